Source: an optimization exercise on an open RTL-to-GDS flow (aim: small area). Production flows keep margins and buffers that such runs may drop. Where RTL was checked, it was by simulation tests only, not by an equivalence proof against the original. The runs stand in the order in which they began. Some may have run side by side, so a run need not build on the results above it, and the first need not be the original design. Not every run is shown, and edits may drop behaviour that the tests do not exercise. Function not checked in run 11: the RTL went through the layout flow alone. The clock port is modelled as an ideal driver; clocking choices that lean on that would not hold on a real chip. Power and IR drop assume default switching activity.

==> run.sh <==
#!/bin/bash
# synth_recipe.tcl (not shown) runs the flow's synth.tcl, then flattens the netlist and writes it again
# the make line also repeats each setting of config.mk as NAME=value (left out here)
make -C /OpenROAD-flow-scripts/flow DESIGN_CONFIG=/design/flow/config.mk WORK_HOME=/design/flow/orfs CLKGATE_MAP_FILE= SYNTH_SCRIPT=/design/flow/synth_recipe.tcl finish
==> config.mk <==
export PLATFORM = sky130hd
export DESIGN_NAME = color_find
export DESIGN_NICKNAME = color_find
export VERILOG_FILES = /design/flow/design.v
export SDC_FILE = /design/flow/constraint.sdc
export NUM_CORES = 4
export LEC_CHECK = 0
export CAP_MARGIN = 20
export CORE_MARGIN = 2
export CORE_UTILIZATION = 40
export SLEW_MARGIN = 20
==> constraint.sdc <==
create_clock -name core_clock -period 160.0 [get_ports {clk}]
set_input_delay 32.0000 -clock core_clock [delete_from_list [all_inputs] [get_ports {clk}]]
set_output_delay 32.0000 -clock core_clock [all_outputs]
set_load 0.01 [all_outputs]
==> design.v <==
`timescale 1ns / 1ps
module color_find #(
    DISPLAY_W = 640,
    DISPLAY_H = 480
) (
    input clk,
    input reset,
    input [9:0] x_pixel,
    input [9:0] y_pixel,
    input [3:0] R,
    input [3:0] G,
    input [3:0] B,
    output logic [1:0] USER
);
    reg [31:0] blue_flag_U_count;
    reg [31:0] blue_flag_D_count;
    reg [31:0] red_flag_U_count;
    reg [31:0] red_flag_D_count;
    reg blue_flag, red_flag;
    rgb4_to_color_detect u_rgb_to_color_detect (
        .R      (R),
        .G      (G),
        .B      (B),
        .is_red (red_flag),
        .is_blue(blue_flag)
    );
    always_ff @(posedge clk, posedge reset) begin : COLOR_FIND
        if (reset) begin
            blue_flag_U_count <= 0;
            blue_flag_D_count <= 0;
            red_flag_U_count  <= 0;
            red_flag_D_count  <= 0;
        end else begin
            if (x_pixel == DISPLAY_W && y_pixel == DISPLAY_H) begin
                USER[1] <= (red_flag_D_count < red_flag_U_count);
                USER[0] <= (blue_flag_D_count < blue_flag_U_count);
            end else if (x_pixel == 0 && y_pixel == 0) begin
                blue_flag_U_count <= 0;
                blue_flag_D_count <= 0;
                red_flag_U_count  <= 0;
                red_flag_D_count  <= 0;
            end else begin
                if (blue_flag) begin   
                    if (y_pixel < DISPLAY_H >> 1)   
                        blue_flag_U_count <= blue_flag_U_count + 1;
                    else blue_flag_D_count <= blue_flag_D_count + 1;
                end else if (red_flag) begin   
                    if (y_pixel < DISPLAY_H >> 1)   
                        red_flag_U_count <= red_flag_U_count + 1;
                    else red_flag_D_count <= red_flag_D_count + 1;
                end
            end
        end
    end
endmodule
module rgb4_to_color_detect (
    input  [3:0] R,
    input  [3:0] G,
    input  [3:0] B,
    output       is_red,
    output       is_blue
);
    wire [7:0] R8 = (R * 255) / 15;
    wire [7:0] G8 = (G * 255) / 15;
    wire [7:0] B8 = (B * 255) / 15;
    wire [7:0] Cmax = (R8 > G8) ? ((R8 > B8) ? R8 : B8) : ((G8 > B8) ? G8 : B8);
    wire [7:0] Cmin = (R8 < G8) ? ((R8 < B8) ? R8 : B8) : ((G8 < B8) ? G8 : B8);
    wire [7:0] delta = Cmax - Cmin;
    wire [7:0] V = Cmax;
    wire [15:0] S = (Cmax == 0) ? 0 : (delta * 255) / Cmax;
    reg [15:0] H_raw;
    always @(*) begin
        if (delta == 0) begin
            H_raw = 0;
        end else if (Cmax == R8) begin
            H_raw = (60 * (G8 - B8)) / delta;
            if (H_raw < 0) H_raw = H_raw + 360;
        end else if (Cmax == G8) begin
            H_raw = (60 * (B8 - R8)) / delta + 120;
        end else begin
            H_raw = (60 * (R8 - G8)) / delta + 240;
        end
    end
    wire [8:0] H = H_raw % 360;
    assign is_red  = (S > 50 && V > 50) && (H <= 15 || H >= 345);
    assign is_blue = (S > 50 && V > 50) && (H >= 210 && H <= 270);
endmodule
==> results of run 1 <==
==> kinds of logic (layout without fill, tap and decap cells) <==
kind of cell,Yosys count,count (layout),synth area share [%]
compound gates,4505,4505,32.48
xor+xnor,837,837,7.543
fa+ha+maj,1269,1269,16.84
buf+inv,1006,840,4.357
flops,130,130,3.320
mux,419,419,4.592
other cells,1,16,0.003816
simple gates,5950,5950,30.86
==> worst paths after layout <==
check                                startpoint               endpoint  slack, ps
setup / recovery                           R[1]    red_flag_D_count[0]      10350
hold / removal             red_flag_U_count[24]   red_flag_U_count[24]        550
setup reg to reg            red_flag_U_count[1]                USER[1]     155350
hold reg to reg            red_flag_U_count[24]   red_flag_U_count[24]        550
max in group asynchronous                 reset  blue_flag_U_count[10]     126500
min in group asynchronous                 reset    red_flag_U_count[3]      32180
==> cells in the mapped netlist, types with 183 or more instances <==
| cell | count |
|---|---|
| nor2_1 | 1514 |
| nand2_1 | 1166 |
| ha_1 | 1155 |
| nor3_1 | 889 |
| a21oi_1 | 874 |
| o21a_1 | 677 |
| o21ai_0 | 630 |
| inv_1 | 622 |
| xnor2_1 | 596 |
| nand3_1 | 441 |
| o31ai_1 | 290 |
| nand4_1 | 256 |
| a21o_1 | 249 |
| xor2_1 | 231 |
| mux2_2 | 213 |
| clkbuf_1 | 205 |
| a211oi_1 | 197 |
| and2_1 | 187 |
| mux2i_1 | 183 |
==> final cells by class <==
class                   instances  area [um^2]
multi-input cells           12996        91020
clock inverters                 9        80.08
fillers                     25732       141000
repair buffers                172         1376
clock buffers                  23        488.0
inverters                     636         2427
flip-flops and latches        130         3263
well taps                    3202         4006
==> critical path: cells and delay by family <==
| kind | cells | cell delay (ps) |
|---|---|---|
| xor gates and xnor gates | 5 | 1710 |
| AOI/OAI and AO/OA | 258 | 56200 |
| muxes | 14 | 4260 |
| adders and majority gates | 41 | 12900 |
| and+or+nand+nor | 155 | 36240 |
| buffers and inverters | 38 | 6290 |
==> sequential cells by signal (all words and copies together), names as in the netlist <==
signal,flops
USER,2
blue_flag_D_count,32
blue_flag_U_count,32
red_flag_D_count,32
red_flag_U_count,32
==> routing by layer <==
layer  GRT usage, %  wire [um]  up-vias
met4          5.365       7388        0
met2          38.42     134800     2402
li1               -          -    53289
met1          33.87     153600    48853
met5              0          0        -
met3          1.195      11980      327
==> per-stage QoR <==
stage	setup slack, ps	TNS (ps)
after detailed placement	8748	0
after global routing	-12.86	-20.08
final	10350	0
after CTS	8760	0
after floorplan	23520	0
after global placement	9563	0
==> timing repair <==
action / 4_1_cts / 5_1_grt
gates resized for setup: 0 / 26
endpoints found under the setup margin: 0 / 128
hold endpoints to repair: 0 / 0
buffers inserted: 0 / 7
==> placed cells by master, fill, tap and decap left out, drive strengths merged, types with 180 or more instances in the layout <==
cell type | netlist | routed
a21o | 251 | 251
a21oi | 889 | 889
nand4 | 266 | 266
ha | 1155 | 1155
nor2 | 1526 | 1526
mux2i | 191 | 191
nand2b | 180 | 180
and3 | 184 | 184
nor2b | 183 | 183
o21ai | 734 | 734
nand2 | 1174 | 1174
o31ai | 302 | 302
and2 | 193 | 193
or2 | 205 | 205
inv | 634 | 633
xor2 | 234 | 234
o21a | 679 | 679
a211oi | 218 | 218
xnor2 | 602 | 602
mux2 | 228 | 228
nor3 | 912 | 912
nand3 | 449 | 449
==> flow_metrics.env, run 1 <==
export IMPL_status="finished clean"
export IMPL_hpwl_um=249100
export IMPL_syn_avg_cell_area_um2=6.962
export IMPL_async_flop_share_pct=98.46
export IMPL_whs_path_depth=2
export IMPL_synth_seq_cells=130
export IMPL_yosysSeqAreaShare_pct=3.320
export IMPL_rows=181
export IMPL_worstPathRequired_ps=160300
export IMPL_nets=15238
export IMPL_critPathKind="input pin to flop"
export IMPL_clk_pin_slew_ps=60
export IMPL_grt_pass1_wl_um=506200
export IMPL_drc=0
export IMPL_synth_edf_count=2
export IMPL_fmax_mhz=6.682
export IMPL_cpMostUsedCell="o21a_1"
export IMPL_num_io_pins=36
export IMPL_stdcell_area_um2=102700
export IMPL_worst_pin_slew_ps=1197
export IMPL_cts_hold_buffers=0
export IMPL_synth_flop_cell="dfrtp_1"
export IMPL_ys_types=187
export IMPL_detail_route_wl_per_cell_um=17.93
export IMPL_ant_nets=0
export IMPL_cts_tree="yes"
export IMPL_hold_viol=0
export IMPL_n_antenna_cell=0
export IMPL_rr_worst_depth=32
export IMPL_placedCellCount=17128
export IMPL_coreArea_um2=243700
export IMPL_clock_sinks=130
export IMPL_io_buffers=35
export IMPL_synth_area_leader_cell="ha_1"
export IMPL_layout_cells_non_filler=17168
export IMPL_start_kind="input pin"
export IMPL_synth_top_cell_area_share_pct=14.70
export IMPL_insertion_delay_ps=420
export IMPL_drt_iter0_markers=7972
export IMPL_crit_fanout=53
export IMPL_slew_headroom_pct=19.49
export IMPL_period_minus_slack_ps=149650
export IMPL_syn_to_final_growth_pct=4.458
export IMPL_drt_wl_total_um=307800
export IMPL_gp_congestion=0.9437
export IMPL_chipHeight_um=499.7
export IMPL_dr_total_vias=104871
export IMPL_vias_per_cell=6.109
export IMPL_cts_htree_levels=4
export IMPL_report_final_slew_viol_count=0
export IMPL_fp_dieArea_um2=249700
export IMPL_grt_max_degree=96
export IMPL_first_global_vias=96231
export IMPL_setup_violations=0
export IMPL_dpl_cell_area_um2=101900
export IMPL_ys_warn_count=2
export IMPL_timing_final_crit_share_pct=93.53
export IMPL_detail_route_first_pass_iterations=6
export IMPL_die_x_um=499.7
export IMPL_clockBufferDepth=2
export IMPL_netlist_area_um2=98280
export IMPL_grt_remaining_overflow=0
export IMPL_cts_root_buffer="clkbuf_16"
export IMPL_synthCells=14117
export IMPL_ys_top_cells_by_area="ha_1 (15%), nor2_1 (5.8%), xnor2_1 (5.3%)"
export IMPL_cp_slowest_cell="fa_1"
export IMPL_skew_ps=10.01
export IMPL_antenna_found_initial=1
export IMPL_hold_path_class="flop to flop"
export IMPL_max_cap_violations=0
export IMPL_track_usage_pct=23.55
export IMPL_cts_made_buffers=17
export IMPL_worst_hold_slack_ps=546.4
export IMPL_cpPeakStageDelay_ps=710
export IMPL_start_util_pct=40.33
export IMPL_worst_ep_arrival_time_ps=149950
export IMPL_final_core_util_pct=42.13
export IMPL_drive_gt1_share_pct=7.096
export IMPL_cp_end_kind="flop"
Power of run 1 is not shown: default switching activity piles up to over one toggle a cycle in this logic, so the estimate is an artifact.
==> run 2, diff against run 1 <==
==> design.v (replaced) <==
`timescale 1ns / 1ps
module color_find #(
    parameter DISPLAY_W = 640,
    parameter DISPLAY_H = 480
) (
    input clk,
    input reset,
    input [9:0] x_pixel,
    input [9:0] y_pixel,
    input [3:0] R,
    input [3:0] G,
    input [3:0] B,
    output logic [1:0] USER
);
    localparam N = 22;   
    wire is_red, is_blue;
    color_cls u_cls (
        .r3(R[3]), .r2(R[2]), .r1(R[1]), .r0(R[0]),
        .g3(G[3]), .g2(G[2]), .g1(G[1]), .g0(G[0]),
        .b3(B[3]), .b2(B[2]), .b1(B[1]), .b0(B[0]),
        .red(is_red), .blue(is_blue)
    );
    wire latch_pt = (x_pixel == DISPLAY_W) && (y_pixel == DISPLAY_H);
    wire clear_pt = (x_pixel == 0) && (y_pixel == 0);
    wire upper    = (y_pixel < (DISPLAY_H >> 1));
    wire en_b = is_blue & ~latch_pt;
    wire en_r = is_red & ~latch_pt;
    reg [N-1:0] cnt_b, cnt_r;   
    function automatic [N-1:0] step(input [N-1:0] c, input en, input dn);
        reg t;
        integer i;
        begin
            t = en;
            for (i = 0; i < N; i = i + 1) begin
                step[i] = c[i] ^ t;
                t = t & (c[i] ^ dn);
            end
        end
    endfunction
    always_ff @(posedge clk, posedge reset) begin
        if (reset) begin
            cnt_b <= 0;
            cnt_r <= 0;
        end else if (clear_pt & ~latch_pt) begin
            cnt_b <= 0;
            cnt_r <= 0;
        end else begin
            cnt_b <= step(cnt_b, en_b, upper);
            cnt_r <= step(cnt_r, en_r, upper);
        end
    end
    always_ff @(posedge clk) begin
        if (latch_pt & ~reset) USER <= {cnt_r[N-1], cnt_b[N-1]};
    end
endmodule
module color_cls (input r3, r2, r1, r0, g3, g2, g1, g0, b3, b2, b1, b0, output red, blue);
  wire new_n15, new_n16, new_n17, new_n18, new_n19, new_n20, new_n21,     new_n22, new_n23, new_n24, new_n25, new_n26, new_n27, new_n28, new_n29,     new_n30, new_n31, new_n32, new_n33, new_n34, new_n35, new_n36, new_n37,     new_n38, new_n39, new_n40, new_n41, new_n42, new_n43, new_n44, new_n45,     new_n46, new_n47, new_n48, new_n49, new_n50, new_n51, new_n52, new_n53,     new_n54, new_n55, new_n56, new_n57, new_n58, new_n59, new_n60, new_n61,     new_n62, new_n63, new_n64, new_n65, new_n66, new_n67, new_n68, new_n69,     new_n70, new_n71, new_n72, new_n73, new_n74, new_n75, new_n76, new_n77,     new_n78, new_n79, new_n80, new_n81, new_n82, new_n83, new_n84, new_n85,     new_n86, new_n87, new_n88, new_n89, new_n90, new_n91, new_n92, new_n93,     new_n94, new_n95, new_n96, new_n97, new_n98, new_n99, new_n100,     new_n101, new_n102, new_n103, new_n104, new_n105, new_n106, new_n107,     new_n108, new_n109, new_n110, new_n111, new_n112, new_n113, new_n114,     new_n115, new_n116, new_n117, new_n118, new_n119, new_n120, new_n121,     new_n122, new_n123, new_n124, new_n125, new_n126, new_n127, new_n128,     new_n129, new_n130, new_n131, new_n132, new_n133, new_n134, new_n135,     new_n136, new_n137, new_n138, new_n139, new_n140, new_n141, new_n142,     new_n143, new_n144, new_n145, new_n146, new_n147, new_n148, new_n149,     new_n150, new_n151, new_n152, new_n153, new_n154, new_n155, new_n156,     new_n157, new_n158, new_n159, new_n160, new_n161, new_n162, new_n163,     new_n164, new_n165, new_n166, new_n167, new_n168, new_n169, new_n170,     new_n171, new_n172, new_n173, new_n174, new_n175, new_n176, new_n177,     new_n178, new_n179, new_n180, new_n181, new_n182, new_n183, new_n184,     new_n185, new_n186, new_n187, new_n188, new_n189, new_n190, new_n191,     new_n192, new_n193, new_n194, new_n195, new_n196, new_n197, new_n198,     new_n199, new_n200, new_n201, new_n202, new_n203, new_n204, new_n205,     new_n206, new_n207, new_n208, new_n209, new_n210, new_n211, new_n212,     new_n213, new_n214, new_n215, new_n216, new_n217, new_n218, new_n219,     new_n220, new_n221, new_n222, new_n223, new_n224, new_n225, new_n226,     new_n227, new_n228, new_n229, new_n230, new_n231, new_n232, new_n233,     new_n234, new_n235, new_n237, new_n238, new_n239, new_n240, new_n241,     new_n242, new_n243, new_n244, new_n245, new_n246, new_n247, new_n248,     new_n249, new_n250, new_n251, new_n252, new_n253, new_n254, new_n255,     new_n256, new_n257, new_n258, new_n259, new_n260, new_n261, new_n262,     new_n263, new_n264, new_n265, new_n266, new_n267, new_n268, new_n269,     new_n270, new_n271, new_n272, new_n273, new_n274, new_n275, new_n276,     new_n277, new_n278, new_n279, new_n280, new_n281, new_n282, new_n283,     new_n284, new_n285, new_n286, new_n287, new_n288, new_n289, new_n290,     new_n291, new_n292, new_n293, new_n294, new_n295, new_n296, new_n297,     new_n298, new_n299, new_n300, new_n301, new_n302, new_n303, new_n304,     new_n305, new_n306, new_n307, new_n308, new_n309, new_n310, new_n311,     new_n312, new_n313, new_n314, new_n315, new_n316, new_n317, new_n318,     new_n319, new_n320, new_n321, new_n322, new_n323, new_n324, new_n325,     new_n326, new_n327, new_n328, new_n329, new_n330, new_n331, new_n332,     new_n333, new_n334, new_n335, new_n336, new_n337, new_n338, new_n339,     new_n340, new_n341, new_n342, new_n343, new_n344, new_n345, new_n346,     new_n347, new_n348, new_n349;
  assign new_n15 = (~(g3));
  assign new_n16 = (~(b0));
  assign new_n17 = (~(r0)&~(new_n16));
  assign new_n18 = (~(new_n17));
  assign new_n19 = (~(g0)&~(new_n18));
  assign new_n20 = (~(b1));
  assign new_n21 = (~(g0)&~(new_n16));
  assign new_n22 = (~(g0));
  assign new_n23 = (~(b0)&~(new_n22));
  assign new_n24 = (~(new_n21)&~(new_n23));
  assign new_n25 = (~(new_n24));
  assign new_n26 = (~(new_n20)&~(new_n25));
  assign new_n27 = (~(new_n26)) | (~(new_n18));
  assign new_n28 = (~(new_n22)&~(g1)) | (~(b1)&~(g1));
  assign new_n29 = (~(new_n27)) | (~(new_n28));
  assign new_n30 = (~(new_n19)&~(new_n29));
  assign new_n31 = (~(r0)&~(new_n22));
  assign new_n32 = (~(g1)&~(new_n31));
  assign new_n33 = (~(g1));
  assign new_n34 = (~(r0));
  assign new_n35 = (~(g0)&~(new_n34));
  assign new_n36 = (~(new_n33)&~(new_n35));
  assign new_n37 = (~(new_n32)&~(new_n36));
  assign new_n38 = (~(new_n37));
  assign new_n39 = (~(r1));
  assign new_n40 = (~(new_n38)) | (~(new_n39));
  assign new_n41 = (~(new_n23)&~(new_n40));
  assign new_n42 = (~(new_n31));
  assign new_n43 = (~(new_n33)&~(new_n42));
  assign new_n44 = (~(new_n39)&~(new_n43));
  assign new_n45 = (~(new_n44));
  assign new_n46 = (~(new_n32)&~(new_n45));
  assign new_n47 = (~(new_n46));
  assign new_n48 = (~(new_n31)) | (~(b1)) | (~(b0));
  assign new_n49 = (~(new_n48)) | (~(new_n33));
  assign new_n50 = (~(new_n42)&~(new_n49));
  assign new_n51 = (~(new_n50));
  assign new_n52 = (~(new_n35));
  assign new_n53 = (~(b1)&~(new_n52));
  assign new_n54 = (~(new_n53));
  assign new_n55 = (~(new_n33)&~(new_n31));
  assign new_n56 = (~(b1)&~(new_n21));
  assign new_n57 = (~(new_n23));
  assign new_n58 = (~(new_n55)) | (~(new_n56)) | (~(new_n57));
  assign new_n59 = (~(new_n36));
  assign new_n60 = (~(new_n58)&~(new_n39)) | (~(new_n59)&~(new_n39));
  assign new_n61 = (~(new_n51)&~(new_n60)) | (~(new_n33)&~(new_n60)) | (~(new_n54)&~(new_n60));
  assign new_n62 = (~(new_n18)&~(new_n61)) | (~(new_n26)&~(new_n61));
  assign new_n63 = (~(new_n47)&~(new_n62));
  assign new_n64 = (~(new_n30)&~(new_n63)) | (~(new_n41)&~(new_n63));
  assign new_n65 = (~(g2));
  assign new_n66 = (~(new_n15)&~(new_n64)) | (~(new_n65));
  assign new_n67 = (~(new_n56));
  assign new_n68 = (~(g1)&~(new_n35));
  assign new_n69 = (~(new_n68)&~(new_n39)) | (~(new_n42)&~(new_n39));
  assign new_n70 = (~(b1)&~(new_n57));
  assign new_n71 = (~(new_n70));
  assign new_n72 = (~(new_n33)&~(new_n71));
  assign new_n73 = (~(new_n72));
  assign new_n74 = (~(r0)&~(new_n73));
  assign new_n75 = (~(r1)&~(new_n74));
  assign new_n76 = (~(new_n67)&~(new_n69)&~(new_n75)) | (~(new_n15));
  assign new_n77 = (~(g1)&~(g0)&~(new_n67));
  assign new_n78 = (~(new_n77)) | (~(new_n69));
  assign new_n79 = (~(new_n15)&~(new_n65));
  assign new_n80 = (~(r3));
  assign new_n81 = (~(new_n78)&~(new_n80)) | (~(new_n79)&~(new_n80));
  assign new_n82 = (~(r1)&~(g3));
  assign new_n83 = (~(new_n82));
  assign new_n84 = (~(b0)&~(new_n34));
  assign new_n85 = (~(b1)&~(new_n17)&~(new_n84));
  assign new_n86 = (~(new_n85));
  assign new_n87 = (~(new_n83)&~(new_n59)&~(new_n86));
  assign new_n88 = (~(new_n20)&~(new_n84));
  assign new_n89 = (~(new_n88));
  assign new_n90 = (~(new_n17)&~(new_n89));
  assign new_n91 = (~(new_n21)) | (~(b1));
  assign new_n92 = (~(g1)&~(new_n91));
  assign new_n93 = (~(new_n90));
  assign new_n94 = (~(new_n92)&~(new_n93));
  assign new_n95 = (~(new_n32)&~(new_n94));
  assign new_n96 = (~(r1)&~(new_n95));
  assign new_n97 = (~(new_n44)&~(new_n96)) | (~(new_n44)&~(new_n85)) | (~(new_n90)&~(new_n96)) | (~(new_n90)&~(new_n85));
  assign new_n98 = (~(new_n15)&~(new_n97));
  assign new_n99 = (~(new_n87)&~(new_n98)) | (~(new_n65));
  assign new_n100 = (~(g3)&~(new_n65));
  assign new_n101 = (~(new_n100));
  assign new_n102 = (~(new_n86)&~(new_n101)) | (~(new_n39)&~(new_n101));
  assign new_n103 = (~(new_n39)&~(new_n94)) | (~(new_n102));
  assign new_n104 = (~(new_n99)) | (~(new_n103));
  assign new_n105 = (~(r2));
  assign new_n106 = ((new_n66)&(new_n76)&(new_n81)) | ((new_n104)&(new_n105));
  assign new_n107 = (~(r2)&~(new_n80));
  assign new_n108 = (~(new_n107));
  assign new_n109 = (~(new_n106)) | (~(b2)) | (~(new_n108));
  assign new_n110 = (~(g3)&~(new_n64));
  assign new_n111 = (~(new_n110)) | (~(g2));
  assign new_n112 = (~(new_n21)&~(g1)) | (~(new_n20)&~(g1));
  assign new_n113 = (~(new_n112));
  assign new_n114 = (~(b1)&~(new_n113)) | (~(new_n23)&~(new_n113));
  assign new_n115 = (~(new_n32)&~(new_n114));
  assign new_n116 = (~(new_n115)) | (~(new_n39)) | (~(new_n33)) | (~(new_n67));
  assign new_n117 = (~(new_n77)&~(new_n15)) | (~(r1)&~(new_n15));
  assign new_n118 = (~(new_n116)) | (~(new_n117));
  assign new_n119 = (~(new_n76)) | (~(new_n65)) | (~(new_n118));
  assign new_n120 = (~(new_n111)&~(new_n108)) | (~(new_n119)&~(new_n108));
  assign new_n121 = (~(new_n56)&~(new_n33)) | (~(new_n57)&~(new_n33));
  assign new_n122 = (~(new_n91));
  assign new_n123 = (~(new_n122)&~(g1)) | (~(r0)&~(g1));
  assign new_n124 = (~(new_n55)&~(new_n121)&~(new_n123)) | (~(r1));
  assign new_n125 = (~(new_n58)) | (~(new_n39));
  assign new_n126 = (~(new_n31)&~(r1)) | (~(g1)&~(r1)) | (~(b1)&~(r1));
  assign new_n127 = (~(g3)&~(new_n126)&~(new_n69));
  assign new_n128 = (~(new_n124)&~(new_n127)) | (~(g3)&~(new_n127)) | (~(new_n125)&~(new_n127));
  assign new_n129 = (~(new_n89)) | (~(new_n39));
  assign new_n130 = (~(new_n16)&~(new_n52));
  assign new_n131 = (~(new_n129)) | (~(g3)) | (~(new_n28)) | (~(new_n130));
  assign new_n132 = (~(g2)&~(new_n131)) | (~(new_n80));
  assign new_n133 = (~(new_n74));
  assign new_n134 = (~(new_n39)&~(new_n101)&~(new_n133));
  assign new_n135 = (~(new_n132)&~(new_n134)) | (~(r2));
  assign new_n136 = (~(new_n20)&~(new_n26)) | (~(new_n130)&~(new_n26));
  assign new_n137 = (~(new_n136));
  assign new_n138 = (~(new_n123)) | (~(new_n67));
  assign new_n139 = (~(new_n33)&~(new_n137)) | (~(new_n39)) | (~(new_n138));
  assign new_n140 = (~(new_n33)&~(new_n122));
  assign new_n141 = (~(new_n140));
  assign new_n142 = (~(new_n56)&~(new_n141));
  assign new_n143 = (~(new_n33)&~(new_n142)) | (~(new_n56)&~(new_n142));
  assign new_n144 = ((new_n39)) | ((new_n143));
  assign new_n145 = (~(new_n36)&~(new_n139)) | (~(new_n144));
  assign new_n146 = (~(g2)&~(new_n80));
  assign new_n147 = (~(new_n146));
  assign new_n148 = (~(new_n31)&~(new_n35));
  assign new_n149 = (~(new_n148));
  assign new_n150 = (~(new_n83)&~(new_n149)&~(new_n141));
  assign new_n151 = (~(new_n145)&~(new_n147)&~(new_n150)) | (~(g3)&~(new_n147)&~(new_n150));
  assign new_n152 = (~(r3)&~(new_n135)&~(new_n151)) | (~(new_n128)&~(new_n135)&~(new_n151)) | (~(g2)&~(new_n135)&~(new_n151));
  assign new_n153 = (~(b2));
  assign new_n154 = (~(new_n120)&~(new_n152)) | (~(new_n153));
  assign new_n155 = (~(new_n143)) | (~(new_n39)) | (~(new_n58));
  assign new_n156 = (~(new_n20)&~(new_n19));
  assign new_n157 = (~(new_n113)&~(new_n156));
  assign new_n158 = (~(new_n140)&~(new_n157)) | (~(new_n71)&~(new_n157));
  assign new_n159 = (~(new_n158)) | (~(r1));
  assign new_n160 = (~(r1)&~(new_n36));
  assign new_n161 = (~(new_n160));
  assign new_n162 = (~(new_n48)&~(new_n161));
  assign new_n163 = (~(new_n162)) | (~(g3));
  assign new_n164 = (~(new_n163));
  assign new_n165 = (~(new_n155)&~(new_n164)) | (~(new_n159)&~(new_n164)) | (~(new_n15)&~(new_n164));
  assign new_n166 = (~(r1)&~(new_n92));
  assign new_n167 = (~(new_n29)) | (~(new_n33));
  assign new_n168 = (~(new_n166)&~(new_n167));
  assign new_n169 = (~(new_n67)) | (~(new_n55));
  assign new_n170 = (~(g3)&~(new_n147));
  assign new_n171 = (~(new_n169)&~(new_n40)) | (~(new_n170));
  assign new_n172 = (~(new_n15)&~(new_n147)&~(new_n168)) | (~(new_n171));
  assign new_n173 = (~(new_n161)&~(new_n93));
  assign new_n174 = (~(new_n173));
  assign new_n175 = (~(r1)&~(new_n53));
  assign new_n176 = (~(new_n25)&~(new_n143));
  assign new_n177 = (~(new_n176)) | (~(new_n59));
  assign new_n178 = (~(new_n175)&~(new_n177)) | (~(new_n114)&~(new_n174));
  assign new_n179 = (~(new_n101)&~(new_n46));
  assign new_n180 = (~(new_n79));
  assign new_n181 = (~(new_n34)&~(new_n71));
  assign new_n182 = (~(new_n181)&~(r1)) | (~(g1)&~(r1));
  assign new_n183 = ((new_n73)) | ((new_n182));
  assign new_n184 = (~(new_n180)&~(new_n183)) | (~(new_n80));
  assign new_n185 = (~(new_n178)&~(new_n110)&~(new_n184)) | (~(new_n178)&~(new_n65)&~(new_n184)) | (~(new_n179)&~(new_n110)&~(new_n184)) | (~(new_n179)&~(new_n65)&~(new_n184));
  assign new_n186 = (~(r3)&~(new_n172)&~(new_n185)) | (~(g2)&~(new_n172)&~(new_n185)) | (~(new_n165)&~(new_n172)&~(new_n185));
  assign new_n187 = (~(g2)&~(new_n74));
  assign new_n188 = (~(new_n130)&~(new_n65)) | (~(new_n28)&~(new_n65));
  assign new_n189 = (~(r3)&~(g3));
  assign new_n190 = (~(new_n189)) | (~(r1));
  assign new_n191 = (~(new_n43));
  assign new_n192 = (~(new_n144)) | (~(new_n15));
  assign new_n193 = (~(new_n192));
  assign new_n194 = (~(new_n39)&~(new_n34));
  assign new_n195 = (~(new_n194));
  assign new_n196 = (~(new_n72)&~(new_n168)&~(new_n15)) | (~(new_n72)&~(new_n24)&~(new_n15)) | (~(new_n195)&~(new_n168)&~(new_n15)) | (~(new_n195)&~(new_n24)&~(new_n15));
  assign new_n197 = (~(new_n193)&~(new_n196)) | (~(new_n139)&~(new_n196));
  assign new_n198 = (~(new_n191)&~(new_n83)) | (~(g2)) | (~(new_n197));
  assign new_n199 = (~(g2)&~(new_n128)) | (~(new_n198));
  assign new_n200 = (~(new_n199)) | (~(r3));
  assign new_n201 = (~(new_n187)&~(new_n188)&~(new_n190)) | (~(new_n105)) | (~(new_n200));
  assign new_n202 = (~(new_n105)&~(new_n186)) | (~(b2)) | (~(new_n201));
  assign new_n203 = (~(new_n191)&~(new_n70)&~(new_n137));
  assign new_n204 = (~(new_n142)&~(new_n203)) | (~(r1));
  assign new_n205 = (~(new_n33)&~(new_n70));
  assign new_n206 = (~(new_n205)&~(new_n15)&~(new_n114)) | (~(new_n39)&~(new_n15)&~(new_n114)) | (~(new_n91)&~(new_n15)&~(new_n114));
  assign new_n207 = (~(new_n124)) | (~(new_n125));
  assign new_n208 = (~(g3)&~(new_n207)) | (~(new_n80));
  assign new_n209 = (~(new_n204)&~(new_n208)) | (~(new_n206)&~(new_n208));
  assign new_n210 = (~(new_n95)) | (~(new_n39));
  assign new_n211 = (~(new_n203)) | (~(r1));
  assign new_n212 = (~(new_n158)&~(new_n210)&~(new_n176)) | (~(new_n211));
  assign new_n213 = (~(new_n137)&~(r1)&~(new_n92)) | (~(new_n33)&~(r1)&~(new_n92));
  assign new_n214 = (~(new_n60)&~(new_n213)&~(new_n192)) | (~(r3));
  assign new_n215 = (~(new_n212)&~(new_n214)) | (~(g3)&~(new_n214));
  assign new_n216 = (~(new_n141)) | (~(new_n67));
  assign new_n217 = (~(r3)&~(g2));
  assign new_n218 = (~(new_n170)&~(new_n197)&~(new_n105)) | (~(new_n170)&~(new_n217)&~(new_n105)) | (~(new_n216)&~(new_n197)&~(new_n105)) | (~(new_n216)&~(new_n217)&~(new_n105));
  assign new_n219 = (~(new_n65)&~(new_n209)&~(new_n215)) | (~(new_n218));
  assign new_n220 = (~(new_n195)&~(new_n177)) | (~(new_n33)&~(new_n174)) | (~(new_n15));
  assign new_n221 = (~(new_n183)&~(g2)) | (~(g3)&~(g2));
  assign new_n222 = (~(new_n114));
  assign new_n223 = (~(new_n222)) | (~(new_n51));
  assign new_n224 = (~(new_n180)&~(new_n205)&~(new_n223)&~(new_n182));
  assign new_n225 = (~(new_n220)&~(new_n224)) | (~(new_n221)&~(new_n224));
  assign new_n226 = (~(new_n182)) | (~(new_n115));
  assign new_n227 = (~(g1)&~(new_n181));
  assign new_n228 = (~(new_n39)&~(new_n227));
  assign new_n229 = (~(new_n121));
  assign new_n230 = (~(new_n228)&~(new_n15)) | (~(new_n229)&~(new_n15));
  assign new_n231 = (~(new_n142)&~(new_n226)) | (~(new_n230));
  assign new_n232 = (~(new_n165)&~(new_n80)) | (~(new_n65)&~(new_n80));
  assign new_n233 = (~(new_n101)&~(new_n168)) | (~(new_n65)&~(new_n231)) | (~(new_n232));
  assign new_n234 = (~(r3)&~(new_n225)) | (~(new_n105)) | (~(new_n233));
  assign new_n235 = (~(new_n219)&~(b3)) | (~(new_n153)&~(b3)) | (~(new_n234)&~(b3));
  assign red = (~(new_n109)&~(new_n202)) | (~(new_n109)&~(new_n235)) | (~(b3)&~(new_n202)) | (~(new_n154)&~(new_n202)) | (~(b3)&~(new_n235)) | (~(new_n154)&~(new_n235));
  assign new_n237 = (~(new_n168)) | (~(new_n84));
  assign new_n238 = (~(new_n189)) | (~(g2));
  assign new_n239 = (~(new_n36)&~(new_n175)) | (~(new_n80));
  assign new_n240 = (~(new_n176)) | (~(new_n79)) | (~(new_n239));
  assign new_n241 = (~(new_n141)) | (~(new_n67)) | (~(new_n38)) | (~(new_n69));
  assign new_n242 = (~(new_n122)&~(new_n149));
  assign new_n243 = (~(new_n242)) | (~(new_n39)) | (~(new_n33)) | (~(new_n67));
  assign new_n244 = (~(new_n173)&~(new_n15)) | (~(new_n222)&~(new_n15));
  assign new_n245 = (~(new_n241)&~(new_n244)) | (~(new_n15)&~(new_n244)) | (~(new_n243)&~(new_n244));
  assign new_n246 = (~(new_n245)) | (~(new_n146));
  assign new_n247 = (~(new_n55)&~(new_n121));
  assign new_n248 = (~(new_n247)) | (~(new_n49));
  assign new_n249 = (~(new_n59)&~(new_n89)) | (~(new_n248));
  assign new_n250 = (~(new_n249)) | (~(r1));
  assign new_n251 = (~(r1)&~(new_n16)&~(new_n167)) | (~(new_n250));
  assign new_n252 = (~(new_n193)) | (~(new_n217)) | (~(new_n251));
  assign new_n253 = (~(new_n237)&~(new_n238)) | (~(new_n240)) | (~(new_n246)) | (~(new_n252));
  assign new_n254 = (~(new_n39)&~(new_n89));
  assign new_n255 = (~(new_n254)) | (~(new_n33)) | (~(new_n148));
  assign new_n256 = (~(g3)&~(new_n255)) | (~(new_n131));
  assign new_n257 = (~(new_n39)&~(new_n133));
  assign new_n258 = (~(new_n162)&~(new_n257)) | (~(new_n189));
  assign new_n259 = (~(new_n32)&~(new_n44));
  assign new_n260 = (~(new_n80)&~(new_n259)) | (~(g3)) | (~(new_n176));
  assign new_n261 = (~(new_n258)) | (~(new_n260));
  assign new_n262 = (~(new_n217)&~(new_n261)) | (~(new_n217)&~(g2)) | (~(new_n256)&~(new_n261)) | (~(new_n256)&~(g2));
  assign new_n263 = (~(g1)&~(new_n242));
  assign new_n264 = (~(new_n263)) | (~(new_n51));
  assign new_n265 = (~(new_n37)&~(new_n216)&~(new_n264));
  assign new_n266 = (~(new_n39)&~(new_n265)) | (~(new_n40)) | (~(new_n170)) | (~(new_n129));
  assign new_n267 = (~(new_n262)&~(new_n105)) | (~(new_n266)&~(new_n105));
  assign new_n268 = (~(new_n105)&~(b3)&~(new_n267)) | (~(new_n253)&~(b3)&~(new_n267));
  assign new_n269 = (~(r1)&~(new_n249));
  assign new_n270 = (~(new_n92)&~(new_n69)&~(new_n269));
  assign new_n271 = (~(new_n67)&~(new_n149));
  assign new_n272 = (~(new_n271));
  assign new_n273 = (~(new_n272)&~(new_n68)) | (~(g1)&~(new_n68));
  assign new_n274 = (~(r1)&~(new_n273)) | (~(new_n61));
  assign new_n275 = (~(new_n274)&~(g2)) | (~(new_n15)&~(g2));
  assign new_n276 = (~(new_n229)) | (~(new_n160));
  assign new_n277 = (~(new_n28)&~(new_n276)) | (~(g3));
  assign new_n278 = ((new_n275)&(new_n277)) | ((new_n100)&(new_n270)) | ((new_n80));
  assign new_n279 = (~(new_n228)&~(new_n39)) | (~(new_n228)&~(new_n90)) | (~(new_n20)&~(new_n39)) | (~(new_n84)&~(new_n39)) | (~(new_n20)&~(new_n90)) | (~(new_n84)&~(new_n90));
  assign new_n280 = (~(new_n45)) | (~(new_n15));
  assign new_n281 = (~(new_n280)&~(new_n96)) | (~(new_n15)&~(new_n173));
  assign new_n282 = (~(g2)&~(new_n281)) | (~(new_n101)&~(new_n279)) | (~(new_n80));
  assign new_n283 = (~(b3));
  assign new_n284 = (~(new_n227)) | (~(new_n54));
  assign new_n285 = (~(new_n272)) | (~(new_n36)) | (~(new_n89));
  assign new_n286 = (~(r1)&~(new_n32));
  assign new_n287 = (~(new_n284)&~(new_n285)) | (~(new_n284)&~(new_n286)) | (~(r1)&~(new_n285)) | (~(new_n169)&~(new_n285)) | (~(r1)&~(new_n286)) | (~(new_n169)&~(new_n286));
  assign new_n288 = (~(new_n39)&~(new_n58)) | ((new_n287));
  assign new_n289 = (~(new_n284)) | (~(new_n33));
  assign new_n290 = (~(new_n289)&~(g3)) | (~(new_n39)&~(g3));
  assign new_n291 = (~(new_n223)) | (~(new_n52)) | (~(new_n126));
  assign new_n292 = (~(new_n19)&~(new_n37)) | (~(new_n254));
  assign new_n293 = (~(r1)&~(new_n138)) | (~(new_n292));
  assign new_n294 = (~(new_n291)&~(new_n15)) | (~(new_n293)&~(new_n15));
  assign new_n295 = (~(new_n250)&~(new_n294)) | (~(new_n290)&~(new_n294));
  assign new_n296 = (~(new_n288)&~(new_n295)&~(r3)) | (~(new_n288)&~(new_n65)&~(r3)) | (~(new_n100)&~(new_n295)&~(r3)) | (~(new_n100)&~(new_n65)&~(r3));
  assign new_n297 = (~(new_n126)) | (~(new_n52));
  assign new_n298 = (~(new_n297)&~(new_n50));
  assign new_n299 = (~(new_n85)) | (~(r1));
  assign new_n300 = (~(new_n299)&~(new_n47)) | (~(new_n59)&~(new_n47)) | (~(new_n58)&~(new_n47));
  assign new_n301 = (~(new_n298)&~(new_n300)) | (~(new_n15));
  assign new_n302 = (~(new_n255)&~(g2)) | (~(g3)&~(g2));
  assign new_n303 = (~(new_n33)&~(new_n70)&~(new_n149));
  assign new_n304 = (~(new_n93)&~(new_n166)) | (~(new_n39)&~(new_n166));
  assign new_n305 = (~(new_n39)&~(new_n273)) | (~(new_n303)&~(new_n304));
  assign new_n306 = (~(new_n257)) | (~(g3));
  assign new_n307 = (~(g3)&~(new_n305)) | (~(new_n306));
  assign new_n308 = (~(new_n301)&~(new_n307)&~(new_n80)) | (~(new_n301)&~(g2)&~(new_n80)) | (~(new_n302)&~(new_n307)&~(new_n80)) | (~(new_n302)&~(g2)&~(new_n80));
  assign new_n309 = (~(new_n105)&~(new_n296)&~(new_n308));
  assign new_n310 = (~(new_n105)&~(new_n283)&~(new_n309)) | (~(new_n278)&~(new_n283)&~(new_n309)) | (~(new_n282)&~(new_n283)&~(new_n309));
  assign new_n311 = (~(new_n237)&~(g2)) | (~(g3)&~(g2));
  assign new_n312 = (~(g3)&~(new_n270)) | (~(new_n311));
  assign new_n313 = (~(new_n276)&~(new_n30)) | (~(new_n39)&~(new_n248));
  assign new_n314 = (~(new_n313)) | (~(new_n100));
  assign new_n315 = (~(new_n312)&~(new_n105)) | (~(new_n314)&~(new_n105));
  assign new_n316 = (~(new_n291)&~(new_n65)) | (~(new_n293)&~(new_n65));
  assign new_n317 = (~(g2)&~(new_n46)&~(new_n287));
  assign new_n318 = (~(r2)&~(g3)&~(new_n316)&~(new_n317)) | (~(new_n283));
  assign new_n319 = (~(g3)&~(new_n259)) | (~(new_n65)) | (~(new_n299));
  assign new_n320 = (~(g3)&~(new_n299)) | (~(g2)) | (~(new_n131));
  assign new_n321 = (~(new_n319)) | (~(new_n105)) | (~(new_n320));
  assign new_n322 = (~(new_n321)) | (~(b3));
  assign new_n323 = (~(new_n15)&~(new_n279));
  assign new_n324 = (~(new_n15)&~(g2)&~(new_n82)&~(new_n323)) | (~(new_n289)&~(g2)&~(new_n82)&~(new_n323));
  assign new_n325 = (~(g2)&~(new_n105)&~(new_n324)) | (~(new_n281)&~(new_n105)&~(new_n324));
  assign new_n326 = (~(new_n322)&~(new_n325)) | (~(new_n315)&~(new_n318));
  assign new_n327 = (~(new_n326)) | (~(new_n80));
  assign new_n328 = (~(g1)&~(new_n54)) | (~(new_n75));
  assign new_n329 = (~(new_n328)) | (~(new_n15));
  assign new_n330 = (~(new_n133)) | (~(new_n36));
  assign new_n331 = (~(new_n330)&~(new_n39)) | (~(new_n264)&~(new_n39));
  assign new_n332 = (~(new_n270)) | (~(g3)) | (~(new_n129));
  assign new_n333 = (~(new_n329)&~(new_n331)) | (~(new_n65)) | (~(new_n332));
  assign new_n334 = (~(new_n92)&~(new_n180)) | (~(new_n39)&~(new_n180));
  assign new_n335 = (~(new_n274)&~(new_n105)&~(new_n334)) | (~(new_n100)&~(new_n105)&~(new_n334));
  assign new_n336 = (~(new_n65)&~(new_n295));
  assign new_n337 = (~(r2)&~(new_n336));
  assign new_n338 = (~(new_n82)&~(new_n287)) | (~(new_n82)&~(g3)) | (~(new_n249)&~(new_n287)) | (~(new_n249)&~(g3));
  assign new_n339 = (~(new_n338)) | (~(new_n65));
  assign new_n340 = (~(new_n333)&~(new_n337)) | (~(new_n333)&~(new_n339)) | (~(new_n335)&~(new_n337)) | (~(new_n335)&~(new_n339));
  assign new_n341 = (~(new_n164)&~(new_n307)) | (~(new_n65));
  assign new_n342 = (~(new_n256)&~(r2)) | (~(g2)&~(r2));
  assign new_n343 = (~(new_n341)) | (~(new_n342));
  assign new_n344 = (~(new_n245)) | (~(g2));
  assign new_n345 = (~(new_n47)) | (~(new_n15)) | (~(new_n65)) | (~(new_n40));
  assign new_n346 = (~(new_n344)&~(b3)) | (~(r2)&~(b3)) | (~(new_n345)&~(b3));
  assign new_n347 = (~(new_n343)&~(new_n80)) | (~(new_n346)&~(new_n80));
  assign new_n348 = (~(new_n283)&~(new_n340)) | (~(new_n347));
  assign new_n349 = (~(new_n327)) | (~(b2)) | (~(new_n348));
  assign blue = (~(b2)&~(new_n268)&~(new_n310)) | (~(new_n349));
endmodule
--- a/config.mk
+++ b/config.mk
@@ -5,6 +5,7 @@
 export SDC_FILE = /design/flow/constraint.sdc
 export NUM_CORES = 4
 export LEC_CHECK = 0
+export ABC_AREA = 1
 export CAP_MARGIN = 20
 export CORE_MARGIN = 2
 export CORE_UTILIZATION = 40
==> run 2 against run 1 <==
  * Still clean
  * Area after synthesis shrank 95%
  * Synthesized cell count shrank 94%
  * Clock-buffer cell count shrank 18
  * Design area shrank 95%
  * First-iteration DRC count shrank 93%
  * Worst hold slack lost 91 ps
  * Non-clock buffer count shrank 133
  * Global-route usage grew 1.6 points
==> flow_metrics.env, run 2 <==
export IMPL_min_from="cnt_b[21]"
export IMPL_detail_route_wl_per_cell_um=16.32
export IMPL_path_cells="clkdlybuf4s50_1 > inv_2 > a21oi_1 > inv_1 > nor2_1 > nor2_1 > nand2_1 > nand3_1 > nand2_1 > a21oi_1 > a21oi_1 > nand2_1 > nand2_1 > nand4_2 > nor3_2 > nand4_1 > nor2_2 > nand4_1 > nand2_1 > nand2_1 > nor2_1"
export IMPL_clk_pin_slew_ps=60
export IMPL_worst_pin_slew_ps=951.8
export IMPL_status="finished clean"
export IMPL_detail_route_first_pass_iterations=5
export IMPL_reg_top3="cnt_b x22, cnt_r x22, USER x2"
export IMPL_cts_root_buffer="clkbuf_16"
export IMPL_hold_path_endpoint="USER[0]"
export IMPL_cp_slowest_cell="clkdlybuf4s50_1"
export IMPL_cpPeakStageDelay_ps=1060
export IMPL_worstPathRequired_ps=160210
export IMPL_io_buffers=35
export IMPL_max_cap_violations=0
export IMPL_start_util_pct=40.61
export IMPL_fp_dieArea_um2=12990
export IMPL_cpMostUsedCell="nand2_1"
export IMPL_num_io_pins=36
export IMPL_rr_worst_depth=12
export IMPL_grt_pass1_wl_um=25940
export IMPL_rsz0062_at_grt="false"
export IMPL_n_antenna_cell=0
export IMPL_comb_power_share_pct=36.5
export IMPL_hpwl_um=12310
export IMPL_netlist_area_um2=4837
export IMPL_setup_violations=0
export IMPL_coreArea_um2=11910
export IMPL_ys_warn_count=1
export IMPL_drc=0
export IMPL_ys_types=47
export IMPL_internal_power_mw=0.02418
export IMPL_leakagePower_nw=2.723
export IMPL_first_global_vias=5093
export IMPL_die_x_um=114.0
export IMPL_clock_sinks=46
export IMPL_crit_fanout=31
export IMPL_skew_ps=7.944
export IMPL_slew_headroom_pct=36.35
export IMPL_grt_max_degree=45
export IMPL_report_final_slew_viol_count=0
export IMPL_hold_viol=0
export IMPL_cts_made_buffers=5
export IMPL_r2r_start="cnt_r[0]"
export IMPL_synth_most_common_cell="nand2_1"
export IMPL_hold_path_class="flop to flop"
export IMPL_synth_top_cell_area_share_pct=22.76
export IMPL_rows=40
export IMPL_antenna_found_initial=0
export IMPL_power_frac_clock_pct=24.9
export IMPL_p_switching_mw=0.01518
export IMPL_worst_hold_slack_ps=455.5
export IMPL_vias_per_cell=5.567
export IMPL_yosysSeqAreaShare_pct=24.00
export IMPL_start_kind="input pin"
export IMPL_cts_hold_buffers=0
export IMPL_synth_flop_cell="dfrtp_1"
export IMPL_nets=882
export IMPL_ir_worst_vdd_v=0.000005520
export IMPL_synth_area_leader_cell="dfrtp_1"
export IMPL_postCtsResizedCells=0
export IMPL_track_usage_pct=25.18
export IMPL_fmax_mhz=27.65
export IMPL_cts_setup_buffers=0
export IMPL_insertion_delay_ps=290
export IMPL_synth_top_cells_by_count="nand2_1 (241), nor2_1 (97), nand3_1 (89)"
export IMPL_pwr_share_seq_pct=38.7
export IMPL_critPathKind="input pin to flop"
export IMPL_drive_gt1_share_pct=7.236
export IMPL_synth_edf_count=2
export IMPL_synthCells=825
export IMPL_chipHeight_um=114.0
export IMPL_setup_slack_ps=123830
export IMPL_worst_path_buf_inv=3
export IMPL_grt_remaining_overflow=0
export IMPL_async_flop_share_pct=95.65
export IMPL_clockBufferDepth=2
export IMPL_dp_slack_ps=123610
export IMPL_timing_final_crit_share_pct=22.61
export IMPL_cts_htree_levels=2
export IMPL_syn_avg_cell_area_um2=5.863
export IMPL_ys_top_cells_by_area="dfrtp_1 (23%), nand2_1 (19%), nand3_1 (9.2%)"
export IMPL_dr_total_vias=5511
export IMPL_gp_congestion=1.024
export IMPL_period_minus_slack_ps=36170
export IMPL_synth_seq_cells=46
export IMPL_drt_iter0_markers=575
export IMPL_syn_to_final_growth_pct=11.82
export IMPL_cts_tree="yes"
export IMPL_final_cell_mix="nand2_1 (241), nor2_1 (97), nand3_1 (89), inv_1 (82), o21ai_0 (58)"
export IMPL_crit_family="simple AND/OR/NAND/NOR gates"
export IMPL_ant_nets=0
export IMPL_drt_wl_total_um=16160
export IMPL_final_common_cell="nand2_1"
export IMPL_r2r_slack_ps=157750
export IMPL_worst_ep_arrival_time_ps=36380
export IMPL_tns_ps=0
export IMPL_p_per_area_nw_per_um2=7.279
export IMPL_whs_path_depth=0
export IMPL_cp_end_kind="flop"
export IMPL_r2r_end="cnt_r[20]"
export IMPL_swShare_pct=38.57
[run 2: cell count changes after synthesis, moves of 226 or more]
cell / before / now
nand3_1: 441 / 89
a21o_1: 249 / 2
o21ai_0: 630 / 58
nor2_1: 1514 / 97
ha_1: 1155 / 5
inv_1: 622 / 83
o21a_1: 677 / 5
nand4_1: 256 / 15
xnor2_1: 596 / 2
a21oi_1: 874 / 56
nand2_1: 1166 / 241
nor3_1: 889 / 9
xor2_1: 231 / 5
o31ai_1: 290 / 2
[run 2: final cells by class]
class	instances	area [um^2]
timing repair buffer	39	380.4
clock inverter	2	10.01
tap	147	183.9
sequential	46	1161
fill	1293	6502
multi-input combinational	658	3192
clock buffer	5	125.1
inverter	93	356.6
[run 2: power groups by stage]
| stage | logic (mW) | registers, mW | clock network, mW |
|---|---|---|---|
| 5_1_grt | 0.0162 | 0.0155 | 0.0106 |
| 3_3_place_gp | 0.0141 | 0.0153 | 0 |
| 2_1_floorplan | 0.0105 | 0.0151 | 0 |
| 4_1_cts | 0.0142 | 0.0152 | 0.0102 |
| 3_5_place_dp | 0.0142 | 0.0154 | 0 |
| 6_report | 0.0144 | 0.0152 | 0.00979 |
[run 2: per-layer routing]
layer  routed length [um]  global-route usage (%)
met2                 6745                   37.10
met3                 1259                   5.313
met1                 7792                   37.21
met4                  359                   6.667
met5                    0                       0
[run 2: worst max-delay path by stage]
stage | from | end | slack, ps | cells past startpoint
6_report | R[1] | cnt_b[21] | 123830 | 21
4_1_cts | R[1] | cnt_b[21] | 123910 | 21
3_3_place_gp | R[1] | cnt_b[21] | 123540 | 21
3_5_place_dp | R[1] | cnt_b[21] | 123610 | 21
5_1_grt | R[1] | cnt_b[21] | 123390 | 21
2_1_floorplan | G[0] | cnt_r[20] | 125460 | 26
[run 2: worst reg2reg max path: stages, from the launching register on]
cell and delay, ps:
dfrtp_1 400, nor2_1 130, inv_1 50, o21ai_0 410, nand4_4 230, nor2_8 210, nand4_4 130, nor2_4 200
nand2_2 90, nor2_2 120, nand2_1 60, nand2_1 50, nor2_1 50
[run 2: cell families after synthesis]
| family | Yosys count | share of synthesized area [%] |
|---|---|---|
| buffers and inverters | 121 | 10.14 |
| AOI/OAI and AO/OA | 150 | 16.84 |
| DFF | 46 | 24.00 |
| and+or+nand+nor | 496 | 46.46 |
| adders and majority gates | 5 | 1.293 |
| xor gates and xnor gates | 7 | 1.267 |
[run 2: through the flow]
step                cells  power [mW]  area (um^2)  util (%)
floorplan             825     0.02561         4837         -
global placement      983     0.02943         5274     44.28
detailed placement    983     0.02956         5274     44.28
CTS                   990     0.03959         5409     45.41
global route          990     0.04233         5409     45.41
finish                990     0.03937         5409     45.41
==> run 3, diff against run 2 <==
==> design.v (replaced) <==
`timescale 1ns / 1ps
module color_find #(
    parameter DISPLAY_W = 640,
    parameter DISPLAY_H = 480
) (
    input clk,
    input reset,
    input [9:0] x_pixel,
    input [9:0] y_pixel,
    input [3:0] R,
    input [3:0] G,
    input [3:0] B,
    output logic [1:0] USER
);
    localparam N = 22;
    wire is_red, is_blue;
    color_cls u_cls (
        .r3(R[3]), .r2(R[2]), .r1(R[1]), .r0(R[0]),
        .g3(G[3]), .g2(G[2]), .g1(G[1]), .g0(G[0]),
        .b3(B[3]), .b2(B[2]), .b1(B[1]), .b0(B[0]),
        .red(is_red), .blue(is_blue)
    );
    wire latch_pt = (x_pixel == DISPLAY_W) && (y_pixel == DISPLAY_H);
    wire clear_pt = (x_pixel == 0) && (y_pixel == 0);
    wire upper    = (y_pixel < (DISPLAY_H >> 1));
    wire en_b = is_blue & ~latch_pt;
    wire en_r = is_red & ~latch_pt;
    reg [N-1:0] cnt_b, cnt_r;
    wire [N:0] tb, tr;
    assign tb[0] = en_b;
    assign tr[0] = en_r;
    genvar i;
    generate
        for (i = 0; i < N; i = i + 1) begin : g_cnt
            assign tb[i+1] = tb[i] & (cnt_b[i] ^ upper);
            assign tr[i+1] = tr[i] & (cnt_r[i] ^ upper);
            always_ff @(posedge clk, posedge reset) begin
                if (reset) begin
                    cnt_b[i] <= 1'b0;
                    cnt_r[i] <= 1'b0;
                end else begin
                    cnt_b[i] <= ~clear_pt & (cnt_b[i] ^ tb[i]);
                    cnt_r[i] <= ~clear_pt & (cnt_r[i] ^ tr[i]);
                end
            end
        end
    endgenerate
    always_ff @(posedge clk) begin
        if (latch_pt & ~reset) USER <= {cnt_r[N-1], cnt_b[N-1]};
    end
endmodule
module color_cls ( 
    r3, r2, r1, r0, g3, g2, g1, g0, b3, b2, b1, b0,
    red, blue  );
  input  r3, r2, r1, r0, g3, g2, g1, g0, b3, b2, b1, b0;
  output red, blue;
  wire new_n15, new_n16, new_n17, new_n18, new_n19, new_n20, new_n21,
    new_n22, new_n23, new_n24, new_n25, new_n26, new_n27, new_n28, new_n29,
    new_n30, new_n31, new_n32, new_n33, new_n34, new_n35, new_n36, new_n37,
    new_n38, new_n39, new_n40, new_n41, new_n42, new_n43, new_n44, new_n45,
    new_n46, new_n47, new_n48, new_n49, new_n50, new_n51, new_n52, new_n53,
    new_n54, new_n55, new_n56, new_n57, new_n58, new_n59, new_n60, new_n61,
    new_n62, new_n63, new_n64, new_n65, new_n66, new_n67, new_n68, new_n69,
    new_n70, new_n71, new_n72, new_n73, new_n74, new_n75, new_n76, new_n77,
    new_n78, new_n79, new_n80, new_n81, new_n82, new_n83, new_n84, new_n85,
    new_n86, new_n87, new_n88, new_n89, new_n90, new_n91, new_n92, new_n93,
    new_n94, new_n95, new_n96, new_n97, new_n98, new_n99, new_n100,
    new_n101, new_n102, new_n103, new_n104, new_n105, new_n106, new_n107,
    new_n108, new_n109, new_n110, new_n111, new_n112, new_n113, new_n114,
    new_n115, new_n116, new_n117, new_n118, new_n119, new_n120, new_n121,
    new_n122, new_n123, new_n124, new_n125, new_n126, new_n127, new_n128,
    new_n129, new_n130, new_n131, new_n132, new_n133, new_n134, new_n135,
    new_n136, new_n137, new_n138, new_n139, new_n140, new_n141, new_n142,
    new_n143, new_n144, new_n145, new_n146, new_n147, new_n148, new_n149,
    new_n150, new_n151, new_n152, new_n153, new_n154, new_n155, new_n156,
    new_n157, new_n158, new_n159, new_n160, new_n161, new_n162, new_n163,
    new_n164, new_n165, new_n166, new_n167, new_n168, new_n169, new_n170,
    new_n171, new_n172, new_n173, new_n174, new_n175, new_n176, new_n177,
    new_n178, new_n179, new_n180, new_n181, new_n182, new_n183, new_n184,
    new_n185, new_n186, new_n187, new_n188, new_n189, new_n190, new_n191,
    new_n192, new_n193, new_n194, new_n195, new_n196, new_n197, new_n198,
    new_n199, new_n201, new_n202, new_n203, new_n204, new_n205, new_n206,
    new_n207, new_n208, new_n209, new_n210, new_n211, new_n212, new_n213,
    new_n214, new_n215, new_n216, new_n217, new_n218, new_n219, new_n220,
    new_n221;
  assign new_n15 = g2 & ~b2;
  assign new_n16 = ~g2 & b2;
  assign new_n17 = ~new_n15 & ~new_n16;
  assign new_n18 = ~g1 & b1;
  assign new_n19 = g1 & ~b1;
  assign new_n20 = ~new_n18 & ~new_n19;
  assign new_n21 = ~g0 & b0;
  assign new_n22 = new_n20 & new_n21;
  assign new_n23 = ~new_n18 & ~new_n22;
  assign new_n24 = new_n17 & ~new_n23;
  assign new_n25 = ~new_n17 & new_n23;
  assign new_n26 = ~new_n24 & ~new_n25;
  assign new_n27 = ~r2 & b2;
  assign new_n28 = r2 & ~b2;
  assign new_n29 = ~new_n27 & ~new_n28;
  assign new_n30 = r1 & ~b1;
  assign new_n31 = ~r1 & b1;
  assign new_n32 = ~r0 & b0;
  assign new_n33 = ~new_n31 & ~new_n32;
  assign new_n34 = ~new_n30 & ~new_n33;
  assign new_n35 = new_n29 & new_n34;
  assign new_n36 = ~new_n29 & ~new_n34;
  assign new_n37 = ~new_n35 & ~new_n36;
  assign new_n38 = g0 & ~b0;
  assign new_n39 = ~new_n21 & ~new_n38;
  assign new_n40 = new_n20 & new_n39;
  assign new_n41 = new_n17 & new_n40;
  assign new_n42 = ~g3 & b3;
  assign new_n43 = g3 & ~b3;
  assign new_n44 = ~new_n42 & ~new_n43;
  assign new_n45 = ~new_n16 & ~new_n24;
  assign new_n46 = new_n44 & ~new_n45;
  assign new_n47 = ~new_n44 & new_n45;
  assign new_n48 = ~new_n46 & ~new_n47;
  assign new_n49 = ~new_n41 & ~new_n48;
  assign new_n50 = new_n37 & new_n49;
  assign new_n51 = ~r0 & g0;
  assign new_n52 = ~r1 & g1;
  assign new_n53 = r1 & ~g1;
  assign new_n54 = ~new_n52 & ~new_n53;
  assign new_n55 = new_n51 & new_n54;
  assign new_n56 = ~new_n51 & ~new_n54;
  assign new_n57 = ~new_n55 & ~new_n56;
  assign new_n58 = r0 & ~g0;
  assign new_n59 = ~new_n51 & ~new_n58;
  assign new_n60 = ~new_n39 & ~new_n59;
  assign new_n61 = new_n57 & ~new_n60;
  assign new_n62 = ~new_n30 & ~new_n31;
  assign new_n63 = r0 & ~b0;
  assign new_n64 = ~new_n32 & ~new_n63;
  assign new_n65 = ~new_n62 & new_n64;
  assign new_n66 = ~new_n61 & ~new_n65;
  assign new_n67 = ~new_n37 & ~new_n49;
  assign new_n68 = ~new_n66 & ~new_n67;
  assign new_n69 = ~new_n50 & new_n68;
  assign new_n70 = new_n26 & ~new_n69;
  assign new_n71 = ~new_n52 & ~new_n55;
  assign new_n72 = ~r2 & ~g2;
  assign new_n73 = r2 & g2;
  assign new_n74 = ~new_n72 & ~new_n73;
  assign new_n75 = ~new_n71 & ~new_n74;
  assign new_n76 = new_n71 & new_n74;
  assign new_n77 = ~new_n75 & ~new_n76;
  assign new_n78 = ~new_n49 & new_n77;
  assign new_n79 = ~new_n26 & new_n69;
  assign new_n80 = ~new_n78 & ~new_n79;
  assign new_n81 = ~new_n70 & new_n80;
  assign new_n82 = r3 & ~g3;
  assign new_n83 = ~r3 & g3;
  assign new_n84 = ~new_n82 & ~new_n83;
  assign new_n85 = new_n44 & new_n84;
  assign new_n86 = ~new_n81 & new_n85;
  assign new_n87 = ~r2 & g2;
  assign new_n88 = ~new_n75 & ~new_n87;
  assign new_n89 = new_n84 & ~new_n88;
  assign new_n90 = ~new_n84 & new_n88;
  assign new_n91 = ~new_n89 & ~new_n90;
  assign new_n92 = ~new_n29 & new_n77;
  assign new_n93 = new_n91 & new_n92;
  assign new_n94 = ~new_n86 & ~new_n93;
  assign new_n95 = ~new_n20 & ~new_n21;
  assign new_n96 = ~new_n22 & ~new_n95;
  assign new_n97 = ~new_n26 & ~new_n96;
  assign new_n98 = ~new_n37 & new_n97;
  assign new_n99 = ~new_n29 & ~new_n31;
  assign new_n100 = ~new_n35 & ~new_n63;
  assign new_n101 = ~new_n62 & ~new_n100;
  assign new_n102 = ~new_n99 & ~new_n101;
  assign new_n103 = ~new_n42 & ~new_n46;
  assign new_n104 = new_n102 & new_n103;
  assign new_n105 = ~new_n98 & ~new_n104;
  assign new_n106 = r2 & ~r1;
  assign new_n107 = ~r2 & r1;
  assign new_n108 = ~new_n106 & ~new_n107;
  assign new_n109 = b2 & b1;
  assign new_n110 = ~b2 & ~b1;
  assign new_n111 = ~r3 & ~new_n110;
  assign new_n112 = ~new_n109 & new_n111;
  assign new_n113 = ~new_n108 & new_n112;
  assign new_n114 = ~new_n105 & ~new_n113;
  assign new_n115 = new_n26 & new_n103;
  assign new_n116 = new_n39 & ~new_n115;
  assign new_n117 = new_n26 & ~new_n39;
  assign new_n118 = ~new_n116 & ~new_n117;
  assign new_n119 = new_n57 & new_n118;
  assign new_n120 = ~b2 & ~b0;
  assign new_n121 = new_n72 & new_n120;
  assign new_n122 = g3 & ~new_n121;
  assign new_n123 = ~g3 & new_n121;
  assign new_n124 = ~new_n122 & ~new_n123;
  assign new_n125 = ~new_n119 & new_n124;
  assign new_n126 = new_n114 & ~new_n125;
  assign new_n127 = ~new_n94 & new_n126;
  assign new_n128 = ~r3 & b3;
  assign new_n129 = r3 & ~b3;
  assign new_n130 = ~new_n128 & ~new_n129;
  assign new_n131 = ~new_n27 & ~new_n35;
  assign new_n132 = new_n130 & ~new_n131;
  assign new_n133 = ~new_n128 & ~new_n132;
  assign new_n134 = ~new_n39 & ~new_n96;
  assign new_n135 = new_n26 & new_n77;
  assign new_n136 = ~new_n26 & ~new_n77;
  assign new_n137 = new_n57 & ~new_n136;
  assign new_n138 = new_n91 & ~new_n137;
  assign new_n139 = ~new_n135 & ~new_n138;
  assign new_n140 = new_n134 & ~new_n139;
  assign new_n141 = ~new_n130 & new_n131;
  assign new_n142 = ~new_n132 & ~new_n141;
  assign new_n143 = new_n114 & new_n142;
  assign new_n144 = ~new_n140 & new_n143;
  assign new_n145 = ~new_n57 & ~new_n77;
  assign new_n146 = ~new_n114 & new_n145;
  assign new_n147 = new_n59 & ~new_n146;
  assign new_n148 = ~new_n144 & new_n147;
  assign new_n149 = ~new_n57 & new_n148;
  assign new_n150 = ~new_n39 & new_n148;
  assign new_n151 = new_n57 & new_n91;
  assign new_n152 = ~new_n150 & new_n151;
  assign new_n153 = ~new_n149 & ~new_n152;
  assign new_n154 = ~new_n97 & ~new_n103;
  assign new_n155 = ~new_n153 & new_n154;
  assign new_n156 = ~new_n83 & ~new_n89;
  assign new_n157 = new_n57 & new_n77;
  assign new_n158 = ~new_n39 & new_n145;
  assign new_n159 = ~new_n95 & ~new_n158;
  assign new_n160 = ~new_n134 & ~new_n159;
  assign new_n161 = ~new_n157 & ~new_n160;
  assign new_n162 = ~new_n26 & ~new_n142;
  assign new_n163 = ~new_n98 & ~new_n162;
  assign new_n164 = ~new_n91 & ~new_n163;
  assign new_n165 = ~new_n161 & new_n164;
  assign new_n166 = ~new_n140 & ~new_n165;
  assign new_n167 = ~new_n156 & ~new_n166;
  assign new_n168 = new_n54 & new_n59;
  assign new_n169 = new_n39 & ~new_n168;
  assign new_n170 = new_n37 & ~new_n169;
  assign new_n171 = new_n96 & ~new_n170;
  assign new_n172 = new_n142 & ~new_n171;
  assign new_n173 = new_n37 & new_n134;
  assign new_n174 = new_n26 & ~new_n173;
  assign new_n175 = new_n48 & new_n174;
  assign new_n176 = ~new_n172 & new_n175;
  assign new_n177 = ~new_n167 & ~new_n176;
  assign new_n178 = ~new_n155 & new_n177;
  assign new_n179 = new_n133 & ~new_n178;
  assign new_n180 = ~new_n59 & new_n145;
  assign new_n181 = ~new_n91 & new_n180;
  assign new_n182 = ~new_n37 & ~new_n57;
  assign new_n183 = ~new_n142 & ~new_n182;
  assign new_n184 = ~new_n65 & ~new_n183;
  assign new_n185 = ~new_n102 & ~new_n156;
  assign new_n186 = ~new_n184 & new_n185;
  assign new_n187 = ~new_n181 & new_n186;
  assign new_n188 = ~new_n77 & ~new_n168;
  assign new_n189 = ~new_n48 & new_n188;
  assign new_n190 = new_n91 & ~new_n189;
  assign new_n191 = ~new_n81 & new_n190;
  assign new_n192 = ~new_n187 & ~new_n191;
  assign new_n193 = new_n48 & ~new_n181;
  assign new_n194 = new_n81 & ~new_n193;
  assign new_n195 = new_n64 & ~new_n103;
  assign new_n196 = new_n185 & new_n195;
  assign new_n197 = ~new_n194 & new_n196;
  assign new_n198 = new_n192 & new_n197;
  assign new_n199 = ~new_n179 & ~new_n198;
  assign red = ~new_n127 & ~new_n199;
  assign new_n201 = new_n40 & new_n133;
  assign new_n202 = ~new_n172 & new_n201;
  assign new_n203 = new_n49 & new_n202;
  assign new_n204 = new_n172 & new_n181;
  assign new_n205 = new_n118 & new_n204;
  assign new_n206 = ~new_n203 & ~new_n205;
  assign new_n207 = ~new_n156 & ~new_n206;
  assign new_n208 = ~new_n48 & ~new_n57;
  assign new_n209 = new_n37 & new_n65;
  assign new_n210 = new_n77 & new_n209;
  assign new_n211 = ~new_n182 & ~new_n210;
  assign new_n212 = ~new_n208 & new_n211;
  assign new_n213 = ~new_n91 & ~new_n212;
  assign new_n214 = ~new_n49 & new_n57;
  assign new_n215 = ~new_n59 & ~new_n214;
  assign new_n216 = ~new_n213 & new_n215;
  assign new_n217 = new_n133 & ~new_n216;
  assign new_n218 = ~new_n148 & new_n217;
  assign new_n219 = new_n192 & ~new_n218;
  assign new_n220 = ~new_n103 & ~new_n219;
  assign new_n221 = ~new_n207 & ~new_n220;
  assign blue = ~new_n127 & ~new_n221;
endmodule
==> run 3 against run 2 <==
  * Still clean on timing, DRC and antenna
  * Sequential cell count did not move
  * Cell count fell by 34%
  * Combinational power fell by 12%
  * Synthesized cell count fell by 38%
  * Area after synthesis fell by 24%
  * Routed wire length fell by 48%
  * Clock skew barely moved
  * Clock power fell by 9.8%
  * Critical path type unchanged
  * Critical endpoint unchanged
==> flow_metrics.env, run 3 <==
export IMPL_status="finished clean"
export IMPL_yosysSeqAreaShare_pct=31.62
export IMPL_stdcell_area_um2=4260
export IMPL_dp_slack_ps=123720
export IMPL_cts_tree="yes"
export IMPL_ys_warn_count=1
export IMPL_start_util_pct=41.70
export IMPL_clk_pin_slew_ps=100
export IMPL_fin_total_pwr_mw=0.03662
export IMPL_cp_slowest_cell="clkdlybuf4s50_1"
export IMPL_period_minus_slack_ps=35970
export IMPL_r2r_end="cnt_b[21]"
export IMPL_synth_top_cells_by_count="nand2_1 (105), inv_1 (83), nor2_1 (54)"
export IMPL_antenna_found_initial=0
export IMPL_crit_path_start="G[0]"
export IMPL_reg_top3="cnt_b x22, cnt_r x22, USER x2"
export IMPL_fp_dieArea_um2=9963
export IMPL_syn_to_final_growth_pct=16.01
export IMPL_hold_path_class="flop to flop"
export IMPL_postCtsResizedCells=0
export IMPL_worst_pin_slew_ps=910.5
export IMPL_first_global_vias=3292
export IMPL_rsz0062_at_grt="false"
export IMPL_slew_headroom_pct=39.23
export IMPL_n_antenna_cell=0
export IMPL_cts_hold_buffers=0
export IMPL_hpwl_um=6103
export IMPL_cts_setup_buffers=0
export IMPL_ant_nets=0
export IMPL_clock_sinks=46
export IMPL_report_final_slew_viol_count=0
export IMPL_worst_ep_arrival_time_ps=36220
export IMPL_skew_ps=8.412
export IMPL_dr_total_vias=3339
export IMPL_synth_edf_count=2
export IMPL_grt_max_degree=38
export IMPL_setup_violations=0
export IMPL_rr_worst_depth=12
export IMPL_ys_top_cells_by_area="dfrtp_1 (30%), nand2_1 (11%), inv_1 (8.5%)"
export IMPL_leakagePower_nw=2.149
export IMPL_chipHeight_um=99.82
export IMPL_r2r_start="cnt_b[0]"
export IMPL_cpMostUsedCell="nand2_1"
export IMPL_gp_congestion=0.9400
export IMPL_grt_pass1_wl_um=14660
export IMPL_p_per_area_nw_per_um2=8.595
export IMPL_final_cell_mix="nand2_1 (105), inv_1 (82), nor2_1 (53), o21ai_0 (49), dfrtp_1 (44)"
export IMPL_cpPeakStageDelay_ps=480
export IMPL_grt_remaining_overflow=0
export IMPL_synthCells=513
export IMPL_detail_route_first_pass_iterations=5
export IMPL_drt_wl_total_um=8348
export IMPL_track_usage_pct=17.78
export IMPL_worstPathRequired_ps=160240
export IMPL_setup_slack_ps=124030
export IMPL_synth_area_leader_cell="dfrtp_1"
export IMPL_r2r_slack_ps=157970
export IMPL_endpoint="cnt_b[21]"
export IMPL_die_x_um=99.82
export IMPL_synth_flop_cell="dfrtp_1"
export IMPL_drc=0
export IMPL_tns_ps=0
export IMPL_hold_viol=0
export IMPL_cts_root_buffer="clkbuf_8"
export IMPL_timing_final_crit_share_pct=22.48
export IMPL_dpl_cell_area_um2=4148
export IMPL_netlist_area_um2=3672
export IMPL_coreArea_um2=8806
export IMPL_critPathKind="input pin to flop"
export IMPL_drt_iter0_markers=158
export IMPL_crit_fanout=6
export IMPL_cts_made_buffers=5
export IMPL_max_cap_violations=0
export IMPL_cts_htree_levels=2
export IMPL_detail_route_wl_per_cell_um=12.69
export IMPL_nets=606
export IMPL_ir_worst_vdd_v=0.000005994
export IMPL_rows=34
export IMPL_start_kind="input pin"
export IMPL_synth_top_cell_area_share_pct=29.98
export IMPL_cp_end_kind="flop"
export IMPL_drive_gt1_share_pct=7.091
export IMPL_syn_avg_cell_area_um2=7.158
export IMPL_vias_per_cell=5.074
export IMPL_fmax_mhz=27.80
export IMPL_ys_types=46
export IMPL_async_flop_share_pct=95.65
export IMPL_clockBufferDepth=2
export IMPL_synth_most_common_cell="nand2_1"
export IMPL_final_common_cell="nand2_1"
export IMPL_io_buffers=35
export IMPL_insertion_delay_ps=300
export IMPL_num_io_pins=36
export IMPL_synth_seq_cells=46
[run 3: critical path: cells and delay by family]
kind                     cells  cell delay, ps
adder cells (fa/ha/maj)      4            1440
AO/OA/AOI/OAI                4             530
buffers and inverters        4             810
AND/OR/NAND/NOR             13            1450
[run 3: kinds of logic (layout without fill, tap and decap cells)]
group / after synthesis / count (layout) / share of synthesized area, %
multiplexers: 5 / 5 / 1.533
flip-flops: 46 / 46 / 31.62
AND/OR/NAND/NOR: 228 / 228 / 28.86
buffers and inverters: 94 / 131 / 9.676
AO/OA/AOI/OAI: 106 / 106 / 16.22
XOR/XNOR: 11 / 11 / 2.623
adder cells (fa/ha/maj): 23 / 23 / 9.472
[run 3: per-stage QoR]
stage	cells	hold slack, ps	utilization, %
floorplan	513	424.9	-
CTS	658	462.2	48.38
finish	658	458.1	48.38
global placement	650	431.1	47.10
detailed placement	650	438.5	47.10
global route	658	485.6	48.38
[run 3: final cells by class]
type / count / area (um^2)
Clock buffer: 5 / 68.82
Clock inverter: 3 / 43.79
Fill cell: 837 / 4546
Inverter: 85 / 320.3
Multi-Input combinational cell: 373 / 2158
Sequential cell: 46 / 1161
Tap cell: 108 / 135.1
Timing Repair Buffer: 38 / 372.9
[run 3: power by group]
group	internal (mW)	switching (mW)	leakage [nW]
logic	0.00522	0.00748	1.60
registers	0.0135	0.00155	0.492
clock network	0.00469	0.00415	0.0585
[run 3: how the worst min path moves through the flow]
stage / slack, ps / depth (start not counted) / start / end
floorplan: 420 / 0 / cnt_b[21] / USER[0]
global placement: 430 / 0 / cnt_b[21] / USER[0]
detailed placement: 440 / 0 / cnt_b[21] / USER[0]
CTS: 460 / 0 / cnt_b[21] / USER[0]
global route: 490 / 0 / cnt_b[21] / USER[0]
finish: 460 / 0 / cnt_b[21] / USER[0]
[run 3: layer usage]
metal,vias to the layer above,GRT usage [%],share of wire (%)
met1,1520,24.12,49
li1,1728,-,-
met4,0,2.950,0.49
met5,-,0,0
met2,87,30.77,46
met3,4,2.646,5.1
==> run 4, diff against run 3 <==
==> flow/run.sh (new file) <==
#!/bin/bash
# Standard ORFS layout with two changes:
#  - synthesis maps with flow/abc_area.script (area-oriented ABC mapping, no
#    ABC buffering/upsizing); everything else in synthesis is the standard flow's own
#    standard synthesis (synth_recipe.tcl), so registers are unchanged;
#  - port buffers are buf_1 cells (flow/extra.mk).
set -euo pipefail
rm -rf scripts_mod
cp -r "$FLOW_HOME/scripts" scripts_mod
cp flow/abc_area.script scripts_mod/abc_area.script
cat flow/extra.mk >> config.mk
export SCRIPTS_DIR="$PWD/scripts_mod"
bash standard.sh > standard.log 2>&1
==> flow/abc_area.script (new file) <==
strash
dch
amap
topo
==> flow/extra.mk (new file) <==
# small buffers on the ports (the standard flow picks clkdlybuf4s50_1)
export BUFFER_PORTS_ARGS = -buffer_cell sky130_fd_sc_hd__buf_1
==> standard.sh (new file) <==
#!/bin/bash
# synth_recipe.tcl (not shown) runs the flow's synth.tcl, then flattens the netlist and writes it again
# the make line also repeats each setting of config.mk as NAME=value (left out here)
make -C /OpenROAD-flow-scripts/flow DESIGN_CONFIG=/design/flow/config.mk WORK_HOME=/design/flow/orfs CLKGATE_MAP_FILE= SYNTH_SCRIPT=/design/flow/synth_recipe.tcl "${@:-finish}"
--- a/config.mk
+++ b/config.mk
@@ -10,3 +10,5 @@
 export CORE_MARGIN = 2
 export CORE_UTILIZATION = 40
 export SLEW_MARGIN = 20
+# small buffers on the ports (the standard flow picks clkdlybuf4s50_1)
+export BUFFER_PORTS_ARGS = -buffer_cell sky130_fd_sc_hd__buf_1
removed: run.sh
==> run 4 against run 3 <==
  * Still clean
  * Clock-buffer cell count grew 3
  * Sequential cell count stayed put
  * Clock skew about the same
  * Worst hold slack improved by 20 ps
  * Total power down 5.7%
  * Worst setup slack got worse by 5600 ps
  * Utilization decreased by 2.3 points
  * Cell count decreased by 22%
  * Critical path depth rose by 18
  * Critical path type unchanged
  * Critical endpoint unchanged
  * Largest cell class unchanged
  * Largest power group unchanged
==> flow_metrics.env, run 4 <==
export IMPL_status="finished clean"
export IMPL_worst_ep_arrival_time_ps=41760
export IMPL_nets=464
export IMPL_fmax_mhz=24.07
export IMPL_synth_fa_ha_area_share_pct=11.02
export IMPL_synth_most_common_cell="clkinv_1"
export IMPL_worst_pin_slew_ps=924.7
export IMPL_p_switching_mw=0.01239
export IMPL_grt_remaining_overflow=0
export IMPL_skew_ps=8.375
export IMPL_final_common_cell="clkinv_1"
export IMPL_cts_made_buffers=5
export IMPL_synth_top_cells_by_count="clkinv_1 (85), nor2_1 (57), dfrtp_1 (44)"
export IMPL_cts_setup_buffers=0
export IMPL_drt_wl_total_um=6654
export IMPL_ant_nets=0
export IMPL_synth_top_family_by_area="compound AO/OA/AOI/OAI gates"
export IMPL_drc=0
export IMPL_start_util_pct=41.05
export IMPL_clock_sinks=46
export IMPL_final_cell_mix="clkinv_1 (84), nor2_1 (57), dfrtp_1 (44), buf_1 (35), a211oi_1 (32)"
export IMPL_ys_types=30
export IMPL_grt_max_degree=46
export IMPL_num_io_pins=36
export IMPL_clockBufferDepth=2
export IMPL_hpwl_um=4731
export IMPL_synth_edf_count=2
export IMPL_period_minus_slack_ps=41550
export IMPL_async_flop_share_pct=95.65
export IMPL_timing_final_crit_share_pct=25.97
export IMPL_netlist_area_um2=3156
export IMPL_reg_top3="cnt_b x22, cnt_r x22, USER x2"
export IMPL_crit_fanout=4
export IMPL_rows=32
export IMPL_synth_flop_cell="dfrtp_1"
export IMPL_grt_pass1_wl_um=11710
export IMPL_synth_area_leader_cell="dfrtp_1"
export IMPL_chipHeight_um=92.82
export IMPL_cpPeakStageDelay_ps=500
export IMPL_clk_pin_slew_ps=80
export IMPL_muxShareOfSynthArea_pct=0
export IMPL_syn_avg_cell_area_um2=8.717
export IMPL_cts_htree_levels=2
export IMPL_slew_headroom_pct=38.26
export IMPL_first_global_vias=2612
export IMPL_synth_top_cell_area_share_pct=34.89
export IMPL_synth_simple_gate_area_share_pct=12.77
export IMPL_swShare_pct=35.89
export IMPL_coreArea_um2=7687
export IMPL_r2r_slack_ps=153170
export IMPL_die_x_um=92.82
export IMPL_track_usage_pct=16.25
export IMPL_detail_route_first_pass_iterations=4
export IMPL_cts_root_buffer="clkbuf_8"
export IMPL_gp_congestion=0.9382
export IMPL_synth_xor_area_share_pct=0
export IMPL_dr_total_vias=2870
export IMPL_cts_hold_buffers=0
export IMPL_postCtsResizedCells=0
export IMPL_cp_end_kind="flop"
export IMPL_rsz0062_at_grt="false"
export IMPL_internal_power_mw=0.02214
export IMPL_io_buffers=35
export IMPL_p_per_area_nw_per_um2=9.749
export IMPL_synthCells=362
export IMPL_antenna_found_initial=0
export IMPL_ys_top_cells_by_area="dfrtp_1 (35%), clkinv_1 (10%), a221oi_1 (8.3%)"
export IMPL_setup_slack_ps=118450
export IMPL_insertion_delay_ps=290
export IMPL_nFillCells=757
export IMPL_report_final_slew_viol_count=0
export IMPL_drt_iter0_markers=207
export IMPL_comb_power_share_pct=32.1
export IMPL_ir_worst_vdd_v=0.000005497
export IMPL_fp_dieArea_um2=8616
export IMPL_yosysSeqAreaShare_pct=36.80
export IMPL_hold_viol=0
export IMPL_dp_slack_ps=118130
export IMPL_ys_warn_count=1
export IMPL_cpMostUsedCell="o221ai_1"
export IMPL_synth_compound_area_share_pct=29.30
export IMPL_drive_gt1_share_pct=2.696
export IMPL_power_frac_clock_pct=19.7
export IMPL_start_kind="input pin"
export IMPL_worstPathRequired_ps=160210
export IMPL_n_antenna_cell=0
export IMPL_pwr_share_seq_pct=48.2
export IMPL_synth_seq_cells=46
export IMPL_leakagePower_nw=1.251
export IMPL_vias_per_cell=5.627
export IMPL_detail_route_wl_per_cell_um=13.05
export IMPL_final_core_util_pct=46.08
export IMPL_syn_to_final_growth_pct=12.25
export IMPL_critPathKind="input pin to flop"
export IMPL_hold_path_class="flop to flop"
export IMPL_setup_violations=0
export IMPL_max_cap_violations=0
export IMPL_tns_ps=0
export IMPL_cts_tree="yes"
export IMPL_cp_slowest_cell="fa_1"
-- run 4: cell types whose count changed in the layout (fill, tap and decap cells not counted), sizes merged, moves of 25 or more --
cell,change
clkdlybuf4s50,-35
o21ai,-50
o221ai,+25
inv,-83
buf,+35
a211oi,+31
a21oi,-33
nand3,-30
clkinv,+81
a221oi,+30
nand2,-97
-- run 4: path summary, 6_finish.rpt --
path                       startpoint   endpoint  cells past startpoint
max                              G[0]  cnt_b[21]                     43
min                         cnt_r[21]  cnt_r[21]                      1
max reg2reg                  cnt_b[0]  cnt_b[21]                     29
min reg2reg                 cnt_r[21]  cnt_r[21]                      1
max in group asynchronous       reset  cnt_b[10]                      2
min in group asynchronous       reset  cnt_r[21]                      2
-- run 4: critical path: cells and delay by family --
| kind | cells | cell delay [ps] |
|---|---|---|
| AO/OA/AOI/OAI | 27 | 7000 |
| adder cells (fa/ha/maj) | 4 | 1480 |
| buffers and inverters | 9 | 940 |
| AND/OR/NAND/NOR | 3 | 320 |
-- run 4: stage by stage --
step	power (mW)	instances	area, um^2	hold WS (ps)
floorplan	0.02517	362	3156	443.0
global placement	0.02764	502	3462	463.5
detailed placement	0.02789	502	3462	470.8
CTS	0.03481	510	3542	483.2
global route	0.03720	510	3542	498.8
finish	0.03453	510	3542	478.2
-- run 4: area by class of cell --
class                      count  area [um^2]  share of cell area [%]
tap                          102        127.6                   3.603
inverter                      85        319.1                   9.007
multi-input combinational    231         1700                   48.00
clock buffer                   8        80.08                   2.261
sequential                    46         1161                   32.78
timing repair buffer          38        153.9                   4.345
-- run 4: per-layer routing --
layer  part of all wire (%)  up-vias  GRT usage, %
met5                      0        -             0
met4                   0.90        0         3.554
met3                    6.2       10         2.685
met2                     43       95         24.82
met1                     50     1323         24.21
li1                       -     1442             -
-- run 4: kinds of logic (layout without fill, tap and decap cells) --
| kind of cell | Yosys count | count (layout) |
|---|---|---|
| compound gates | 117 | 117 |
| buf+inv | 85 | 131 |
| simple gates | 91 | 91 |
| fa+ha+maj | 23 | 23 |
| flops | 46 | 46 |
-- run 4: power groups by stage --
stage	combinational, mW	sequential, mW	clock [mW]
CTS	0.0111	0.0166	0.00709
global placement	0.0109	0.0167	0
detailed placement	0.0110	0.0169	0
global route	0.0126	0.0171	0.00756
finish	0.0111	0.0166	0.00680
floorplan	0.00864	0.0165	0
==> run 5, diff against run 4 <==
==> design.v (replaced) <==
`timescale 1ns / 1ps
module color_find #(
    parameter DISPLAY_W = 640,
    parameter DISPLAY_H = 480
) (
    input clk,
    input reset,
    input [9:0] x_pixel,
    input [9:0] y_pixel,
    input [3:0] R,
    input [3:0] G,
    input [3:0] B,
    output logic [1:0] USER
);
    localparam N = 22;
    wire is_red, is_blue;
    color_cls u_cls (
        .r3(R[3]), .r2(R[2]), .r1(R[1]), .r0(R[0]),
        .g3(G[3]), .g2(G[2]), .g1(G[1]), .g0(G[0]),
        .b3(B[3]), .b2(B[2]), .b1(B[1]), .b0(B[0]),
        .red(is_red), .blue(is_blue)
    );
    wire latch_pt = (x_pixel == DISPLAY_W) && (y_pixel == DISPLAY_H);
    wire clear_pt = (x_pixel == 0) && (y_pixel == 0);
    wire upper    = (y_pixel < (DISPLAY_H >> 1));
    reg zero;
    always_ff @(posedge clk, posedge reset) begin
        if (reset) zero <= 1'b1;
        else zero <= clear_pt | (zero & latch_pt);
    end
    wire en_b = is_blue & ~latch_pt;
    wire en_r = is_red & ~latch_pt;
    wire n_s0_b = ~(zero & en_b);
    wire n_s1_b = ~(zero & en_b & upper);
    wire n_s0_r = ~(zero & en_r);
    wire n_s1_r = ~(zero & en_r & upper);
    reg  [N-1:0] cnt_b, cnt_r;
    wire [N-1:0] nx_b, nx_r;
    cnt_next u_nb (.c(cnt_b), .en(en_b), .dn(upper), .n_keep(zero),
                   .n_s0(n_s0_b), .n_s1(n_s1_b), .d(nx_b));
    cnt_next u_nr (.c(cnt_r), .en(en_r), .dn(upper), .n_keep(zero),
                   .n_s0(n_s0_r), .n_s1(n_s1_r), .d(nx_r));
    always_ff @(posedge clk) begin
        cnt_b <= nx_b;
        cnt_r <= nx_r;
    end
    always_ff @(posedge clk) begin
        if (latch_pt & ~reset) USER <= {cnt_r[N-1] & ~zero, cnt_b[N-1] & ~zero};
    end
endmodule
module cnt_next (
    input  [21:0] c,
    input         en,
    input         dn,
    input         n_keep,
    input         n_s0,
    input         n_s1,
    output [21:0] d
);
    wire [21:0] t;   
    wire [21:0] nx;  
    assign t[0] = en;
    genvar i;
    generate
        for (i = 0; i < 22; i = i + 1) begin : g_bit
            if (i % 2 == 0) begin : g_even
                g_xnor2 u_x (.A(c[i]), .B(t[i]), .Y(nx[i]));
                if (i < 21) begin : g_ch
                    wire p;
                    g_xor2  u_p (.A(c[i]), .B(dn), .X(p));
                    g_nand2 u_t (.A(t[i]), .B(p), .Y(t[i+1]));
                end
            end else begin : g_odd
                g_xor2 u_x (.A(c[i]), .B(t[i]), .X(nx[i]));
                if (i < 21) begin : g_ch
                    wire np;
                    g_xnor2 u_p (.A(c[i]), .B(dn), .Y(np));
                    g_nor2  u_t (.A(t[i]), .B(np), .Y(t[i+1]));
                end
            end
            g_o21ai u_d (.A1(nx[i]), .A2(n_keep), .B1(i == 0 ? n_s0 : n_s1), .Y(d[i]));
        end
    endgenerate
endmodule
module color_cls (input r3, r2, r1, r0, g3, g2, g1, g0, b3, b2, b1, b0, output red, blue);
  wire new_n15, new_n16, new_n17, new_n18, new_n19, new_n20, new_n21, new_n22, new_n23, new_n24, new_n25, new_n26, new_n27, new_n28, new_n29, new_n30, new_n31, new_n32, new_n33, new_n34, new_n35, new_n36, new_n37, new_n38, new_n39, new_n40, new_n41, new_n42, new_n43, new_n44, new_n45, new_n46, new_n47, new_n48, new_n49, new_n50, new_n51, new_n52, new_n53, new_n54, new_n55, new_n56, new_n57, new_n58, new_n59, new_n60, new_n61, new_n62, new_n63, new_n64, new_n65, new_n66, new_n67, new_n68, new_n69, new_n70, new_n71, new_n72, new_n73, new_n74, new_n75, new_n76, new_n77, new_n78, new_n79, new_n80, new_n81, new_n82, new_n83, new_n84, new_n85, new_n86, new_n87, new_n88, new_n89, new_n90, new_n91, new_n92, new_n93, new_n94, new_n95, new_n96, new_n97, new_n98, new_n99, new_n100, new_n101, new_n102, new_n103, new_n104, new_n105, new_n106, new_n107, new_n108, new_n109, new_n110, new_n111, new_n112, new_n113, new_n114, new_n115, new_n116, new_n117, new_n118, new_n119, new_n120, new_n121, new_n122, new_n123, new_n124, new_n125, new_n126, new_n127, new_n128, new_n129, new_n130, new_n131, new_n132, new_n133, new_n134, new_n135, new_n136, new_n137, new_n138, new_n139, new_n140, new_n141, new_n143, new_n144, new_n145, new_n146, new_n147, new_n148, new_n149, new_n150;
  g_clkinv u_0 (.A(r2), .Y(new_n15));
  g_nor2 u_1 (.A(new_n15), .B(b2), .Y(new_n16));
  g_a21oi u_2 (.A1(new_n15), .A2(b2), .B1(new_n16), .Y(new_n17));
  g_clkinv u_3 (.A(g1), .Y(new_n18));
  g_clkinv u_4 (.A(g0), .Y(new_n19));
  g_nor2 u_5 (.A(r0), .B(new_n19), .Y(new_n20));
  g_clkinv u_6 (.A(r1), .Y(new_n21));
  g_a22oi u_7 (.A1(new_n21), .A2(g1), .B1(r1), .B2(new_n18), .Y(new_n22));
  g_nand2 u_8 (.A(new_n20), .B(new_n22), .Y(new_n23));
  g_o21ai u_9 (.A1(r1), .A2(new_n18), .B1(new_n23), .Y(new_n24));
  g_clkinv u_10 (.A(g2), .Y(new_n25));
  g_a22oi u_11 (.A1(new_n15), .A2(g2), .B1(r2), .B2(new_n25), .Y(new_n26));
  g_nand2 u_12 (.A(new_n24), .B(new_n26), .Y(new_n27));
  g_o21ai u_13 (.A1(new_n24), .A2(new_n26), .B1(new_n27), .Y(new_n28));
  g_o21ai u_14 (.A1(r2), .A2(new_n25), .B1(new_n27), .Y(new_n29));
  g_clkinv u_15 (.A(g3), .Y(new_n30));
  g_clkinv u_16 (.A(r3), .Y(new_n31));
  g_a22oi u_17 (.A1(r3), .A2(new_n30), .B1(new_n31), .B2(g3), .Y(new_n32));
  g_nand2 u_18 (.A(new_n29), .B(new_n32), .Y(new_n33));
  g_o21ai u_19 (.A1(new_n29), .A2(new_n32), .B1(new_n33), .Y(new_n34));
  g_clkinv u_20 (.A(b2), .Y(new_n35));
  g_o22ai u_21 (.A1(g2), .A2(new_n35), .B1(new_n25), .B2(b2), .Y(new_n36));
  g_clkinv u_22 (.A(new_n36), .Y(new_n37));
  g_clkinv u_23 (.A(b1), .Y(new_n38));
  g_clkinv u_24 (.A(b0), .Y(new_n39));
  g_nor2 u_25 (.A(g0), .B(new_n39), .Y(new_n40));
  g_a22oi u_26 (.A1(new_n18), .A2(b1), .B1(g1), .B2(new_n38), .Y(new_n41));
  g_nand2 u_27 (.A(new_n40), .B(new_n41), .Y(new_n42));
  g_o21ai u_28 (.A1(g1), .A2(new_n38), .B1(new_n42), .Y(new_n43));
  g_nand2 u_29 (.A(new_n37), .B(new_n43), .Y(new_n44));
  g_o21ai u_30 (.A1(new_n37), .A2(new_n43), .B1(new_n44), .Y(new_n45));
  g_a21oi u_31 (.A1(g0), .A2(new_n39), .B1(new_n40), .Y(new_n46));
  g_nand2 u_32 (.A(new_n41), .B(new_n46), .Y(new_n47));
  g_clkinv u_33 (.A(b3), .Y(new_n48));
  g_a22oi u_34 (.A1(new_n30), .A2(b3), .B1(g3), .B2(new_n48), .Y(new_n49));
  g_o21ai u_35 (.A1(g2), .A2(new_n35), .B1(new_n44), .Y(new_n50));
  g_nand2 u_36 (.A(new_n49), .B(new_n50), .Y(new_n51));
  g_o21ai u_37 (.A1(new_n49), .A2(new_n50), .B1(new_n51), .Y(new_n52));
  g_o21ai u_38 (.A1(new_n36), .A2(new_n47), .B1(new_n52), .Y(new_n53));
  g_clkinv u_39 (.A(new_n53), .Y(new_n54));
  g_nor2 u_40 (.A(new_n21), .B(b1), .Y(new_n55));
  g_clkinv u_41 (.A(r0), .Y(new_n56));
  g_nand2 u_42 (.A(new_n56), .B(b0), .Y(new_n57));
  g_nor2 u_43 (.A(r1), .B(new_n38), .Y(new_n58));
  g_clkinv u_44 (.A(new_n58), .Y(new_n59));
  g_o21ai u_45 (.A1(new_n55), .A2(new_n57), .B1(new_n59), .Y(new_n60));
  g_nand2 u_46 (.A(new_n17), .B(new_n60), .Y(new_n61));
  g_o21ai u_47 (.A1(new_n17), .A2(new_n60), .B1(new_n61), .Y(new_n62));
  g_clkinv u_48 (.A(new_n62), .Y(new_n63));
  g_nor2 u_49 (.A(new_n55), .B(new_n58), .Y(new_n64));
  g_o21ai u_50 (.A1(new_n56), .A2(b0), .B1(new_n57), .Y(new_n65));
  g_nor2 u_51 (.A(new_n64), .B(new_n65), .Y(new_n66));
  g_clkinv u_52 (.A(new_n46), .Y(new_n67));
  g_a21oi u_53 (.A1(r0), .A2(new_n19), .B1(new_n20), .Y(new_n68));
  g_clkinv u_54 (.A(new_n68), .Y(new_n69));
  g_o21ai u_55 (.A1(new_n20), .A2(new_n22), .B1(new_n23), .Y(new_n70));
  g_a21oi u_56 (.A1(new_n67), .A2(new_n69), .B1(new_n70), .Y(new_n71));
  g_nor2 u_57 (.A(new_n66), .B(new_n71), .Y(new_n72));
  g_a221oi u_58 (.A1(new_n54), .A2(new_n63), .B1(new_n53), .B2(new_n62), .C1(new_n72), .Y(new_n73));
  g_clkinv u_59 (.A(new_n28), .Y(new_n74));
  g_nor2 u_60 (.A(new_n45), .B(new_n73), .Y(new_n75));
  g_a221oi u_61 (.A1(new_n45), .A2(new_n73), .B1(new_n53), .B2(new_n74), .C1(new_n75), .Y(new_n76));
  g_a22oi u_62 (.A1(new_n31), .A2(b3), .B1(r3), .B2(new_n48), .Y(new_n77));
  g_nand2 u_63 (.A(new_n49), .B(new_n77), .Y(new_n78));
  g_o32a u_64 (.A1(new_n17), .A2(new_n28), .A3(new_n34), .B1(new_n76), .B2(new_n78), .X(new_n79));
  g_o21ai u_65 (.A1(new_n40), .A2(new_n41), .B1(new_n42), .Y(new_n80));
  g_a22oi u_66 (.A1(r0), .A2(new_n39), .B1(new_n17), .B2(new_n60), .Y(new_n81));
  g_o22a u_67 (.A1(new_n58), .A2(new_n17), .B1(new_n64), .B2(new_n81), .X(new_n82));
  g_o21ai u_68 (.A1(g3), .A2(new_n48), .B1(new_n51), .Y(new_n83));
  g_clkinv u_69 (.A(new_n83), .Y(new_n84));
  g_clkinv u_70 (.A(new_n45), .Y(new_n85));
  g_clkinv u_71 (.A(new_n80), .Y(new_n86));
  g_nor2 u_72 (.A(new_n85), .B(new_n86), .Y(new_n87));
  g_nand2 u_73 (.A(r2), .B(r1), .Y(new_n88));
  g_nand2 u_74 (.A(new_n35), .B(new_n38), .Y(new_n89));
  g_o2111ai u_75 (.A1(new_n59), .A2(new_n16), .B1(new_n31), .C1(new_n88), .D1(new_n89), .Y(new_n90));
  g_o221ai u_76 (.A1(new_n80), .A2(new_n82), .B1(new_n84), .B2(new_n87), .C1(new_n90), .Y(new_n91));
  g_nor4 u_77 (.A(g2), .B(b2), .C(r2), .D(b0), .Y(new_n92));
  g_o22ai u_78 (.A1(new_n45), .A2(new_n46), .B1(new_n85), .B2(new_n67), .Y(new_n93));
  g_nand2 u_79 (.A(new_n30), .B(new_n92), .Y(new_n94));
  g_o221a u_80 (.A1(new_n30), .A2(new_n92), .B1(new_n70), .B2(new_n93), .C1(new_n94), .X(new_n95));
  g_nor3 u_81 (.A(new_n79), .B(new_n91), .C(new_n95), .Y(new_n96));
  g_clkinv u_82 (.A(new_n65), .Y(new_n97));
  g_o21ai u_83 (.A1(r3), .A2(new_n30), .B1(new_n33), .Y(new_n98));
  g_nor2b u_84 (.A(new_n82), .B_N(new_n98), .Y(new_n99));
  g_clkinv u_85 (.A(new_n52), .Y(new_n100));
  g_nand4 u_86 (.A(new_n70), .B(new_n28), .C(new_n34), .D(new_n69), .Y(new_n101));
  g_nand2 u_87 (.A(new_n100), .B(new_n101), .Y(new_n102));
  g_nand3 u_88 (.A(new_n70), .B(new_n28), .C(new_n91), .Y(new_n103));
  g_nand2 u_89 (.A(new_n68), .B(new_n103), .Y(new_n104));
  g_nand2 u_90 (.A(new_n67), .B(new_n80), .Y(new_n105));
  g_a21oi u_91 (.A1(new_n45), .A2(new_n28), .B1(new_n70), .Y(new_n106));
  g_nor2 u_92 (.A(new_n34), .B(new_n106), .Y(new_n107));
  g_a21oi u_93 (.A1(new_n85), .A2(new_n74), .B1(new_n107), .Y(new_n108));
  g_nor2 u_94 (.A(new_n105), .B(new_n108), .Y(new_n109));
  g_o21ai u_95 (.A1(r2), .A2(new_n35), .B1(new_n61), .Y(new_n110));
  g_nand2 u_96 (.A(new_n77), .B(new_n110), .Y(new_n111));
  g_o21ai u_97 (.A1(new_n77), .A2(new_n110), .B1(new_n111), .Y(new_n112));
  g_clkinv u_98 (.A(new_n112), .Y(new_n113));
  g_clkinv u_99 (.A(new_n87), .Y(new_n114));
  g_o22ai u_100 (.A1(new_n85), .A2(new_n113), .B1(new_n63), .B2(new_n114), .Y(new_n115));
  g_o21ai u_101 (.A1(new_n84), .A2(new_n115), .B1(new_n113), .Y(new_n116));
  g_nor2 u_102 (.A(new_n109), .B(new_n116), .Y(new_n117));
  g_nor2 u_103 (.A(new_n104), .B(new_n117), .Y(new_n118));
  g_nor3 u_104 (.A(new_n100), .B(new_n74), .C(new_n118), .Y(new_n119));
  g_nor2b u_105 (.A(new_n63), .B_N(new_n70), .Y(new_n120));
  g_clkinv u_106 (.A(new_n66), .Y(new_n121));
  g_o21ai u_107 (.A1(new_n113), .A2(new_n120), .B1(new_n121), .Y(new_n122));
  g_nand3 u_108 (.A(new_n122), .B(new_n99), .C(new_n101), .Y(new_n123));
  g_o31ai u_109 (.A1(new_n34), .A2(new_n119), .A3(new_n76), .B1(new_n123), .Y(new_n124));
  g_a21oi u_110 (.A1(new_n76), .A2(new_n102), .B1(new_n124), .Y(new_n125));
  g_nor2 u_111 (.A(new_n62), .B(new_n105), .Y(new_n126));
  g_a21oi u_112 (.A1(new_n64), .A2(new_n97), .B1(new_n47), .Y(new_n127));
  g_a211oi u_113 (.A1(new_n62), .A2(new_n86), .B1(new_n112), .C1(new_n127), .Y(new_n128));
  g_or4 u_114 (.A(new_n45), .B(new_n126), .C(new_n128), .D(new_n52), .X(new_n129));
  g_clkinv u_115 (.A(new_n34), .Y(new_n130));
  g_a31oi u_116 (.A1(new_n70), .A2(new_n28), .A3(new_n67), .B1(new_n80), .Y(new_n131));
  g_o21ai u_117 (.A1(new_n105), .A2(new_n106), .B1(new_n115), .Y(new_n132));
  g_nor3 u_118 (.A(new_n130), .B(new_n131), .C(new_n132), .Y(new_n133));
  g_o21ai u_119 (.A1(new_n109), .A2(new_n133), .B1(new_n98), .Y(new_n134));
  g_nor2 u_120 (.A(new_n22), .B(new_n104), .Y(new_n135));
  g_nor2 u_121 (.A(new_n46), .B(new_n104), .Y(new_n136));
  g_nor3 u_122 (.A(new_n70), .B(new_n34), .C(new_n136), .Y(new_n137));
  g_o211ai u_123 (.A1(new_n135), .A2(new_n137), .B1(new_n83), .C1(new_n114), .Y(new_n138));
  g_o21ai u_124 (.A1(r3), .A2(new_n48), .B1(new_n111), .Y(new_n139));
  g_a31oi u_125 (.A1(new_n129), .A2(new_n134), .A3(new_n138), .B1(new_n139), .Y(new_n140));
  g_a41oi u_126 (.A1(new_n97), .A2(new_n83), .A3(new_n99), .A4(new_n125), .B1(new_n140), .Y(new_n141));
  g_nor2 u_127 (.A(new_n96), .B(new_n141), .Y(red));
  g_or4 u_128 (.A(new_n93), .B(new_n86), .C(new_n101), .D(new_n116), .X(new_n143));
  g_nor4 u_129 (.A(new_n47), .B(new_n139), .C(new_n53), .D(new_n128), .Y(new_n144));
  g_nand2 u_130 (.A(new_n98), .B(new_n144), .Y(new_n145));
  g_nor2 u_131 (.A(new_n121), .B(new_n62), .Y(new_n146));
  g_a221oi u_132 (.A1(new_n70), .A2(new_n52), .B1(new_n74), .B2(new_n146), .C1(new_n120), .Y(new_n147));
  g_o221a u_133 (.A1(new_n70), .A2(new_n54), .B1(new_n130), .B2(new_n147), .C1(new_n69), .X(new_n148));
  g_nor3 u_134 (.A(new_n139), .B(new_n148), .C(new_n118), .Y(new_n149));
  g_o21ai u_135 (.A1(new_n124), .A2(new_n149), .B1(new_n83), .Y(new_n150));
  g_a31oi u_136 (.A1(new_n143), .A2(new_n145), .A3(new_n150), .B1(new_n96), .Y(blue));
endmodule
module g_a211oi (input A1, input A2, input B1, input C1, output Y);
  assign Y = (~A1&~B1&~C1) | (~A2&~B1&~C1);
endmodule
module g_a21oi (input A1, input A2, input B1, output Y);
  assign Y = (~A1&~B1) | (~A2&~B1);
endmodule
module g_a221oi (input A1, input A2, input B1, input B2, input C1, output Y);
  assign Y = (~A1&~B1&~C1) | (~A1&~B2&~C1) | (~A2&~B1&~C1) | (~A2&~B2&~C1);
endmodule
module g_a22oi (input A1, input A2, input B1, input B2, output Y);
  assign Y = (~A1&~B1) | (~A1&~B2) | (~A2&~B1) | (~A2&~B2);
endmodule
module g_a31oi (input A1, input A2, input A3, input B1, output Y);
  assign Y = (~A1&~B1) | (~A2&~B1) | (~A3&~B1);
endmodule
module g_a41oi (input A1, input A2, input A3, input A4, input B1, output Y);
  assign Y = (~A1&~B1) | (~A2&~B1) | (~A3&~B1) | (~A4&~B1);
endmodule
module g_clkinv (input A, output Y);
  assign Y = (~A);
endmodule
module g_nand2 (input A, input B, output Y);
  assign Y = (~A) | (~B);
endmodule
module g_nand3 (input A, input B, input C, output Y);
  assign Y = (~A) | (~B) | (~C);
endmodule
module g_nand4 (input A, input B, input C, input D, output Y);
  assign Y = (~A) | (~B) | (~C) | (~D);
endmodule
module g_nor2 (input A, input B, output Y);
  assign Y = (~A&~B);
endmodule
module g_nor2b (input A, input B_N, output Y);
  assign Y = (~A&B_N);
endmodule
module g_nor3 (input A, input B, input C, output Y);
  assign Y = (~A&~B&~C);
endmodule
module g_nor4 (input A, input B, input C, input D, output Y);
  assign Y = (~A&~B&~C&~D);
endmodule
module g_o2111ai (input A1, input A2, input B1, input C1, input D1, output Y);
  assign Y = (~A1&~A2) | (~B1) | (~C1) | (~D1);
endmodule
module g_o211ai (input A1, input A2, input B1, input C1, output Y);
  assign Y = (~A1&~A2) | (~B1) | (~C1);
endmodule
module g_o21ai (input A1, input A2, input B1, output Y);
  assign Y = (~A1&~A2) | (~B1);
endmodule
module g_o221a (input A1, input A2, input B1, input B2, input C1, output X);
  assign X = (A1&B1&C1) | (A2&B1&C1) | (A1&B2&C1) | (A2&B2&C1);
endmodule
module g_o221ai (input A1, input A2, input B1, input B2, input C1, output Y);
  assign Y = (~B1&~B2) | (~A1&~A2) | (~C1);
endmodule
module g_o22a (input A1, input A2, input B1, input B2, output X);
  assign X = (A1&B1) | (A2&B1) | (A1&B2) | (A2&B2);
endmodule
module g_o22ai (input A1, input A2, input B1, input B2, output Y);
  assign Y = (~B1&~B2) | (~A1&~A2);
endmodule
module g_o31ai (input A1, input A2, input A3, input B1, output Y);
  assign Y = (~A1&~A2&~A3) | (~B1);
endmodule
module g_o32a (input A1, input A2, input A3, input B1, input B2, output X);
  assign X = (A1&B1) | (A1&B2) | (A2&B1) | (A3&B1) | (A2&B2) | (A3&B2);
endmodule
module g_or4 (input A, input B, input C, input D, output X);
  assign X = (A) | (B) | (C) | (D);
endmodule
module g_xnor2 (input A, input B, output Y);
  assign Y = (~A&~B) | (A&B);
endmodule
module g_xor2 (input A, input B, output X);
  assign X = (A&~B) | (~A&B);
endmodule
--- a/flow/run.sh
+++ b/flow/run.sh
@@ -3,7 +3,8 @@
 #  - synthesis maps with flow/abc_area.script (area-oriented ABC mapping, no
 #    ABC buffering/upsizing); everything else in synthesis is the standard flow's own
 #    standard synthesis (synth_recipe.tcl), so registers are unchanged;
-#  - port buffers are buf_1 cells (flow/extra.mk).
+#  - no full-adder extraction, buf_1 port buffers and a smaller clock
+#    tree (flow/extra.mk).
 set -euo pipefail
 rm -rf scripts_mod
 cp -r "$FLOW_HOME/scripts" scripts_mod
==> flow/extra.mk (replaced) <==
# no full-adder extraction: ABC maps all logic
export ADDER_MAP_FILE =
# small buffers on the ports (the standard flow picks clkdlybuf4s50_1)
export BUFFER_PORTS_ARGS = -buffer_cell sky130_fd_sc_hd__buf_1
# smaller clock tree, no dummy loads
export CTS_ARGS = -sink_clustering_enable -repair_clock_nets -dont_use_dummy_load -buf_list sky130_fd_sc_hd__clkbuf_16 -root_buf sky130_fd_sc_hd__clkbuf_16 -sink_clustering_size 50 -sink_clustering_max_diameter 500
--- a/config.mk
+++ b/config.mk
@@ -10,5 +10,11 @@
 export CORE_MARGIN = 2
 export CORE_UTILIZATION = 40
 export SLEW_MARGIN = 20
+export SYNTH_HIERARCHICAL = 1
+export SYNTH_MINIMUM_KEEP_SIZE = 0
+# no full-adder extraction: ABC maps all logic
+export ADDER_MAP_FILE =
 # small buffers on the ports (the standard flow picks clkdlybuf4s50_1)
 export BUFFER_PORTS_ARGS = -buffer_cell sky130_fd_sc_hd__buf_1
+# smaller clock tree, no dummy loads
+export CTS_ARGS = -sink_clustering_enable -repair_clock_nets -dont_use_dummy_load -buf_list sky130_fd_sc_hd__clkbuf_16 -root_buf sky130_fd_sc_hd__clkbuf_16 -sink_clustering_size 50 -sink_clustering_max_diameter 500
==> run 5 against run 4 <==
  * Still clean
  * Total power fell by 6.7%
  * Via count rose by 8.8%
  * Design area fell by 5.5%
  * Sequential power fell by 9%
  * Sequential cell count rose by 1
  * Sequential share of layout area fell by 3.9 points
  * Synthesized cell count rose by 30%
  * Cell count rose by 20%
  * Routed wire length rose by 0.29%
  * Non-clock buffer count fell by 1
  * Fmax rose by 8.0%
  * Critical path type unchanged
==> flow_metrics.env, run 5 <==
export IMPL_rsz0062_at_grt="false"
export IMPL_crit_fanout=5
export IMPL_clock_sinks=47
export IMPL_synth_area_leader_cell="dfxtp_1"
export IMPL_report_final_slew_viol_count=0
export IMPL_drt_wl_total_um=6673
export IMPL_grt_pass1_wl_um=10830
export IMPL_cts_tree="yes"
export IMPL_ant_nets=0
export IMPL_syn_avg_cell_area_um2=6.261
export IMPL_num_io_pins=36
export IMPL_detail_route_wl_per_cell_um=10.94
export IMPL_p_per_area_nw_per_um2=9.622
export IMPL_vias_per_cell=5.120
export IMPL_drt_iter0_markers=174
export IMPL_worst_hold_slack_ps=563.2
export IMPL_antenna_found_initial=0
export IMPL_syn_to_final_growth_pct=13.98
export IMPL_fmax_mhz=25.99
export IMPL_stdcell_area_um2=3347
export IMPL_worst_pin_slew_ps=818.1
export IMPL_ir_worst_vdd_v=0.000003887
export IMPL_synth_flop_cell="dfxtp_1"
export IMPL_worstPathRequired_ps=160200
export IMPL_synth_most_common_cell="o21ai_0"
export IMPL_cts_hold_buffers=0
export IMPL_ys_types=30
export IMPL_yosysSeqAreaShare_pct=32.94
export IMPL_start_util_pct=40.92
export IMPL_insertion_delay_ps=280
export IMPL_cts_setup_buffers=0
export IMPL_reg_top3="cnt_b x22, cnt_r x22, USER x2"
export IMPL_fp_dieArea_um2=8043
export IMPL_hold_path_class="flop to flop"
export IMPL_fin_total_pwr_mw=0.03221
export IMPL_ys_top_cells_by_area="dfxtp_1 (30%), o21ai_0 (19%), nor2_1 (11%)"
export IMPL_hold_viol=0
export IMPL_drc=0
export IMPL_skew_ps=19.84
export IMPL_ys_warn_count=7
export IMPL_tns_ps=0
export IMPL_leakagePower_nw=1.092
export IMPL_synth_top_cell_area_share_pct=30.00
export IMPL_cts_htree_levels=2
export IMPL_synth_top_cells_by_count="o21ai_0 (110), nor2_1 (89), nand2_1 (84)"
export IMPL_timing_final_crit_share_pct=24.05
export IMPL_cts_root_buffer="clkbuf_16"
export IMPL_clockBufferDepth=2
export IMPL_placedCellCount=605
export IMPL_max_cap_violations=0
export IMPL_grt_remaining_overflow=0
export IMPL_drive_gt1_share_pct=1.761
export IMPL_rr_worst_depth=26
export IMPL_start_kind="input pin"
export IMPL_slew_headroom_pct=44.88
export IMPL_hpwl_um=4840
export IMPL_final_common_cell="o21ai_0"
export IMPL_rows=31
export IMPL_grt_max_degree=87
export IMPL_first_global_vias=2491
export IMPL_setup_violations=0
export IMPL_status="finished clean"
export IMPL_detail_route_first_pass_iterations=4
export IMPL_whs_path_depth=2
export IMPL_track_usage_pct=16.74
export IMPL_async_flop_share_pct=2.128
export IMPL_cpPeakStageDelay_ps=450
export IMPL_io_buffers=35
export IMPL_nFillCells=763
export IMPL_synth_edf_count=2
export IMPL_period_minus_slack_ps=38470
export IMPL_netlist_area_um2=2937
export IMPL_nets=547
export IMPL_chipHeight_um=89.68
export IMPL_dr_total_vias=3123
export IMPL_cp_slowest_cell="a221oi_1"
export IMPL_clk_pin_slew_ps=70
export IMPL_synth_seq_cells=47
export IMPL_cp_end_kind="flop"
export IMPL_synthCells=469
export IMPL_die_x_um=89.68
export IMPL_gp_congestion=0.9634
export IMPL_worst_ep_arrival_time_ps=38670
export IMPL_n_antenna_cell=0
export IMPL_postCtsResizedCells=0
export IMPL_critPathKind="input pin to flop"
export IMPL_layout_cells_non_filler=610
export IMPL_final_cell_mix="o21ai_0 (110), nor2_1 (89), nand2_1 (84), a21oi_1 (52), dfxtp_1 (44)"
export IMPL_coreArea_um2=7176
export IMPL_cts_made_buffers=5
export IMPL_dpl_cell_area_um2=3222
-- run 5: through the flow --
| step | setup slack [ps] | utilization [%] |
|---|---|---|
| after detailed placement | 121320 | 44.90 |
| after global routing | 120470 | 46.64 |
| after CTS | 121570 | 46.64 |
| after global placement | 121330 | 44.90 |
| after floorplan | 121470 | - |
| final | 121530 | 46.64 |
-- run 5: worst paths after layout --
| kind | start | to | slack (ps) |
|---|---|---|---|
| setup reg to reg | cnt_r[0] | cnt_r[21] | 156130 |
| hold reg to reg | cnt_b[21] | cnt_b[21] | 560 |
| setup / recovery | B[1] | cnt_r[21] | 121530 |
| max in group asynchronous | reset | zero | 128290 |
| hold / removal | cnt_b[21] | cnt_b[21] | 560 |
| min in group asynchronous | reset | zero | 31690 |
-- run 5: critical path: cells and delay by family --
kind / cells / cell delay, ps
compound gates: 12 / 2480
simple gates: 27 / 3740
buf+inv: 3 / 430
-- run 5: logic make-up after synthesis --
| group | count (synthesis) | share of synthesized area, % |
|---|---|---|
| AND/OR/NAND/NOR | 202 | 28.08 |
| AO/OA/AOI/OAI | 190 | 35.15 |
| flip-flops | 47 | 32.94 |
| buffers and inverters | 30 | 3.835 |
-- run 5: final cells by class --
type	instances	area [um^2]	share of cell area (%)
Multi-Input combinational cell	392	1872	55.93
Sequential cell	47	967.2	28.90
Timing Repair Buffer	37	146.4	4.374
Clock buffer	5	125.1	3.738
Tap cell	99	123.9	3.701
Inverter	30	112.6	3.364
-- run 5: Yosys stat by module, one instance, submodules excluded, a selection --
| module | copies in the design | cells | flops+latches | cell area, um^2 |
|---|---|---|---|---|
| g_nand4 | 1 | 1 | 0 | 6.256 |
| g_a21oi | 8 | 1 | 0 | 5.005 |
| g_o211ai | 1 | 1 | 0 | 7.507 |
| g_o22ai | 3 | 1 | 0 | 6.256 |
| g_nor2b | 2 | 1 | 0 | 6.256 |
| g_o221a | 2 | 1 | 0 | 11.26 |
| g_o221ai | 1 | 1 | 0 | 8.758 |
| g_or4 | 2 | 1 | 0 | 7.507 |
| g_o31ai | 1 | 1 | 0 | 7.507 |
-- run 5: layer usage --
metal	GRT usage, %	wire [um]
met1	21.80	3323
met2	27.87	2950
met3	2.742	249
met4	6.106	150
met5	0	0
-- run 5: power breakdown --
part	switching (mW)	internal (mW)
registers	0.00149	0.0136
logic	0.00460	0.00306
clock network	0.00391	0.00552
total	0.0100	0.0222
==> run 6, diff against run 5 <==
==> flow/extra.mk (replaced) <==
# no full-adder extraction: ABC maps all logic
export ADDER_MAP_FILE =
# small buffers on the ports (the standard flow picks clkdlybuf4s50_1)
export BUFFER_PORTS_ARGS = -buffer_cell sky130_fd_sc_hd__buf_1
# smaller clock tree, no dummy loads
export CTS_ARGS = -sink_clustering_enable -repair_clock_nets -dont_use_dummy_load -buf_list sky130_fd_sc_hd__clkbuf_8 -root_buf sky130_fd_sc_hd__clkbuf_8
--- a/config.mk
+++ b/config.mk
@@ -17,4 +17,4 @@
 # small buffers on the ports (the standard flow picks clkdlybuf4s50_1)
 export BUFFER_PORTS_ARGS = -buffer_cell sky130_fd_sc_hd__buf_1
 # smaller clock tree, no dummy loads
-export CTS_ARGS = -sink_clustering_enable -repair_clock_nets -dont_use_dummy_load -buf_list sky130_fd_sc_hd__clkbuf_16 -root_buf sky130_fd_sc_hd__clkbuf_16 -sink_clustering_size 50 -sink_clustering_max_diameter 500
+export CTS_ARGS = -sink_clustering_enable -repair_clock_nets -dont_use_dummy_load -buf_list sky130_fd_sc_hd__clkbuf_8 -root_buf sky130_fd_sc_hd__clkbuf_8
==> run 6 against run 5 <==
  * Still clean on timing, DRC and antenna
  * Via count rose by 0.70%
  * First-iteration DRC count rose by 4.6%
  * Area after synthesis did not move
  * Utilization fell by 0.78 points
  * Largest cell class unchanged
==> flow_metrics.env, run 6 <==
export IMPL_status="finished clean"
export IMPL_grt_remaining_overflow=0
export IMPL_fmax_mhz=26.02
export IMPL_cts_root_buffer="clkbuf_8"
export IMPL_dr_total_vias=3145
export IMPL_crit_family="simple AND/OR/NAND/NOR gates"
export IMPL_report_final_slew_viol_count=0
export IMPL_worst_ep_arrival_time_ps=38640
export IMPL_worst_path_buf_inv=3
export IMPL_final_core_util_pct=45.86
export IMPL_cp_slowest_cell="a221oi_1"
export IMPL_first_global_vias=2496
export IMPL_die_x_um=89.68
export IMPL_worstPathRequired_ps=160210
export IMPL_vias_per_cell=5.156
export IMPL_drt_wl_total_um=6671
export IMPL_detail_route_wl_per_cell_um=10.94
export IMPL_cts_tree="yes"
export IMPL_dpl_cell_area_um2=3222
export IMPL_timing_final_crit_share_pct=24.02
export IMPL_postCtsResizedCells=0
export IMPL_io_buffers=35
export IMPL_chipHeight_um=89.68
export IMPL_cp_end_kind="flop"
export IMPL_synth_edf_count=2
export IMPL_ys_top_cells_by_area="dfxtp_1 (30%), o21ai_0 (19%), nor2_1 (11%)"
export IMPL_nets=547
export IMPL_p_switching_mw=0.009674
export IMPL_cts_made_buffers=5
export IMPL_antenna_found_initial=0
export IMPL_swShare_pct=33.17
export IMPL_insertion_delay_ps=290
export IMPL_rsz0062_at_grt="false"
export IMPL_synth_most_common_cell="o21ai_0"
export IMPL_track_usage_pct=16.57
export IMPL_worst_hold_slack_ps=566.8
export IMPL_nFillCells=768
export IMPL_crit_fanout=5
export IMPL_slew_headroom_pct=46.26
export IMPL_synth_area_leader_cell="dfxtp_1"
export IMPL_synth_flop_cell="dfxtp_1"
export IMPL_worst_pin_slew_ps=797.7
export IMPL_drc=0
export IMPL_cpPeakStageDelay_ps=440
export IMPL_setup_violations=0
export IMPL_hold_viol=0
export IMPL_synth_top_cell_area_share_pct=30.00
export IMPL_drive_gt1_share_pct=1.761
export IMPL_clock_sinks=47
export IMPL_reg_top3="cnt_b x22, cnt_r x22, USER x2"
export IMPL_critPathKind="input pin to flop"
export IMPL_syn_to_final_growth_pct=12.06
export IMPL_internal_power_mw=0.01949
export IMPL_coreArea_um2=7176
export IMPL_skew_ps=25.14
export IMPL_synth_seq_cells=47
export IMPL_cts_setup_buffers=0
export IMPL_final_common_cell="o21ai_0"
export IMPL_tns_ps=0
export IMPL_ir_worst_vdd_v=0.000003871
export IMPL_ys_warn_count=7
export IMPL_hold_path_class="flop to flop"
export IMPL_comb_power_share_pct=26.3
export IMPL_period_minus_slack_ps=38430
export IMPL_setup_slack_ps=121570
export IMPL_hpwl_um=4840
export IMPL_drt_iter0_markers=182
export IMPL_rows=31
export IMPL_power_frac_clock_pct=21.9
export IMPL_ant_nets=0
export IMPL_clk_pin_slew_ps=90
export IMPL_dp_slack_ps=121320
export IMPL_synthCells=469
export IMPL_pwr_share_seq_pct=51.8
export IMPL_async_flop_share_pct=2.128
export IMPL_cts_htree_levels=2
export IMPL_fp_dieArea_um2=8043
export IMPL_syn_avg_cell_area_um2=6.261
export IMPL_cts_hold_buffers=0
export IMPL_num_io_pins=36
export IMPL_max_cap_violations=0
export IMPL_start_util_pct=40.92
export IMPL_stdcell_area_um2=3291
export IMPL_ys_types=30
export IMPL_leakagePower_nw=1.066
export IMPL_start_kind="input pin"
export IMPL_netlist_area_um2=2937
export IMPL_gp_congestion=0.9634
export IMPL_detail_route_first_pass_iterations=4
export IMPL_final_cell_mix="o21ai_0 (110), nor2_1 (89), nand2_1 (84), a21oi_1 (52), dfxtp_1 (44)"
export IMPL_n_antenna_cell=0
export IMPL_clockBufferDepth=2
export IMPL_grt_pass1_wl_um=10810
export IMPL_p_per_area_nw_per_um2=8.863
export IMPL_grt_max_degree=87
export IMPL_synth_top_cells_by_count="o21ai_0 (110), nor2_1 (89), nand2_1 (84)"
export IMPL_yosysSeqAreaShare_pct=32.94
## run 6: cell types whose count changed in the layout (fill, tap and decap cells not counted)
cell       previous run  this run
clkbuf_8              0         5
clkbuf_16             5         0
## run 6: Yosys stat by module, one instance, submodules excluded, a selection
| module | cells | flops+latches | cell area, um^2 | copies in the design |
|---|---|---|---|---|
| g_nand3 | 1 | 0 | 5.005 | 2 |
| g_nor2b | 1 | 0 | 6.256 | 2 |
| g_o221ai | 1 | 0 | 8.758 | 1 |
| g_or4 | 1 | 0 | 7.507 | 2 |
| color_find | 74 | 47 | 1114 | 1 |
| g_nor2 | 1 | 0 | 3.754 | 39 |
| g_a31oi | 1 | 0 | 6.256 | 3 |
| g_a211oi | 1 | 0 | 7.507 | 1 |
| g_a221oi | 1 | 0 | 8.758 | 3 |
## run 6: cell families after synthesis
| kind of cell | count (synthesis) | share of synthesized area (%) |
|---|---|---|
| AND/OR/NAND/NOR | 202 | 28.08 |
| AO/OA/AOI/OAI | 190 | 35.15 |
| flip-flops | 47 | 32.94 |
| buffers and inverters | 30 | 3.835 |
## run 6: path summary, 6_finish.rpt
check | startpoint | endpoint | slack [ps] | cells after the start
max | B[1] | cnt_r[21] | 121570 | 42
min | cnt_b[21] | cnt_b[21] | 570 | 2
max reg2reg | cnt_r[0] | cnt_r[21] | 156150 | 26
min reg2reg | cnt_b[21] | cnt_b[21] | 570 | 2
max in group asynchronous | reset | zero | 128310 | 2
min in group asynchronous | reset | zero | 31670 | 2
## run 6: layer usage
metal | track usage [%] | share of wire (%) | routed length, um | up-vias
li1 | - | - | - | 1750
met1 | 21.52 | 49 | 3300 | 1309
met2 | 28.21 | 45 | 2978 | 75
met3 | 2.468 | 3.9 | 257 | 11
met4 | 5.292 | 2.0 | 134 | 0
met5 | 0 | 0 | 0 | -
## run 6: cell type report
cell class	count	area [um^2]	area share (%)
Clock buffer	5	68.82	2.091
Inverter	30	112.6	3.422
Sequential cell	47	967.2	29.39
Tap cell	99	123.9	3.764
Timing Repair Buffer	37	146.4	4.449
Multi-Input combinational cell	392	1872	56.88
## run 6: tightest hold or removal path: stages (launching register included)
cell and delay, ps:
dfxtp_1 330, a21oi_1 130, o21ai_0 70
## run 6: power groups by stage
stage	Clock [mW]	Combinational (mW)	Sequential, mW
CTS	0.00673	0.00761	0.0151
detailed placement	0	0.00760	0.0154
global route	0.00704	0.00889	0.0155
finish	0.00639	0.00767	0.0151
global placement	0	0.00765	0.0153
floorplan	0	0.00596	0.0151
## run 6: stage by stage
| stage | power (mW) | cells |
|---|---|---|
| after global routing | 0.03141 | 610 |
| final | 0.02917 | 610 |
| after floorplan | 0.02106 | 469 |
| after CTS | 0.02944 | 610 |
| after global placement | 0.02295 | 605 |
| after detailed placement | 0.02295 | 605 |
==> run 7, diff against run 6 <==
==> flow/extra.mk (replaced) <==
# no full-adder extraction: ABC maps all logic
export ADDER_MAP_FILE =
# small buffers on the ports (the standard flow picks clkdlybuf4s50_1)
export BUFFER_PORTS_ARGS = -buffer_cell sky130_fd_sc_hd__buf_1
# smaller clock tree, no dummy loads
export CTS_ARGS = -repair_clock_nets -dont_use_dummy_load -buf_list sky130_fd_sc_hd__clkbuf_8 -root_buf sky130_fd_sc_hd__clkbuf_8
--- a/config.mk
+++ b/config.mk
@@ -17,4 +17,4 @@
 # small buffers on the ports (the standard flow picks clkdlybuf4s50_1)
 export BUFFER_PORTS_ARGS = -buffer_cell sky130_fd_sc_hd__buf_1
 # smaller clock tree, no dummy loads
-export CTS_ARGS = -sink_clustering_enable -repair_clock_nets -dont_use_dummy_load -buf_list sky130_fd_sc_hd__clkbuf_8 -root_buf sky130_fd_sc_hd__clkbuf_8
+export CTS_ARGS = -repair_clock_nets -dont_use_dummy_load -buf_list sky130_fd_sc_hd__clkbuf_8 -root_buf sky130_fd_sc_hd__clkbuf_8
==> run 7 against run 6 <==
  * Fmax is the same
  * Worst hold slack unchanged
  * Register-to-register slack about the same
  * Sequential power about the same
  * Sequential share of layout area did not move
  * Synthesized cell count unchanged
  * Clock power hardly changed
  * Critical path depth stayed put
  * Combinational power about the same
  * Total power unchanged
  * Critical endpoint unchanged
  * Largest cell class unchanged
  * Largest power group unchanged
==> flow_metrics.env, run 7 <==
export IMPL_status="finished clean"
export IMPL_internal_power_mw=0.01949
export IMPL_drt_iter0_markers=182
export IMPL_chipHeight_um=89.68
export IMPL_crit_fanout=5
export IMPL_clock_sinks=47
export IMPL_num_io_pins=36
export IMPL_worst_pin_slew_ps=797.7
export IMPL_synth_flop_cell="dfxtp_1"
export IMPL_vias_per_cell=5.156
export IMPL_postCtsResizedCells=0
export IMPL_insertion_delay_ps=290
export IMPL_syn_avg_cell_area_um2=6.261
export IMPL_leakagePower_nw=1.066
export IMPL_start_util_pct=40.92
export IMPL_yosysSeqAreaShare_pct=32.94
export IMPL_coreArea_um2=7176
export IMPL_rows=31
export IMPL_nets=547
export IMPL_start_kind="input pin"
export IMPL_comb_power_share_pct=26.3
export IMPL_nFillCells=768
export IMPL_drive_gt1_share_pct=1.761
export IMPL_cp_slowest_cell="a221oi_1"
export IMPL_netlist_area_um2=2937
export IMPL_n_antenna_cell=0
export IMPL_ir_worst_vdd_v=0.000003871
export IMPL_ys_top_cells_by_area="dfxtp_1 (30%), o21ai_0 (19%), nor2_1 (11%)"
export IMPL_cpPeakStageDelay_ps=440
export IMPL_cts_htree_levels=2
export IMPL_period_minus_slack_ps=38430
export IMPL_power_frac_clock_pct=21.9
export IMPL_skew_ps=25.14
export IMPL_synth_most_common_cell="o21ai_0"
export IMPL_setup_violations=0
export IMPL_syn_to_final_growth_pct=12.06
export IMPL_final_core_util_pct=45.86
export IMPL_worst_ep_arrival_time_ps=38640
export IMPL_cts_hold_buffers=0
export IMPL_timing_final_crit_share_pct=24.02
export IMPL_critPathKind="input pin to flop"
export IMPL_io_buffers=35
export IMPL_cts_setup_buffers=0
export IMPL_clk_pin_slew_ps=90
export IMPL_synth_edf_count=2
export IMPL_multi_input_area_um2=1872
export IMPL_max_cap_violations=0
export IMPL_synth_area_leader_cell="dfxtp_1"
export IMPL_p_per_area_nw_per_um2=8.863
export IMPL_synth_top_cell_area_share_pct=30.00
export IMPL_cts_tree="yes"
export IMPL_final_common_cell="o21ai_0"
export IMPL_gp_congestion=0.9634
export IMPL_first_global_vias=2496
export IMPL_crit_family="simple AND/OR/NAND/NOR gates"
export IMPL_hold_path_class="flop to flop"
export IMPL_synthCells=469
export IMPL_die_x_um=89.68
export IMPL_drc=0
export IMPL_fin_total_pwr_mw=0.02917
export IMPL_drt_wl_total_um=6671
export IMPL_detail_route_first_pass_iterations=4
export IMPL_slew_headroom_pct=46.26
export IMPL_grt_remaining_overflow=0
export IMPL_cp_end_kind="flop"
export IMPL_pwr_share_seq_pct=51.8
export IMPL_antenna_found_initial=0
export IMPL_synth_seq_cells=47
export IMPL_reg_top3="cnt_b x22, cnt_r x22, USER x2"
export IMPL_fmax_mhz=26.02
export IMPL_detail_route_wl_per_cell_um=10.94
export IMPL_track_usage_pct=16.57
export IMPL_synth_top_cells_by_count="o21ai_0 (110), nor2_1 (89), nand2_1 (84)"
export IMPL_seqCellArea_um2=967.2
export IMPL_dr_total_vias=3145
export IMPL_hpwl_um=4840
export IMPL_async_flop_share_pct=2.128
export IMPL_ys_types=30
export IMPL_rsz0062_at_grt="false"
export IMPL_final_cell_mix="o21ai_0 (110), nor2_1 (89), nand2_1 (84), a21oi_1 (52), dfxtp_1 (44)"
export IMPL_cts_root_buffer="clkbuf_8"
export IMPL_tns_ps=0
export IMPL_swShare_pct=33.17
export IMPL_grt_pass1_wl_um=10810
export IMPL_report_final_slew_viol_count=0
export IMPL_grt_max_degree=87
export IMPL_worst_path_buf_inv=3
export IMPL_worstPathRequired_ps=160210
export IMPL_p_switching_mw=0.009674
export IMPL_ys_warn_count=7
export IMPL_ant_nets=0
export IMPL_cts_made_buffers=5
export IMPL_fp_dieArea_um2=8043
export IMPL_hold_viol=0
export IMPL_clockBufferDepth=2
[run 7: worst register-to-register path, delay by kind of cell, from the launching register on]
kind	cells	cell delay, ps
and+or+nand+nor	23	3100
DFF	1	370
AOI/OAI and AO/OA	3	310
[run 7: layout make-up]
type                    instances  area share, %
multi-input cells             392          56.88
repair buffers                 37          4.449
clock buffers                   5          2.091
inverters                      30          3.422
well taps                      99          3.764
flip-flops and latches         47          29.39
[run 7: cell families after synthesis]
kind of cell	Yosys count	synth area share, %
compound gates	190	35.15
buf+inv	30	3.835
flops	47	32.94
simple gates	202	28.08
[run 7: final timing paths]
| kind | startpoint | end | slack [ps] | cells after the start |
|---|---|---|---|---|
| max in group asynchronous | reset | zero | 128310 | 2 |
| worst min register to register | cnt_b[21] | cnt_b[21] | 570 | 2 |
| worst max register to register | cnt_r[0] | cnt_r[21] | 156150 | 26 |
| worst max-delay path | B[1] | cnt_r[21] | 121570 | 42 |
| worst min-delay path | cnt_b[21] | cnt_b[21] | 570 | 2 |
| min in group asynchronous | reset | zero | 31670 | 2 |
[run 7: through the flow]
stage,setup slack [ps],std cells,area [um^2],hold WS [ps]
detailed placement,121320,605,3222,557.4
global route,120480,610,3291,602.3
global placement,121330,605,3222,544.4
CTS,121590,610,3291,570.1
floorplan,121470,469,2937,526.5
finish,121570,610,3291,566.8
[run 7: metal layers]
layer	wire length [um]	share of wire, %	track usage (%)	vias to the layer above
met4	134	2.0	5.292	0
met1	3300	49	21.52	1309
met3	257	3.9	2.468	11
li1	-	-	-	1750
met5	0	0	0	-
met2	2978	45	28.21	75
[run 7: power by group through the flow]
stage,registers (mW),clock network [mW],logic (mW)
floorplan,0.0151,0,0.00596
global placement,0.0153,0,0.00765
detailed placement,0.0154,0,0.00760
CTS,0.0151,0.00673,0.00761
global route,0.0155,0.00704,0.00889
finish,0.0151,0.00639,0.00767
[run 7: per-module statistics from Yosys (local to each module, per instance), a selection]
module    cells inside  copies in the design  flops+latches  cell area [um^2]
g_a211oi             1                     1              0             7.507
g_o22ai              1                     3              0             6.256
g_a41oi              1                     1              0             8.758
g_nor4               1                     2              0             6.256
g_clkinv             1                    28              0             3.754
g_o221a              1                     2              0             11.26
g_o221ai             1                     1              0             8.758
g_xnor2              2                    42              0             8.758
g_a22oi              1                     7              0             7.507
==> run 8, diff against run 7 <==
==> flow/extra.mk (replaced) <==
# no full-adder extraction: ABC maps all logic
export ADDER_MAP_FILE =
# small buffers on the ports (the standard flow picks clkdlybuf4s50_1)
export BUFFER_PORTS_ARGS = -buffer_cell sky130_fd_sc_hd__buf_1
# smaller clock tree, no dummy loads
export CTS_ARGS = -sink_clustering_enable -repair_clock_nets -dont_use_dummy_load -buf_list sky130_fd_sc_hd__clkbuf_8 -root_buf sky130_fd_sc_hd__clkbuf_8
==> config.mk (replaced) <==
export PLATFORM = sky130hd
export DESIGN_NAME = color_find
export DESIGN_NICKNAME = color_find
export VERILOG_FILES = /design/flow/design.v
export SDC_FILE = /design/flow/constraint.sdc
export NUM_CORES = 4
export LEC_CHECK = 0
export ABC_AREA = 1
export CAP_MARGIN = 0
export CORE_MARGIN = 2
export CORE_UTILIZATION = 40
export SLEW_MARGIN = 0
export SYNTH_HIERARCHICAL = 1
export SYNTH_MINIMUM_KEEP_SIZE = 0
# no full-adder extraction: ABC maps all logic
export ADDER_MAP_FILE =
# small buffers on the ports (the standard flow picks clkdlybuf4s50_1)
export BUFFER_PORTS_ARGS = -buffer_cell sky130_fd_sc_hd__buf_1
# smaller clock tree, no dummy loads
export CTS_ARGS = -sink_clustering_enable -repair_clock_nets -dont_use_dummy_load -buf_list sky130_fd_sc_hd__clkbuf_8 -root_buf sky130_fd_sc_hd__clkbuf_8
==> run 8 against run 7 <==
  * Sequential power about the same
  * Area after synthesis unchanged
  * Global-route usage unchanged
  * Via count unchanged
  * Synthesized cell count unchanged
  * Sequential share of layout area unchanged
  * First-iteration DRC count unchanged
  * Still clean on timing, DRC and antenna
  * Sequential cell count unchanged
  * Utilization unchanged
  * Fmax unchanged
  * Largest cell class unchanged
==> flow_metrics.env, run 8 <==
export IMPL_die_x_um=89.68
export IMPL_fmax_mhz=26.02
export IMPL_num_io_pins=36
export IMPL_drt_wl_total_um=6671
export IMPL_grt_max_degree=87
export IMPL_syn_avg_cell_area_um2=6.261
export IMPL_max_cap_violations=0
export IMPL_ys_types=30
export IMPL_track_usage_pct=16.57
export IMPL_drt_iter0_markers=182
export IMPL_synth_edf_count=2
export IMPL_report_final_slew_viol_count=0
export IMPL_worst_ep_arrival_time_ps=38640
export IMPL_fin_total_pwr_mw=0.02917
export IMPL_detail_route_wl_per_cell_um=10.94
export IMPL_synth_top_cells_by_count="o21ai_0 (110), nor2_1 (89), nand2_1 (84)"
export IMPL_detail_route_first_pass_iterations=4
export IMPL_rr_worst_depth=26
export IMPL_endpoint="cnt_r[21]"
export IMPL_hold_viol=0
export IMPL_ant_nets=0
export IMPL_io_buffers=35
export IMPL_coreArea_um2=7176
export IMPL_final_core_util_pct=45.86
export IMPL_fp_dieArea_um2=8043
export IMPL_synth_fa_ha_area_share_pct=0
export IMPL_insertion_delay_ps=290
export IMPL_synth_xor_area_share_pct=0
export IMPL_synth_compound_area_share_pct=35.15
export IMPL_synth_top_family_by_area="compound AO/OA/AOI/OAI gates"
export IMPL_crit_fanout=5
export IMPL_rsz0062_at_grt="false"
export IMPL_vias_per_cell=5.156
export IMPL_antenna_found_initial=0
export IMPL_timing_final_crit_share_pct=24.02
export IMPL_cpPeakStageDelay_ps=440
export IMPL_gp_congestion=0.9634
export IMPL_placedCellCount=605
export IMPL_skew_ps=25.14
export IMPL_cp_end_kind="flop"
export IMPL_cts_root_buffer="clkbuf_8"
export IMPL_drc=0
export IMPL_final_cell_mix="o21ai_0 (110), nor2_1 (89), nand2_1 (84), a21oi_1 (52), dfxtp_1 (44)"
export IMPL_period_minus_slack_ps=38430
export IMPL_drive_gt1_share_pct=1.761
export IMPL_tns_ps=0
export IMPL_n_antenna_cell=0
export IMPL_clock_sinks=47
export IMPL_nets=547
export IMPL_syn_to_final_growth_pct=12.06
export IMPL_netlist_area_um2=2937
export IMPL_critPathKind="input pin to flop"
export IMPL_worst_hold_slack_ps=566.8
export IMPL_dpl_cell_area_um2=3222
export IMPL_synth_flop_cell="dfxtp_1"
export IMPL_async_flop_share_pct=2.128
export IMPL_cts_htree_levels=2
export IMPL_r2r_end="cnt_r[21]"
export IMPL_postCtsResizedCells=0
export IMPL_r2r_start="cnt_r[0]"
export IMPL_setup_slack_ps=121570
export IMPL_dp_slack_ps=121320
export IMPL_status="finished clean"
export IMPL_worst_pin_slew_ps=797.7
export IMPL_synthCells=469
export IMPL_first_global_vias=2496
export IMPL_cp_slowest_cell="a221oi_1"
export IMPL_slew_headroom_pct=46.26
export IMPL_cts_made_buffers=5
export IMPL_synth_top_cell_area_share_pct=30.00
export IMPL_synth_area_leader_cell="dfxtp_1"
export IMPL_synth_seq_cells=47
export IMPL_synth_simple_gate_area_share_pct=28.08
export IMPL_synth_most_common_cell="o21ai_0"
export IMPL_nFillCells=768
export IMPL_stdcell_area_um2=3291
export IMPL_worstPathRequired_ps=160210
export IMPL_start_util_pct=40.92
export IMPL_final_common_cell="o21ai_0"
export IMPL_layout_cells_non_filler=610
export IMPL_chipHeight_um=89.68
export IMPL_clockBufferDepth=2
export IMPL_cts_setup_buffers=0
export IMPL_ys_warn_count=7
export IMPL_rows=31
export IMPL_ys_top_cells_by_area="dfxtp_1 (30%), o21ai_0 (19%), nor2_1 (11%)"
export IMPL_grt_pass1_wl_um=10810
export IMPL_reg_top3="cnt_b x22, cnt_r x22, USER x2"
export IMPL_muxShareOfSynthArea_pct=0
export IMPL_hpwl_um=4840
export IMPL_cts_hold_buffers=0
export IMPL_crit_path_start="B[1]"
export IMPL_ir_worst_vdd_v=0.000003871
export IMPL_grt_remaining_overflow=0
export IMPL_leakagePower_nw=1.066
export IMPL_start_kind="input pin"
export IMPL_r2r_slack_ps=156150
export IMPL_dr_total_vias=3145
export IMPL_hold_path_class="flop to flop"
export IMPL_p_per_area_nw_per_um2=8.863
export IMPL_yosysSeqAreaShare_pct=32.94
export IMPL_cts_tree="yes"
export IMPL_clk_pin_slew_ps=90
export IMPL_setup_violations=0
-- run 8: worst min-delay path by stage --
stage	startpoint	endpoint	slack, ps	cells past startpoint
after floorplan	cnt_b[21]	cnt_b[21]	530	2
after global placement	cnt_r[21]	cnt_r[21]	540	2
after detailed placement	cnt_b[21]	cnt_b[21]	560	2
after CTS	cnt_b[21]	cnt_b[21]	570	2
after global routing	cnt_r[2]	cnt_r[2]	600	2
final	cnt_b[21]	cnt_b[21]	570	2
-- run 8: Yosys stat by module, one instance, submodules excluded, a selection --
| module | cells | cell area (um^2) | copies in the design | flops+latches |
|---|---|---|---|---|
| g_o2111ai | 1 | 8.758 | 1 | 0 |
| g_o22a | 1 | 8.758 | 1 | 0 |
| g_nor2b | 1 | 6.256 | 2 | 0 |
| g_a21oi | 1 | 5.005 | 8 | 0 |
| g_xnor2 | 2 | 8.758 | 42 | 0 |
| g_nor3 | 1 | 5.005 | 5 | 0 |
-- run 8: worst max-delay path, delay by kind of cell --
kind	cells	cell delay (ps)
AND/OR/NAND/NOR	27	3730
buffers and inverters	3	430
AO/OA/AOI/OAI	12	2470
-- run 8: logic make-up (layout without fill, tap and decap cells) --
kind of cell,after synthesis,in the layout
AND/OR/NAND/NOR,202,202
AO/OA/AOI/OAI,190,190
flip-flops,47,47
buffers and inverters,30,72
-- run 8: per-layer routing --
| metal | vias to the layer above | track usage (%) | share of wire (%) |
|---|---|---|---|
| met1 | 1309 | 21.52 | 49 |
| met5 | - | 0 | 0 |
| met2 | 75 | 28.21 | 45 |
| li1 | 1750 | - | - |
| met4 | 0 | 5.292 | 2.0 |
| met3 | 11 | 2.468 | 3.9 |
-- run 8: report_power, final --
part | leakage, nW | internal [mW] | switching, mW
registers | 0.392 | 0.0136 | 0.00149
clock network | 0.0359 | 0.00283 | 0.00357
logic | 0.638 | 0.00306 | 0.00461
total | 1.07 | 0.0195 | 0.00967
-- run 8: layout make-up --
type	instances	area [um^2]	area share, %
inverter	30	112.6	3.422
sequential	47	967.2	29.39
tap	99	123.9	3.764
clock buffer	5	68.82	2.091
multi-input combinational	392	1872	56.88
timing repair buffer	37	146.4	4.449
==> run 9, diff against run 8 <==
==> design.v (replaced) <==
`timescale 1ns / 1ps
module color_find #(
    parameter DISPLAY_W = 640,
    parameter DISPLAY_H = 480
) (
    input clk,
    input reset,
    input [9:0] x_pixel,
    input [9:0] y_pixel,
    input [3:0] R,
    input [3:0] G,
    input [3:0] B,
    output logic [1:0] USER
);
    localparam N = 22;
    wire is_red, is_blue;
    color_cls u_cls (
        .r3(R[3]), .r2(R[2]), .r1(R[1]), .r0(R[0]),
        .g3(G[3]), .g2(G[2]), .g1(G[1]), .g0(G[0]),
        .b3(B[3]), .b2(B[2]), .b1(B[1]), .b0(B[0]),
        .red(is_red), .blue(is_blue)
    );
    wire latch_pt = (x_pixel == DISPLAY_W) && (y_pixel == DISPLAY_H);
    wire clear_pt = (x_pixel == 0) && (y_pixel == 0);
    wire upper    = (y_pixel < (DISPLAY_H >> 1));
    reg zero;
    always_ff @(posedge clk, posedge reset) begin
        if (reset) zero <= 1'b1;
        else zero <= clear_pt | (zero & latch_pt);
    end
    wire en_b = is_blue & ~latch_pt;
    wire en_r = is_red & ~latch_pt;
    reg  [N-1:0] cnt_b, cnt_r;   
    reg          par_b, par_r;   
    wire [N-1:0] nx_b, nx_r;
    wire         npar_b, npar_r;
    gcnt_next u_nb (.c(cnt_b), .par(par_b), .en(en_b), .dn(upper), .zero(zero),
                    .d(nx_b), .npar(npar_b));
    gcnt_next u_nr (.c(cnt_r), .par(par_r), .en(en_r), .dn(upper), .zero(zero),
                    .d(nx_r), .npar(npar_r));
    always_ff @(posedge clk) begin
        cnt_b <= nx_b;
        cnt_r <= nx_r;
        par_b <= npar_b;
        par_r <= npar_r;
    end
    always_ff @(posedge clk) begin
        if (latch_pt & ~reset) USER <= {cnt_r[N-1] & ~zero, cnt_b[N-1] & ~zero};
    end
endmodule
module gcnt_next (
    input  [21:0] c,
    input         par,
    input         en,
    input         dn,
    input         zero,
    output [21:0] d,
    output        npar
);
    wire m = par ^ dn;
    wire [20:0] w;
    wire [20:1] fl;
    assign w[0] = en & m;
    genvar i;
    generate
        for (i = 1; i <= 20; i = i + 1) begin : g_bit
            wire nx;   
            if (i % 2 == 1) begin : g_odd
                g_nand2 u_f (.A(w[i-1]), .B(c[i-1]), .Y(fl[i]));
                g_nand2 u_w (.A(w[i-1]), .B(fl[i]), .Y(w[i]));
                g_xor2  u_x (.A(c[i]), .B(fl[i]), .X(nx));
            end else begin : g_even
                g_nor2  u_w (.A(w[i-1]), .B(c[i-1]), .Y(w[i]));
                g_nor2  u_f (.A(w[i-1]), .B(w[i]), .Y(fl[i]));
                g_xnor2 u_x (.A(c[i]), .B(fl[i]), .Y(nx));
            end
            g_nor2 u_d (.A(zero), .B(nx), .Y(d[i]));
        end
    endgenerate
    assign d[0]  = zero ? (en & ~dn) : (c[0] ^ (en & ~m));
    assign d[21] = zero ? (en & dn) : (c[21] ^ w[20]);
    assign npar  = zero ? en : (par ^ en);
endmodule
module color_cls (input r3, r2, r1, r0, g3, g2, g1, g0, b3, b2, b1, b0, output red, blue);
  wire new_n15, new_n16, new_n17, new_n18, new_n19, new_n20, new_n21, new_n22, new_n23, new_n24, new_n25, new_n26, new_n27, new_n28, new_n29, new_n30, new_n31, new_n32, new_n33, new_n34, new_n35, new_n36, new_n37, new_n38, new_n39, new_n40, new_n41, new_n42, new_n43, new_n44, new_n45, new_n46, new_n47, new_n48, new_n49, new_n50, new_n51, new_n52, new_n53, new_n54, new_n55, new_n56, new_n57, new_n58, new_n59, new_n60, new_n61, new_n62, new_n63, new_n64, new_n65, new_n66, new_n67, new_n68, new_n69, new_n70, new_n71, new_n72, new_n73, new_n74, new_n75, new_n76, new_n77, new_n78, new_n79, new_n80, new_n81, new_n82, new_n83, new_n84, new_n85, new_n86, new_n87, new_n88, new_n89, new_n90, new_n91, new_n92, new_n93, new_n94, new_n95, new_n96, new_n97, new_n98, new_n99, new_n100, new_n101, new_n102, new_n103, new_n104, new_n105, new_n106, new_n107, new_n108, new_n109, new_n110, new_n111, new_n112, new_n113, new_n114, new_n115, new_n116, new_n117, new_n118, new_n119, new_n120, new_n121, new_n122, new_n123, new_n124, new_n125, new_n126, new_n127, new_n128, new_n129, new_n130, new_n131, new_n132, new_n133, new_n134, new_n136, new_n137, new_n138, new_n139, new_n140, new_n141, new_n142, new_n143, new_n144, new_n145;
  g_clkinv u_0 (.A(r3), .Y(new_n15));
  g_clkinv u_1 (.A(r2), .Y(new_n16));
  g_clkinv u_2 (.A(r1), .Y(new_n17));
  g_nand2 u_3 (.A(new_n16), .B(new_n17), .Y(new_n18));
  g_clkinv u_4 (.A(b2), .Y(new_n19));
  g_clkinv u_5 (.A(b1), .Y(new_n20));
  g_a222oi u_6 (.A1(r2), .A2(r1), .B1(b2), .B2(b1), .C1(new_n19), .C2(new_n20), .Y(new_n21));
  g_clkinv u_7 (.A(g0), .Y(new_n22));
  g_nand2 u_8 (.A(new_n22), .B(b0), .Y(new_n23));
  g_nand2 u_9 (.A(g1), .B(new_n20), .Y(new_n24));
  g_o21ai u_10 (.A1(g1), .A2(new_n20), .B1(new_n24), .Y(new_n25));
  g_o22ai u_11 (.A1(g1), .A2(new_n20), .B1(new_n23), .B2(new_n25), .Y(new_n26));
  g_clkinv u_12 (.A(g2), .Y(new_n27));
  g_a22oi u_13 (.A1(new_n27), .A2(b2), .B1(g2), .B2(new_n19), .Y(new_n28));
  g_nand2 u_14 (.A(new_n26), .B(new_n28), .Y(new_n29));
  g_o21ai u_15 (.A1(new_n26), .A2(new_n28), .B1(new_n29), .Y(new_n30));
  g_nand2 u_16 (.A(new_n23), .B(new_n25), .Y(new_n31));
  g_o21ai u_17 (.A1(new_n23), .A2(new_n25), .B1(new_n31), .Y(new_n32));
  g_clkinv u_18 (.A(b3), .Y(new_n33));
  g_o21ai u_19 (.A1(g2), .A2(new_n19), .B1(new_n29), .Y(new_n34));
  g_clkinv u_20 (.A(g3), .Y(new_n35));
  g_a22oi u_21 (.A1(new_n35), .A2(b3), .B1(g3), .B2(new_n33), .Y(new_n36));
  g_nand2 u_22 (.A(new_n34), .B(new_n36), .Y(new_n37));
  g_o21a u_23 (.A1(g3), .A2(new_n33), .B1(new_n37), .X(new_n38));
  g_a21oi u_24 (.A1(new_n30), .A2(new_n32), .B1(new_n38), .Y(new_n39));
  g_a31o u_25 (.A1(new_n15), .A2(new_n18), .A3(new_n21), .B1(new_n39), .X(new_n40));
  g_nor4 u_26 (.A(g2), .B(b2), .C(r2), .D(b0), .Y(new_n41));
  g_o21ai u_27 (.A1(new_n22), .A2(b0), .B1(new_n23), .Y(new_n42));
  g_o22ai u_28 (.A1(r3), .A2(new_n35), .B1(new_n15), .B2(g3), .Y(new_n43));
  g_clkinv u_29 (.A(new_n43), .Y(new_n44));
  g_nor2 u_30 (.A(r0), .B(new_n22), .Y(new_n45));
  g_clkinv u_31 (.A(new_n45), .Y(new_n46));
  g_nand2 u_32 (.A(new_n17), .B(g1), .Y(new_n47));
  g_o21ai u_33 (.A1(new_n17), .A2(g1), .B1(new_n47), .Y(new_n48));
  g_o21ai u_34 (.A1(new_n46), .A2(new_n48), .B1(new_n47), .Y(new_n49));
  g_a22oi u_35 (.A1(new_n16), .A2(g2), .B1(r2), .B2(new_n27), .Y(new_n50));
  g_nand2 u_36 (.A(new_n49), .B(new_n50), .Y(new_n51));
  g_o21ai u_37 (.A1(r2), .A2(new_n27), .B1(new_n51), .Y(new_n52));
  g_nand2 u_38 (.A(new_n44), .B(new_n52), .Y(new_n53));
  g_o21ai u_39 (.A1(new_n44), .A2(new_n52), .B1(new_n53), .Y(new_n54));
  g_nor2 u_40 (.A(new_n42), .B(new_n54), .Y(new_n55));
  g_o21ai u_41 (.A1(new_n34), .A2(new_n36), .B1(new_n37), .Y(new_n56));
  g_clkinv u_42 (.A(new_n56), .Y(new_n57));
  g_nor3 u_43 (.A(new_n55), .B(new_n57), .C(new_n40), .Y(new_n58));
  g_clkinv u_44 (.A(new_n48), .Y(new_n59));
  g_clkinv u_45 (.A(r0), .Y(new_n60));
  g_o21ai u_46 (.A1(new_n60), .A2(g0), .B1(new_n46), .Y(new_n61));
  g_nor2 u_47 (.A(new_n59), .B(new_n61), .Y(new_n62));
  g_clkinv u_48 (.A(new_n32), .Y(new_n63));
  g_o22ai u_49 (.A1(new_n46), .A2(new_n48), .B1(new_n45), .B2(new_n59), .Y(new_n64));
  g_clkinv u_50 (.A(new_n64), .Y(new_n65));
  g_o22ai u_51 (.A1(new_n32), .A2(new_n62), .B1(new_n63), .B2(new_n65), .Y(new_n66));
  g_clkinv u_52 (.A(new_n66), .Y(new_n67));
  g_nor2 u_53 (.A(new_n35), .B(new_n41), .Y(new_n68));
  g_a221oi u_54 (.A1(new_n35), .A2(new_n41), .B1(new_n58), .B2(new_n67), .C1(new_n68), .Y(new_n69));
  g_clkinv u_55 (.A(new_n54), .Y(new_n70));
  g_o22ai u_56 (.A1(new_n70), .A2(new_n66), .B1(new_n54), .B2(new_n67), .Y(new_n71));
  g_o21ai u_57 (.A1(new_n49), .A2(new_n50), .B1(new_n51), .Y(new_n72));
  g_a21oi u_58 (.A1(new_n48), .A2(new_n72), .B1(new_n58), .Y(new_n73));
  g_o21a u_59 (.A1(new_n48), .A2(new_n72), .B1(new_n58), .X(new_n74));
  g_nor3 u_60 (.A(new_n73), .B(new_n61), .C(new_n74), .Y(new_n75));
  g_a22oi u_61 (.A1(new_n16), .A2(b2), .B1(r2), .B2(new_n19), .Y(new_n76));
  g_nor2 u_62 (.A(new_n17), .B(b1), .Y(new_n77));
  g_nand2 u_63 (.A(new_n60), .B(b0), .Y(new_n78));
  g_o22ai u_64 (.A1(r1), .A2(new_n20), .B1(new_n77), .B2(new_n78), .Y(new_n79));
  g_nand2 u_65 (.A(new_n76), .B(new_n79), .Y(new_n80));
  g_o21ai u_66 (.A1(new_n76), .A2(new_n79), .B1(new_n80), .Y(new_n81));
  g_clkinv u_67 (.A(new_n30), .Y(new_n82));
  g_nor2 u_68 (.A(r1), .B(new_n20), .Y(new_n83));
  g_o21ai u_69 (.A1(new_n60), .A2(b0), .B1(new_n78), .Y(new_n84));
  g_clkinv u_70 (.A(new_n84), .Y(new_n85));
  g_o21ai u_71 (.A1(new_n83), .A2(new_n77), .B1(new_n85), .Y(new_n86));
  g_o21ai u_72 (.A1(new_n82), .A2(new_n86), .B1(new_n64), .Y(new_n87));
  g_nor2 u_73 (.A(new_n30), .B(new_n32), .Y(new_n88));
  g_o21ai u_74 (.A1(r2), .A2(new_n19), .B1(new_n80), .Y(new_n89));
  g_nor2 u_75 (.A(new_n15), .B(b3), .Y(new_n90));
  g_a21oi u_76 (.A1(new_n15), .A2(b3), .B1(new_n90), .Y(new_n91));
  g_nand2 u_77 (.A(new_n89), .B(new_n91), .Y(new_n92));
  g_o21ai u_78 (.A1(new_n89), .A2(new_n91), .B1(new_n92), .Y(new_n93));
  g_clkinv u_79 (.A(new_n93), .Y(new_n94));
  g_nand2 u_80 (.A(new_n94), .B(new_n86), .Y(new_n95));
  g_o21ai u_81 (.A1(new_n84), .A2(new_n81), .B1(new_n95), .Y(new_n96));
  g_a21oi u_82 (.A1(new_n88), .A2(new_n96), .B1(new_n64), .Y(new_n97));
  g_o21ai u_83 (.A1(new_n70), .A2(new_n97), .B1(new_n56), .Y(new_n98));
  g_o311a u_84 (.A1(new_n81), .A2(new_n87), .A3(new_n56), .B1(new_n61), .C1(new_n98), .X(new_n99));
  g_o21ai u_85 (.A1(r3), .A2(new_n33), .B1(new_n92), .Y(new_n100));
  g_o21bai u_86 (.A1(new_n75), .A2(new_n99), .B1_N(new_n100), .Y(new_n101));
  g_o21a u_87 (.A1(new_n69), .A2(new_n71), .B1(new_n101), .X(new_n102));
  g_clkinv u_88 (.A(new_n81), .Y(new_n103));
  g_o32ai u_89 (.A1(r2), .A2(new_n47), .A3(new_n46), .B1(new_n90), .B2(new_n43), .Y(new_n104));
  g_o21ai u_90 (.A1(new_n93), .A2(new_n103), .B1(new_n104), .Y(new_n105));
  g_nor3 u_91 (.A(new_n40), .B(new_n102), .C(new_n105), .Y(new_n106));
  g_o21a u_92 (.A1(new_n70), .A2(new_n62), .B1(new_n39), .X(new_n107));
  g_clkinv u_93 (.A(new_n42), .Y(new_n108));
  g_o21ai u_94 (.A1(new_n108), .A2(new_n85), .B1(new_n65), .Y(new_n109));
  g_o21ai u_95 (.A1(new_n70), .A2(new_n72), .B1(new_n109), .Y(new_n110));
  g_o21a u_96 (.A1(new_n100), .A2(new_n107), .B1(new_n110), .X(new_n111));
  g_a21oi u_97 (.A1(new_n72), .A2(new_n65), .B1(new_n108), .Y(new_n112));
  g_nor2 u_98 (.A(new_n30), .B(new_n112), .Y(new_n113));
  g_o21a u_99 (.A1(r3), .A2(new_n35), .B1(new_n53), .X(new_n114));
  g_a21oi u_100 (.A1(new_n108), .A2(new_n81), .B1(new_n56), .Y(new_n115));
  g_nand2 u_101 (.A(new_n103), .B(new_n66), .Y(new_n116));
  g_nor2 u_102 (.A(new_n108), .B(new_n94), .Y(new_n117));
  g_o21ai u_103 (.A1(new_n63), .A2(new_n117), .B1(new_n105), .Y(new_n118));
  g_a31oi u_104 (.A1(new_n31), .A2(new_n116), .A3(new_n117), .B1(new_n118), .Y(new_n119));
  g_or3 u_105 (.A(new_n114), .B(new_n115), .C(new_n119), .X(new_n120));
  g_nor3 u_106 (.A(new_n113), .B(new_n120), .C(new_n55), .Y(new_n121));
  g_nor2 u_107 (.A(new_n84), .B(new_n95), .Y(new_n122));
  g_o21ai u_108 (.A1(new_n42), .A2(new_n122), .B1(new_n103), .Y(new_n123));
  g_o21a u_109 (.A1(new_n82), .A2(new_n56), .B1(new_n123), .X(new_n124));
  g_nor2 u_110 (.A(new_n88), .B(new_n124), .Y(new_n125));
  g_a21oi u_111 (.A1(new_n63), .A2(new_n123), .B1(new_n93), .Y(new_n126));
  g_nor3 u_112 (.A(new_n56), .B(new_n125), .C(new_n126), .Y(new_n127));
  g_clkinv u_113 (.A(new_n72), .Y(new_n128));
  g_o21ai u_114 (.A1(new_n128), .A2(new_n103), .B1(new_n87), .Y(new_n129));
  g_o211ai u_115 (.A1(new_n72), .A2(new_n81), .B1(new_n129), .C1(new_n93), .Y(new_n130));
  g_nor3 u_116 (.A(new_n82), .B(new_n86), .C(new_n130), .Y(new_n131));
  g_nor2 u_117 (.A(new_n122), .B(new_n131), .Y(new_n132));
  g_o21ai u_118 (.A1(new_n70), .A2(new_n132), .B1(new_n100), .Y(new_n133));
  g_o31ai u_119 (.A1(new_n111), .A2(new_n121), .A3(new_n127), .B1(new_n133), .Y(new_n134));
  g_nor2 u_120 (.A(new_n106), .B(new_n134), .Y(red));
  g_nor2 u_121 (.A(new_n94), .B(new_n67), .Y(new_n136));
  g_nor2 u_122 (.A(new_n25), .B(new_n28), .Y(new_n137));
  g_a21oi u_123 (.A1(new_n108), .A2(new_n137), .B1(new_n57), .Y(new_n138));
  g_o32a u_124 (.A1(new_n38), .A2(new_n136), .A3(new_n96), .B1(new_n100), .B2(new_n138), .X(new_n139));
  g_nor2b u_125 (.A(new_n124), .B_N(new_n96), .Y(new_n140));
  g_a21oi u_126 (.A1(new_n72), .A2(new_n84), .B1(new_n94), .Y(new_n141));
  g_nor2 u_127 (.A(new_n57), .B(new_n141), .Y(new_n142));
  g_a21oi u_128 (.A1(new_n82), .A2(new_n86), .B1(new_n130), .Y(new_n143));
  g_o31a u_129 (.A1(new_n54), .A2(new_n142), .A3(new_n143), .B1(new_n101), .X(new_n144));
  g_o32a u_130 (.A1(new_n114), .A2(new_n139), .A3(new_n140), .B1(new_n38), .B2(new_n144), .X(new_n145));
  g_nor2 u_131 (.A(new_n106), .B(new_n145), .Y(blue));
endmodule
module g_a21oi (input A1, input A2, input B1, output Y);
  assign Y = (~A1&~B1) | (~A2&~B1);
endmodule
module g_a221oi (input A1, input A2, input B1, input B2, input C1, output Y);
  assign Y = (~A1&~B1&~C1) | (~A1&~B2&~C1) | (~A2&~B1&~C1) | (~A2&~B2&~C1);
endmodule
module g_a222oi (input A1, input A2, input B1, input B2, input C1, input C2, output Y);
  assign Y = (~A1&~B1&~C1) | (~A1&~B1&~C2) | (~A1&~B2&~C1) | (~A2&~B1&~C1) | (~A1&~B2&~C2) | (~A2&~B1&~C2) | (~A2&~B2&~C1) | (~A2&~B2&~C2);
endmodule
module g_a22oi (input A1, input A2, input B1, input B2, output Y);
  assign Y = (~A1&~B1) | (~A1&~B2) | (~A2&~B1) | (~A2&~B2);
endmodule
module g_a31o (input A1, input A2, input A3, input B1, output X);
  assign X = (A1&A2&A3) | (B1);
endmodule
module g_a31oi (input A1, input A2, input A3, input B1, output Y);
  assign Y = (~A1&~B1) | (~A2&~B1) | (~A3&~B1);
endmodule
module g_clkinv (input A, output Y);
  assign Y = (~A);
endmodule
module g_nand2 (input A, input B, output Y);
  assign Y = (~A) | (~B);
endmodule
module g_nor2 (input A, input B, output Y);
  assign Y = (~A&~B);
endmodule
module g_nor2b (input A, input B_N, output Y);
  assign Y = (~A&B_N);
endmodule
module g_nor3 (input A, input B, input C, output Y);
  assign Y = (~A&~B&~C);
endmodule
module g_nor4 (input A, input B, input C, input D, output Y);
  assign Y = (~A&~B&~C&~D);
endmodule
module g_o211ai (input A1, input A2, input B1, input C1, output Y);
  assign Y = (~A1&~A2) | (~B1) | (~C1);
endmodule
module g_o21a (input A1, input A2, input B1, output X);
  assign X = (A1&B1) | (A2&B1);
endmodule
module g_o21ai (input A1, input A2, input B1, output Y);
  assign Y = (~A1&~A2) | (~B1);
endmodule
module g_o21bai (input A1, input A2, input B1_N, output Y);
  assign Y = (~A1&~A2) | (B1_N);
endmodule
module g_o22ai (input A1, input A2, input B1, input B2, output Y);
  assign Y = (~B1&~B2) | (~A1&~A2);
endmodule
module g_o311a (input A1, input A2, input A3, input B1, input C1, output X);
  assign X = (A1&B1&C1) | (A2&B1&C1) | (A3&B1&C1);
endmodule
module g_o31a (input A1, input A2, input A3, input B1, output X);
  assign X = (A1&B1) | (A2&B1) | (A3&B1);
endmodule
module g_o31ai (input A1, input A2, input A3, input B1, output Y);
  assign Y = (~A1&~A2&~A3) | (~B1);
endmodule
module g_o32a (input A1, input A2, input A3, input B1, input B2, output X);
  assign X = (A1&B1) | (A1&B2) | (A2&B1) | (A3&B1) | (A2&B2) | (A3&B2);
endmodule
module g_o32ai (input A1, input A2, input A3, input B1, input B2, output Y);
  assign Y = (~A1&~A2&~A3) | (~B1&~B2);
endmodule
module g_or3 (input A, input B, input C, output X);
  assign X = (A) | (B) | (C);
endmodule
module g_xnor2 (input A, input B, output Y);
  assign Y = (~A&~B) | (A&B);
endmodule
module g_xor2 (input A, input B, output X);
  assign X = (A&~B) | (~A&B);
endmodule
--- a/config.mk
+++ b/config.mk
@@ -6,10 +6,10 @@
 export NUM_CORES = 4
 export LEC_CHECK = 0
 export ABC_AREA = 1
-export CAP_MARGIN = 0
+export CAP_MARGIN = 20
 export CORE_MARGIN = 2
-export CORE_UTILIZATION = 40
-export SLEW_MARGIN = 0
+export CORE_UTILIZATION = 70
+export SLEW_MARGIN = 20
 export SYNTH_HIERARCHICAL = 1
 export SYNTH_MINIMUM_KEEP_SIZE = 0
 # no full-adder extraction: ABC maps all logic
==> run 9 against run 8 <==
  * Design area decreased by 11%
  * Register-to-register slack got worse by 350 ps
  * Critical path type unchanged
  * Sequential share of layout area increased by 3.5 points
  * Non-clock buffer count decreased by 2
  * Worst setup slack got worse by 470 ps
  * Synthesized cell count decreased by 10%
  * Routed wire length decreased by 14%
  * Clock-buffer cell count unchanged
  * Fmax decreased by 1.2%
  * First-iteration DRC count increased by 21%
  * Highest routed layer unchanged
  * Still clean
==> flow_metrics.env, run 9 <==
export IMPL_highest_layer="met4"
export IMPL_route_met2_wl_um=2667
export IMPL_ys_warn_count=7
export IMPL_drt_iter0_markers=220
export IMPL_grt_pass1_wl_um=9563
export IMPL_crit_fanout=6
export IMPL_synthCells=420
export IMPL_rows=22
export IMPL_grt_remaining_overflow=0
export IMPL_slew_headroom_pct=43.53
export IMPL_tns_ps=0
export IMPL_met3_length_um=378
export IMPL_antenna_found_initial=0
export IMPL_crit_family="simple AND/OR/NAND/NOR gates"
export IMPL_chipHeight_um=65.91
export IMPL_cp_depth=49
export IMPL_worst_pin_slew_ps=838.1
export IMPL_reg_top3="cnt_b x21, cnt_r x21, USER x2"
export IMPL_cpPeakStageDelay_ps=660
export IMPL_cts_hold_buffers=0
export IMPL_critPathKind="input pin to flop"
export IMPL_start_util_pct=73.27
export IMPL_r2r_slack_ps=155800
export IMPL_grt_max_degree=50
export IMPL_postCtsResizedCells=0
export IMPL_cp_end_kind="flop"
export IMPL_gp_congestion=1.006
export IMPL_start_kind="input pin"
export IMPL_detail_route_wl_per_cell_um=11.25
export IMPL_final_common_cell="nor2_1"
export IMPL_drt_wl_total_um=5716
export IMPL_worst_path_buf_inv=4
export IMPL_ir_worst_vdd_v=0.000007677
export IMPL_max_cap_violations=0
export IMPL_worst_hold_slack_ps=528.1
export IMPL_cts_made_buffers=5
export IMPL_cts_root_buffer="clkbuf_8"
export IMPL_vias_per_cell=5.652
export IMPL_coreArea_um2=3661
export IMPL_timing_final_crit_share_pct=24.31
export IMPL_syn_avg_cell_area_um2=6.387
export IMPL_r2r_end="cnt_b[21]"
export IMPL_netlist_area_um2=2683
export IMPL_wl_met1_um=2579
export IMPL_track_usage_pct=27.80
export IMPL_r2r_start="par_b"
export IMPL_cts_setup_buffers=0
export IMPL_dr_total_vias=2871
export IMPL_fmax_mhz=25.71
export IMPL_nFillCells=267
export IMPL_whs_path_depth=2
export IMPL_io_buffers=35
export IMPL_hold_viol=0
export IMPL_nets=496
export IMPL_setup_violations=0
export IMPL_worst_ep_arrival_time_ps=39030
export IMPL_syn_to_final_growth_pct=9.701
export IMPL_cts_htree_levels=2
export IMPL_endpoint="cnt_b[21]"
export IMPL_die_x_um=65.91
export IMPL_crit_path_start="B[1]"
export IMPL_period_minus_slack_ps=38900
export IMPL_first_global_vias=2409
export IMPL_clockBufferDepth=2
export IMPL_drc=0
export IMPL_rsz0062_at_grt="false"
export IMPL_num_io_pins=36
export IMPL_hpwl_um=4368
export IMPL_rr_worst_depth=35
export IMPL_detail_route_first_pass_iterations=5
export IMPL_worstPathRequired_ps=160140
export IMPL_clock_sinks=47
export IMPL_fp_dieArea_um2=4343
export IMPL_hold_path_class="flop to flop"
export IMPL_insertion_delay_ps=290
export IMPL_ant_nets=0
export IMPL_status="finished clean"
export IMPL_report_final_slew_viol_count=0
export IMPL_skew_ps=20.31
export IMPL_clk_pin_slew_ps=80
export IMPL_final_cell_mix="nor2_1 (121), nand2_1 (75), o21ai_0 (48), dfxtp_1 (44), buf_1 (35)"
export IMPL_drive_gt1_share_pct=1.304
export IMPL_n_antenna_cell=0
export IMPL_cp_slowest_cell="o21ai_0"
export IMPL_cpMostUsedCell="nand2_1"
export IMPL_p_per_area_nw_per_um2=13.91
export IMPL_cts_tree="yes"
export IMPL_leakagePower_nw=1.098
[run 9: cell count changes in the layout (fill, tap and decap cells not counted), sizes merged, moves of 7 or more]
cell	delta
nor2	+32
o21ai	-62
o21a	+7
o22ai	+7
nand2	-9
a21oi	-20
[run 9: worst register-to-register path: cells and delay by family, from the launching register on]
| family | cells | cell delay [ps] |
|---|---|---|
| compound gates | 2 | 270 |
| xor+xnor | 1 | 140 |
| buf+inv | 1 | 90 |
| flops | 1 | 360 |
| simple gates | 31 | 3210 |
[run 9: layout make-up]
cell class	instances	area, um^2	area share (%)
flip-flops and latches	47	967.2	32.87
inverters	31	116.4	3.954
clock buffers	5	68.82	2.338
well taps	48	60.06	2.041
repair buffers	35	131.4	4.464
multi-input cells	342	1599	54.34
[run 9: metal layers]
metal / GRT usage (%) / up-vias
met3: 5.281 / 11
met4: 10.42 / 0
met5: 0 / -
met1: 34.20 / 1221
li1: - / 1519
met2: 47.98 / 120
[run 9: power by group]
group	switching, mW	internal, mW	leakage, nW	total, mW
combinational	0.00758	0.00597	0.664	0.0136
clock	0.00327	0.00281	0.0359	0.00609
sequential	0.00371	0.0176	0.398	0.0213
[run 9: stage by stage]
stage | utilization (%) | cells | cell area, um^2 | worst slack (ps) | total power [mW]
after floorplan | - | 420 | 2683 | 122380 | 0.03167
after global placement | 78.50 | 503 | 2874 | 121220 | 0.03377
after detailed placement | 78.50 | 503 | 2874 | 120990 | 0.03486
after CTS | 80.38 | 508 | 2943 | 121270 | 0.04098
after global routing | 80.38 | 508 | 2943 | 120250 | 0.04425
final | 80.38 | 508 | 2943 | 121100 | 0.04095
[run 9: worst min path at each step]
stage	start	end	slack (ps)
after floorplan	cnt_b[21]	cnt_b[21]	490
after global placement	cnt_b[19]	cnt_b[19]	510
after detailed placement	cnt_r[11]	cnt_r[11]	520
after CTS	cnt_r[11]	cnt_r[11]	530
after global routing	cnt_r[12]	cnt_r[12]	560
final	cnt_r[13]	cnt_r[13]	530
==> run 10, diff against run 9 <==
--- a/config.mk
+++ b/config.mk
@@ -8,7 +8,7 @@
 export ABC_AREA = 1
 export CAP_MARGIN = 20
 export CORE_MARGIN = 2
-export CORE_UTILIZATION = 70
+export CORE_UTILIZATION = 40
 export SLEW_MARGIN = 20
 export SYNTH_HIERARCHICAL = 1
 export SYNTH_MINIMUM_KEEP_SIZE = 0
==> run 10 against run 9 <==
  * Sequential power about the same
  * Non-clock buffer count up 1
  * Clock-buffer cell count unchanged
  * Via count is 4.7% lower
  * Sequential share of layout area decreased by 0.48 points
  * Synthesized cell count did not move
  * Clock skew is 4.8 ps lower
  * Total power down 0.84%
  * Design area is 1.5% higher
  * Critical path type unchanged
==> flow_metrics.env, run 10 <==
export IMPL_status="finished clean"
export IMPL_stdcell_area_um2=2987
export IMPL_n_antenna_cell=0
export IMPL_gp_congestion=0.9655
export IMPL_p_per_area_nw_per_um2=13.59
export IMPL_clock_sinks=47
export IMPL_cts_root_buffer="clkbuf_8"
export IMPL_slew_headroom_pct=41.89
export IMPL_worstPathRequired_ps=160140
export IMPL_clockBufferDepth=2
export IMPL_cts_setup_buffers=0
export IMPL_cts_made_buffers=5
export IMPL_timing_final_crit_share_pct=24.17
export IMPL_crit_fanout=5
export IMPL_reg_top3="cnt_b x21, cnt_r x21, USER x2"
export IMPL_rr_worst_depth=35
export IMPL_worst_pin_slew_ps=871.6
export IMPL_chipHeight_um=85.89
export IMPL_dr_total_vias=2736
export IMPL_grt_pass1_wl_um=9390
export IMPL_whs_path_depth=2
export IMPL_die_x_um=85.89
export IMPL_hold_viol=0
export IMPL_hold_path_class="flop to flop"
export IMPL_grt_remaining_overflow=0
export IMPL_cpPeakStageDelay_ps=590
export IMPL_dpl_cell_area_um2=2918
export IMPL_synthCells=420
export IMPL_nFillCells=669
export IMPL_cts_hold_buffers=0
export IMPL_insertion_delay_ps=290
export IMPL_syn_avg_cell_area_um2=6.387
export IMPL_coreArea_um2=6422
export IMPL_postCtsResizedCells=0
export IMPL_track_usage_pct=15.49
export IMPL_tns_ps=0
export IMPL_cpMostUsedCell="nand2_1"
export IMPL_cp_depth=50
export IMPL_worst_path_buf_inv=3
export IMPL_ant_nets=0
export IMPL_netlist_area_um2=2683
export IMPL_num_io_pins=36
export IMPL_drt_wl_total_um=5461
export IMPL_worst_ep_arrival_time_ps=38810
export IMPL_antenna_found_initial=0
export IMPL_detail_route_first_pass_iterations=4
export IMPL_setup_violations=0
export IMPL_crit_family="simple AND/OR/NAND/NOR gates"
export IMPL_cp_end_kind="flop"
export IMPL_syn_to_final_growth_pct=11.33
export IMPL_report_final_slew_viol_count=0
export IMPL_vias_per_cell=5.086
export IMPL_rows=29
export IMPL_period_minus_slack_ps=38670
export IMPL_cp_slowest_cell="o21ai_0"
export IMPL_ir_worst_vdd_v=0.000004870
export IMPL_hpwl_um=4177
export IMPL_final_common_cell="nor2_1"
export IMPL_detail_route_wl_per_cell_um=10.15
export IMPL_grt_max_degree=50
export IMPL_drt_iter0_markers=106
export IMPL_leakagePower_nw=1.103
export IMPL_cts_htree_levels=2
export IMPL_skew_ps=15.56
export IMPL_cts_tree="yes"
export IMPL_io_buffers=35
export IMPL_fp_dieArea_um2=7377
export IMPL_start_util_pct=41.77
export IMPL_rsz0062_at_grt="false"
export IMPL_drive_gt1_share_pct=1.518
export IMPL_critPathKind="input pin to flop"
export IMPL_fin_total_pwr_mw=0.04060
export IMPL_nets=497
export IMPL_max_cap_violations=0
export IMPL_clk_pin_slew_ps=80
export IMPL_ys_warn_count=7
export IMPL_final_cell_mix="nor2_1 (121), nand2_1 (75), o21ai_0 (48), dfxtp_1 (44), buf_1 (35)"
export IMPL_first_global_vias=2317
export IMPL_fmax_mhz=25.86
export IMPL_drc=0
export IMPL_start_kind="input pin"
run 10: through the flow:
| step | worst slack (ps) | hold WS, ps | cells | utilization (%) |
|---|---|---|---|---|
| finish | 121330 | 532.1 | 538 | 46.50 |
| global route | 120230 | 568.7 | 538 | 46.50 |
| CTS | 121410 | 538.5 | 538 | 46.50 |
| detailed placement | 121130 | 516.2 | 533 | 45.43 |
| global placement | 121040 | 507.3 | 533 | 45.43 |
| floorplan | 122380 | 494.2 | 420 | - |
run 10: cell type report:
cell class | instances | area [um^2] | share of cell area, %
inverters | 31 | 116.4 | 3.896
flip-flops and latches | 47 | 967.2 | 32.38
clock buffers | 5 | 68.82 | 2.304
well taps | 77 | 96.34 | 3.226
multi-input cells | 342 | 1599 | 53.54
repair buffers | 36 | 138.9 | 4.650
run 10: path summary, 6_finish.rpt:
check	endpoint	start	slack [ps]
min in group asynchronous	zero	reset	31680
worst min register to register	cnt_r[3]	cnt_r[3]	530
worst max-delay path	cnt_r[21]	R[1]	121330
max in group asynchronous	zero	reset	128300
worst min-delay path	cnt_r[3]	cnt_r[3]	530
worst max register to register	cnt_r[21]	par_r	155880
run 10: power by group:
part / internal [mW] / total [mW] / switching (mW)
sequential: 0.0176 / 0.0212 / 0.00362
combinational: 0.00601 / 0.0131 / 0.00709
clock: 0.00282 / 0.00630 / 0.00347
run 10: worst min-delay path: cells and delay by family (launching register included):
family / cells / cell delay, ps
AND/OR/NAND/NOR: 1 / 80
AO/OA/AOI/OAI: 1 / 70
flip-flops: 1 / 350
run 10: metal layers:
| layer | up-vias | share of wire (%) | track usage [%] |
|---|---|---|---|
| li1 | 1529 | - | - |
| met1 | 1127 | 50 | 19.69 |
| met2 | 73 | 43 | 25.79 |
| met3 | 7 | 5.1 | 3.176 |
| met4 | 0 | 1.4 | 5.916 |
| met5 | - | 0 | 0 |
==> run 11, diff against run 10 <==
--- a/design.v
+++ b/design.v
@@ -20,19 +20,34 @@
         .b3(B[3]), .b2(B[2]), .b1(B[1]), .b0(B[0]),
         .red(is_red), .blue(is_blue)
     );
-    wire latch_pt = (x_pixel == DISPLAY_W) && (y_pixel == DISPLAY_H);
-    wire clear_pt = (x_pixel == 0) && (y_pixel == 0);
-    wire upper    = (y_pixel < (DISPLAY_H >> 1));
+    wire [9:0] x = x_pixel, y = y_pixel;
+    wire z0, z1, z2, lo_n, pt_n, y5_8_n, x79_n, y5_8_z, y4_7_n;
+    wire latch_pt, clear_pt, upper;
+    g_nor4  u_z0 (.A(x[0]), .B(x[1]), .C(x[2]), .D(x[3]), .Y(z0));
+    g_nor4  u_z1 (.A(x[4]), .B(x[5]), .C(x[6]), .D(y[0]), .Y(z1));
+    g_nor4  u_z2 (.A(y[1]), .B(y[2]), .C(y[3]), .D(y[4]), .Y(z2));
+    g_nor2  u_lo (.A(x[8]), .B(y[9]), .Y(lo_n));
+    g_nand4 u_pt (.A(z0), .B(z1), .C(z2), .D(lo_n), .Y(pt_n));
+    g_nand4 u_y5 (.A(y[8]), .B(y[7]), .C(y[6]), .D(y[5]), .Y(y5_8_n));
+    g_nand2 u_x7 (.A(x[9]), .B(x[7]), .Y(x79_n));
+    g_nor3  u_lt (.A(pt_n), .B(y5_8_n), .C(x79_n), .Y(latch_pt));
+    g_nor4  u_yz (.A(y[8]), .B(y[7]), .C(y[6]), .D(y[5]), .Y(y5_8_z));
+    g_nor4b u_cl (.A(pt_n), .B(x[9]), .C(x[7]), .D_N(y5_8_z), .Y(clear_pt));
+    g_nand4 u_y4 (.A(y[7]), .B(y[6]), .C(y[5]), .D(y[4]), .Y(y4_7_n));
+    g_nor3b u_up (.A(y[9]), .B(y[8]), .C_N(y4_7_n), .Y(upper));
     reg zero;
+    wire zero_d;
+    g_a21o u_zd (.A1(zero), .A2(latch_pt), .B1(clear_pt), .X(zero_d));
     always_ff @(posedge clk, posedge reset) begin
         if (reset) zero <= 1'b1;
-        else zero <= clear_pt | (zero & latch_pt);
+        else zero <= zero_d;
     end
-    wire en_b = is_blue & ~latch_pt;
-    wire en_r = is_red & ~latch_pt;
-    reg  [N-1:0] cnt_b, cnt_r;   
+    wire en_b, en_r;
+    g_nor2b u_eb (.A(latch_pt), .B_N(is_blue), .Y(en_b));
+    g_nor2b u_er (.A(latch_pt), .B_N(is_red), .Y(en_r));
+    reg  [N-2:0] cnt_b, cnt_r;   
     reg          par_b, par_r;   
-    wire [N-1:0] nx_b, nx_r;
+    wire [N-2:0] nx_b, nx_r;
     wire         npar_b, npar_r;
     gcnt_next u_nb (.c(cnt_b), .par(par_b), .en(en_b), .dn(upper), .zero(zero),
                     .d(nx_b), .npar(npar_b));
@@ -44,41 +59,53 @@
         par_b <= npar_b;
         par_r <= npar_r;
     end
+    wire user_en;
+    wire [1:0] user_d;
+    g_nor2b u_ue (.A(reset), .B_N(latch_pt), .Y(user_en));
+    g_nor2b u_u0 (.A(zero), .B_N(cnt_b[N-2]), .Y(user_d[0]));
+    g_nor2b u_u1 (.A(zero), .B_N(cnt_r[N-2]), .Y(user_d[1]));
     always_ff @(posedge clk) begin
-        if (latch_pt & ~reset) USER <= {cnt_r[N-1] & ~zero, cnt_b[N-1] & ~zero};
+        if (user_en) USER <= user_d;
     end
 endmodule
 module gcnt_next (
-    input  [21:0] c,
+    input  [20:0] c,
     input         par,
     input         en,
     input         dn,
     input         zero,
-    output [21:0] d,
+    output [20:0] d,
     output        npar
 );
     wire m = par ^ dn;
     wire [20:0] w;
-    wire [20:1] fl;
+    wire [19:1] fl;
     assign w[0] = en & m;
     genvar i;
     generate
         for (i = 1; i <= 20; i = i + 1) begin : g_bit
-            wire nx;   
             if (i % 2 == 1) begin : g_odd
                 g_nand2 u_f (.A(w[i-1]), .B(c[i-1]), .Y(fl[i]));
                 g_nand2 u_w (.A(w[i-1]), .B(fl[i]), .Y(w[i]));
-                g_xor2  u_x (.A(c[i]), .B(fl[i]), .X(nx));
             end else begin : g_even
                 g_nor2  u_w (.A(w[i-1]), .B(c[i-1]), .Y(w[i]));
-                g_nor2  u_f (.A(w[i-1]), .B(w[i]), .Y(fl[i]));
-                g_xnor2 u_x (.A(c[i]), .B(fl[i]), .Y(nx));
+                if (i < 20) begin : g_f
+                    g_nor2 u_f (.A(w[i-1]), .B(w[i]), .Y(fl[i]));
+                end
+            end
+            if (i < 20) begin : g_d
+                wire nx;   
+                if (i % 2 == 1) begin : g_x
+                    g_xor2  u_x (.A(c[i]), .B(fl[i]), .X(nx));
+                end else begin : g_x
+                    g_xnor2 u_x (.A(c[i]), .B(fl[i]), .Y(nx));
+                end
+                g_nor2 u_d (.A(zero), .B(nx), .Y(d[i]));
             end
-            g_nor2 u_d (.A(zero), .B(nx), .Y(d[i]));
         end
     endgenerate
     assign d[0]  = zero ? (en & ~dn) : (c[0] ^ (en & ~m));
-    assign d[21] = zero ? (en & dn) : (c[21] ^ w[20]);
+    assign d[20] = zero ? (en & dn) : (c[20] ^ w[20]);
     assign npar  = zero ? en : (par ^ en);
 endmodule
 module color_cls (input r3, r2, r1, r0, g3, g2, g1, g0, b3, b2, b1, b0, output red, blue);
@@ -216,6 +243,9 @@
   g_o32a u_130 (.A1(new_n114), .A2(new_n139), .A3(new_n140), .B1(new_n38), .B2(new_n144), .X(new_n145));
   g_nor2 u_131 (.A(new_n106), .B(new_n145), .Y(blue));
 endmodule
+module g_a21o (input A1, input A2, input B1, output X);
+  assign X = (A1&A2) | (B1);
+endmodule
 module g_a21oi (input A1, input A2, input B1, output Y);
   assign Y = (~A1&~B1) | (~A2&~B1);
 endmodule
@@ -240,6 +270,9 @@
 module g_nand2 (input A, input B, output Y);
   assign Y = (~A) | (~B);
 endmodule
+module g_nand4 (input A, input B, input C, input D, output Y);
+  assign Y = (~A) | (~B) | (~C) | (~D);
+endmodule
 module g_nor2 (input A, input B, output Y);
   assign Y = (~A&~B);
 endmodule
@@ -249,9 +282,15 @@
 module g_nor3 (input A, input B, input C, output Y);
   assign Y = (~A&~B&~C);
 endmodule
+module g_nor3b (input A, input B, input C_N, output Y);
+  assign Y = (~A&~B&C_N);
+endmodule
 module g_nor4 (input A, input B, input C, input D, output Y);
   assign Y = (~A&~B&~C&~D);
 endmodule
+module g_nor4b (input A, input B, input C, input D_N, output Y);
+  assign Y = (~A&~B&~C&D_N);
+endmodule
 module g_o211ai (input A1, input A2, input B1, input C1, output Y);
   assign Y = (~A1&~A2) | (~B1) | (~C1);
 endmodule
--- a/config.mk
+++ b/config.mk
@@ -8,7 +8,7 @@
 export ABC_AREA = 1
 export CAP_MARGIN = 20
 export CORE_MARGIN = 2
-export CORE_UTILIZATION = 40
+export CORE_UTILIZATION = 70
 export SLEW_MARGIN = 20
 export SYNTH_HIERARCHICAL = 1
 export SYNTH_MINIMUM_KEEP_SIZE = 0
==> run 11 against run 10 <==
  * Sequential power hardly changed
  * Worst hold slack hardly changed
  * Sequential share of layout area rose by 0.64 points
  * Clock-buffer cell count unchanged
  * Cell count down 6.3%
  * Routed wire length rose by 8.0%
  * Non-clock buffer count is 1 lower
  * Die area down 41%
  * Still clean on timing, DRC and antenna
  * Design area is 1.9% lower
  * Global-route usage is 14 points higher
==> flow_metrics.env, run 11 <==
export IMPL_drt_iter0_markers=206
export IMPL_final_common_cell="nor2_1"
export IMPL_synth_seq_cells=47
export IMPL_clock_sinks=47
export IMPL_placedCellCount=499
export IMPL_grt_pass1_wl_um=9694
export IMPL_synth_top_cell_area_share_pct=33.01
export IMPL_fin_total_pwr_mw=0.04136
export IMPL_cts_htree_levels=2
export IMPL_netlist_area_um2=2669
export IMPL_clk_pin_slew_ps=90
export IMPL_drc=0
export IMPL_hold_path_class="flop to flop"
export IMPL_detail_route_wl_per_cell_um=11.70
export IMPL_nets=492
export IMPL_synth_top_family_by_area="simple AND/OR/NAND/NOR gates"
export IMPL_synth_top_cells_by_count="nor2_1 (117), nand2_1 (75), o21ai_0 (48)"
export IMPL_drt_wl_total_um=5897
export IMPL_period_minus_slack_ps=38810
export IMPL_grt_max_degree=50
export IMPL_dr_total_vias=2848
export IMPL_synth_area_leader_cell="dfxtp_1"
export IMPL_status="finished clean"
export IMPL_rows=22
export IMPL_fmax_mhz=25.77
export IMPL_fp_dieArea_um2=4322
export IMPL_worst_hold_slack_ps=531.9
export IMPL_detail_route_first_pass_iterations=4
export IMPL_hpwl_um=4512
export IMPL_grt_remaining_overflow=0
export IMPL_slew_headroom_pct=39.74
export IMPL_crit_fanout=7
export IMPL_cpPeakStageDelay_ps=740
export IMPL_hold_viol=0
export IMPL_ir_worst_vdd_v=0.00001055
export IMPL_ys_warn_count=7
export IMPL_p_per_area_nw_per_um2=14.12
export IMPL_nFillCells=270
export IMPL_final_cell_mix="nor2_1 (117), nand2_1 (75), o21ai_0 (48), dfxtp_1 (44), buf_1 (35)"
export IMPL_synth_fa_ha_area_share_pct=0
export IMPL_n_antenna_cell=0
export IMPL_reg_top3="cnt_b x21, cnt_r x21, USER x2"
export IMPL_cp_slowest_cell="o21ai_0"
export IMPL_setup_slack_ps=121200
export IMPL_timing_final_crit_share_pct=24.25
export IMPL_antenna_found_initial=0
export IMPL_cp_end_kind="flop"
export IMPL_coreArea_um2=3661
export IMPL_gp_congestion=0.9881
export IMPL_die_x_um=65.75
export IMPL_track_usage_pct=29.07
export IMPL_rsz0062_at_grt="false"
export IMPL_leakagePower_nw=1.098
export IMPL_ys_types=32
export IMPL_ys_top_cells_by_area="dfxtp_1 (33%), nor2_1 (16%), nand2_1 (11%)"
export IMPL_dp_slack_ps=121130
export IMPL_clockBufferDepth=2
export IMPL_syn_avg_cell_area_um2=6.415
export IMPL_start_kind="input pin"
export IMPL_report_final_slew_viol_count=0
export IMPL_synth_compound_area_share_pct=25.83
export IMPL_muxShareOfSynthArea_pct=0
export IMPL_synth_edf_count=2
export IMPL_io_buffers=35
export IMPL_first_global_vias=2386
export IMPL_chipHeight_um=65.75
export IMPL_skew_ps=17.82
export IMPL_cts_tree="yes"
export IMPL_insertion_delay_ps=300
export IMPL_cts_root_buffer="clkbuf_8"
export IMPL_tns_ps=0
export IMPL_worst_pin_slew_ps=894.5
export IMPL_synthCells=416
export IMPL_worst_ep_arrival_time_ps=38960
export IMPL_seqCellArea_um2=967.2
export IMPL_yosysSeqAreaShare_pct=36.24
export IMPL_synth_xor_area_share_pct=0.6564
export IMPL_cts_made_buffers=5
export IMPL_cts_setup_buffers=0
export IMPL_drive_gt1_share_pct=1.316
export IMPL_cts_hold_buffers=0
export IMPL_start_util_pct=72.90
export IMPL_vias_per_cell=5.651
export IMPL_multi_input_area_um2=1585
export IMPL_layout_cells_non_filler=504
export IMPL_num_io_pins=36
export IMPL_synth_flop_cell="dfxtp_1"
export IMPL_ant_nets=0
export IMPL_critPathKind="input pin to flop"
export IMPL_synth_most_common_cell="nor2_1"
export IMPL_async_flop_share_pct=2.128
export IMPL_synth_simple_gate_area_share_pct=32.91
export IMPL_setup_violations=0
export IMPL_worstPathRequired_ps=160150
export IMPL_postCtsResizedCells=0
export IMPL_cpMostUsedCell="nand2_1"
export IMPL_syn_to_final_growth_pct=9.752
export IMPL_max_cap_violations=0
[run 11: Yosys stat by module (local to each module, per instance), a selection]
module | cells | area (um^2)
g_a21o | 1 | 7.507
g_a21oi | 1 | 5.005
g_a221oi | 1 | 8.758
g_a222oi | 1 | 10.01
g_a22oi | 1 | 7.507
g_a31o | 1 | 8.758
g_a31oi | 1 | 6.256
g_clkinv | 1 | 3.754
g_nand4 | 1 | 6.256
g_nor4b | 1 | 8.758
g_o21ai | 1 | 5.005
g_o22ai | 1 | 6.256
g_o31a | 1 | 8.758
gcnt_next | 13 | 72.57
[run 11: per-layer routing]
| layer | routed length [um] | share of wire [%] | GRT usage, % |
|---|---|---|---|
| met1 | 2571 | 44 | 35.65 |
| met2 | 2873 | 49 | 50.76 |
| met3 | 381 | 6.5 | 6.164 |
| met4 | 70 | 1.2 | 8.854 |
| met5 | 0 | 0 | 0 |
[run 11: area by class of cell]
cell class              instances  share of cell area [%]
inverters                      31                   3.973
repair buffers                 35                   4.485
clock buffers                   5                   2.349
multi-input cells             338                   54.12
flip-flops and latches         47                   33.02
well taps                      48                   2.050
[run 11: through the flow]
step | area (um^2) | utilization [%]
6_report | 2929 | 80.01
5_1_grt | 2929 | 80.01
4_1_cts | 2929 | 80.01
3_5_place_dp | 2860 | 78.13
3_3_place_gp | 2860 | 78.13
2_1_floorplan | 2669 | -
[run 11: logic make-up (layout without fill, tap and decap cells)]
| kind of cell | Yosys count | count (layout) |
|---|---|---|
| AND/OR/NAND/NOR | 218 | 218 |
| AO/OA/AOI/OAI | 118 | 118 |
| flip-flops | 47 | 47 |
| buffers and inverters | 31 | 71 |
| XOR/XNOR | 2 | 2 |
[run 11: where the power goes]
part	switching, mW	internal [mW]	leakage [nW]
clock	0.00356	0.00282	0.0359
sequential	0.00375	0.0176	0.398
combinational	0.00768	0.00597	0.664
[run 11: final timing paths]
| check | startpoint | endpoint | slack [ps] | cells after the start |
|---|---|---|---|---|
| setup / recovery | R[1] | cnt_r[20] | 121200 | 48 |
| hold / removal | cnt_b[15] | cnt_b[15] | 530 | 2 |
| setup reg to reg | par_r | cnt_r[20] | 155670 | 35 |
| hold reg to reg | cnt_b[15] | cnt_b[15] | 530 | 2 |
| max in group asynchronous | reset | zero | 128290 | 2 |
| min in group asynchronous | reset | zero | 31690 | 2 |
[run 11: critical path, delay by kind of cell]
kind | cells | cell delay, ps
AO/OA/AOI/OAI | 8 | 2180
XOR/XNOR | 1 | 130
buffers and inverters | 4 | 610
AND/OR/NAND/NOR | 35 | 4040
==> run 12, diff against run 11 <==
--- a/design.v
+++ b/design.v
@@ -77,36 +77,46 @@
     output [20:0] d,
     output        npar
 );
-    wire m = par ^ dn;
+    wire pz, m;
+    g_nor2b u_pz (.A(zero), .B_N(par), .Y(pz));
+    g_xor2  u_np (.A(en), .B(pz), .X(npar));
+    g_xor2  u_m  (.A(dn), .B(pz), .X(m));
     wire [20:0] w;
     wire [19:1] fl;
-    assign w[0] = en & m;
+    g_nand2 u_w0 (.A(en), .B(m), .Y(w[0]));
     genvar i;
     generate
         for (i = 1; i <= 20; i = i + 1) begin : g_bit
             if (i % 2 == 1) begin : g_odd
-                g_nand2 u_f (.A(w[i-1]), .B(c[i-1]), .Y(fl[i]));
-                g_nand2 u_w (.A(w[i-1]), .B(fl[i]), .Y(w[i]));
+                g_nor2 u_w (.A(w[i-1]), .B(c[i-1]), .Y(w[i]));
+                g_nor2 u_f (.A(w[i-1]), .B(w[i]), .Y(fl[i]));
             end else begin : g_even
-                g_nor2  u_w (.A(w[i-1]), .B(c[i-1]), .Y(w[i]));
+                wire f;
+                g_nand2 u_f (.A(w[i-1]), .B(c[i-1]), .Y(f));
+                g_nand2 u_w (.A(w[i-1]), .B(f), .Y(w[i]));
                 if (i < 20) begin : g_f
-                    g_nor2 u_f (.A(w[i-1]), .B(w[i]), .Y(fl[i]));
+                    assign fl[i] = f;
                 end
             end
             if (i < 20) begin : g_d
                 wire nx;   
                 if (i % 2 == 1) begin : g_x
-                    g_xor2  u_x (.A(c[i]), .B(fl[i]), .X(nx));
-                end else begin : g_x
                     g_xnor2 u_x (.A(c[i]), .B(fl[i]), .Y(nx));
+                end else begin : g_x
+                    g_xor2  u_x (.A(c[i]), .B(fl[i]), .X(nx));
                 end
                 g_nor2 u_d (.A(zero), .B(nx), .Y(d[i]));
             end
         end
     endgenerate
-    assign d[0]  = zero ? (en & ~dn) : (c[0] ^ (en & ~m));
-    assign d[20] = zero ? (en & dn) : (c[20] ^ w[20]);
-    assign npar  = zero ? en : (par ^ en);
+    wire f0, cz0;
+    g_nor2b u_f0 (.A(m), .B_N(en), .Y(f0));
+    g_nor2b u_c0 (.A(zero), .B_N(c[0]), .Y(cz0));
+    g_xor2  u_d0 (.A(cz0), .B(f0), .X(d[0]));
+    wire nx20, ns20;
+    g_xor2  u_x20 (.A(c[20]), .B(w[20]), .X(nx20));
+    g_nand3 u_s20 (.A(zero), .B(en), .C(dn), .Y(ns20));
+    g_o21ai u_d20 (.A1(nx20), .A2(zero), .B1(ns20), .Y(d[20]));
 endmodule
 module color_cls (input r3, r2, r1, r0, g3, g2, g1, g0, b3, b2, b1, b0, output red, blue);
   wire new_n15, new_n16, new_n17, new_n18, new_n19, new_n20, new_n21, new_n22, new_n23, new_n24, new_n25, new_n26, new_n27, new_n28, new_n29, new_n30, new_n31, new_n32, new_n33, new_n34, new_n35, new_n36, new_n37, new_n38, new_n39, new_n40, new_n41, new_n42, new_n43, new_n44, new_n45, new_n46, new_n47, new_n48, new_n49, new_n50, new_n51, new_n52, new_n53, new_n54, new_n55, new_n56, new_n57, new_n58, new_n59, new_n60, new_n61, new_n62, new_n63, new_n64, new_n65, new_n66, new_n67, new_n68, new_n69, new_n70, new_n71, new_n72, new_n73, new_n74, new_n75, new_n76, new_n77, new_n78, new_n79, new_n80, new_n81, new_n82, new_n83, new_n84, new_n85, new_n86, new_n87, new_n88, new_n89, new_n90, new_n91, new_n92, new_n93, new_n94, new_n95, new_n96, new_n97, new_n98, new_n99, new_n100, new_n101, new_n102, new_n103, new_n104, new_n105, new_n106, new_n107, new_n108, new_n109, new_n110, new_n111, new_n112, new_n113, new_n114, new_n115, new_n116, new_n117, new_n118, new_n119, new_n120, new_n121, new_n122, new_n123, new_n124, new_n125, new_n126, new_n127, new_n128, new_n129, new_n130, new_n131, new_n132, new_n133, new_n134, new_n136, new_n137, new_n138, new_n139, new_n140, new_n141, new_n142, new_n143, new_n144, new_n145;
@@ -270,6 +280,9 @@
 module g_nand2 (input A, input B, output Y);
   assign Y = (~A) | (~B);
 endmodule
+module g_nand3 (input A, input B, input C, output Y);
+  assign Y = (~A) | (~B) | (~C);
+endmodule
 module g_nand4 (input A, input B, input C, input D, output Y);
   assign Y = (~A) | (~B) | (~C) | (~D);
 endmodule
==> run 12 against run 11 <==
  * Worst setup slack lost 64 ps
  * First-iteration DRC count grew 28%
  * Clock power shrank 3%
  * Clock skew grew 6.4 ps
  * Still clean
  * Utilization grew 0.14 points
  * Critical endpoint unchanged
==> flow_metrics.env, run 12 <==
export IMPL_n_antenna_cell=0
export IMPL_postCtsResizedCells=0
export IMPL_synth_flop_cell="dfxtp_1"
export IMPL_cpPeakStageDelay_ps=650
export IMPL_cts_hold_buffers=0
export IMPL_io_buffers=35
export IMPL_synth_most_common_cell="nor2_1"
export IMPL_crit_fanout=6
export IMPL_antenna_found_initial=0
export IMPL_die_x_um=65.72
export IMPL_synth_area_leader_cell="dfxtp_1"
export IMPL_fp_dieArea_um2=4318
export IMPL_drt_wl_total_um=5907
export IMPL_drt_iter0_markers=263
export IMPL_first_global_vias=2508
export IMPL_dpl_cell_area_um2=2865
export IMPL_worst_pin_slew_ps=861.2
export IMPL_clock_sinks=47
export IMPL_cpMostUsedCell="nand2_1"
export IMPL_final_cell_mix="nor2_1 (123), nand2_1 (77), o21ai_0 (50), dfxtp_1 (44), a21oi_1 (36)"
export IMPL_cts_root_buffer="clkbuf_8"
export IMPL_netlist_area_um2=2666
export IMPL_ys_types=31
export IMPL_syn_avg_cell_area_um2=6.348
export IMPL_tns_ps=0
export IMPL_start_util_pct=72.83
export IMPL_critPathKind="input pin to flop"
export IMPL_r2r_start="zero"
export IMPL_report_final_slew_viol_count=0
export IMPL_rr_worst_depth=35
export IMPL_coreArea_um2=3661
export IMPL_period_minus_slack_ps=38870
export IMPL_async_flop_share_pct=2.128
export IMPL_r2r_end="cnt_r[20]"
export IMPL_grt_max_degree=50
export IMPL_hpwl_um=4604
export IMPL_detail_route_wl_per_cell_um=11.61
export IMPL_fmax_mhz=25.73
export IMPL_synth_edf_count=2
export IMPL_yosysSeqAreaShare_pct=36.27
export IMPL_ant_nets=0
export IMPL_ir_worst_vdd_v=0.00001083
export IMPL_hold_path_class="flop to flop"
export IMPL_setup_violations=0
export IMPL_hold_path_endpoint="cnt_r[16]"
export IMPL_dr_total_vias=2889
export IMPL_seqCellArea_um2=967.2
export IMPL_dp_slack_ps=121070
export IMPL_cts_tree="yes"
export IMPL_cts_htree_levels=2
export IMPL_p_per_area_nw_per_um2=13.81
export IMPL_insertion_delay_ps=290
export IMPL_gp_congestion=1.097
export IMPL_cp_end_kind="flop"
export IMPL_nets=497
export IMPL_ys_top_cells_by_area="dfxtp_1 (33%), nor2_1 (17%), nand2_1 (11%)"
export IMPL_grt_remaining_overflow=0
export IMPL_drive_gt1_share_pct=1.518
export IMPL_status="finished clean"
export IMPL_vias_per_cell=5.676
export IMPL_timing_final_crit_share_pct=24.29
export IMPL_cts_setup_buffers=0
export IMPL_detail_route_first_pass_iterations=6
export IMPL_nFillCells=277
export IMPL_cts_made_buffers=5
export IMPL_final_common_cell="nor2_1"
export IMPL_clockBufferDepth=2
export IMPL_cp_slowest_cell="o21ai_0"
export IMPL_num_io_pins=36
export IMPL_worst_ep_arrival_time_ps=39010
export IMPL_synthCells=420
export IMPL_syn_to_final_growth_pct=10.04
export IMPL_skew_ps=24.23
export IMPL_track_usage_pct=29.21
export IMPL_min_from="cnt_r[16]"
export IMPL_fin_total_pwr_mw=0.04052
export IMPL_chipHeight_um=65.72
export IMPL_worstPathRequired_ps=160140
export IMPL_stdcell_area_um2=2934
export IMPL_ys_warn_count=7
export IMPL_setup_slack_ps=121130
export IMPL_slew_headroom_pct=42.59
export IMPL_synth_top_cells_by_count="nor2_1 (123), nand2_1 (77), o21ai_0 (50)"
export IMPL_rows=22
export IMPL_synth_seq_cells=47
export IMPL_r2r_slack_ps=154750
export IMPL_reg_top3="cnt_b x21, cnt_r x21, USER x2"
export IMPL_synth_top_cell_area_share_pct=33.04
export IMPL_start_kind="input pin"
export IMPL_rsz0062_at_grt="false"
export IMPL_leakagePower_nw=1.108
export IMPL_clk_pin_slew_ps=70
export IMPL_max_cap_violations=0
export IMPL_grt_pass1_wl_um=9873
export IMPL_drc=0
export IMPL_multi_input_area_um2=1605
export IMPL_worst_hold_slack_ps=535.6
export IMPL_hold_viol=0
export IMPL_whs_path_depth=2
run 12: kinds of logic after synthesis:
kind of cell / synth area share (%)
simple gates: 35.38
flops: 36.27
compound gates: 24.82
buf+inv: 3.519
run 12: power breakdown:
group	internal [mW]	switching [mW]	leakage (nW)
clock	0.00282	0.00337	0.0359
combinational	0.00572	0.00744	0.674
sequential	0.0176	0.00354	0.398
run 12: metal layers:
| metal | track usage, % | up-vias | part of all wire, % |
|---|---|---|---|
| li1 | - | 1514 | - |
| met3 | 6.164 | 17 | 7.9 |
| met1 | 35.06 | 1227 | 43 |
| met4 | 8.854 | 0 | 1.8 |
| met2 | 51.89 | 131 | 48 |
| met5 | 0 | - | 0 |
run 12: modules after synthesis, one instance, submodules excluded, a selection:
module    cell area [um^2]  flops+latches
g_o32a               10.01              0
g_o311a              10.01              0
g_a221oi             8.758              0
g_xor2               8.758              0
g_nor3b              7.507              0
g_o22ai              6.256              0
g_nand3              5.005              0
run 12: through the flow:
stage,instances,util (%)
finish,509,80.14
detailed placement,504,78.26
floorplan,420,-
global route,509,80.14
CTS,509,80.14
global placement,504,78.26
run 12: worst max-delay path by stage:
stage               startpoint         to  slack [ps]  depth (start not counted)
finish                    B[1]  cnt_r[20]      121130                         49
floorplan                 B[1]  cnt_b[20]      122510                         48
global route              B[1]  cnt_r[20]      120230                         49
global placement          B[1]  cnt_b[20]      121340                         49
detailed placement        B[1]  cnt_r[20]      121070                         49
CTS                       B[1]  cnt_r[20]      121310                         49
run 12: area by class of cell:
cell class / instances / area share (%)
inverters: 25 / 3.198
well taps: 48 / 2.047
multi-input cells: 348 / 54.71
clock buffers: 5 / 2.345
repair buffers: 36 / 4.733
flip-flops and latches: 47 / 32.96
run 12: critical path, delay by kind of cell:
family / cells / cell delay [ps]
buf+inv: 3 / 580
compound gates: 9 / 2060
simple gates: 37 / 4340
==> run 13, diff against run 12 <==
--- a/flow/run.sh
+++ b/flow/run.sh
@@ -10,5 +10,6 @@
 cp -r "$FLOW_HOME/scripts" scripts_mod
 cp flow/abc_area.script scripts_mod/abc_area.script
 cat flow/extra.mk >> config.mk
+if [[ -f flow/pre_cts.tcl ]]; then echo "export PRE_CTS_TCL = $PWD/flow/pre_cts.tcl" >> config.mk; fi
 export SCRIPTS_DIR="$PWD/scripts_mod"
 bash standard.sh > standard.log 2>&1
==> flow/extra.mk (replaced) <==
# no full-adder extraction: ABC maps all logic
export ADDER_MAP_FILE =
# small buffers on the ports (the standard flow picks clkdlybuf4s50_1)
export BUFFER_PORTS_ARGS = -buffer_cell sky130_fd_sc_hd__buf_1
# smaller clock tree, no dummy loads
export CTS_ARGS = -sink_clustering_enable -repair_clock_nets -dont_use_dummy_load -buf_list sky130_fd_sc_hd__clkbuf_16 -root_buf sky130_fd_sc_hd__clkbuf_16
==> flow/pre_cts.tcl (new file) <==
# One clock buffer, at the middle of the flip-flops, driving all of them.
set xs 0
set ys 0
set n 0
foreach inst [get_cells *] {
  if { [get_property $inst is_sequential] } {
    set loc [[sta::sta_to_db_inst $inst] getLocation]
    set xs [expr { $xs + [lindex $loc 0] }]
    set ys [expr { $ys + [lindex $loc 1] }]
    incr n
  }
}
set dbu [[ord::get_db_tech] getDbUnitsPerMicron]
set x [expr { $xs / $n / double($dbu) }]
set y [expr { $ys / $n / double($dbu) }]
puts "pre_cts: $n flip-flops, clock buffer at $x $y"
insert_buffer -buffer_cell sky130_fd_sc_hd__clkbuf_16 -net clk -buffer_name clkbuf_root -location [list $x $y]
--- a/config.mk
+++ b/config.mk
@@ -17,4 +17,5 @@
 # small buffers on the ports (the standard flow picks clkdlybuf4s50_1)
 export BUFFER_PORTS_ARGS = -buffer_cell sky130_fd_sc_hd__buf_1
 # smaller clock tree, no dummy loads
-export CTS_ARGS = -sink_clustering_enable -repair_clock_nets -dont_use_dummy_load -buf_list sky130_fd_sc_hd__clkbuf_8 -root_buf sky130_fd_sc_hd__clkbuf_8
+export CTS_ARGS = -sink_clustering_enable -repair_clock_nets -dont_use_dummy_load -buf_list sky130_fd_sc_hd__clkbuf_16 -root_buf sky130_fd_sc_hd__clkbuf_16
+export PRE_CTS_TCL = /design/flow/flow/pre_cts.tcl
==> run 13 against run 12 <==
  * The flow now stops in clock tree synthesis (4_1_cts)
  * Synthesized cell count unchanged
  * Area after synthesis unchanged
==> flow_metrics.env, run 13 <==
export IMPL_synth_flop_cell="dfxtp_1"
export IMPL_error_line="Error: cts.tcl, 6 instance objects do not have a is_sequential property."
export IMPL_start_util_pct=72.83
export IMPL_status="stopped before the end"
export IMPL_ys_top_cells_by_area="dfxtp_1 (33%), nor2_1 (17%), nand2_1 (11%)"
export IMPL_die_x_um=65.72
export IMPL_ys_warn_count=7
export IMPL_rows=22
export IMPL_netlist_area_um2=2666
export IMPL_synth_most_common_cell="nor2_1"
export IMPL_synth_top_cells_by_count="nor2_1 (123), nand2_1 (77), o21ai_0 (50)"
export IMPL_syn_avg_cell_area_um2=6.348
export IMPL_hpwl_um=4604
export IMPL_synth_top_cell_area_share_pct=33.04
export IMPL_lastStage="clock tree synthesis (4_1_cts)"
export IMPL_async_flop_share_pct=2.128
export IMPL_synth_edf_count=2
export IMPL_ys_types=31
export IMPL_synth_seq_cells=47
export IMPL_chipHeight_um=65.72
export IMPL_dpl_cell_area_um2=2865
export IMPL_synth_area_leader_cell="dfxtp_1"
export IMPL_synthCells=420
export IMPL_gp_congestion=1.097
export IMPL_num_io_pins=36
export IMPL_yosysSeqAreaShare_pct=36.27
export IMPL_io_buffers=35
-- run 13: cell counts after synthesis --
Identical to the previous run, type by type.
-- run 13: cells by family after synthesis --
family	Yosys count	share of synthesized area, %
AO/OA/AOI/OAI	116	24.82
flip-flops	47	36.27
buffers and inverters	25	3.519
AND/OR/NAND/NOR	232	35.38
-- run 13: how the worst max path moves through the flow --
stage,start,endpoint
2_1_floorplan,B[1],cnt_b[20]
3_5_place_dp,B[1],cnt_r[20]
3_3_place_gp,B[1],cnt_b[20]
-- run 13: per-stage QoR --
step | worst slack (ps) | utilization (%) | cells
after floorplan | 122510 | - | 420
after global placement | 121340 | 78.26 | 504
after detailed placement | 121070 | 78.26 | 504
-- run 13: Yosys stat by module (local to each module, per instance), excerpt --
module / times used / area (um^2) / cells
g_nor4b: 1 / 8.758 / 1
g_o21bai: 1 / 7.507 / 1
g_or3: 1 / 6.256 / 1
g_a21oi: 10 / 5.005 / 1
g_a222oi: 1 / 10.01 / 1
g_nand2: 57 / 3.754 / 1
==> run 14, diff against run 13 <==
==> flow/pre_cts.tcl (replaced) <==
# Clock buffers placed by hand: the flip-flops are split by x into
# 3 groups of equal size; each group gets one sky130_fd_sc_hd__clkbuf_8 at its middle,
# driven by the clock port.
set ffs {}
foreach inst [[ord::get_db_block] getInsts] {
  if { [[$inst getMaster] isSequential] } {
    set loc [$inst getLocation]
    lappend ffs [list [lindex $loc 0] [lindex $loc 1] $inst]
  }
}
set ffs [lsort -integer -index 0 $ffs]
set n [llength $ffs]
set k 3
set dbu [[ord::get_db_tech] getDbUnitsPerMicron]
for { set g 0 } { $g < $k } { incr g } {
  set lo [expr { $g * $n / $k }]
  set hi [expr { ($g + 1) * $n / $k }]
  set xs 0; set ys 0; set pins {}
  for { set i $lo } { $i < $hi } { incr i } {
    set e [lindex $ffs $i]
    set xs [expr { $xs + [lindex $e 0] }]
    set ys [expr { $ys + [lindex $e 1] }]
    set inst [lindex $e 2]
    foreach it [$inst getITerms] {
      if { [[$it getMTerm] getSigType] == "CLOCK" || [[$it getMTerm] getName] == "CLK" } {
        lappend pins [get_pins [$inst getName]/[[$it getMTerm] getName]]
      }
    }
  }
  set m [expr { $hi - $lo }]
  set x [expr { $xs / $m / double($dbu) }]
  set y [expr { $ys / $m / double($dbu) }]
  puts "pre_cts: group $g: $m flip-flops, [llength $pins] clock pins, buffer at $x $y"
  insert_buffer -buffer_cell sky130_fd_sc_hd__clkbuf_8 -net clk -load_pins $pins -buffer_name clkbuf_g$g -location [list $x $y]
}
==> run 14 against run 13 <==
  * Now clean on timing, DRC and antenna
  * Synthesized cell count unchanged
  * Area after synthesis unchanged
==> flow_metrics.env, run 14 <==
export IMPL_status="finished clean"
export IMPL_coreArea_um2=3661
export IMPL_p_per_area_nw_per_um2=17.73
export IMPL_cpPeakStageDelay_ps=650
export IMPL_timing_final_crit_share_pct=24.50
export IMPL_yosysSeqAreaShare_pct=36.27
export IMPL_track_usage_pct=38.20
export IMPL_postCtsResizedCells=0
export IMPL_syn_avg_cell_area_um2=6.348
export IMPL_synth_most_common_cell="nor2_1"
export IMPL_first_global_vias=2967
export IMPL_ir_worst_vdd_v=0.00001172
export IMPL_antenna_found_initial=0
export IMPL_pwr_share_seq_pct=38.2
export IMPL_crit_fanout=6
export IMPL_hold_viol=0
export IMPL_cp_end_kind="flop"
export IMPL_hpwl_um=4604
export IMPL_start_util_pct=72.83
export IMPL_hold_path_class="flop to flop"
export IMPL_setup_slack_ps=120800
export IMPL_ys_top_cells_by_area="dfxtp_1 (33%), nor2_1 (17%), nand2_1 (11%)"
export IMPL_max_cap_violations=0
export IMPL_cts_setup_buffers=0
export IMPL_drc=0
export IMPL_r2r_end="cnt_r[20]"
export IMPL_dpl_cell_area_um2=2865
export IMPL_crit_path_start="B[1]"
export IMPL_tns_ps=0
export IMPL_rsz0062_at_grt="false"
export IMPL_io_buffers=35
export IMPL_synth_top_cells_by_count="nor2_1 (123), nand2_1 (77), o21ai_0 (50)"
export IMPL_multi_input_area_um2=1605
export IMPL_grt_pass1_wl_um=12590
export IMPL_internal_power_mw=0.03805
export IMPL_nFillCells=199
export IMPL_fmax_mhz=25.51
export IMPL_clk_pin_slew_ps=40
export IMPL_rr_worst_depth=35
export IMPL_chipHeight_um=65.72
export IMPL_leakagePower_nw=1.242
export IMPL_whs_path_depth=2
export IMPL_fin_total_pwr_mw=0.05686
export IMPL_seqCellArea_um2=967.2
export IMPL_async_flop_share_pct=2.128
export IMPL_r2r_start="zero"
export IMPL_period_minus_slack_ps=39210
export IMPL_die_x_um=65.72
export IMPL_synth_area_leader_cell="dfxtp_1"
export IMPL_worstPathRequired_ps=160460
export IMPL_detail_route_wl_per_cell_um=15.15
export IMPL_report_final_slew_viol_count=0
export IMPL_hold_path_endpoint="cnt_b[6]"
export IMPL_grt_max_degree=50
export IMPL_start_kind="input pin"
export IMPL_power_frac_clock_pct=36.5
export IMPL_slew_headroom_pct=41.61
export IMPL_drt_iter0_markers=357
export IMPL_reg_top3="cnt_b x21, cnt_r x21, USER x2"
export IMPL_gp_congestion=1.097
export IMPL_ant_nets=0
export IMPL_syn_to_final_growth_pct=20.27
export IMPL_grt_remaining_overflow=0
export IMPL_netlist_area_um2=2666
export IMPL_synth_flop_cell="dfxtp_1"
export IMPL_drt_wl_total_um=7865
export IMPL_comb_power_share_pct=25.3
export IMPL_final_common_cell="nor2_1"
export IMPL_min_from="cnt_b[6]"
export IMPL_skew_ps=15.23
export IMPL_synthCells=420
export IMPL_cts_hold_buffers=0
export IMPL_drive_gt1_share_pct=3.609
export IMPL_vias_per_cell=6.112
export IMPL_critPathKind="input pin to flop"
export IMPL_setup_violations=0
export IMPL_final_cell_mix="nor2_1 (123), nand2_1 (77), o21ai_0 (50), dfxtp_1 (44), a21oi_1 (36)"
export IMPL_cpMostUsedCell="nand2_1"
export IMPL_p_switching_mw=0.01882
export IMPL_num_io_pins=36
export IMPL_synth_top_cell_area_share_pct=33.04
export IMPL_dr_total_vias=3172
export IMPL_rows=22
export IMPL_synth_edf_count=2
export IMPL_r2r_slack_ps=154010
export IMPL_swShare_pct=33.09
export IMPL_n_antenna_cell=0
export IMPL_ys_types=31
export IMPL_cts_tree="yes"
export IMPL_dp_slack_ps=121070
export IMPL_worst_hold_slack_ps=528.8
export IMPL_nets=507
export IMPL_synth_seq_cells=47
export IMPL_cp_slowest_cell="o21ai_0"
export IMPL_detail_route_first_pass_iterations=5
export IMPL_stdcell_area_um2=3207
export IMPL_worst_ep_arrival_time_ps=39660
export IMPL_insertion_delay_ps=610
export IMPL_worst_pin_slew_ps=875.9
export IMPL_ys_warn_count=7
export IMPL_fp_dieArea_um2=4318
[run 14: cell counts after synthesis]
No cell type changed its count.
[run 14: kinds of logic (layout without fill, tap and decap cells)]
group / Yosys count / count (layout) / share of synthesized area, %
simple gates: 232 / 232 / 35.38
flops: 47 / 47 / 36.27
buf+inv: 25 / 76 / 3.519
compound gates: 116 / 116 / 24.82
[run 14: per-layer routing]
| layer | vias up | wire, um | global-route usage, % |
|---|---|---|---|
| met5 | - | 0 | 0 |
| met2 | 181 | 3818 | 67.42 |
| met4 | 0 | 415 | 24.48 |
| li1 | 1536 | - | - |
| met1 | 1401 | 2974 | 40.35 |
| met3 | 54 | 656 | 8.904 |
[run 14: worst max path at each step]
stage	end	slack, ps	cells past startpoint
3_5_place_dp	cnt_r[20]	121070	49
3_3_place_gp	cnt_b[20]	121340	49
4_1_cts	cnt_r[20]	121170	49
6_report	cnt_r[20]	120800	49
2_1_floorplan	cnt_b[20]	122510	48
5_1_grt	cnt_r[20]	120120	49
[run 14: per-stage QoR]
step,util (%),cells
after floorplan,-,420
after CTS,87.59,519
after global routing,87.59,519
final,87.59,519
after detailed placement,78.26,504
after global placement,78.26,504
[run 14: per-module statistics from Yosys (local to each module, per instance), a selection]
| module | area [um^2] | copies in the design | cells | flip-flops and latches |
|---|---|---|---|---|
| g_or3 | 6.256 | 1 | 1 | 0 |
| g_a22oi | 7.507 | 4 | 1 | 0 |
| g_nor3 | 5.005 | 7 | 1 | 0 |
| g_a21o | 7.507 | 1 | 1 | 0 |
| g_a31oi | 6.256 | 1 | 1 | 0 |
| g_o22ai | 6.256 | 6 | 1 | 0 |
| g_nand3 | 5.005 | 2 | 1 | 0 |
| g_o21bai | 7.507 | 1 | 1 | 0 |
[run 14: final cells by class, without the clock buffers]
cell class / instances / area share [%]
inverter: 25 / 2.926
sequential: 47 / 30.16
multi-input combinational: 348 / 50.06
tap: 48 / 1.873
timing repair buffer: 36 / 4.331
[run 14: critical path: cells and delay by family]
family          cells  cell delay [ps]
simple gates       37             5020
compound gates      9             2070
buf+inv             3              570
[run 14: power groups by stage]
stage                     sequential (mW)  combinational (mW)  clock [mW]
after floorplan                    0.0206              0.0105           0
after detailed placement           0.0214              0.0129           0
after global placement             0.0212              0.0122           0
after CTS                          0.0216              0.0139      0.0208
final                              0.0217              0.0144      0.0207
after global routing               0.0224              0.0158      0.0214
==> run 15, diff against run 14 <==
==> flow/extra.mk (replaced) <==
# no full-adder extraction: ABC maps all logic
export ADDER_MAP_FILE =
# small buffers on the ports (the standard flow picks clkdlybuf4s50_1)
export BUFFER_PORTS_ARGS = -buffer_cell sky130_fd_sc_hd__buf_1
# smaller clock tree, no dummy loads
export CTS_ARGS = -sink_clustering_enable -repair_clock_nets -dont_use_dummy_load -buf_list sky130_fd_sc_hd__clkbuf_8 -root_buf sky130_fd_sc_hd__clkbuf_8
--- a/config.mk
+++ b/config.mk
@@ -17,5 +17,5 @@
 # small buffers on the ports (the standard flow picks clkdlybuf4s50_1)
 export BUFFER_PORTS_ARGS = -buffer_cell sky130_fd_sc_hd__buf_1
 # smaller clock tree, no dummy loads
-export CTS_ARGS = -sink_clustering_enable -repair_clock_nets -dont_use_dummy_load -buf_list sky130_fd_sc_hd__clkbuf_16 -root_buf sky130_fd_sc_hd__clkbuf_16
+export CTS_ARGS = -sink_clustering_enable -repair_clock_nets -dont_use_dummy_load -buf_list sky130_fd_sc_hd__clkbuf_8 -root_buf sky130_fd_sc_hd__clkbuf_8
 export PRE_CTS_TCL = /design/flow/flow/pre_cts.tcl
==> run 15 against run 14 <==
  * Critical path depth unchanged
  * Critical path type unchanged
  * Sequential power decreased by 3%
  * Combinational power decreased by 9%
  * Cell count decreased by 2.3%
  * Clock skew decreased by 5.2 ps
==> flow_metrics.env, run 15 <==
export IMPL_status="finished clean"
export IMPL_ir_worst_vdd_v=0.00001091
export IMPL_final_common_cell="nor2_1"
export IMPL_hpwl_um=4604
export IMPL_netlist_area_um2=2666
export IMPL_track_usage_pct=27.65
export IMPL_nets=495
export IMPL_use_met1_pct=33.98
export IMPL_r2r_start="zero"
export IMPL_worst_pin_slew_ps=832.0
export IMPL_start_util_pct=72.83
export IMPL_tns_ps=0
export IMPL_reg_top3="cnt_b x21, cnt_r x21, USER x2"
export IMPL_crit_family="simple AND/OR/NAND/NOR gates"
export IMPL_vias_per_cell=5.645
export IMPL_detail_route_wl_per_cell_um=11.63
export IMPL_syn_avg_cell_area_um2=6.348
export IMPL_fmax_mhz=25.68
export IMPL_antenna_found_initial=0
export IMPL_io_buffers=35
export IMPL_drt_iter0_markers=235
export IMPL_grt_pass1_wl_um=9818
export IMPL_setup_violations=0
export IMPL_r2r_slack_ps=154760
export IMPL_synth_edf_count=2
export IMPL_n_antenna_cell=0
export IMPL_grt_util_met3_pct=2.740
export IMPL_period_minus_slack_ps=38950
export IMPL_gp_congestion=1.097
export IMPL_die_x_um=65.72
export IMPL_grt_max_degree=50
export IMPL_rows=22
export IMPL_num_io_pins=36
export IMPL_max_cap_violations=0
export IMPL_worstPathRequired_ps=160020
export IMPL_skew_ps=10.02
export IMPL_clk_pin_slew_ps=90
export IMPL_p_per_area_nw_per_um2=13.37
export IMPL_synth_top_cells_by_count="nor2_1 (123), nand2_1 (77), o21ai_0 (50)"
export IMPL_leakagePower_nw=1.094
export IMPL_synthCells=420
export IMPL_synth_top_cell_area_share_pct=33.04
export IMPL_drc=0
export IMPL_hold_path_class="flop to flop"
export IMPL_final_cell_mix="nor2_1 (123), nand2_1 (77), o21ai_0 (50), dfxtp_1 (44), a21oi_1 (36)"
export IMPL_cpMostUsedCell="nand2_1"
export IMPL_synth_most_common_cell="nor2_1"
export IMPL_rsz0062_at_grt="false"
export IMPL_synth_seq_cells=47
export IMPL_worst_ep_arrival_time_ps=38960
export IMPL_grt_remaining_overflow=0
export IMPL_yosysSeqAreaShare_pct=36.27
export IMPL_async_flop_share_pct=2.128
export IMPL_grtUsageMet2_pct=52.90
export IMPL_syn_to_final_growth_pct=9.010
export IMPL_hold_viol=0
export IMPL_synth_area_leader_cell="dfxtp_1"
export IMPL_r2r_end="cnt_r[20]"
export IMPL_coreArea_um2=3661
export IMPL_critPathKind="input pin to flop"
export IMPL_ant_nets=0
export IMPL_timing_final_crit_share_pct=24.34
export IMPL_ys_types=31
export IMPL_synth_flop_cell="dfxtp_1"
export IMPL_start_kind="input pin"
export IMPL_report_final_slew_viol_count=0
export IMPL_hold_path_endpoint="cnt_b[14]"
export IMPL_drive_gt1_share_pct=1.089
export IMPL_first_global_vias=2493
export IMPL_worst_path_buf_inv=3
export IMPL_cts_setup_buffers=0
export IMPL_ys_warn_count=7
export IMPL_dr_total_vias=2862
export IMPL_grt_busiest_layer="met2"
export IMPL_postCtsResizedCells=0
export IMPL_cts_hold_buffers=0
export IMPL_min_from="cnt_b[14]"
export IMPL_crit_fanout=6
export IMPL_chipHeight_um=65.72
export IMPL_insertion_delay_ps=150
export IMPL_ys_top_cells_by_area="dfxtp_1 (33%), nor2_1 (17%), nand2_1 (11%)"
export IMPL_detail_route_first_pass_iterations=7
export IMPL_rr_worst_depth=35
export IMPL_drt_wl_total_um=5895
export IMPL_whs_path_depth=2
export IMPL_cp_end_kind="flop"
export IMPL_cp_slowest_cell="o21ai_0"
export IMPL_fin_total_pwr_mw=0.03885
export IMPL_cpPeakStageDelay_ps=640
export IMPL_fp_dieArea_um2=4318
export IMPL_slew_headroom_pct=44.53
==> run 15: cell types whose count changed in the layout (fill, tap and decap cells not counted), sizes merged <==
| cell | previous run | this run |
|---|---|---|
| clkbuf | 15 | 3 |
==> run 15: per-stage QoR <==
| step | instance area (um^2) | utilization (%) | hold WS [ps] | cells | worst slack, ps |
|---|---|---|---|---|---|
| after floorplan | 2666 | - | 497.0 | 420 | 122510 |
| after global placement | 2865 | 78.26 | 509.0 | 504 | 121340 |
| after detailed placement | 2865 | 78.26 | 519.4 | 504 | 121070 |
| after CTS | 2907 | 79.39 | 520.6 | 507 | 121000 |
| after global routing | 2907 | 79.39 | 571.8 | 507 | 120110 |
| final | 2907 | 79.39 | 536.2 | 507 | 121050 |
==> run 15: how the worst max path moves through the flow <==
stage               startpoint         to  depth (start not counted)
global route              B[1]  cnt_r[20]                         49
CTS                       B[1]  cnt_r[20]                         49
detailed placement        B[1]  cnt_r[20]                         49
finish                    B[1]  cnt_r[20]                         49
global placement          B[1]  cnt_b[20]                         49
floorplan                 B[1]  cnt_b[20]                         48
==> run 15: layout make-up, without the clock buffers <==
| class | instances | area, um^2 |
|---|---|---|
| multi-input combinational | 348 | 1605 |
| sequential | 47 | 967.2 |
| fill | 279 | 754.5 |
| timing repair buffer | 36 | 138.9 |
| inverter | 25 | 93.84 |
| tap | 48 | 60.06 |
==> run 15: metal layers <==
layer | wire [um] | share of wire [%]
met1 | 2509 | 43
met5 | 0 | 0
met4 | 111 | 1.9
met3 | 455 | 7.7
met2 | 2818 | 48
==> run 15: power breakdown <==
part	switching [mW]	leakage, nW	internal (mW)
logic	0.00742	0.674	0.00572
clock network	0.00283	0.0216	0.00173
registers	0.00354	0.398	0.0176
total	0.0138	1.09	0.0251
==> run 15: per-module statistics from Yosys (local to each module, per instance), a selection <==
module	flops+latches	copies in the design
g_a21o	0	1
g_a22oi	0	4
g_a31oi	0	1
g_nand2	0	57
g_nand3	0	2
g_nor3	0	7
g_nor4	0	5
g_o21ai	0	30
g_o311a	0	1
g_o31a	0	1
g_o31ai	0	1
g_o32ai	0	1
g_xnor2	0	20
==> run 15: cells by family after synthesis <==
group	Yosys count	synth area share, %
buffers and inverters	25	3.519
AO/OA/AOI/OAI	116	24.82
AND/OR/NAND/NOR	232	35.38
flip-flops	47	36.27
==> run 15: tightest hold or removal path, delay by kind of cell (launching register included) <==
kind | cells | cell delay [ps]
DFF | 1 | 350
and+or+nand+nor | 1 | 80
AOI/OAI and AO/OA | 1 | 70
==> run 16, diff against run 15 <==
==> flow/extra.mk (replaced) <==
# no full-adder extraction: ABC maps all logic
export ADDER_MAP_FILE =
# small buffers on the ports (the standard flow picks clkdlybuf4s50_1)
export BUFFER_PORTS_ARGS = -buffer_cell sky130_fd_sc_hd__buf_1
# smaller clock tree, no dummy loads
export CTS_ARGS = -sink_clustering_enable -repair_clock_nets -dont_use_dummy_load -buf_list sky130_fd_sc_hd__clkbuf_4 -root_buf sky130_fd_sc_hd__clkbuf_4
--- a/flow/pre_cts.tcl
+++ b/flow/pre_cts.tcl
@@ -1,5 +1,5 @@
 # Clock buffers placed by hand: the flip-flops are split by x into
-# 3 groups of equal size; each group gets one sky130_fd_sc_hd__clkbuf_8 at its middle,
+# 4 groups of equal size; each group gets one sky130_fd_sc_hd__clkbuf_4 at its middle,
 # driven by the clock port.
 set ffs {}
 foreach inst [[ord::get_db_block] getInsts] {
@@ -10,7 +10,7 @@
 }
 set ffs [lsort -integer -index 0 $ffs]
 set n [llength $ffs]
-set k 3
+set k 4
 set dbu [[ord::get_db_tech] getDbUnitsPerMicron]
 for { set g 0 } { $g < $k } { incr g } {
   set lo [expr { $g * $n / $k }]
@@ -31,5 +31,5 @@
   set x [expr { $xs / $m / double($dbu) }]
   set y [expr { $ys / $m / double($dbu) }]
   puts "pre_cts: group $g: $m flip-flops, [llength $pins] clock pins, buffer at $x $y"
-  insert_buffer -buffer_cell sky130_fd_sc_hd__clkbuf_8 -net clk -load_pins $pins -buffer_name clkbuf_g$g -location [list $x $y]
+  insert_buffer -buffer_cell sky130_fd_sc_hd__clkbuf_4 -net clk -load_pins $pins -buffer_name clkbuf_g$g -location [list $x $y]
 }
--- a/config.mk
+++ b/config.mk
@@ -17,5 +17,5 @@
 # small buffers on the ports (the standard flow picks clkdlybuf4s50_1)
 export BUFFER_PORTS_ARGS = -buffer_cell sky130_fd_sc_hd__buf_1
 # smaller clock tree, no dummy loads
-export CTS_ARGS = -sink_clustering_enable -repair_clock_nets -dont_use_dummy_load -buf_list sky130_fd_sc_hd__clkbuf_8 -root_buf sky130_fd_sc_hd__clkbuf_8
+export CTS_ARGS = -sink_clustering_enable -repair_clock_nets -dont_use_dummy_load -buf_list sky130_fd_sc_hd__clkbuf_4 -root_buf sky130_fd_sc_hd__clkbuf_4
 export PRE_CTS_TCL = /design/flow/flow/pre_cts.tcl
==> run 16 against run 15 <==
  * Sequential power barely moved
  * Synthesized cell count is the same
  * Register-to-register slack got worse by 60 ps
  * First-iteration DRC count grew 1.7%
  * Design area decreased by 0.39%
  * Total power fell by 1.4%
  * Largest cell class unchanged
  * Highest routed layer unchanged
==> flow_metrics.env, run 16 <==
export IMPL_status="finished clean"
export IMPL_insertion_delay_ps=180
export IMPL_grt_remaining_overflow=0
export IMPL_n_antenna_cell=0
export IMPL_chipHeight_um=65.72
export IMPL_gp_congestion=1.097
export IMPL_track_usage_pct=27.61
export IMPL_worst_pin_slew_ps=838.0
export IMPL_tns_ps=0
export IMPL_final_cell_mix="nor2_1 (123), nand2_1 (77), o21ai_0 (50), dfxtp_1 (44), a21oi_1 (36)"
export IMPL_skew_ps=15.52
export IMPL_hold_path_endpoint="cnt_b[6]"
export IMPL_drt_wl_total_um=5840
export IMPL_synthCells=420
export IMPL_seqCellArea_um2=967.2
export IMPL_stdcell_area_um2=2895
export IMPL_hold_path_class="flop to flop"
export IMPL_max_cap_violations=0
export IMPL_rows=22
export IMPL_p_switching_mw=0.01378
export IMPL_io_buffers=35
export IMPL_ir_worst_vdd_v=0.000007750
export IMPL_hpwl_um=4604
export IMPL_layout_cells_non_filler=508
export IMPL_vias_per_cell=5.610
export IMPL_start_kind="input pin"
export IMPL_netlist_area_um2=2666
export IMPL_detail_route_first_pass_iterations=5
export IMPL_fmax_mhz=25.69
export IMPL_final_common_cell="nor2_1"
export IMPL_nets=496
export IMPL_worst_ep_arrival_time_ps=38970
export IMPL_synth_most_common_cell="nor2_1"
export IMPL_antenna_found_initial=0
export IMPL_min_from="cnt_b[6]"
export IMPL_syn_avg_cell_area_um2=6.348
export IMPL_start_util_pct=72.83
export IMPL_internal_power_mw=0.02452
export IMPL_synth_seq_cells=47
export IMPL_crit_fanout=6
export IMPL_synth_area_leader_cell="dfxtp_1"
export IMPL_reg_top3="cnt_b x21, cnt_r x21, USER x2"
export IMPL_cts_setup_buffers=0
export IMPL_detail_route_wl_per_cell_um=11.50
export IMPL_pwr_share_seq_pct=55.1
export IMPL_ys_types=31
export IMPL_grt_pass1_wl_um=9811
export IMPL_r2r_end="cnt_r[20]"
export IMPL_synth_edf_count=2
export IMPL_clk_pin_slew_ps=120
export IMPL_ys_warn_count=7
export IMPL_rr_worst_depth=35
export IMPL_drive_gt1_share_pct=1.304
export IMPL_report_final_slew_viol_count=0
export IMPL_synth_top_cells_by_count="nor2_1 (123), nand2_1 (77), o21ai_0 (50)"
export IMPL_critPathKind="input pin to flop"
export IMPL_hold_viol=0
export IMPL_setup_violations=0
export IMPL_fin_total_pwr_mw=0.03829
export IMPL_cp_slowest_cell="o21ai_0"
export IMPL_synth_top_cell_area_share_pct=33.04
export IMPL_num_io_pins=36
export IMPL_ant_nets=0
export IMPL_cpMostUsedCell="nand2_1"
export IMPL_syn_to_final_growth_pct=8.588
export IMPL_power_frac_clock_pct=10.5
export IMPL_cp_end_kind="flop"
export IMPL_fp_dieArea_um2=4318
export IMPL_timing_final_crit_share_pct=24.33
export IMPL_cpPeakStageDelay_ps=640
export IMPL_postCtsResizedCells=0
export IMPL_worstPathRequired_ps=160040
export IMPL_coreArea_um2=3661
export IMPL_slew_headroom_pct=44.14
export IMPL_leakagePower_nw=1.091
export IMPL_first_global_vias=2495
export IMPL_r2r_slack_ps=154700
export IMPL_r2r_start="zero"
export IMPL_multi_input_area_um2=1605
export IMPL_placedCellCount=504
export IMPL_drc=0
export IMPL_p_per_area_nw_per_um2=13.23
export IMPL_dr_total_vias=2850
export IMPL_die_x_um=65.72
export IMPL_dpl_cell_area_um2=2865
export IMPL_period_minus_slack_ps=38930
export IMPL_async_flop_share_pct=2.128
export IMPL_nFillCells=283
export IMPL_grt_max_degree=50
export IMPL_cts_hold_buffers=0
export IMPL_ys_top_cells_by_area="dfxtp_1 (33%), nor2_1 (17%), nand2_1 (11%)"
export IMPL_swShare_pct=35.98
export IMPL_yosysSeqAreaShare_pct=36.27
export IMPL_drt_iter0_markers=239
export IMPL_synth_flop_cell="dfxtp_1"
export IMPL_whs_path_depth=2
export IMPL_comb_power_share_pct=34.3
export IMPL_rsz0062_at_grt="false"
[run 16: how the worst max path moves through the flow]
stage / start / end / slack, ps / cells past startpoint
CTS: B[1] / cnt_r[20] / 121040 / 49
global placement: B[1] / cnt_b[20] / 121340 / 49
detailed placement: B[1] / cnt_r[20] / 121070 / 49
floorplan: B[1] / cnt_b[20] / 122510 / 48
finish: B[1] / cnt_r[20] / 121070 / 49
global route: B[1] / cnt_r[20] / 120160 / 49
[run 16: cells by family after synthesis]
kind of cell / Yosys count / share of synthesized area (%)
AND/OR/NAND/NOR: 232 / 35.38
flip-flops: 47 / 36.27
buffers and inverters: 25 / 3.519
AO/OA/AOI/OAI: 116 / 24.82
[run 16: layout make-up, without the clock buffers]
cell class                      instances  share of cell area, %
Multi-Input combinational cell        348                  55.45
Sequential cell                        47                  33.41
Timing Repair Buffer                   36                  4.797
Inverter                               25                  3.241
Tap cell                               48                  2.074
[run 16: power groups by stage]
| stage | Combinational [mW] | Sequential [mW] | Clock [mW] |
|---|---|---|---|
| 6_report | 0.0132 | 0.0211 | 0.00403 |
| 5_1_grt | 0.0150 | 0.0219 | 0.00452 |
| 2_1_floorplan | 0.0105 | 0.0206 | 0 |
| 3_3_place_gp | 0.0122 | 0.0212 | 0 |
| 3_5_place_dp | 0.0129 | 0.0214 | 0 |
| 4_1_cts | 0.0130 | 0.0214 | 0.00298 |
[run 16: critical path, delay by kind of cell]
| kind | cells | cell delay (ps) |
|---|---|---|
| compound gates | 9 | 2030 |
| simple gates | 37 | 4350 |
| buf+inv | 3 | 570 |
[run 16: modules after synthesis (local to each module, per instance), a selection]
module,copies in the design,flops+latches
g_o21ai,30,0
g_clkinv,24,0
g_nand4,3,0
g_or3,1,0
g_xnor2,20,0
g_o21a,7,0
g_nor2,97,0
g_nand2,57,0
g_nor4,5,0
g_a22oi,4,0
g_a21oi,10,0
g_a221oi,1,0
g_o31ai,1,0
g_o32ai,1,0
g_nand3,2,0
g_a31oi,1,0
[run 16: metrics by stage]
stage / setup WS, ps / hold slack, ps / util, %
after floorplan: 122510 / 497.0 / -
after global placement: 121340 / 509.0 / 78.26
after detailed placement: 121070 / 519.4 / 78.26
after CTS: 121040 / 520.6 / 79.08
after global routing: 120160 / 575.4 / 79.08
final: 121070 / 543.1 / 79.08
[run 16: routing by layer]
metal  vias up  part of all wire (%)  track usage [%]
li1       1519                     -                -
met1      1199                    43            33.87
met2       120                    49            52.78
met3        12                   7.1            2.740
met4         0                   1.3            3.646
met5         -                     0                0
==> run 17, diff against run 16 <==
==> design.v (replaced) <==
`timescale 1ns / 1ps
module color_find #(
    parameter DISPLAY_W = 640,
    parameter DISPLAY_H = 480
) (
    input clk,
    input reset,
    input [9:0] x_pixel,
    input [9:0] y_pixel,
    input [3:0] R,
    input [3:0] G,
    input [3:0] B,
    output logic [1:0] USER
);
    localparam N = 22;
    wire is_red, is_blue;
    color_cls u_cls (
        .r3(R[3]), .r2(R[2]), .r1(R[1]), .r0(R[0]),
        .g3(G[3]), .g2(G[2]), .g1(G[1]), .g0(G[0]),
        .b3(B[3]), .b2(B[2]), .b1(B[1]), .b0(B[0]),
        .red(is_red), .blue(is_blue)
    );
    wire [9:0] x = x_pixel, y = y_pixel;
    wire z0, z1, z2, lo_n, pt_n, y5_8_n, x79_n, y5_8_z, y4_7_n;
    wire latch_pt, clear_pt, upper;
    g_nor4  u_z0 (.A(x[0]), .B(x[1]), .C(x[2]), .D(x[3]), .Y(z0));
    g_nor4  u_z1 (.A(x[4]), .B(x[5]), .C(x[6]), .D(y[0]), .Y(z1));
    g_nor4  u_z2 (.A(y[1]), .B(y[2]), .C(y[3]), .D(y[4]), .Y(z2));
    g_nor2  u_lo (.A(x[8]), .B(y[9]), .Y(lo_n));
    g_nand4 u_pt (.A(z0), .B(z1), .C(z2), .D(lo_n), .Y(pt_n));
    g_nand4 u_y5 (.A(y[8]), .B(y[7]), .C(y[6]), .D(y[5]), .Y(y5_8_n));
    g_nand2 u_x7 (.A(x[9]), .B(x[7]), .Y(x79_n));
    g_nor3  u_lt (.A(pt_n), .B(y5_8_n), .C(x79_n), .Y(latch_pt));
    g_nor4  u_yz (.A(y[8]), .B(y[7]), .C(y[6]), .D(y[5]), .Y(y5_8_z));
    g_nor4b u_cl (.A(pt_n), .B(x[9]), .C(x[7]), .D_N(y5_8_z), .Y(clear_pt));
    g_nand4 u_y4 (.A(y[7]), .B(y[6]), .C(y[5]), .D(y[4]), .Y(y4_7_n));
    g_nor3b u_up (.A(y[9]), .B(y[8]), .C_N(y4_7_n), .Y(upper));
    reg zero;
    wire zero_d;
    g_a21o u_zd (.A1(zero), .A2(latch_pt), .B1(clear_pt), .X(zero_d));
    always_ff @(posedge clk, posedge reset) begin
        if (reset) zero <= 1'b1;
        else zero <= zero_d;
    end
    wire en_b, en_r;
    g_nor2b u_eb (.A(latch_pt), .B_N(is_blue), .Y(en_b));
    g_nor2b u_er (.A(latch_pt), .B_N(is_red), .Y(en_r));
    reg  [N-2:0] cnt_b, cnt_r;   
    reg          par_b, par_r;   
    wire [N-2:0] nx_b, nx_r;
    wire         npar_b, npar_r;
    gcnt_next u_nb (.c(cnt_b), .par(par_b), .en(en_b), .dn(upper), .zero(zero),
                    .d(nx_b), .npar(npar_b));
    gcnt_next u_nr (.c(cnt_r), .par(par_r), .en(en_r), .dn(upper), .zero(zero),
                    .d(nx_r), .npar(npar_r));
    always_ff @(posedge clk) begin
        cnt_b <= nx_b;
        cnt_r <= nx_r;
        par_b <= npar_b;
        par_r <= npar_r;
    end
    wire user_en;
    wire [1:0] user_d;
    g_nor2b u_ue (.A(reset), .B_N(latch_pt), .Y(user_en));
    g_nor2b u_u0 (.A(zero), .B_N(cnt_b[N-2]), .Y(user_d[0]));
    g_nor2b u_u1 (.A(zero), .B_N(cnt_r[N-2]), .Y(user_d[1]));
    always_ff @(posedge clk) begin
        if (user_en) USER <= user_d;
    end
endmodule
module gcnt_next (
    input  [20:0] c,
    input         par,
    input         en,
    input         dn,
    input         zero,
    output [20:0] d,
    output        npar
);
    wire pz, m;
    g_nor2b u_pz (.A(zero), .B_N(par), .Y(pz));
    g_xor2  u_np (.A(en), .B(pz), .X(npar));
    g_xor2  u_m  (.A(dn), .B(pz), .X(m));
    wire [20:0] w;
    wire [19:1] fl;
    g_nand2 u_w0 (.A(en), .B(m), .Y(w[0]));
    genvar i;
    generate
        for (i = 1; i <= 20; i = i + 1) begin : g_bit
            if (i % 2 == 1) begin : g_odd
                g_nor2 u_w (.A(w[i-1]), .B(c[i-1]), .Y(w[i]));
                g_nor2 u_f (.A(w[i-1]), .B(w[i]), .Y(fl[i]));
            end else begin : g_even
                wire f;
                g_nand2 u_f (.A(w[i-1]), .B(c[i-1]), .Y(f));
                g_nand2 u_w (.A(w[i-1]), .B(f), .Y(w[i]));
                if (i < 20) begin : g_f
                    assign fl[i] = f;
                end
            end
            if (i < 20) begin : g_d
                wire nx;   
                if (i % 2 == 1) begin : g_x
                    g_xnor2 u_x (.A(c[i]), .B(fl[i]), .Y(nx));
                end else begin : g_x
                    g_xor2  u_x (.A(c[i]), .B(fl[i]), .X(nx));
                end
                g_nor2 u_d (.A(zero), .B(nx), .Y(d[i]));
            end
        end
    endgenerate
    wire f0, cz0;
    g_nor2b u_f0 (.A(m), .B_N(en), .Y(f0));
    g_nor2b u_c0 (.A(zero), .B_N(c[0]), .Y(cz0));
    g_xor2  u_d0 (.A(cz0), .B(f0), .X(d[0]));
    wire nx20, ns20;
    g_xor2  u_x20 (.A(c[20]), .B(w[20]), .X(nx20));
    g_nand3 u_s20 (.A(zero), .B(en), .C(dn), .Y(ns20));
    g_o21ai u_d20 (.A1(nx20), .A2(zero), .B1(ns20), .Y(d[20]));
endmodule
module color_cls (input r3, r2, r1, r0, g3, g2, g1, g0, b3, b2, b1, b0, output red, blue);
  wire new_n15, new_n16, new_n17, new_n18, new_n19, new_n20, new_n21, new_n22, new_n23, new_n24, new_n25, new_n26, new_n27, new_n28, new_n29, new_n30, new_n31, new_n32, new_n33, new_n34, new_n35, new_n36, new_n37, new_n38, new_n39, new_n40, new_n41, new_n42, new_n43, new_n44, new_n45, new_n46, new_n47, new_n48, new_n49, new_n50, new_n51, new_n52, new_n53, new_n54, new_n55, new_n56, new_n57, new_n58, new_n59, new_n60, new_n61, new_n62, new_n63, new_n64, new_n65, new_n66, new_n67, new_n68, new_n69, new_n70, new_n71, new_n72, new_n73, new_n74, new_n75, new_n76, new_n77, new_n78, new_n79, new_n80, new_n81, new_n82, new_n83, new_n84, new_n85, new_n86, new_n87, new_n88, new_n89, new_n90, new_n91, new_n92, new_n93, new_n94, new_n95, new_n96, new_n97, new_n98, new_n99, new_n100, new_n101, new_n102, new_n103, new_n104, new_n105, new_n106, new_n107, new_n108, new_n109, new_n110, new_n111, new_n112, new_n113, new_n114, new_n115, new_n116, new_n117, new_n118, new_n119, new_n120, new_n121, new_n122, new_n123, new_n124, new_n125, new_n126, new_n127, new_n129, new_n130, new_n131, new_n132, new_n133, new_n134, new_n135, new_n136, new_n137, new_n138, new_n139, new_n140;
  g_clkinv u_0 (.A(r1), .Y(new_n15));
  g_clkinv u_1 (.A(b1), .Y(new_n16));
  g_nor2 u_2 (.A(new_n15), .B(new_n16), .Y(new_n17));
  g_a21oi u_3 (.A1(new_n15), .A2(new_n16), .B1(new_n17), .Y(new_n18));
  g_clkinv u_4 (.A(b0), .Y(new_n19));
  g_clkinv u_5 (.A(r0), .Y(new_n20));
  g_o22ai u_6 (.A1(r0), .A2(new_n19), .B1(new_n20), .B2(b0), .Y(new_n21));
  g_nor2 u_7 (.A(new_n18), .B(new_n21), .Y(new_n22));
  g_clkinv u_8 (.A(g0), .Y(new_n23));
  g_a22oi u_9 (.A1(new_n20), .A2(g0), .B1(r0), .B2(new_n23), .Y(new_n24));
  g_nand2 u_10 (.A(new_n23), .B(b0), .Y(new_n25));
  g_clkinv u_11 (.A(g1), .Y(new_n26));
  g_o22ai u_12 (.A1(g1), .A2(new_n16), .B1(new_n26), .B2(b1), .Y(new_n27));
  g_nand2 u_13 (.A(new_n25), .B(new_n27), .Y(new_n28));
  g_o21ai u_14 (.A1(new_n25), .A2(new_n27), .B1(new_n28), .Y(new_n29));
  g_clkinv u_15 (.A(g2), .Y(new_n30));
  g_clkinv u_16 (.A(b2), .Y(new_n31));
  g_a22oi u_17 (.A1(new_n30), .A2(b2), .B1(g2), .B2(new_n31), .Y(new_n32));
  g_o22ai u_18 (.A1(g1), .A2(new_n16), .B1(new_n25), .B2(new_n27), .Y(new_n33));
  g_nand2 u_19 (.A(new_n32), .B(new_n33), .Y(new_n34));
  g_o21ai u_20 (.A1(new_n32), .A2(new_n33), .B1(new_n34), .Y(new_n35));
  g_o22ai u_21 (.A1(r1), .A2(new_n26), .B1(new_n15), .B2(g1), .Y(new_n36));
  g_nor3 u_22 (.A(r0), .B(new_n23), .C(new_n36), .Y(new_n37));
  g_o21bai u_23 (.A1(r1), .A2(new_n26), .B1_N(new_n37), .Y(new_n38));
  g_clkinv u_24 (.A(r2), .Y(new_n39));
  g_a22oi u_25 (.A1(new_n39), .A2(g2), .B1(r2), .B2(new_n30), .Y(new_n40));
  g_nand2 u_26 (.A(new_n38), .B(new_n40), .Y(new_n41));
  g_o21a u_27 (.A1(new_n38), .A2(new_n40), .B1(new_n41), .X(new_n42));
  g_nor2 u_28 (.A(new_n21), .B(new_n42), .Y(new_n43));
  g_nor4 u_29 (.A(new_n24), .B(new_n29), .C(new_n35), .D(new_n43), .Y(new_n44));
  g_o21ai u_30 (.A1(new_n23), .A2(b0), .B1(new_n25), .Y(new_n45));
  g_nand2 u_31 (.A(new_n21), .B(new_n45), .Y(new_n46));
  g_nand2 u_32 (.A(new_n39), .B(new_n31), .Y(new_n47));
  g_nor2 u_33 (.A(new_n17), .B(new_n47), .Y(new_n48));
  g_clkinv u_34 (.A(g3), .Y(new_n49));
  g_a21oi u_35 (.A1(new_n19), .A2(new_n48), .B1(new_n49), .Y(new_n50));
  g_a31oi u_36 (.A1(new_n19), .A2(new_n48), .A3(new_n49), .B1(new_n50), .Y(new_n51));
  g_nand2 u_37 (.A(new_n46), .B(new_n51), .Y(new_n52));
  g_clkinv u_38 (.A(r3), .Y(new_n53));
  g_clkinv u_39 (.A(b3), .Y(new_n54));
  g_nor2 u_40 (.A(new_n53), .B(new_n54), .Y(new_n55));
  g_nor3 u_41 (.A(new_n31), .B(b1), .C(new_n36), .Y(new_n56));
  g_a311oi u_42 (.A1(new_n31), .A2(b1), .A3(g1), .B1(new_n56), .C1(g3), .Y(new_n57));
  g_o22ai u_43 (.A1(new_n44), .A2(new_n52), .B1(new_n55), .B2(new_n57), .Y(new_n58));
  g_nor3 u_44 (.A(r0), .B(new_n19), .C(new_n18), .Y(new_n59));
  g_o21bai u_45 (.A1(r1), .A2(new_n16), .B1_N(new_n59), .Y(new_n60));
  g_o21ai u_46 (.A1(new_n39), .A2(new_n31), .B1(new_n47), .Y(new_n61));
  g_nand2 u_47 (.A(new_n60), .B(new_n61), .Y(new_n62));
  g_o21ai u_48 (.A1(r2), .A2(new_n31), .B1(new_n62), .Y(new_n63));
  g_o22ai u_49 (.A1(new_n53), .A2(new_n54), .B1(r3), .B2(b3), .Y(new_n64));
  g_nand2 u_50 (.A(new_n63), .B(new_n64), .Y(new_n65));
  g_o21ai u_51 (.A1(new_n63), .A2(new_n64), .B1(new_n65), .Y(new_n66));
  g_clkinv u_52 (.A(new_n66), .Y(new_n67));
  g_o21ai u_53 (.A1(new_n60), .A2(new_n61), .B1(new_n62), .Y(new_n68));
  g_clkinv u_54 (.A(new_n68), .Y(new_n69));
  g_nand2 u_55 (.A(new_n29), .B(new_n35), .Y(new_n70));
  g_nor2 u_56 (.A(new_n69), .B(new_n70), .Y(new_n71));
  g_nor2 u_57 (.A(new_n67), .B(new_n71), .Y(new_n72));
  g_a31oi u_58 (.A1(r0), .A2(new_n19), .A3(new_n18), .B1(new_n59), .Y(new_n73));
  g_a22oi u_59 (.A1(new_n49), .A2(b3), .B1(g3), .B2(new_n54), .Y(new_n74));
  g_o21ai u_60 (.A1(g2), .A2(new_n31), .B1(new_n34), .Y(new_n75));
  g_nand2 u_61 (.A(new_n74), .B(new_n75), .Y(new_n76));
  g_o21ai u_62 (.A1(g3), .A2(new_n54), .B1(new_n76), .Y(new_n77));
  g_clkinv u_63 (.A(new_n77), .Y(new_n78));
  g_a31oi u_64 (.A1(new_n69), .A2(new_n73), .A3(new_n78), .B1(new_n66), .Y(new_n79));
  g_nor4 u_65 (.A(new_n22), .B(new_n58), .C(new_n72), .D(new_n79), .Y(new_n80));
  g_clkinv u_66 (.A(new_n22), .Y(new_n81));
  g_a22oi u_67 (.A1(new_n53), .A2(g3), .B1(r3), .B2(new_n49), .Y(new_n82));
  g_o21ai u_68 (.A1(r2), .A2(new_n30), .B1(new_n41), .Y(new_n83));
  g_nand2 u_69 (.A(new_n82), .B(new_n83), .Y(new_n84));
  g_o21ai u_70 (.A1(new_n82), .A2(new_n83), .B1(new_n84), .Y(new_n85));
  g_nand2 u_71 (.A(new_n69), .B(new_n73), .Y(new_n86));
  g_o21ai u_72 (.A1(new_n74), .A2(new_n75), .B1(new_n76), .Y(new_n87));
  g_nand2 u_73 (.A(new_n86), .B(new_n87), .Y(new_n88));
  g_nand2 u_74 (.A(new_n70), .B(new_n88), .Y(new_n89));
  g_nand2 u_75 (.A(new_n85), .B(new_n89), .Y(new_n90));
  g_nor3 u_76 (.A(new_n66), .B(new_n81), .C(new_n90), .Y(new_n91));
  g_nand2b u_77 (.A_N(new_n21), .B(new_n18), .Y(new_n92));
  g_nand2 u_78 (.A(new_n29), .B(new_n45), .Y(new_n93));
  g_nor2 u_79 (.A(new_n92), .B(new_n93), .Y(new_n94));
  g_nand2 u_80 (.A(new_n35), .B(new_n94), .Y(new_n95));
  g_nor2 u_81 (.A(new_n42), .B(new_n95), .Y(new_n96));
  g_o21a u_82 (.A1(r3), .A2(new_n54), .B1(new_n65), .X(new_n97));
  g_nor3 u_83 (.A(new_n91), .B(new_n96), .C(new_n97), .Y(new_n98));
  g_clkinv u_84 (.A(new_n87), .Y(new_n99));
  g_nor2b u_85 (.A(new_n81), .B_N(new_n61), .Y(new_n100));
  g_o21ai u_86 (.A1(new_n45), .A2(new_n100), .B1(new_n67), .Y(new_n101));
  g_nand2 u_87 (.A(new_n101), .B(new_n93), .Y(new_n102));
  g_a221oi u_88 (.A1(new_n69), .A2(new_n102), .B1(new_n67), .B2(new_n29), .C1(new_n35), .Y(new_n103));
  g_nor2 u_89 (.A(new_n100), .B(new_n93), .Y(new_n104));
  g_nor2 u_90 (.A(new_n66), .B(new_n71), .Y(new_n105));
  g_clkinv u_91 (.A(new_n85), .Y(new_n106));
  g_o2111ai u_92 (.A1(new_n106), .A2(new_n42), .B1(new_n67), .C1(new_n87), .D1(new_n104), .Y(new_n107));
  g_o311ai u_93 (.A1(new_n104), .A2(new_n105), .A3(new_n90), .B1(new_n78), .C1(new_n107), .Y(new_n108));
  g_a21oi u_94 (.A1(new_n99), .A2(new_n103), .B1(new_n108), .Y(new_n109));
  g_nand2 u_95 (.A(new_n36), .B(new_n24), .Y(new_n110));
  g_o22ai u_96 (.A1(new_n110), .A2(new_n42), .B1(new_n24), .B2(new_n87), .Y(new_n111));
  g_clkinv u_97 (.A(new_n111), .Y(new_n112));
  g_a31o u_98 (.A1(r0), .A2(new_n23), .A3(new_n36), .B1(new_n37), .X(new_n113));
  g_nand2 u_99 (.A(new_n46), .B(new_n106), .Y(new_n114));
  g_o21ai u_100 (.A1(new_n113), .A2(new_n114), .B1(new_n110), .Y(new_n115));
  g_nand2 u_101 (.A(new_n67), .B(new_n92), .Y(new_n116));
  g_a21o u_102 (.A1(new_n24), .A2(new_n71), .B1(new_n113), .X(new_n117));
  g_nand2 u_103 (.A(new_n66), .B(new_n117), .Y(new_n118));
  g_o21a u_104 (.A1(r3), .A2(new_n49), .B1(new_n84), .X(new_n119));
  g_a31o u_105 (.A1(new_n116), .A2(new_n86), .A3(new_n118), .B1(new_n119), .X(new_n120));
  g_nor2 u_106 (.A(new_n27), .B(new_n45), .Y(new_n121));
  g_o21ai u_107 (.A1(new_n99), .A2(new_n121), .B1(new_n97), .Y(new_n122));
  g_nand2 u_108 (.A(new_n35), .B(new_n99), .Y(new_n123));
  g_a21oi u_109 (.A1(new_n101), .A2(new_n123), .B1(new_n120), .Y(new_n124));
  g_nor3 u_110 (.A(new_n103), .B(new_n122), .C(new_n124), .Y(new_n125));
  g_a21oi u_111 (.A1(new_n120), .A2(new_n77), .B1(new_n125), .Y(new_n126));
  g_a31oi u_112 (.A1(new_n70), .A2(new_n112), .A3(new_n115), .B1(new_n126), .Y(new_n127));
  g_nor4 u_113 (.A(new_n80), .B(new_n98), .C(new_n109), .D(new_n127), .Y(red));
  g_o21ai u_114 (.A1(new_n117), .A2(new_n44), .B1(new_n114), .Y(new_n129));
  g_nand2 u_115 (.A(new_n111), .B(new_n129), .Y(new_n130));
  g_o21ai u_116 (.A1(new_n111), .A2(new_n129), .B1(new_n130), .Y(new_n131));
  g_nand2 u_117 (.A(new_n69), .B(new_n87), .Y(new_n132));
  g_o22ai u_118 (.A1(new_n69), .A2(new_n87), .B1(new_n29), .B2(new_n73), .Y(new_n133));
  g_nor2 u_119 (.A(new_n22), .B(new_n42), .Y(new_n134));
  g_o21ai u_120 (.A1(new_n67), .A2(new_n134), .B1(new_n87), .Y(new_n135));
  g_o21ai u_121 (.A1(new_n85), .A2(new_n94), .B1(new_n95), .Y(new_n136));
  g_a22oi u_122 (.A1(new_n68), .A2(new_n99), .B1(new_n135), .B2(new_n136), .Y(new_n137));
  g_a31oi u_123 (.A1(new_n66), .A2(new_n132), .A3(new_n133), .B1(new_n137), .Y(new_n138));
  g_a21oi u_124 (.A1(new_n97), .A2(new_n131), .B1(new_n138), .Y(new_n139));
  g_o21a u_125 (.A1(new_n78), .A2(new_n139), .B1(new_n119), .X(new_n140));
  g_nor3 u_126 (.A(new_n126), .B(new_n80), .C(new_n140), .Y(blue));
endmodule
module g_a21o (input A1, input A2, input B1, output X);
  assign X = (A1&A2) | (B1);
endmodule
module g_a21oi (input A1, input A2, input B1, output Y);
  assign Y = (~A1&~B1) | (~A2&~B1);
endmodule
module g_a221oi (input A1, input A2, input B1, input B2, input C1, output Y);
  assign Y = (~A1&~B1&~C1) | (~A1&~B2&~C1) | (~A2&~B1&~C1) | (~A2&~B2&~C1);
endmodule
module g_a22oi (input A1, input A2, input B1, input B2, output Y);
  assign Y = (~A1&~B1) | (~A1&~B2) | (~A2&~B1) | (~A2&~B2);
endmodule
module g_a311oi (input A1, input A2, input A3, input B1, input C1, output Y);
  assign Y = (~A1&~B1&~C1) | (~A2&~B1&~C1) | (~A3&~B1&~C1);
endmodule
module g_a31o (input A1, input A2, input A3, input B1, output X);
  assign X = (A1&A2&A3) | (B1);
endmodule
module g_a31oi (input A1, input A2, input A3, input B1, output Y);
  assign Y = (~A1&~B1) | (~A2&~B1) | (~A3&~B1);
endmodule
module g_clkinv (input A, output Y);
  assign Y = (~A);
endmodule
module g_nand2 (input A, input B, output Y);
  assign Y = (~A) | (~B);
endmodule
module g_nand2b (input A_N, input B, output Y);
  assign Y = (A_N) | (~B);
endmodule
module g_nand3 (input A, input B, input C, output Y);
  assign Y = (~A) | (~B) | (~C);
endmodule
module g_nand4 (input A, input B, input C, input D, output Y);
  assign Y = (~A) | (~B) | (~C) | (~D);
endmodule
module g_nor2 (input A, input B, output Y);
  assign Y = (~A&~B);
endmodule
module g_nor2b (input A, input B_N, output Y);
  assign Y = (~A&B_N);
endmodule
module g_nor3 (input A, input B, input C, output Y);
  assign Y = (~A&~B&~C);
endmodule
module g_nor3b (input A, input B, input C_N, output Y);
  assign Y = (~A&~B&C_N);
endmodule
module g_nor4 (input A, input B, input C, input D, output Y);
  assign Y = (~A&~B&~C&~D);
endmodule
module g_nor4b (input A, input B, input C, input D_N, output Y);
  assign Y = (~A&~B&~C&D_N);
endmodule
module g_o2111ai (input A1, input A2, input B1, input C1, input D1, output Y);
  assign Y = (~A1&~A2) | (~B1) | (~C1) | (~D1);
endmodule
module g_o21a (input A1, input A2, input B1, output X);
  assign X = (A1&B1) | (A2&B1);
endmodule
module g_o21ai (input A1, input A2, input B1, output Y);
  assign Y = (~A1&~A2) | (~B1);
endmodule
module g_o21bai (input A1, input A2, input B1_N, output Y);
  assign Y = (~A1&~A2) | (B1_N);
endmodule
module g_o22ai (input A1, input A2, input B1, input B2, output Y);
  assign Y = (~B1&~B2) | (~A1&~A2);
endmodule
module g_o311ai (input A1, input A2, input A3, input B1, input C1, output Y);
  assign Y = (~A1&~A2&~A3) | (~B1) | (~C1);
endmodule
module g_xnor2 (input A, input B, output Y);
  assign Y = (~A&~B) | (A&B);
endmodule
module g_xor2 (input A, input B, output X);
  assign X = (A&~B) | (~A&B);
endmodule
==> flow/extra.mk (replaced) <==
# no full-adder extraction: ABC maps all logic
export ADDER_MAP_FILE =
# small buffers on the ports (the standard flow picks clkdlybuf4s50_1)
export BUFFER_PORTS_ARGS = -buffer_cell sky130_fd_sc_hd__buf_1
# smaller clock tree, no dummy loads
export CTS_ARGS = -sink_clustering_enable -repair_clock_nets -dont_use_dummy_load -buf_list sky130_fd_sc_hd__clkbuf_8 -root_buf sky130_fd_sc_hd__clkbuf_8
--- a/flow/pre_cts.tcl
+++ b/flow/pre_cts.tcl
@@ -1,5 +1,5 @@
 # Clock buffers placed by hand: the flip-flops are split by x into
-# 4 groups of equal size; each group gets one sky130_fd_sc_hd__clkbuf_4 at its middle,
+# 3 groups of equal size; each group gets one sky130_fd_sc_hd__clkbuf_8 at its middle,
 # driven by the clock port.
 set ffs {}
 foreach inst [[ord::get_db_block] getInsts] {
@@ -10,7 +10,7 @@
 }
 set ffs [lsort -integer -index 0 $ffs]
 set n [llength $ffs]
-set k 4
+set k 3
 set dbu [[ord::get_db_tech] getDbUnitsPerMicron]
 for { set g 0 } { $g < $k } { incr g } {
   set lo [expr { $g * $n / $k }]
@@ -31,5 +31,5 @@
   set x [expr { $xs / $m / double($dbu) }]
   set y [expr { $ys / $m / double($dbu) }]
   puts "pre_cts: group $g: $m flip-flops, [llength $pins] clock pins, buffer at $x $y"
-  insert_buffer -buffer_cell sky130_fd_sc_hd__clkbuf_4 -net clk -load_pins $pins -buffer_name clkbuf_g$g -location [list $x $y]
+  insert_buffer -buffer_cell sky130_fd_sc_hd__clkbuf_8 -net clk -load_pins $pins -buffer_name clkbuf_g$g -location [list $x $y]
 }
--- a/config.mk
+++ b/config.mk
@@ -17,5 +17,5 @@
 # small buffers on the ports (the standard flow picks clkdlybuf4s50_1)
 export BUFFER_PORTS_ARGS = -buffer_cell sky130_fd_sc_hd__buf_1
 # smaller clock tree, no dummy loads
-export CTS_ARGS = -sink_clustering_enable -repair_clock_nets -dont_use_dummy_load -buf_list sky130_fd_sc_hd__clkbuf_4 -root_buf sky130_fd_sc_hd__clkbuf_4
+export CTS_ARGS = -sink_clustering_enable -repair_clock_nets -dont_use_dummy_load -buf_list sky130_fd_sc_hd__clkbuf_8 -root_buf sky130_fd_sc_hd__clkbuf_8
 export PRE_CTS_TCL = /design/flow/flow/pre_cts.tcl
==> run 17 against run 16 <==
  * Design area shrank 0.99%
  * Worst hold slack worse by 6.9 ps
  * Combinational power is 8% lower
  * Still clean
  * Global-route usage is essentially flat
  * Utilization fell by 0.19 points
  * Area after synthesis is 1.2% lower
  * Sequential share of layout area up 0.34 points
  * Total power decreased by 1.2%
==> flow_metrics.env, run 17 <==
export IMPL_synth_top_cells_by_count="nor2_1 (118), nand2_1 (89), dfxtp_1 (44)"
export IMPL_dpl_cell_area_um2=2825
export IMPL_grt_remaining_overflow=0
export IMPL_io_buffers=35
export IMPL_netlist_area_um2=2634
export IMPL_die_x_um=65.34
export IMPL_detail_route_first_pass_iterations=5
export IMPL_ys_types=27
export IMPL_synth_most_common_cell="nor2_1"
export IMPL_ys_top_cells_by_area="dfxtp_1 (33%), nor2_1 (17%), nand2_1 (13%)"
export IMPL_setup_violations=0
export IMPL_crit_fanout=6
export IMPL_n_antenna_cell=0
export IMPL_chipHeight_um=65.34
export IMPL_swShare_pct=35.14
export IMPL_num_io_pins=36
export IMPL_cpMostUsedCell="nand2_1"
export IMPL_syn_avg_cell_area_um2=6.346
export IMPL_grt_pass1_wl_um=9687
export IMPL_antenna_found_initial=0
export IMPL_max_cap_violations=0
export IMPL_hpwl_um=4497
export IMPL_coreArea_um2=3633
export IMPL_ant_nets=0
export IMPL_fin_total_pwr_mw=0.03782
export IMPL_clk_pin_slew_ps=90
export IMPL_reg_top3="cnt_b x21, cnt_r x21, USER x2"
export IMPL_nFillCells=277
export IMPL_synth_area_leader_cell="dfxtp_1"
export IMPL_rsz0062_at_grt="false"
export IMPL_cp_end_kind="flop"
export IMPL_slew_headroom_pct=40.74
export IMPL_start_kind="input pin"
export IMPL_cpPeakStageDelay_ps=560
export IMPL_power_frac_clock_pct=12.1
export IMPL_fmax_mhz=25.78
export IMPL_stdcell_area_um2=2867
export IMPL_hold_viol=0
export IMPL_p_switching_mw=0.01329
export IMPL_postCtsResizedCells=0
export IMPL_grt_max_degree=50
export IMPL_multi_input_area_um2=1592
export IMPL_dr_total_vias=2770
export IMPL_syn_to_final_growth_pct=8.836
export IMPL_fp_dieArea_um2=4269
export IMPL_drt_iter0_markers=207
export IMPL_synth_seq_cells=47
export IMPL_tns_ps=0
export IMPL_synthCells=415
export IMPL_gp_congestion=0.9902
export IMPL_comb_power_share_pct=32.1
export IMPL_insertion_delay_ps=150
export IMPL_worstPathRequired_ps=160000
export IMPL_placedCellCount=498
export IMPL_track_usage_pct=27.57
export IMPL_report_final_slew_viol_count=0
export IMPL_ir_worst_vdd_v=0.00001239
export IMPL_drive_gt1_share_pct=0.8830
export IMPL_yosysSeqAreaShare_pct=36.72
export IMPL_synth_edf_count=2
export IMPL_worst_pin_slew_ps=879.7
export IMPL_worst_ep_arrival_time_ps=38780
export IMPL_cts_hold_buffers=0
export IMPL_p_per_area_nw_per_um2=13.20
export IMPL_final_core_util_pct=78.89
export IMPL_critPathKind="input pin to flop"
export IMPL_async_flop_share_pct=2.128
export IMPL_drt_wl_total_um=5759
export IMPL_cts_setup_buffers=0
export IMPL_layout_cells_non_filler=501
export IMPL_seqCellArea_um2=967.2
export IMPL_detail_route_wl_per_cell_um=11.50
export IMPL_period_minus_slack_ps=38780
export IMPL_internal_power_mw=0.02453
export IMPL_final_cell_mix="nor2_1 (118), nand2_1 (89), dfxtp_1 (44), o21ai_0 (41), buf_1 (35)"
export IMPL_r2r_slack_ps=154770
export IMPL_status="finished clean"
export IMPL_hold_path_class="flop to flop"
export IMPL_vias_per_cell=5.529
export IMPL_timing_final_crit_share_pct=24.24
export IMPL_rows=22
export IMPL_first_global_vias=2429
export IMPL_nets=489
export IMPL_cp_slowest_cell="o21ai_0"
export IMPL_drc=0
export IMPL_ys_warn_count=7
export IMPL_pwr_share_seq_pct=55.8
export IMPL_start_util_pct=72.49
export IMPL_skew_ps=2.110
export IMPL_synth_flop_cell="dfxtp_1"
export IMPL_synth_top_cell_area_share_pct=33.44
export IMPL_final_common_cell="nor2_1"
export IMPL_leakagePower_nw=1.091
## run 17: cell types whose count changed after synthesis, moves of 2 or more
cell,delta
nand2_1,+12
o21a_1,-3
a21oi_1,-4
a31oi_1,+4
o21ai_0,-9
clkinv_1,-5
nor4_1,+2
o22ai_1,+2
a22oi_1,+2
o32a_1,-2
nor2_1,-5
## run 17: stage by stage
stage / hold slack, ps / setup slack (ps)
after floorplan: 497.0 / 122350
after global placement: 505.6 / 121400
after detailed placement: 518.0 / 121250
after CTS: 518.0 / 121190
after global routing: 570.6 / 120120
final: 536.3 / 121220
## run 17: kinds of logic (layout without fill, tap and decap cells)
kind of cell / after synthesis / in the layout / share of synthesized area, %
buffers and inverters: 20 / 58 / 2.850
AND/OR/NAND/NOR: 242 / 242 / 37.48
AO/OA/AOI/OAI: 106 / 106 / 22.95
flip-flops: 47 / 47 / 36.72
## run 17: cell type report, without the clock buffers
class,instances,share of cell area (%)
repair buffers,35,4.583
well taps,48,2.095
flip-flops and latches,47,33.74
multi-input cells,348,55.52
inverters,20,2.619
## run 17: final timing paths
path	startpoint	depth (start not counted)	endpoint
max	B[1]	49	cnt_b[20]
min	cnt_b[16]	2	cnt_b[16]
max reg2reg	zero	35	cnt_b[20]
min reg2reg	cnt_b[16]	2	cnt_b[16]
max in group asynchronous	reset	2	zero
min in group asynchronous	reset	2	zero
## run 17: per-layer routing
metal  part of all wire [%]  GRT usage [%]
met1                     44          34.64
met2                     48          50.77
met3                    5.3          2.226
met4                    2.1          7.031
met5                      0              0
## run 17: Yosys stat by module, one instance, submodules excluded, a selection
module / copies in the design / cell area, um^2
g_a31oi: 5 / 6.256
g_a311oi: 1 / 8.758
g_nor2: 92 / 3.754
g_o21ai: 21 / 5.005
g_o21bai: 2 / 7.507
g_nor3: 8 / 5.005
## run 17: power by group through the flow
stage / registers (mW) / clock network (mW) / logic [mW]
CTS: 0.0214 / 0.00349 / 0.0120
global placement: 0.0210 / 0 / 0.0112
detailed placement: 0.0214 / 0 / 0.0119
global route: 0.0218 / 0.00515 / 0.0139
floorplan: 0.0205 / 0 / 0.00967
finish: 0.0211 / 0.00458 / 0.0121
## run 17: worst max-delay path: cells and delay by family
kind | cells | cell delay, ps
buf+inv | 3 | 650
compound gates | 11 | 2100
simple gates | 35 | 4030
==> run 18, diff against run 17 <==
==> flow/extra.mk (replaced) <==
# no full-adder extraction: ABC maps all logic
export ADDER_MAP_FILE =
# small buffers on the ports (the standard flow picks clkdlybuf4s50_1)
export BUFFER_PORTS_ARGS = -buffer_cell sky130_fd_sc_hd__buf_1
# smaller clock tree, no dummy loads
export CTS_ARGS = -sink_clustering_enable -repair_clock_nets -dont_use_dummy_load -buf_list sky130_fd_sc_hd__clkbuf_4 -root_buf sky130_fd_sc_hd__clkbuf_4
--- a/flow/pre_cts.tcl
+++ b/flow/pre_cts.tcl
@@ -1,5 +1,5 @@
 # Clock buffers placed by hand: the flip-flops are split by x into
-# 3 groups of equal size; each group gets one sky130_fd_sc_hd__clkbuf_8 at its middle,
+# 4 groups of equal size; each group gets one sky130_fd_sc_hd__clkbuf_4 at its middle,
 # driven by the clock port.
 set ffs {}
 foreach inst [[ord::get_db_block] getInsts] {
@@ -10,7 +10,7 @@
 }
 set ffs [lsort -integer -index 0 $ffs]
 set n [llength $ffs]
-set k 3
+set k 4
 set dbu [[ord::get_db_tech] getDbUnitsPerMicron]
 for { set g 0 } { $g < $k } { incr g } {
   set lo [expr { $g * $n / $k }]
@@ -31,5 +31,5 @@
   set x [expr { $xs / $m / double($dbu) }]
   set y [expr { $ys / $m / double($dbu) }]
   puts "pre_cts: group $g: $m flip-flops, [llength $pins] clock pins, buffer at $x $y"
-  insert_buffer -buffer_cell sky130_fd_sc_hd__clkbuf_8 -net clk -load_pins $pins -buffer_name clkbuf_g$g -location [list $x $y]
+  insert_buffer -buffer_cell sky130_fd_sc_hd__clkbuf_4 -net clk -load_pins $pins -buffer_name clkbuf_g$g -location [list $x $y]
 }
--- a/config.mk
+++ b/config.mk
@@ -8,7 +8,7 @@
 export ABC_AREA = 1
 export CAP_MARGIN = 20
 export CORE_MARGIN = 2
-export CORE_UTILIZATION = 70
+export CORE_UTILIZATION = 85
 export SLEW_MARGIN = 20
 export SYNTH_HIERARCHICAL = 1
 export SYNTH_MINIMUM_KEEP_SIZE = 0
@@ -17,5 +17,5 @@
 # small buffers on the ports (the standard flow picks clkdlybuf4s50_1)
 export BUFFER_PORTS_ARGS = -buffer_cell sky130_fd_sc_hd__buf_1
 # smaller clock tree, no dummy loads
-export CTS_ARGS = -sink_clustering_enable -repair_clock_nets -dont_use_dummy_load -buf_list sky130_fd_sc_hd__clkbuf_8 -root_buf sky130_fd_sc_hd__clkbuf_8
+export CTS_ARGS = -sink_clustering_enable -repair_clock_nets -dont_use_dummy_load -buf_list sky130_fd_sc_hd__clkbuf_4 -root_buf sky130_fd_sc_hd__clkbuf_4
 export PRE_CTS_TCL = /design/flow/flow/pre_cts.tcl
==> run 18 against run 17 <==
  * The run now fails in global placement without I/O (3_1_place_gp_skip_io)
  * Synthesized cell count unchanged
  * Area after synthesis did not move
==> flow_metrics.env, run 18 <==
export IMPL_synth_top_cell_area_share_pct=33.44
export IMPL_synth_edf_count=2
export IMPL_lastStage="global placement without I/O (3_1_place_gp_skip_io)"
export IMPL_async_flop_share_pct=2.128
export IMPL_synth_most_common_cell="nor2_1"
export IMPL_status="stopped before the end"
export IMPL_ys_types=27
export IMPL_synth_seq_cells=47
export IMPL_synth_area_leader_cell="dfxtp_1"
export IMPL_synth_top_cells_by_count="nor2_1 (118), nand2_1 (89), dfxtp_1 (44)"
export IMPL_netlist_area_um2=2634
export IMPL_synthCells=415
export IMPL_error_line="[ERROR GPL-0301] Utilization 106.147 % exceeds 100%."
export IMPL_rows=20
export IMPL_chipHeight_um=59.67
export IMPL_die_x_um=59.67
export IMPL_syn_avg_cell_area_um2=6.346
export IMPL_yosysSeqAreaShare_pct=36.72
export IMPL_ys_top_cells_by_area="dfxtp_1 (33%), nor2_1 (17%), nand2_1 (13%)"
export IMPL_ys_warn_count=7
export IMPL_start_util_pct=87.71
export IMPL_synth_flop_cell="dfxtp_1"
-- run 18: cell counts after synthesis --
Identical to the previous run, type by type.
-- run 18: logic make-up after synthesis --
group	count (synthesis)	share of synthesized area (%)
simple gates	242	37.48
flops	47	36.72
buf+inv	20	2.850
compound gates	106	22.95
-- run 18: modules after synthesis (local to each module, per instance), a selection --
module | cells inside | cell area (um^2)
g_xor2 | 2 | 8.758
g_nand2 | 1 | 3.754
g_o21ai | 1 | 5.005
g_nor4 | 1 | 6.256
g_o21a | 1 | 7.507
g_a221oi | 1 | 8.758
g_clkinv | 1 | 3.754
g_a31o | 1 | 8.758
==> run 19, diff against run 18 <==
==> flow/extra.mk (replaced) <==
# no full-adder extraction: ABC maps all logic
export ADDER_MAP_FILE =
# small buffers on the ports (the standard flow picks clkdlybuf4s50_1)
export BUFFER_PORTS_ARGS = -buffer_cell sky130_fd_sc_hd__buf_1
# smaller clock tree, no dummy loads
export CTS_ARGS = -sink_clustering_enable -repair_clock_nets -dont_use_dummy_load -buf_list sky130_fd_sc_hd__clkbuf_8 -root_buf sky130_fd_sc_hd__clkbuf_8
--- a/flow/pre_cts.tcl
+++ b/flow/pre_cts.tcl
@@ -1,5 +1,5 @@
 # Clock buffers placed by hand: the flip-flops are split by x into
-# 4 groups of equal size; each group gets one sky130_fd_sc_hd__clkbuf_4 at its middle,
+# 3 groups of equal size; each group gets one sky130_fd_sc_hd__clkbuf_8 at its middle,
 # driven by the clock port.
 set ffs {}
 foreach inst [[ord::get_db_block] getInsts] {
@@ -10,7 +10,7 @@
 }
 set ffs [lsort -integer -index 0 $ffs]
 set n [llength $ffs]
-set k 4
+set k 3
 set dbu [[ord::get_db_tech] getDbUnitsPerMicron]
 for { set g 0 } { $g < $k } { incr g } {
   set lo [expr { $g * $n / $k }]
@@ -31,5 +31,5 @@
   set x [expr { $xs / $m / double($dbu) }]
   set y [expr { $ys / $m / double($dbu) }]
   puts "pre_cts: group $g: $m flip-flops, [llength $pins] clock pins, buffer at $x $y"
-  insert_buffer -buffer_cell sky130_fd_sc_hd__clkbuf_4 -net clk -load_pins $pins -buffer_name clkbuf_g$g -location [list $x $y]
+  insert_buffer -buffer_cell sky130_fd_sc_hd__clkbuf_8 -net clk -load_pins $pins -buffer_name clkbuf_g$g -location [list $x $y]
 }
--- a/config.mk
+++ b/config.mk
@@ -17,5 +17,5 @@
 # small buffers on the ports (the standard flow picks clkdlybuf4s50_1)
 export BUFFER_PORTS_ARGS = -buffer_cell sky130_fd_sc_hd__buf_1
 # smaller clock tree, no dummy loads
-export CTS_ARGS = -sink_clustering_enable -repair_clock_nets -dont_use_dummy_load -buf_list sky130_fd_sc_hd__clkbuf_4 -root_buf sky130_fd_sc_hd__clkbuf_4
+export CTS_ARGS = -sink_clustering_enable -repair_clock_nets -dont_use_dummy_load -buf_list sky130_fd_sc_hd__clkbuf_8 -root_buf sky130_fd_sc_hd__clkbuf_8
 export PRE_CTS_TCL = /design/flow/flow/pre_cts.tcl
==> run 19 against run 18 <==
  * Area after synthesis did not move
  * The run again fails in global placement without I/O (3_1_place_gp_skip_io)
  * Synthesized cell count did not move
==> flow_metrics.env, run 19 <==
export IMPL_syn_avg_cell_area_um2=6.346
export IMPL_ys_warn_count=7
export IMPL_synth_flop_cell="dfxtp_1"
export IMPL_ys_types=27
export IMPL_synth_seq_cells=47
export IMPL_synth_area_leader_cell="dfxtp_1"
export IMPL_synth_edf_count=2
export IMPL_netlist_area_um2=2634
export IMPL_rows=20
export IMPL_synthCells=415
export IMPL_ys_top_cells_by_area="dfxtp_1 (33%), nor2_1 (17%), nand2_1 (13%)"
export IMPL_async_flop_share_pct=2.128
export IMPL_chipHeight_um=59.67
export IMPL_synth_most_common_cell="nor2_1"
export IMPL_die_x_um=59.67
export IMPL_synth_top_cell_area_share_pct=33.44
export IMPL_yosysSeqAreaShare_pct=36.72
export IMPL_lastStage="global placement without I/O (3_1_place_gp_skip_io)"
export IMPL_start_util_pct=87.71
export IMPL_error_line="[ERROR GPL-0301] Utilization 106.147 % exceeds 100%."
export IMPL_synth_top_cells_by_count="nor2_1 (118), nand2_1 (89), dfxtp_1 (44)"
export IMPL_status="stopped before the end"
run 19: cell counts after synthesis:
No cell type changed its count.
run 19: cell families after synthesis:
logic type | after synthesis | synth area share, %
buffers and inverters | 20 | 2.850
DFF | 47 | 36.72
and+or+nand+nor | 242 | 37.48
AOI/OAI and AO/OA | 106 | 22.95
run 19: Yosys stat by module, one instance, submodules excluded, a selection:
| module | copies in the design | cells inside |
|---|---|---|
| g_nor4b | 1 | 1 |
| g_nor2b | 12 | 1 |
| g_o22ai | 8 | 1 |
| g_a31oi | 5 | 1 |
| g_a21oi | 6 | 1 |
| g_nand2 | 69 | 1 |
==> run 20, diff against run 19 <==
==> design.v (replaced) <==
`timescale 1ns / 1ps
module color_find #(
    parameter DISPLAY_W = 640,
    parameter DISPLAY_H = 480
) (
    input clk,
    input reset,
    input [9:0] x_pixel,
    input [9:0] y_pixel,
    input [3:0] R,
    input [3:0] G,
    input [3:0] B,
    output logic [1:0] USER
);
    localparam N = 22;
    wire is_red, is_blue;
    color_cls u_cls (
        .r3(R[3]), .r2(R[2]), .r1(R[1]), .r0(R[0]),
        .g3(G[3]), .g2(G[2]), .g1(G[1]), .g0(G[0]),
        .b3(B[3]), .b2(B[2]), .b1(B[1]), .b0(B[0]),
        .red(is_red), .blue(is_blue)
    );
    wire [9:0] x = x_pixel, y = y_pixel;
    wire z0, z1, z2, lo_n, pt_n, y5_8_n, x79_n, y5_8_z, y4_7_n;
    wire latch_pt, clear_pt, upper;
    g_nor4  u_z0 (.A(x[0]), .B(x[1]), .C(x[2]), .D(x[3]), .Y(z0));
    g_nor4  u_z1 (.A(x[4]), .B(x[5]), .C(x[6]), .D(y[0]), .Y(z1));
    g_nor4  u_z2 (.A(y[1]), .B(y[2]), .C(y[3]), .D(y[4]), .Y(z2));
    g_nor2  u_lo (.A(x[8]), .B(y[9]), .Y(lo_n));
    g_nand4 u_pt (.A(z0), .B(z1), .C(z2), .D(lo_n), .Y(pt_n));
    g_nand4 u_y5 (.A(y[8]), .B(y[7]), .C(y[6]), .D(y[5]), .Y(y5_8_n));
    g_nand2 u_x7 (.A(x[9]), .B(x[7]), .Y(x79_n));
    g_nor3  u_lt (.A(pt_n), .B(y5_8_n), .C(x79_n), .Y(latch_pt));
    g_nor4  u_yz (.A(y[8]), .B(y[7]), .C(y[6]), .D(y[5]), .Y(y5_8_z));
    g_nor4b u_cl (.A(pt_n), .B(x[9]), .C(x[7]), .D_N(y5_8_z), .Y(clear_pt));
    g_nand4 u_y4 (.A(y[7]), .B(y[6]), .C(y[5]), .D(y[4]), .Y(y4_7_n));
    g_nor3b u_up (.A(y[9]), .B(y[8]), .C_N(y4_7_n), .Y(upper));
    reg zero;
    wire zero_d;
    g_a21o u_zd (.A1(zero), .A2(latch_pt), .B1(clear_pt), .X(zero_d));
    always_ff @(posedge clk, posedge reset) begin
        if (reset) zero <= 1'b1;
        else zero <= zero_d;
    end
    wire en_b, en_r;
    g_nor2b u_eb (.A(latch_pt), .B_N(is_blue), .Y(en_b));
    g_nor2b u_er (.A(latch_pt), .B_N(is_red), .Y(en_r));
    reg  [N-2:0] cnt_b, cnt_r;   
    reg          par_b, par_r;   
    wire [N-2:0] nx_b, nx_r;
    wire         npar_b, npar_r;
    gcnt_next u_nb (.c(cnt_b), .par(par_b), .en(en_b), .dn(upper), .zero(zero),
                    .d(nx_b), .npar(npar_b));
    gcnt_next u_nr (.c(cnt_r), .par(par_r), .en(en_r), .dn(upper), .zero(zero),
                    .d(nx_r), .npar(npar_r));
    always_ff @(posedge clk) begin
        cnt_b <= nx_b;
        cnt_r <= nx_r;
        par_b <= npar_b;
        par_r <= npar_r;
    end
    wire user_en;
    wire [1:0] user_d;
    g_nor2b u_ue (.A(reset), .B_N(latch_pt), .Y(user_en));
    g_nor2b u_u0 (.A(zero), .B_N(cnt_b[N-2]), .Y(user_d[0]));
    g_nor2b u_u1 (.A(zero), .B_N(cnt_r[N-2]), .Y(user_d[1]));
    always_ff @(posedge clk) begin
        if (user_en) USER <= user_d;
    end
endmodule
module gcnt_next (
    input  [20:0] c,
    input         par,
    input         en,
    input         dn,
    input         zero,
    output [20:0] d,
    output        npar
);
    wire pz, m;
    g_nor2b u_pz (.A(zero), .B_N(par), .Y(pz));
    g_xor2  u_np (.A(en), .B(pz), .X(npar));
    g_xor2  u_m  (.A(dn), .B(pz), .X(m));
    wire [20:0] w;
    wire [19:1] fl;
    g_nand2 u_w0 (.A(en), .B(m), .Y(w[0]));
    genvar i;
    generate
        for (i = 1; i <= 20; i = i + 1) begin : g_bit
            if (i % 2 == 1) begin : g_odd
                g_nor2 u_w (.A(w[i-1]), .B(c[i-1]), .Y(w[i]));
                g_nor2 u_f (.A(w[i-1]), .B(w[i]), .Y(fl[i]));
            end else begin : g_even
                wire f;
                g_nand2 u_f (.A(w[i-1]), .B(c[i-1]), .Y(f));
                g_nand2 u_w (.A(w[i-1]), .B(f), .Y(w[i]));
                if (i < 20) begin : g_f
                    assign fl[i] = f;
                end
            end
            if (i < 20) begin : g_d
                wire nx;   
                if (i % 2 == 1) begin : g_x
                    g_xnor2 u_x (.A(c[i]), .B(fl[i]), .Y(nx));
                end else begin : g_x
                    g_xor2  u_x (.A(c[i]), .B(fl[i]), .X(nx));
                end
                g_nor2 u_d (.A(zero), .B(nx), .Y(d[i]));
            end
        end
    endgenerate
    wire f0, cz0;
    g_nor2b u_f0 (.A(m), .B_N(en), .Y(f0));
    g_nor2b u_c0 (.A(zero), .B_N(c[0]), .Y(cz0));
    g_xor2  u_d0 (.A(cz0), .B(f0), .X(d[0]));
    wire nx20, ns20;
    g_xor2  u_x20 (.A(c[20]), .B(w[20]), .X(nx20));
    g_nand3 u_s20 (.A(zero), .B(en), .C(dn), .Y(ns20));
    g_o21ai u_d20 (.A1(nx20), .A2(zero), .B1(ns20), .Y(d[20]));
endmodule
module color_cls (input r3, r2, r1, r0, g3, g2, g1, g0, b3, b2, b1, b0, output red, blue);
  wire new_n15, new_n16, new_n17, new_n18, new_n19, new_n20, new_n21, new_n22, new_n23, new_n24, new_n25, new_n26, new_n27, new_n28, new_n29, new_n30, new_n31, new_n32, new_n33, new_n34, new_n35, new_n36, new_n37, new_n38, new_n39, new_n40, new_n41, new_n42, new_n43, new_n44, new_n45, new_n46, new_n47, new_n48, new_n49, new_n50, new_n51, new_n52, new_n53, new_n54, new_n55, new_n56, new_n57, new_n58, new_n59, new_n60, new_n61, new_n62, new_n63, new_n64, new_n65, new_n66, new_n67, new_n68, new_n69, new_n70, new_n71, new_n72, new_n73, new_n74, new_n75, new_n76, new_n77, new_n78, new_n79, new_n80, new_n81, new_n82, new_n83, new_n84, new_n85, new_n86, new_n87, new_n88, new_n89, new_n90, new_n91, new_n92, new_n93, new_n94, new_n95, new_n96, new_n97, new_n98, new_n99, new_n100, new_n101, new_n102, new_n103, new_n104, new_n105, new_n106, new_n107, new_n108, new_n109, new_n110, new_n111, new_n112, new_n113, new_n114, new_n115, new_n116, new_n117, new_n118, new_n119, new_n120, new_n121, new_n122, new_n123, new_n124, new_n125, new_n126, new_n127, new_n128, new_n129, new_n130, new_n131, new_n132, new_n133, new_n134, new_n135, new_n136, new_n138;
  g_clkinv u_0 (.A(r0), .Y(new_n15));
  g_clkinv u_1 (.A(r1), .Y(new_n16));
  g_clkinv u_2 (.A(b1), .Y(new_n17));
  g_o22ai u_3 (.A1(new_n16), .A2(b1), .B1(r1), .B2(new_n17), .Y(new_n18));
  g_a21oi u_4 (.A1(new_n15), .A2(b0), .B1(new_n18), .Y(new_n19));
  g_o21ai u_5 (.A1(new_n15), .A2(b0), .B1(new_n19), .Y(new_n20));
  g_clkinv u_6 (.A(b0), .Y(new_n21));
  g_or2 u_7 (.A(g0), .B(new_n21), .X(new_n22));
  g_clkinv u_8 (.A(g1), .Y(new_n23));
  g_a22oi u_9 (.A1(g1), .A2(new_n17), .B1(new_n23), .B2(b1), .Y(new_n24));
  g_nand2 u_10 (.A(new_n22), .B(new_n24), .Y(new_n25));
  g_o21ai u_11 (.A1(new_n22), .A2(new_n24), .B1(new_n25), .Y(new_n26));
  g_clkinv u_12 (.A(b2), .Y(new_n27));
  g_clkinv u_13 (.A(g2), .Y(new_n28));
  g_a22oi u_14 (.A1(g2), .A2(new_n27), .B1(new_n28), .B2(b2), .Y(new_n29));
  g_o21ai u_15 (.A1(new_n23), .A2(b1), .B1(new_n25), .Y(new_n30));
  g_nand2 u_16 (.A(new_n29), .B(new_n30), .Y(new_n31));
  g_o21ai u_17 (.A1(new_n29), .A2(new_n30), .B1(new_n31), .Y(new_n32));
  g_nor2 u_18 (.A(new_n26), .B(new_n32), .Y(new_n33));
  g_clkinv u_19 (.A(b3), .Y(new_n34));
  g_clkinv u_20 (.A(g3), .Y(new_n35));
  g_a22oi u_21 (.A1(g3), .A2(new_n34), .B1(new_n35), .B2(b3), .Y(new_n36));
  g_o21ai u_22 (.A1(new_n28), .A2(b2), .B1(new_n31), .Y(new_n37));
  g_nand2 u_23 (.A(new_n36), .B(new_n37), .Y(new_n38));
  g_o21ai u_24 (.A1(new_n36), .A2(new_n37), .B1(new_n38), .Y(new_n39));
  g_clkinv u_25 (.A(r2), .Y(new_n40));
  g_a22oi u_26 (.A1(new_n40), .A2(b2), .B1(r2), .B2(new_n27), .Y(new_n41));
  g_a21oi u_27 (.A1(r1), .A2(new_n17), .B1(new_n19), .Y(new_n42));
  g_nand2 u_28 (.A(new_n41), .B(new_n42), .Y(new_n43));
  g_o21ai u_29 (.A1(new_n41), .A2(new_n42), .B1(new_n43), .Y(new_n44));
  g_o21a u_30 (.A1(new_n15), .A2(b0), .B1(new_n18), .X(new_n45));
  g_nor2 u_31 (.A(new_n19), .B(new_n45), .Y(new_n46));
  g_nor2 u_32 (.A(new_n44), .B(new_n46), .Y(new_n47));
  g_nor2 u_33 (.A(new_n39), .B(new_n47), .Y(new_n48));
  g_o21ai u_34 (.A1(new_n35), .A2(b3), .B1(new_n38), .Y(new_n49));
  g_clkinv u_35 (.A(r3), .Y(new_n50));
  g_o21ai u_36 (.A1(r2), .A2(new_n27), .B1(new_n43), .Y(new_n51));
  g_nor2 u_37 (.A(new_n50), .B(new_n51), .Y(new_n52));
  g_nand2 u_38 (.A(new_n34), .B(new_n52), .Y(new_n53));
  g_nand2 u_39 (.A(new_n49), .B(new_n53), .Y(new_n54));
  g_nor2 u_40 (.A(new_n33), .B(new_n48), .Y(new_n55));
  g_clkinv u_41 (.A(new_n33), .Y(new_n56));
  g_nor2b u_42 (.A(new_n56), .B_N(new_n44), .Y(new_n57));
  g_nor2 u_43 (.A(new_n55), .B(new_n57), .Y(new_n58));
  g_nor2 u_44 (.A(new_n26), .B(new_n58), .Y(new_n59));
  g_nor2 u_45 (.A(r3), .B(new_n35), .Y(new_n60));
  g_a21oi u_46 (.A1(r3), .A2(new_n35), .B1(new_n60), .Y(new_n61));
  g_o22ai u_47 (.A1(r2), .A2(new_n28), .B1(new_n40), .B2(g2), .Y(new_n62));
  g_clkinv u_48 (.A(new_n62), .Y(new_n63));
  g_nor2 u_49 (.A(new_n16), .B(g1), .Y(new_n64));
  g_a21oi u_50 (.A1(new_n16), .A2(g1), .B1(new_n64), .Y(new_n65));
  g_clkinv u_51 (.A(new_n65), .Y(new_n66));
  g_a21oi u_52 (.A1(new_n15), .A2(g0), .B1(new_n66), .Y(new_n67));
  g_nor2 u_53 (.A(new_n64), .B(new_n67), .Y(new_n68));
  g_nand2 u_54 (.A(new_n63), .B(new_n68), .Y(new_n69));
  g_o21ai u_55 (.A1(r2), .A2(new_n28), .B1(new_n69), .Y(new_n70));
  g_nand2 u_56 (.A(new_n61), .B(new_n70), .Y(new_n71));
  g_o21ai u_57 (.A1(new_n61), .A2(new_n70), .B1(new_n71), .Y(new_n72));
  g_o221ai u_58 (.A1(new_n33), .A2(new_n48), .B1(new_n54), .B2(new_n59), .C1(new_n72), .Y(new_n73));
  g_nand2 u_59 (.A(new_n50), .B(new_n51), .Y(new_n74));
  g_o21ai u_60 (.A1(new_n34), .A2(new_n52), .B1(new_n74), .Y(new_n75));
  g_o21ai u_61 (.A1(new_n20), .A2(new_n73), .B1(new_n75), .Y(new_n76));
  g_nand2 u_62 (.A(g0), .B(new_n21), .Y(new_n77));
  g_nand2 u_63 (.A(new_n22), .B(new_n77), .Y(new_n78));
  g_clkinv u_64 (.A(new_n49), .Y(new_n79));
  g_o21ai u_65 (.A1(new_n15), .A2(g0), .B1(new_n79), .Y(new_n80));
  g_a21oi u_66 (.A1(new_n15), .A2(g0), .B1(new_n80), .Y(new_n81));
  g_o21ai u_67 (.A1(r0), .A2(new_n21), .B1(new_n45), .Y(new_n82));
  g_o21ai u_68 (.A1(new_n26), .A2(new_n81), .B1(new_n82), .Y(new_n83));
  g_nor3 u_69 (.A(b2), .B(new_n62), .C(b0), .Y(new_n84));
  g_nor2 u_70 (.A(new_n35), .B(new_n84), .Y(new_n85));
  g_a21oi u_71 (.A1(new_n34), .A2(new_n84), .B1(new_n85), .Y(new_n86));
  g_nor2 u_72 (.A(b2), .B(new_n62), .Y(new_n87));
  g_nor2 u_73 (.A(new_n28), .B(new_n17), .Y(new_n88));
  g_a2111oi u_74 (.A1(new_n16), .A2(new_n87), .B1(new_n88), .C1(new_n64), .D1(b3), .Y(new_n89));
  g_a2111o u_75 (.A1(new_n83), .A2(new_n86), .B1(new_n60), .C1(new_n89), .D1(new_n58), .X(new_n90));
  g_nor2 u_76 (.A(new_n34), .B(new_n74), .Y(new_n91));
  g_a211o u_77 (.A1(new_n46), .A2(new_n58), .B1(new_n76), .C1(new_n91), .X(new_n92));
  g_o21ai u_78 (.A1(new_n44), .A2(new_n46), .B1(new_n92), .Y(new_n93));
  g_a21boi u_79 (.A1(new_n20), .A2(new_n90), .B1_N(new_n93), .Y(new_n94));
  g_nor2 u_80 (.A(new_n78), .B(new_n94), .Y(new_n95));
  g_o211ai u_81 (.A1(new_n63), .A2(new_n68), .B1(new_n90), .C1(new_n69), .Y(new_n96));
  g_nand2b u_82 (.A_N(new_n57), .B(new_n81), .Y(new_n97));
  g_nor2 u_83 (.A(new_n26), .B(new_n81), .Y(new_n98));
  g_nand2 u_84 (.A(new_n98), .B(new_n78), .Y(new_n99));
  g_nand2 u_85 (.A(new_n32), .B(new_n99), .Y(new_n100));
  g_a31o u_86 (.A1(new_n39), .A2(new_n97), .A3(new_n100), .B1(new_n75), .X(new_n101));
  g_a31oi u_87 (.A1(new_n66), .A2(new_n81), .A3(new_n96), .B1(new_n101), .Y(new_n102));
  g_o21a u_88 (.A1(new_n54), .A2(new_n95), .B1(new_n102), .X(new_n103));
  g_o21ai u_89 (.A1(new_n47), .A2(new_n92), .B1(new_n71), .Y(new_n104));
  g_nor2 u_90 (.A(new_n60), .B(new_n104), .Y(new_n105));
  g_o21a u_91 (.A1(new_n96), .A2(new_n105), .B1(new_n44), .X(new_n106));
  g_o32ai u_92 (.A1(new_n26), .A2(new_n58), .A3(new_n54), .B1(new_n103), .B2(new_n106), .Y(new_n107));
  g_clkinv u_93 (.A(new_n39), .Y(new_n108));
  g_nor2 u_94 (.A(new_n99), .B(new_n94), .Y(new_n109));
  g_o22ai u_95 (.A1(new_n108), .A2(new_n107), .B1(new_n73), .B2(new_n109), .Y(new_n110));
  g_nor2 u_96 (.A(new_n107), .B(new_n110), .Y(new_n111));
  g_a21oi u_97 (.A1(new_n20), .A2(new_n111), .B1(new_n102), .Y(new_n112));
  g_nand2 u_98 (.A(new_n56), .B(new_n100), .Y(new_n113));
  g_nor2 u_99 (.A(new_n79), .B(new_n110), .Y(new_n114));
  g_nor2 u_100 (.A(new_n113), .B(new_n114), .Y(new_n115));
  g_o22ai u_101 (.A1(new_n78), .A2(new_n113), .B1(new_n108), .B2(new_n115), .Y(new_n116));
  g_o21ai u_102 (.A1(new_n80), .A2(new_n116), .B1(new_n67), .Y(new_n117));
  g_clkinv u_103 (.A(new_n117), .Y(new_n118));
  g_o21ai u_104 (.A1(new_n97), .A2(new_n118), .B1(new_n72), .Y(new_n119));
  g_nor2 u_105 (.A(new_n82), .B(new_n93), .Y(new_n120));
  g_o21ai u_106 (.A1(new_n107), .A2(new_n110), .B1(new_n109), .Y(new_n121));
  g_o211ai u_107 (.A1(new_n65), .A2(new_n80), .B1(new_n117), .C1(new_n121), .Y(new_n122));
  g_o31a u_108 (.A1(new_n98), .A2(new_n120), .A3(new_n115), .B1(new_n122), .X(new_n123));
  g_nor2 u_109 (.A(new_n119), .B(new_n123), .Y(new_n124));
  g_o21ai u_110 (.A1(new_n108), .A2(new_n107), .B1(new_n124), .Y(new_n125));
  g_nor2 u_111 (.A(new_n112), .B(new_n125), .Y(new_n126));
  g_nor2 u_112 (.A(new_n76), .B(new_n126), .Y(new_n127));
  g_a21oi u_113 (.A1(new_n112), .A2(new_n125), .B1(new_n114), .Y(new_n128));
  g_nor2 u_114 (.A(new_n116), .B(new_n121), .Y(new_n129));
  g_nor3 u_115 (.A(new_n91), .B(new_n128), .C(new_n129), .Y(new_n130));
  g_nor3b u_116 (.A(new_n105), .B(new_n127), .C_N(new_n116), .Y(new_n131));
  g_o22ai u_117 (.A1(new_n34), .A2(new_n74), .B1(new_n112), .B2(new_n125), .Y(new_n132));
  g_nor3 u_118 (.A(new_n105), .B(new_n120), .C(new_n103), .Y(new_n133));
  g_o31ai u_119 (.A1(new_n39), .A2(new_n47), .A3(new_n132), .B1(new_n133), .Y(new_n134));
  g_o21ai u_120 (.A1(new_n79), .A2(new_n131), .B1(new_n134), .Y(new_n135));
  g_a31oi u_121 (.A1(new_n56), .A2(new_n122), .A3(new_n119), .B1(new_n135), .Y(new_n136));
  g_nor3 u_122 (.A(new_n127), .B(new_n130), .C(new_n136), .Y(red));
  g_nor2 u_123 (.A(new_n132), .B(new_n130), .Y(new_n138));
  g_nor2 u_124 (.A(new_n135), .B(new_n138), .Y(blue));
endmodule
module g_a2111o (input A1, input A2, input B1, input C1, input D1, output X);
  assign X = (A1&A2) | (B1) | (C1) | (D1);
endmodule
module g_a2111oi (input A1, input A2, input B1, input C1, input D1, output Y);
  assign Y = (~A1&~B1&~C1&~D1) | (~A2&~B1&~C1&~D1);
endmodule
module g_a211o (input A1, input A2, input B1, input C1, output X);
  assign X = (A1&A2) | (B1) | (C1);
endmodule
module g_a21boi (input A1, input A2, input B1_N, output Y);
  assign Y = (~A1&B1_N) | (~A2&B1_N);
endmodule
module g_a21o (input A1, input A2, input B1, output X);
  assign X = (A1&A2) | (B1);
endmodule
module g_a21oi (input A1, input A2, input B1, output Y);
  assign Y = (~A1&~B1) | (~A2&~B1);
endmodule
module g_a22oi (input A1, input A2, input B1, input B2, output Y);
  assign Y = (~A1&~B1) | (~A1&~B2) | (~A2&~B1) | (~A2&~B2);
endmodule
module g_a31o (input A1, input A2, input A3, input B1, output X);
  assign X = (A1&A2&A3) | (B1);
endmodule
module g_a31oi (input A1, input A2, input A3, input B1, output Y);
  assign Y = (~A1&~B1) | (~A2&~B1) | (~A3&~B1);
endmodule
module g_clkinv (input A, output Y);
  assign Y = (~A);
endmodule
module g_nand2 (input A, input B, output Y);
  assign Y = (~A) | (~B);
endmodule
module g_nand2b (input A_N, input B, output Y);
  assign Y = (A_N) | (~B);
endmodule
module g_nand3 (input A, input B, input C, output Y);
  assign Y = (~A) | (~B) | (~C);
endmodule
module g_nand4 (input A, input B, input C, input D, output Y);
  assign Y = (~A) | (~B) | (~C) | (~D);
endmodule
module g_nor2 (input A, input B, output Y);
  assign Y = (~A&~B);
endmodule
module g_nor2b (input A, input B_N, output Y);
  assign Y = (~A&B_N);
endmodule
module g_nor3 (input A, input B, input C, output Y);
  assign Y = (~A&~B&~C);
endmodule
module g_nor3b (input A, input B, input C_N, output Y);
  assign Y = (~A&~B&C_N);
endmodule
module g_nor4 (input A, input B, input C, input D, output Y);
  assign Y = (~A&~B&~C&~D);
endmodule
module g_nor4b (input A, input B, input C, input D_N, output Y);
  assign Y = (~A&~B&~C&D_N);
endmodule
module g_o211ai (input A1, input A2, input B1, input C1, output Y);
  assign Y = (~A1&~A2) | (~B1) | (~C1);
endmodule
module g_o21a (input A1, input A2, input B1, output X);
  assign X = (A1&B1) | (A2&B1);
endmodule
module g_o21ai (input A1, input A2, input B1, output Y);
  assign Y = (~A1&~A2) | (~B1);
endmodule
module g_o221ai (input A1, input A2, input B1, input B2, input C1, output Y);
  assign Y = (~B1&~B2) | (~A1&~A2) | (~C1);
endmodule
module g_o22ai (input A1, input A2, input B1, input B2, output Y);
  assign Y = (~B1&~B2) | (~A1&~A2);
endmodule
module g_o31a (input A1, input A2, input A3, input B1, output X);
  assign X = (A1&B1) | (A2&B1) | (A3&B1);
endmodule
module g_o31ai (input A1, input A2, input A3, input B1, output Y);
  assign Y = (~A1&~A2&~A3) | (~B1);
endmodule
module g_o32ai (input A1, input A2, input A3, input B1, input B2, output Y);
  assign Y = (~A1&~A2&~A3) | (~B1&~B2);
endmodule
module g_or2 (input A, input B, output X);
  assign X = (A) | (B);
endmodule
module g_xnor2 (input A, input B, output Y);
  assign Y = (~A&~B) | (A&B);
endmodule
module g_xor2 (input A, input B, output X);
  assign X = (A&~B) | (~A&B);
endmodule
--- a/config.mk
+++ b/config.mk
@@ -8,7 +8,7 @@
 export ABC_AREA = 1
 export CAP_MARGIN = 20
 export CORE_MARGIN = 2
-export CORE_UTILIZATION = 85
+export CORE_UTILIZATION = 70
 export SLEW_MARGIN = 20
 export SYNTH_HIERARCHICAL = 1
 export SYNTH_MINIMUM_KEEP_SIZE = 0
==> run 20 against run 19 <==
  * The run now finishes clean
  * Synthesized cell count is 0.48% lower
  * Area after synthesis is 0.71% lower
==> flow_metrics.env, run 20 <==
export IMPL_status="finished clean"
export IMPL_ys_types=32
export IMPL_cts_setup_buffers=0
export IMPL_syn_avg_cell_area_um2=6.332
export IMPL_vias_per_cell=5.471
export IMPL_synth_area_leader_cell="dfxtp_1"
export IMPL_drive_gt1_share_pct=0.8869
export IMPL_hold_path_class="flop to flop"
export IMPL_fin_total_pwr_mw=0.03871
export IMPL_synth_fa_ha_area_share_pct=0
export IMPL_detail_route_first_pass_iterations=5
export IMPL_report_final_slew_viol_count=0
export IMPL_timing_final_crit_share_pct=25.78
export IMPL_drt_wl_total_um=5275
export IMPL_gp_congestion=0.9670
export IMPL_p_per_area_nw_per_um2=13.59
export IMPL_async_flop_share_pct=2.128
export IMPL_n_antenna_cell=0
export IMPL_nFillCells=278
export IMPL_period_minus_slack_ps=41250
export IMPL_rsz0062_at_grt="false"
export IMPL_cp_end_kind="flop"
export IMPL_die_x_um=65.12
export IMPL_stdcell_area_um2=2848
export IMPL_final_core_util_pct=78.37
export IMPL_max_cap_violations=0
export IMPL_synth_top_cells_by_count="nor2_1 (134), nand2_1 (77), o21ai_0 (45)"
export IMPL_clk_pin_slew_ps=100
export IMPL_worst_hold_slack_ps=536.1
export IMPL_io_buffers=35
export IMPL_ir_worst_vdd_v=0.00001032
export IMPL_num_io_pins=36
export IMPL_critPathKind="input pin to flop"
export IMPL_synth_top_cell_area_share_pct=33.68
export IMPL_start_util_pct=71.97
export IMPL_antenna_found_initial=0
export IMPL_final_common_cell="nor2_1"
export IMPL_hpwl_um=4077
export IMPL_postCtsResizedCells=0
export IMPL_drt_iter0_markers=147
export IMPL_r2r_slack_ps=154880
export IMPL_worst_pin_slew_ps=854.9
export IMPL_skew_ps=6.765
export IMPL_synth_seq_cells=47
export IMPL_cp_slowest_cell="a211o_1"
export IMPL_comb_power_share_pct=33.5
export IMPL_drc=0
export IMPL_pwr_share_seq_pct=54.5
export IMPL_detail_route_wl_per_cell_um=10.57
export IMPL_swShare_pct=35.26
export IMPL_nets=487
export IMPL_grt_pass1_wl_um=8983
export IMPL_p_switching_mw=0.01365
export IMPL_internal_power_mw=0.02506
export IMPL_insertion_delay_ps=150
export IMPL_start_kind="input pin"
export IMPL_dr_total_vias=2730
export IMPL_setup_violations=0
export IMPL_leakagePower_nw=1.090
export IMPL_tns_ps=0
export IMPL_grt_remaining_overflow=0
export IMPL_synth_xor_area_share_pct=0
export IMPL_dpl_cell_area_um2=2806
export IMPL_synthCells=413
export IMPL_worstPathRequired_ps=160010
export IMPL_chipHeight_um=65.12
export IMPL_synth_simple_gate_area_share_pct=37.56
export IMPL_reg_top3="cnt_b x21, cnt_r x21, USER x2"
export IMPL_dp_slack_ps=118840
export IMPL_power_frac_clock_pct=12.0
export IMPL_cpMostUsedCell="nor2_1"
export IMPL_worst_ep_arrival_time_ps=41270
export IMPL_crit_fanout=5
export IMPL_coreArea_um2=3633
export IMPL_cpPeakStageDelay_ps=320
export IMPL_synth_compound_area_share_pct=22.87
export IMPL_grt_max_degree=50
export IMPL_hold_viol=0
export IMPL_rows=22
export IMPL_placedCellCount=496
export IMPL_muxShareOfSynthArea_pct=0
export IMPL_synth_top_family_by_area="simple AND/OR/NAND/NOR gates"
export IMPL_track_usage_pct=25.06
export IMPL_slew_headroom_pct=43.01
export IMPL_final_cell_mix="nor2_1 (134), nand2_1 (77), o21ai_0 (45), dfxtp_1 (44)"
export IMPL_cts_hold_buffers=0
export IMPL_netlist_area_um2=2615
export IMPL_ys_warn_count=7
export IMPL_fmax_mhz=24.24
export IMPL_ys_top_cells_by_area="dfxtp_1 (34%), nor2_1 (19%), nand2_1 (11%)"
export IMPL_yosysSeqAreaShare_pct=36.99
export IMPL_synth_flop_cell="dfxtp_1"
export IMPL_synth_edf_count=2
export IMPL_layout_cells_non_filler=499
export IMPL_fp_dieArea_um2=4241
export IMPL_setup_slack_ps=118750
export IMPL_synth_most_common_cell="nor2_1"
export IMPL_ant_nets=0
export IMPL_first_global_vias=2295
export IMPL_syn_to_final_growth_pct=8.899
run 20: power groups by stage:
| stage | registers [mW] | logic, mW | clock network (mW) |
|---|---|---|---|
| 2_1_floorplan | 0.0206 | 0.0106 | 0 |
| 3_3_place_gp | 0.0210 | 0.0122 | 0 |
| 3_5_place_dp | 0.0213 | 0.0128 | 0 |
| 4_1_cts | 0.0214 | 0.0129 | 0.00349 |
| 5_1_grt | 0.0219 | 0.0151 | 0.00522 |
| 6_report | 0.0211 | 0.0130 | 0.00464 |
run 20: area by class of cell, without the clock buffers:
cell class | count | area, um^2 | area share, %
timing repair buffer | 35 | 131.4 | 4.613
multi-input combinational | 348 | 1580 | 55.49
inverter | 18 | 67.56 | 2.373
sequential | 47 | 967.2 | 33.96
tap | 48 | 60.06 | 2.109
run 20: routing by layer:
layer / wire [um] / part of all wire (%) / up-vias / track usage (%)
li1: - / - / 1480 / -
met1: 2333 / 44 / 1167 / 30.53
met2: 2600 / 49 / 71 / 49.23
met3: 279 / 5.3 / 12 / 2.055
met4: 61 / 1.2 / 0 / 2.865
met5: 0 / 0 / - / 0
run 20: Yosys stat by module, one instance, submodules excluded, a selection:
module     flip-flops and latches  times used  area [um^2]  cells
g_nor3b                         0           2        7.507      1
g_o31ai                         0           1        7.507      1
g_a2111oi                       0           1        8.758      1
g_o21a                          0           3        7.507      1
g_nand2b                        0           1        6.256      1
g_xnor2                         0          20        8.758      2
g_a21o                          0           1        7.507      1
g_o32ai                         0           1        8.758      1
g_a22oi                         0           4        7.507      1
run 20: worst max-delay path, delay by kind of cell:
family,cells,cell delay [ps]
buffers and inverters,2,280
and+or+nand+nor,46,5120
AOI/OAI and AO/OA,21,3850
run 20: logic make-up (layout without fill, tap and decap cells):
kind of cell,Yosys count,after routing
AO/OA/AOI/OAI,106,106
buffers and inverters,18,56
flip-flops,47,47
AND/OR/NAND/NOR,242,242
run 20: final timing paths:
kind / from / depth (start not counted) / end
max in group asynchronous: reset / 2 / zero
min in group asynchronous: reset / 2 / zero
setup reg to reg: zero / 35 / cnt_b[20]
setup / recovery: B[1] / 69 / cnt_r[20]
hold / removal: cnt_r[10] / 2 / cnt_r[10]
hold reg to reg: cnt_r[10] / 2 / cnt_r[10]
==> run 21, diff against run 20 <==
==> design.v (replaced) <==
`timescale 1ns / 1ps
module color_find #(
    parameter DISPLAY_W = 640,
    parameter DISPLAY_H = 480
) (
    input clk,
    input reset,
    input [9:0] x_pixel,
    input [9:0] y_pixel,
    input [3:0] R,
    input [3:0] G,
    input [3:0] B,
    output logic [1:0] USER
);
    localparam N = 22;
    wire [9:0] x = x_pixel, y = y_pixel;
    wire z0, z1, z2, lo_n, pt_n, y5_8_n, x79_n, y5_8_z, y4_7_n;
    wire latch_pt, clear_pt, upper;
    g_nor4  u_z0 (.A(x[0]), .B(x[1]), .C(x[2]), .D(x[3]), .Y(z0));
    g_nor4  u_z1 (.A(x[4]), .B(x[5]), .C(x[6]), .D(y[0]), .Y(z1));
    g_nor4  u_z2 (.A(y[1]), .B(y[2]), .C(y[3]), .D(y[4]), .Y(z2));
    g_nor2  u_lo (.A(x[8]), .B(y[9]), .Y(lo_n));
    g_nand4 u_pt (.A(z0), .B(z1), .C(z2), .D(lo_n), .Y(pt_n));
    g_nand4 u_y5 (.A(y[8]), .B(y[7]), .C(y[6]), .D(y[5]), .Y(y5_8_n));
    g_nand2 u_x7 (.A(x[9]), .B(x[7]), .Y(x79_n));
    g_nor3  u_lt (.A(pt_n), .B(y5_8_n), .C(x79_n), .Y(latch_pt));
    g_nor4  u_yz (.A(y[8]), .B(y[7]), .C(y[6]), .D(y[5]), .Y(y5_8_z));
    g_nor4b u_cl (.A(pt_n), .B(x[9]), .C(x[7]), .D_N(y5_8_z), .Y(clear_pt));
    g_nand4 u_y4 (.A(y[7]), .B(y[6]), .C(y[5]), .D(y[4]), .Y(y4_7_n));
    g_nor3b u_up (.A(y[9]), .B(y[8]), .C_N(y4_7_n), .Y(upper));
    reg zero;
    wire zero_d;
    g_a21o u_zd (.A1(zero), .A2(latch_pt), .B1(clear_pt), .X(zero_d));
    always_ff @(posedge clk, posedge reset) begin
        if (reset) zero <= 1'b1;
        else zero <= zero_d;
    end
    wire en_b, en_r;
    color_cls u_cls (
        .lt(latch_pt),
        .r3(R[3]), .r2(R[2]), .r1(R[1]), .r0(R[0]),
        .g3(G[3]), .g2(G[2]), .g1(G[1]), .g0(G[0]),
        .b3(B[3]), .b2(B[2]), .b1(B[1]), .b0(B[0]),
        .en_red(en_r), .en_blue(en_b)
    );
    reg  [N-2:0] cnt_b, cnt_r;   
    reg          par_b, par_r;   
    wire [N-2:0] nx_b, nx_r;
    wire         npar_b, npar_r;
    gcnt_next u_nb (.c(cnt_b), .par(par_b), .en(en_b), .dn(upper), .zero(zero),
                    .d(nx_b), .npar(npar_b));
    gcnt_next u_nr (.c(cnt_r), .par(par_r), .en(en_r), .dn(upper), .zero(zero),
                    .d(nx_r), .npar(npar_r));
    always_ff @(posedge clk) begin
        cnt_b <= nx_b;
        cnt_r <= nx_r;
        par_b <= npar_b;
        par_r <= npar_r;
    end
    wire user_en;
    wire [1:0] user_d;
    g_nor2b u_ue (.A(reset), .B_N(latch_pt), .Y(user_en));
    g_nor2b u_u0 (.A(zero), .B_N(cnt_b[N-2]), .Y(user_d[0]));
    g_nor2b u_u1 (.A(zero), .B_N(cnt_r[N-2]), .Y(user_d[1]));
    always_ff @(posedge clk) begin
        if (user_en) USER <= user_d;
    end
endmodule
module gcnt_next (
    input  [20:0] c,
    input         par,
    input         en,
    input         dn,
    input         zero,
    output [20:0] d,
    output        npar
);
    wire pz, m;
    g_nor2b u_pz (.A(zero), .B_N(par), .Y(pz));
    g_xor2  u_np (.A(en), .B(pz), .X(npar));
    g_xor2  u_m  (.A(dn), .B(pz), .X(m));
    wire [20:0] w;
    wire [19:1] fl;
    g_nand2 u_w0 (.A(en), .B(m), .Y(w[0]));
    genvar i;
    generate
        for (i = 1; i <= 20; i = i + 1) begin : g_bit
            if (i % 2 == 1) begin : g_odd
                g_nor2 u_w (.A(w[i-1]), .B(c[i-1]), .Y(w[i]));
                g_nor2 u_f (.A(w[i-1]), .B(w[i]), .Y(fl[i]));
            end else begin : g_even
                wire f;
                g_nand2 u_f (.A(w[i-1]), .B(c[i-1]), .Y(f));
                g_nand2 u_w (.A(w[i-1]), .B(f), .Y(w[i]));
                if (i < 20) begin : g_f
                    assign fl[i] = f;
                end
            end
            if (i < 20) begin : g_d
                wire nx;   
                if (i % 2 == 1) begin : g_x
                    g_xnor2 u_x (.A(c[i]), .B(fl[i]), .Y(nx));
                end else begin : g_x
                    g_xor2  u_x (.A(c[i]), .B(fl[i]), .X(nx));
                end
                g_nor2 u_d (.A(zero), .B(nx), .Y(d[i]));
            end
        end
    endgenerate
    wire f0, cz0;
    g_nor2b u_f0 (.A(m), .B_N(en), .Y(f0));
    g_nor2b u_c0 (.A(zero), .B_N(c[0]), .Y(cz0));
    g_xor2  u_d0 (.A(cz0), .B(f0), .X(d[0]));
    wire nx20, ns20;
    g_xor2  u_x20 (.A(c[20]), .B(w[20]), .X(nx20));
    g_nand3 u_s20 (.A(zero), .B(en), .C(dn), .Y(ns20));
    g_o21ai u_d20 (.A1(nx20), .A2(zero), .B1(ns20), .Y(d[20]));
endmodule
module color_cls (input lt, r3, r2, r1, r0, g3, g2, g1, g0, b3, b2, b1, b0, output en_red, en_blue);
  wire new_n16, new_n17, new_n18, new_n19, new_n20, new_n21, new_n22, new_n23, new_n24, new_n25, new_n26, new_n27, new_n28, new_n29, new_n30, new_n31, new_n32, new_n33, new_n34, new_n35, new_n36, new_n37, new_n38, new_n39, new_n40, new_n41, new_n42, new_n43, new_n44, new_n45, new_n46, new_n47, new_n48, new_n49, new_n50, new_n51, new_n52, new_n53, new_n54, new_n55, new_n56, new_n57, new_n58, new_n59, new_n60, new_n61, new_n62, new_n63, new_n64, new_n65, new_n66, new_n67, new_n68, new_n69, new_n70, new_n71, new_n72, new_n73, new_n74, new_n75, new_n76, new_n77, new_n78, new_n79, new_n80, new_n81, new_n82, new_n83, new_n84, new_n85, new_n86, new_n87, new_n88, new_n89, new_n90, new_n91, new_n92, new_n93, new_n94, new_n95, new_n96, new_n97, new_n98, new_n99, new_n100, new_n101, new_n102, new_n103, new_n104, new_n105, new_n106, new_n107, new_n108, new_n109, new_n110, new_n111, new_n112, new_n113, new_n114, new_n115, new_n116, new_n117, new_n118, new_n119, new_n120, new_n121, new_n122, new_n123, new_n124, new_n125, new_n126, new_n127, new_n128, new_n129, new_n130, new_n131, new_n132, new_n133;
  g_clkinv u_0 (.A(g0), .Y(new_n16));
  g_nand2 u_1 (.A(new_n16), .B(b0), .Y(new_n17));
  g_clkinv u_2 (.A(b1), .Y(new_n18));
  g_clkinv u_3 (.A(g1), .Y(new_n19));
  g_a22oi u_4 (.A1(g1), .A2(new_n18), .B1(new_n19), .B2(b1), .Y(new_n20));
  g_nand2 u_5 (.A(new_n17), .B(new_n20), .Y(new_n21));
  g_o21ai u_6 (.A1(new_n17), .A2(new_n20), .B1(new_n21), .Y(new_n22));
  g_o21ai u_7 (.A1(new_n19), .A2(b1), .B1(new_n21), .Y(new_n23));
  g_clkinv u_8 (.A(b2), .Y(new_n24));
  g_clkinv u_9 (.A(g2), .Y(new_n25));
  g_a22oi u_10 (.A1(g2), .A2(new_n24), .B1(new_n25), .B2(b2), .Y(new_n26));
  g_nand2 u_11 (.A(new_n23), .B(new_n26), .Y(new_n27));
  g_o21ai u_12 (.A1(new_n23), .A2(new_n26), .B1(new_n27), .Y(new_n28));
  g_nor2 u_13 (.A(new_n22), .B(new_n28), .Y(new_n29));
  g_clkinv u_14 (.A(new_n29), .Y(new_n30));
  g_clkinv u_15 (.A(r0), .Y(new_n31));
  g_clkinv u_16 (.A(b3), .Y(new_n32));
  g_clkinv u_17 (.A(g3), .Y(new_n33));
  g_o22ai u_18 (.A1(g3), .A2(b3), .B1(new_n33), .B2(new_n32), .Y(new_n34));
  g_o21a u_19 (.A1(new_n25), .A2(b2), .B1(new_n27), .X(new_n35));
  g_nand2 u_20 (.A(new_n34), .B(new_n35), .Y(new_n36));
  g_o21ai u_21 (.A1(g3), .A2(new_n32), .B1(new_n36), .Y(new_n37));
  g_o21ai u_22 (.A1(new_n31), .A2(g0), .B1(new_n37), .Y(new_n38));
  g_clkinv u_23 (.A(r1), .Y(new_n39));
  g_a22oi u_24 (.A1(r1), .A2(new_n19), .B1(new_n39), .B2(g1), .Y(new_n40));
  g_o21ai u_25 (.A1(r0), .A2(new_n16), .B1(new_n40), .Y(new_n41));
  g_o21ai u_26 (.A1(new_n16), .A2(b0), .B1(new_n17), .Y(new_n42));
  g_a21oi u_27 (.A1(new_n31), .A2(g0), .B1(new_n38), .Y(new_n43));
  g_or2 u_28 (.A(new_n22), .B(new_n43), .X(new_n44));
  g_nand2b u_29 (.A_N(new_n44), .B(new_n42), .Y(new_n45));
  g_nand2 u_30 (.A(new_n28), .B(new_n45), .Y(new_n46));
  g_nand2 u_31 (.A(new_n30), .B(new_n46), .Y(new_n47));
  g_o21ai u_32 (.A1(new_n34), .A2(new_n35), .B1(new_n36), .Y(new_n48));
  g_nor2b u_33 (.A(b3), .B_N(r3), .Y(new_n49));
  g_clkinv u_34 (.A(r2), .Y(new_n50));
  g_o22ai u_35 (.A1(new_n39), .A2(b1), .B1(r1), .B2(new_n18), .Y(new_n51));
  g_a21oi u_36 (.A1(new_n31), .A2(b0), .B1(new_n51), .Y(new_n52));
  g_o21bai u_37 (.A1(new_n39), .A2(b1), .B1_N(new_n52), .Y(new_n53));
  g_a22oi u_38 (.A1(r2), .A2(new_n24), .B1(new_n50), .B2(b2), .Y(new_n54));
  g_nand2 u_39 (.A(new_n53), .B(new_n54), .Y(new_n55));
  g_o21ai u_40 (.A1(new_n50), .A2(b2), .B1(new_n55), .Y(new_n56));
  g_a21o u_41 (.A1(new_n49), .A2(new_n56), .B1(new_n37), .X(new_n57));
  g_clkinv u_42 (.A(new_n48), .Y(new_n58));
  g_o21a u_43 (.A1(new_n31), .A2(b0), .B1(new_n51), .X(new_n59));
  g_nor2 u_44 (.A(new_n52), .B(new_n59), .Y(new_n60));
  g_o21ai u_45 (.A1(new_n53), .A2(new_n54), .B1(new_n55), .Y(new_n61));
  g_clkinv u_46 (.A(new_n61), .Y(new_n62));
  g_nor2 u_47 (.A(new_n60), .B(new_n62), .Y(new_n63));
  g_nor2 u_48 (.A(new_n58), .B(new_n63), .Y(new_n64));
  g_nor2 u_49 (.A(new_n29), .B(new_n64), .Y(new_n65));
  g_nor2 u_50 (.A(new_n30), .B(new_n61), .Y(new_n66));
  g_nor2 u_51 (.A(new_n65), .B(new_n66), .Y(new_n67));
  g_nor2 u_52 (.A(new_n44), .B(new_n67), .Y(new_n68));
  g_clkinv u_53 (.A(new_n68), .Y(new_n69));
  g_o22ai u_54 (.A1(r3), .A2(new_n32), .B1(new_n49), .B2(new_n56), .Y(new_n70));
  g_clkinv u_55 (.A(new_n70), .Y(new_n71));
  g_nor3 u_56 (.A(r3), .B(new_n32), .C(new_n56), .Y(new_n72));
  g_a2111oi u_57 (.A1(new_n60), .A2(new_n67), .B1(new_n63), .C1(new_n71), .D1(new_n72), .Y(new_n73));
  g_o22ai u_58 (.A1(new_n50), .A2(g2), .B1(r2), .B2(new_n25), .Y(new_n74));
  g_clkinv u_59 (.A(b0), .Y(new_n75));
  g_o21ai u_60 (.A1(r0), .A2(new_n75), .B1(new_n59), .Y(new_n76));
  g_o311a u_61 (.A1(new_n25), .A2(g1), .A3(g0), .B1(new_n76), .C1(new_n44), .X(new_n77));
  g_nor4 u_62 (.A(b2), .B(b0), .C(new_n74), .D(new_n77), .Y(new_n78));
  g_nand3 u_63 (.A(new_n33), .B(new_n32), .C(new_n78), .Y(new_n79));
  g_o21ai u_64 (.A1(new_n31), .A2(b0), .B1(new_n52), .Y(new_n80));
  g_nor2 u_65 (.A(r3), .B(new_n33), .Y(new_n81));
  g_o21ai u_66 (.A1(g2), .A2(new_n19), .B1(new_n77), .Y(new_n82));
  g_o21a u_67 (.A1(new_n33), .A2(new_n32), .B1(new_n82), .X(new_n83));
  g_or4 u_68 (.A(new_n67), .B(new_n81), .C(new_n78), .D(new_n83), .X(new_n84));
  g_nand3 u_69 (.A(new_n79), .B(new_n80), .C(new_n84), .Y(new_n85));
  g_o21ai u_70 (.A1(new_n63), .A2(new_n73), .B1(new_n85), .Y(new_n86));
  g_clkinv u_71 (.A(new_n86), .Y(new_n87));
  g_nor2 u_72 (.A(new_n42), .B(new_n87), .Y(new_n88));
  g_clkinv u_73 (.A(new_n43), .Y(new_n89));
  g_clkinv u_74 (.A(new_n74), .Y(new_n90));
  g_o21ai u_75 (.A1(new_n39), .A2(g1), .B1(new_n41), .Y(new_n91));
  g_nand2 u_76 (.A(new_n90), .B(new_n91), .Y(new_n92));
  g_o21ai u_77 (.A1(new_n90), .A2(new_n91), .B1(new_n92), .Y(new_n93));
  g_nor4 u_78 (.A(new_n38), .B(new_n40), .C(new_n93), .D(new_n89), .Y(new_n94));
  g_a311oi u_79 (.A1(new_n89), .A2(new_n58), .A3(new_n46), .B1(new_n70), .C1(new_n94), .Y(new_n95));
  g_o21a u_80 (.A1(new_n57), .A2(new_n88), .B1(new_n95), .X(new_n96));
  g_o21a u_81 (.A1(new_n50), .A2(g2), .B1(new_n92), .X(new_n97));
  g_a21oi u_82 (.A1(r3), .A2(new_n33), .B1(new_n81), .Y(new_n98));
  g_a211oi u_83 (.A1(new_n97), .A2(new_n98), .B1(new_n73), .C1(new_n81), .Y(new_n99));
  g_nor2 u_84 (.A(new_n99), .B(new_n96), .Y(new_n100));
  g_nand3 u_85 (.A(new_n93), .B(new_n86), .C(new_n100), .Y(new_n101));
  g_o221ai u_86 (.A1(new_n57), .A2(new_n69), .B1(new_n62), .B2(new_n96), .C1(new_n101), .Y(new_n102));
  g_nand2 u_87 (.A(new_n97), .B(new_n98), .Y(new_n103));
  g_o21ai u_88 (.A1(new_n97), .A2(new_n98), .B1(new_n103), .Y(new_n104));
  g_o221ai u_89 (.A1(new_n29), .A2(new_n64), .B1(new_n57), .B2(new_n68), .C1(new_n104), .Y(new_n105));
  g_nor2 u_90 (.A(new_n45), .B(new_n87), .Y(new_n106));
  g_o22ai u_91 (.A1(new_n48), .A2(new_n102), .B1(new_n105), .B2(new_n106), .Y(new_n107));
  g_nor2 u_92 (.A(new_n37), .B(new_n107), .Y(new_n108));
  g_nor2 u_93 (.A(new_n47), .B(new_n108), .Y(new_n109));
  g_o22ai u_94 (.A1(new_n42), .A2(new_n47), .B1(new_n48), .B2(new_n109), .Y(new_n110));
  g_nor2 u_95 (.A(new_n38), .B(new_n110), .Y(new_n111));
  g_o22ai u_96 (.A1(new_n38), .A2(new_n40), .B1(new_n41), .B2(new_n111), .Y(new_n112));
  g_nor2 u_97 (.A(new_n41), .B(new_n111), .Y(new_n113));
  g_o21ai u_98 (.A1(new_n102), .A2(new_n107), .B1(new_n106), .Y(new_n114));
  g_o311ai u_99 (.A1(new_n89), .A2(new_n66), .A3(new_n113), .B1(new_n104), .C1(new_n114), .Y(new_n115));
  g_or3 u_100 (.A(new_n63), .B(new_n73), .C(new_n76), .X(new_n116));
  g_nor2 u_101 (.A(new_n102), .B(new_n107), .Y(new_n117));
  g_a21oi u_102 (.A1(new_n80), .A2(new_n117), .B1(new_n95), .Y(new_n118));
  g_o211ai u_103 (.A1(new_n47), .A2(new_n108), .B1(new_n116), .C1(new_n44), .Y(new_n119));
  g_a21oi u_104 (.A1(new_n112), .A2(new_n119), .B1(new_n115), .Y(new_n120));
  g_o21ai u_105 (.A1(new_n48), .A2(new_n102), .B1(new_n120), .Y(new_n121));
  g_nor2 u_106 (.A(new_n118), .B(new_n121), .Y(new_n122));
  g_nor2 u_107 (.A(new_n72), .B(new_n122), .Y(new_n123));
  g_nand2 u_108 (.A(new_n64), .B(new_n123), .Y(new_n124));
  g_nor2 u_109 (.A(new_n70), .B(new_n99), .Y(new_n125));
  g_a21oi u_110 (.A1(new_n110), .A2(new_n125), .B1(new_n37), .Y(new_n126));
  g_a31o u_111 (.A1(new_n100), .A2(new_n116), .A3(new_n124), .B1(new_n126), .X(new_n127));
  g_a31oi u_112 (.A1(new_n30), .A2(new_n112), .A3(new_n115), .B1(new_n127), .Y(new_n128));
  g_o21ai u_113 (.A1(new_n80), .A2(new_n105), .B1(new_n70), .Y(new_n129));
  g_a21oi u_114 (.A1(new_n118), .A2(new_n121), .B1(new_n108), .Y(new_n130));
  g_nor2 u_115 (.A(new_n72), .B(new_n130), .Y(new_n131));
  g_o21ai u_116 (.A1(new_n110), .A2(new_n114), .B1(new_n131), .Y(new_n132));
  g_o21ai u_117 (.A1(new_n122), .A2(new_n129), .B1(new_n132), .Y(new_n133));
  g_nor3 u_118 (.A(new_n128), .B(new_n133), .C(lt), .Y(en_red));
  g_a211oi u_119 (.A1(new_n123), .A2(new_n132), .B1(new_n127), .C1(lt), .Y(en_blue));
endmodule
module g_a2111oi (input A1, input A2, input B1, input C1, input D1, output Y);
  assign Y = (~A1&~B1&~C1&~D1) | (~A2&~B1&~C1&~D1);
endmodule
module g_a211oi (input A1, input A2, input B1, input C1, output Y);
  assign Y = (~A1&~B1&~C1) | (~A2&~B1&~C1);
endmodule
module g_a21o (input A1, input A2, input B1, output X);
  assign X = (A1&A2) | (B1);
endmodule
module g_a21oi (input A1, input A2, input B1, output Y);
  assign Y = (~A1&~B1) | (~A2&~B1);
endmodule
module g_a22oi (input A1, input A2, input B1, input B2, output Y);
  assign Y = (~A1&~B1) | (~A1&~B2) | (~A2&~B1) | (~A2&~B2);
endmodule
module g_a311oi (input A1, input A2, input A3, input B1, input C1, output Y);
  assign Y = (~A1&~B1&~C1) | (~A2&~B1&~C1) | (~A3&~B1&~C1);
endmodule
module g_a31o (input A1, input A2, input A3, input B1, output X);
  assign X = (A1&A2&A3) | (B1);
endmodule
module g_a31oi (input A1, input A2, input A3, input B1, output Y);
  assign Y = (~A1&~B1) | (~A2&~B1) | (~A3&~B1);
endmodule
module g_clkinv (input A, output Y);
  assign Y = (~A);
endmodule
module g_nand2 (input A, input B, output Y);
  assign Y = (~A) | (~B);
endmodule
module g_nand2b (input A_N, input B, output Y);
  assign Y = (A_N) | (~B);
endmodule
module g_nand3 (input A, input B, input C, output Y);
  assign Y = (~A) | (~B) | (~C);
endmodule
module g_nand4 (input A, input B, input C, input D, output Y);
  assign Y = (~A) | (~B) | (~C) | (~D);
endmodule
module g_nor2 (input A, input B, output Y);
  assign Y = (~A&~B);
endmodule
module g_nor2b (input A, input B_N, output Y);
  assign Y = (~A&B_N);
endmodule
module g_nor3 (input A, input B, input C, output Y);
  assign Y = (~A&~B&~C);
endmodule
module g_nor3b (input A, input B, input C_N, output Y);
  assign Y = (~A&~B&C_N);
endmodule
module g_nor4 (input A, input B, input C, input D, output Y);
  assign Y = (~A&~B&~C&~D);
endmodule
module g_nor4b (input A, input B, input C, input D_N, output Y);
  assign Y = (~A&~B&~C&D_N);
endmodule
module g_o211ai (input A1, input A2, input B1, input C1, output Y);
  assign Y = (~A1&~A2) | (~B1) | (~C1);
endmodule
module g_o21a (input A1, input A2, input B1, output X);
  assign X = (A1&B1) | (A2&B1);
endmodule
module g_o21ai (input A1, input A2, input B1, output Y);
  assign Y = (~A1&~A2) | (~B1);
endmodule
module g_o21bai (input A1, input A2, input B1_N, output Y);
  assign Y = (~A1&~A2) | (B1_N);
endmodule
module g_o221ai (input A1, input A2, input B1, input B2, input C1, output Y);
  assign Y = (~B1&~B2) | (~A1&~A2) | (~C1);
endmodule
module g_o22ai (input A1, input A2, input B1, input B2, output Y);
  assign Y = (~B1&~B2) | (~A1&~A2);
endmodule
module g_o311a (input A1, input A2, input A3, input B1, input C1, output X);
  assign X = (A1&B1&C1) | (A2&B1&C1) | (A3&B1&C1);
endmodule
module g_o311ai (input A1, input A2, input A3, input B1, input C1, output Y);
  assign Y = (~A1&~A2&~A3) | (~B1) | (~C1);
endmodule
module g_or2 (input A, input B, output X);
  assign X = (A) | (B);
endmodule
module g_or3 (input A, input B, input C, output X);
  assign X = (A) | (B) | (C);
endmodule
module g_or4 (input A, input B, input C, input D, output X);
  assign X = (A) | (B) | (C) | (D);
endmodule
module g_xnor2 (input A, input B, output Y);
  assign Y = (~A&~B) | (A&B);
endmodule
module g_xor2 (input A, input B, output X);
  assign X = (A&~B) | (~A&B);
endmodule
==> run 21 against run 20 <==
  * Still clean on timing, DRC and antenna
  * Worst hold slack improved by 1.6 ps
  * Utilization increased by 0.22 points
  * Combinational power decreased by 4%
  * Area after synthesis decreased by 0.53%
  * Synthesized cell count decreased by 1.7%
  * Worst setup slack got worse by 300 ps
  * Design area decreased by 0.48%
  * Fmax decreased by 0.72%
  * Sequential cell count unchanged
  * Clock skew decreased by 2.0 ps
  * Highest routed layer unchanged
==> flow_metrics.env, run 21 <==
export IMPL_status="finished clean"
export IMPL_grt_remaining_overflow=0
export IMPL_ys_types=33
export IMPL_muxShareOfSynthArea_pct=0
export IMPL_period_minus_slack_ps=41550
export IMPL_synth_seq_cells=47
export IMPL_setup_violations=0
export IMPL_synth_fa_ha_area_share_pct=0
export IMPL_worstPathRequired_ps=160010
export IMPL_timing_final_crit_share_pct=25.97
export IMPL_synth_compound_area_share_pct=23.47
export IMPL_detail_route_wl_per_cell_um=10.32
export IMPL_dr_total_vias=2706
export IMPL_drt_iter0_markers=175
export IMPL_ys_warn_count=7
export IMPL_synth_simple_gate_area_share_pct=36.46
export IMPL_whs_path_depth=2
export IMPL_yosysSeqAreaShare_pct=37.18
export IMPL_cp_depth=70
export IMPL_fmax_mhz=24.07
export IMPL_synthCells=406
export IMPL_synth_area_leader_cell="dfxtp_1"
export IMPL_reg_top3="cnt_b x21, cnt_r x21, USER x2"
export IMPL_ant_nets=0
export IMPL_first_global_vias=2393
export IMPL_synth_edf_count=2
export IMPL_cp_end_kind="flop"
export IMPL_start_util_pct=72.14
export IMPL_max_cap_violations=0
export IMPL_synth_top_cell_area_share_pct=33.86
export IMPL_track_usage_pct=25.49
export IMPL_antenna_found_initial=0
export IMPL_gp_congestion=0.9513
export IMPL_clk_pin_slew_ps=90
export IMPL_hold_path_class="flop to flop"
export IMPL_rr_worst_depth=35
export IMPL_rsz0062_at_grt="false"
export IMPL_cts_hold_buffers=0
export IMPL_netlist_area_um2=2601
export IMPL_cpPeakStageDelay_ps=450
export IMPL_final_common_cell="nor2_1"
export IMPL_r2r_slack_ps=154960
export IMPL_detail_route_first_pass_iterations=5
export IMPL_ir_worst_vdd_v=0.00001178
export IMPL_async_flop_share_pct=2.128
export IMPL_crit_fanout=5
export IMPL_p_per_area_nw_per_um2=13.39
export IMPL_synth_top_family_by_area="simple AND/OR/NAND/NOR gates"
export IMPL_grt_pass1_wl_um=9073
export IMPL_critPathKind="input pin to flop"
export IMPL_report_final_slew_viol_count=0
export IMPL_skew_ps=4.748
export IMPL_tns_ps=0
export IMPL_coreArea_um2=3606
export IMPL_syn_avg_cell_area_um2=6.407
export IMPL_r2r_end="cnt_r[20]"
export IMPL_n_antenna_cell=0
export IMPL_chipHeight_um=64.96
export IMPL_synth_flop_cell="dfxtp_1"
export IMPL_nets=480
export IMPL_insertion_delay_ps=150
export IMPL_start_kind="input pin"
export IMPL_syn_to_final_growth_pct=8.947
export IMPL_drt_wl_total_um=5079
export IMPL_cp_slowest_cell="a211oi_1"
export IMPL_min_from="cnt_r[8]"
export IMPL_worst_hold_slack_ps=537.7
export IMPL_grt_max_degree=50
export IMPL_num_io_pins=36
export IMPL_r2r_start="zero"
export IMPL_hold_path_endpoint="cnt_r[8]"
export IMPL_fp_dieArea_um2=4220
export IMPL_vias_per_cell=5.500
export IMPL_hold_viol=0
export IMPL_drc=0
export IMPL_final_cell_mix="nor2_1 (126), nand2_1 (73), o21ai_0 (44), dfxtp_1 (44), buf_1 (35)"
export IMPL_rows=22
export IMPL_synth_xor_area_share_pct=0
export IMPL_crit_family="simple AND/OR/NAND/NOR gates"
export IMPL_drive_gt1_share_pct=0.9009
export IMPL_synth_most_common_cell="nor2_1"
export IMPL_synth_top_cells_by_count="nor2_1 (126), nand2_1 (73), dfxtp_1 (44), o21ai_0 (44), a21oi_1 (33)"
export IMPL_ys_top_cells_by_area="dfxtp_1 (34%), nor2_1 (18%), nand2_1 (11%)"
export IMPL_hpwl_um=4003
export IMPL_cpMostUsedCell="nand2_1"
export IMPL_leakagePower_nw=1.068
export IMPL_io_buffers=35
export IMPL_cts_setup_buffers=0
export IMPL_postCtsResizedCells=0
export IMPL_die_x_um=64.96
export IMPL_worst_ep_arrival_time_ps=41560
export IMPL_worst_path_buf_inv=3
export IMPL_worst_pin_slew_ps=841.9
export IMPL_slew_headroom_pct=43.88
run 21: cell types whose count changed after synthesis, sizes merged, moves of 2 or more:
cell,delta
a211oi,+2
a21oi,-2
clkinv,+2
nand2,-4
nand3,+3
nor2,-8
nor2b,-2
nor3,-2
nor4,+2
o21a,+2
o22ai,+2
run 21: worst max path at each step:
stage	from	endpoint	slack [ps]
after floorplan	G[1]	cnt_b[20]	120210
after detailed placement	G[1]	cnt_b[20]	118520
final	G[1]	cnt_b[20]	118450
after CTS	G[1]	cnt_b[20]	118470
after global placement	B[0]	cnt_r[20]	118840
after global routing	G[1]	cnt_b[20]	116850
run 21: Yosys stat by module, one instance, submodules excluded, excerpt:
module | copies in the design | cells inside | cell area (um^2)
g_xor2 | 26 | 2 | 8.758
g_o221ai | 2 | 1 | 8.758
g_o21bai | 1 | 1 | 7.507
g_nor2 | 100 | 1 | 3.754
g_a22oi | 4 | 1 | 7.507
g_nand2b | 1 | 1 | 6.256
g_a21oi | 7 | 1 | 5.005
run 21: logic make-up after synthesis:
kind of cell	count (synthesis)
and+or+nand+nor	232
AOI/OAI and AO/OA	107
DFF	47
buffers and inverters	20
run 21: area by class of cell, without the clock buffers:
class | instances | area (um^2)
multi-input cells | 339 | 1559
flip-flops and latches | 47 | 967.2
fillers | 315 | 772.0
repair buffers | 35 | 131.4
inverters | 20 | 75.07
well taps | 48 | 60.06
run 21: per-layer routing:
| metal | part of all wire (%) | vias to the layer above | track usage, % |
|---|---|---|---|
| met5 | 0 | - | 0 |
| met4 | 1.3 | 0 | 2.660 |
| met3 | 4.3 | 12 | 1.389 |
| met2 | 48 | 68 | 51.42 |
| met1 | 46 | 1148 | 30.08 |
| li1 | - | 1478 | - |
run 21: per-stage QoR:
step / utilization [%] / power [mW] / area, um^2 / setup WS (ps) / cells
2_1_floorplan: - / 0.03066 / 2601 / 120210 / 406
3_3_place_gp: 77.45 / 0.03263 / 2793 / 118840 / 489
3_5_place_dp: 77.45 / 0.03354 / 2793 / 118520 / 489
4_1_cts: 78.59 / 0.03720 / 2834 / 118470 / 492
5_1_grt: 78.59 / 0.04138 / 2834 / 116850 / 492
6_report: 78.59 / 0.03794 / 2834 / 118450 / 492
run 21: worst register-to-register path, delay by kind of cell, from the launching register on:
kind / cells / cell delay (ps)
AO/OA/AOI/OAI: 3 / 410
AND/OR/NAND/NOR: 32 / 3400
flip-flops: 1 / 1100
run 21: power breakdown:
part / switching [mW] / total, mW / internal [mW]
logic: 0.00697 / 0.0125 / 0.00550
registers: 0.00342 / 0.0210 / 0.0175
clock network: 0.00278 / 0.00451 / 0.00173
total: 0.0132 / 0.0379 / 0.0248
==> run 22, diff against run 21 <==
==> flow/extra.mk (replaced) <==
# no full-adder extraction: ABC maps all logic
export ADDER_MAP_FILE =
# small buffers on the ports (the standard flow picks clkdlybuf4s50_1)
export BUFFER_PORTS_ARGS = -buffer_cell sky130_fd_sc_hd__buf_1
# smaller clock tree, no dummy loads
export CTS_ARGS = -sink_clustering_enable -repair_clock_nets -dont_use_dummy_load -buf_list sky130_fd_sc_hd__clkbuf_4 -root_buf sky130_fd_sc_hd__clkbuf_4
==> flow/pre_cts.tcl (replaced) <==
# Clock buffers placed by hand: the flip-flops are split into 4 groups of
# equal size (halves by x, then each half into halves by y); each group
# gets one sky130_fd_sc_hd__clkbuf_4 at its middle, driven by the clock port.
set ffs {}
foreach inst [[ord::get_db_block] getInsts] {
  if { [[$inst getMaster] isSequential] } {
    set loc [$inst getLocation]
    lappend ffs [list [lindex $loc 0] [lindex $loc 1] $inst]
  }
}
set ffs [lsort -integer -index 0 $ffs]
set n [llength $ffs]
set h [expr { $n / 2 }]
set groups [list]
foreach half [list [lrange $ffs 0 [expr { $h - 1 }]] [lrange $ffs $h end]] {
  set half [lsort -integer -index 1 $half]
  set m [llength $half]
  set q [expr { $m / 2 }]
  lappend groups [lrange $half 0 [expr { $q - 1 }]] [lrange $half $q end]
}
set dbu [[ord::get_db_tech] getDbUnitsPerMicron]
set g 0
foreach grp $groups {
  set xs 0; set ys 0; set pins {}
  foreach e $grp {
    set xs [expr { $xs + [lindex $e 0] }]
    set ys [expr { $ys + [lindex $e 1] }]
    set inst [lindex $e 2]
    foreach it [$inst getITerms] {
      if { [[$it getMTerm] getSigType] == "CLOCK" || [[$it getMTerm] getName] == "CLK" } {
        lappend pins [get_pins [$inst getName]/[[$it getMTerm] getName]]
      }
    }
  }
  set m [llength $grp]
  set x [expr { $xs / $m / double($dbu) }]
  set y [expr { $ys / $m / double($dbu) }]
  puts "pre_cts: group $g: $m flip-flops, [llength $pins] clock pins, buffer at $x $y"
  insert_buffer -buffer_cell sky130_fd_sc_hd__clkbuf_4 -net clk -load_pins $pins -buffer_name clkbuf_g$g -location [list $x $y]
  incr g
}
--- a/config.mk
+++ b/config.mk
@@ -17,5 +17,5 @@
 # small buffers on the ports (the standard flow picks clkdlybuf4s50_1)
 export BUFFER_PORTS_ARGS = -buffer_cell sky130_fd_sc_hd__buf_1
 # smaller clock tree, no dummy loads
-export CTS_ARGS = -sink_clustering_enable -repair_clock_nets -dont_use_dummy_load -buf_list sky130_fd_sc_hd__clkbuf_8 -root_buf sky130_fd_sc_hd__clkbuf_8
+export CTS_ARGS = -sink_clustering_enable -repair_clock_nets -dont_use_dummy_load -buf_list sky130_fd_sc_hd__clkbuf_4 -root_buf sky130_fd_sc_hd__clkbuf_4
 export PRE_CTS_TCL = /design/flow/flow/pre_cts.tcl
==> run 22 against run 21 <==
  * Still clean
  * Area after synthesis did not move
  * Sequential share of layout area rose by 0.14 points
  * Total power fell by 1.4%
  * First-iteration DRC count fell by 4.0%
  * Clock skew rose by 2.7 ps
  * Worst setup slack improved by 32 ps
  * Fmax barely moved
  * Design area fell by 0.40%
  * Worst hold slack improved by 4.3 ps
  * Synthesized cell count did not move
  * Highest routed layer unchanged
==> flow_metrics.env, run 22 <==
export IMPL_status="finished clean"
export IMPL_dr_total_vias=2670
export IMPL_cp_slowest_cell="a211oi_1"
export IMPL_multi_input_area_um2=1559
export IMPL_vias_per_cell=5.416
export IMPL_drc=0
export IMPL_start_kind="input pin"
export IMPL_clk_pin_slew_ps=110
export IMPL_synth_seq_cells=47
export IMPL_ir_worst_vdd_v=0.000008144
export IMPL_stdcell_area_um2=2823
export IMPL_syn_avg_cell_area_um2=6.407
export IMPL_nets=481
export IMPL_r2r_start="zero"
export IMPL_grt_remaining_overflow=0
export IMPL_reg_top3="cnt_b x21, cnt_r x21, USER x2"
export IMPL_critPathKind="input pin to flop"
export IMPL_timing_final_crit_share_pct=25.95
export IMPL_ys_types=33
export IMPL_fmax_mhz=24.09
export IMPL_cp_end_kind="flop"
export IMPL_dpl_cell_area_um2=2793
export IMPL_hpwl_um=4003
export IMPL_drive_gt1_share_pct=1.124
export IMPL_crit_path_start="G[1]"
export IMPL_ys_top_cells_by_area="dfxtp_1 (34%), nor2_1 (18%), nand2_1 (11%)"
export IMPL_detail_route_first_pass_iterations=4
export IMPL_synth_most_common_cell="nor2_1"
export IMPL_max_cap_violations=0
export IMPL_io_buffers=35
export IMPL_min_from="cnt_b[14]"
export IMPL_synth_top_cell_area_share_pct=33.86
export IMPL_crit_family="simple AND/OR/NAND/NOR gates"
export IMPL_postCtsResizedCells=0
export IMPL_syn_to_final_growth_pct=8.514
export IMPL_start_util_pct=72.14
export IMPL_drt_wl_total_um=5119
export IMPL_insertion_delay_ps=170
export IMPL_detail_route_wl_per_cell_um=10.38
export IMPL_die_x_um=64.96
export IMPL_hold_viol=0
export IMPL_nFillCells=319
export IMPL_worst_path_buf_inv=3
export IMPL_worst_pin_slew_ps=826.8
export IMPL_synthCells=406
export IMPL_fp_dieArea_um2=4220
export IMPL_cts_setup_buffers=0
export IMPL_rows=22
export IMPL_period_minus_slack_ps=41520
export IMPL_final_common_cell="nor2_1"
export IMPL_drt_iter0_markers=168
export IMPL_p_per_area_nw_per_um2=13.25
export IMPL_grt_max_degree=50
export IMPL_grt_pass1_wl_um=9073
export IMPL_track_usage_pct=25.64
export IMPL_yosysSeqAreaShare_pct=37.18
export IMPL_chipHeight_um=64.96
export IMPL_skew_ps=7.409
export IMPL_async_flop_share_pct=2.128
export IMPL_crit_fanout=5
export IMPL_gp_congestion=0.9513
export IMPL_ant_nets=0
export IMPL_cts_hold_buffers=0
export IMPL_n_antenna_cell=0
export IMPL_cpPeakStageDelay_ps=440
export IMPL_synth_top_cells_by_count="nor2_1 (126), nand2_1 (73), dfxtp_1 (44), o21ai_0 (44), a21oi_1 (33)"
export IMPL_coreArea_um2=3606
export IMPL_netlist_area_um2=2601
export IMPL_worstPathRequired_ps=160040
export IMPL_antenna_found_initial=0
export IMPL_report_final_slew_viol_count=0
export IMPL_final_cell_mix="nor2_1 (126), nand2_1 (73), o21ai_0 (44), dfxtp_1 (44), buf_1 (35)"
export IMPL_ys_warn_count=7
export IMPL_slew_headroom_pct=44.88
export IMPL_first_global_vias=2387
export IMPL_fin_total_pwr_mw=0.03741
export IMPL_synth_flop_cell="dfxtp_1"
export IMPL_num_io_pins=36
export IMPL_hold_path_class="flop to flop"
export IMPL_synth_edf_count=2
export IMPL_worst_ep_arrival_time_ps=41560
export IMPL_rsz0062_at_grt="false"
export IMPL_cpMostUsedCell="nand2_1"
export IMPL_seqCellArea_um2=967.2
export IMPL_leakagePower_nw=1.065
export IMPL_setup_violations=0
export IMPL_tns_ps=0
export IMPL_synth_area_leader_cell="dfxtp_1"
[run 22: cell count changes in the layout (fill, tap and decap cells not counted)]
| cell | before | now |
|---|---|---|
| clkbuf_8 | 3 | 0 |
| clkbuf_4 | 0 | 4 |
[run 22: final cells by class, without the clock buffers]
class | count | area share, %
multi-input cells | 339 | 55.23
inverters | 20 | 2.660
repair buffers | 35 | 4.654
well taps | 48 | 2.128
flip-flops and latches | 47 | 34.26
[run 22: kinds of logic after synthesis]
kind of cell	synth area share, %
and+or+nand+nor	36.46
AOI/OAI and AO/OA	23.47
DFF	37.18
buffers and inverters	2.886
[run 22: tightest hold or removal path, cell delays in order, from the launching register on]
cell and delay [ps]:
dfxtp_1 360, a21oi_1 70, nor2_1 80
[run 22: per-stage QoR]
| step | setup WS [ps] | util [%] | instances | hold slack (ps) |
|---|---|---|---|---|
| 2_1_floorplan | 120210 | - | 406 | 497.0 |
| 3_3_place_gp | 118840 | 77.45 | 489 | 506.8 |
| 3_5_place_dp | 118520 | 77.45 | 489 | 514.5 |
| 4_1_cts | 118460 | 78.28 | 493 | 515.8 |
| 5_1_grt | 116890 | 78.28 | 493 | 569.6 |
| 6_report | 118480 | 78.28 | 493 | 542.0 |
[run 22: final timing paths]
| check | endpoint | slack [ps] | depth (start not counted) |
|---|---|---|---|
| setup / recovery | cnt_b[20] | 118480 | 70 |
| hold / removal | cnt_b[14] | 540 | 2 |
| setup reg to reg | cnt_r[20] | 154980 | 35 |
| hold reg to reg | cnt_b[14] | 540 | 2 |
| max in group asynchronous | zero | 128190 | 2 |
| min in group asynchronous | zero | 31790 | 2 |
[run 22: per-layer routing]
layer | track usage [%] | up-vias | part of all wire (%)
met5 | 0 | - | 0
met4 | 5.851 | 0 | 1.9
met3 | 1.215 | 11 | 4.0
li1 | - | 1486 | -
met1 | 30.41 | 1111 | 46
met2 | 50.13 | 62 | 48
[run 22: modules after synthesis (local to each module, per instance), excerpt]
module	cells inside	flops+latches	times used	area (um^2)
g_clkinv	1	0	19	3.754
g_a21o	1	0	2	7.507
g_a211oi	1	0	2	7.507
g_o21a	1	0	5	7.507
g_nand4	1	0	3	6.256
g_or2	1	0	1	6.256
g_nor4b	1	0	1	8.758
g_o221ai	1	0	2	8.758
g_o22ai	1	0	7	6.256
g_or3	1	0	1	6.256
g_nor3	1	0	3	5.005
g_o21bai	1	0	1	7.507
g_a21oi	1	0	7	5.005
g_xor2	2	0	26	8.758
g_or4	1	0	1	7.507
[run 22: power breakdown]
part / switching, mW / total (mW) / internal [mW]
Sequential: 0.00342 / 0.0209 / 0.0175
Combinational: 0.00698 / 0.0125 / 0.00550
Clock: 0.00278 / 0.00399 / 0.00120
Total: 0.0132 / 0.0374 / 0.0242

## static timing again, ports no longer ideal
How much do the figures lean on ideal ports? The routed layouts below were timed once more, with nothing changed but the port constraints.
Step 1, drivers: a clkbuf_16 drives clk and a buf_2 each remaining input, both assumed.
Step 2 times the ports against the registers' clock, not the clock port: input delays grow and output delays shrink by t, the midpoint of the rising clock arrivals with the driver on.
Three values: ideal, step 1, step 2; two values: the first two.
| run | shift t [ns] | slack for setup (ns) | worst setup path after step 2 | worst slew at a driven data input, ns |
|---|---|---|---|---|
| run 1 | 0.466 | 10.347 / 10.341 / 9.875 | input to register | 0.10 |
| run 2 | 0.319 | 123.829 / 123.843 / 123.524 | input to register | 0.04 |
| run 3 | 0.328 | 124.025 / 124.029 / 123.702 | input to register | 0.04 |
| run 4 | 0.317 | 118.447 / 118.452 / 118.135 | input to register | 0.03 |
| run 5 | 0.307 | 121.526 / 121.538 / 121.231 | input to register | 0.03 |
| run 6 | 0.307 | 121.573 / 121.580 / 121.273 | input to register | 0.03 |
| run 7 | 0.307 | 121.573 / 121.580 / 121.273 | input to register | 0.03 |
| run 8 | 0.307 | 121.573 / 121.580 / 121.273 | input to register | 0.03 |
| run 9 | 0.310 | 121.101 / 121.107 / 120.797 | input to register | 0.03 |
| run 10 | 0.309 | 121.330 / 121.336 / 121.027 | input to register | 0.03 |
| run 11 | 0.317 | 121.195 / 121.199 / 120.882 | input to register | 0.03 |
| run 12 | 0.311 | 121.131 / 121.137 / 120.826 | input to register | 0.05 |
| run 14 | 0.643 | 120.795 / 120.808 / 120.165 | input to register | 0.05 |
| run 15 | 0.193 | 121.052 / 121.073 / 120.880 | input to register | 0.04 |
| run 16 | 0.211 | 121.070 / 121.088 / 120.877 | input to register | 0.04 |
| run 17 | 0.193 | 121.217 / 121.237 / 121.044 | input to register | 0.03 |
| run 20 | 0.195 | 118.748 / 118.769 / 118.574 | input to register | 0.04 |
| run 21 | 0.192 | 118.449 / 118.470 / 118.279 | input to register | 0.04 |
| run 22 | 0.214 | 118.481 / 118.504 / 118.290 | input to register | 0.04 |
After both steps setup and hold are still met in every run listed. For run 14, which loses most, drivers alone change the setup slack by +0.013 ns; drivers and shift together by -0.630 ns.
